This is an optimization exercise on Yosys and OpenROAD, whose aim is small area and a short achievable clock period, not a production implementation. Where RTL was checked, it was by simulation tests only, not by an equivalence proof against the original. The runs stand in the order in which they began. Some may have run side by side, so a run need not build on the results above it, and the first need not be the original design. Some runs may be left out. An edit can pass the tests and still lose a function that they never use. Function not checked in runs 2 to 5, 7, 8 and 12: the RTL went through the layout flow alone. Power is estimated from default activity; no workload was simulated.

File: config.mk
export PLATFORM = sky130hd
export DESIGN_NAME = pipelined_regfile_4stage
export DESIGN_NICKNAME = pipelined_regfile_4stage
export VERILOG_FILES = /design/flow/design.v
export SDC_FILE = /design/flow/constraint.sdc
export NUM_CORES = 4
export LEC_CHECK = 0
export CAP_MARGIN = 20
export CORE_MARGIN = 2
export CORE_UTILIZATION = 40
export PLACE_DENSITY = 0.6
export SLEW_MARGIN = 20
File: constraint.sdc
create_clock -name core_clock -period 9.0 [get_ports {clk}]
set_input_delay 1.8000 -clock core_clock [delete_from_list [all_inputs] [get_ports {clk}]]
set_output_delay 1.8000 -clock core_clock [all_outputs]
set_load 0.01 [all_outputs]
File: design.v
`timescale 1ns / 10ps
`timescale 1ns / 10ps
module PC1(
       clk,
		 rst,       
		 nextPC,		 
		 currPC);
		 input clk,rst;		 
		 input [16 - 1:0]nextPC;		  
		 output reg [16 - 1:0]currPC;
always @( posedge clk)
begin
if (rst) begin
	 currPC <= 16'h0000;
	end else begin
	 currPC <= nextPC;
	end
end
endmodule	
`timescale 1ns / 10ps
module control(
  input [3:0] inst, 
  output reg wen,
  output reg mem_read,
  output reg mem_write,
  output reg regDst,
  output reg ALUSrc,
  output reg MemToReg,
  output reg branch,
  output reg jump,
  output reg jr,
  output reg jal,
  output reg [3:0] aluop
  );
  always@(*)
 	 begin
		wen = 1;
		mem_read = 0;
		mem_write = 0;
		regDst = 0;
		ALUSrc = 0;
		MemToReg = 1;
		branch = 0;
		aluop = inst[3:0];
		jump=0;
		jr=0;
		jal=0;
		if(aluop==4'b1000)  
		begin
			ALUSrc = 1;
			mem_read = 1;
			MemToReg = 0;
		end
		if(aluop==4'b1001)  
		begin
			wen = 0;
			ALUSrc = 1;
			wen = 0;
			mem_write = 1;
			regDst = 1;
		end
		if(aluop==4'b0100|aluop==4'b0101) 
		begin
			ALUSrc = 1;
		end
		if(aluop==4'b1010) 
		begin
			wen = 0;
			branch = 1;
			regDst = 1;
		end
		if(aluop==4'b1011) 
		begin
			wen = 0;
			jump = 1;
		end
		if(aluop==4'b1100) 
		begin
			wen = 0;
			jr = 1;
		end
		if(aluop==4'b1101) 
		begin
			wen = 1;
			jr = 1;
			jal = 1;
		end
	end
endmodule
`timescale 1ns / 10ps
module regfile (
	clk,
	rst,
	wen,
	raddr1, 
	raddr2, 
	waddr, 
	wdata, 
	rdata1,
	rdata2
	);
	input clk;
	input rst;
	input wen;
	input [4-1:0] raddr1; 
	input [4-1:0] raddr2; 
	input [4-1:0] waddr; 
	input [16-1:0] wdata; 
	output [16-1:0] rdata1;
	output [16-1:0] rdata2;
	reg [16-1:0] regdata [0:16-1];
integer i;
	always@(posedge clk)
		begin
			if(rst)
				begin
					for (i=0; i<16; i=i+1)
						regdata[i] <=0;
					regdata[0] <=6; 
					regdata[1] <=66; 
					regdata[2] <=0; 
					regdata[3] <=3; 
					regdata[7] <=0; 
					regdata[8] <=66; 
				end
			else
				regdata[waddr] <= ((wen == 1)) ? wdata : regdata[waddr];
		end
	assign rdata1 = ((wen) && (waddr == raddr1)) ? wdata : regdata[raddr1];
	assign rdata2 = ((wen) && (waddr == raddr2)) ? wdata : regdata[raddr2];
endmodule 
`timescale 1ns / 10ps
module ID_EXE_stage (
	input  clk,  rst, wen_in1, mem_read_in, mem_write_in, mem_to_reg_in, jal_in,
	input [16-1:0] rdata1_in,
	input [16-1:0] rdata2_in1,
	input [16-1:0] rdata2_in2,
	input [16-1:0] imm_in,
	input [3:0] opcode_in,
	input [4-1:0]waddr_in, 
	input [16-1:0]nPC_in,
	input branch_in,
	output reg wen_out1, mem_read_out, mem_write_out, mem_to_reg_out, jal_out,
	output reg [16-1:0] rdata1_out,
	output reg [16-1:0] rdata2_out1,
	output reg [16-1:0] rdata2_out2,
	output reg [16-1:0] imm_out,
	output reg [3:0] opcode_out,
	output reg[4-1:0]waddr_out,
	output reg [16-1:0]nPC_out,
	output reg branch_out
	);
always @ (posedge clk) begin
	if(rst)
	begin
		wen_out1<=0;
		mem_read_out<=0;
		mem_write_out<=0;
		mem_to_reg_out<=0;
		waddr_out <= 0;
		rdata1_out <= 0;
		rdata2_out1 <= 0;
		rdata2_out2 <= 0;
		imm_out<=0;
		opcode_out<=0;
		nPC_out<=0;
		branch_out<=0;
		jal_out<=0;
	end
   else
	begin
		wen_out1<=wen_in1;
		mem_read_out<=mem_read_in;
		mem_write_out<=mem_write_in;
		mem_to_reg_out<=mem_to_reg_in;
		waddr_out <= waddr_in;
		rdata1_out <= rdata1_in;
		rdata2_out1 <= rdata2_in1;
		rdata2_out2 <= rdata2_in2;
		imm_out<=imm_in;
		opcode_out<=opcode_in;
		nPC_out<=nPC_in;
		branch_out<=branch_in;
		jal_out<=jal_in;
	end
end
endmodule
`timescale 1ns / 10ps
module alu(
   a,    
   b,    
   op,    
   imm,    
   out,    
	zero    
   );
   input [16-1:0] a, b;
   input [3:0] op;
   input [16-1:0] imm;
   output reg [16-1:0] out;
   output reg zero;
always @(a or b or op or imm)
begin
   case(op)
       4'b0000: out = a+b;
       4'b0001: out = a - b;
       4'b0010: out = a & b;
       4'b0011: out = a^b;
       4'b0100: out = a << imm;
       4'b0101: out = a >> imm;
       4'b0110: out = a<=b;
       4'b0111: out = a*b;
       4'b1000: out = a + imm;
		 4'b1001: out = a + imm;
		 4'b1010: out = a - b;
       default: out = 0;
   endcase
	if(out==0)
		zero=1;
	else
		zero=0;
end
endmodule
`timescale 1ns / 1ps
`timescale 1ns / 10ps
module EXE_DM_stage(
    input clk, rst, wen_in2, mem_read_in, mem_write_in, mem_to_reg_in, jal_in,
	 input [4-1:0] waddr_in, 
	 input [16-1:0] aluout_in,
	 input [16-1:0] read_data2_in,
    input [16-1:0] nPC_in,
	 output reg wen_out2, mem_read_out, mem_write_out, mem_to_reg_out, jal_out, 
	 output reg[4-1:0] waddr_out,
	 output reg[16-1:0] aluout_out,
	 output reg[16-1:0] read_data2_out,
	 output reg[16-1:0] nPC_out
    );
always@(posedge clk)
begin
	if(rst)
	begin
		wen_out2<=0;
		mem_read_out<=0;
		mem_write_out<=0;
		mem_to_reg_out<=0;
		waddr_out<=0;
		aluout_out<=0;
		read_data2_out<=0;
		jal_out<=0;
		nPC_out<=0;
	end
	else begin
		wen_out2<=wen_in2;
		mem_read_out<=mem_read_in;
		mem_write_out<=mem_write_in;
		mem_to_reg_out<=mem_to_reg_in;
		waddr_out<=waddr_in;
		aluout_out<=aluout_in;
		read_data2_out<=read_data2_in;
		jal_out<=jal_in;
		nPC_out<=nPC_in;
	end
end
endmodule
`timescale 1ns / 1ps
`timescale 1ns / 10ps
module DM_WB_stage(
    input clk, rst, MemtoReg_in, wen_in, jal_in,
    input [16-1:0] aluout_in,
    input [4-1:0] waddr_in,
	 input [16-1:0] dm_in,
	 input [16-1:0] nPC_in,
	 output reg [16-1:0] dm_out,
    output reg wen_out, jal_out,
    output reg MemtoReg_out,
    output reg [16-1:0]aluout_out,
    output reg [4-1:0] waddr_out,
	 output reg [16-1:0] nPC_out
    );
always @(posedge clk)
begin
	if(rst)
	begin
		wen_out<=0;
		MemtoReg_out<=0;
		aluout_out<=0;			
		waddr_out<=0;
		dm_out<=0;
		jal_out<=0;
		nPC_out<=0;
	end
	else
	begin
		dm_out<=dm_in;
		wen_out<=wen_in;
		MemtoReg_out<=MemtoReg_in;
		aluout_out<=aluout_in;
		waddr_out<=waddr_in;
		jal_out<=jal_in;
		nPC_out<=nPC_in;
	end
end
endmodule
`timescale 1ns / 1ps
`timescale 1ns / 10ps
module pipelined_regfile_4stage(clk, rst, imem_addr, imem_rdata, dmem_addr, dmem_wdata, dmem_we, dmem_rdata, wb_en, wb_addr, wb_data);
input clk;
input rst;
output [16-1:0] imem_addr;
input [16-1:0] imem_rdata;
output [16-1:0] dmem_addr;
output [16-1:0] dmem_wdata;
output dmem_we;
input [16-1:0] dmem_rdata;
output wb_en;
output [4-1:0] wb_addr;
output [16-1:0] wb_data;
wire [16-1:0] dm_out_DM_WB; 
wire [16-1:0] aluout_DM_WB; 
wire [4-1:0] waddr_out_DM_WB; 
wire [16-1:0] PCOUT;
wire [16-1:0] rdata1;
wire [16-1:0] rdata1_ID_EXE;
wire [16-1:0] rdata2;
wire [16-1:0] rdata2_ID_EXE_mux;
wire [16-1:0] rdata2_ID_EXE_pure;
wire [16-1:0] res;
wire [16-1:0] INST;
wire [3:0] aluop;
wire [3:0] aluop_ID_EXE;
wire [4-1:0] waddr_out_ID_EXE;
wire [16-1:0] aluout;
wire [4-1:0] waddr_out_EXE_DM;
wire [16-1:0] aluout_EXE_DM;
wire branch_out_ID_EXE;
wire [16-1:0]PCIN;
wire [16-1:0]nPC_out_ID_EXE;
wire [16-1:0]nPC_out_EXE_DM;
wire [16-1:0]nPC_out_DM_WB;
wire mem_read;
wire mem_read_ID_EXE;
wire mem_read_EXE_DM;
wire PCSrc;  
wire branch_cont;  
wire reg_dst;
wire alu_src;
wire jump;
wire jump_reg;
wire jal;
wire jal_ID_EXE;
wire jal_EXE_DM;
wire jal_DM_WB;
wire mem_write;
wire mem_write_ID_EXE;
wire mem_write_EXE_DM;
wire mem_to_reg;
wire mem_to_reg_ID_EXE;
wire mem_to_reg_EXE_DM;
wire MemtoReg_DM_WB; 
wire zero_out;  
wire [16-1:0] imm;
wire [16-1:0] imm_ID_EXE;
wire wen;
wire wen_out_ID_EXE;
wire wen_out_EXE_DM;
wire wen_out_DM_WB; 
wire [16-1:0] rdata2_EXE_DM;
wire [16-1:0] dm_data_out;
wire [4-1:0] read_addr2;
wire [16-1:0] alu_input2;
wire [16-1:0] write_data_reg;
wire [16-1:0] write_data_mux;
wire [16-1:0] PC_value;
wire [16-1:0] PC_value_mux;
wire [16-1:0] PC_value_jump;
wire [16-1:0] PC_value_jump_reg;
wire [4-1:0] waddr_mux;
assign PCSrc=(branch_out_ID_EXE)&&(zero_out);  
assign PCIN = PCOUT + 16'b1;  
assign PC_value = (PCSrc==1) ? (res):(PCIN); 
assign PC_value_jump = {{PCOUT[15:12]},{INST[11:0]}}; 
assign PC_value_mux=(jump==1) ? PC_value_jump : PC_value; 
assign PC_value_jump_reg = (jump_reg==1) ? rdata1 : PC_value_mux; 
assign write_data_mux = (jal_DM_WB==1) ? nPC_out_DM_WB : write_data_reg; 
assign read_addr2=(reg_dst==1)? INST[11:8]: INST[3:0];  
assign imm={{12{INST[3]}}, {{INST[3:0]}}};
assign alu_input2=(alu_src==1)?imm:rdata2;
assign res=imm_ID_EXE+nPC_out_ID_EXE;  
assign write_data_reg=(MemtoReg_DM_WB==1)? (aluout_DM_WB) : (dm_out_DM_WB);  
assign waddr_mux=(jal_DM_WB==1)? 4'b1111 : waddr_out_DM_WB;
PC1 pc(.clk(clk), .rst(rst), .nextPC(PC_value_jump_reg), .currPC(PCOUT)); 
assign imem_addr = PCOUT;
assign INST = imem_rdata;
assign dmem_addr = aluout_EXE_DM;
assign dmem_wdata = rdata2_EXE_DM;
assign dmem_we = mem_write_EXE_DM;
assign dm_data_out = (mem_read_EXE_DM==1'b1) ? dmem_rdata : 16'b0;
assign wb_en = wen_out_DM_WB;
assign wb_addr = waddr_mux;
assign wb_data = write_data_mux;
control C0 (.inst(INST[15:12]), .wen(wen), .aluop(aluop), .mem_read(mem_read), .mem_write(mem_write), .regDst(reg_dst), .ALUSrc(alu_src), .MemToReg(mem_to_reg), .branch(branch_cont), .jump(jump), .jr(jump_reg), .jal(jal));
regfile  RF0 (.clk(clk), .rst(rst), .wen(wen_out_DM_WB), .raddr1(INST[7:4]), .raddr2(read_addr2), .waddr(waddr_mux), .wdata(write_data_mux), .rdata1(rdata1), .rdata2(rdata2)); 
ID_EXE_stage PIPE1(.clk(clk), .rst(rst), .wen_in1(wen), .nPC_in(PCIN), .mem_read_in(mem_read), .mem_write_in(mem_write), .mem_to_reg_in(mem_to_reg), .jal_in(jal), .rdata1_in(rdata1), .rdata2_in1(alu_input2), .rdata2_in2(rdata2), .imm_in(imm),.opcode_in(aluop), .waddr_in(INST[11:8]), .wen_out1(wen_out_ID_EXE), .mem_read_out(mem_read_ID_EXE), .mem_write_out(mem_write_ID_EXE), .mem_to_reg_out(mem_to_reg_ID_EXE), .jal_out(jal_ID_EXE), .waddr_out(waddr_out_ID_EXE), .imm_out(imm_ID_EXE), .rdata1_out(rdata1_ID_EXE), .rdata2_out1(rdata2_ID_EXE_mux), .rdata2_out2(rdata2_ID_EXE_pure),.nPC_out(nPC_out_ID_EXE), .opcode_out(aluop_ID_EXE),.branch_in(branch_cont),.branch_out(branch_out_ID_EXE));
alu ALU0(.a(rdata1_ID_EXE), .b(rdata2_ID_EXE_mux), .op(aluop_ID_EXE), .imm(imm_ID_EXE), .out(aluout),.zero(zero_out)); 
EXE_DM_stage PIPE2(.clk(clk), .rst(rst), .wen_in2(wen_out_ID_EXE), .mem_read_in(mem_read_ID_EXE), .mem_write_in(mem_write_ID_EXE), .mem_to_reg_in(mem_to_reg_ID_EXE), .jal_in(jal_ID_EXE), .nPC_in(nPC_out_ID_EXE), .waddr_in(waddr_out_ID_EXE), .aluout_in(aluout), .read_data2_in(rdata2_ID_EXE_pure), .wen_out2(wen_out_EXE_DM), .mem_read_out(mem_read_EXE_DM), .mem_write_out(mem_write_EXE_DM), .mem_to_reg_out(mem_to_reg_EXE_DM), .jal_out(jal_EXE_DM), .nPC_out(nPC_out_EXE_DM),.waddr_out(waddr_out_EXE_DM), .aluout_out(aluout_EXE_DM), .read_data2_out(rdata2_EXE_DM));
DM_WB_stage PIPE3(.clk(clk), .rst(rst), .MemtoReg_in(mem_to_reg_EXE_DM), .wen_in(wen_out_EXE_DM), .jal_in(jal_EXE_DM), .nPC_in(nPC_out_EXE_DM), .aluout_in(aluout_EXE_DM), .waddr_in(waddr_out_EXE_DM), .dm_in(dm_data_out), .dm_out(dm_out_DM_WB), .wen_out(wen_out_DM_WB), .jal_out(jal_DM_WB), .nPC_out(nPC_out_DM_WB), .MemtoReg_out(MemtoReg_DM_WB), .aluout_out(aluout_DM_WB), .waddr_out(waddr_out_DM_WB));
endmodule
File: run.sh
#!/bin/bash
# synth_recipe.tcl (not shown) runs the flow's synth.tcl, then flattens the netlist and writes it again
# the make line also repeats each setting of config.mk as NAME=value (left out here)
make -C /OpenROAD-flow-scripts/flow DESIGN_CONFIG=/design/flow/config.mk WORK_HOME=/design/flow/orfs CLKGATE_MAP_FILE= SYNTH_SCRIPT=/design/flow/synth_recipe.tcl finish
==> summary.md, run 1 <==
| Metric | Value |
|---|---|
| Number of buffers added by the clock tree synthesis step | `51` |
| Max-cap violation count | `0` |
| Status | `timing/DRC/antenna clean` |
| Area of the die | `around 73000 um^2` |
| Clock-pin slew of the registers on the worst-case setup and hold paths | `roughly 0.07 ns` |
| I/O pin cnt | `approximately 100` |
| Worst-path cell with the longest stage delay | `dfxtp_1` |
| Fraction of final layout cells sized beyond drive strength 1 | `12.38%` |
| Slowest cell delay on critical path | `0.87 ns` |
| Main area contributors after synthesis | `edfxtp_1 (27%), dfxtp_1 (15%), mux4_2 (12%)` |
| Synth top area share | `26.99%` |
| Post-layout nets | `a little under 3000` |
| Adder-cell share of the synthesized area | `a little over a tenth` |
| Global-route usage over all layers | `26.53%` |
| Number of placement rows | `97` |
| Worst path most repeated cell | `xnor2_1` |
| Total stage count of the critical path | `20` |
| Clock sinks | `466` |
| Vias per Instance | `roughly 6` |
| Arrival time at the worst endpoint | `roughly 8.0 ns` |
| Total leakage power | `0.01222 uW` |
| CP Data Required Time | `9.52 ns` |
| Cell class contributing the biggest share of worst-path delay | `adder cells` |
| Area inside the core boundary | `70270 um^2` |
| Worst Reg2Reg Path Length in Cells | `20` |
| Number of buffers on the longest clock path | `3` |
| Average footprint of a synthesized cell | `10.77 um^2` |
| Post-synthesis register bit count | `around 470` |
| WL per Instance | `about 27 um` |
| Final Wtd Congestion | `between 0.9 and 1` |
| Period utilization | `between 80 and 90%` |
| Number of buffers and inverters on the critical path | `2` |
| Shortest clock period the worst path allows after layout | `~7.5 ns` |
| Critical-path cell list | `inv_1 > nor2_1 > ha_1 > ha_1 > fa_1 > fa_1 > inv_1 > fa_1 > fa_1 > xnor2_1 > xnor2_1 > xnor2_1 > xnor2_1 > xnor3_1 > xnor2_1 > o21ai_0 > a221oi_2 > and4_1 > mux2_2 > o21ai_0` |
| Setup Buffers After CTS | `0` |
| Number of buffers added to fix hold violations after cts | `0` |
| Netlist area before placement | `between 20000 and 30000 um^2` |
| Largest family of logic cells by synthesized area | `simple AND/OR/NAND/NOR gates` |
| Post-route antenna net violation count | `0` |
| Setup-violating endpoint count in the final report | `0` |
| Library cell with the largest summed area after synthesis | `edfxtp_1` |
| Async SR Flop Fraction | `0%` |
| Port Buffers | `~100` |
| H-tree lvl count | `2` |
| Residual overflow from global routing | `0` |
| Non-Filler Cell Area, Final | `between 30000 and 40000 um^2` |
| Placed instance area | `between 30000 and 40000 um^2` |
| Share of synthesized area spent on multiplexers | `~15%` |
| Overall via count from detail_route | `about 22000` |
| Worst-Skew Late Latency | `~0.62 ns` |
| Via count of the first global-routing pass | `around 21000` |
| Count of TritonRoute iterations in the first routing pass | `5` |
| Clock tree from TritonCTS | `done` |
| Cells on Worst Hold Path | `1` |
| Share of the synthesized netlist area taken by xor and xnor gates | `2.754%` |
| Yosys warnings | `7` |
| Worst min-delay path endpoint | `PIPE2.read_data2_out[4]$_SDFF_PP0_` |
| Die width | `~270 um` |
| Commonest register cell after synthesis | `edfxtp_1` |
| Total Negative Setup Slacks | `0 ns` |
| Transition time at the pin with the least slew margin | `~1.2 ns` |
| Area growth from synthesis to layout | `12.99%` |
| Most frequent cells in the layout | `nor2_1 (373), edfxtp_1 (256), nand2_1 (216)` |
| Terminus of the critical flop-to-flop path | `pc.currPC[9]$_SDFF_PP0_` |
| Clock Root Buffer | `clkbuf_16` |
| Basic-gate share of the synthesized area counting and, or, nand and nor cells | `15.41%` |
| Cell count after placement | `3560` |
| Starting density of the core | `between 40 and 50%` |
| Number of antenna violations at the first check in global routing | `8` |
| Class of the most critical setup path | `reg -> reg` |
| Gate count of the mapped netlist | `2644` |
| Startpoint type of the worst setup path | `flop` |
| Total power per unit cell area | `around 180 nW/um^2` |
| Global-route wire length before repair | `between 100000 and 150000 um` |
| Worst min-delay path category | `reg -> reg` |
| Type of element capturing the critical path | `flop` |
| Number of pins with negative max-slew slack in the final report | `0` |
| Post-detailed-placement half-perimeter wirelength | `between 70000 and 80000 um` |
| Worst r2r src | `PIPE1.rdata1_out[0]$_SDFF_PP0_` |
| Sequential share of the synthesized area | `41.75%` |
| Residual DRC count | `0` |
| Pin count of the biggest net entering global routing | `80` |
| CP Max Fanout | `12` |
| Cell variety after synth | `slightly above 90` |
| IR Drop Worst-Case VDD | `0.0001413 V` |
| Worst slew margin relative to its limit | `between 20% and 30%` |
| Fmax | `between 0.1 and 0.15 GHz` |
| Compound-gate portion of the synthesized area | `9.155%` |
| Die height | `between 200 and 300 um` |
| Setup repair after global routing missed its margin | `false` |
| Post-Route Skew | `around 0.031 ns` |
| # resized after CTS | `0` |
| Minimum setup slack among reg-to-reg paths | `around 1.5 ns` |
| Final hold slack | `around 0.43 ns` |
| Start point of the worst min-delay path | `PIPE1.rdata2_out2[4]$_SDFF_PP0_` |
| Count of final hold-check violations | `0` |
| Most common cell after layout, fill and taps aside | `nor2_1` |
| EDFF count, synth | `between 200 and 300` |
| Total wire length | `roughly 98000 um` |
| Number of nets produced by synthesis | `~2900` |
| Count of placed standard cells in the final layout, fillers left out | `around 3700` |
| Iteration-0 DRC Markers | `approximately 2400` |
how the worst max path moves through the flow:
stage / start / end / slack, ns
CTS: PIPE1.rdata1_out[0]$_SDFF_PP0_ / pc.currPC[9]$_SDFF_PP0_ / 1.66
floorplan: PIPE1.rdata1_out[1]$_SDFF_PP0_ / pc.currPC[10]$_SDFF_PP0_ / 2.58
global route: PIPE1.rdata1_out[10]$_SDFF_PP0_ / pc.currPC[9]$_SDFF_PP0_ / 1.25
finish: PIPE1.rdata1_out[0]$_SDFF_PP0_ / pc.currPC[9]$_SDFF_PP0_ / 1.55
detailed placement: PIPE1.rdata1_out[7]$_SDFF_PP0_ / pc.currPC[9]$_SDFF_PP0_ / 1.72
global placement: PIPE1.rdata1_out[0]$_SDFF_PP0_ / pc.currPC[9]$_SDFF_PP0_ / 1.86
per-stage QoR:
stage / utilization (%) / total power (uW) / worst slack [ns]
finish: 45.79 / 5879 / 1.546
global route: 45.78 / 6074 / 1.251
CTS: 45.77 / 5875 / 1.655
detailed placement: 43.29 / 3724 / 1.721
global placement: 43.29 / 3719 / 1.858
floorplan: - / 3270 / 2.576
routing by layer:
metal	global-route usage [%]	up-vias	wire length (um)
li1	-	9392	-
met1	35.89	10870	39760
met2	39.40	1109	42980
met3	7.313	214	10360
met4	12.50	8	5220
met5	0	-	52
synthesized netlist by cell type, drive strengths merged, types with 53 or more instances:
library cell and instances:
fa 83, clkbuf 132, mux2i 72, inv 175, a21oi 72, edfxtp 256
dfxtp 210, ha 112, xnor2 58, mux4 155, buf 53, nor2 373
nor2b 108, nand2 216, and2 83
cells by family after synthesis:
kind of cell | after synthesis
XOR/XNOR | 88
AND/OR/NAND/NOR | 937
multiplexers | 233
flip-flops | 466
adder cells (fa/ha/maj) | 195
AO/OA/AOI/OAI | 364
buffers and inverters | 361
state kept, by name (all words and copies together), names as in the netlist, 4 cells and up:
name and flops:
PIPE1.waddr_out 4, PIPE1.nPC_out 16, PIPE3.dm_out 16, PIPE1.opcode_out 4, PIPE1.rdata1_out 16, PIPE2.aluout_out 16, RF0.regdata 256, PIPE3.waddr_out 4
PIPE2.nPC_out 16, PIPE2.waddr_out 4, PIPE2.read_data2_out 16, PIPE1.rdata2_out1 16, pc.currPC 16, PIPE3.aluout_out 16, PIPE1.rdata2_out2 16, PIPE3.nPC_out 16
PIPE1.imm_out 4
report_power, final:
| group | leakage, uW | internal, uW | total (uW) | switching (uW) |
|---|---|---|---|---|
| Sequential | 0.00435 | 2350 | 2450 | 102 |
| Clock | 0.000862 | 1260 | 2170 | 919 |
| Combinational | 0.00701 | 514 | 1260 | 742 |
layout make-up:
cell class / count / area, um^2
diodes: 5 / 12.51
clock buffers: 75 / 1540
clock inverters: 19 / 201.4
fillers: 6465 / 38090
inverters: 176 / 660.6
multi-input cells: 1817 / 15210
flip-flops and latches: 466 / 11890
well taps: 940 / 1176
repair buffers: 161 / 1485
==> run 2, diff against run 1 <==
==> design.v (replaced) <==
`timescale 1ns / 10ps
module mul16_csa(input [15:0] a, input [15:0] b, output [15:0] s, output [15:0] c);
wire m1;
wire m2;
wire m3;
wire m4;
wire m5;
wire m6;
wire m7;
wire m8;
wire m9;
wire m10;
wire m11;
wire m12;
wire m13;
wire m14;
wire m15;
wire m16;
wire m17;
wire m18;
wire m19;
wire m20;
wire m21;
wire m22;
wire m23;
wire m24;
wire m25;
wire m26;
wire m27;
wire m28;
wire m29;
wire m30;
wire m31;
wire m32;
wire m33;
wire m34;
wire m35;
wire m36;
wire m37;
wire m38;
wire m39;
wire m40;
wire m41;
wire m42;
wire m43;
wire m44;
wire m45;
wire m46;
wire m47;
wire m48;
wire m49;
wire m50;
wire m51;
wire m52;
wire m53;
wire m54;
wire m55;
wire m56;
wire m57;
wire m58;
wire m59;
wire m60;
wire m61;
wire m62;
wire m63;
wire m64;
wire m65;
wire m66;
wire m67;
wire m68;
wire m69;
wire m70;
wire m71;
wire m72;
wire m73;
wire m74;
wire m75;
wire m76;
wire m77;
wire m78;
wire m79;
wire m80;
wire m81;
wire m82;
wire m83;
wire m84;
wire m85;
wire m86;
wire m87;
wire m88;
wire m89;
wire m90;
wire m91;
wire m92;
wire m93;
wire m94;
wire m95;
wire m96;
wire m97;
wire m98;
wire m99;
wire m100;
wire m101;
wire m102;
wire m103;
wire m104;
wire m105;
wire m106;
wire m107;
wire m108;
wire m109;
wire m110;
wire m111;
wire m112;
wire m113;
wire m114;
wire m115;
wire m116;
wire m117;
wire m118;
wire m119;
wire m120;
wire m121;
wire m122;
wire m123;
wire m124;
wire m125;
wire m126;
wire m127;
wire m128;
wire m129;
wire m130;
wire m131;
wire m132;
wire m133;
wire m134;
wire m135;
wire m136;
wire m137;
wire m138;
wire m139;
wire m140;
wire m141;
wire m142;
wire m143;
wire m144;
wire m145;
wire m146;
wire m147;
wire m148;
wire m149;
wire m150;
wire m151;
wire m152;
wire m153;
wire m154;
wire m155;
wire m156;
wire m157;
wire m158;
wire m159;
wire m160;
wire m161;
wire m162;
wire m163;
wire m164;
wire m165;
wire m166;
wire m167;
wire m168;
wire m169;
wire m170;
wire m171;
wire m172;
wire m173;
wire m174;
wire m175;
wire m176;
wire m177;
wire m178;
wire m179;
wire m180;
wire m181;
wire m182;
wire m183;
wire m184;
wire m185;
wire m186;
wire m187;
wire m188;
wire m189;
wire m190;
wire m191;
wire m192;
wire m193;
wire m194;
wire m195;
wire m196;
wire m197;
wire m198;
wire m199;
wire m200;
wire m201;
wire m202;
wire m203;
wire m204;
wire m205;
wire m206;
wire m207;
wire m208;
wire m209;
wire m210;
assign m1 = (a[13] & b[0]) ^ (a[12] & b[1]);
assign m2 = (a[13] & b[0]) & (a[12] & b[1]);
assign m3 = (a[14] & b[0]) ^ (a[13] & b[1]) ^ (a[12] & b[2]);
assign m4 = ((a[14] & b[0]) & (a[13] & b[1])) | ((a[12] & b[2]) & ((a[14] & b[0]) ^ (a[13] & b[1])));
assign m5 = (a[11] & b[3]) ^ (a[10] & b[4]);
assign m6 = (a[11] & b[3]) & (a[10] & b[4]);
assign m7 = (a[15] & b[0]) ^ (a[14] & b[1]) ^ (a[13] & b[2]);
assign m8 = ((a[15] & b[0]) & (a[14] & b[1])) | ((a[13] & b[2]) & ((a[15] & b[0]) ^ (a[14] & b[1])));
assign m9 = (a[12] & b[3]) ^ (a[11] & b[4]) ^ (a[10] & b[5]);
assign m10 = ((a[12] & b[3]) & (a[11] & b[4])) | ((a[10] & b[5]) & ((a[12] & b[3]) ^ (a[11] & b[4])));
assign m11 = (a[9] & b[6]) ^ (a[8] & b[7]);
assign m12 = (a[9] & b[6]) & (a[8] & b[7]);
assign m13 = (a[9] & b[0]) ^ (a[8] & b[1]);
assign m14 = (a[9] & b[0]) & (a[8] & b[1]);
assign m15 = (a[10] & b[0]) ^ (a[9] & b[1]) ^ (a[8] & b[2]);
assign m16 = ((a[10] & b[0]) & (a[9] & b[1])) | ((a[8] & b[2]) & ((a[10] & b[0]) ^ (a[9] & b[1])));
assign m17 = (a[7] & b[3]) ^ (a[6] & b[4]);
assign m18 = (a[7] & b[3]) & (a[6] & b[4]);
assign m19 = (a[11] & b[0]) ^ (a[10] & b[1]) ^ (a[9] & b[2]);
assign m20 = ((a[11] & b[0]) & (a[10] & b[1])) | ((a[9] & b[2]) & ((a[11] & b[0]) ^ (a[10] & b[1])));
assign m21 = (a[8] & b[3]) ^ (a[7] & b[4]) ^ (a[6] & b[5]);
assign m22 = ((a[8] & b[3]) & (a[7] & b[4])) | ((a[6] & b[5]) & ((a[8] & b[3]) ^ (a[7] & b[4])));
assign m23 = (a[5] & b[6]) ^ (a[4] & b[7]);
assign m24 = (a[5] & b[6]) & (a[4] & b[7]);
assign m25 = (a[12] & b[0]) ^ (a[11] & b[1]) ^ (a[10] & b[2]);
assign m26 = ((a[12] & b[0]) & (a[11] & b[1])) | ((a[10] & b[2]) & ((a[12] & b[0]) ^ (a[11] & b[1])));
assign m27 = (a[9] & b[3]) ^ (a[8] & b[4]) ^ (a[7] & b[5]);
assign m28 = ((a[9] & b[3]) & (a[8] & b[4])) | ((a[7] & b[5]) & ((a[9] & b[3]) ^ (a[8] & b[4])));
assign m29 = (a[6] & b[6]) ^ (a[5] & b[7]) ^ (a[4] & b[8]);
assign m30 = ((a[6] & b[6]) & (a[5] & b[7])) | ((a[4] & b[8]) & ((a[6] & b[6]) ^ (a[5] & b[7])));
assign m31 = (a[3] & b[9]) ^ (a[2] & b[10]);
assign m32 = (a[3] & b[9]) & (a[2] & b[10]);
assign m33 = (a[11] & b[2]) ^ (a[10] & b[3]) ^ (a[9] & b[4]);
assign m34 = ((a[11] & b[2]) & (a[10] & b[3])) | ((a[9] & b[4]) & ((a[11] & b[2]) ^ (a[10] & b[3])));
assign m35 = (a[8] & b[5]) ^ (a[7] & b[6]) ^ (a[6] & b[7]);
assign m36 = ((a[8] & b[5]) & (a[7] & b[6])) | ((a[6] & b[7]) & ((a[8] & b[5]) ^ (a[7] & b[6])));
assign m37 = (a[5] & b[8]) ^ (a[4] & b[9]) ^ (a[3] & b[10]);
assign m38 = ((a[5] & b[8]) & (a[4] & b[9])) | ((a[3] & b[10]) & ((a[5] & b[8]) ^ (a[4] & b[9])));
assign m39 = (a[2] & b[11]) ^ (a[1] & b[12]) ^ (a[0] & b[13]);
assign m40 = ((a[2] & b[11]) & (a[1] & b[12])) | ((a[0] & b[13]) & ((a[2] & b[11]) ^ (a[1] & b[12])));
assign m41 = (a[9] & b[5]) ^ (a[8] & b[6]) ^ (a[7] & b[7]);
assign m42 = ((a[9] & b[5]) & (a[8] & b[6])) | ((a[7] & b[7]) & ((a[9] & b[5]) ^ (a[8] & b[6])));
assign m43 = (a[6] & b[8]) ^ (a[5] & b[9]) ^ (a[4] & b[10]);
assign m44 = ((a[6] & b[8]) & (a[5] & b[9])) | ((a[4] & b[10]) & ((a[6] & b[8]) ^ (a[5] & b[9])));
assign m45 = (a[3] & b[11]) ^ (a[2] & b[12]) ^ (a[1] & b[13]);
assign m46 = ((a[3] & b[11]) & (a[2] & b[12])) | ((a[1] & b[13]) & ((a[3] & b[11]) ^ (a[2] & b[12])));
assign m47 = (a[0] & b[14]) ^ m3 ^ m5;
assign m48 = ((a[0] & b[14]) & m3) | (m5 & ((a[0] & b[14]) ^ m3));
assign m49 = (a[7] & b[8]) ^ (a[6] & b[9]) ^ (a[5] & b[10]);
assign m50 = ((a[7] & b[8]) & (a[6] & b[9])) | ((a[5] & b[10]) & ((a[7] & b[8]) ^ (a[6] & b[9])));
assign m51 = (a[4] & b[11]) ^ (a[3] & b[12]) ^ (a[2] & b[13]);
assign m52 = ((a[4] & b[11]) & (a[3] & b[12])) | ((a[2] & b[13]) & ((a[4] & b[11]) ^ (a[3] & b[12])));
assign m53 = (a[1] & b[14]) ^ (a[0] & b[15]) ^ m7;
assign m54 = ((a[1] & b[14]) & (a[0] & b[15])) | (m7 & ((a[1] & b[14]) ^ (a[0] & b[15])));
assign m55 = m9 ^ m11 ^ m4;
assign m56 = (m9 & m11) | (m4 & (m9 ^ m11));
assign m57 = (a[6] & b[0]) ^ (a[5] & b[1]);
assign m58 = (a[6] & b[0]) & (a[5] & b[1]);
assign m59 = (a[7] & b[0]) ^ (a[6] & b[1]) ^ (a[5] & b[2]);
assign m60 = ((a[7] & b[0]) & (a[6] & b[1])) | ((a[5] & b[2]) & ((a[7] & b[0]) ^ (a[6] & b[1])));
assign m61 = (a[4] & b[3]) ^ (a[3] & b[4]);
assign m62 = (a[4] & b[3]) & (a[3] & b[4]);
assign m63 = (a[8] & b[0]) ^ (a[7] & b[1]) ^ (a[6] & b[2]);
assign m64 = ((a[8] & b[0]) & (a[7] & b[1])) | ((a[6] & b[2]) & ((a[8] & b[0]) ^ (a[7] & b[1])));
assign m65 = (a[5] & b[3]) ^ (a[4] & b[4]) ^ (a[3] & b[5]);
assign m66 = ((a[5] & b[3]) & (a[4] & b[4])) | ((a[3] & b[5]) & ((a[5] & b[3]) ^ (a[4] & b[4])));
assign m67 = (a[2] & b[6]) ^ (a[1] & b[7]);
assign m68 = (a[2] & b[6]) & (a[1] & b[7]);
assign m69 = (a[7] & b[2]) ^ (a[6] & b[3]) ^ (a[5] & b[4]);
assign m70 = ((a[7] & b[2]) & (a[6] & b[3])) | ((a[5] & b[4]) & ((a[7] & b[2]) ^ (a[6] & b[3])));
assign m71 = (a[4] & b[5]) ^ (a[3] & b[6]) ^ (a[2] & b[7]);
assign m72 = ((a[4] & b[5]) & (a[3] & b[6])) | ((a[2] & b[7]) & ((a[4] & b[5]) ^ (a[3] & b[6])));
assign m73 = (a[1] & b[8]) ^ (a[0] & b[9]) ^ m13;
assign m74 = ((a[1] & b[8]) & (a[0] & b[9])) | (m13 & ((a[1] & b[8]) ^ (a[0] & b[9])));
assign m75 = (a[5] & b[5]) ^ (a[4] & b[6]) ^ (a[3] & b[7]);
assign m76 = ((a[5] & b[5]) & (a[4] & b[6])) | ((a[3] & b[7]) & ((a[5] & b[5]) ^ (a[4] & b[6])));
assign m77 = (a[2] & b[8]) ^ (a[1] & b[9]) ^ (a[0] & b[10]);
assign m78 = ((a[2] & b[8]) & (a[1] & b[9])) | ((a[0] & b[10]) & ((a[2] & b[8]) ^ (a[1] & b[9])));
assign m79 = m15 ^ m17 ^ m14;
assign m80 = (m15 & m17) | (m14 & (m15 ^ m17));
assign m81 = (a[3] & b[8]) ^ (a[2] & b[9]) ^ (a[1] & b[10]);
assign m82 = ((a[3] & b[8]) & (a[2] & b[9])) | ((a[1] & b[10]) & ((a[3] & b[8]) ^ (a[2] & b[9])));
assign m83 = (a[0] & b[11]) ^ m19 ^ m21;
assign m84 = ((a[0] & b[11]) & m19) | (m21 & ((a[0] & b[11]) ^ m19));
assign m85 = m23 ^ m16 ^ m18;
assign m86 = (m23 & m16) | (m18 & (m23 ^ m16));
assign m87 = (a[1] & b[11]) ^ (a[0] & b[12]) ^ m25;
assign m88 = ((a[1] & b[11]) & (a[0] & b[12])) | (m25 & ((a[1] & b[11]) ^ (a[0] & b[12])));
assign m89 = m27 ^ m29 ^ m31;
assign m90 = (m27 & m29) | (m31 & (m27 ^ m29));
assign m91 = m20 ^ m22 ^ m24;
assign m92 = (m20 & m22) | (m24 & (m20 ^ m22));
assign m93 = m1 ^ m33 ^ m35;
assign m94 = (m1 & m33) | (m35 & (m1 ^ m33));
assign m95 = m37 ^ m39 ^ m26;
assign m96 = (m37 & m39) | (m26 & (m37 ^ m39));
assign m97 = m28 ^ m30 ^ m32;
assign m98 = (m28 & m30) | (m32 & (m28 ^ m30));
assign m99 = m2 ^ m41 ^ m43;
assign m100 = (m2 & m41) | (m43 & (m2 ^ m41));
assign m101 = m45 ^ m47 ^ m34;
assign m102 = (m45 & m47) | (m34 & (m45 ^ m47));
assign m103 = m36 ^ m38 ^ m40;
assign m104 = (m36 & m38) | (m40 & (m36 ^ m38));
assign m105 = m6 ^ m49 ^ m51;
assign m106 = (m6 & m49) | (m51 & (m6 ^ m49));
assign m107 = m53 ^ m55 ^ m42;
assign m108 = (m53 & m55) | (m42 & (m53 ^ m55));
assign m109 = m44 ^ m46 ^ m48;
assign m110 = (m44 & m46) | (m48 & (m44 ^ m46));
assign m111 = (a[4] & b[0]) ^ (a[3] & b[1]);
assign m112 = (a[4] & b[0]) & (a[3] & b[1]);
assign m113 = (a[5] & b[0]) ^ (a[4] & b[1]) ^ (a[3] & b[2]);
assign m114 = ((a[5] & b[0]) & (a[4] & b[1])) | ((a[3] & b[2]) & ((a[5] & b[0]) ^ (a[4] & b[1])));
assign m115 = (a[2] & b[3]) ^ (a[1] & b[4]);
assign m116 = (a[2] & b[3]) & (a[1] & b[4]);
assign m117 = (a[4] & b[2]) ^ (a[3] & b[3]) ^ (a[2] & b[4]);
assign m118 = ((a[4] & b[2]) & (a[3] & b[3])) | ((a[2] & b[4]) & ((a[4] & b[2]) ^ (a[3] & b[3])));
assign m119 = (a[1] & b[5]) ^ (a[0] & b[6]) ^ m57;
assign m120 = ((a[1] & b[5]) & (a[0] & b[6])) | (m57 & ((a[1] & b[5]) ^ (a[0] & b[6])));
assign m121 = (a[2] & b[5]) ^ (a[1] & b[6]) ^ (a[0] & b[7]);
assign m122 = ((a[2] & b[5]) & (a[1] & b[6])) | ((a[0] & b[7]) & ((a[2] & b[5]) ^ (a[1] & b[6])));
assign m123 = m59 ^ m61 ^ m58;
assign m124 = (m59 & m61) | (m58 & (m59 ^ m61));
assign m125 = (a[0] & b[8]) ^ m63 ^ m65;
assign m126 = ((a[0] & b[8]) & m63) | (m65 & ((a[0] & b[8]) ^ m63));
assign m127 = m67 ^ m60 ^ m62;
assign m128 = (m67 & m60) | (m62 & (m67 ^ m60));
assign m129 = m69 ^ m71 ^ m73;
assign m130 = (m69 & m71) | (m73 & (m69 ^ m71));
assign m131 = m64 ^ m66 ^ m68;
assign m132 = (m64 & m66) | (m68 & (m64 ^ m66));
assign m133 = m75 ^ m77 ^ m79;
assign m134 = (m75 & m77) | (m79 & (m75 ^ m77));
assign m135 = m70 ^ m72 ^ m74;
assign m136 = (m70 & m72) | (m74 & (m70 ^ m72));
assign m137 = m81 ^ m83 ^ m85;
assign m138 = (m81 & m83) | (m85 & (m81 ^ m83));
assign m139 = m76 ^ m78 ^ m80;
assign m140 = (m76 & m78) | (m80 & (m76 ^ m78));
assign m141 = m87 ^ m89 ^ m91;
assign m142 = (m87 & m89) | (m91 & (m87 ^ m89));
assign m143 = m82 ^ m84 ^ m86;
assign m144 = (m82 & m84) | (m86 & (m82 ^ m84));
assign m145 = m93 ^ m95 ^ m97;
assign m146 = (m93 & m95) | (m97 & (m93 ^ m95));
assign m147 = m88 ^ m90 ^ m92;
assign m148 = (m88 & m90) | (m92 & (m88 ^ m90));
assign m149 = m99 ^ m101 ^ m103;
assign m150 = (m99 & m101) | (m103 & (m99 ^ m101));
assign m151 = m94 ^ m96 ^ m98;
assign m152 = (m94 & m96) | (m98 & (m94 ^ m96));
assign m153 = m105 ^ m107 ^ m109;
assign m154 = (m105 & m107) | (m109 & (m105 ^ m107));
assign m155 = m100 ^ m102 ^ m104;
assign m156 = (m100 & m102) | (m104 & (m100 ^ m102));
assign m157 = (a[3] & b[0]) ^ (a[2] & b[1]);
assign m158 = (a[3] & b[0]) & (a[2] & b[1]);
assign m159 = (a[2] & b[2]) ^ (a[1] & b[3]) ^ (a[0] & b[4]);
assign m160 = ((a[2] & b[2]) & (a[1] & b[3])) | ((a[0] & b[4]) & ((a[2] & b[2]) ^ (a[1] & b[3])));
assign m161 = (a[0] & b[5]) ^ m113 ^ m115;
assign m162 = ((a[0] & b[5]) & m113) | (m115 & ((a[0] & b[5]) ^ m113));
assign m163 = m117 ^ m119 ^ m114;
assign m164 = (m117 & m119) | (m114 & (m117 ^ m119));
assign m165 = m121 ^ m123 ^ m118;
assign m166 = (m121 & m123) | (m118 & (m121 ^ m123));
assign m167 = m125 ^ m127 ^ m122;
assign m168 = (m125 & m127) | (m122 & (m125 ^ m127));
assign m169 = m129 ^ m131 ^ m126;
assign m170 = (m129 & m131) | (m126 & (m129 ^ m131));
assign m171 = m133 ^ m135 ^ m130;
assign m172 = (m133 & m135) | (m130 & (m133 ^ m135));
assign m173 = m137 ^ m139 ^ m134;
assign m174 = (m137 & m139) | (m134 & (m137 ^ m139));
assign m175 = m141 ^ m143 ^ m138;
assign m176 = (m141 & m143) | (m138 & (m141 ^ m143));
assign m177 = m145 ^ m147 ^ m142;
assign m178 = (m145 & m147) | (m142 & (m145 ^ m147));
assign m179 = m149 ^ m151 ^ m146;
assign m180 = (m149 & m151) | (m146 & (m149 ^ m151));
assign m181 = m153 ^ m155 ^ m150;
assign m182 = (m153 & m155) | (m150 & (m153 ^ m155));
assign m183 = (a[2] & b[0]) ^ (a[1] & b[1]);
assign m184 = (a[2] & b[0]) & (a[1] & b[1]);
assign m185 = (a[1] & b[2]) ^ (a[0] & b[3]) ^ m157;
assign m186 = ((a[1] & b[2]) & (a[0] & b[3])) | (m157 & ((a[1] & b[2]) ^ (a[0] & b[3])));
assign m187 = m111 ^ m159 ^ m158;
assign m188 = (m111 & m159) | (m158 & (m111 ^ m159));
assign m189 = m112 ^ m161 ^ m160;
assign m190 = (m112 & m161) | (m160 & (m112 ^ m161));
assign m191 = m116 ^ m163 ^ m162;
assign m192 = (m116 & m163) | (m162 & (m116 ^ m163));
assign m193 = m120 ^ m165 ^ m164;
assign m194 = (m120 & m165) | (m164 & (m120 ^ m165));
assign m195 = m124 ^ m167 ^ m166;
assign m196 = (m124 & m167) | (m166 & (m124 ^ m167));
assign m197 = m128 ^ m169 ^ m168;
assign m198 = (m128 & m169) | (m168 & (m128 ^ m169));
assign m199 = m132 ^ m171 ^ m170;
assign m200 = (m132 & m171) | (m170 & (m132 ^ m171));
assign m201 = m136 ^ m173 ^ m172;
assign m202 = (m136 & m173) | (m172 & (m136 ^ m173));
assign m203 = m140 ^ m175 ^ m174;
assign m204 = (m140 & m175) | (m174 & (m140 ^ m175));
assign m205 = m144 ^ m177 ^ m176;
assign m206 = (m144 & m177) | (m176 & (m144 ^ m177));
assign m207 = m148 ^ m179 ^ m178;
assign m208 = (m148 & m179) | (m178 & (m148 ^ m179));
assign m209 = m152 ^ m181 ^ m180;
assign m210 = (m152 & m181) | (m180 & (m152 ^ m181));
assign s[0] = (a[0] & b[0]);
assign c[0] = 1'b0;
assign s[1] = (a[1] & b[0]);
assign c[1] = (a[0] & b[1]);
assign s[2] = (a[0] & b[2]);
assign c[2] = m183;
assign s[3] = m185;
assign c[3] = m184;
assign s[4] = m187;
assign c[4] = m186;
assign s[5] = m189;
assign c[5] = m188;
assign s[6] = m191;
assign c[6] = m190;
assign s[7] = m193;
assign c[7] = m192;
assign s[8] = m195;
assign c[8] = m194;
assign s[9] = m197;
assign c[9] = m196;
assign s[10] = m199;
assign c[10] = m198;
assign s[11] = m201;
assign c[11] = m200;
assign s[12] = m203;
assign c[12] = m202;
assign s[13] = m205;
assign c[13] = m204;
assign s[14] = m207;
assign c[14] = m206;
assign s[15] = m209;
assign c[15] = m208;
endmodule
`timescale 1ns / 1ps
module pipelined_regfile_4stage(clk, rst, imem_addr, imem_rdata, dmem_addr, dmem_wdata, dmem_we, dmem_rdata, wb_en, wb_addr, wb_data);
input clk;
input rst;
output [15:0] imem_addr;
input [15:0] imem_rdata;
output [15:0] dmem_addr;
output [15:0] dmem_wdata;
output dmem_we;
input [15:0] dmem_rdata;
output wb_en;
output [3:0] wb_addr;
output [15:0] wb_data;
reg [15:0] pc_q;           
reg        jr_q;           
reg [3:0]  op_q;           
reg [15:0] a_q, b_q, npc_q;
reg [3:0]  imm_q, rd_q;
reg        we_q, ld_q, wen2_q, cin_q;    
reg [3:0]  waddr2_q;
reg [15:0] x_q, y_q;
reg        wen3_q;         
reg [3:0]  waddr3_q;
reg [15:0] wdata3_q;
wire [15:0] inst = imem_rdata;
wire [3:0]  op = inst[15:12];
wire [3:0]  rs = inst[7:4];
wire [3:0]  r2 = (op == 4'h9 || op == 4'hA) ? inst[11:8] : inst[3:0];
wire [15:0] wsel = wen3_q ? (16'd1 << waddr3_q) : 16'd0;
wire [15:0] rs_oh = 16'd1 << rs;
wire [15:0] r2_oh = 16'd1 << r2;
wire [15:0] regq [0:15];
reg [15:0] rd1, rd2;
integer k;
always @(*) begin
	rd1 = (|(rs_oh & wsel)) ? wdata3_q : 16'd0;
	rd2 = (|(r2_oh & wsel)) ? wdata3_q : 16'd0;
	for (k = 0; k < 16; k = k + 1) begin
		rd1 = rd1 | ({16{rs_oh[k] & ~wsel[k]}} & regq[k]);
		rd2 = rd2 | ({16{r2_oh[k] & ~wsel[k]}} & regq[k]);
	end
end
wire [15:0] cur = jr_q ? a_q : pc_q;    
wire [15:0] cur1 = cur + 16'd1;
wire [15:0] simm = {{12{imm_q[3]}}, imm_q};
wire        eq = (a_q == b_q);
wire        taken = (op_q == 4'hA) && eq;
wire [15:0] target = npc_q + simm;
wire [15:0] pc_next = (op == 4'hB) ? {cur[15:12], inst[11:0]} :
                      taken ? target : cur1;
wire [15:0] ms, mc;
mul16_csa MUL0(.a(a_q), .b(b_q), .s(ms), .c(mc));
wire [15:0] shl = imm_q[3] ? 16'd0 : (a_q << imm_q[2:0]);
wire [15:0] shr = imm_q[3] ? 16'd0 : (a_q >> imm_q[2:0]);
wire [15:0] addr = a_q + simm;
reg [15:0] x_d, y_d;
always @(*) begin
	y_d = 16'd0;
	case (op_q)
		4'h0: begin x_d = a_q; y_d = b_q; end
		4'h1: begin x_d = a_q; y_d = ~b_q; end
		4'h2: x_d = a_q & b_q;
		4'h3: x_d = a_q ^ b_q;
		4'h4: x_d = shl;
		4'h5: x_d = shr;
		4'h6: x_d = {15'd0, a_q <= b_q};
		4'h7: begin x_d = ms; y_d = mc; end
		4'h8: x_d = addr;
		4'h9: begin x_d = addr; y_d = b_q; end
		4'hD: x_d = npc_q;
		default: x_d = 16'd0;
	endcase
end
wire wen_e = !(op_q == 4'h9 || op_q == 4'hA || op_q == 4'hB || op_q == 4'hC);
wire [15:0] sum = x_q + y_q + {15'd0, cin_q};
wire [15:0] wdata_d = ld_q ? dmem_rdata : sum;
assign imem_addr = cur;
assign dmem_addr = x_q;
assign dmem_wdata = y_q;
assign dmem_we = we_q;
assign wb_en = wen3_q;
assign wb_addr = waddr3_q;
assign wb_data = wdata3_q;
always @(posedge clk) begin
	if (rst) begin
		pc_q <= 16'd0;
		jr_q <= 1'b0;
		op_q <= 4'hB;
		we_q <= 1'b0;
		ld_q <= 1'b0;
		wen2_q <= 1'b0;
		wen3_q <= 1'b0;
	end else begin
		pc_q <= pc_next;
		jr_q <= (op == 4'hC || op == 4'hD);
		op_q <= op;
		we_q <= (op_q == 4'h9);
		ld_q <= (op_q == 4'h8);
		wen2_q <= wen_e;
		wen3_q <= wen2_q;
	end
	a_q <= rd1;
	b_q <= rd2;
	npc_q <= cur1;
	imm_q <= inst[3:0];
	rd_q <= inst[11:8];
	x_q <= x_d;
	y_q <= y_d;
	cin_q <= (op_q == 4'h1);
	waddr2_q <= (op_q == 4'hD) ? 4'hF : rd_q;
	waddr3_q <= waddr2_q;
	wdata3_q <= wdata_d;
end
wire [15:0] nrst = {16{~rst}};
wire [15:0] wd_0  = wdata3_q & nrst;
wire [15:0] wd_6  = (wdata3_q & nrst) | {13'd0, rst, rst, 1'b0};
wire [15:0] wd_66 = (wdata3_q & nrst) | {9'd0, rst, 4'd0, rst, 1'b0};
wire [15:0] wd_3  = (wdata3_q & nrst) | {14'd0, rst, rst};
genvar g;
generate
	for (g = 0; g < 16; g = g + 1) begin : RF
		reg [15:0] r;
		wire [15:0] d = (g == 0) ? wd_6 : (g == 1 || g == 8) ? wd_66 : (g == 3) ? wd_3 : wd_0;
		always @(posedge clk)
			if (rst | wsel[g])
				r <= d;
		assign regq[g] = r;
	end
endgenerate
endmodule
--- a/config.mk
+++ b/config.mk
@@ -10,3 +10,4 @@
 export CORE_UTILIZATION = 40
 export PLACE_DENSITY = 0.6
+export SETUP_SLACK_MARGIN = 4
 export SLEW_MARGIN = 20
==> run 2 against run 1 <==
Against the previous run:
- count of clock-buffer cells in the layout decreased by 17
- total power increased by 25%
- routed wire length decreased by 5.3%
- first-iteration DRC count increased by 12%
==> summary.md, run 2 <==
| Metric | Value |
|---|---|
| Filler instances | `5383 (-17%)` |
| Post-synth top cells | `edfxtp_1 (256), nand2_1 (200), dfxtp_1 (138)` |
| Arrival time at the worst endpoint | `5.31 ns (-2.66 ns)` |
| # resized after CTS | `0 (unchanged)` |
| Minimum setup slack among reg-to-reg paths | `4.10 ns (+2.55 ns)` |
| Setup repair after global routing missed its margin | `false` |
| Sw Pwr | `2837 uW (+61%)` |
| CP Max Fanout | `10 (-2)` |
| Cells on Worst Hold Path | `0 (-1)` |
| Final core utilization | `46.22% (+0.43 points)` |
| Synth top area share | `32.49% (+5.5 points)` |
| Post-Route Skew | `0.02419 ns (-0.006482 ns)` |
| Number of nets produced by synthesis | `2451 (-15%)` |
| Worst-Skew Late Latency | `0.60 ns (-0.02 ns)` |
| Async SR Flop Fraction | `0% (unchanged)` |
| Fraction of final layout cells sized beyond drive strength 1 | `9.419% (-3.0 points)` |
| Total Power Consumption | `7378 uW (+25%)` |
| Most frequent cells in the layout | `edfxtp_1 (256), nand2_1 (199), dfxtp_1 (138)` |
| Port Buffers | `103 (unchanged)` |
| Start point of the worst min-delay path | `waddr2_q[3]$_SDFF_PN1_` |
| I/O pin cnt | `104 (unchanged)` |
| Die height | `247.2 um (-8.7%)` |
| Residual overflow from global routing | `0 (unchanged)` |
| Global-route usage over all layers | `30.23% (+3.7 points)` |
| Count of final hold-check violations | `0 (unchanged)` |
| Fraction of power consumed by combinational cells | `39.5% (+18 points)` |
| Area growth from synthesis to layout | `14.85%` |
| Post-layout nets | `2527 (-13%)` |
| Class of the most critical setup path | `reg -> reg` |
| P_int | `4540 uW (+10%)` |
| Period utilization | `54.48% (-28 points)` |
| Status | `timing/DRC/antenna clean` |
| Global-route wire length before repair | `134900 um (-6.4%)` |
| Starting density of the core | `40.24% (-0.29 points)` |
| Total wire length | `93120 um (-5.3%)` |
| CP Data Required Time | `9.41 ns (-0.11 ns)` |
| Iteration-0 DRC Markers | `2699 (+12%)` |
| Number of buffers added to fix hold violations after cts | `0 (unchanged)` |
| Clock Root Buffer | `clkbuf_16` |
| Power share of the sequential group | `34.9% (-6.7 points)` |
| Startpoint type of the worst setup path | `flop` |
| Residual DRC count | `0 (unchanged)` |
| Clk network pwr share | `25.5% (-12 points)` |
| Clock-pin slew of the registers on the worst-case setup and hold paths | `0.06 ns (about the same)` |
| Post-route antenna net violation count | `0 (unchanged)` |
| Clock sinks | `394 (-15%)` |
| Number of buffers added by the clock tree synthesis step | `45 (-12%)` |
| WL per Instance | `29.74 um (+11%)` |
| Library cell with the largest summed area after synthesis | `edfxtp_1` |
| Post-synthesis register bit count | `394 (-15%)` |
| Vias per Instance | `6.540 (+11%)` |
| Number of pins with negative max-slew slack in the final report | `0 (unchanged)` |
| Netlist area before placement | `23660 um^2 (-17%)` |
| IR Drop Worst-Case VDD | `0.0001599 V (+13%)` |
| Worst min-delay path endpoint | `waddr3_q[3]$_DFF_P_` |
| Most common cell after layout, fill and taps aside | `edfxtp_1` |
| Via count of the first global-routing pass | `20350 (-4.6%)` |
| EDFF count, synth | `256 (unchanged)` |
| Number of antenna violations at the first check in global routing | `3 (-5)` |
| Number of buffers on the longest clock path | `3 (unchanged)` |
| Average footprint of a synthesized cell | `10.54 um^2 (-2.1%)` |
| Fmax | `0.2039 GHz (+52%)` |
| Total power per unit cell area | `271.5 nW/um^2 (+49%)` |
| Worst r2r src | `a_q[10]$_DFF_P_` |
| Yosys warnings | `1 (-6)` |
| Main area contributors after synthesis | `edfxtp_1 (32%), dfxtp_1 (12%), fa_1 (6.9%)` |
| Register with the highest flop count | `RF.r` |
| Area of the die | `61110 um^2 (-17%)` |
| Cell variety after synth | `92 (unchanged)` |
| Overall via count from detail_route | `20480 (-5.2%)` |
| Total Negative Setup Slacks | `0 ns (unchanged)` |
| Commonest register cell after synthesis | `edfxtp_1` |
| Area inside the core boundary | `58800 um^2 (-16%)` |
| Total leakage power | `0.01019 uW (-17%)` |
| H-tree lvl count | `2 (unchanged)` |
| Switching share of power | `38.46% (+8.5 points)` |
| Largest register FFs | `256 (unchanged)` |
| Worst min-delay path category | `reg -> reg` |
| Count of TritonRoute iterations in the first routing pass | `9 (+4)` |
| Shortest clock period the worst path allows after layout | `4.903 ns (-2.551 ns)` |
| Max-cap violation count | `0 (unchanged)` |
| Pin count of the biggest net entering global routing | `43 (-46%)` |
| Worst slew margin relative to its limit | `16.18% (-5.5 points)` |
| Non-Filler Cell Area, Final | `27170 um^2 (-16%)` |
| Type of element capturing the critical path | `flop` |
| Transition time at the pin with the least slew margin | `1.257 ns (+0.08638 ns)` |
| Most common cell in the synthesized netlist | `edfxtp_1` |
| Worst Reg2Reg Path Length in Cells | `13 (-35%)` |
| Placed instance area | `25650 um^2 (-16%)` |
| Gate count of the mapped netlist | `2244 (-15%)` |
| Sequential share of the synthesized area | `44.17% (+2.4 points)` |
| Setup-violating endpoint count in the final report | `0 (unchanged)` |
| Terminus of the critical flop-to-flop path | `x_q[14]$_DFF_P_` |
| Die width | `247.2 um (-8.7%)` |
| Final Wtd Congestion | `0.9486 (+1.5%)` |
| Post-detailed-placement half-perimeter wirelength | `60850 um (-15%)` |
| Clock tree from TritonCTS | `done` |
| Setup Buffers After CTS | `0 (unchanged)` |
| Number of placement rows | `89 (-8.2%)` |
run 2: cell count changes in the layout (fill, tap and decap cells not counted), moves of 49 or more:
cell      before  now
a22oi_1        9   58
inv_1        175  125
nor2b_1      107   21
a221oi_1       7  115
dfxtp_1      209  138
nor2_1       373  120
mux4_2       154    2
a22o_1         3   86
o21ai_0       43   98
run 2: stage by stage:
stage | setup WS [ns] | hold WS [ns] | cells
after floorplan | 4.868 | 0.3096 | 2244
after global placement | 3.926 | 0.3579 | 3042
after detailed placement | 3.805 | 0.3274 | 3045
after CTS | 4.164 | 0.3529 | 3129
after global routing | 4.020 | 0.3562 | 3130
final | 4.097 | 0.3530 | 3131
run 2: cells by family (layout without fill, tap and decap cells):
group	after synthesis	count (layout)	share of synthesized area (%)
flops	394	394	44.17
buf+inv	268	381	4.855
compound gates	640	640	20.20
fa+ha+maj	173	173	11.75
simple gates	640	640	13.77
other cells	0	1	0
mux	52	52	2.385
xor+xnor	77	77	2.882
run 2: worst max path at each step:
stage | from | end | depth (start not counted)
detailed placement | imem_rdata[12] | b_q[7]$_DFF_P_ | 8
global placement | imem_rdata[12] | b_q[8]$_DFF_P_ | 8
floorplan | b_q[0]$_DFF_P_ | x_q[14]$_DFF_P_ | 12
global route | a_q[10]$_DFF_P_ | x_q[14]$_DFF_P_ | 13
CTS | a_q[10]$_DFF_P_ | x_q[14]$_DFF_P_ | 13
finish | a_q[10]$_DFF_P_ | x_q[14]$_DFF_P_ | 13
run 2: area by class of cell:
| class | instances | area (um^2) | area share [%] |
|---|---|---|---|
| multi-input combinational | 1582 | 12220 | 44.98 |
| sequential | 394 | 10450 | 38.45 |
| timing repair buffer | 169 | 1544 | 5.682 |
| clock buffer | 58 | 1195 | 4.397 |
| tap | 773 | 967.2 | 3.559 |
| inverter | 128 | 481.7 | 1.773 |
| clock inverter | 26 | 311.5 | 1.146 |
| antenna | 1 | 2.502 | 0.009209 |
run 2: critical path: stages (launching register included):
cell     delay, ns
dfxtp_1       0.31
buf_4         0.27
inv_1         0.25
nor2_1        0.26
ha_1          0.28
inv_1         0.08
fa_1          0.41
fa_1          0.49
fa_1          0.55
fa_1          0.45
fa_1          0.60
o21ai_0       0.11
nor3_1        0.38
o21ai_0       0.26
run 2: power groups by stage:
stage               combinational [uW]  clock [uW]  sequential (uW)
floorplan                         1750           0             2490
global placement                  2760           0             2600
detailed placement                2830           0             2600
CTS                               2870        1900             2570
global route                      3140        1980             2600
finish                            2920        1880             2580
run 2: per-layer routing:
| layer | track usage (%) | up-vias | wire length, um |
|---|---|---|---|
| li1 | - | 8601 | - |
| met1 | 36.80 | 9924 | 34450 |
| met2 | 47.64 | 1495 | 41670 |
| met3 | 7.456 | 454 | 10170 |
| met4 | 19.80 | 2 | 6815 |
| met5 | 0 | - | 16 |
==> run 3, diff against run 2 <==
--- a/config.mk
+++ b/config.mk
@@ -10,4 +10,4 @@
 export CORE_UTILIZATION = 40
 export PLACE_DENSITY = 0.6
-export SETUP_SLACK_MARGIN = 4
+export SETUP_SLACK_MARGIN = 5
 export SLEW_MARGIN = 20
==> run 3 against run 2 <==
Against the previous run:
- critical path type unchanged
- count of clock-buffer cells in the layout fell by 6
- critical endpoint is now x_q[13]$_DFF_P_
- clock skew is 0.0061 ns higher
- final area rose by 2.9%
- still clean on timing, DRC and antenna
- maximum frequency rose by 15%
==> summary.md, run 3 <==
| Metric | Value |
|---|---|
| CP Data Required Time | `9.47 ns (+0.06 ns)` |
| Total Negative Setup Slacks | `0 ns (unchanged)` |
| IR Drop Worst-Case VDD | `0.0001800 V (+13%)` |
| Period utilization | `47.19% (-7.3 points)` |
| Global-route usage over all layers | `30.31% (+0.079 points)` |
| Transition time at the pin with the least slew margin | `1.136 ns (-0.1210 ns)` |
| Worst r2r src | `a_q[10]$_DFF_P_` |
| Type of element capturing the critical path | `flop` |
| Post-layout nets | `2563 (+1.4%)` |
| Worst path most repeated cell | `fa_1` |
| Number of buffers added by the clock tree synthesis step | `46 (+2.2%)` |
| Port Buffers | `103 (unchanged)` |
| Worst min-delay path category | `reg -> reg` |
| Total wire length | `93430 um (+0.34%)` |
| Worst-Skew Late Latency | `0.62 ns (+0.02 ns)` |
| Total leakage power | `0.01052 uW (+3.2%)` |
| Via count of the first global-routing pass | `20470 (+0.60%)` |
| Post-Route Skew | `0.03034 ns (+0.006149 ns)` |
| Cells on Worst Hold Path | `0 (unchanged)` |
| Post-detailed-placement half-perimeter wirelength | `61110 um (+0.43%)` |
| Class of the most critical setup path | `reg -> reg` |
| WL per Instance | `29.50 um (-0.80%)` |
| Async SR Flop Fraction | `0% (unchanged)` |
| Most common cell after layout, fill and taps aside | `edfxtp_1` |
| Average footprint of a synthesized cell | `10.54 um^2 (unchanged)` |
| Max-cap violation count | `0 (unchanged)` |
| Number of buffers on the longest clock path | `3 (unchanged)` |
| Starting density of the core | `40.24% (unchanged)` |
| Vias per Instance | `6.513 (-0.40%)` |
| Post-route antenna net violation count | `0 (unchanged)` |
| Clock Root Buffer | `clkbuf_16` |
| Number of nets produced by synthesis | `2451 (unchanged)` |
| Area growth from synthesis to layout | `18.21%` |
| Final Wtd Congestion | `0.9996 (+5.4%)` |
| Critical-path cell list | `buf_8 > clkinvlp_4 > nor2_4 > fa_1 > inv_1 > fa_1 > fa_1 > fa_1 > inv_1 > fa_1 > a22oi_2 > o311ai_1 > a211o_1` |
| Start point of the worst min-delay path | `waddr2_q[1]$_SDFF_PN1_` |
| Iteration-0 DRC Markers | `2817 (+4.4%)` |
| Post-synthesis register bit count | `394 (unchanged)` |
| Fraction of final layout cells sized beyond drive strength 1 | `13.96% (+4.5 points)` |
| Yosys warnings | `1 (unchanged)` |
| EDFF count, synth | `256 (unchanged)` |
| Number of antenna violations at the first check in global routing | `3 (unchanged)` |
| Overall via count from detail_route | `20630 (+0.74%)` |
| Worst slew margin relative to its limit | `24.06% (+7.9 points)` |
| Main area contributors after synthesis | `edfxtp_1 (32%), dfxtp_1 (12%), fa_1 (6.9%)` |
| Residual DRC count | `0 (unchanged)` |
| Final hold slack | `0.3459 ns (-0.007104 ns)` |
| Status | `timing/DRC/antenna clean` |
| Pin count of the biggest net entering global routing | `43 (unchanged)` |
| Startpoint type of the worst setup path | `flop` |
| Cell variety after synth | `92 (unchanged)` |
| Count of TritonRoute iterations in the first routing pass | `9 (unchanged)` |
| Setup-violating endpoint count in the final report | `0 (unchanged)` |
| Die height | `247.2 um (unchanged)` |
| H-tree lvl count | `2 (unchanged)` |
| Setup repair after global routing missed its margin | `true` |
| Shortest clock period the worst path allows after layout | `4.247 ns (-0.6559 ns)` |
| I/O pin cnt | `104 (unchanged)` |
| Worst Reg2Reg Path Length in Cells | `13 (unchanged)` |
| Register with the highest flop count | `RF.r` |
| Residual overflow from global routing | `0 (unchanged)` |
| Worst-path cell with the longest stage delay | `fa_1` |
| Commonest register cell after synthesis | `edfxtp_1` |
| Arrival time at the worst endpoint | `4.72 ns (-0.59 ns)` |
| CP Max Fanout | `7 (-3)` |
| Most common cell in the synthesized netlist | `edfxtp_1` |
| Most frequent cells in the layout | `edfxtp_1 (256), nand2_1 (198), dfxtp_1 (122)` |
| Clock-pin slew of the registers on the worst-case setup and hold paths | `0.06 ns (about the same)` |
| Clock tree from TritonCTS | `done` |
| Slowest cell delay on critical path | `0.51 ns (-0.09 ns)` |
| Number of buffers added to fix hold violations after cts | `0 (unchanged)` |
| Gate count of the mapped netlist | `2244 (unchanged)` |
| Sequential share of the synthesized area | `44.17% (unchanged)` |
| Area of the die | `61110 um^2 (unchanged)` |
| Largest register FFs | `256 (unchanged)` |
| Number of placement rows | `89 (unchanged)` |
| Worst min-delay path endpoint | `waddr3_q[1]$_DFF_P_` |
| Synth top area share | `32.49% (unchanged)` |
| Library cell with the largest summed area after synthesis | `edfxtp_1` |
| Number of pins with negative max-slew slack in the final report | `0 (unchanged)` |
| Minimum setup slack among reg-to-reg paths | `4.75 ns (+0.66 ns)` |
| Total Power Consumption | `7616 uW (+3.2%)` |
| Clock sinks | `394 (unchanged)` |
| Area inside the core boundary | `58800 um^2 (unchanged)` |
| Die width | `247.2 um (unchanged)` |
| Netlist area before placement | `23660 um^2 (unchanged)` |
| Terminus of the critical flop-to-flop path | `x_q[13]$_DFF_P_` |
| Fmax | `0.2354 GHz (+15%)` |
| Total power per unit cell area | `272.3 nW/um^2 (+0.30%)` |
| Post-synth top cells | `edfxtp_1 (256), nand2_1 (200), dfxtp_1 (138)` |
| Global-route wire length before repair | `135800 um (+0.68%)` |
| Count of final hold-check violations | `0 (unchanged)` |
## run 3: per-stage QoR
step                      setup slack (ns)  cell area (um^2)  std cells  util (%)
final                                4.753             27970       3167     47.57
after global routing                 4.690             27970       3166     47.57
after CTS                            4.653             27560       3143     46.87
after detailed placement             3.856             25570       3037     43.48
after global placement               3.940             25570       3037     43.48
after floorplan                      5.005             23690       2244         -
## run 3: timing repair
action / CTS / global route
endpoints found under the setup margin: 39 / 46
cloned: 0 / 1
pin swaps: 17 / 41
buffers inserted: 21 / 20
gates resized for setup: 79 / 58
## run 3: cell families (layout without fill, tap and decap cells)
kind of cell / count (synthesis) / in the layout / synth area share, %
compound gates: 640 / 640 / 20.20
simple gates: 640 / 640 / 13.77
flops: 394 / 394 / 44.17
buf+inv: 268 / 417 / 4.855
fa+ha+maj: 173 / 173 / 11.75
xor+xnor: 77 / 77 / 2.882
mux: 52 / 52 / 2.385
other cells: 0 / 1 / 0
## run 3: how the worst max path moves through the flow
stage	cells past startpoint	startpoint	slack, ns	to
final	13	a_q[10]$_DFF_P_	4.75	x_q[13]$_DFF_P_
after global routing	12	b_q[1]$_DFF_P_	4.69	x_q[14]$_DFF_P_
after CTS	12	b_q[1]$_DFF_P_	4.65	x_q[14]$_DFF_P_
after detailed placement	8	imem_rdata[13]	3.86	b_q[12]$_DFF_P_
after global placement	8	imem_rdata[12]	3.94	b_q[12]$_DFF_P_
after floorplan	13	a_q[5]$_DFF_P_	5.00	x_q[13]$_DFF_P_
## run 3: metal layers
layer  share of wire [%]  wire, um  global-route usage, %  vias to the layer above
met1                  37     34910                  36.90                     9980
met4                 7.2      6734                  18.51                        4
met3                  10      9375                  6.859                      451
met2                  45     42390                  48.85                     1497
met5               0.026        24                      0                        -
li1                    -         -                      -                     8696
## run 3: worst max-delay path: cells and delay by family (launching register included)
kind	cells	cell delay [ns]
adder cells (fa/ha/maj)	5	2.40
AO/OA/AOI/OAI	3	0.66
buffers and inverters	4	0.47
flip-flops	1	0.33
AND/OR/NAND/NOR	1	0.26
## run 3: area by class of cell
class | count | area [um^2]
inverter | 128 | 504.2
timing repair buffer | 204 | 1958
fill | 5319 | 30830
multi-input combinational | 1582 | 12480
antenna | 1 | 2.502
tap | 773 | 967.2
clock inverter | 33 | 377.9
clock buffer | 52 | 1195
sequential | 394 | 10490
## run 3: power breakdown
part	internal, uW	total (uW)	leakage, uW	switching [uW]
registers	2300	2630	0.00377	326
clock network	1140	1960	0.000763	820
logic	1280	3030	0.00598	1750
==> run 4, diff against run 3 <==
--- a/config.mk
+++ b/config.mk
@@ -8,6 +8,8 @@
 export CAP_MARGIN = 20
 export CORE_MARGIN = 2
-export CORE_UTILIZATION = 40
-export PLACE_DENSITY = 0.6
+export CORE_UTILIZATION = 55
+export CTS_BUF_LIST = sky130_fd_sc_hd__clkbuf_4
+export CTS_CLUSTER_SIZE = 20
+export PLACE_DENSITY = 0.7
 export SETUP_SLACK_MARGIN = 5
 export SLEW_MARGIN = 20
==> run 4 against run 3 <==
Against the previous run:
- count of clock-buffer cells in the layout increased by 103
- total power decreased by 2.9%
- clock skew increased by 0.061 ns
- worst hold slack got worse by 0.015 ns
- sequential power about the same
- combinational power increased by 4%
- critical path type unchanged
- critical endpoint is now x_q[15]$_DFF_P_
- largest power group unchanged
- highest routed layer unchanged
==> summary.md, run 4 <==
| Metric | Value |
|---|---|
| Commonest register cell after synthesis | `edfxtp_1` |
| Terminus of the critical flop-to-flop path | `x_q[15]$_DFF_P_` |
| Cell count after placement | `2806 (-7.6%)` |
| Most common cell after layout, fill and taps aside | `edfxtp_1` |
| Placed instance area | `25330 um^2 (-0.94%)` |
| Class of the most critical setup path | `reg -> reg` |
| Status | `timing/DRC/antenna clean` |
| Cells on Worst Hold Path | `0 (unchanged)` |
| Sequential share of the synthesized area | `44.17% (unchanged)` |
| CP Data Required Time | `9.80 ns (+0.33 ns)` |
| Area of the die | `44690 um^2 (-27%)` |
| Port Buffers | `103 (unchanged)` |
| Number of pins with negative max-slew slack in the final report | `0 (unchanged)` |
| Count of placed standard cells in the final layout, fillers left out | `3057 (-3.5%)` |
| Slowest cell delay on critical path | `0.54 ns (+0.03 ns)` |
| Post-Route Skew | `0.09092 ns (+0.06057 ns)` |
| Library cell with the largest summed area after synthesis | `edfxtp_1` |
| Number of buffers added by the clock tree synthesis step | `100 (+120%)` |
| Post-route antenna net violation count | `0 (unchanged)` |
| Global-route wire length before repair | `133400 um (-1.8%)` |
| Residual DRC count | `0 (unchanged)` |
| Number of buffers on the longest clock path | `3 (unchanged)` |
| Average footprint of a synthesized cell | `10.54 um^2 (unchanged)` |
| Worst-Skew Late Latency | `0.96 ns (+0.34 ns)` |
| Startpoint type of the worst setup path | `flop` |
| EDFF count, synth | `256 (unchanged)` |
| Final Wtd Congestion | `0.9853 (-1.4%)` |
| Fraction of final layout cells sized beyond drive strength 1 | `18.44% (+4.5 points)` |
| Total Power Consumption | `7395 uW (-2.9%)` |
| Transition time at the pin with the least slew margin | `1.139 ns (+0.002282 ns)` |
| Global-route usage over all layers | `41.02% (+11 points)` |
| Post-detailed-placement half-perimeter wirelength | `58330 um (-4.6%)` |
| Fmax | `0.2341 GHz (-0.58%)` |
| Largest register FFs | `256 (unchanged)` |
| Worst slew margin relative to its limit | `23.91% (-0.15 points)` |
| Async SR Flop Fraction | `0% (unchanged)` |
| Count of TritonRoute iterations in the first routing pass | `9 (unchanged)` |
| Die width | `211.4 um (-14%)` |
| Max-cap violation count | `0 (unchanged)` |
| Shortest clock period the worst path allows after layout | `4.272 ns (+0.02479 ns)` |
| Type of element capturing the critical path | `flop` |
| Yosys warnings | `1 (unchanged)` |
| Worst min-delay path category | `reg -> reg` |
| Clock sinks | `394 (unchanged)` |
| Post-synthesis register bit count | `394 (unchanged)` |
| Starting density of the core | `56.03% (+16 points)` |
| Residual overflow from global routing | `0 (unchanged)` |
| Critical-path cell list | `buf_8 > and2_4 > fa_1 > inv_1 > fa_1 > fa_1 > fa_1 > fa_2 > xnor2_2 > xnor2_1 > xnor2_1 > xnor2_1 > xnor2_2 > o211ai_1` |
| Total Negative Setup Slacks | `0 ns (unchanged)` |
| Period utilization | `47.47% (+0.28 points)` |
| Worst Reg2Reg Path Length in Cells | `14 (+1)` |
| Total wire length | `92110 um (-1.4%)` |
| Final core utilization | `66.01% (+18 points)` |
| Post-layout nets | `2635 (+2.8%)` |
| Die height | `211.4 um (-14%)` |
| Netlist area before placement | `23660 um^2 (unchanged)` |
| Gate count of the mapped netlist | `2244 (unchanged)` |
| Iteration-0 DRC Markers | `3063 (+8.7%)` |
| Vias per Instance | `6.963 (+6.9%)` |
| Most frequent cells in the layout | `edfxtp_1 (256), nand2_1 (199), clkbuf_4 (155)` |
| Arrival time at the worst endpoint | `5.07 ns (+0.35 ns)` |
| Via count of the first global-routing pass | `21120 (+3.2%)` |
| Total power per unit cell area | `265.3 nW/um^2 (-2.6%)` |
| Worst min-delay path endpoint | `waddr3_q[1]$_DFF_P_` |
| Area growth from synthesis to layout | `17.81%` |
| I/O pin cnt | `104 (unchanged)` |
| Setup-violating endpoint count in the final report | `0 (unchanged)` |
| Synth top area share | `32.49% (unchanged)` |
| Count of final hold-check violations | `0 (unchanged)` |
| Clock tree from TritonCTS | `done` |
| Non-Filler Cell Area, Final | `27870 um^2 (-0.34%)` |
| Cell variety after synth | `92 (unchanged)` |
| Clock Root Buffer | `clkbuf_4` |
| Start point of the worst min-delay path | `waddr2_q[1]$_SDFF_PN1_` |
| Worst r2r src | `a_q[13]$_DFF_P_` |
| Pin count of the biggest net entering global routing | `43 (unchanged)` |
| Number of antenna violations at the first check in global routing | `3 (unchanged)` |
| Area inside the core boundary | `42230 um^2 (-28%)` |
| Filler instances | `3346 (-37%)` |
| Setup repair after global routing missed its margin | `true` |
| IR Drop Worst-Case VDD | `0.0002255 V (+25%)` |
| Clock-pin slew of the registers on the worst-case setup and hold paths | `0.06 ns (about the same)` |
| Post-synth top cells | `edfxtp_1 (256), nand2_1 (200), dfxtp_1 (138)` |
| Total leakage power | `0.01077 uW (+2.4%)` |
| WL per Instance | `30.13 um (+2.1%)` |
| Overall via count from detail_route | `21290 (+3.2%)` |
| Number of placement rows | `75 (-16%)` |
| Worst-path cell with the longest stage delay | `fa_1` |
| Minimum setup slack among reg-to-reg paths | `4.73 ns (-0.02 ns)` |
| CP Max Fanout | `3 (-4)` |
| Most common cell in the synthesized netlist | `edfxtp_1` |
| Number of nets produced by synthesis | `2451 (unchanged)` |
| Main area contributors after synthesis | `edfxtp_1 (32%), dfxtp_1 (12%), fa_1 (6.9%)` |
| H-tree lvl count | `3 (+1)` |
| Register with the highest flop count | `RF.r` |
| Worst path most repeated cell | `fa_1` |
[run 4: worst max-delay path, delay by kind of cell, from the launching register on]
kind / cells / cell delay (ns)
AO/OA/AOI/OAI: 1 / 0.33
buffers and inverters: 2 / 0.16
adder cells (fa/ha/maj): 5 / 2.32
XOR/XNOR: 5 / 0.84
flip-flops: 1 / 0.32
AND/OR/NAND/NOR: 1 / 0.15
[run 4: worst max-delay path by stage]
stage	from	endpoint	slack, ns	cells past startpoint
after floorplan	a_q[5]$_DFF_P_	x_q[13]$_DFF_P_	5.00	13
final	a_q[13]$_DFF_P_	x_q[15]$_DFF_P_	4.73	14
after global routing	a_q[13]$_DFF_P_	x_q[15]$_DFF_P_	4.70	14
after global placement	imem_rdata[12]	b_q[10]$_DFF_P_	3.90	8
after detailed placement	imem_rdata[12]	b_q[8]$_DFF_P_	3.85	8
after CTS	a_q[13]$_DFF_P_	x_q[15]$_DFF_P_	4.76	14
[run 4: kinds of logic (layout without fill, tap and decap cells)]
family                   count (synthesis)  count (layout)  synth area share [%]
multiplexers                            52              52                 2.385
adder cells (fa/ha/maj)                173             173                 11.75
AO/OA/AOI/OAI                          640             640                 20.20
AND/OR/NAND/NOR                        640             640                 13.77
other                                    0               7                     0
flip-flops                             394             394                 44.17
XOR/XNOR                                77              77                 2.882
buffers and inverters                  268             535                 4.855
[run 4: report_power, final]
| group | switching [uW] | internal (uW) | leakage (uW) | total (uW) |
|---|---|---|---|---|
| sequential | 328 | 2300 | 0.00378 | 2630 |
| clock | 774 | 845 | 0.000810 | 1620 |
| combinational | 1780 | 1360 | 0.00619 | 3150 |
| total | 2880 | 4510 | 0.0108 | 7390 |
[run 4: what timing repair did]
item	in CTS	in global routing
gates cloned	4	2
pin swaps	25	28
hold buffers	0	0
setup endpoints to repair	46	22
buffers inserted	38	14
resized for setup	133	52
[run 4: layer usage]
metal	vias to the layer above	global-route usage (%)	share of wire, %
met5	-	0	0.0098
met4	2	28.92	8.2
met3	538	11.51	12
met2	1701	63.23	44
met1	10130	49.84	35
li1	8918	-	-
[run 4: final cells by class]
class                           count  area, um^2  area share (%)
Antenna cell                        7       17.52         0.06285
Clock buffer                      155        1164           4.175
Timing Repair Buffer              222        2278           8.174
Inverter                          128       494.2           1.773
Multi-Input combinational cell   1582       12540           45.00
Sequential cell                   394       10510           37.72
Tap cell                          539       674.4           2.420
Clock inverter                     30       188.9          0.6778
[run 4: metrics by stage]
stage,hold slack (ns),setup WS [ns]
2_1_floorplan,0.3096,5.005
3_3_place_gp,0.3107,3.905
3_5_place_dp,0.3121,3.853
4_1_cts,0.3353,4.760
5_1_grt,0.3511,4.700
6_report,0.3309,4.728
==> run 5, diff against run 4 <==
==> design.v (replaced) <==
`timescale 1ns / 10ps
module mul16_csa(input [15:0] a, input [15:0] b, output [15:0] s, output [15:0] c, output [15:0] t);
wire m1;
wire m2;
wire m3;
wire m4;
wire m5;
wire m6;
wire m7;
wire m8;
wire m9;
wire m10;
wire m11;
wire m12;
wire m13;
wire m14;
wire m15;
wire m16;
wire m17;
wire m18;
wire m19;
wire m20;
wire m21;
wire m22;
wire m23;
wire m24;
wire m25;
wire m26;
wire m27;
wire m28;
wire m29;
wire m30;
wire m31;
wire m32;
wire m33;
wire m34;
wire m35;
wire m36;
wire m37;
wire m38;
wire m39;
wire m40;
wire m41;
wire m42;
wire m43;
wire m44;
wire m45;
wire m46;
wire m47;
wire m48;
wire m49;
wire m50;
wire m51;
wire m52;
wire m53;
wire m54;
wire m55;
wire m56;
wire m57;
wire m58;
wire m59;
wire m60;
wire m61;
wire m62;
wire m63;
wire m64;
wire m65;
wire m66;
wire m67;
wire m68;
wire m69;
wire m70;
wire m71;
wire m72;
wire m73;
wire m74;
wire m75;
wire m76;
wire m77;
wire m78;
wire m79;
wire m80;
wire m81;
wire m82;
wire m83;
wire m84;
wire m85;
wire m86;
wire m87;
wire m88;
wire m89;
wire m90;
wire m91;
wire m92;
wire m93;
wire m94;
wire m95;
wire m96;
wire m97;
wire m98;
wire m99;
wire m100;
wire m101;
wire m102;
wire m103;
wire m104;
wire m105;
wire m106;
wire m107;
wire m108;
wire m109;
wire m110;
wire m111;
wire m112;
wire m113;
wire m114;
wire m115;
wire m116;
wire m117;
wire m118;
wire m119;
wire m120;
wire m121;
wire m122;
wire m123;
wire m124;
wire m125;
wire m126;
wire m127;
wire m128;
wire m129;
wire m130;
wire m131;
wire m132;
wire m133;
wire m134;
wire m135;
wire m136;
wire m137;
wire m138;
wire m139;
wire m140;
wire m141;
wire m142;
wire m143;
wire m144;
wire m145;
wire m146;
wire m147;
wire m148;
wire m149;
wire m150;
wire m151;
wire m152;
wire m153;
wire m154;
wire m155;
wire m156;
wire m157;
wire m158;
wire m159;
wire m160;
wire m161;
wire m162;
wire m163;
wire m164;
wire m165;
wire m166;
wire m167;
wire m168;
wire m169;
wire pp0_0 = a[0] & b[0];
wire pp0_1 = a[1] & b[0];
wire pp1_0 = a[0] & b[1];
wire pp0_2 = a[2] & b[0];
wire pp1_1 = a[1] & b[1];
wire pp2_0 = a[0] & b[2];
wire pp0_3 = a[3] & b[0];
wire pp1_2 = a[2] & b[1];
wire pp2_1 = a[1] & b[2];
wire pp3_0 = a[0] & b[3];
wire pp0_4 = a[4] & b[0];
wire pp1_3 = a[3] & b[1];
wire pp2_2 = a[2] & b[2];
wire pp3_1 = a[1] & b[3];
wire pp4_0 = a[0] & b[4];
wire pp0_5 = a[5] & b[0];
wire pp1_4 = a[4] & b[1];
wire pp2_3 = a[3] & b[2];
wire pp3_2 = a[2] & b[3];
wire pp4_1 = a[1] & b[4];
wire pp5_0 = a[0] & b[5];
wire pp0_6 = a[6] & b[0];
wire pp1_5 = a[5] & b[1];
wire pp2_4 = a[4] & b[2];
wire pp3_3 = a[3] & b[3];
wire pp4_2 = a[2] & b[4];
wire pp5_1 = a[1] & b[5];
wire pp6_0 = a[0] & b[6];
wire pp0_7 = a[7] & b[0];
wire pp1_6 = a[6] & b[1];
wire pp2_5 = a[5] & b[2];
wire pp3_4 = a[4] & b[3];
wire pp4_3 = a[3] & b[4];
wire pp5_2 = a[2] & b[5];
wire pp6_1 = a[1] & b[6];
wire pp7_0 = a[0] & b[7];
wire pp0_8 = a[8] & b[0];
wire pp1_7 = a[7] & b[1];
wire pp2_6 = a[6] & b[2];
wire pp3_5 = a[5] & b[3];
wire pp4_4 = a[4] & b[4];
wire pp5_3 = a[3] & b[5];
wire pp6_2 = a[2] & b[6];
wire pp7_1 = a[1] & b[7];
wire pp8_0 = a[0] & b[8];
wire pp0_9 = a[9] & b[0];
wire pp1_8 = a[8] & b[1];
wire pp2_7 = a[7] & b[2];
wire pp3_6 = a[6] & b[3];
wire pp4_5 = a[5] & b[4];
wire pp5_4 = a[4] & b[5];
wire pp6_3 = a[3] & b[6];
wire pp7_2 = a[2] & b[7];
wire pp8_1 = a[1] & b[8];
wire pp9_0 = a[0] & b[9];
wire pp0_10 = a[10] & b[0];
wire pp1_9 = a[9] & b[1];
wire pp2_8 = a[8] & b[2];
wire pp3_7 = a[7] & b[3];
wire pp4_6 = a[6] & b[4];
wire pp5_5 = a[5] & b[5];
wire pp6_4 = a[4] & b[6];
wire pp7_3 = a[3] & b[7];
wire pp8_2 = a[2] & b[8];
wire pp9_1 = a[1] & b[9];
wire pp10_0 = a[0] & b[10];
wire pp0_11 = a[11] & b[0];
wire pp1_10 = a[10] & b[1];
wire pp2_9 = a[9] & b[2];
wire pp3_8 = a[8] & b[3];
wire pp4_7 = a[7] & b[4];
wire pp5_6 = a[6] & b[5];
wire pp6_5 = a[5] & b[6];
wire pp7_4 = a[4] & b[7];
wire pp8_3 = a[3] & b[8];
wire pp9_2 = a[2] & b[9];
wire pp10_1 = a[1] & b[10];
wire pp11_0 = a[0] & b[11];
wire pp0_12 = a[12] & b[0];
wire pp1_11 = a[11] & b[1];
wire pp2_10 = a[10] & b[2];
wire pp3_9 = a[9] & b[3];
wire pp4_8 = a[8] & b[4];
wire pp5_7 = a[7] & b[5];
wire pp6_6 = a[6] & b[6];
wire pp7_5 = a[5] & b[7];
wire pp8_4 = a[4] & b[8];
wire pp9_3 = a[3] & b[9];
wire pp10_2 = a[2] & b[10];
wire pp11_1 = a[1] & b[11];
wire pp12_0 = a[0] & b[12];
wire pp0_13 = a[13] & b[0];
wire pp1_12 = a[12] & b[1];
wire pp2_11 = a[11] & b[2];
wire pp3_10 = a[10] & b[3];
wire pp4_9 = a[9] & b[4];
wire pp5_8 = a[8] & b[5];
wire pp6_7 = a[7] & b[6];
wire pp7_6 = a[6] & b[7];
wire pp8_5 = a[5] & b[8];
wire pp9_4 = a[4] & b[9];
wire pp10_3 = a[3] & b[10];
wire pp11_2 = a[2] & b[11];
wire pp12_1 = a[1] & b[12];
wire pp13_0 = a[0] & b[13];
wire pp0_14 = a[14] & b[0];
wire pp1_13 = a[13] & b[1];
wire pp2_12 = a[12] & b[2];
wire pp3_11 = a[11] & b[3];
wire pp4_10 = a[10] & b[4];
wire pp5_9 = a[9] & b[5];
wire pp6_8 = a[8] & b[6];
wire pp7_7 = a[7] & b[7];
wire pp8_6 = a[6] & b[8];
wire pp9_5 = a[5] & b[9];
wire pp10_4 = a[4] & b[10];
wire pp11_3 = a[3] & b[11];
wire pp12_2 = a[2] & b[12];
wire pp13_1 = a[1] & b[13];
wire pp14_0 = a[0] & b[14];
wire pp0_15 = a[15] & b[0];
wire pp1_14 = a[14] & b[1];
wire pp2_13 = a[13] & b[2];
wire pp3_12 = a[12] & b[3];
wire pp4_11 = a[11] & b[4];
wire pp5_10 = a[10] & b[5];
wire pp6_9 = a[9] & b[6];
wire pp7_8 = a[8] & b[7];
wire pp8_7 = a[7] & b[8];
wire pp9_6 = a[6] & b[9];
wire pp10_5 = a[5] & b[10];
wire pp11_4 = a[4] & b[11];
wire pp12_3 = a[3] & b[12];
wire pp13_2 = a[2] & b[13];
wire pp14_1 = a[1] & b[14];
wire pp15_0 = a[0] & b[15];
assign m1 = pp0_3 ^ pp1_2;
assign m2 = pp0_3 & pp1_2;
assign m3 = pp0_4 ^ pp1_3 ^ pp2_2;
assign m4 = (pp0_4 & pp1_3) | (pp2_2 & (pp0_4 ^ pp1_3));
assign m5 = pp3_1 ^ pp4_0;
assign m6 = pp3_1 & pp4_0;
assign m7 = pp0_5 ^ pp1_4 ^ pp2_3;
assign m8 = (pp0_5 & pp1_4) | (pp2_3 & (pp0_5 ^ pp1_4));
assign m9 = pp3_2 ^ pp4_1 ^ pp5_0;
assign m10 = (pp3_2 & pp4_1) | (pp5_0 & (pp3_2 ^ pp4_1));
assign m11 = m6 ^ m4;
assign m12 = m6 & m4;
assign m13 = pp0_6 ^ pp1_5 ^ pp2_4;
assign m14 = (pp0_6 & pp1_5) | (pp2_4 & (pp0_6 ^ pp1_5));
assign m15 = pp3_3 ^ pp4_2 ^ pp5_1;
assign m16 = (pp3_3 & pp4_2) | (pp5_1 & (pp3_3 ^ pp4_2));
assign m17 = pp6_0 ^ m10 ^ m8;
assign m18 = (pp6_0 & m10) | (m8 & (pp6_0 ^ m10));
assign m19 = m13 ^ m15;
assign m20 = m13 & m15;
assign m21 = pp0_7 ^ pp1_6 ^ pp2_5;
assign m22 = (pp0_7 & pp1_6) | (pp2_5 & (pp0_7 ^ pp1_6));
assign m23 = pp3_4 ^ pp4_3 ^ pp5_2;
assign m24 = (pp3_4 & pp4_3) | (pp5_2 & (pp3_4 ^ pp4_3));
assign m25 = pp6_1 ^ pp7_0 ^ m14;
assign m26 = (pp6_1 & pp7_0) | (m14 & (pp6_1 ^ pp7_0));
assign m27 = m16 ^ m21 ^ m23;
assign m28 = (m16 & m21) | (m23 & (m16 ^ m21));
assign m29 = m20 ^ m18;
assign m30 = m20 & m18;
assign m31 = pp0_8 ^ pp1_7 ^ pp2_6;
assign m32 = (pp0_8 & pp1_7) | (pp2_6 & (pp0_8 ^ pp1_7));
assign m33 = pp3_5 ^ pp4_4 ^ pp5_3;
assign m34 = (pp3_5 & pp4_4) | (pp5_3 & (pp3_5 ^ pp4_4));
assign m35 = pp6_2 ^ pp7_1 ^ pp8_0;
assign m36 = (pp6_2 & pp7_1) | (pp8_0 & (pp6_2 ^ pp7_1));
assign m37 = m22 ^ m24 ^ m31;
assign m38 = (m22 & m24) | (m31 & (m22 ^ m24));
assign m39 = m33 ^ m35 ^ m26;
assign m40 = (m33 & m35) | (m26 & (m33 ^ m35));
assign m41 = m28 ^ m37;
assign m42 = m28 & m37;
assign m43 = pp0_9 ^ pp1_8 ^ pp2_7;
assign m44 = (pp0_9 & pp1_8) | (pp2_7 & (pp0_9 ^ pp1_8));
assign m45 = pp3_6 ^ pp4_5 ^ pp5_4;
assign m46 = (pp3_6 & pp4_5) | (pp5_4 & (pp3_6 ^ pp4_5));
assign m47 = pp6_3 ^ pp7_2 ^ pp8_1;
assign m48 = (pp6_3 & pp7_2) | (pp8_1 & (pp6_3 ^ pp7_2));
assign m49 = pp9_0 ^ m32 ^ m34;
assign m50 = (pp9_0 & m32) | (m34 & (pp9_0 ^ m32));
assign m51 = m36 ^ m43 ^ m45;
assign m52 = (m36 & m43) | (m45 & (m36 ^ m43));
assign m53 = m47 ^ m38 ^ m49;
assign m54 = (m47 & m38) | (m49 & (m47 ^ m38));
assign m55 = m51 ^ m42;
assign m56 = m51 & m42;
assign m57 = pp0_10 ^ pp10_0 ^ pp1_9;
assign m58 = (pp0_10 & pp10_0) | (pp1_9 & (pp0_10 ^ pp10_0));
assign m59 = pp2_8 ^ pp3_7 ^ pp4_6;
assign m60 = (pp2_8 & pp3_7) | (pp4_6 & (pp2_8 ^ pp3_7));
assign m61 = pp5_5 ^ pp6_4 ^ pp7_3;
assign m62 = (pp5_5 & pp6_4) | (pp7_3 & (pp5_5 ^ pp6_4));
assign m63 = pp8_2 ^ pp9_1 ^ m44;
assign m64 = (pp8_2 & pp9_1) | (m44 & (pp8_2 ^ pp9_1));
assign m65 = m46 ^ m48 ^ m57;
assign m66 = (m46 & m48) | (m57 & (m46 ^ m48));
assign m67 = m59 ^ m61 ^ m50;
assign m68 = (m59 & m61) | (m50 & (m59 ^ m61));
assign m69 = m52 ^ m63 ^ m65;
assign m70 = (m52 & m63) | (m65 & (m52 ^ m63));
assign m71 = m54 ^ m56;
assign m72 = m54 & m56;
assign m73 = pp0_11 ^ pp10_1 ^ pp11_0;
assign m74 = (pp0_11 & pp10_1) | (pp11_0 & (pp0_11 ^ pp10_1));
assign m75 = pp1_10 ^ pp2_9 ^ pp3_8;
assign m76 = (pp1_10 & pp2_9) | (pp3_8 & (pp1_10 ^ pp2_9));
assign m77 = pp4_7 ^ pp5_6 ^ pp6_5;
assign m78 = (pp4_7 & pp5_6) | (pp6_5 & (pp4_7 ^ pp5_6));
assign m79 = pp7_4 ^ pp8_3 ^ pp9_2;
assign m80 = (pp7_4 & pp8_3) | (pp9_2 & (pp7_4 ^ pp8_3));
assign m81 = m58 ^ m60 ^ m62;
assign m82 = (m58 & m60) | (m62 & (m58 ^ m60));
assign m83 = m73 ^ m75 ^ m77;
assign m84 = (m73 & m75) | (m77 & (m73 ^ m75));
assign m85 = m79 ^ m64 ^ m66;
assign m86 = (m79 & m64) | (m66 & (m79 ^ m64));
assign m87 = m81 ^ m83 ^ m68;
assign m88 = (m81 & m83) | (m68 & (m81 ^ m83));
assign m89 = m70 ^ m85;
assign m90 = m70 & m85;
assign m91 = pp0_12 ^ pp10_2 ^ pp11_1;
assign m92 = (pp0_12 & pp10_2) | (pp11_1 & (pp0_12 ^ pp10_2));
assign m93 = pp12_0 ^ pp1_11 ^ pp2_10;
assign m94 = (pp12_0 & pp1_11) | (pp2_10 & (pp12_0 ^ pp1_11));
assign m95 = pp3_9 ^ pp4_8 ^ pp5_7;
assign m96 = (pp3_9 & pp4_8) | (pp5_7 & (pp3_9 ^ pp4_8));
assign m97 = pp6_6 ^ pp7_5 ^ pp8_4;
assign m98 = (pp6_6 & pp7_5) | (pp8_4 & (pp6_6 ^ pp7_5));
assign m99 = pp9_3 ^ m74 ^ m76;
assign m100 = (pp9_3 & m74) | (m76 & (pp9_3 ^ m74));
assign m101 = m78 ^ m80 ^ m91;
assign m102 = (m78 & m80) | (m91 & (m78 ^ m80));
assign m103 = m93 ^ m95 ^ m97;
assign m104 = (m93 & m95) | (m97 & (m93 ^ m95));
assign m105 = m82 ^ m84 ^ m99;
assign m106 = (m82 & m84) | (m99 & (m82 ^ m84));
assign m107 = m101 ^ m103 ^ m86;
assign m108 = (m101 & m103) | (m86 & (m101 ^ m103));
assign m109 = m105 ^ m90;
assign m110 = m105 & m90;
assign m111 = pp0_13 ^ pp10_3 ^ pp11_2;
assign m112 = (pp0_13 & pp10_3) | (pp11_2 & (pp0_13 ^ pp10_3));
assign m113 = pp12_1 ^ pp13_0 ^ pp1_12;
assign m114 = (pp12_1 & pp13_0) | (pp1_12 & (pp12_1 ^ pp13_0));
assign m115 = pp2_11 ^ pp3_10 ^ pp4_9;
assign m116 = (pp2_11 & pp3_10) | (pp4_9 & (pp2_11 ^ pp3_10));
assign m117 = pp5_8 ^ pp6_7 ^ pp7_6;
assign m118 = (pp5_8 & pp6_7) | (pp7_6 & (pp5_8 ^ pp6_7));
assign m119 = pp8_5 ^ pp9_4 ^ m92;
assign m120 = (pp8_5 & pp9_4) | (m92 & (pp8_5 ^ pp9_4));
assign m121 = m94 ^ m96 ^ m98;
assign m122 = (m94 & m96) | (m98 & (m94 ^ m96));
assign m123 = m111 ^ m113 ^ m115;
assign m124 = (m111 & m113) | (m115 & (m111 ^ m113));
assign m125 = m117 ^ m100 ^ m102;
assign m126 = (m117 & m100) | (m102 & (m117 ^ m100));
assign m127 = m104 ^ m119 ^ m121;
assign m128 = (m104 & m119) | (m121 & (m104 ^ m119));
assign m129 = m123 ^ m106 ^ m125;
assign m130 = (m123 & m106) | (m125 & (m123 ^ m106));
assign m131 = m127 ^ m108;
assign m132 = m127 & m108;
assign m133 = pp0_14 ^ pp10_4 ^ pp11_3;
assign m134 = (pp0_14 & pp10_4) | (pp11_3 & (pp0_14 ^ pp10_4));
assign m135 = pp12_2 ^ pp13_1 ^ pp14_0;
assign m136 = (pp12_2 & pp13_1) | (pp14_0 & (pp12_2 ^ pp13_1));
assign m137 = pp1_13 ^ pp2_12 ^ pp3_11;
assign m138 = (pp1_13 & pp2_12) | (pp3_11 & (pp1_13 ^ pp2_12));
assign m139 = pp4_10 ^ pp5_9 ^ pp6_8;
assign m140 = (pp4_10 & pp5_9) | (pp6_8 & (pp4_10 ^ pp5_9));
assign m141 = pp7_7 ^ pp8_6 ^ pp9_5;
assign m142 = (pp7_7 & pp8_6) | (pp9_5 & (pp7_7 ^ pp8_6));
assign m143 = m112 ^ m114 ^ m116;
assign m144 = (m112 & m114) | (m116 & (m112 ^ m114));
assign m145 = m118 ^ m133 ^ m135;
assign m146 = (m118 & m133) | (m135 & (m118 ^ m133));
assign m147 = m137 ^ m139 ^ m141;
assign m148 = (m137 & m139) | (m141 & (m137 ^ m139));
assign m149 = m120 ^ m122 ^ m124;
assign m150 = (m120 & m122) | (m124 & (m120 ^ m122));
assign m151 = m143 ^ m145 ^ m147;
assign m152 = (m143 & m145) | (m147 & (m143 ^ m145));
assign m153 = m126 ^ m128 ^ m149;
assign m154 = (m126 & m128) | (m149 & (m126 ^ m128));
assign m155 = m151 ^ m130;
assign m156 = m151 & m130;
assign m157 = pp0_15 ^ pp10_5 ^ pp11_4;
assign m158 = pp12_3 ^ pp13_2 ^ pp14_1;
assign m159 = pp15_0 ^ pp1_14 ^ pp2_13;
assign m160 = pp3_12 ^ pp4_11 ^ pp5_10;
assign m161 = pp6_9 ^ pp7_8 ^ pp8_7;
assign m162 = pp9_6 ^ m157 ^ m158;
assign m163 = m159 ^ m160 ^ m161;
assign m164 = m134 ^ m136 ^ m138;
assign m165 = m140 ^ m142 ^ m162;
assign m166 = m163 ^ m164 ^ m144;
assign m167 = m146 ^ m148 ^ m165;
assign m168 = m166 ^ m150 ^ m152;
assign m169 = m167 ^ m168 ^ m154;
assign s[0] = pp0_0;
assign c[0] = 1'b0;
assign t[0] = 1'b0;
assign s[1] = pp0_1;
assign c[1] = pp1_0;
assign t[1] = 1'b0;
assign s[2] = pp0_2;
assign c[2] = pp1_1;
assign t[2] = pp2_0;
assign s[3] = pp2_1;
assign c[3] = pp3_0;
assign t[3] = m1;
assign s[4] = m2;
assign c[4] = m3;
assign t[4] = m5;
assign s[5] = m7;
assign c[5] = m9;
assign t[5] = m11;
assign s[6] = m12;
assign c[6] = m17;
assign t[6] = m19;
assign s[7] = m25;
assign c[7] = m27;
assign t[7] = m29;
assign s[8] = m30;
assign c[8] = m39;
assign t[8] = m41;
assign s[9] = m40;
assign c[9] = m53;
assign t[9] = m55;
assign s[10] = m67;
assign c[10] = m69;
assign t[10] = m71;
assign s[11] = m72;
assign c[11] = m87;
assign t[11] = m89;
assign s[12] = m88;
assign c[12] = m107;
assign t[12] = m109;
assign s[13] = m110;
assign c[13] = m129;
assign t[13] = m131;
assign s[14] = m153;
assign c[14] = m132;
assign t[14] = m155;
assign s[15] = m156;
assign c[15] = m169;
assign t[15] = 1'b0;
endmodule
`timescale 1ns / 1ps
module pipelined_regfile_4stage(clk, rst, imem_addr, imem_rdata, dmem_addr, dmem_wdata, dmem_we, dmem_rdata, wb_en, wb_addr, wb_data);
input clk;
input rst;
output [15:0] imem_addr;
input [15:0] imem_rdata;
output [15:0] dmem_addr;
output [15:0] dmem_wdata;
output dmem_we;
input [15:0] dmem_rdata;
output wb_en;
output [3:0] wb_addr;
output [15:0] wb_data;
reg [15:0] pc_q;           
reg        jr_q;           
reg [3:0]  op_q;           
reg [15:0] a_q, b_q, npc_q;
reg [3:0]  imm_q, rd_q;
reg        we_q, ld_q, wen2_q, cin_q, com_q;    
reg [3:0]  waddr2_q;
reg [15:0] x_q, y_q, z_q;
reg        wen3_q;         
reg [3:0]  waddr3_q;
reg [15:0] wdata3_q;
wire [15:0] inst = imem_rdata;
wire [3:0]  op = inst[15:12];
wire [3:0]  rs = inst[7:4];
wire [3:0]  r2 = (op == 4'h9 || op == 4'hA) ? inst[11:8] : inst[3:0];
wire [15:0] wsel = wen3_q ? (16'd1 << waddr3_q) : 16'd0;
wire [15:0] rs_oh = 16'd1 << rs;
wire        sll = (op == 4'h4);
wire [15:0] r2_oh = sll ? 16'd0 : (16'd1 << r2);
wire [15:0] shf = inst[3] ? 16'd0 : (16'd1 << inst[2:0]);
wire [15:0] regq [0:15];
reg [15:0] rd1, rd2;
integer k;
always @(*) begin
	rd1 = (|(rs_oh & wsel)) ? wdata3_q : 16'd0;
	rd2 = (|(r2_oh & wsel)) ? wdata3_q : sll ? shf : 16'd0;
	for (k = 0; k < 16; k = k + 1) begin
		rd1 = rd1 | ({16{rs_oh[k] & ~wsel[k]}} & regq[k]);
		rd2 = rd2 | ({16{r2_oh[k] & ~wsel[k]}} & regq[k]);
	end
end
wire [15:0] cur = jr_q ? a_q : pc_q;    
wire [15:0] cur1 = cur + 16'd1;
wire [15:0] simm = {{12{imm_q[3]}}, imm_q};
wire        eq = (a_q == b_q);
wire        taken = (op_q == 4'hA) && eq;
wire [15:0] asum = ((op_q == 4'hA) ? npc_q : a_q) + simm;
wire [15:0] target = asum;
wire [15:0] pc_next = (op == 4'hB) ? {cur[15:12], inst[11:0]} :
                      taken ? target : cur1;
wire [15:0] ms, mc, mt;
mul16_csa MUL0(.a(a_q), .b(b_q), .s(ms), .c(mc), .t(mt));
wire [15:0] shr = imm_q[3] ? 16'd0 : (a_q >> imm_q[2:0]);
wire [15:0] addr = asum;
reg [15:0] x_d, y_d;
always @(*) begin
	y_d = 16'd0;
	case (op_q)
		4'h0: begin x_d = a_q; y_d = b_q; end
		4'h1: begin x_d = a_q; y_d = ~b_q; end
		4'h2: x_d = a_q & b_q;
		4'h3: x_d = a_q ^ b_q;
		4'h4: begin x_d = ms; y_d = mc; end
		4'h5: x_d = shr;
		4'h6: begin x_d = ~a_q; y_d = b_q; end
		4'h7: begin x_d = ms; y_d = mc; end
		4'h8: x_d = addr;
		4'h9: begin x_d = addr; y_d = b_q; end
		4'hD: x_d = npc_q;
		default: x_d = 16'd0;
	endcase
end
wire wen_e = !(op_q == 4'h9 || op_q == 4'hA || op_q == 4'hB || op_q == 4'hC);
wire [15:0] p3 = x_q ^ y_q ^ z_q;
wire [15:0] g3 = (x_q & y_q) | (z_q & (x_q ^ y_q));
wire [16:0] sum = {1'b0, p3} + {g3, 1'b0} + {16'd0, cin_q};
wire [15:0] wdata_d = ld_q ? dmem_rdata : com_q ? {15'd0, sum[16]} : sum[15:0];
assign imem_addr = cur;
assign dmem_addr = x_q;
assign dmem_wdata = y_q;
assign dmem_we = we_q;
assign wb_en = wen3_q;
assign wb_addr = waddr3_q;
assign wb_data = wdata3_q;
always @(posedge clk) begin
	if (rst) begin
		pc_q <= 16'd0;
		jr_q <= 1'b0;
		op_q <= 4'hB;
		we_q <= 1'b0;
		ld_q <= 1'b0;
		wen2_q <= 1'b0;
		wen3_q <= 1'b0;
	end else begin
		pc_q <= pc_next;
		jr_q <= (op == 4'hC || op == 4'hD);
		op_q <= op;
		we_q <= (op_q == 4'h9);
		ld_q <= (op_q == 4'h8);
		wen2_q <= wen_e;
		wen3_q <= wen2_q;
	end
	a_q <= rd1;
	b_q <= rd2;
	npc_q <= cur1;
	imm_q <= inst[3:0];
	rd_q <= inst[11:8];
	x_q <= x_d;
	y_q <= y_d;
	z_q <= (op_q == 4'h7 || op_q == 4'h4) ? mt : 16'd0;
	cin_q <= (op_q == 4'h1 || op_q == 4'h6);
	com_q <= (op_q == 4'h6);
	waddr2_q <= (op_q == 4'hD) ? 4'hF : rd_q;
	waddr3_q <= waddr2_q;
	wdata3_q <= wdata_d;
end
wire [15:0] nrst = {16{~rst}};
wire [15:0] wd_0  = wdata3_q & nrst;
wire [15:0] wd_6  = (wdata3_q & nrst) | {13'd0, rst, rst, 1'b0};
wire [15:0] wd_66 = (wdata3_q & nrst) | {9'd0, rst, 4'd0, rst, 1'b0};
wire [15:0] wd_3  = (wdata3_q & nrst) | {14'd0, rst, rst};
genvar g;
generate
	for (g = 0; g < 16; g = g + 1) begin : RF
		reg [15:0] r;
		wire [15:0] d = (g == 0) ? wd_6 : (g == 1 || g == 8) ? wd_66 : (g == 3) ? wd_3 : wd_0;
		always @(posedge clk)
			if (rst | wsel[g])
				r <= d;
		assign regq[g] = r;
	end
endgenerate
endmodule
==> flow/run.sh (new file) <==
#!/bin/bash
# The standard layout (standard.sh, standard synthesis included), with one change:
# the buffers that placement puts on every input and output port are buf_4 cells instead of
# the resizer's default pick (a slow clock-delay buffer). The make output goes to
# standard.log; ORFS keeps each step's log under orfs/logs/.
set -euo pipefail
export BUFFER_PORTS_ARGS="-buffer_cell sky130_fd_sc_hd__buf_4"
bash standard.sh > standard.log 2>&1
==> standard.sh (new file) <==
#!/bin/bash
# synth_recipe.tcl (not shown) runs the flow's synth.tcl, then flattens the netlist and writes it again
# the make line also repeats each setting of config.mk as NAME=value (left out here)
make -C /OpenROAD-flow-scripts/flow DESIGN_CONFIG=/design/flow/config.mk WORK_HOME=/design/flow/orfs CLKGATE_MAP_FILE= SYNTH_SCRIPT=/design/flow/synth_recipe.tcl "${@:-finish}"
--- a/config.mk
+++ b/config.mk
@@ -8,8 +8,6 @@
 export CAP_MARGIN = 20
 export CORE_MARGIN = 2
-export CORE_UTILIZATION = 55
-export CTS_BUF_LIST = sky130_fd_sc_hd__clkbuf_4
-export CTS_CLUSTER_SIZE = 20
-export PLACE_DENSITY = 0.7
+export CORE_UTILIZATION = 40
+export PLACE_DENSITY = 0.6
 export SETUP_SLACK_MARGIN = 5
 export SLEW_MARGIN = 20
removed: run.sh
==> run 5 against run 4 <==
Against the previous run:
- first-iteration DRC count down 7.0%
- largest power group is now sequential cells
- highest routed layer is now met4
- critical path type unchanged
- count of clock-buffer cells in the layout down 104
- die area up 33%
- final cell count up 1.8%
==> summary.md, run 5 <==
| Metric | Value |
|---|---|
| Period utilization | `44.98% (-2.5 points)` |
| IR Drop Worst-Case VDD | `0.0001894 V (-16%)` |
| Area inside the core boundary | `56600 um^2 (+34%)` |
| Residual DRC count | `0 (unchanged)` |
| Fraction of final layout cells sized beyond drive strength 1 | `19.94% (+1.5 points)` |
| Post-detailed-placement half-perimeter wirelength | `66290 um (+14%)` |
| Filler instances | `5171 (+55%)` |
| Worst min-delay path category | `reg -> reg` |
| CP Max Fanout | `7 (+4)` |
| Sequential share of the synthesized area | `46.67% (+2.5 points)` |
| Pin count of the biggest net entering global routing | `41 (-4.7%)` |
| Startpoint type of the worst setup path | `flop` |
| Shortest clock period the worst path allows after layout | `4.048 ns (-0.2237 ns)` |
| Starting density of the core | `40.62% (-15 points)` |
| Netlist area before placement | `22990 um^2 (-2.8%)` |
| Final core utilization | `48.82% (-17 points)` |
| Cell count after placement | `2969 (+5.8%)` |
| Clock Root Buffer | `clkbuf_16` |
| Most common cell in the synthesized netlist | `edfxtp_1` |
| Clock-pin slew of the registers on the worst-case setup and hold paths | `0.07 ns (about the same)` |
| Port Buffers | `103 (unchanged)` |
| Count of final hold-check violations | `0 (unchanged)` |
| Number of diodes added for antenna fixing | `0 (-7)` |
| Number of pins with negative max-slew slack in the final report | `0 (unchanged)` |
| Total leakage power | `0.01066 uW (-1.1%)` |
| Max-cap violation count | `0 (unchanged)` |
| Global-route wire length before repair | `140000 um (+5.0%)` |
| Worst slew margin relative to its limit | `24.51% (+0.60 points)` |
| Worst-Skew Late Latency | `0.60 ns (-0.36 ns)` |
| Via count of the first global-routing pass | `20160 (-4.5%)` |
| Transition time at the pin with the least slew margin | `1.126 ns (-0.01243 ns)` |
| Count of TritonRoute iterations in the first routing pass | `9 (unchanged)` |
| Residual overflow from global routing | `0 (unchanged)` |
| Most frequent cells in the layout | `edfxtp_1 (256), buf_4 (205), a22oi_1 (202)` |
| Post-Route Skew | `0.03634 ns (-0.05457 ns)` |
| Average footprint of a synthesized cell | `10.55 um^2 (about the same)` |
| Placed instance area | `25060 um^2 (-1.1%)` |
| Die height | `243.8 um (+15%)` |
| Type of element capturing the critical path | `flop` |
| Die width | `243.8 um (+15%)` |
| Clock tree from TritonCTS | `done` |
| Final Wtd Congestion | `0.9924 (+0.72%)` |
| Vias per Instance | `6.539 (-6.1%)` |
| Number of antenna violations at the first check in global routing | `3 (unchanged)` |
| Number of nets produced by synthesis | `2357 (-3.8%)` |
| Cell variety after synth | `77 (-16%)` |
| I/O pin cnt | `104 (unchanged)` |
| Global-route usage over all layers | `32.51% (-8.5 points)` |
| Status | `timing/DRC/antenna clean` |
| EDFF count, synth | `256 (unchanged)` |
| H-tree lvl count | `2 (-1)` |
| Count of placed standard cells in the final layout, fillers left out | `3113 (+1.8%)` |
| Minimum setup slack among reg-to-reg paths | `4.95 ns (+0.22 ns)` |
| Register with the highest flop count | `RF.r` |
| Setup repair after global routing missed its margin | `true` |
| Post-route antenna net violation count | `0 (unchanged)` |
| Arrival time at the worst endpoint | `4.52 ns (-0.55 ns)` |
| Non-Filler Cell Area, Final | `27640 um^2 (-0.85%)` |
| CP Data Required Time | `9.47 ns (-0.33 ns)` |
| Yosys warnings | `1 (unchanged)` |
| Post-synthesis register bit count | `408 (+3.6%)` |
| Largest register FFs | `256 (unchanged)` |
| Main area contributors after synthesis | `edfxtp_1 (33%), dfxtp_1 (13%), fa_1 (7.1%)` |
| Number of buffers added to fix hold violations after cts | `0 (unchanged)` |
| Post-synth top cells | `edfxtp_1 (256), a22oi_1 (202), nand2_1 (168)` |
| Number of placement rows | `87 (+16%)` |
| Async SR Flop Fraction | `0% (unchanged)` |
| Most common cell after layout, fill and taps aside | `edfxtp_1` |
| WL per Instance | `31.77 um (+5.5%)` |
| Area of the die | `59410 um^2 (+33%)` |
| Class of the most critical setup path | `reg -> reg` |
| Gate count of the mapped netlist | `2179 (-2.9%)` |
| Post-layout nets | `2499 (-5.2%)` |
| Area growth from synthesis to layout | `20.20%` |
| Fmax | `0.2470 GHz (+5.5%)` |
| Commonest register cell after synthesis | `edfxtp_1` |
| Total wire length | `98910 um (+7.4%)` |
| Total power per unit cell area | `236.2 nW/um^2 (-11%)` |
| Number of buffers added by the clock tree synthesis step | `44 (-56%)` |
| Overall via count from detail_route | `20360 (-4.4%)` |
| Iteration-0 DRC Markers | `2850 (-7.0%)` |
| Total Negative Setup Slacks | `0 ns (unchanged)` |
| Clock sinks | `408 (+3.6%)` |
| Library cell with the largest summed area after synthesis | `edfxtp_1` |
| Number of buffers on the longest clock path | `3 (unchanged)` |
| Synth top area share | `33.43% (+0.94 points)` |
| Setup-violating endpoint count in the final report | `0 (unchanged)` |
-- run 5: cell types whose count changed after synthesis, moves of 28 or more --
cell      delta
a22oi_1    +144
a221oi_1    -79
a22o_1      -66
nand4_1     +51
nand2_1     -32
ha_1        -28
-- run 5: power breakdown --
| part | switching (uW) | total, uW | internal (uW) |
|---|---|---|---|
| Combinational | 1110 | 1840 | 736 |
| Sequential | 371 | 2730 | 2360 |
| Clock | 798 | 1950 | 1160 |
| Total | 2280 | 6530 | 4250 |
-- run 5: cells by family (layout without fill, tap and decap cells) --
family	count (synthesis)	count (layout)	share of synthesized area, %
AND/OR/NAND/NOR	675	675	14.82
multiplexers	65	65	3.107
adder cells (fa/ha/maj)	144	144	10.48
XOR/XNOR	69	69	2.721
AO/OA/AOI/OAI	584	584	18.33
buffers and inverters	234	412	3.869
flip-flops	408	408	46.67
-- run 5: worst paths after layout --
path	startpoint	to	cells past startpoint
worst max-delay path	b_q[3]$_DFF_P_	y_q[15]$_DFF_P_	15
worst min-delay path	waddr2_q[0]$_SDFF_PN1_	waddr3_q[0]$_DFF_P_	0
worst max register to register	b_q[3]$_DFF_P_	y_q[15]$_DFF_P_	15
worst min register to register	waddr2_q[0]$_SDFF_PN1_	waddr3_q[0]$_DFF_P_	0
-- run 5: worst max-delay path, cell delays in order (launching register included) --
cell and delay (ns):
dfxtp_2 0.32, buf_8 0.13, and2_1 0.16, fa_1 0.51, inv_2 0.05, fa_2 0.38, fa_1 0.47, fa_2 0.40
xnor2_2 0.16, xnor2_1 0.14, xnor2_1 0.26, xnor2_1 0.17, xnor3_1 0.27, a31oi_1 0.21, o22a_1 0.18, o21ai_2 0.09
-- run 5: repair_timing --
action,4_1_cts,5_1_grt
gates resized for setup,65,68
cloned,0,4
endpoints found under the setup margin,28,30
setup buffers,21,35
pin swaps,10,14
-- run 5: metal layers --
metal | vias to the layer above | track usage (%) | part of all wire (%)
met2 | 1484 | 52.10 | 45
met5 | - | 0 | 0
met3 | 472 | 7.832 | 10
li1 | 8536 | - | -
met4 | 0 | 20.18 | 8.0
met1 | 9863 | 39.49 | 36
-- run 5: metrics by stage --
stage	hold WS, ns	power, uW	setup slack [ns]
after floorplan	0.3096	3555	4.830
after global placement	0.3135	4361	3.851
after detailed placement	0.3164	4371	3.710
after CTS	0.3320	6369	4.905
after global routing	0.3388	6774	4.851
final	0.3323	6526	4.952
-- run 5: layout make-up --
type	count	area [um^2]	share of cell area (%)
Clock buffer	51	1137	4.116
Clock inverter	31	432.9	1.567
Inverter	100	379.1	1.372
Multi-Input combinational cell	1537	11970	43.30
Sequential cell	408	10810	39.10
Tap cell	756	945.9	3.423
Timing Repair Buffer	230	1968	7.122
==> run 6, diff against run 5 <==
--- a/design.v
+++ b/design.v
@@ -542,5 +542,5 @@
 reg [15:0] a_q, b_q, npc_q;
 reg [3:0]  imm_q, rd_q;
-reg        we_q, ld_q, wen2_q, cin_q, com_q;    
+reg        we_q, ld_q, wen2_q, cin_q;    
 reg [3:0]  waddr2_q;
 reg [15:0] x_q, y_q, z_q;
@@ -554,7 +554,5 @@
 wire [15:0] wsel = wen3_q ? (16'd1 << waddr3_q) : 16'd0;
 wire [15:0] rs_oh = 16'd1 << rs;
-wire        sll = (op == 4'h4);
-wire [15:0] r2_oh = sll ? 16'd0 : (16'd1 << r2);
-wire [15:0] shf = inst[3] ? 16'd0 : (16'd1 << inst[2:0]);
+wire [15:0] r2_oh = 16'd1 << r2;
 wire [15:0] regq [0:15];
 reg [15:0] rd1, rd2;
@@ -562,5 +560,5 @@
 always @(*) begin
 	rd1 = (|(rs_oh & wsel)) ? wdata3_q : 16'd0;
-	rd2 = (|(r2_oh & wsel)) ? wdata3_q : sll ? shf : 16'd0;
+	rd2 = (|(r2_oh & wsel)) ? wdata3_q : 16'd0;
 	for (k = 0; k < 16; k = k + 1) begin
 		rd1 = rd1 | ({16{rs_oh[k] & ~wsel[k]}} & regq[k]);
@@ -573,12 +571,12 @@
 wire        eq = (a_q == b_q);
 wire        taken = (op_q == 4'hA) && eq;
-wire [15:0] asum = ((op_q == 4'hA) ? npc_q : a_q) + simm;
-wire [15:0] target = asum;
+wire [15:0] target = npc_q + simm;
 wire [15:0] pc_next = (op == 4'hB) ? {cur[15:12], inst[11:0]} :
                       taken ? target : cur1;
 wire [15:0] ms, mc, mt;
 mul16_csa MUL0(.a(a_q), .b(b_q), .s(ms), .c(mc), .t(mt));
+wire [15:0] shl = imm_q[3] ? 16'd0 : (a_q << imm_q[2:0]);
 wire [15:0] shr = imm_q[3] ? 16'd0 : (a_q >> imm_q[2:0]);
-wire [15:0] addr = asum;
+wire [15:0] addr = a_q + simm;
 reg [15:0] x_d, y_d;
 always @(*) begin
@@ -589,7 +587,7 @@
 		4'h2: x_d = a_q & b_q;
 		4'h3: x_d = a_q ^ b_q;
-		4'h4: begin x_d = ms; y_d = mc; end
+		4'h4: x_d = shl;
 		4'h5: x_d = shr;
-		4'h6: begin x_d = ~a_q; y_d = b_q; end
+		4'h6: x_d = {15'd0, a_q <= b_q};
 		4'h7: begin x_d = ms; y_d = mc; end
 		4'h8: x_d = addr;
@@ -602,6 +600,6 @@
 wire [15:0] p3 = x_q ^ y_q ^ z_q;
 wire [15:0] g3 = (x_q & y_q) | (z_q & (x_q ^ y_q));
-wire [16:0] sum = {1'b0, p3} + {g3, 1'b0} + {16'd0, cin_q};
-wire [15:0] wdata_d = ld_q ? dmem_rdata : com_q ? {15'd0, sum[16]} : sum[15:0];
+wire [15:0] sum = p3 + {g3[14:0], 1'b0} + {15'd0, cin_q};
+wire [15:0] wdata_d = ld_q ? dmem_rdata : sum;
 assign imem_addr = cur;
 assign dmem_addr = x_q;
@@ -636,7 +634,6 @@
 	x_q <= x_d;
 	y_q <= y_d;
-	z_q <= (op_q == 4'h7 || op_q == 4'h4) ? mt : 16'd0;
-	cin_q <= (op_q == 4'h1 || op_q == 4'h6);
-	com_q <= (op_q == 4'h6);
+	z_q <= (op_q == 4'h7) ? mt : 16'd0;
+	cin_q <= (op_q == 4'h1);
 	waddr2_q <= (op_q == 4'hD) ? 4'hF : rd_q;
 	waddr3_q <= waddr2_q;
==> run.sh (new file) <==
#!/bin/bash
# synth_recipe.tcl (not shown) runs the flow's synth.tcl, then flattens the netlist and writes it again
# the make line also repeats each setting of config.mk as NAME=value (left out here)
make -C /OpenROAD-flow-scripts/flow DESIGN_CONFIG=/design/flow/config.mk WORK_HOME=/design/flow/orfs CLKGATE_MAP_FILE= SYNTH_SCRIPT=/design/flow/synth_recipe.tcl finish
removed: flow/run.sh
removed: standard.sh
==> run 6 against run 5 <==
Against the previous run:
- register-to-register slack better by 0.11 ns
- clock skew decreased by 0.012 ns
- die area rose by 2.1%
- count of clock-buffer cells in the layout up 13
- flip-flop and latch count is 1 lower
- still clean
- highest routed layer unchanged
- sequential share of layout area is 0.73 points lower
- worst hold slack lost 0.0059 ns
- final cell count grew 0.80%
- first-iteration DRC count shrank 11%
- area after synthesis is 2.1% higher
==> summary.md, run 6 <==
| Metric | Value |
|---|---|
| Total wire length | `89860 um (-9.1%)` |
| Number of nets produced by synthesis | `2413 (+2.4%)` |
| Post-synth top cells | `a22oi_1 (262), edfxtp_1 (256), nand2_1 (170)` |
| Netlist area before placement | `23480 um^2 (+2.1%)` |
| Total leakage power | `0.01032 uW (-3.2%)` |
| Overall via count from detail_route | `19980 (-1.8%)` |
| Total power per unit cell area | `233.6 nW/um^2 (-1.1%)` |
| Post-route antenna net violation count | `0 (unchanged)` |
| Max-cap violation count | `0 (unchanged)` |
| Total Negative Setup Slacks | `0 ns (unchanged)` |
| Cell variety after synth | `80 (+3.9%)` |
| Die height | `246.3 um (+1.0%)` |
| Number of buffers on the longest clock path | `3 (unchanged)` |
| Count of final hold-check violations | `0 (unchanged)` |
| Pin count of the biggest net entering global routing | `61 (+49%)` |
| Critical-path cell list | `clkdlybuf4s50_1 > and2b_2 > nand2b_4 > mux2_4 > buf_6 > nor2_1 > a222oi_1 > o32ai_2 > nor3_4 > buf_12 > buf_8 > o2111ai_1` |
| Die width | `246.3 um (+1.0%)` |
| Adder-cell share of the synthesized area | `11.95% (+1.5 points)` |
| Worst-path cell with the longest stage delay | `clkdlybuf4s50_1` |
| IR Drop Worst-Case VDD | `0.0001496 V (-21%)` |
| Worst-Skew Late Latency | `0.61 ns (about the same)` |
| Gate count of the mapped netlist | `2204 (+1.1%)` |
| Yosys warnings | `1 (unchanged)` |
| Number of buffers and inverters on the critical path | `4 (+2)` |
| Register with the highest flop count | `RF.r` |
| Number of diodes added for antenna fixing | `0 (unchanged)` |
| Async SR Flop Fraction | `0% (unchanged)` |
| Compound-gate portion of the synthesized area | `17.83% (-0.50 points)` |
| Residual DRC count | `0 (unchanged)` |
| Area growth from synthesis to layout | `19.22%` |
| Setup repair after global routing missed its margin | `true` |
| Most common cell in the synthesized netlist | `a22oi_1` |
| Clock-pin slew of the registers on the worst-case setup and hold paths | `0.07 ns (about the same)` |
| Fmax | `0.2515 GHz (+1.8%)` |
| Final core utilization | `48.33% (-0.50 points)` |
| Number of placement rows | `88 (+1.1%)` |
| Most frequent cells in the layout | `a22oi_1 (262), edfxtp_1 (256), nand2_1 (170)` |
| Clock sinks | `407 (-0.25%)` |
| Number of buffers added to fix hold violations after cts | `0 (unchanged)` |
| Setup-violating endpoint count in the final report | `0 (unchanged)` |
| Sequential share of the synthesized area | `45.62% (-1.0 points)` |
| Worst slew margin relative to its limit | `25.10% (+0.59 points)` |
| Count of TritonRoute iterations in the first routing pass | `6 (-3)` |
| Area inside the core boundary | `57920 um^2 (+2.3%)` |
| Period utilization | `44.17% (-0.81 points)` |
| CP Max Fanout | `6 (-1)` |
| Vias per Instance | `6.368 (-2.6%)` |
| Clock tree from TritonCTS | `done` |
| Share of synthesized area spent on multiplexers | `2.963% (-0.14 points)` |
| Starting density of the core | `40.54% (-0.084 points)` |
| Total Power Consumption | `6537 uW (+0.16%)` |
| Transition time at the pin with the least slew margin | `1.113 ns (-0.01293 ns)` |
| Status | `timing/DRC/antenna clean` |
| Global-route wire length before repair | `131100 um (-6.4%)` |
| WL per Instance | `28.64 um (-9.9%)` |
| Fraction of final layout cells sized beyond drive strength 1 | `13.44% (-6.5 points)` |
| Reg area | `10740 um^2 (-0.63%)` |
| I/O pin cnt | `104 (unchanged)` |
| Main area contributors after synthesis | `edfxtp_1 (33%), dfxtp_1 (13%), a22oi_1 (8.4%)` |
| EDFF count, synth | `256 (unchanged)` |
| Number of antenna violations at the first check in global routing | `3 (unchanged)` |
| Cell class contributing the biggest share of worst-path delay | `buffers and inverters` |
| Crit path launch | `imem_rdata[14]` |
| Largest family of logic cells by synthesized area | `compound AO/OA/AOI/OAI gates` |
| Basic-gate share of the synthesized area counting and, or, nand and nor cells | `14.54% (-0.28 points)` |
| Largest register FFs | `256 (unchanged)` |
| Most common cell after layout, fill and taps aside | `a22oi_1` |
| Final Wtd Congestion | `0.9216 (-7.1%)` |
| CP Data Required Time | `9.45 ns (-0.02 ns)` |
| Area of the die | `60640 um^2 (+2.1%)` |
| Port Buffers | `103 (unchanged)` |
| H-tree lvl count | `2 (unchanged)` |
| Type of element capturing the critical path | `flop` |
| Arrival time at the worst endpoint | `4.43 ns (-0.09 ns)` |
| Start point of the worst min-delay path | `waddr2_q[1]$_SDFF_PN1_` |
| Share of the synthesized netlist area taken by xor and xnor gates | `3.017% (+0.30 points)` |
| Worst min-delay path category | `reg -> reg` |
| Post-synthesis register bit count | `407 (-0.25%)` |
| Startpoint type of the worst setup path | `input pin` |
| Via count of the first global-routing pass | `19930 (-1.1%)` |
| Clock Root Buffer | `clkbuf_16` |
| Filler instances | `5287 (+2.2%)` |
| Post-detailed-placement half-perimeter wirelength | `58160 um (-12%)` |
| Class of the most critical setup path | `in -> reg` |
| Global-route usage over all layers | `29.39% (-3.1 points)` |
| Commonest register cell after synthesis | `edfxtp_1` |
| Library cell with the largest summed area after synthesis | `edfxtp_1` |
| Number of buffers added by the clock tree synthesis step | `46 (+4.5%)` |
| Worst r2r src | `b_q[10]$_DFF_P_` |
| Shortest clock period the worst path allows after layout | `3.976 ns (-0.07280 ns)` |
| Post-Route Skew | `0.02474 ns (-0.01160 ns)` |
| Average footprint of a synthesized cell | `10.65 um^2 (+0.95%)` |
| Iteration-0 DRC Markers | `2538 (-11%)` |
| Post-layout nets | `2544 (+1.8%)` |
| Slowest cell delay on critical path | `0.52 ns (about the same)` |
| Multi-input combinational cell area | `12210 um^2 (+2.1%)` |
| Synth top area share | `32.75% (-0.69 points)` |
| Number of pins with negative max-slew slack in the final report | `0 (unchanged)` |
| Residual overflow from global routing | `0 (unchanged)` |
==> run 6: changes by cell type after synthesis, moves of 17 or more <==
cell | previous run | this run
or2_2 | 11 | 32
clkbuf_1 | 120 | 103
nand3_1 | 58 | 34
a22o_1 | 20 | 3
and3_1 | 29 | 11
ha_1 | 63 | 93
a221oi_1 | 36 | 7
nor2_1 | 125 | 157
a22oi_1 | 202 | 262
==> run 6: stage by stage <==
stage	instances	hold WS [ns]	instance area, um^2	worst slack (ns)
3_3_place_gp	2989	0.3106	25510	3.697
5_1_grt	3138	0.3383	27990	4.952
6_report	3138	0.3264	27990	5.024
4_1_cts	3115	0.3280	27610	4.925
2_1_floorplan	2204	0.3096	23480	5.085
3_5_place_dp	2993	0.3121	25560	3.867
==> run 6: cell families (layout without fill, tap and decap cells) <==
group	after synthesis	after routing
muxes	51	51
AOI/OAI and AO/OA	583	583
DFF	407	407
xor gates and xnor gates	80	80
buffers and inverters	242	410
adders and majority gates	175	175
and+or+nand+nor	666	667
==> run 6: final timing paths <==
check | endpoint | slack (ns) | cells past startpoint
worst max-delay path | b_q[15]$_DFF_P_ | 5.02 | 12
worst min register to register | waddr3_q[1]$_DFF_P_ | 0.33 | 0
worst max register to register | x_q[13]$_DFF_P_ | 5.06 | 10
worst min-delay path | waddr3_q[1]$_DFF_P_ | 0.33 | 0
==> run 6: area by class of cell <==
class	count	share of cell area (%)
multi-input combinational	1556	43.64
sequential	407	38.37
timing repair buffer	206	7.430
clock buffer	64	4.466
tap	765	3.420
inverter	118	1.614
clock inverter	22	1.068
==> run 6: what timing repair did <==
action | CTS | global route
cloned | 1 | 1
endpoints found under the hold margin | 0 | 0
resized for setup | 26 | 34
buffers inserted | 35 | 22
setup endpoints to repair | 58 | 35
pin swaps | 15 | 8
==> run 6: power by group <==
part,leakage (uW),switching [uW],total (uW),internal [uW]
clock,0.000736,811,1940,1130
sequential,0.00388,319,2660,2340
combinational,0.00570,1160,1940,780
total,0.0103,2290,6540,4250
==> run 6: metal layers <==
metal	wire [um]	vias up	GRT usage [%]	part of all wire (%)
met2	40630	1323	46.46	45
met5	0	-	0	0
li1	-	8487	-	-
met3	9010	366	7.015	10
met4	6625	0	17.98	7.4
met1	33600	9806	36.33	37
==> run 7, diff against run 6 <==
==> design.v (replaced) <==
`timescale 1ns / 10ps
module mul16_csa(input [15:0] a, input [15:0] b, output [15:0] s, output [15:0] c, output [15:0] t);
wire m1;
wire m2;
wire m3;
wire m4;
wire m5;
wire m6;
wire m7;
wire m8;
wire m9;
wire m10;
wire m11;
wire m12;
wire m13;
wire m14;
wire m15;
wire m16;
wire m17;
wire m18;
wire m19;
wire m20;
wire m21;
wire m22;
wire m23;
wire m24;
wire m25;
wire m26;
wire m27;
wire m28;
wire m29;
wire m30;
wire m31;
wire m32;
wire m33;
wire m34;
wire m35;
wire m36;
wire m37;
wire m38;
wire m39;
wire m40;
wire m41;
wire m42;
wire m43;
wire m44;
wire m45;
wire m46;
wire m47;
wire m48;
wire m49;
wire m50;
wire m51;
wire m52;
wire m53;
wire m54;
wire m55;
wire m56;
wire m57;
wire m58;
wire m59;
wire m60;
wire m61;
wire m62;
wire m63;
wire m64;
wire m65;
wire m66;
wire m67;
wire m68;
wire m69;
wire m70;
wire m71;
wire m72;
wire m73;
wire m74;
wire m75;
wire m76;
wire m77;
wire m78;
wire one0 = b[0] ^ 1'b0;
wire two0 = (b[1] & ~b[0] & ~1'b0) | (~b[1] & b[0] & 1'b0);
wire neg0 = b[1];
wire pp0_0 = (one0 & a[0]) ^ neg0;
wire pp0_1 = ((one0 & a[1]) | (two0 & a[0])) ^ neg0;
wire pp0_2 = ((one0 & a[2]) | (two0 & a[1])) ^ neg0;
wire pp0_3 = ((one0 & a[3]) | (two0 & a[2])) ^ neg0;
wire pp0_4 = ((one0 & a[4]) | (two0 & a[3])) ^ neg0;
wire pp0_5 = ((one0 & a[5]) | (two0 & a[4])) ^ neg0;
wire pp0_6 = ((one0 & a[6]) | (two0 & a[5])) ^ neg0;
wire pp0_7 = ((one0 & a[7]) | (two0 & a[6])) ^ neg0;
wire pp0_8 = ((one0 & a[8]) | (two0 & a[7])) ^ neg0;
wire pp0_9 = ((one0 & a[9]) | (two0 & a[8])) ^ neg0;
wire pp0_10 = ((one0 & a[10]) | (two0 & a[9])) ^ neg0;
wire pp0_11 = ((one0 & a[11]) | (two0 & a[10])) ^ neg0;
wire pp0_12 = ((one0 & a[12]) | (two0 & a[11])) ^ neg0;
wire pp0_13 = ((one0 & a[13]) | (two0 & a[12])) ^ neg0;
wire pp0_14 = ((one0 & a[14]) | (two0 & a[13])) ^ neg0;
wire pp0_15 = ((one0 & a[15]) | (two0 & a[14])) ^ neg0;
wire one1 = b[2] ^ b[1];
wire two1 = (b[3] & ~b[2] & ~b[1]) | (~b[3] & b[2] & b[1]);
wire neg1 = b[3];
wire pp1_0 = (one1 & a[0]) ^ neg1;
wire pp1_1 = ((one1 & a[1]) | (two1 & a[0])) ^ neg1;
wire pp1_2 = ((one1 & a[2]) | (two1 & a[1])) ^ neg1;
wire pp1_3 = ((one1 & a[3]) | (two1 & a[2])) ^ neg1;
wire pp1_4 = ((one1 & a[4]) | (two1 & a[3])) ^ neg1;
wire pp1_5 = ((one1 & a[5]) | (two1 & a[4])) ^ neg1;
wire pp1_6 = ((one1 & a[6]) | (two1 & a[5])) ^ neg1;
wire pp1_7 = ((one1 & a[7]) | (two1 & a[6])) ^ neg1;
wire pp1_8 = ((one1 & a[8]) | (two1 & a[7])) ^ neg1;
wire pp1_9 = ((one1 & a[9]) | (two1 & a[8])) ^ neg1;
wire pp1_10 = ((one1 & a[10]) | (two1 & a[9])) ^ neg1;
wire pp1_11 = ((one1 & a[11]) | (two1 & a[10])) ^ neg1;
wire pp1_12 = ((one1 & a[12]) | (two1 & a[11])) ^ neg1;
wire pp1_13 = ((one1 & a[13]) | (two1 & a[12])) ^ neg1;
wire one2 = b[4] ^ b[3];
wire two2 = (b[5] & ~b[4] & ~b[3]) | (~b[5] & b[4] & b[3]);
wire neg2 = b[5];
wire pp2_0 = (one2 & a[0]) ^ neg2;
wire pp2_1 = ((one2 & a[1]) | (two2 & a[0])) ^ neg2;
wire pp2_2 = ((one2 & a[2]) | (two2 & a[1])) ^ neg2;
wire pp2_3 = ((one2 & a[3]) | (two2 & a[2])) ^ neg2;
wire pp2_4 = ((one2 & a[4]) | (two2 & a[3])) ^ neg2;
wire pp2_5 = ((one2 & a[5]) | (two2 & a[4])) ^ neg2;
wire pp2_6 = ((one2 & a[6]) | (two2 & a[5])) ^ neg2;
wire pp2_7 = ((one2 & a[7]) | (two2 & a[6])) ^ neg2;
wire pp2_8 = ((one2 & a[8]) | (two2 & a[7])) ^ neg2;
wire pp2_9 = ((one2 & a[9]) | (two2 & a[8])) ^ neg2;
wire pp2_10 = ((one2 & a[10]) | (two2 & a[9])) ^ neg2;
wire pp2_11 = ((one2 & a[11]) | (two2 & a[10])) ^ neg2;
wire one3 = b[6] ^ b[5];
wire two3 = (b[7] & ~b[6] & ~b[5]) | (~b[7] & b[6] & b[5]);
wire neg3 = b[7];
wire pp3_0 = (one3 & a[0]) ^ neg3;
wire pp3_1 = ((one3 & a[1]) | (two3 & a[0])) ^ neg3;
wire pp3_2 = ((one3 & a[2]) | (two3 & a[1])) ^ neg3;
wire pp3_3 = ((one3 & a[3]) | (two3 & a[2])) ^ neg3;
wire pp3_4 = ((one3 & a[4]) | (two3 & a[3])) ^ neg3;
wire pp3_5 = ((one3 & a[5]) | (two3 & a[4])) ^ neg3;
wire pp3_6 = ((one3 & a[6]) | (two3 & a[5])) ^ neg3;
wire pp3_7 = ((one3 & a[7]) | (two3 & a[6])) ^ neg3;
wire pp3_8 = ((one3 & a[8]) | (two3 & a[7])) ^ neg3;
wire pp3_9 = ((one3 & a[9]) | (two3 & a[8])) ^ neg3;
wire one4 = b[8] ^ b[7];
wire two4 = (b[9] & ~b[8] & ~b[7]) | (~b[9] & b[8] & b[7]);
wire neg4 = b[9];
wire pp4_0 = (one4 & a[0]) ^ neg4;
wire pp4_1 = ((one4 & a[1]) | (two4 & a[0])) ^ neg4;
wire pp4_2 = ((one4 & a[2]) | (two4 & a[1])) ^ neg4;
wire pp4_3 = ((one4 & a[3]) | (two4 & a[2])) ^ neg4;
wire pp4_4 = ((one4 & a[4]) | (two4 & a[3])) ^ neg4;
wire pp4_5 = ((one4 & a[5]) | (two4 & a[4])) ^ neg4;
wire pp4_6 = ((one4 & a[6]) | (two4 & a[5])) ^ neg4;
wire pp4_7 = ((one4 & a[7]) | (two4 & a[6])) ^ neg4;
wire one5 = b[10] ^ b[9];
wire two5 = (b[11] & ~b[10] & ~b[9]) | (~b[11] & b[10] & b[9]);
wire neg5 = b[11];
wire pp5_0 = (one5 & a[0]) ^ neg5;
wire pp5_1 = ((one5 & a[1]) | (two5 & a[0])) ^ neg5;
wire pp5_2 = ((one5 & a[2]) | (two5 & a[1])) ^ neg5;
wire pp5_3 = ((one5 & a[3]) | (two5 & a[2])) ^ neg5;
wire pp5_4 = ((one5 & a[4]) | (two5 & a[3])) ^ neg5;
wire pp5_5 = ((one5 & a[5]) | (two5 & a[4])) ^ neg5;
wire one6 = b[12] ^ b[11];
wire two6 = (b[13] & ~b[12] & ~b[11]) | (~b[13] & b[12] & b[11]);
wire neg6 = b[13];
wire pp6_0 = (one6 & a[0]) ^ neg6;
wire pp6_1 = ((one6 & a[1]) | (two6 & a[0])) ^ neg6;
wire pp6_2 = ((one6 & a[2]) | (two6 & a[1])) ^ neg6;
wire pp6_3 = ((one6 & a[3]) | (two6 & a[2])) ^ neg6;
wire one7 = b[14] ^ b[13];
wire two7 = (b[15] & ~b[14] & ~b[13]) | (~b[15] & b[14] & b[13]);
wire neg7 = b[15];
wire pp7_0 = (one7 & a[0]) ^ neg7;
wire pp7_1 = ((one7 & a[1]) | (two7 & a[0])) ^ neg7;
assign m1 = neg2 ^ pp0_4;
assign m2 = neg2 & pp0_4;
assign m3 = pp0_5 ^ pp1_3;
assign m4 = pp0_5 & pp1_3;
assign m5 = neg3 ^ pp0_6 ^ pp1_4;
assign m6 = (neg3 & pp0_6) | (pp1_4 & (neg3 ^ pp0_6));
assign m7 = pp2_2 ^ pp3_0;
assign m8 = pp2_2 & pp3_0;
assign m9 = pp0_7 ^ pp1_5 ^ pp2_3;
assign m10 = (pp0_7 & pp1_5) | (pp2_3 & (pp0_7 ^ pp1_5));
assign m11 = pp3_1 ^ m8;
assign m12 = pp3_1 & m8;
assign m13 = neg4 ^ pp0_8 ^ pp1_6;
assign m14 = (neg4 & pp0_8) | (pp1_6 & (neg4 ^ pp0_8));
assign m15 = pp2_4 ^ pp3_2 ^ pp4_0;
assign m16 = (pp2_4 & pp3_2) | (pp4_0 & (pp2_4 ^ pp3_2));
assign m17 = m12 ^ m10;
assign m18 = m12 & m10;
assign m19 = pp0_9 ^ pp1_7 ^ pp2_5;
assign m20 = (pp0_9 & pp1_7) | (pp2_5 & (pp0_9 ^ pp1_7));
assign m21 = pp3_3 ^ pp4_1 ^ m14;
assign m22 = (pp3_3 & pp4_1) | (m14 & (pp3_3 ^ pp4_1));
assign m23 = m16 ^ m19;
assign m24 = m16 & m19;
assign m25 = neg5 ^ pp0_10 ^ pp1_8;
assign m26 = (neg5 & pp0_10) | (pp1_8 & (neg5 ^ pp0_10));
assign m27 = pp2_6 ^ pp3_4 ^ pp4_2;
assign m28 = (pp2_6 & pp3_4) | (pp4_2 & (pp2_6 ^ pp3_4));
assign m29 = pp5_0 ^ m20 ^ m25;
assign m30 = (pp5_0 & m20) | (m25 & (pp5_0 ^ m20));
assign m31 = m27 ^ m24;
assign m32 = m27 & m24;
assign m33 = pp0_11 ^ pp1_9 ^ pp2_7;
assign m34 = (pp0_11 & pp1_9) | (pp2_7 & (pp0_11 ^ pp1_9));
assign m35 = pp3_5 ^ pp4_3 ^ pp5_1;
assign m36 = (pp3_5 & pp4_3) | (pp5_1 & (pp3_5 ^ pp4_3));
assign m37 = m26 ^ m28 ^ m33;
assign m38 = (m26 & m28) | (m33 & (m26 ^ m28));
assign m39 = m35 ^ m32;
assign m40 = m35 & m32;
assign m41 = neg6 ^ pp0_12 ^ pp1_10;
assign m42 = (neg6 & pp0_12) | (pp1_10 & (neg6 ^ pp0_12));
assign m43 = pp2_8 ^ pp3_6 ^ pp4_4;
assign m44 = (pp2_8 & pp3_6) | (pp4_4 & (pp2_8 ^ pp3_6));
assign m45 = pp5_2 ^ pp6_0 ^ m34;
assign m46 = (pp5_2 & pp6_0) | (m34 & (pp5_2 ^ pp6_0));
assign m47 = m36 ^ m41 ^ m43;
assign m48 = (m36 & m41) | (m43 & (m36 ^ m41));
assign m49 = m38 ^ m45;
assign m50 = m38 & m45;
assign m51 = pp0_13 ^ pp1_11 ^ pp2_9;
assign m52 = (pp0_13 & pp1_11) | (pp2_9 & (pp0_13 ^ pp1_11));
assign m53 = pp3_7 ^ pp4_5 ^ pp5_3;
assign m54 = (pp3_7 & pp4_5) | (pp5_3 & (pp3_7 ^ pp4_5));
assign m55 = pp6_1 ^ m42 ^ m44;
assign m56 = (pp6_1 & m42) | (m44 & (pp6_1 ^ m42));
assign m57 = m51 ^ m53 ^ m46;
assign m58 = (m51 & m53) | (m46 & (m51 ^ m53));
assign m59 = m48 ^ m55;
assign m60 = m48 & m55;
assign m61 = neg7 ^ pp0_14 ^ pp1_12;
assign m62 = (neg7 & pp0_14) | (pp1_12 & (neg7 ^ pp0_14));
assign m63 = pp2_10 ^ pp3_8 ^ pp4_6;
assign m64 = (pp2_10 & pp3_8) | (pp4_6 & (pp2_10 ^ pp3_8));
assign m65 = pp5_4 ^ pp6_2 ^ pp7_0;
assign m66 = (pp5_4 & pp6_2) | (pp7_0 & (pp5_4 ^ pp6_2));
assign m67 = m52 ^ m54 ^ m61;
assign m68 = (m52 & m54) | (m61 & (m52 ^ m54));
assign m69 = m63 ^ m65 ^ m56;
assign m70 = (m63 & m65) | (m56 & (m63 ^ m65));
assign m71 = m67 ^ m60;
assign m72 = m67 & m60;
assign m73 = pp0_15 ^ pp1_13 ^ pp2_11;
assign m74 = pp3_9 ^ pp4_7 ^ pp5_5;
assign m75 = pp6_3 ^ pp7_1 ^ m73;
assign m76 = m74 ^ m62 ^ m64;
assign m77 = m66 ^ m75 ^ m76;
assign m78 = m68 ^ m77 ^ m70;
assign s[0] = neg0;
assign c[0] = pp0_0;
assign t[0] = 1'b0;
assign s[1] = pp0_1;
assign c[1] = 1'b0;
assign t[1] = 1'b0;
assign s[2] = neg1;
assign c[2] = pp0_2;
assign t[2] = pp1_0;
assign s[3] = pp0_3;
assign c[3] = pp1_1;
assign t[3] = 1'b0;
assign s[4] = pp1_2;
assign c[4] = pp2_0;
assign t[4] = m1;
assign s[5] = pp2_1;
assign c[5] = m2;
assign t[5] = m3;
assign s[6] = m4;
assign c[6] = m5;
assign t[6] = m7;
assign s[7] = m6;
assign c[7] = m9;
assign t[7] = m11;
assign s[8] = m13;
assign c[8] = m15;
assign t[8] = m17;
assign s[9] = m18;
assign c[9] = m21;
assign t[9] = m23;
assign s[10] = m22;
assign c[10] = m29;
assign t[10] = m31;
assign s[11] = m30;
assign c[11] = m37;
assign t[11] = m39;
assign s[12] = m47;
assign c[12] = m40;
assign t[12] = m49;
assign s[13] = m50;
assign c[13] = m57;
assign t[13] = m59;
assign s[14] = m58;
assign c[14] = m69;
assign t[14] = m71;
assign s[15] = m72;
assign c[15] = m78;
assign t[15] = 1'b0;
endmodule
`timescale 1ns / 1ps
module pipelined_regfile_4stage(clk, rst, imem_addr, imem_rdata, dmem_addr, dmem_wdata, dmem_we, dmem_rdata, wb_en, wb_addr, wb_data);
input clk;
input rst;
output [15:0] imem_addr;
input [15:0] imem_rdata;
output [15:0] dmem_addr;
output [15:0] dmem_wdata;
output dmem_we;
input [15:0] dmem_rdata;
output wb_en;
output [3:0] wb_addr;
output [15:0] wb_data;
reg [15:0] pc_q;           
reg        jr_q;           
reg [3:0]  op_q;           
reg [15:0] a_q, b_q, npc_q;
reg [3:0]  imm_q, rd_q;
reg        we_q, ld_q, wen2_q, cin_q, com_q;    
reg [3:0]  waddr2_q;
reg [15:0] x_q, y_q, z_q;
reg        wen3_q;         
reg [3:0]  waddr3_q;
reg [15:0] wdata3_q;
wire [15:0] inst = imem_rdata;
wire [3:0]  op = inst[15:12];
wire [3:0]  rs = inst[7:4];
wire [3:0]  r2 = op[3] ? inst[11:8] : inst[3:0];
wire [15:0] wsel = wen3_q ? (16'd1 << waddr3_q) : 16'd0;
wire [15:0] rs_oh = 16'd1 << rs;
wire        sll = (op == 4'h4);
wire [15:0] r2_oh = sll ? 16'd0 : (16'd1 << r2);
wire [15:0] shf = inst[3] ? 16'd0 : (16'd1 << inst[2:0]);
wire [15:0] regq [0:15];
reg [15:0] rd1, rd2;
integer k;
always @(*) begin
	rd1 = (|(rs_oh & wsel)) ? wdata3_q : 16'd0;
	rd2 = (|(r2_oh & wsel)) ? wdata3_q : sll ? shf : 16'd0;
	for (k = 0; k < 16; k = k + 1) begin
		rd1 = rd1 | ({16{rs_oh[k] & ~wsel[k]}} & regq[k]);
		rd2 = rd2 | ({16{r2_oh[k] & ~wsel[k]}} & regq[k]);
	end
end
wire [15:0] cur = jr_q ? a_q : pc_q;    
wire [15:0] cur1 = cur + 16'd1;
wire [15:0] simm = {{12{imm_q[3]}}, imm_q};
wire        eq = (a_q == b_q);
wire        taken = (op_q == 4'hA) && eq;
wire [15:0] target = npc_q + simm;
wire        jump = (op == 4'hB);
wire [15:0] pc_next = (taken && !jump) ? target :
                      jump ? {cur[15:12], inst[11:0]} : cur1;
wire [15:0] ms, mc, mt;
mul16_csa MUL0(.a(a_q), .b(b_q), .s(ms), .c(mc), .t(mt));
wire [15:0] shr = imm_q[3] ? 16'd0 : (a_q >> imm_q[2:0]);
wire [15:0] addr = a_q + simm;
reg [15:0] x_d, y_d;
always @(*) begin
	y_d = 16'd0;
	case (op_q)
		4'h0: begin x_d = a_q; y_d = b_q; end
		4'h1: begin x_d = a_q; y_d = ~b_q; end
		4'h2: x_d = a_q & b_q;
		4'h3: x_d = a_q ^ b_q;
		4'h4: begin x_d = ms; y_d = mc; end
		4'h5: x_d = shr;
		4'h6: begin x_d = ~a_q; y_d = b_q; end
		4'h7: begin x_d = ms; y_d = mc; end
		4'h8: x_d = addr;
		4'h9: begin x_d = addr; y_d = b_q; end
		4'hD: x_d = npc_q;
		default: x_d = 16'd0;
	endcase
end
wire wen_e = !(op_q == 4'h9 || op_q == 4'hA || op_q == 4'hB || op_q == 4'hC);
wire [15:0] p3 = x_q ^ y_q ^ z_q;
wire [15:0] g3 = (x_q & y_q) | (z_q & (x_q ^ y_q));
wire [16:0] sum = {1'b0, p3} + {g3, 1'b0} + {16'd0, cin_q};
wire [15:0] wdata_d = ld_q ? dmem_rdata : com_q ? {15'd0, sum[16]} : sum[15:0];
assign imem_addr = cur;
assign dmem_addr = x_q;
assign dmem_wdata = y_q;
assign dmem_we = we_q;
assign wb_en = wen3_q;
assign wb_addr = waddr3_q;
assign wb_data = wdata3_q;
always @(posedge clk) begin
	if (rst) begin
		pc_q <= 16'd0;
		jr_q <= 1'b0;
		op_q <= 4'hB;
		we_q <= 1'b0;
		ld_q <= 1'b0;
		wen2_q <= 1'b0;
		wen3_q <= 1'b0;
	end else begin
		pc_q <= pc_next;
		jr_q <= (op == 4'hC || op == 4'hD);
		op_q <= op;
		we_q <= (op_q == 4'h9);
		ld_q <= (op_q == 4'h8);
		wen2_q <= wen_e;
		wen3_q <= wen2_q;
	end
	a_q <= rd1;
	b_q <= rd2;
	npc_q <= cur1;
	imm_q <= inst[3:0];
	rd_q <= inst[11:8];
	x_q <= x_d;
	y_q <= y_d;
	z_q <= (op_q == 4'h7 || op_q == 4'h4) ? mt : 16'd0;
	cin_q <= (op_q == 4'h1 || op_q == 4'h6);
	com_q <= (op_q == 4'h6);
	waddr2_q <= (op_q == 4'hD) ? 4'hF : rd_q;
	waddr3_q <= waddr2_q;
	wdata3_q <= wdata_d;
end
wire [15:0] nrst = {16{~rst}};
wire [15:0] wd_0  = wdata3_q & nrst;
wire [15:0] wd_6  = (wdata3_q & nrst) | {13'd0, rst, rst, 1'b0};
wire [15:0] wd_66 = (wdata3_q & nrst) | {9'd0, rst, 4'd0, rst, 1'b0};
wire [15:0] wd_3  = (wdata3_q & nrst) | {14'd0, rst, rst};
genvar g;
generate
	for (g = 0; g < 16; g = g + 1) begin : RF
		reg [15:0] r;
		wire [15:0] d = (g == 0) ? wd_6 : (g == 1 || g == 8) ? wd_66 : (g == 3) ? wd_3 : wd_0;
		always @(posedge clk)
			if (rst | wsel[g])
				r <= d;
		assign regq[g] = r;
	end
endgenerate
endmodule
==> flow/run.sh (new file) <==
#!/bin/bash
# The standard layout (standard.sh, standard synthesis included), with one change:
# the buffers that placement puts on every input and output port are buf_4 cells instead of
# the resizer's default pick (a slow clock-delay buffer). The make output goes to
# standard.log; ORFS keeps each step's log under orfs/logs/.
set -euo pipefail
export BUFFER_PORTS_ARGS="-buffer_cell sky130_fd_sc_hd__buf_4"
bash standard.sh > standard.log 2>&1
==> standard.sh (new file) <==
#!/bin/bash
# synth_recipe.tcl (not shown) runs the flow's synth.tcl, then flattens the netlist and writes it again
# the make line also repeats each setting of config.mk as NAME=value (left out here)
make -C /OpenROAD-flow-scripts/flow DESIGN_CONFIG=/design/flow/config.mk WORK_HOME=/design/flow/orfs CLKGATE_MAP_FILE= SYNTH_SCRIPT=/design/flow/synth_recipe.tcl "${@:-finish}"
removed: run.sh
==> run 7 against run 6 <==
Against the previous run:
- highest routed layer is now met5
- critical path depth rose by 5
- worst hold slack improved by 0.00069 ns
- critical endpoint is now y_q[15]$_DFF_P_
- clock power barely moved
- combinational power rose by 55%
- routed wire length rose by 5.3%
- global-route usage rose by 0.052 points
- register-to-register slack barely moved
- final area fell by 1.4%
- critical path type is now reg -> reg
- core utilization fell by 1.7 points
==> summary.md, run 7 <==
| Metric | Value |
|---|---|
| Worst r2r src | `b_q[1]$_DFF_P_` |
| Type of element capturing the critical path | `flop` |
| Status | `timing/DRC/antenna clean` |
| Most common cell in the synthesized netlist | `edfxtp_1` |
| Total wire length | `94620 um (+5.3%)` |
| Worst Reg2Reg Path Length in Cells | `17 (+7)` |
| Shortest clock period the worst path allows after layout | `3.926 ns (-0.04925 ns)` |
| CP Max Fanout | `16 (+10)` |
| Post-synth top cells | `edfxtp_1 (256), a22oi_1 (254), nor2_1 (192)` |
| Most common cell after layout, fill and taps aside | `edfxtp_1` |
| Clock sinks | `407 (unchanged)` |
| Number of placement rows | `89 (+1.1%)` |
| Gate count of the mapped netlist | `2412 (+9.4%)` |
| Residual overflow from global routing | `0 (unchanged)` |
| Total leakage power | `0.01024 uW (-0.78%)` |
| Final Wtd Congestion | `0.9256 (+0.43%)` |
| Filler instances | `5458 (+3.2%)` |
| Main area contributors after synthesis | `edfxtp_1 (32%), dfxtp_1 (13%), a22oi_1 (7.9%)` |
| Die height | `249.0 um (+1.1%)` |
| IR Drop Worst-Case VDD | `0.0001749 V (+17%)` |
| Sequential share of the synthesized area | `44.60% (-1.0 points)` |
| Iteration-0 DRC Markers | `3094 (+22%)` |
| CP Data Required Time | `9.50 ns (+0.05 ns)` |
| Netlist area before placement | `24020 um^2 (+2.3%)` |
| Setup repair after global routing missed its margin | `true` |
| Total power per unit cell area | `275.9 nW/um^2 (+18%)` |
| Number of antenna violations at the first check in global routing | `1 (-2)` |
| Startpoint type of the worst setup path | `flop` |
| Via count of the first global-routing pass | `20640 (+3.6%)` |
| Commonest register cell after synthesis | `edfxtp_1` |
| Number of diodes added for antenna fixing | `0 (unchanged)` |
| Area growth from synthesis to layout | `14.91%` |
| I/O pin cnt | `104 (unchanged)` |
| WL per Instance | `28.91 um (+0.95%)` |
| Post-layout nets | `2614 (+2.8%)` |
| Worst-Skew Late Latency | `0.61 ns (about the same)` |
| Transition time at the pin with the least slew margin | `1.089 ns (-0.02381 ns)` |
| Final WS setup | `5.074 ns (+0.04925 ns)` |
| Vias per Instance | `6.625 (+4.0%)` |
| Die width | `249.0 um (+1.1%)` |
| Fmax | `0.2547 GHz (+1.3%)` |
| Async SR Flop Fraction | `0% (unchanged)` |
| Slowest cell delay on critical path | `0.44 ns (-0.08 ns)` |
| Start point of the worst min-delay path | `waddr2_q[1]$_SDFF_PN1_` |
| Count of TritonRoute iterations in the first routing pass | `10 (+4)` |
| Class of the most critical setup path | `reg -> reg` |
| Terminus of the critical flop-to-flop path | `y_q[15]$_DFF_P_` |
| Period utilization | `43.63% (-0.55 points)` |
| Fraction of final layout cells sized beyond drive strength 1 | `15.00% (+1.6 points)` |
| Average footprint of a synthesized cell | `9.957 um^2 (-6.5%)` |
| Number of buffers added by the clock tree synthesis step | `46 (unchanged)` |
| Post-route antenna net violation count | `0 (unchanged)` |
| Post-detailed-placement half-perimeter wirelength | `60820 um (+4.6%)` |
| Largest register FFs | `256 (unchanged)` |
| Library cell with the largest summed area after synthesis | `edfxtp_1` |
| Post-Route Skew | `0.01591 ns (-0.008829 ns)` |
| Count of final hold-check violations | `0 (unchanged)` |
| Post-synthesis register bit count | `407 (unchanged)` |
| Clock tree from TritonCTS | `done` |
| Minimum setup slack among reg-to-reg paths | `5.07 ns (about the same)` |
| Worst min-delay path endpoint | `waddr3_q[1]$_DFF_P_` |
| Number of buffers on the longest clock path | `3 (unchanged)` |
| Critical-path cell list | `buf_12 > xor2_1 > and2_4 > a22oi_1 > o21ai_0 > fa_1 > inv_1 > fa_1 > inv_1 > fa_1 > xnor2_1 > xnor2_1 > xnor2_1 > xnor2_1 > xnor2_1 > nand3_1 > a221oi_1` |
| Cell variety after synth | `89 (+11%)` |
| Clock Root Buffer | `clkbuf_16` |
| Total Negative Setup Slacks | `0 ns (unchanged)` |
| Max-cap violation count | `0 (unchanged)` |
| Number of nets produced by synthesis | `2564 (+6.3%)` |
| Register with the highest flop count | `RF.r` |
| Worst min-delay path category | `reg -> reg` |
| Area of the die | `62020 um^2 (+2.3%)` |
| Residual DRC count | `0 (unchanged)` |
| Pre-CTS setup slack | `4.232 ns (+0.3642 ns)` |
| Global-route wire length before repair | `136400 um (+4.0%)` |
| Area inside the core boundary | `59240 um^2 (+2.3%)` |
| Pin count of the biggest net entering global routing | `66 (+8.2%)` |
| Cells on Worst Hold Path | `0 (unchanged)` |
| Global-route usage over all layers | `29.44% (+0.052 points)` |
| Number of buffers added to fix hold violations after cts | `0 (unchanged)` |
| Most frequent cells in the layout | `edfxtp_1 (256), a22oi_1 (254), nor2_1 (189)` |
| H-tree lvl count | `2 (unchanged)` |
| Worst-path cell with the longest stage delay | `fa_1` |
| Setup-violating endpoint count in the final report | `0 (unchanged)` |
| Overall via count from detail_route | `21680 (+8.5%)` |
| Port Buffers | `103 (unchanged)` |
| Worst slew margin relative to its limit | `26.45% (+1.3 points)` |
| Number of pins with negative max-slew slack in the final report | `0 (unchanged)` |
| Starting density of the core | `40.54% (about the same)` |
| Clock-pin slew of the registers on the worst-case setup and hold paths | `0.06 ns (about the same)` |
| Yosys warnings | `1 (unchanged)` |
| Arrival time at the worst endpoint | `4.43 ns (about the same)` |
| Worst path most repeated cell | `xnor2_1` |
| EDFF count, synth | `256 (unchanged)` |
| Synth top area share | `32.01% (-0.74 points)` |
-- run 7: power breakdown --
group          switching (uW)  internal, uW  total [uW]
logic                    1850          1160        3000
clock network             808          1120        1930
registers                 313          2370        2680
total                    2970          4650        7620
-- run 7: kinds of logic (layout without fill, tap and decap cells) --
logic type      Yosys count  in the layout  synth area share, %
mux                      65             65                3.027
xor+xnor                114            114                4.215
simple gates            663            663                13.65
buf+inv                 249            337                4.032
compound gates          782            782                22.50
flops                   407            407                44.60
fa+ha+maj               132            132                7.982
-- run 7: critical path, delay by kind of cell (launching register included) --
kind            cells  cell delay [ns]
xor+xnor            6             1.17
fa+ha+maj           3             1.03
compound gates      3             0.56
flops               1             0.38
simple gates        2             0.36
buf+inv             3             0.30
-- run 7: how the worst max path moves through the flow --
stage / start / endpoint / slack (ns) / depth (start not counted)
finish: b_q[1]$_DFF_P_ / y_q[15]$_DFF_P_ / 5.07 / 17
global route: b_q[9]$_DFF_P_ / y_q[15]$_DFF_P_ / 4.91 / 17
CTS: b_q[1]$_DFF_P_ / y_q[15]$_DFF_P_ / 4.96 / 17
detailed placement: imem_rdata[14] / b_q[3]$_DFF_P_ / 4.23 / 9
global placement: imem_rdata[14] / b_q[1]$_DFF_P_ / 4.26 / 9
floorplan: imem_rdata[15] / b_q[9]$_DFF_P_ / 5.13 / 11
-- run 7: final cells by class --
| class | instances | area (um^2) | area share [%] |
|---|---|---|---|
| multi-input combinational | 1756 | 12590 | 45.64 |
| sequential | 407 | 10730 | 38.88 |
| clock buffer | 63 | 1318 | 4.774 |
| inverter | 65 | 245.2 | 0.8886 |
| tap | 773 | 967.2 | 3.505 |
| timing repair buffer | 186 | 1484 | 5.377 |
| clock inverter | 23 | 259.0 | 0.9385 |
-- run 7: routing by layer --
| layer | track usage (%) | routed length (um) | share of wire (%) | up-vias |
|---|---|---|---|---|
| met1 | 37.22 | 36230 | 38 | 10400 |
| met4 | 18.95 | 7031 | 7.4 | 2 |
| met5 | 0 | 12 | 0.013 | - |
| li1 | - | - | - | 9286 |
| met3 | 5.528 | 9309 | 9.8 | 439 |
| met2 | 46.39 | 42030 | 44 | 1560 |
-- run 7: timing repair --
| action | 4_1_cts | 5_1_grt |
|---|---|---|
| pin swaps | 4 | 3 |
| setup endpoints to repair | 13 | 20 |
| buffers inserted | 8 | 5 |
| gates cloned | 0 | 1 |
| resized for setup | 7 | 17 |
-- run 7: metrics by stage --
| stage | cells | area, um^2 | hold WS, ns | util [%] | total power (uW) |
|---|---|---|---|---|---|
| final | 3273 | 27600 | 0.3271 | 46.58 | 7615 |
| after global routing | 3273 | 27600 | 0.3262 | 46.58 | 7963 |
| after global placement | 3171 | 25770 | 0.3128 | 43.51 | 5554 |
| after floorplan | 2412 | 24020 | 0.3096 | - | 4478 |
| after CTS | 3267 | 27470 | 0.3263 | 46.36 | 7543 |
| after detailed placement | 3173 | 25800 | 0.3143 | 43.56 | 5596 |
==> run 8, diff against run 7 <==
==> flow/run.sh (replaced) <==
#!/bin/bash
set -euo pipefail
export BUFFER_PORTS_ARGS="-buffer_cell sky130_fd_sc_hd__buf_4"
export SETUP_SLACK_MARGIN=5.5
bash standard.sh > standard.log 2>&1
--- a/config.mk
+++ b/config.mk
@@ -10,4 +10,3 @@
 export CORE_UTILIZATION = 40
 export PLACE_DENSITY = 0.6
-export SETUP_SLACK_MARGIN = 5
 export SLEW_MARGIN = 20
==> run 8 against run 7 <==
Against the previous run:
- still clean
- sequential power increased by 1%
- clock skew increased by 0.010 ns
- synthesized cell count unchanged
- combinational power increased by 3%
- non-clock buffer count increased by 25
- flip-flop and latch count unchanged
- via count about the same
- die area unchanged
- first-iteration DRC count decreased by 7.8%
- largest power group unchanged
==> summary.md, run 8 <==
| Metric | Value |
|---|---|
| Residual overflow from global routing | `0 (unchanged)` |
| Count of TritonRoute iterations in the first routing pass | `10 (unchanged)` |
| Arrival time at the worst endpoint | `4.09 ns (-0.34 ns)` |
| Cell class contributing the biggest share of worst-path delay | `adder cells` |
| Fraction of final layout cells sized beyond drive strength 1 | `17.55% (+2.6 points)` |
| Worst path most repeated cell | `xnor2_1` |
| Die height | `249.0 um (unchanged)` |
| Clock Root Buffer | `clkbuf_16` |
| Global-route wire length before repair | `138300 um (+1.4%)` |
| Critical-path cell list | `buf_6 > clkinv_2 > o221a_2 > o22ai_1 > fa_1 > fa_2 > xnor2_1 > xnor2_1 > xnor2_1 > xnor2_1 > xnor2_1 > nand3_1 > a221oi_2` |
| Number of buffers added by the clock tree synthesis step | `45 (-2.2%)` |
| Netlist area before placement | `24020 um^2 (unchanged)` |
| WL per Instance | `29.42 um (+1.8%)` |
| Post-detailed-placement half-perimeter wirelength | `60900 um (+0.13%)` |
| Clock-pin slew of the registers on the worst-case setup and hold paths | `0.07 ns (about the same)` |
| Number of placement rows | `89 (unchanged)` |
| Worst slew margin relative to its limit | `28.61% (+2.2 points)` |
| Worst-Skew Late Latency | `0.60 ns (about the same)` |
| Type of element capturing the critical path | `flop` |
| Async SR Flop Fraction | `0% (unchanged)` |
| Port Buffers | `103 (unchanged)` |
| Yosys warnings | `1 (unchanged)` |
| Area growth from synthesis to layout | `17.79%` |
| Residual DRC count | `0 (unchanged)` |
| Average footprint of a synthesized cell | `9.957 um^2 (unchanged)` |
| Largest register FFs | `256 (unchanged)` |
| Sequential share of the synthesized area | `44.60% (unchanged)` |
| Post-synth top cells | `edfxtp_1 (256), a22oi_1 (254), nor2_1 (192)` |
| Library cell with the largest summed area after synthesis | `edfxtp_1` |
| Status | `timing/DRC/antenna clean` |
| Slowest cell delay on critical path | `0.49 ns (+0.05 ns)` |
| Final Wtd Congestion | `0.9347 (+0.98%)` |
| Commonest register cell after synthesis | `edfxtp_1` |
| Global-route usage over all layers | `29.99% (+0.55 points)` |
| Area inside the core boundary | `59240 um^2 (unchanged)` |
| Transition time at the pin with the least slew margin | `1.067 ns (-0.02256 ns)` |
| Number of buffers and inverters on the critical path | `2 (-1)` |
| Number of antenna violations at the first check in global routing | `3 (+2)` |
| Class of the most critical setup path | `reg -> reg` |
| CP Data Required Time | `9.51 ns (about the same)` |
| Starting density of the core | `40.54% (unchanged)` |
| Setup-violating endpoint count in the final report | `0 (unchanged)` |
| Gate count of the mapped netlist | `2412 (unchanged)` |
| CP Max Fanout | `29 (+13)` |
| Total power per unit cell area | `272.2 nW/um^2 (-1.3%)` |
| Clock tree from TritonCTS | `done` |
| Synth top area share | `32.01% (unchanged)` |
| Multi-input combinational cell area | `12860 um^2 (+2.1%)` |
| EDFF count, synth | `256 (unchanged)` |
| Max-cap violation count | `0 (unchanged)` |
| Final hold slack | `0.3176 ns (-0.009534 ns)` |
| Number of nets produced by synthesis | `2564 (unchanged)` |
| Area of the die | `62020 um^2 (unchanged)` |
| Startpoint type of the worst setup path | `flop` |
| Via count of the first global-routing pass | `20830 (+0.88%)` |
| Most common cell in the synthesized netlist | `edfxtp_1` |
| Period utilization | `39.68% (-3.9 points)` |
| Worst-path cell with the longest stage delay | `fa_1` |
| Die width | `249.0 um (unchanged)` |
| Register with the highest flop count | `RF.r` |
| Fmax | `0.2800 GHz (+9.9%)` |
| Post-layout nets | `2639 (+0.96%)` |
| Reg area | `10750 um^2 (+0.21%)` |
| Post-Route Skew | `0.02630 ns (+0.01039 ns)` |
| Setup repair after global routing missed its margin | `true` |
| Filler instances | `5389 (-1.3%)` |
| Shortest clock period the worst path allows after layout | `3.571 ns (-0.3551 ns)` |
| Iteration-0 DRC Markers | `2854 (-7.8%)` |
| I/O pin cnt | `104 (unchanged)` |
| Worst min-delay path category | `reg -> reg` |
| Number of buffers on the longest clock path | `3 (unchanged)` |
| Total leakage power | `0.01051 uW (+2.6%)` |
| Post-synthesis register bit count | `407 (unchanged)` |
| Number of buffers added to fix hold violations after cts | `0 (unchanged)` |
| Clock sinks | `407 (unchanged)` |
| H-tree lvl count | `2 (unchanged)` |
| Total Negative Setup Slacks | `0 ns (unchanged)` |
| Vias per Instance | `6.576 (-0.73%)` |
| Overall via count from detail_route | `21700 (+0.060%)` |
| IR Drop Worst-Case VDD | `0.0001668 V (-4.6%)` |
| Number of pins with negative max-slew slack in the final report | `0 (unchanged)` |
| Total wire length | `97040 um (+2.6%)` |
| Main area contributors after synthesis | `edfxtp_1 (32%), dfxtp_1 (13%), a22oi_1 (7.9%)` |
| Pin count of the biggest net entering global routing | `66 (unchanged)` |
| Cell variety after synth | `89 (unchanged)` |
| Post-route antenna net violation count | `0 (unchanged)` |
| Most frequent cells in the layout | `edfxtp_1 (256), a22oi_1 (252), nor2_1 (189)` |
| Count of final hold-check violations | `0 (unchanged)` |
| Most common cell after layout, fill and taps aside | `edfxtp_1` |
==> run 8: worst paths after layout <==
| check | start | cells after the start | slack, ns | to |
|---|---|---|---|---|
| worst max-delay path | a_q[1]$_DFF_P_ | 13 | 5.43 | y_q[15]$_DFF_P_ |
| worst min-delay path | waddr2_q[0]$_SDFF_PN1_ | 0 | 0.32 | waddr3_q[0]$_DFF_P_ |
| worst max register to register | a_q[1]$_DFF_P_ | 13 | 5.43 | y_q[15]$_DFF_P_ |
| worst min register to register | waddr2_q[0]$_SDFF_PN1_ | 0 | 0.32 | waddr3_q[0]$_DFF_P_ |
==> run 8: kinds of logic after synthesis <==
group | share of synthesized area (%)
AO/OA/AOI/OAI | 22.50
XOR/XNOR | 4.215
adder cells (fa/ha/maj) | 7.982
buffers and inverters | 4.032
flip-flops | 44.60
multiplexers | 3.027
AND/OR/NAND/NOR | 13.65
==> run 8: worst register-to-register path: cells and delay by family, from the launching register on <==
kind / cells / cell delay, ns
xor gates and xnor gates: 5 / 0.81
and+or+nand+nor: 1 / 0.10
AOI/OAI and AO/OA: 3 / 0.79
buffers and inverters: 2 / 0.59
adders and majority gates: 2 / 0.87
DFF: 1 / 0.32
==> run 8: cell type report <==
cell class              count  share of cell area [%]
clock inverters            21                  0.8669
clock buffers              63                   4.436
diodes                      2                 0.01769
repair buffers            211                   6.922
well taps                 773                   3.419
multi-input cells        1757                   45.46
inverters                  65                  0.8669
flip-flops and latches    407                   38.01
==> run 8: metrics by stage <==
stage / utilization, % / cells / power (uW) / instance area, um^2 / setup WS [ns]
after floorplan: - / 2412 / 4498 / 24270 / 5.487
after global placement: 43.59 / 3171 / 5548 / 25820 / 4.605
after detailed placement: 43.59 / 3171 / 5585 / 25820 / 4.588
after CTS: 47.19 / 3285 / 7545 / 27960 / 5.381
after global routing: 47.74 / 3297 / 8072 / 28280 / 5.285
final: 47.75 / 3299 / 7700 / 28290 / 5.429
==> run 8: layer usage <==
layer	track usage, %	wire length [um]
met5	0	26
met4	17.54	6704
met3	6.374	9049
met2	48.26	44040
met1	37.29	37220
==> run 8: repair_timing <==
action | 4_1_cts | 5_1_grt
gates resized for setup | 63 | 54
cloned | 3 | 5
setup buffers | 27 | 7
pin swaps | 14 | 9
endpoints found under the setup margin | 48 | 31
==> run 8: power by group <==
| part | total (uW) | internal, uW | switching (uW) | leakage (uW) |
|---|---|---|---|---|
| registers | 2720 | 2370 | 352 | 0.00388 |
| clock network | 1890 | 1100 | 789 | 0.000720 |
| logic | 3090 | 1240 | 1850 | 0.00591 |
==> run 9, diff against run 8 <==
--- a/design.v
+++ b/design.v
@@ -1,4 +1,4 @@
 `timescale 1ns / 10ps
-module mul16_csa(input [15:0] a, input [15:0] b, output [15:0] s, output [15:0] c, output [15:0] t);
+module mul16_csa(input [15:0] a, input [15:0] b, output [15:0] s, output [15:0] c, output [15:0] t, output [2:0] e);
 wire m1;
 wire m2;
@@ -77,6 +77,4 @@
 wire m75;
 wire m76;
-wire m77;
-wire m78;
 wire one0 = b[0] ^ 1'b0;
 wire two0 = (b[1] & ~b[0] & ~1'b0) | (~b[1] & b[0] & 1'b0);
@@ -251,6 +249,4 @@
 assign m75 = pp6_3 ^ pp7_1 ^ m73;
 assign m76 = m74 ^ m62 ^ m64;
-assign m77 = m66 ^ m75 ^ m76;
-assign m78 = m68 ^ m77 ^ m70;
 assign s[0] = neg0;
 assign c[0] = pp0_0;
@@ -272,15 +268,15 @@
 assign t[5] = m3;
 assign s[6] = m4;
-assign c[6] = m5;
-assign t[6] = m7;
+assign c[6] = m7;
+assign t[6] = m5;
 assign s[7] = m6;
-assign c[7] = m9;
-assign t[7] = m11;
+assign c[7] = m11;
+assign t[7] = m9;
 assign s[8] = m13;
 assign c[8] = m15;
 assign t[8] = m17;
 assign s[9] = m18;
-assign c[9] = m21;
-assign t[9] = m23;
+assign c[9] = m23;
+assign t[9] = m21;
 assign s[10] = m22;
 assign c[10] = m29;
@@ -293,12 +289,15 @@
 assign t[12] = m49;
 assign s[13] = m50;
-assign c[13] = m57;
-assign t[13] = m59;
+assign c[13] = m59;
+assign t[13] = m57;
 assign s[14] = m58;
 assign c[14] = m69;
 assign t[14] = m71;
-assign s[15] = m72;
-assign c[15] = m78;
-assign t[15] = 1'b0;
+assign e[0] = m68;
+assign e[1] = m70;
+assign e[2] = m72;
+assign s[15] = m66;
+assign c[15] = m75;
+assign t[15] = m76;
 endmodule
 `timescale 1ns / 1ps
@@ -316,5 +315,4 @@
 output [15:0] wb_data;
 reg [15:0] pc_q;           
-reg        jr_q;           
 reg [3:0]  op_q;           
 reg [15:0] a_q, b_q, npc_q;
@@ -323,4 +321,5 @@
 reg [3:0]  waddr2_q;
 reg [15:0] x_q, y_q, z_q;
+reg [2:0]  e_q;            
 reg        wen3_q;         
 reg [3:0]  waddr3_q;
@@ -346,5 +345,5 @@
 	end
 end
-wire [15:0] cur = jr_q ? a_q : pc_q;    
+wire [15:0] cur = pc_q;    
 wire [15:0] cur1 = cur + 16'd1;
 wire [15:0] simm = {{12{imm_q[3]}}, imm_q};
@@ -353,8 +352,11 @@
 wire [15:0] target = npc_q + simm;
 wire        jump = (op == 4'hB);
-wire [15:0] pc_next = (taken && !jump) ? target :
+wire        jr = (op == 4'hC || op == 4'hD);
+wire [15:0] pc_next = jr ? rd1 :
+                      (taken && !jump) ? target :
                       jump ? {cur[15:12], inst[11:0]} : cur1;
 wire [15:0] ms, mc, mt;
-mul16_csa MUL0(.a(a_q), .b(b_q), .s(ms), .c(mc), .t(mt));
+wire [2:0]  me;
+mul16_csa MUL0(.a(a_q), .b(b_q), .s(ms), .c(mc), .t(mt), .e(me));
 wire [15:0] shr = imm_q[3] ? 16'd0 : (a_q >> imm_q[2:0]);
 wire [15:0] addr = a_q + simm;
@@ -381,5 +383,5 @@
 wire [15:0] g3 = (x_q & y_q) | (z_q & (x_q ^ y_q));
 wire [16:0] sum = {1'b0, p3} + {g3, 1'b0} + {16'd0, cin_q};
-wire [15:0] wdata_d = ld_q ? dmem_rdata : com_q ? {15'd0, sum[16]} : sum[15:0];
+wire [15:0] wdata_d = ld_q ? dmem_rdata : com_q ? {15'd0, sum[16]} : {sum[15] ^ (^e_q), sum[14:0]};
 assign imem_addr = cur;
 assign dmem_addr = x_q;
@@ -392,5 +394,4 @@
 	if (rst) begin
 		pc_q <= 16'd0;
-		jr_q <= 1'b0;
 		op_q <= 4'hB;
 		we_q <= 1'b0;
@@ -400,5 +401,4 @@
 	end else begin
 		pc_q <= pc_next;
-		jr_q <= (op == 4'hC || op == 4'hD);
 		op_q <= op;
 		we_q <= (op_q == 4'h9);
@@ -415,4 +415,5 @@
 	y_q <= y_d;
 	z_q <= (op_q == 4'h7 || op_q == 4'h4) ? mt : 16'd0;
+	e_q <= (op_q == 4'h7 || op_q == 4'h4) ? me : 3'd0;
 	cin_q <= (op_q == 4'h1 || op_q == 4'h6);
 	com_q <= (op_q == 4'h6);
--- a/config.mk
+++ b/config.mk
@@ -9,4 +9,6 @@
 export CORE_MARGIN = 2
 export CORE_UTILIZATION = 40
+export CTS_CLUSTER_DIAMETER = 100
+export CTS_CLUSTER_SIZE = 22
 export PLACE_DENSITY = 0.6
 export SLEW_MARGIN = 20
==> run 9 against run 8 <==
Against the previous run:
- largest power group is now sequential cells
- worst hold slack better by 0.017 ns
- combinational power shrank 15%
- flip-flop and latch count is 3 higher
- register-to-register slack improved by 0.10 ns
- sequential share of layout area is 0.58 points higher
- global-route usage is 3.2 points higher
- count of clock-buffer cells in the layout fell by 25
- via count up 5.2%
- non-clock buffer count up 4
- critical path type is now in -> reg
- final cell count is 0.42% higher
==> summary.md, run 9 <==
| Metric | Value |
|---|---|
| Final hold slack | `0.3341 ns (+0.01652 ns)` |
| Post-synthesis register bit count | `410 (+0.74%)` |
| Overall via count from detail_route | `22820 (+5.2%)` |
| Commonest register cell after synthesis | `edfxtp_1` |
| Most frequent cells in the layout | `edfxtp_1 (256), a22oi_1 (233), nand2_1 (230)` |
| Number of buffers added to fix hold violations after cts | `0 (unchanged)` |
| Global-route usage over all layers | `33.22% (+3.2 points)` |
| Period utilization | `38.99% (-0.69 points)` |
| P_int | `3906 uW (-17%)` |
| Die width | `252.1 um (+1.2%)` |
| Die height | `252.1 um (+1.2%)` |
| Via count of the first global-routing pass | `21470 (+3.1%)` |
| Post-route antenna net violation count | `0 (unchanged)` |
| Starting density of the core | `40.63% (+0.096 points)` |
| Fraction of final layout cells sized beyond drive strength 1 | `15.90% (-1.7 points)` |
| Shortest clock period the worst path allows after layout | `3.510 ns (-0.06178 ns)` |
| Final WS setup | `5.490 ns (+0.06178 ns)` |
| Area of the die | `63540 um^2 (+2.5%)` |
| Worst min-delay path category | `reg -> reg` |
| Worst-Skew Late Latency | `0.62 ns (+0.02 ns)` |
| Power share of the sequential group | `40.9% (+5.6 points)` |
| Fmax | `0.2849 GHz (+1.8%)` |
| Count of TritonRoute iterations in the first routing pass | `9 (-1)` |
| Library cell with the largest summed area after synthesis | `edfxtp_1` |
| Max-cap violation count | `0 (unchanged)` |
| Post-detailed-placement half-perimeter wirelength | `71370 um (+17%)` |
| Clock Root Buffer | `clkbuf_16` |
| I/O pin cnt | `104 (unchanged)` |
| Clock sinks | `410 (+0.74%)` |
| Synth top area share | `31.23% (-0.78 points)` |
| Total power per unit cell area | `234.0 nW/um^2 (-14%)` |
| Port Buffers | `103 (unchanged)` |
| Number of buffers added by the clock tree synthesis step | `24 (-47%)` |
| Largest family of logic cells by synthesized area | `compound AO/OA/AOI/OAI gates` |
| Largest register FFs | `256 (unchanged)` |
| Worst slew margin relative to its limit | `23.73% (-4.9 points)` |
| CP Max Fanout | `20 (-31%)` |
| Setup repair after global routing missed its margin | `true` |
| Class of the most critical setup path | `in -> reg` |
| Register with the highest flop count | `RF.r` |
| Sw Pwr | `2640 uW (-12%)` |
| Share of synthesized area spent on multiplexers | `1.931% (-1.1 points)` |
| Minimum setup slack among reg-to-reg paths | `5.53 ns (+0.10 ns)` |
| Fraction of power consumed by combinational cells | `40.4% (+0.2 points)` |
| Vias per Instance | `6.888 (+4.7%)` |
| Post-Route Skew | `0.06810 ns (+0.04180 ns)` |
| Netlist area before placement | `24620 um^2 (+2.5%)` |
| Most common cell after layout, fill and taps aside | `edfxtp_1` |
| Number of buffers on the longest clock path | `3 (unchanged)` |
| Pin count of the biggest net entering global routing | `55 (-17%)` |
| WL per Instance | `33.27 um (+13%)` |
| Number of nets produced by synthesis | `2625 (+2.4%)` |
| Compound-gate portion of the synthesized area | `23.84% (+1.3 points)` |
| Total leakage power | `0.01041 uW (-0.90%)` |
| Residual DRC count | `0 (unchanged)` |
| Main area contributors after synthesis | `edfxtp_1 (31%), dfxtp_1 (13%), a22oi_1 (7.3%)` |
| Startpoint type of the worst setup path | `input pin` |
| Adder-cell share of the synthesized area | `8.264% (+0.28 points)` |
| Total Negative Setup Slacks | `0 ns (unchanged)` |
| Gate count of the mapped netlist | `2473 (+2.5%)` |
| Setup-violating endpoint count in the final report | `0 (unchanged)` |
| Number of antenna violations at the first check in global routing | `6 (+3)` |
| Post-synth top cells | `edfxtp_1 (256), a22oi_1 (241), nand2_1 (233)` |
| Type of element capturing the critical path | `flop` |
| Area inside the core boundary | `60580 um^2 (+2.3%)` |
| Average footprint of a synthesized cell | `9.954 um^2 (about the same)` |
| CP Data Required Time | `9.44 ns (-0.07 ns)` |
| Most common cell in the synthesized netlist | `edfxtp_1` |
| Yosys warnings | `1 (unchanged)` |
| Final Wtd Congestion | `1.025 (+9.7%)` |
| Global-route wire length before repair | `152900 um (+11%)` |
| Residual overflow from global routing | `0 (unchanged)` |
| Filler instances | `5592 (+3.8%)` |
| Number of placement rows | `90 (+1.1%)` |
| Clk network pwr share | `18.8% (-5.7 points)` |
| Area growth from synthesis to layout | `13.62%` |
| Pre-CTS setup slack | `4.409 ns (-0.1794 ns)` |
| H-tree lvl count | `1 (-1)` |
| Basic-gate share of the synthesized area counting and, or, nand and nor cells | `14.15% (+0.50 points)` |
| IR Drop Worst-Case VDD | `0.0001656 V (-0.73%)` |
| Iteration-0 DRC Markers | `4013 (+41%)` |
| Switching share of power | `40.33% (+1.5 points)` |
| Clock-pin slew of the registers on the worst-case setup and hold paths | `0.09 ns (+0.02 ns)` |
| Transition time at the pin with the least slew margin | `1.140 ns (+0.07288 ns)` |
| Async SR Flop Fraction | `0% (unchanged)` |
| Cell variety after synth | `97 (+9.0%)` |
| Total wire length | `110200 um (+14%)` |
| Sequential share of the synthesized area | `43.75% (-0.85 points)` |
| EDFF count, synth | `256 (unchanged)` |
| Status | `timing/DRC/antenna clean` |
| Number of pins with negative max-slew slack in the final report | `0 (unchanged)` |
| Clock tree from TritonCTS | `done` |
| Post-layout nets | `2663 (+0.91%)` |
| Arrival time at the worst endpoint | `3.95 ns (-0.14 ns)` |
| Share of the synthesized netlist area taken by xor and xnor gates | `3.593% (-0.62 points)` |
| Count of final hold-check violations | `0 (unchanged)` |
[run 9: repair_timing]
item / in CTS / in global routing
pin swaps: 3 / 16
resized for setup: 51 / 78
endpoints found under the setup margin: 43 / 34
setup buffers: 8 / 22
gates cloned: 2 / 4
[run 9: logic make-up after synthesis]
family / after synthesis
AO/OA/AOI/OAI: 815
XOR/XNOR: 101
adder cells (fa/ha/maj): 143
buffers and inverters: 275
flip-flops: 410
multiplexers: 42
AND/OR/NAND/NOR: 687
[run 9: final timing paths]
kind	from	endpoint	cells after the start
max	imem_rdata[15]	pc_q[11]$_SDFF_PP0_	8
min	waddr2_q[0]$_SDFF_PN1_	waddr3_q[0]$_DFF_P_	0
max reg2reg	b_q[1]$_DFF_P_	x_q[13]$_DFF_P_	12
min reg2reg	waddr2_q[0]$_SDFF_PN1_	waddr3_q[0]$_DFF_P_	0
[run 9: layout make-up]
type | instances | area [um^2] | area share (%)
Clock buffer | 38 | 684.4 | 2.447
Timing Repair Buffer | 215 | 1944 | 6.952
Clock inverter | 6 | 85.08 | 0.3042
Sequential cell | 410 | 10790 | 38.59
Multi-Input combinational cell | 1788 | 13200 | 47.19
Inverter | 72 | 279.0 | 0.9976
Antenna cell | 2 | 5.005 | 0.01789
Tap cell | 782 | 978.4 | 3.498
[run 9: power by group through the flow]
stage          clock network, uW  logic (uW)  registers, uW
2_1_floorplan                  0        1510           2560
5_1_grt                     1300        2820           2690
4_1_cts                     1230        2480           2660
3_5_place_dp                   0        2410           2690
3_3_place_gp                   0        2360           2700
6_report                    1230        2640           2670
[run 9: layer usage]
layer | vias up | part of all wire [%] | GRT usage, % | wire length [um]
li1 | 9553 | - | - | -
met1 | 11090 | 37 | 42.41 | 40710
met2 | 1732 | 43 | 51.26 | 47560
met3 | 437 | 12 | 7.046 | 13100
met4 | 6 | 8.0 | 21.13 | 8828
met5 | - | 0.033 | 0 | 36
[run 9: per-stage QoR]
step	util, %	cell area (um^2)	cells	total power (uW)
floorplan	-	24990	2473	4071
global placement	43.40	26290	3230	5062
detailed placement	43.43	26310	3231	5102
CTS	45.21	27390	3285	6364
global route	46.16	27970	3312	6809
finish	46.17	27970	3313	6546
[run 9: worst max-delay path, cell delays in order]
cell	delay [ns]
buf_4	0.21
nand4b_1	0.13
buf_4	0.31
nand4_1	0.27
or4_4	0.61
o211a_1	0.19
a211oi_2	0.34
nor3_1	0.07
==> run 10, diff against run 9 <==
==> design.v (replaced) <==
`timescale 1ns / 10ps
module mul16_csa(input [15:0] a, input [15:0] b, output [15:0] s, output [15:0] c, output [15:0] t, output [2:0] e);
wire m1;
wire m2;
wire m3;
wire m4;
wire m5;
wire m6;
wire m7;
wire m8;
wire m9;
wire m10;
wire m11;
wire m12;
wire m13;
wire m14;
wire m15;
wire m16;
wire m17;
wire m18;
wire m19;
wire m20;
wire m21;
wire m22;
wire m23;
wire m24;
wire m25;
wire m26;
wire m27;
wire m28;
wire m29;
wire m30;
wire m31;
wire m32;
wire m33;
wire m34;
wire m35;
wire m36;
wire m37;
wire m38;
wire m39;
wire m40;
wire m41;
wire m42;
wire m43;
wire m44;
wire m45;
wire m46;
wire m47;
wire m48;
wire m49;
wire m50;
wire m51;
wire m52;
wire m53;
wire m54;
wire m55;
wire m56;
wire m57;
wire m58;
wire m59;
wire m60;
wire m61;
wire m62;
wire m63;
wire m64;
wire m65;
wire m66;
wire m67;
wire m68;
wire m69;
wire m70;
wire m71;
wire m72;
wire m73;
wire m74;
wire m75;
wire m76;
wire m77;
wire m78;
wire m79;
wire m80;
wire m81;
wire m82;
wire m83;
wire m84;
wire m85;
wire m86;
wire m87;
wire m88;
wire m89;
wire m90;
wire m91;
wire m92;
wire m93;
wire m94;
wire m95;
wire m96;
wire m97;
wire m98;
wire m99;
wire m100;
wire m101;
wire m102;
wire m103;
wire m104;
wire m105;
wire m106;
wire m107;
wire m108;
wire m109;
wire m110;
wire m111;
wire m112;
wire m113;
wire m114;
wire m115;
wire m116;
wire m117;
wire m118;
wire m119;
wire m120;
wire m121;
wire m122;
wire m123;
wire m124;
wire m125;
wire m126;
wire m127;
wire m128;
wire m129;
wire m130;
wire m131;
wire m132;
wire m133;
wire m134;
wire m135;
wire m136;
wire m137;
wire m138;
wire m139;
wire m140;
wire m141;
wire m142;
wire m143;
wire m144;
wire m145;
wire m146;
wire m147;
wire m148;
wire m149;
wire m150;
wire m151;
wire m152;
wire m153;
wire m154;
wire m155;
wire m156;
wire m157;
wire m158;
wire m159;
wire m160;
wire m161;
wire m162;
wire m163;
wire m164;
wire m165;
wire m166;
wire m167;
wire pp0_0 = a[0] & b[0];
wire pp0_1 = a[1] & b[0];
wire pp1_0 = a[0] & b[1];
wire pp0_2 = a[2] & b[0];
wire pp1_1 = a[1] & b[1];
wire pp2_0 = a[0] & b[2];
wire pp0_3 = a[3] & b[0];
wire pp1_2 = a[2] & b[1];
wire pp2_1 = a[1] & b[2];
wire pp3_0 = a[0] & b[3];
wire pp0_4 = a[4] & b[0];
wire pp1_3 = a[3] & b[1];
wire pp2_2 = a[2] & b[2];
wire pp3_1 = a[1] & b[3];
wire pp4_0 = a[0] & b[4];
wire pp0_5 = a[5] & b[0];
wire pp1_4 = a[4] & b[1];
wire pp2_3 = a[3] & b[2];
wire pp3_2 = a[2] & b[3];
wire pp4_1 = a[1] & b[4];
wire pp5_0 = a[0] & b[5];
wire pp0_6 = a[6] & b[0];
wire pp1_5 = a[5] & b[1];
wire pp2_4 = a[4] & b[2];
wire pp3_3 = a[3] & b[3];
wire pp4_2 = a[2] & b[4];
wire pp5_1 = a[1] & b[5];
wire pp6_0 = a[0] & b[6];
wire pp0_7 = a[7] & b[0];
wire pp1_6 = a[6] & b[1];
wire pp2_5 = a[5] & b[2];
wire pp3_4 = a[4] & b[3];
wire pp4_3 = a[3] & b[4];
wire pp5_2 = a[2] & b[5];
wire pp6_1 = a[1] & b[6];
wire pp7_0 = a[0] & b[7];
wire pp0_8 = a[8] & b[0];
wire pp1_7 = a[7] & b[1];
wire pp2_6 = a[6] & b[2];
wire pp3_5 = a[5] & b[3];
wire pp4_4 = a[4] & b[4];
wire pp5_3 = a[3] & b[5];
wire pp6_2 = a[2] & b[6];
wire pp7_1 = a[1] & b[7];
wire pp8_0 = a[0] & b[8];
wire pp0_9 = a[9] & b[0];
wire pp1_8 = a[8] & b[1];
wire pp2_7 = a[7] & b[2];
wire pp3_6 = a[6] & b[3];
wire pp4_5 = a[5] & b[4];
wire pp5_4 = a[4] & b[5];
wire pp6_3 = a[3] & b[6];
wire pp7_2 = a[2] & b[7];
wire pp8_1 = a[1] & b[8];
wire pp9_0 = a[0] & b[9];
wire pp0_10 = a[10] & b[0];
wire pp1_9 = a[9] & b[1];
wire pp2_8 = a[8] & b[2];
wire pp3_7 = a[7] & b[3];
wire pp4_6 = a[6] & b[4];
wire pp5_5 = a[5] & b[5];
wire pp6_4 = a[4] & b[6];
wire pp7_3 = a[3] & b[7];
wire pp8_2 = a[2] & b[8];
wire pp9_1 = a[1] & b[9];
wire pp10_0 = a[0] & b[10];
wire pp0_11 = a[11] & b[0];
wire pp1_10 = a[10] & b[1];
wire pp2_9 = a[9] & b[2];
wire pp3_8 = a[8] & b[3];
wire pp4_7 = a[7] & b[4];
wire pp5_6 = a[6] & b[5];
wire pp6_5 = a[5] & b[6];
wire pp7_4 = a[4] & b[7];
wire pp8_3 = a[3] & b[8];
wire pp9_2 = a[2] & b[9];
wire pp10_1 = a[1] & b[10];
wire pp11_0 = a[0] & b[11];
wire pp0_12 = a[12] & b[0];
wire pp1_11 = a[11] & b[1];
wire pp2_10 = a[10] & b[2];
wire pp3_9 = a[9] & b[3];
wire pp4_8 = a[8] & b[4];
wire pp5_7 = a[7] & b[5];
wire pp6_6 = a[6] & b[6];
wire pp7_5 = a[5] & b[7];
wire pp8_4 = a[4] & b[8];
wire pp9_3 = a[3] & b[9];
wire pp10_2 = a[2] & b[10];
wire pp11_1 = a[1] & b[11];
wire pp12_0 = a[0] & b[12];
wire pp0_13 = a[13] & b[0];
wire pp1_12 = a[12] & b[1];
wire pp2_11 = a[11] & b[2];
wire pp3_10 = a[10] & b[3];
wire pp4_9 = a[9] & b[4];
wire pp5_8 = a[8] & b[5];
wire pp6_7 = a[7] & b[6];
wire pp7_6 = a[6] & b[7];
wire pp8_5 = a[5] & b[8];
wire pp9_4 = a[4] & b[9];
wire pp10_3 = a[3] & b[10];
wire pp11_2 = a[2] & b[11];
wire pp12_1 = a[1] & b[12];
wire pp13_0 = a[0] & b[13];
wire pp0_14 = a[14] & b[0];
wire pp1_13 = a[13] & b[1];
wire pp2_12 = a[12] & b[2];
wire pp3_11 = a[11] & b[3];
wire pp4_10 = a[10] & b[4];
wire pp5_9 = a[9] & b[5];
wire pp6_8 = a[8] & b[6];
wire pp7_7 = a[7] & b[7];
wire pp8_6 = a[6] & b[8];
wire pp9_5 = a[5] & b[9];
wire pp10_4 = a[4] & b[10];
wire pp11_3 = a[3] & b[11];
wire pp12_2 = a[2] & b[12];
wire pp13_1 = a[1] & b[13];
wire pp14_0 = a[0] & b[14];
wire pp0_15 = a[15] & b[0];
wire pp1_14 = a[14] & b[1];
wire pp2_13 = a[13] & b[2];
wire pp3_12 = a[12] & b[3];
wire pp4_11 = a[11] & b[4];
wire pp5_10 = a[10] & b[5];
wire pp6_9 = a[9] & b[6];
wire pp7_8 = a[8] & b[7];
wire pp8_7 = a[7] & b[8];
wire pp9_6 = a[6] & b[9];
wire pp10_5 = a[5] & b[10];
wire pp11_4 = a[4] & b[11];
wire pp12_3 = a[3] & b[12];
wire pp13_2 = a[2] & b[13];
wire pp14_1 = a[1] & b[14];
wire pp15_0 = a[0] & b[15];
assign m1 = pp0_3 ^ pp1_2;
assign m2 = pp0_3 & pp1_2;
assign m3 = pp0_4 ^ pp1_3 ^ pp2_2;
assign m4 = (pp0_4 & pp1_3) | (pp2_2 & (pp0_4 ^ pp1_3));
assign m5 = pp3_1 ^ pp4_0;
assign m6 = pp3_1 & pp4_0;
assign m7 = pp0_5 ^ pp1_4 ^ pp2_3;
assign m8 = (pp0_5 & pp1_4) | (pp2_3 & (pp0_5 ^ pp1_4));
assign m9 = pp3_2 ^ pp4_1 ^ pp5_0;
assign m10 = (pp3_2 & pp4_1) | (pp5_0 & (pp3_2 ^ pp4_1));
assign m11 = m6 ^ m4;
assign m12 = m6 & m4;
assign m13 = pp0_6 ^ pp1_5 ^ pp2_4;
assign m14 = (pp0_6 & pp1_5) | (pp2_4 & (pp0_6 ^ pp1_5));
assign m15 = pp3_3 ^ pp4_2 ^ pp5_1;
assign m16 = (pp3_3 & pp4_2) | (pp5_1 & (pp3_3 ^ pp4_2));
assign m17 = pp6_0 ^ m10 ^ m8;
assign m18 = (pp6_0 & m10) | (m8 & (pp6_0 ^ m10));
assign m19 = m13 ^ m15;
assign m20 = m13 & m15;
assign m21 = pp0_7 ^ pp1_6 ^ pp2_5;
assign m22 = (pp0_7 & pp1_6) | (pp2_5 & (pp0_7 ^ pp1_6));
assign m23 = pp3_4 ^ pp4_3 ^ pp5_2;
assign m24 = (pp3_4 & pp4_3) | (pp5_2 & (pp3_4 ^ pp4_3));
assign m25 = pp6_1 ^ pp7_0 ^ m14;
assign m26 = (pp6_1 & pp7_0) | (m14 & (pp6_1 ^ pp7_0));
assign m27 = m16 ^ m21 ^ m23;
assign m28 = (m16 & m21) | (m23 & (m16 ^ m21));
assign m29 = m20 ^ m18;
assign m30 = m20 & m18;
assign m31 = pp0_8 ^ pp1_7 ^ pp2_6;
assign m32 = (pp0_8 & pp1_7) | (pp2_6 & (pp0_8 ^ pp1_7));
assign m33 = pp3_5 ^ pp4_4 ^ pp5_3;
assign m34 = (pp3_5 & pp4_4) | (pp5_3 & (pp3_5 ^ pp4_4));
assign m35 = pp6_2 ^ pp7_1 ^ pp8_0;
assign m36 = (pp6_2 & pp7_1) | (pp8_0 & (pp6_2 ^ pp7_1));
assign m37 = m22 ^ m24 ^ m31;
assign m38 = (m22 & m24) | (m31 & (m22 ^ m24));
assign m39 = m33 ^ m35 ^ m26;
assign m40 = (m33 & m35) | (m26 & (m33 ^ m35));
assign m41 = m28 ^ m37;
assign m42 = m28 & m37;
assign m43 = pp0_9 ^ pp1_8 ^ pp2_7;
assign m44 = (pp0_9 & pp1_8) | (pp2_7 & (pp0_9 ^ pp1_8));
assign m45 = pp3_6 ^ pp4_5 ^ pp5_4;
assign m46 = (pp3_6 & pp4_5) | (pp5_4 & (pp3_6 ^ pp4_5));
assign m47 = pp6_3 ^ pp7_2 ^ pp8_1;
assign m48 = (pp6_3 & pp7_2) | (pp8_1 & (pp6_3 ^ pp7_2));
assign m49 = pp9_0 ^ m32 ^ m34;
assign m50 = (pp9_0 & m32) | (m34 & (pp9_0 ^ m32));
assign m51 = m36 ^ m43 ^ m45;
assign m52 = (m36 & m43) | (m45 & (m36 ^ m43));
assign m53 = m47 ^ m38 ^ m49;
assign m54 = (m47 & m38) | (m49 & (m47 ^ m38));
assign m55 = m51 ^ m42;
assign m56 = m51 & m42;
assign m57 = pp0_10 ^ pp10_0 ^ pp1_9;
assign m58 = (pp0_10 & pp10_0) | (pp1_9 & (pp0_10 ^ pp10_0));
assign m59 = pp2_8 ^ pp3_7 ^ pp4_6;
assign m60 = (pp2_8 & pp3_7) | (pp4_6 & (pp2_8 ^ pp3_7));
assign m61 = pp5_5 ^ pp6_4 ^ pp7_3;
assign m62 = (pp5_5 & pp6_4) | (pp7_3 & (pp5_5 ^ pp6_4));
assign m63 = pp8_2 ^ pp9_1 ^ m44;
assign m64 = (pp8_2 & pp9_1) | (m44 & (pp8_2 ^ pp9_1));
assign m65 = m46 ^ m48 ^ m57;
assign m66 = (m46 & m48) | (m57 & (m46 ^ m48));
assign m67 = m59 ^ m61 ^ m50;
assign m68 = (m59 & m61) | (m50 & (m59 ^ m61));
assign m69 = m52 ^ m63 ^ m65;
assign m70 = (m52 & m63) | (m65 & (m52 ^ m63));
assign m71 = m56 ^ m54;
assign m72 = m56 & m54;
assign m73 = pp0_11 ^ pp10_1 ^ pp11_0;
assign m74 = (pp0_11 & pp10_1) | (pp11_0 & (pp0_11 ^ pp10_1));
assign m75 = pp1_10 ^ pp2_9 ^ pp3_8;
assign m76 = (pp1_10 & pp2_9) | (pp3_8 & (pp1_10 ^ pp2_9));
assign m77 = pp4_7 ^ pp5_6 ^ pp6_5;
assign m78 = (pp4_7 & pp5_6) | (pp6_5 & (pp4_7 ^ pp5_6));
assign m79 = pp7_4 ^ pp8_3 ^ pp9_2;
assign m80 = (pp7_4 & pp8_3) | (pp9_2 & (pp7_4 ^ pp8_3));
assign m81 = m58 ^ m60 ^ m62;
assign m82 = (m58 & m60) | (m62 & (m58 ^ m60));
assign m83 = m73 ^ m75 ^ m77;
assign m84 = (m73 & m75) | (m77 & (m73 ^ m75));
assign m85 = m79 ^ m64 ^ m66;
assign m86 = (m79 & m64) | (m66 & (m79 ^ m64));
assign m87 = m81 ^ m83 ^ m68;
assign m88 = (m81 & m83) | (m68 & (m81 ^ m83));
assign m89 = m70 ^ m85;
assign m90 = m70 & m85;
assign m91 = pp0_12 ^ pp10_2 ^ pp11_1;
assign m92 = (pp0_12 & pp10_2) | (pp11_1 & (pp0_12 ^ pp10_2));
assign m93 = pp12_0 ^ pp1_11 ^ pp2_10;
assign m94 = (pp12_0 & pp1_11) | (pp2_10 & (pp12_0 ^ pp1_11));
assign m95 = pp3_9 ^ pp4_8 ^ pp5_7;
assign m96 = (pp3_9 & pp4_8) | (pp5_7 & (pp3_9 ^ pp4_8));
assign m97 = pp6_6 ^ pp7_5 ^ pp8_4;
assign m98 = (pp6_6 & pp7_5) | (pp8_4 & (pp6_6 ^ pp7_5));
assign m99 = pp9_3 ^ m74 ^ m76;
assign m100 = (pp9_3 & m74) | (m76 & (pp9_3 ^ m74));
assign m101 = m78 ^ m80 ^ m91;
assign m102 = (m78 & m80) | (m91 & (m78 ^ m80));
assign m103 = m93 ^ m95 ^ m97;
assign m104 = (m93 & m95) | (m97 & (m93 ^ m95));
assign m105 = m82 ^ m84 ^ m99;
assign m106 = (m82 & m84) | (m99 & (m82 ^ m84));
assign m107 = m101 ^ m103 ^ m86;
assign m108 = (m101 & m103) | (m86 & (m101 ^ m103));
assign m109 = m105 ^ m90;
assign m110 = m105 & m90;
assign m111 = pp0_13 ^ pp10_3 ^ pp11_2;
assign m112 = (pp0_13 & pp10_3) | (pp11_2 & (pp0_13 ^ pp10_3));
assign m113 = pp12_1 ^ pp13_0 ^ pp1_12;
assign m114 = (pp12_1 & pp13_0) | (pp1_12 & (pp12_1 ^ pp13_0));
assign m115 = pp2_11 ^ pp3_10 ^ pp4_9;
assign m116 = (pp2_11 & pp3_10) | (pp4_9 & (pp2_11 ^ pp3_10));
assign m117 = pp5_8 ^ pp6_7 ^ pp7_6;
assign m118 = (pp5_8 & pp6_7) | (pp7_6 & (pp5_8 ^ pp6_7));
assign m119 = pp8_5 ^ pp9_4 ^ m92;
assign m120 = (pp8_5 & pp9_4) | (m92 & (pp8_5 ^ pp9_4));
assign m121 = m94 ^ m96 ^ m98;
assign m122 = (m94 & m96) | (m98 & (m94 ^ m96));
assign m123 = m111 ^ m113 ^ m115;
assign m124 = (m111 & m113) | (m115 & (m111 ^ m113));
assign m125 = m117 ^ m100 ^ m102;
assign m126 = (m117 & m100) | (m102 & (m117 ^ m100));
assign m127 = m104 ^ m119 ^ m121;
assign m128 = (m104 & m119) | (m121 & (m104 ^ m119));
assign m129 = m123 ^ m106 ^ m125;
assign m130 = (m123 & m106) | (m125 & (m123 ^ m106));
assign m131 = m127 ^ m108;
assign m132 = m127 & m108;
assign m133 = pp0_14 ^ pp10_4 ^ pp11_3;
assign m134 = (pp0_14 & pp10_4) | (pp11_3 & (pp0_14 ^ pp10_4));
assign m135 = pp12_2 ^ pp13_1 ^ pp14_0;
assign m136 = (pp12_2 & pp13_1) | (pp14_0 & (pp12_2 ^ pp13_1));
assign m137 = pp1_13 ^ pp2_12 ^ pp3_11;
assign m138 = (pp1_13 & pp2_12) | (pp3_11 & (pp1_13 ^ pp2_12));
assign m139 = pp4_10 ^ pp5_9 ^ pp6_8;
assign m140 = (pp4_10 & pp5_9) | (pp6_8 & (pp4_10 ^ pp5_9));
assign m141 = pp7_7 ^ pp8_6 ^ pp9_5;
assign m142 = (pp7_7 & pp8_6) | (pp9_5 & (pp7_7 ^ pp8_6));
assign m143 = m112 ^ m114 ^ m116;
assign m144 = (m112 & m114) | (m116 & (m112 ^ m114));
assign m145 = m118 ^ m133 ^ m135;
assign m146 = (m118 & m133) | (m135 & (m118 ^ m133));
assign m147 = m137 ^ m139 ^ m141;
assign m148 = (m137 & m139) | (m141 & (m137 ^ m139));
assign m149 = m120 ^ m122 ^ m124;
assign m150 = (m120 & m122) | (m124 & (m120 ^ m122));
assign m151 = m143 ^ m145 ^ m147;
assign m152 = (m143 & m145) | (m147 & (m143 ^ m145));
assign m153 = m126 ^ m128 ^ m149;
assign m154 = (m126 & m128) | (m149 & (m126 ^ m128));
assign m155 = m151 ^ m130;
assign m156 = m151 & m130;
assign m157 = pp0_15 ^ pp10_5 ^ pp11_4;
assign m158 = pp12_3 ^ pp13_2 ^ pp14_1;
assign m159 = pp15_0 ^ pp1_14 ^ pp2_13;
assign m160 = pp3_12 ^ pp4_11 ^ pp5_10;
assign m161 = pp6_9 ^ pp7_8 ^ pp8_7;
assign m162 = pp9_6 ^ m157 ^ m158;
assign m163 = m159 ^ m160 ^ m161;
assign m164 = m134 ^ m136 ^ m138;
assign m165 = m140 ^ m142 ^ m162;
assign m166 = m163 ^ m164 ^ m144;
assign m167 = m146 ^ m148 ^ m165;
assign s[0] = pp0_0;
assign c[0] = 1'b0;
assign t[0] = 1'b0;
assign s[1] = pp0_1;
assign c[1] = pp1_0;
assign t[1] = 1'b0;
assign s[2] = pp0_2;
assign c[2] = pp1_1;
assign t[2] = pp2_0;
assign s[3] = pp2_1;
assign c[3] = pp3_0;
assign t[3] = m1;
assign s[4] = m2;
assign c[4] = m5;
assign t[4] = m3;
assign s[5] = m7;
assign c[5] = m9;
assign t[5] = m11;
assign s[6] = m12;
assign c[6] = m19;
assign t[6] = m17;
assign s[7] = m25;
assign c[7] = m27;
assign t[7] = m29;
assign s[8] = m30;
assign c[8] = m41;
assign t[8] = m39;
assign s[9] = m40;
assign c[9] = m53;
assign t[9] = m55;
assign s[10] = m67;
assign c[10] = m69;
assign t[10] = m71;
assign s[11] = m72;
assign c[11] = m89;
assign t[11] = m87;
assign s[12] = m88;
assign c[12] = m107;
assign t[12] = m109;
assign s[13] = m110;
assign c[13] = m129;
assign t[13] = m131;
assign s[14] = m153;
assign c[14] = m132;
assign t[14] = m155;
assign e[0] = m167;
assign e[1] = m154;
assign e[2] = m156;
assign s[15] = m166;
assign c[15] = m150;
assign t[15] = m152;
endmodule
`timescale 1ns / 1ps
module pipelined_regfile_4stage(clk, rst, imem_addr, imem_rdata, dmem_addr, dmem_wdata, dmem_we, dmem_rdata, wb_en, wb_addr, wb_data);
input clk;
input rst;
output [15:0] imem_addr;
input [15:0] imem_rdata;
output [15:0] dmem_addr;
output [15:0] dmem_wdata;
output dmem_we;
input [15:0] dmem_rdata;
output wb_en;
output [3:0] wb_addr;
output [15:0] wb_data;
reg [15:0] pc_q;           
reg [3:0]  op_q;           
reg [15:0] a_q, b_q, npc_q;
reg [3:0]  imm_q, rd_q;
reg        we_q, ld_q, wen2_q, cin_q, com_q;    
reg [3:0]  waddr2_q;
reg [15:0] x_q, y_q, z_q;
reg [2:0]  e_q;            
reg        wen3_q;         
reg [3:0]  waddr3_q;
reg [15:0] wdata3_q;
wire [15:0] inst = imem_rdata;
wire [3:0]  op = inst[15:12];
wire [3:0]  rs = inst[7:4];
wire [3:0]  r2 = op[3] ? inst[11:8] : inst[3:0];
wire [15:0] wsel = wen3_q ? (16'd1 << waddr3_q) : 16'd0;
wire [15:0] rs_oh = 16'd1 << rs;
wire        sll = (op == 4'h4);
wire [15:0] r2_oh = sll ? 16'd0 : (16'd1 << r2);
wire [15:0] shf = inst[3] ? 16'd0 : (16'd1 << inst[2:0]);
wire [15:0] regq [0:15];
reg [15:0] rd1, rd2;
integer k;
always @(*) begin
	rd1 = (|(rs_oh & wsel)) ? wdata3_q : 16'd0;
	rd2 = (|(r2_oh & wsel)) ? wdata3_q : sll ? shf : 16'd0;
	for (k = 0; k < 16; k = k + 1) begin
		rd1 = rd1 | ({16{rs_oh[k] & ~wsel[k]}} & regq[k]);
		rd2 = rd2 | ({16{r2_oh[k] & ~wsel[k]}} & regq[k]);
	end
end
wire [15:0] cur = pc_q;    
wire [15:0] cur1 = cur + 16'd1;
wire [15:0] simm = {{12{imm_q[3]}}, imm_q};
wire        eq = (a_q == b_q);
wire        taken = (op_q == 4'hA) && eq;
wire [15:0] target = npc_q + simm;
wire        jump = (op == 4'hB);
wire        jr = (op == 4'hC || op == 4'hD);
wire [15:0] pc_next = jr ? rd1 :
                      (taken && !jump) ? target :
                      jump ? {cur[15:12], inst[11:0]} : cur1;
wire [15:0] ms, mc, mt;
wire [2:0]  me;
mul16_csa MUL0(.a(a_q), .b(b_q), .s(ms), .c(mc), .t(mt), .e(me));
wire [15:0] shr = imm_q[3] ? 16'd0 : (a_q >> imm_q[2:0]);
wire [15:0] addr = a_q + simm;
reg [15:0] x_d, y_d;
always @(*) begin
	y_d = 16'd0;
	case (op_q)
		4'h0: begin x_d = a_q; y_d = b_q; end
		4'h1: begin x_d = a_q; y_d = ~b_q; end
		4'h2: x_d = a_q & b_q;
		4'h3: x_d = a_q ^ b_q;
		4'h4: begin x_d = ms; y_d = mc; end
		4'h5: x_d = shr;
		4'h6: begin x_d = ~a_q; y_d = b_q; end
		4'h7: begin x_d = ms; y_d = mc; end
		4'h8: x_d = addr;
		4'h9: begin x_d = addr; y_d = b_q; end
		4'hD: x_d = npc_q;
		default: x_d = 16'd0;
	endcase
end
wire wen_e = !(op_q == 4'h9 || op_q == 4'hA || op_q == 4'hB || op_q == 4'hC);
wire [15:0] p3 = x_q ^ y_q ^ z_q;
wire [15:0] g3 = (x_q & y_q) | (z_q & (x_q ^ y_q));
wire [16:0] sum = {1'b0, p3} + {g3, 1'b0} + {16'd0, cin_q};
wire [15:0] wdata_d = ld_q ? dmem_rdata : com_q ? {15'd0, sum[16]} : {sum[15] ^ (^e_q), sum[14:0]};
assign imem_addr = cur;
assign dmem_addr = x_q;
assign dmem_wdata = y_q;
assign dmem_we = we_q;
assign wb_en = wen3_q;
assign wb_addr = waddr3_q;
assign wb_data = wdata3_q;
always @(posedge clk) begin
	if (rst) begin
		pc_q <= 16'd0;
		op_q <= 4'hB;
		we_q <= 1'b0;
		ld_q <= 1'b0;
		wen2_q <= 1'b0;
		wen3_q <= 1'b0;
	end else begin
		pc_q <= pc_next;
		op_q <= op;
		we_q <= (op_q == 4'h9);
		ld_q <= (op_q == 4'h8);
		wen2_q <= wen_e;
		wen3_q <= wen2_q;
	end
	a_q <= rd1;
	b_q <= rd2;
	npc_q <= cur1;
	imm_q <= inst[3:0];
	rd_q <= inst[11:8];
	x_q <= x_d;
	y_q <= y_d;
	z_q <= (op_q == 4'h7 || op_q == 4'h4) ? mt : 16'd0;
	e_q <= (op_q == 4'h7 || op_q == 4'h4) ? me : 3'd0;
	cin_q <= (op_q == 4'h1 || op_q == 4'h6);
	com_q <= (op_q == 4'h6);
	waddr2_q <= (op_q == 4'hD) ? 4'hF : rd_q;
	waddr3_q <= waddr2_q;
	wdata3_q <= wdata_d;
end
wire [15:0] nrst = {16{~rst}};
wire [15:0] wd_0  = wdata3_q & nrst;
wire [15:0] wd_6  = (wdata3_q & nrst) | {13'd0, rst, rst, 1'b0};
wire [15:0] wd_66 = (wdata3_q & nrst) | {9'd0, rst, 4'd0, rst, 1'b0};
wire [15:0] wd_3  = (wdata3_q & nrst) | {14'd0, rst, rst};
genvar g;
generate
	for (g = 0; g < 16; g = g + 1) begin : RF
		reg [15:0] r;
		wire [15:0] d = (g == 0) ? wd_6 : (g == 1 || g == 8) ? wd_66 : (g == 3) ? wd_3 : wd_0;
		always @(posedge clk)
			if (rst | wsel[g])
				r <= d;
		assign regq[g] = r;
	end
endgenerate
endmodule
==> run 10 against run 9 <==
Against the previous run:
- sequential share of layout area rose by 1.5 points
- via count fell by 9.9%
- total power fell by 6.9%
- critical path type unchanged
- critical endpoint is now b_q[0]$_DFF_P_
- largest power group unchanged
==> summary.md, run 10 <==
| Metric | Value |
|---|---|
| Post-route antenna net violation count | `0 (unchanged)` |
| Setup-violating endpoint count in the final report | `0 (unchanged)` |
| EDFF count, synth | `256 (unchanged)` |
| Post-detailed-placement half-perimeter wirelength | `62290 um (-13%)` |
| Status | `timing/DRC/antenna clean` |
| Clock Root Buffer | `clkbuf_16` |
| Worst-Skew Late Latency | `0.59 ns (-0.03 ns)` |
| Area growth from synthesis to layout | `15.83%` |
| Synth top area share | `32.89% (+1.7 points)` |
| Via count of the first global-routing pass | `19820 (-7.7%)` |
| Netlist area before placement | `23370 um^2 (-5.1%)` |
| Startpoint type of the worst setup path | `input pin` |
| Class of the most critical setup path | `in -> reg` |
| Gate count of the mapped netlist | `2158 (-13%)` |
| Terminus of the critical flop-to-flop path | `wdata3_q[15]$_DFF_P_` |
| Cell variety after synth | `80 (-18%)` |
| Post-Route Skew | `0.01943 ns (-0.04867 ns)` |
| Transition time at the pin with the least slew margin | `1.076 ns (-0.06384 ns)` |
| I/O pin cnt | `104 (unchanged)` |
| Main area contributors after synthesis | `edfxtp_1 (33%), dfxtp_1 (13%), fa_1 (7.1%)` |
| Residual overflow from global routing | `0 (unchanged)` |
| Worst r2r src | `x_q[2]$_DFF_P_` |
| Average footprint of a synthesized cell | `10.83 um^2 (+8.8%)` |
| Crit path launch | `imem_rdata[13]` |
| Number of nets produced by synthesis | `2352 (-10%)` |
| Number of placement rows | `88 (-2.2%)` |
| Post-layout nets | `2457 (-7.7%)` |
| Number of antenna violations at the first check in global routing | `3 (-3)` |
| Fmax | `0.2785 GHz (-2.3%)` |
| Start point of the worst min-delay path | `waddr2_q[0]$_SDFF_PN1_` |
| Overall via count from detail_route | `20560 (-9.9%)` |
| Number of buffers on the longest clock path | `3 (unchanged)` |
| Async SR Flop Fraction | `0% (unchanged)` |
| Register with the highest flop count | `RF.r` |
| Fraction of final layout cells sized beyond drive strength 1 | `17.95% (+2.1 points)` |
| Yosys warnings | `1 (unchanged)` |
| Shortest clock period the worst path allows after layout | `3.591 ns (+0.08100 ns)` |
| Sequential share of the synthesized area | `46.17% (+2.4 points)` |
| Minimum setup slack among reg-to-reg paths | `5.53 ns (about the same)` |
| Arrival time at the worst endpoint | `4.07 ns (+0.12 ns)` |
| WL per Instance | `31.51 um (-5.3%)` |
| Placed instance area | `25260 um^2 (-4.0%)` |
| Largest register FFs | `256 (unchanged)` |
| Global-route usage over all layers | `30.72% (-2.5 points)` |
| IR Drop Worst-Case VDD | `0.0001975 V (+19%)` |
| Most common cell after layout, fill and taps aside | `edfxtp_1` |
| H-tree lvl count | `1 (unchanged)` |
| Die height | `245.7 um (-2.5%)` |
| Worst Reg2Reg Path Length in Cells | `8 (-4)` |
| Setup repair after global routing missed its margin | `true` |
| Pin count of the biggest net entering global routing | `41 (-25%)` |
| Type of element capturing the critical path | `flop` |
| Total wire length | `95960 um (-13%)` |
| Library cell with the largest summed area after synthesis | `edfxtp_1` |
| CP Max Fanout | `14 (-30%)` |
| CP Data Required Time | `9.48 ns (+0.04 ns)` |
| Post-synth top cells | `edfxtp_1 (256), a22oi_1 (220), nand2_1 (164)` |
| Area inside the core boundary | `57700 um^2 (-4.8%)` |
| Non-Filler Cell Area, Final | `27070 um^2 (-3.2%)` |
| Number of pins with negative max-slew slack in the final report | `0 (unchanged)` |
| Number of buffers added to fix hold violations after cts | `0 (unchanged)` |
| Clock tree from TritonCTS | `done` |
| Most frequent cells in the layout | `edfxtp_1 (256), a22oi_1 (218), buf_4 (195)` |
| Count of final hold-check violations | `0 (unchanged)` |
| Clock-pin slew of the registers on the worst-case setup and hold paths | `0.09 ns (about the same)` |
| Endpoint of the most critical setup path | `b_q[0]$_DFF_P_` |
| Total power per unit cell area | `225.2 nW/um^2 (-3.8%)` |
| Total leakage power | `0.01054 uW (+1.2%)` |
| Clock sinks | `411 (+0.24%)` |
| Max-cap violation count | `0 (unchanged)` |
| Number of buffers added by the clock tree synthesis step | `24 (unchanged)` |
| Die width | `245.7 um (-2.5%)` |
| Period utilization | `39.89% (+0.90 points)` |
| Iteration-0 DRC Markers | `2834 (-29%)` |
| Worst slew margin relative to its limit | `28.00% (+4.3 points)` |
| Total Negative Setup Slacks | `0 ns (unchanged)` |
| Commonest register cell after synthesis | `edfxtp_1` |
| Vias per Instance | `6.752 (-2.0%)` |
| Starting density of the core | `40.51% (-0.13 points)` |
| Residual DRC count | `0 (unchanged)` |
| Most common cell in the synthesized netlist | `edfxtp_1` |
| Port Buffers | `103 (unchanged)` |
| Worst min-delay path category | `reg -> reg` |
| Area of the die | `60370 um^2 (-5.0%)` |
| Count of TritonRoute iterations in the first routing pass | `8 (-1)` |
| Global-route wire length before repair | `135700 um (-11%)` |
| Final Wtd Congestion | `0.9848 (-4.0%)` |
| Post-synthesis register bit count | `411 (+0.24%)` |
run 10: cell count changes after synthesis, sizes merged, moves of 19 or more:
cell	delta
nand2	-69
buf	-32
fa	+42
o211ai	-19
and2	+44
a21oi	-48
nor2	-34
a22oi	-21
o21ai	-78
xor2	-36
maj3	-25
clkbuf	-23
run 10: cells by family after synthesis:
family                     Yosys count  synth area share, %
DFF                                411                46.17
and+or+nand+nor                    610                13.74
AOI/OAI and AO/OA                  629                20.25
adders and majority gates          160                11.23
buffers and inverters              236                4.026
xor gates and xnor gates            71                2.661
muxes                               41                1.917
run 10: layout make-up:
cell class / count / area [um^2]
fillers: 5319 / 30630
multi-input cells: 1515 / 12200
flip-flops and latches: 411 / 10860
repair buffers: 223 / 1962
well taps: 765 / 957.2
clock buffers: 36 / 666.9
inverters: 88 / 340.3
clock inverters: 6 / 78.83
diodes: 1 / 2.502
run 10: timing repair:
action,in CTS,in global routing
pin swaps,7,26
resized for setup,88,49
setup buffers,20,47
endpoints found under the hold margin,0,0
gates cloned,1,3
setup endpoints to repair,45,33
run 10: worst min-delay path by stage:
| stage | cells after the start | endpoint | slack (ns) |
|---|---|---|---|
| after floorplan | 0 | waddr3_q[0]$_DFF_P_ | 0.31 |
| after global placement | 0 | waddr3_q[1]$_DFF_P_ | 0.31 |
| after detailed placement | 0 | waddr3_q[3]$_DFF_P_ | 0.31 |
| after CTS | 0 | waddr3_q[0]$_DFF_P_ | 0.33 |
| after global routing | 0 | waddr3_q[0]$_DFF_P_ | 0.35 |
| final | 0 | waddr3_q[0]$_DFF_P_ | 0.34 |
run 10: power by group:
part / internal, uW / leakage, uW / total (uW) / switching (uW)
registers: 2410 / 0.00391 / 2880 / 474
logic: 839 / 0.00626 / 2030 / 1190
clock network: 529 / 0.000357 / 1190 / 656
total: 3770 / 0.0105 / 6100 / 2320
run 10: per-stage QoR:
step	worst slack [ns]	std cells	hold slack (ns)	power [uW]	utilization [%]
after global placement	4.460	2930	0.3106	4710	43.73
after floorplan	5.178	2158	0.3096	3817	-
after global routing	5.469	3044	0.3458	6346	46.91
after detailed placement	4.460	2931	0.3121	4728	43.77
final	5.409	3045	0.3373	6096	46.92
after CTS	5.399	2994	0.3334	5952	45.76
run 10: metal layers:
metal,global-route usage (%),vias up,wire length [um]
met4,15.12,2,6012
met3,7.661,417,11740
met1,40.24,10070,36350
li1,-,8477,-
met5,0.2451,-,13
met2,47.35,1590,41850
run 10: worst max-delay path: stages:
cell and delay (ns):
buf_6 0.10, or3b_4 0.46, a22o_4 0.30, and4b_1 0.24, buf_12 0.17, a222oi_1 0.33, nand3_1 0.14, a211o_1 0.25
a221o_1 0.26
==> run 11, diff against run 10 <==
==> design.v: back to that of run 9 <==
--- a/config.mk
+++ b/config.mk
@@ -8,7 +8,7 @@
 export CAP_MARGIN = 20
 export CORE_MARGIN = 2
-export CORE_UTILIZATION = 40
+export CORE_UTILIZATION = 55
 export CTS_CLUSTER_DIAMETER = 100
 export CTS_CLUSTER_SIZE = 22
-export PLACE_DENSITY = 0.6
+export PLACE_DENSITY = 0.7
 export SLEW_MARGIN = 20
==> run 11 against run 10 <==
Against the previous run:
- still clean
- clock skew is 0.0014 ns higher
- first-iteration DRC count is 13% higher
- clock power is 4% lower
- sequential power is 6.9% lower
- routed wire length is 0.44% lower
- via count is 8.5% higher
- maximum frequency is 1.4% higher
- combinational power is 21% higher
- total power is 3.0% higher
- setup slack better by 0.048 ns
- critical path depth is 1 lower
- final area is 1.0% higher
- critical path type unchanged
- critical endpoint is now b_q[1]$_DFF_P_
- highest routed layer is now met4
==> summary.md, run 11 <==
| Metric | Value |
|---|---|
| Arrival time at the worst endpoint | `4.00 ns (-0.07 ns)` |
| Post-route antenna net violation count | `0 (unchanged)` |
| Number of buffers on the longest clock path | `3 (unchanged)` |
| Post-synth top cells | `edfxtp_1 (256), a22oi_1 (241), nand2_1 (233)` |
| Final hold slack | `0.3396 ns (+0.002334 ns)` |
| Total power per unit cell area | `229.7 nW/um^2 (+2.0%)` |
| Worst min-delay path category | `reg -> reg` |
| Vias per Instance | `7.197 (+6.6%)` |
| Residual overflow from global routing | `0 (unchanged)` |
| WL per Instance | `30.81 um (-2.2%)` |
| Number of pins with negative max-slew slack in the final report | `0 (unchanged)` |
| Most frequent cells in the layout | `edfxtp_1 (256), a22oi_1 (231), nand2_1 (225)` |
| Startpoint type of the worst setup path | `input pin` |
| CP Data Required Time | `9.46 ns (-0.02 ns)` |
| Crit path launch | `imem_rdata[12]` |
| I/O pin cnt | `104 (unchanged)` |
| Global-route wire length before repair | `138700 um (+2.2%)` |
| Pin count of the biggest net entering global routing | `61 (+49%)` |
| Die height | `215.6 um (-12%)` |
| Post-detailed-placement half-perimeter wirelength | `64560 um (+3.6%)` |
| Max-cap violation count | `0 (unchanged)` |
| Async SR Flop Fraction | `0% (unchanged)` |
| Average footprint of a synthesized cell | `9.954 um^2 (-8.1%)` |
| Setup-violating endpoint count in the final report | `0 (unchanged)` |
| Sequential share of the synthesized area | `43.75% (-2.4 points)` |
| Netlist area before placement | `24620 um^2 (+5.3%)` |
| Most common cell in the synthesized netlist | `edfxtp_1` |
| Most common cell after layout, fill and taps aside | `edfxtp_1` |
| Fraction of final layout cells sized beyond drive strength 1 | `15.42% (-2.5 points)` |
| Clock sinks | `410 (-0.24%)` |
| Residual DRC count | `0 (unchanged)` |
| Clock-pin slew of the registers on the worst-case setup and hold paths | `0.10 ns (about the same)` |
| Type of element capturing the critical path | `flop` |
| Largest register FFs | `256 (unchanged)` |
| Global-route usage over all layers | `40.07% (+9.3 points)` |
| Number of nets produced by synthesis | `2625 (+12%)` |
| Yosys warnings | `1 (unchanged)` |
| Register with the highest flop count | `RF.r` |
| Gate count of the mapped netlist | `2473 (+15%)` |
| H-tree lvl count | `1 (unchanged)` |
| Placed instance area | `26040 um^2 (+3.1%)` |
| CP Max Fanout | `16 (+2)` |
| Start point of the worst min-delay path | `waddr2_q[0]$_SDFF_PN1_` |
| Class of the most critical setup path | `in -> reg` |
| Area of the die | `46470 um^2 (-23%)` |
| Overall via count from detail_route | `22320 (+8.5%)` |
| Non-Filler Cell Area, Final | `27340 um^2 (+1.0%)` |
| Port Buffers | `103 (unchanged)` |
| Iteration-0 DRC Markers | `3195 (+13%)` |
| Library cell with the largest summed area after synthesis | `edfxtp_1` |
| Starting density of the core | `55.67% (+15 points)` |
| Area growth from synthesis to layout | `11.06%` |
| Commonest register cell after synthesis | `edfxtp_1` |
| Total leakage power | `0.01023 uW (-2.9%)` |
| Clock Root Buffer | `clkbuf_16` |
| Via count of the first global-routing pass | `21140 (+6.7%)` |
| Synth top area share | `31.23% (-1.7 points)` |
| Post-synthesis register bit count | `410 (-0.24%)` |
| EDFF count, synth | `256 (unchanged)` |
| IR Drop Worst-Case VDD | `0.0002074 V (+5.0%)` |
| Transition time at the pin with the least slew margin | `1.116 ns (+0.04031 ns)` |
| Number of antenna violations at the first check in global routing | `0 (-3)` |
| Die width | `215.6 um (-12%)` |
| Shortest clock period the worst path allows after layout | `3.542 ns (-0.04839 ns)` |
| Number of diodes added for antenna fixing | `0 (-1)` |
| Final Wtd Congestion | `1.014 (+2.9%)` |
| Count of TritonRoute iterations in the first routing pass | `10 (+2)` |
| Post-Route Skew | `0.02087 ns (+0.001445 ns)` |
| Post-layout nets | `2647 (+7.7%)` |
| Clock tree from TritonCTS | `done` |
| Number of buffers added to fix hold violations after cts | `0 (unchanged)` |
| Worst slew margin relative to its limit | `25.31% (-2.7 points)` |
| Fmax | `0.2823 GHz (+1.4%)` |
| Number of placement rows | `77 (-13%)` |
| Worst-Skew Late Latency | `0.60 ns (about the same)` |
| Area inside the core boundary | `44220 um^2 (-23%)` |
| Number of buffers added by the clock tree synthesis step | `23 (-4.2%)` |
| Status | `timing/DRC/antenna clean` |
| Cell variety after synth | `97 (+21%)` |
| Count of final hold-check violations | `0 (unchanged)` |
| Worst r2r src | `b_q[0]$_DFF_P_` |
| Period utilization | `39.36% (-0.54 points)` |
| Setup repair after global routing missed its margin | `true` |
| Total Negative Setup Slacks | `0 ns (unchanged)` |
| Total wire length | `95540 um (-0.44%)` |
| Main area contributors after synthesis | `edfxtp_1 (31%), dfxtp_1 (13%), a22oi_1 (7.3%)` |
==> run 11: cell types whose count changed after synthesis, sizes merged, moves of 19 or more <==
cell / delta
clkbuf: +23
xor2: +36
and2: -44
maj3: +25
fa: -42
buf: +32
a21oi: +48
o21ai: +78
nand2: +69
nor2: +34
a22oi: +21
o211ai: +19
==> run 11: metal layers <==
| metal | track usage, % | wire length, um | part of all wire, % | vias to the layer above |
|---|---|---|---|---|
| met3 | 8.668 | 10870 | 11 | 418 |
| met1 | 49.99 | 34180 | 36 | 10700 |
| li1 | - | - | - | 9507 |
| met5 | 0 | 0 | 0 | - |
| met4 | 24.16 | 7149 | 7.5 | 0 |
| met2 | 64.03 | 43340 | 45 | 1690 |
==> run 11: path summary, 6_finish.rpt <==
| path | endpoint | slack [ns] | cells after the start |
|---|---|---|---|
| min reg2reg | waddr3_q[0]$_DFF_P_ | 0.34 | 0 |
| min | waddr3_q[0]$_DFF_P_ | 0.34 | 0 |
| max reg2reg | x_q[14]$_DFF_P_ | 5.54 | 8 |
| max | b_q[1]$_DFF_P_ | 5.46 | 8 |
==> run 11: through the flow <==
step	worst slack [ns]	power (uW)	std cells	utilization (%)
floorplan	5.425	4071	2473	-
global placement	4.254	4940	3036	58.88
detailed placement	4.185	4992	3036	58.88
CTS	5.508	6160	3090	61.23
global route	5.466	6543	3101	61.83
finish	5.458	6279	3101	61.83
==> run 11: what timing repair did <==
action                     4_1_cts  5_1_grt
gates resized for setup         69       51
pin swaps                        6       16
setup endpoints to repair      247       36
gates cloned                     2        0
buffers inserted                13       11
==> run 11: logic make-up (layout without fill, tap and decap cells) <==
| kind of cell | Yosys count | in the layout | synth area share, % |
|---|---|---|---|
| adder cells (fa/ha/maj) | 143 | 143 | 8.264 |
| multiplexers | 42 | 42 | 1.931 |
| XOR/XNOR | 101 | 101 | 3.593 |
| flip-flops | 410 | 410 | 43.75 |
| AO/OA/AOI/OAI | 815 | 815 | 23.84 |
| AND/OR/NAND/NOR | 687 | 687 | 14.15 |
| buffers and inverters | 275 | 311 | 4.468 |
==> run 11: area by class of cell <==
cell class / count / area, um^2
flip-flops and latches: 410 / 10800
repair buffers: 200 / 1704
inverters: 72 / 286.5
fillers: 3598 / 16880
well taps: 592 / 740.7
multi-input cells: 1788 / 13140
clock buffers: 36 / 624.3
clock inverters: 3 / 51.30
==> run 11: critical path: stages <==
cell	delay, ns
buf_4	0.12
or3b_4	0.45
a21o_4	0.26
and4_4	0.27
a222oi_1	0.38
nand3_1	0.18
a211oi_2	0.38
o211ai_1	0.15
==> run 11: power by group <==
group	internal (uW)	leakage (uW)	switching (uW)
sequential	2360	0.00390	325
combinational	944	0.00600	1510
clock	493	0.000324	643
total	3800	0.0102	2480
==> run 12, diff against run 11 <==
==> design.v (replaced) <==
`timescale 1ns / 10ps
module mul16_csa(input [15:0] a, input [15:0] b, output [15:0] s, output [15:0] c, output [15:0] t, output [2:0] e);
wire m1;
wire m2;
wire m3;
wire m4;
wire m5;
wire m6;
wire m7;
wire m8;
wire m9;
wire m10;
wire m11;
wire m12;
wire m13;
wire m14;
wire m15;
wire m16;
wire m17;
wire m18;
wire m19;
wire m20;
wire m21;
wire m22;
wire m23;
wire m24;
wire m25;
wire m26;
wire m27;
wire m28;
wire m29;
wire m30;
wire m31;
wire m32;
wire m33;
wire m34;
wire m35;
wire m36;
wire m37;
wire m38;
wire m39;
wire m40;
wire m41;
wire m42;
wire m43;
wire m44;
wire m45;
wire m46;
wire m47;
wire m48;
wire m49;
wire m50;
wire m51;
wire m52;
wire m53;
wire m54;
wire m55;
wire m56;
wire m57;
wire m58;
wire m59;
wire m60;
wire m61;
wire m62;
wire m63;
wire m64;
wire m65;
wire m66;
wire m67;
wire m68;
wire m69;
wire m70;
wire m71;
wire m72;
wire m73;
wire m74;
wire m75;
wire m76;
wire m77;
wire m78;
wire m79;
wire m80;
wire m81;
wire m82;
wire m83;
wire m84;
wire m85;
wire m86;
wire m87;
wire m88;
wire m89;
wire m90;
wire m91;
wire m92;
wire m93;
wire m94;
wire m95;
wire m96;
wire m97;
wire m98;
wire m99;
wire m100;
wire m101;
wire m102;
wire m103;
wire m104;
wire m105;
wire m106;
wire m107;
wire m108;
wire m109;
wire m110;
wire m111;
wire m112;
wire m113;
wire m114;
wire m115;
wire m116;
wire m117;
wire m118;
wire m119;
wire m120;
wire m121;
wire m122;
wire m123;
wire m124;
wire m125;
wire m126;
wire m127;
wire m128;
wire m129;
wire m130;
wire m131;
wire m132;
wire m133;
wire m134;
wire m135;
wire m136;
wire m137;
wire m138;
wire m139;
wire m140;
wire m141;
wire m142;
wire m143;
wire m144;
wire m145;
wire m146;
wire m147;
wire m148;
wire m149;
wire m150;
wire m151;
wire m152;
wire m153;
wire m154;
wire m155;
wire m156;
wire m157;
wire m158;
wire m159;
wire m160;
wire m161;
wire m162;
wire m163;
wire m164;
wire m165;
wire m166;
wire m167;
wire pp0_0 = a[0] & b[0];
wire pp0_1 = a[1] & b[0];
wire pp1_0 = a[0] & b[1];
wire pp0_2 = a[2] & b[0];
wire pp1_1 = a[1] & b[1];
wire pp2_0 = a[0] & b[2];
wire pp0_3 = a[3] & b[0];
wire pp1_2 = a[2] & b[1];
wire pp2_1 = a[1] & b[2];
wire pp3_0 = a[0] & b[3];
wire pp0_4 = a[4] & b[0];
wire pp1_3 = a[3] & b[1];
wire pp2_2 = a[2] & b[2];
wire pp3_1 = a[1] & b[3];
wire pp4_0 = a[0] & b[4];
wire pp0_5 = a[5] & b[0];
wire pp1_4 = a[4] & b[1];
wire pp2_3 = a[3] & b[2];
wire pp3_2 = a[2] & b[3];
wire pp4_1 = a[1] & b[4];
wire pp5_0 = a[0] & b[5];
wire pp0_6 = a[6] & b[0];
wire pp1_5 = a[5] & b[1];
wire pp2_4 = a[4] & b[2];
wire pp3_3 = a[3] & b[3];
wire pp4_2 = a[2] & b[4];
wire pp5_1 = a[1] & b[5];
wire pp6_0 = a[0] & b[6];
wire pp0_7 = a[7] & b[0];
wire pp1_6 = a[6] & b[1];
wire pp2_5 = a[5] & b[2];
wire pp3_4 = a[4] & b[3];
wire pp4_3 = a[3] & b[4];
wire pp5_2 = a[2] & b[5];
wire pp6_1 = a[1] & b[6];
wire pp7_0 = a[0] & b[7];
wire pp0_8 = a[8] & b[0];
wire pp1_7 = a[7] & b[1];
wire pp2_6 = a[6] & b[2];
wire pp3_5 = a[5] & b[3];
wire pp4_4 = a[4] & b[4];
wire pp5_3 = a[3] & b[5];
wire pp6_2 = a[2] & b[6];
wire pp7_1 = a[1] & b[7];
wire pp8_0 = a[0] & b[8];
wire pp0_9 = a[9] & b[0];
wire pp1_8 = a[8] & b[1];
wire pp2_7 = a[7] & b[2];
wire pp3_6 = a[6] & b[3];
wire pp4_5 = a[5] & b[4];
wire pp5_4 = a[4] & b[5];
wire pp6_3 = a[3] & b[6];
wire pp7_2 = a[2] & b[7];
wire pp8_1 = a[1] & b[8];
wire pp9_0 = a[0] & b[9];
wire pp0_10 = a[10] & b[0];
wire pp1_9 = a[9] & b[1];
wire pp2_8 = a[8] & b[2];
wire pp3_7 = a[7] & b[3];
wire pp4_6 = a[6] & b[4];
wire pp5_5 = a[5] & b[5];
wire pp6_4 = a[4] & b[6];
wire pp7_3 = a[3] & b[7];
wire pp8_2 = a[2] & b[8];
wire pp9_1 = a[1] & b[9];
wire pp10_0 = a[0] & b[10];
wire pp0_11 = a[11] & b[0];
wire pp1_10 = a[10] & b[1];
wire pp2_9 = a[9] & b[2];
wire pp3_8 = a[8] & b[3];
wire pp4_7 = a[7] & b[4];
wire pp5_6 = a[6] & b[5];
wire pp6_5 = a[5] & b[6];
wire pp7_4 = a[4] & b[7];
wire pp8_3 = a[3] & b[8];
wire pp9_2 = a[2] & b[9];
wire pp10_1 = a[1] & b[10];
wire pp11_0 = a[0] & b[11];
wire pp0_12 = a[12] & b[0];
wire pp1_11 = a[11] & b[1];
wire pp2_10 = a[10] & b[2];
wire pp3_9 = a[9] & b[3];
wire pp4_8 = a[8] & b[4];
wire pp5_7 = a[7] & b[5];
wire pp6_6 = a[6] & b[6];
wire pp7_5 = a[5] & b[7];
wire pp8_4 = a[4] & b[8];
wire pp9_3 = a[3] & b[9];
wire pp10_2 = a[2] & b[10];
wire pp11_1 = a[1] & b[11];
wire pp12_0 = a[0] & b[12];
wire pp0_13 = a[13] & b[0];
wire pp1_12 = a[12] & b[1];
wire pp2_11 = a[11] & b[2];
wire pp3_10 = a[10] & b[3];
wire pp4_9 = a[9] & b[4];
wire pp5_8 = a[8] & b[5];
wire pp6_7 = a[7] & b[6];
wire pp7_6 = a[6] & b[7];
wire pp8_5 = a[5] & b[8];
wire pp9_4 = a[4] & b[9];
wire pp10_3 = a[3] & b[10];
wire pp11_2 = a[2] & b[11];
wire pp12_1 = a[1] & b[12];
wire pp13_0 = a[0] & b[13];
wire pp0_14 = a[14] & b[0];
wire pp1_13 = a[13] & b[1];
wire pp2_12 = a[12] & b[2];
wire pp3_11 = a[11] & b[3];
wire pp4_10 = a[10] & b[4];
wire pp5_9 = a[9] & b[5];
wire pp6_8 = a[8] & b[6];
wire pp7_7 = a[7] & b[7];
wire pp8_6 = a[6] & b[8];
wire pp9_5 = a[5] & b[9];
wire pp10_4 = a[4] & b[10];
wire pp11_3 = a[3] & b[11];
wire pp12_2 = a[2] & b[12];
wire pp13_1 = a[1] & b[13];
wire pp14_0 = a[0] & b[14];
wire pp0_15 = a[15] & b[0];
wire pp1_14 = a[14] & b[1];
wire pp2_13 = a[13] & b[2];
wire pp3_12 = a[12] & b[3];
wire pp4_11 = a[11] & b[4];
wire pp5_10 = a[10] & b[5];
wire pp6_9 = a[9] & b[6];
wire pp7_8 = a[8] & b[7];
wire pp8_7 = a[7] & b[8];
wire pp9_6 = a[6] & b[9];
wire pp10_5 = a[5] & b[10];
wire pp11_4 = a[4] & b[11];
wire pp12_3 = a[3] & b[12];
wire pp13_2 = a[2] & b[13];
wire pp14_1 = a[1] & b[14];
wire pp15_0 = a[0] & b[15];
assign m1 = pp0_3 ^ pp1_2;
assign m2 = pp0_3 & pp1_2;
assign m3 = pp0_4 ^ pp1_3 ^ pp2_2;
assign m4 = (pp0_4 & pp1_3) | (pp2_2 & (pp0_4 ^ pp1_3));
assign m5 = pp3_1 ^ pp4_0;
assign m6 = pp3_1 & pp4_0;
assign m7 = pp0_5 ^ pp1_4 ^ pp2_3;
assign m8 = (pp0_5 & pp1_4) | (pp2_3 & (pp0_5 ^ pp1_4));
assign m9 = pp3_2 ^ pp4_1 ^ pp5_0;
assign m10 = (pp3_2 & pp4_1) | (pp5_0 & (pp3_2 ^ pp4_1));
assign m11 = m6 ^ m4;
assign m12 = m6 & m4;
assign m13 = pp0_6 ^ pp1_5 ^ pp2_4;
assign m14 = (pp0_6 & pp1_5) | (pp2_4 & (pp0_6 ^ pp1_5));
assign m15 = pp3_3 ^ pp4_2 ^ pp5_1;
assign m16 = (pp3_3 & pp4_2) | (pp5_1 & (pp3_3 ^ pp4_2));
assign m17 = pp6_0 ^ m10 ^ m8;
assign m18 = (pp6_0 & m10) | (m8 & (pp6_0 ^ m10));
assign m19 = m13 ^ m15;
assign m20 = m13 & m15;
assign m21 = pp0_7 ^ pp1_6 ^ pp2_5;
assign m22 = (pp0_7 & pp1_6) | (pp2_5 & (pp0_7 ^ pp1_6));
assign m23 = pp3_4 ^ pp4_3 ^ pp5_2;
assign m24 = (pp3_4 & pp4_3) | (pp5_2 & (pp3_4 ^ pp4_3));
assign m25 = pp6_1 ^ pp7_0 ^ m14;
assign m26 = (pp6_1 & pp7_0) | (m14 & (pp6_1 ^ pp7_0));
assign m27 = m16 ^ m21 ^ m23;
assign m28 = (m16 & m21) | (m23 & (m16 ^ m21));
assign m29 = m20 ^ m18;
assign m30 = m20 & m18;
assign m31 = pp0_8 ^ pp1_7 ^ pp2_6;
assign m32 = (pp0_8 & pp1_7) | (pp2_6 & (pp0_8 ^ pp1_7));
assign m33 = pp3_5 ^ pp4_4 ^ pp5_3;
assign m34 = (pp3_5 & pp4_4) | (pp5_3 & (pp3_5 ^ pp4_4));
assign m35 = pp6_2 ^ pp7_1 ^ pp8_0;
assign m36 = (pp6_2 & pp7_1) | (pp8_0 & (pp6_2 ^ pp7_1));
assign m37 = m22 ^ m24 ^ m31;
assign m38 = (m22 & m24) | (m31 & (m22 ^ m24));
assign m39 = m33 ^ m35 ^ m26;
assign m40 = (m33 & m35) | (m26 & (m33 ^ m35));
assign m41 = m28 ^ m37;
assign m42 = m28 & m37;
assign m43 = pp0_9 ^ pp1_8 ^ pp2_7;
assign m44 = (pp0_9 & pp1_8) | (pp2_7 & (pp0_9 ^ pp1_8));
assign m45 = pp3_6 ^ pp4_5 ^ pp5_4;
assign m46 = (pp3_6 & pp4_5) | (pp5_4 & (pp3_6 ^ pp4_5));
assign m47 = pp6_3 ^ pp7_2 ^ pp8_1;
assign m48 = (pp6_3 & pp7_2) | (pp8_1 & (pp6_3 ^ pp7_2));
assign m49 = pp9_0 ^ m32 ^ m34;
assign m50 = (pp9_0 & m32) | (m34 & (pp9_0 ^ m32));
assign m51 = m36 ^ m43 ^ m45;
assign m52 = (m36 & m43) | (m45 & (m36 ^ m43));
assign m53 = m47 ^ m38 ^ m49;
assign m54 = (m47 & m38) | (m49 & (m47 ^ m38));
assign m55 = m51 ^ m42;
assign m56 = m51 & m42;
assign m57 = pp0_10 ^ pp10_0 ^ pp1_9;
assign m58 = (pp0_10 & pp10_0) | (pp1_9 & (pp0_10 ^ pp10_0));
assign m59 = pp2_8 ^ pp3_7 ^ pp4_6;
assign m60 = (pp2_8 & pp3_7) | (pp4_6 & (pp2_8 ^ pp3_7));
assign m61 = pp5_5 ^ pp6_4 ^ pp7_3;
assign m62 = (pp5_5 & pp6_4) | (pp7_3 & (pp5_5 ^ pp6_4));
assign m63 = pp8_2 ^ pp9_1 ^ m44;
assign m64 = (pp8_2 & pp9_1) | (m44 & (pp8_2 ^ pp9_1));
assign m65 = m46 ^ m48 ^ m57;
assign m66 = (m46 & m48) | (m57 & (m46 ^ m48));
assign m67 = m59 ^ m61 ^ m50;
assign m68 = (m59 & m61) | (m50 & (m59 ^ m61));
assign m69 = m52 ^ m63 ^ m65;
assign m70 = (m52 & m63) | (m65 & (m52 ^ m63));
assign m71 = m56 ^ m54;
assign m72 = m56 & m54;
assign m73 = pp0_11 ^ pp10_1 ^ pp11_0;
assign m74 = (pp0_11 & pp10_1) | (pp11_0 & (pp0_11 ^ pp10_1));
assign m75 = pp1_10 ^ pp2_9 ^ pp3_8;
assign m76 = (pp1_10 & pp2_9) | (pp3_8 & (pp1_10 ^ pp2_9));
assign m77 = pp4_7 ^ pp5_6 ^ pp6_5;
assign m78 = (pp4_7 & pp5_6) | (pp6_5 & (pp4_7 ^ pp5_6));
assign m79 = pp7_4 ^ pp8_3 ^ pp9_2;
assign m80 = (pp7_4 & pp8_3) | (pp9_2 & (pp7_4 ^ pp8_3));
assign m81 = m58 ^ m60 ^ m62;
assign m82 = (m58 & m60) | (m62 & (m58 ^ m60));
assign m83 = m73 ^ m75 ^ m77;
assign m84 = (m73 & m75) | (m77 & (m73 ^ m75));
assign m85 = m79 ^ m64 ^ m66;
assign m86 = (m79 & m64) | (m66 & (m79 ^ m64));
assign m87 = m81 ^ m83 ^ m68;
assign m88 = (m81 & m83) | (m68 & (m81 ^ m83));
assign m89 = m70 ^ m85;
assign m90 = m70 & m85;
assign m91 = pp0_12 ^ pp10_2 ^ pp11_1;
assign m92 = (pp0_12 & pp10_2) | (pp11_1 & (pp0_12 ^ pp10_2));
assign m93 = pp12_0 ^ pp1_11 ^ pp2_10;
assign m94 = (pp12_0 & pp1_11) | (pp2_10 & (pp12_0 ^ pp1_11));
assign m95 = pp3_9 ^ pp4_8 ^ pp5_7;
assign m96 = (pp3_9 & pp4_8) | (pp5_7 & (pp3_9 ^ pp4_8));
assign m97 = pp6_6 ^ pp7_5 ^ pp8_4;
assign m98 = (pp6_6 & pp7_5) | (pp8_4 & (pp6_6 ^ pp7_5));
assign m99 = pp9_3 ^ m74 ^ m76;
assign m100 = (pp9_3 & m74) | (m76 & (pp9_3 ^ m74));
assign m101 = m78 ^ m80 ^ m91;
assign m102 = (m78 & m80) | (m91 & (m78 ^ m80));
assign m103 = m93 ^ m95 ^ m97;
assign m104 = (m93 & m95) | (m97 & (m93 ^ m95));
assign m105 = m82 ^ m84 ^ m99;
assign m106 = (m82 & m84) | (m99 & (m82 ^ m84));
assign m107 = m101 ^ m103 ^ m86;
assign m108 = (m101 & m103) | (m86 & (m101 ^ m103));
assign m109 = m105 ^ m90;
assign m110 = m105 & m90;
assign m111 = pp0_13 ^ pp10_3 ^ pp11_2;
assign m112 = (pp0_13 & pp10_3) | (pp11_2 & (pp0_13 ^ pp10_3));
assign m113 = pp12_1 ^ pp13_0 ^ pp1_12;
assign m114 = (pp12_1 & pp13_0) | (pp1_12 & (pp12_1 ^ pp13_0));
assign m115 = pp2_11 ^ pp3_10 ^ pp4_9;
assign m116 = (pp2_11 & pp3_10) | (pp4_9 & (pp2_11 ^ pp3_10));
assign m117 = pp5_8 ^ pp6_7 ^ pp7_6;
assign m118 = (pp5_8 & pp6_7) | (pp7_6 & (pp5_8 ^ pp6_7));
assign m119 = pp8_5 ^ pp9_4 ^ m92;
assign m120 = (pp8_5 & pp9_4) | (m92 & (pp8_5 ^ pp9_4));
assign m121 = m94 ^ m96 ^ m98;
assign m122 = (m94 & m96) | (m98 & (m94 ^ m96));
assign m123 = m111 ^ m113 ^ m115;
assign m124 = (m111 & m113) | (m115 & (m111 ^ m113));
assign m125 = m117 ^ m100 ^ m102;
assign m126 = (m117 & m100) | (m102 & (m117 ^ m100));
assign m127 = m104 ^ m119 ^ m121;
assign m128 = (m104 & m119) | (m121 & (m104 ^ m119));
assign m129 = m123 ^ m106 ^ m125;
assign m130 = (m123 & m106) | (m125 & (m123 ^ m106));
assign m131 = m127 ^ m108;
assign m132 = m127 & m108;
assign m133 = pp0_14 ^ pp10_4 ^ pp11_3;
assign m134 = (pp0_14 & pp10_4) | (pp11_3 & (pp0_14 ^ pp10_4));
assign m135 = pp12_2 ^ pp13_1 ^ pp14_0;
assign m136 = (pp12_2 & pp13_1) | (pp14_0 & (pp12_2 ^ pp13_1));
assign m137 = pp1_13 ^ pp2_12 ^ pp3_11;
assign m138 = (pp1_13 & pp2_12) | (pp3_11 & (pp1_13 ^ pp2_12));
assign m139 = pp4_10 ^ pp5_9 ^ pp6_8;
assign m140 = (pp4_10 & pp5_9) | (pp6_8 & (pp4_10 ^ pp5_9));
assign m141 = pp7_7 ^ pp8_6 ^ pp9_5;
assign m142 = (pp7_7 & pp8_6) | (pp9_5 & (pp7_7 ^ pp8_6));
assign m143 = m112 ^ m114 ^ m116;
assign m144 = (m112 & m114) | (m116 & (m112 ^ m114));
assign m145 = m118 ^ m133 ^ m135;
assign m146 = (m118 & m133) | (m135 & (m118 ^ m133));
assign m147 = m137 ^ m139 ^ m141;
assign m148 = (m137 & m139) | (m141 & (m137 ^ m139));
assign m149 = m120 ^ m122 ^ m124;
assign m150 = (m120 & m122) | (m124 & (m120 ^ m122));
assign m151 = m143 ^ m145 ^ m147;
assign m152 = (m143 & m145) | (m147 & (m143 ^ m145));
assign m153 = m126 ^ m128 ^ m149;
assign m154 = (m126 & m128) | (m149 & (m126 ^ m128));
assign m155 = m151 ^ m130;
assign m156 = m151 & m130;
assign m157 = pp0_15 ^ pp10_5 ^ pp11_4;
assign m158 = pp12_3 ^ pp13_2 ^ pp14_1;
assign m159 = pp15_0 ^ pp1_14 ^ pp2_13;
assign m160 = pp3_12 ^ pp4_11 ^ pp5_10;
assign m161 = pp6_9 ^ pp7_8 ^ pp8_7;
assign m162 = pp9_6 ^ m157 ^ m158;
assign m163 = m159 ^ m160 ^ m161;
assign m164 = m134 ^ m136 ^ m138;
assign m165 = m140 ^ m142 ^ m162;
assign m166 = m163 ^ m164 ^ m144;
assign m167 = m146 ^ m148 ^ m165;
assign s[0] = pp0_0;
assign c[0] = 1'b0;
assign t[0] = 1'b0;
assign s[1] = pp0_1;
assign c[1] = pp1_0;
assign t[1] = 1'b0;
assign s[2] = pp0_2;
assign c[2] = pp1_1;
assign t[2] = pp2_0;
assign s[3] = pp2_1;
assign c[3] = pp3_0;
assign t[3] = m1;
assign s[4] = m2;
assign c[4] = m5;
assign t[4] = m3;
assign s[5] = m7;
assign c[5] = m9;
assign t[5] = m11;
assign s[6] = m12;
assign c[6] = m19;
assign t[6] = m17;
assign s[7] = m25;
assign c[7] = m27;
assign t[7] = m29;
assign s[8] = m30;
assign c[8] = m41;
assign t[8] = m39;
assign s[9] = m40;
assign c[9] = m53;
assign t[9] = m55;
assign s[10] = m67;
assign c[10] = m69;
assign t[10] = m71;
assign s[11] = m72;
assign c[11] = m89;
assign t[11] = m87;
assign s[12] = m88;
assign c[12] = m107;
assign t[12] = m109;
assign s[13] = m110;
assign c[13] = m129;
assign t[13] = m131;
assign s[14] = m153;
assign c[14] = m132;
assign t[14] = m155;
assign e[0] = m167;
assign e[1] = m154;
assign e[2] = m156;
assign s[15] = m166;
assign c[15] = m150;
assign t[15] = m152;
endmodule
`timescale 1ns / 1ps
module pipelined_regfile_4stage(clk, rst, imem_addr, imem_rdata, dmem_addr, dmem_wdata, dmem_we, dmem_rdata, wb_en, wb_addr, wb_data);
input clk;
input rst;
output [15:0] imem_addr;
input [15:0] imem_rdata;
output [15:0] dmem_addr;
output [15:0] dmem_wdata;
output dmem_we;
input [15:0] dmem_rdata;
output wb_en;
output [3:0] wb_addr;
output [15:0] wb_data;
reg [15:0] pc_q;           
reg [3:0]  op_q;           
reg [15:0] a_q, b_q, npc_q;
reg [3:0]  imm_q, rd_q;
reg        we_q, ld_q, wen2_q, cin_q;    
reg [1:0]  rsel_q;         
reg [3:0]  waddr2_q;
reg [15:0] x_q, y_q, z_q;
reg [2:0]  e_q;            
reg        wen3_q;         
reg [3:0]  waddr3_q;
reg [15:0] wdata3_q;
wire [15:0] inst = imem_rdata;
wire [3:0]  op = inst[15:12];
wire [3:0]  rs = inst[7:4];
wire [3:0]  r2 = op[3] ? inst[11:8] : inst[3:0];
wire [15:0] wsel = wen3_q ? (16'd1 << waddr3_q) : 16'd0;
wire [15:0] rs_oh = 16'd1 << rs;
wire [15:0] r2_oh = 16'd1 << r2;
wire [15:0] regq [0:15];
reg [15:0] rd1, rd2;
integer k;
always @(*) begin
	rd1 = (|(rs_oh & wsel)) ? wdata3_q : 16'd0;
	rd2 = (|(r2_oh & wsel)) ? wdata3_q : 16'd0;
	for (k = 0; k < 16; k = k + 1) begin
		rd1 = rd1 | ({16{rs_oh[k] & ~wsel[k]}} & regq[k]);
		rd2 = rd2 | ({16{r2_oh[k] & ~wsel[k]}} & regq[k]);
	end
end
wire [15:0] cur = pc_q;    
wire [15:0] cur1 = cur + 16'd1;
wire [15:0] simm = {{12{imm_q[3]}}, imm_q};
wire        eq = (a_q == b_q);
wire        taken = (op_q == 4'hA) && eq;
wire [15:0] target = npc_q + simm;
wire        jump = (op == 4'hB);
wire        jr = (op == 4'hC || op == 4'hD);
wire [15:0] pc_next = jr ? rd1 :
                      (taken && !jump) ? target :
                      jump ? {cur[15:12], inst[11:0]} : cur1;
wire [15:0] ms, mc, mt;
wire [2:0]  me;
mul16_csa MUL0(.a(a_q), .b(b_q), .s(ms), .c(mc), .t(mt), .e(me));
wire [15:0] shl = imm_q[3] ? 16'd0 : (a_q << imm_q[2:0]);
wire [15:0] shr = imm_q[3] ? 16'd0 : (a_q >> imm_q[2:0]);
wire [15:0] addr = a_q + simm;
reg [15:0] x_d, y_d;
always @(*) begin
	y_d = 16'd0;
	case (op_q)
		4'h0: begin x_d = a_q; y_d = b_q; end
		4'h1: begin x_d = a_q; y_d = ~b_q; end
		4'h2: begin x_d = a_q; y_d = b_q; end
		4'h3: begin x_d = a_q; y_d = b_q; end
		4'h4: x_d = shl;
		4'h5: x_d = shr;
		4'h6: begin x_d = ~a_q; y_d = b_q; end
		4'h7: begin x_d = ms; y_d = mc; end
		4'h8: x_d = addr;
		4'h9: begin x_d = addr; y_d = b_q; end
		4'hD: x_d = npc_q;
		default: x_d = 16'd0;
	endcase
end
wire wen_e = !(op_q == 4'h9 || op_q == 4'hA || op_q == 4'hB || op_q == 4'hC);
wire [15:0] p3 = x_q ^ y_q ^ z_q;
wire [15:0] g3 = (x_q & y_q) | (z_q & (x_q ^ y_q));
wire [16:0] sum = {1'b0, p3} + {g3, 1'b0} + {16'd0, cin_q};
reg [15:0] res;
always @(*)
	case (rsel_q)
		2'd0: res = {sum[15] ^ (^e_q), sum[14:0]};
		2'd1: res = {15'd0, sum[16]};
		2'd2: res = g3;
		default: res = p3;
	endcase
wire [15:0] wdata_d = ld_q ? dmem_rdata : res;
assign imem_addr = cur;
assign dmem_addr = x_q;
assign dmem_wdata = y_q;
assign dmem_we = we_q;
assign wb_en = wen3_q;
assign wb_addr = waddr3_q;
assign wb_data = wdata3_q;
always @(posedge clk) begin
	if (rst) begin
		pc_q <= 16'd0;
		op_q <= 4'hB;
		we_q <= 1'b0;
		ld_q <= 1'b0;
		wen2_q <= 1'b0;
		wen3_q <= 1'b0;
	end else begin
		pc_q <= pc_next;
		op_q <= op;
		we_q <= (op_q == 4'h9);
		ld_q <= (op_q == 4'h8);
		wen2_q <= wen_e;
		wen3_q <= wen2_q;
	end
	a_q <= rd1;
	b_q <= rd2;
	npc_q <= cur1;
	imm_q <= inst[3:0];
	rd_q <= inst[11:8];
	x_q <= x_d;
	y_q <= y_d;
	z_q <= (op_q == 4'h7) ? mt : 16'd0;
	e_q <= (op_q == 4'h7) ? me : 3'd0;
	cin_q <= (op_q == 4'h1 || op_q == 4'h6);
	rsel_q <= (op_q == 4'h6) ? 2'd1 : (op_q == 4'h2) ? 2'd2 : (op_q == 4'h3) ? 2'd3 : 2'd0;
	waddr2_q <= (op_q == 4'hD) ? 4'hF : rd_q;
	waddr3_q <= waddr2_q;
	wdata3_q <= wdata_d;
end
wire [15:0] nrst = {16{~rst}};
wire [15:0] wd_0  = wdata3_q & nrst;
wire [15:0] wd_6  = (wdata3_q & nrst) | {13'd0, rst, rst, 1'b0};
wire [15:0] wd_66 = (wdata3_q & nrst) | {9'd0, rst, 4'd0, rst, 1'b0};
wire [15:0] wd_3  = (wdata3_q & nrst) | {14'd0, rst, rst};
genvar g;
generate
	for (g = 0; g < 16; g = g + 1) begin : RF
		reg [15:0] r;
		wire [15:0] d = (g == 0) ? wd_6 : (g == 1 || g == 8) ? wd_66 : (g == 3) ? wd_3 : wd_0;
		always @(posedge clk)
			if (rst | wsel[g])
				r <= d;
		assign regq[g] = r;
	end
endgenerate
endmodule
==> run 12 against run 11 <==
Against the previous run:
- still clean
- critical path depth rose by 2
- combinational power fell by about 20%
- worst hold slack got worse by 0.0060 ns
==> summary.md, run 12 <==
| Metric | Value |
|---|---|
| Iteration-0 DRC Markers | `3410 (+6.7%)` |
| Library cell with the largest summed area after synthesis | `edfxtp_1` |
| Number of placement rows | `76 (-1.3%)` |
| Starting density of the core | `55.77% (+0.10 points)` |
| Worst slew margin relative to its limit | `23.54% (-1.8 points)` |
| Netlist area before placement | `24080 um^2 (-2.2%)` |
| Filler instances | `3408 (-5.3%)` |
| Clock-pin slew of the registers on the worst-case setup and hold paths | `0.09 ns (about the same)` |
| Endpoint of the most critical setup path | `pc_q[13]$_SDFFE_PP0P_` |
| Most common cell in the synthesized netlist | `a22oi_1` |
| Main area contributors after synthesis | `edfxtp_1 (32%), dfxtp_1 (13%), a22oi_1 (8.9%)` |
| Terminus of the critical flop-to-flop path | `x_q[14]$_DFF_P_` |
| Fmax | `0.2832 GHz (+0.32%)` |
| Type of element capturing the critical path | `flop` |
| Die height | `213.2 um (-1.1%)` |
| Async SR Flop Fraction | `0% (unchanged)` |
| Total Negative Setup Slacks | `0 ns (unchanged)` |
| Port Buffers | `103 (unchanged)` |
| Setup-violating endpoint count in the final report | `0 (unchanged)` |
| Most common cell after layout, fill and taps aside | `a22oi_1` |
| Number of buffers on the longest clock path | `3 (unchanged)` |
| Post-synth top cells | `a22oi_1 (285), edfxtp_1 (256), nand2_1 (182)` |
| Count of final hold-check violations | `0 (unchanged)` |
| Area growth from synthesis to layout | `13.09%` |
| Residual DRC count | `0 (unchanged)` |
| Post-layout nets | `2606 (-1.5%)` |
| Total leakage power | `0.01035 uW (+1.1%)` |
| Max-cap violation count | `0 (unchanged)` |
| Number of nets produced by synthesis | `2509 (-4.4%)` |
| Average footprint of a synthesized cell | `10.37 um^2 (+4.2%)` |
| Status | `timing/DRC/antenna clean` |
| Post-detailed-placement half-perimeter wirelength | `60590 um (-6.1%)` |
| Class of the most critical setup path | `in -> reg` |
| Minimum setup slack among reg-to-reg paths | `5.53 ns (about the same)` |
| Global-route usage over all layers | `39.87% (-0.20 points)` |
| Yosys warnings | `1 (unchanged)` |
| Via count of the first global-routing pass | `20050 (-5.2%)` |
| Pin count of the biggest net entering global routing | `45 (-26%)` |
| Worst Reg2Reg Path Length in Cells | `12 (+4)` |
| Fraction of final layout cells sized beyond drive strength 1 | `16.64% (+1.2 points)` |
| Post-synthesis register bit count | `412 (+0.49%)` |
| Clock sinks | `412 (+0.49%)` |
| Total power per unit cell area | `212.6 nW/um^2 (-7.4%)` |
| EDFF count, synth | `256 (unchanged)` |
| IR Drop Worst-Case VDD | `0.0001928 V (-7.0%)` |
| Area inside the core boundary | `43170 um^2 (-2.4%)` |
| Worst min-delay path category | `reg -> reg` |
| Synth top area share | `31.93% (+0.70 points)` |
| Arrival time at the worst endpoint | `4.03 ns (+0.03 ns)` |
| CP Max Fanout | `16 (unchanged)` |
| Final WS setup | `5.469 ns (+0.01125 ns)` |
| CP Data Required Time | `9.50 ns (+0.04 ns)` |
| Shortest clock period the worst path allows after layout | `3.531 ns (-0.01125 ns)` |
| Area of the die | `45470 um^2 (-2.2%)` |
| Register with the highest flop count | `RF.r` |
| Setup repair after global routing missed its margin | `true` |
| Sequential share of the synthesized area | `44.90% (+1.1 points)` |
| Worst r2r src | `a_q[2]$_DFF_P_` |
| Post-route antenna net violation count | `0 (unchanged)` |
| Most frequent cells in the layout | `a22oi_1 (285), edfxtp_1 (256), buf_4 (198)` |
| Transition time at the pin with the least slew margin | `1.145 ns (+0.02836 ns)` |
| WL per Instance | `30.29 um (-1.7%)` |
| Post-Route Skew | `0.03367 ns (+0.01280 ns)` |
| Startpoint type of the worst setup path | `input pin` |
| Commonest register cell after synthesis | `edfxtp_1` |
| Count of TritonRoute iterations in the first routing pass | `7 (-3)` |
| Die width | `213.2 um (-1.1%)` |
| Cell variety after synth | `84 (-13%)` |
| Global-route wire length before repair | `131700 um (-5.1%)` |
| H-tree lvl count | `1 (unchanged)` |
| Number of buffers added to fix hold violations after cts | `0 (unchanged)` |
| Clock tree from TritonCTS | `done` |
| Pre-CTS setup slack | `4.527 ns (+0.3426 ns)` |
| Vias per Instance | `7.000 (-2.7%)` |
| Crit path launch | `imem_rdata[7]` |
| Gate count of the mapped netlist | `2322 (-6.1%)` |
| Residual overflow from global routing | `0 (unchanged)` |
| Total wire length | `91560 um (-4.2%)` |
| Overall via count from detail_route | `21160 (-5.2%)` |
| I/O pin cnt | `104 (unchanged)` |
| Number of pins with negative max-slew slack in the final report | `0 (unchanged)` |
| Number of buffers added by the clock tree synthesis step | `23 (unchanged)` |
| Largest register FFs | `256 (unchanged)` |
| Period utilization | `39.23% (-0.12 points)` |
| Number of antenna violations at the first check in global routing | `2 (+2)` |
| Worst-Skew Late Latency | `0.60 ns (about the same)` |
| Final Wtd Congestion | `0.9618 (-5.1%)` |
| Clock Root Buffer | `clkbuf_16` |
==> run 12: changes by cell type after synthesis, sizes merged, moves of 25 or more <==
cell    before  now
inv         70  140
nand2      233  183
a22oi      241  285
a21oi      113   70
and2        28   71
fa          41   83
xor2        58   24
clkbuf     137  105
o21ai      149  117
nand4       48   77
xnor2       43   71
a22o        26    0
maj3        25    0
==> run 12: how the worst min path moves through the flow <==
stage | from | end | slack [ns] | depth (start not counted)
2_1_floorplan | waddr2_q[0]$_SDFF_PN1_ | waddr3_q[0]$_DFF_P_ | 0.31 | 0
3_3_place_gp | waddr2_q[0]$_SDFF_PN1_ | waddr3_q[0]$_DFF_P_ | 0.32 | 0
3_5_place_dp | waddr2_q[1]$_SDFF_PN1_ | waddr3_q[1]$_DFF_P_ | 0.31 | 0
4_1_cts | waddr2_q[1]$_SDFF_PN1_ | waddr3_q[1]$_DFF_P_ | 0.33 | 0
5_1_grt | waddr2_q[2]$_SDFF_PN1_ | waddr3_q[2]$_DFF_P_ | 0.34 | 0
6_report | waddr2_q[1]$_SDFF_PN1_ | waddr3_q[1]$_DFF_P_ | 0.33 | 0
==> run 12: metrics by stage <==
step	hold WS, ns	power (uW)	instances	utilization, %	cell area, um^2
after global placement	0.3157	4440	2922	59.31	25600
final	0.3336	5789	3023	63.08	27230
after CTS	0.3333	5609	2978	61.76	26660
after detailed placement	0.3121	4476	2923	59.38	25630
after floorplan	0.3096	3714	2322	-	24150
after global routing	0.3413	6009	3019	63.05	27220
==> run 12: area by class of cell <==
type	count	area (um^2)	share of cell area [%]
Antenna cell	4	10.01	0.03676
Tap cell	585	732.0	2.688
Clock buffer	37	628.1	2.307
Inverter	142	538.0	1.976
Timing Repair Buffer	221	1954	7.177
Clock inverter	3	51.30	0.1884
Sequential cell	412	10900	40.02
Multi-Input combinational cell	1619	12420	45.61
==> run 12: kinds of logic after synthesis <==
logic type               count (synthesis)  share of synthesized area (%)
AND/OR/NAND/NOR                        669                          13.99
AO/OA/AOI/OAI                          647                          19.70
flip-flops                             412                          44.90
buffers and inverters                  291                          4.900
adder cells (fa/ha/maj)                153                          10.54
XOR/XNOR                                95                          3.456
multiplexers                            55                          2.510
==> run 12: power breakdown <==
part	switching, uW	internal, uW	total (uW)
clock	628	494	1120
combinational	1190	765	1960
sequential	330	2380	2710
total	2150	3640	5790
==> run 12: worst max-delay path, cell delays in order <==
cell      delay [ns]
buf_4           0.24
nand2_2         0.23
a211oi_4        0.58
buf_4           0.39
a22oi_1         0.14
nand4_1         0.13
nor2_1          0.05
o21ai_2         0.10
nor2_1          0.10
nor4_2          0.27
==> run 12: per-layer routing <==
metal  share of wire (%)  GRT usage, %
met5                   0        0.3337
met2                  42         58.72
met1                  36         52.29
met3                  15         12.59
met4                 7.0         22.01
==> run 12: timing repair <==
action	CTS	global route
pin swaps	9	20
setup buffers	14	37
gates resized for setup	56	57
endpoints found under the setup margin	38	29
cloned	1	3
==> run 13, diff against run 12 <==
--- a/design.v
+++ b/design.v
@@ -540,6 +540,5 @@
 reg [15:0] a_q, b_q, npc_q;
 reg [3:0]  imm_q, rd_q;
-reg        we_q, ld_q, wen2_q, cin_q;    
-reg [1:0]  rsel_q;         
+reg        we_q, ld_q, wen2_q, cin_q, com_q;    
 reg [3:0]  waddr2_q;
 reg [15:0] x_q, y_q, z_q;
@@ -554,5 +553,7 @@
 wire [15:0] wsel = wen3_q ? (16'd1 << waddr3_q) : 16'd0;
 wire [15:0] rs_oh = 16'd1 << rs;
-wire [15:0] r2_oh = 16'd1 << r2;
+wire        sll = (op == 4'h4);
+wire [15:0] r2_oh = sll ? 16'd0 : (16'd1 << r2);
+wire [15:0] shf = inst[3] ? 16'd0 : (16'd1 << inst[2:0]);
 wire [15:0] regq [0:15];
 reg [15:0] rd1, rd2;
@@ -560,5 +561,5 @@
 always @(*) begin
 	rd1 = (|(rs_oh & wsel)) ? wdata3_q : 16'd0;
-	rd2 = (|(r2_oh & wsel)) ? wdata3_q : 16'd0;
+	rd2 = (|(r2_oh & wsel)) ? wdata3_q : sll ? shf : 16'd0;
 	for (k = 0; k < 16; k = k + 1) begin
 		rd1 = rd1 | ({16{rs_oh[k] & ~wsel[k]}} & regq[k]);
@@ -580,5 +581,4 @@
 wire [2:0]  me;
 mul16_csa MUL0(.a(a_q), .b(b_q), .s(ms), .c(mc), .t(mt), .e(me));
-wire [15:0] shl = imm_q[3] ? 16'd0 : (a_q << imm_q[2:0]);
 wire [15:0] shr = imm_q[3] ? 16'd0 : (a_q >> imm_q[2:0]);
 wire [15:0] addr = a_q + simm;
@@ -589,7 +589,7 @@
 		4'h0: begin x_d = a_q; y_d = b_q; end
 		4'h1: begin x_d = a_q; y_d = ~b_q; end
-		4'h2: begin x_d = a_q; y_d = b_q; end
-		4'h3: begin x_d = a_q; y_d = b_q; end
-		4'h4: x_d = shl;
+		4'h2: x_d = a_q & b_q;
+		4'h3: x_d = a_q ^ b_q;
+		4'h4: begin x_d = ms; y_d = mc; end
 		4'h5: x_d = shr;
 		4'h6: begin x_d = ~a_q; y_d = b_q; end
@@ -605,13 +605,5 @@
 wire [15:0] g3 = (x_q & y_q) | (z_q & (x_q ^ y_q));
 wire [16:0] sum = {1'b0, p3} + {g3, 1'b0} + {16'd0, cin_q};
-reg [15:0] res;
-always @(*)
-	case (rsel_q)
-		2'd0: res = {sum[15] ^ (^e_q), sum[14:0]};
-		2'd1: res = {15'd0, sum[16]};
-		2'd2: res = g3;
-		default: res = p3;
-	endcase
-wire [15:0] wdata_d = ld_q ? dmem_rdata : res;
+wire [15:0] wdata_d = ld_q ? dmem_rdata : com_q ? {15'd0, sum[16]} : {sum[15] ^ (^e_q), sum[14:0]};
 assign imem_addr = cur;
 assign dmem_addr = x_q;
@@ -644,8 +636,8 @@
 	x_q <= x_d;
 	y_q <= y_d;
-	z_q <= (op_q == 4'h7) ? mt : 16'd0;
-	e_q <= (op_q == 4'h7) ? me : 3'd0;
+	z_q <= (op_q == 4'h7 || op_q == 4'h4) ? mt : 16'd0;
+	e_q <= (op_q == 4'h7 || op_q == 4'h4) ? me : 3'd0;
 	cin_q <= (op_q == 4'h1 || op_q == 4'h6);
-	rsel_q <= (op_q == 4'h6) ? 2'd1 : (op_q == 4'h2) ? 2'd2 : (op_q == 4'h3) ? 2'd3 : 2'd0;
+	com_q <= (op_q == 4'h6);
 	waddr2_q <= (op_q == 4'hD) ? 4'hF : rd_q;
 	waddr3_q <= waddr2_q;
--- a/config.mk
+++ b/config.mk
@@ -9,6 +9,6 @@
 export CORE_MARGIN = 2
 export CORE_UTILIZATION = 55
-export CTS_CLUSTER_DIAMETER = 100
-export CTS_CLUSTER_SIZE = 22
+export CTS_CLUSTER_DIAMETER = 90
+export CTS_CLUSTER_SIZE = 26
 export PLACE_DENSITY = 0.7
 export SLEW_MARGIN = 20
==> run 13 against run 12 <==
Against the previous run:
- maximum frequency down 1.2%
- final cell count down 7.1%
- total power up 3.9%
- setup slack worse by 0.041 ns
- combinational power grew 5%
- flip-flop and latch count is 1 lower
- worst hold slack improved by 0.0053 ns
- largest power group unchanged
- highest routed layer unchanged
==> summary.md, run 13 <==
| Metric | Value |
|---|---|
| Status | `timing/DRC/antenna clean` |
| Area growth from synthesis to layout | `13.53%` |
| Type of element capturing the critical path | `flop` |
| Clock tree from TritonCTS | `done` |
| Transition time at the pin with the least slew margin | `1.162 ns (+0.01693 ns)` |
| Post-route antenna net violation count | `0 (unchanged)` |
| Starting density of the core | `55.71% (-0.060 points)` |
| Worst Reg2Reg Path Length in Cells | `10 (-2)` |
| Residual DRC count | `0 (unchanged)` |
| Number of antenna violations at the first check in global routing | `1 (-1)` |
| Total leakage power | `0.01045 uW (+0.97%)` |
| Fmax | `0.2799 GHz (-1.2%)` |
| Max-cap violation count | `0 (unchanged)` |
| Number of buffers on the longest clock path | `3 (unchanged)` |
| Post-synth top cells | `edfxtp_1 (256), a22oi_1 (220), nand2_1 (164)` |
| Fraction of final layout cells sized beyond drive strength 1 | `17.89% (+1.2 points)` |
| Pin count of the biggest net entering global routing | `41 (-8.9%)` |
| Worst min-delay path endpoint | `waddr3_q[3]$_DFF_P_` |
| EDFF count, synth | `256 (unchanged)` |
| Startpoint type of the worst setup path | `input pin` |
| Most frequent cells in the layout | `edfxtp_1 (256), a22oi_1 (218), buf_4 (197)` |
| Main area contributors after synthesis | `edfxtp_1 (33%), dfxtp_1 (13%), fa_1 (7.1%)` |
| Worst min-delay path category | `reg -> reg` |
| Most common cell after layout, fill and taps aside | `edfxtp_1` |
| Largest register FFs | `256 (unchanged)` |
| Number of buffers added to fix hold violations after cts | `0 (unchanged)` |
| Worst-Skew Late Latency | `0.59 ns (about the same)` |
| Number of placement rows | `75 (-1.3%)` |
| Worst slew margin relative to its limit | `22.01% (-1.5 points)` |
| CP Data Required Time | `9.44 ns (-0.06 ns)` |
| Period utilization | `39.69% (+0.46 points)` |
| Number of nets produced by synthesis | `2352 (-6.3%)` |
| Setup-violating endpoint count in the final report | `0 (unchanged)` |
| Post-detailed-placement half-perimeter wirelength | `59380 um (-2.0%)` |
| Die width | `210.1 um (-1.5%)` |
| Reg area | `10850 um^2 (-0.42%)` |
| Count of TritonRoute iterations in the first routing pass | `12 (+5)` |
| Sequential share of the synthesized area | `46.17% (+1.3 points)` |
| Port Buffers | `103 (unchanged)` |
| Cells on Worst Hold Path | `0 (unchanged)` |
| Residual overflow from global routing | `0 (unchanged)` |
| Final Wtd Congestion | `0.9724 (+1.1%)` |
| Register with the highest flop count | `RF.r` |
| Number of pins with negative max-slew slack in the final report | `0 (unchanged)` |
| Clock Root Buffer | `clkbuf_16` |
| IR Drop Worst-Case VDD | `0.0001822 V (-5.5%)` |
| Number of diodes added for antenna fixing | `0 (-4)` |
| Cell variety after synth | `80 (-4.8%)` |
| Arrival time at the worst endpoint | `4.01 ns (-0.02 ns)` |
| Area inside the core boundary | `41950 um^2 (-2.8%)` |
| Synth top area share | `32.89% (+0.97 points)` |
| Number of buffers added by the clock tree synthesis step | `22 (-4.3%)` |
| Placed instance area | `24990 um^2 (-2.5%)` |
| H-tree lvl count | `1 (unchanged)` |
| Commonest register cell after synthesis | `edfxtp_1` |
| Post-Route Skew | `0.03391 ns (+0.0002339 ns)` |
| Start point of the worst min-delay path | `waddr2_q[3]$_SDFF_PN1_` |
| Multi-input combinational cell area | `12150 um^2 (-2.1%)` |
| WL per Instance | `31.70 um (+4.7%)` |
| Clock-pin slew of the registers on the worst-case setup and hold paths | `0.10 ns (about the same)` |
| Yosys warnings | `1 (unchanged)` |
| Global-route usage over all layers | `39.63% (-0.23 points)` |
| I/O pin cnt | `104 (unchanged)` |
| Class of the most critical setup path | `in -> reg` |
| Overall via count from detail_route | `20180 (-4.6%)` |
| Post-layout nets | `2448 (-6.1%)` |
| Via count of the first global-routing pass | `19380 (-3.3%)` |
| Die height | `210.1 um (-1.5%)` |
| Iteration-0 DRC Markers | `3020 (-11%)` |
| Library cell with the largest summed area after synthesis | `edfxtp_1` |
| Clock sinks | `411 (-0.24%)` |
| Shortest clock period the worst path allows after layout | `3.572 ns (+0.04136 ns)` |
| Gate count of the mapped netlist | `2158 (-7.1%)` |
| Total power per unit cell area | `226.7 nW/um^2 (+6.6%)` |
| Most common cell in the synthesized netlist | `edfxtp_1` |
| Total Negative Setup Slacks | `0 ns (unchanged)` |
| Total wire length | `89050 um (-2.7%)` |
| Filler instances | `3341 (-2.0%)` |
| Setup repair after global routing missed its margin | `true` |
| Post-synthesis register bit count | `411 (-0.24%)` |
| Area of the die | `44150 um^2 (-2.9%)` |
| Global-route wire length before repair | `128500 um (-2.4%)` |
| Worst r2r src | `x_q[2]$_DFF_P_` |
| CP Max Fanout | `5 (-11)` |
| Non-Filler Cell Area, Final | `26530 um^2 (-2.6%)` |
| Average footprint of a synthesized cell | `10.83 um^2 (+4.4%)` |
| Terminus of the critical flop-to-flop path | `wdata3_q[14]$_DFF_P_` |
| Netlist area before placement | `23370 um^2 (-2.9%)` |
| Count of final hold-check violations | `0 (unchanged)` |
| Minimum setup slack among reg-to-reg paths | `5.53 ns (about the same)` |
| Async SR Flop Fraction | `0% (unchanged)` |
| Vias per Instance | `7.184 (+2.6%)` |
run 13: cell types whose count changed in the layout (fill, tap and decap cells not counted), moves of 18 or more:
cell / previous run / this run
xnor2_1: 71 / 49
inv_1: 138 / 83
nor2_1: 153 / 105
a211o_1: 3 / 23
nand2_1: 180 / 162
a22oi_1: 285 / 218
o21ai_0: 72 / 50
run 13: area by class of cell:
| cell class | instances | share of cell area, % |
|---|---|---|
| clock buffer | 32 | 2.216 |
| timing repair buffer | 218 | 6.833 |
| multi-input combinational | 1513 | 45.81 |
| sequential | 411 | 40.90 |
| tap | 539 | 2.542 |
| inverter | 88 | 1.292 |
| clock inverter | 8 | 0.4103 |
run 13: worst max path at each step:
| stage | slack [ns] | from | end |
|---|---|---|---|
| 2_1_floorplan | 5.18 | imem_rdata[12] | b_q[3]$_DFF_P_ |
| 3_3_place_gp | 3.85 | imem_rdata[5] | pc_q[13]$_SDFFE_PP0P_ |
| 3_5_place_dp | 4.15 | imem_rdata[6] | pc_q[13]$_SDFFE_PP0P_ |
| 4_1_cts | 5.46 | imem_rdata[13] | b_q[0]$_DFF_P_ |
| 5_1_grt | 5.38 | imem_rdata[13] | b_q[0]$_DFF_P_ |
| 6_report | 5.43 | imem_rdata[13] | b_q[0]$_DFF_P_ |
run 13: power breakdown:
part	internal, uW	switching, uW	total [uW]
clock network	486	657	1140
registers	2400	415	2820
logic	827	1230	2050
run 13: kinds of logic after synthesis:
family / count (synthesis) / synth area share, %
compound gates: 629 / 20.25
simple gates: 610 / 13.74
flops: 411 / 46.17
buf+inv: 236 / 4.026
fa+ha+maj: 160 / 11.23
xor+xnor: 71 / 2.661
mux: 41 / 1.917
run 13: layer usage:
layer | global-route usage [%] | up-vias | routed length, um
met5 | 0 | - | 0
met3 | 8.269 | 448 | 10440
met4 | 21.99 | 0 | 6873
li1 | - | 8452 | -
met1 | 51.45 | 9732 | 32250
met2 | 62.37 | 1547 | 39490
run 13: repair_timing:
| action | in CTS | in global routing |
|---|---|---|
| pin swaps | 11 | 19 |
| endpoints found under the hold margin | 0 | 0 |
| setup endpoints to repair | 56 | 37 |
| gates cloned | 1 | 1 |
| setup buffers | 14 | 39 |
| gates resized for setup | 84 | 52 |
run 13: worst max-delay path, stage by stage:
cell and delay [ns]:
buf_8 0.09, or3b_4 0.42, a22o_4 0.26, and4b_2 0.28
buf_12 0.15, a222oi_1 0.35, nand3_1 0.13, a211o_1 0.25
a221o_1 0.27
run 13: through the flow:
step	hold WS (ns)	instances	power (uW)	util (%)	setup slack, ns
final	0.3389	2809	6015	63.25	5.428
after global routing	0.3428	2809	6246	63.25	5.378
after CTS	0.3401	2769	5875	62.09	5.455
after detailed placement	0.3157	2714	4709	59.58	4.150
after global placement	0.3104	2714	4692	59.58	3.853
after floorplan	0.3096	2158	3817	-	5.178
==> run 14, diff against run 13 <==
--- a/config.mk
+++ b/config.mk
@@ -9,6 +9,6 @@
 export CORE_MARGIN = 2
 export CORE_UTILIZATION = 55
-export CTS_CLUSTER_DIAMETER = 90
-export CTS_CLUSTER_SIZE = 26
+export CTS_CLUSTER_DIAMETER = 100
+export CTS_CLUSTER_SIZE = 22
 export PLACE_DENSITY = 0.7
 export SLEW_MARGIN = 20
==> run 14 against run 13 <==
Against the previous run:
- area after synthesis is the same
- clock skew shrank 0.011 ns
- flip-flop and latch count did not move
- register-to-register slack got worse by 0.03 ns
- critical endpoint unchanged
==> summary.md, run 14 <==
| Metric | Value |
|---|---|
| Via count of the first global-routing pass | `19480 (+0.51%)` |
| Clock-pin slew of the registers on the worst-case setup and hold paths | `0.10 ns (about the same)` |
| Average footprint of a synthesized cell | `10.83 um^2 (unchanged)` |
| Global-route usage over all layers | `39.97% (+0.33 points)` |
| Async SR Flop Fraction | `0% (unchanged)` |
| Status | `timing/DRC/antenna clean` |
| Register with the highest flop count | `RF.r` |
| Power share of the sequential group | `47.1% (+0.2 points)` |
| Area growth from synthesis to layout | `13.55% (about the same)` |
| Die height | `210.1 um (unchanged)` |
| Most common cell in the synthesized netlist | `edfxtp_1` |
| Fraction of power consumed by combinational cells | `33.8% (-0.3 points)` |
| Setup-violating endpoint count in the final report | `0 (unchanged)` |
| Filler instances | `3368 (+0.81%)` |
| Clock tree from TritonCTS | `done` |
| Post-route antenna net violation count | `0 (unchanged)` |
| Post-synthesis register bit count | `411 (unchanged)` |
| Number of buffers and inverters on the critical path | `2 (unchanged)` |
| Count of final hold-check violations | `0 (unchanged)` |
| Transition time at the pin with the least slew margin | `1.111 ns (-0.05073 ns)` |
| Post-synth top cells | `edfxtp_1 (256), a22oi_1 (220), nand2_1 (164)` |
| Total power per unit cell area | `226.2 nW/um^2 (-0.19%)` |
| Total Negative Setup Slacks | `0 ns (unchanged)` |
| Setup repair after global routing missed its margin | `true` |
| Total wire length | `89530 um (+0.54%)` |
| Yosys warnings | `1 (unchanged)` |
| Clock sinks | `411 (unchanged)` |
| Critical-path cell list | `buf_8 > or3b_4 > a22o_4 > and4b_2 > buf_12 > a222oi_1 > nand3_1 > a211o_1 > a221o_1` |
| Overall via count from detail_route | `20200 (+0.084%)` |
| Vias per Instance | `7.197 (+0.19%)` |
| Worst-Skew Late Latency | `0.61 ns (+0.02 ns)` |
| Clock Root Buffer | `clkbuf_16` |
| Most frequent cells in the layout | `edfxtp_1 (256), a22oi_1 (214), buf_4 (188)` |
| Residual overflow from global routing | `0 (unchanged)` |
| Port Buffers | `103 (unchanged)` |
| Fraction of final layout cells sized beyond drive strength 1 | `17.52% (-0.37 points)` |
| P_int | `3713 uW (-0.10%)` |
| Pin count of the biggest net entering global routing | `41 (unchanged)` |
| Type of element capturing the critical path | `flop` |
| Commonest register cell after synthesis | `edfxtp_1` |
| Multi-input combinational cell area | `12190 um^2 (+0.29%)` |
| Reg area | `10850 um^2 (about the same)` |
| Pre-CTS setup slack | `4.150 ns (unchanged)` |
| Starting density of the core | `55.71% (unchanged)` |
| Class of the most critical setup path | `in -> reg` |
| IR Drop Worst-Case VDD | `0.0002111 V (+16%)` |
| Largest register FFs | `256 (unchanged)` |
| WL per Instance | `31.91 um (+0.64%)` |
| Number of placement rows | `75 (unchanged)` |
| Total leakage power | `0.01044 uW (about the same)` |
| Slowest cell delay on critical path | `0.40 ns (-0.02 ns)` |
| Final WS setup | `5.478 ns (+0.04992 ns)` |
| Post-detailed-placement half-perimeter wirelength | `59380 um (unchanged)` |
| EDFF count, synth | `256 (unchanged)` |
| Worst slew margin relative to its limit | `25.42% (+3.4 points)` |
| Number of antenna violations at the first check in global routing | `1 (unchanged)` |
| I/O pin cnt | `104 (unchanged)` |
| Post-Route Skew | `0.02270 ns (-0.01120 ns)` |
| Residual DRC count | `0 (unchanged)` |
| Most common cell after layout, fill and taps aside | `edfxtp_1` |
| Arrival time at the worst endpoint | `4.02 ns (about the same)` |
| Worst-path cell with the longest stage delay | `or3b_4` |
| Area of the die | `44150 um^2 (unchanged)` |
| Sequential share of the synthesized area | `46.17% (unchanged)` |
| Final Wtd Congestion | `0.9724 (unchanged)` |
| Post-layout nets | `2445 (-0.12%)` |
| Switching share of power | `38.15% (-0.048 points)` |
| Sw Pwr | `2290 uW (-0.31%)` |
| Max-cap violation count | `0 (unchanged)` |
| H-tree lvl count | `1 (unchanged)` |
| Number of buffers added by the clock tree synthesis step | `23 (+4.5%)` |
| Area inside the core boundary | `41950 um^2 (unchanged)` |
| Number of buffers on the longest clock path | `3 (unchanged)` |
| CP Max Fanout | `7 (+2)` |
| Synth top area share | `32.89% (unchanged)` |
| Period utilization | `39.14% (-0.55 points)` |
| Main area contributors after synthesis | `edfxtp_1 (33%), dfxtp_1 (13%), fa_1 (7.1%)` |
| Clk network pwr share | `19.0% (about the same)` |
| Gate count of the mapped netlist | `2158 (unchanged)` |
| CP Data Required Time | `9.50 ns (+0.06 ns)` |
| Number of nets produced by synthesis | `2352 (unchanged)` |
| Number of pins with negative max-slew slack in the final report | `0 (unchanged)` |
| Cell variety after synth | `80 (unchanged)` |
| Worst min-delay path category | `reg -> reg` |
| Global-route wire length before repair | `129400 um (+0.76%)` |
| Startpoint type of the worst setup path | `input pin` |
| Die width | `210.1 um (unchanged)` |
| Shortest clock period the worst path allows after layout | `3.522 ns (-0.04992 ns)` |
| Netlist area before placement | `23370 um^2 (unchanged)` |
| Iteration-0 DRC Markers | `3084 (+2.1%)` |
| Count of TritonRoute iterations in the first routing pass | `7 (-5)` |
| Cell class contributing the biggest share of worst-path delay | `compound AO/OA/AOI/OAI gates` |
| Fmax | `0.2839 GHz (+1.4%)` |
| Library cell with the largest summed area after synthesis | `edfxtp_1` |
-- run 14: cell count changes in the layout (fill, tap and decap cells not counted), sizes merged --
cell	delta
inv	-1
diode	+1
clkbuf	+4
clkinvlp	-2
buf	-4
clkinv	-1
-- run 14: cell families (layout without fill, tap and decap cells) --
| family | count (synthesis) | count (layout) | synth area share (%) |
|---|---|---|---|
| AO/OA/AOI/OAI | 629 | 630 | 20.25 |
| XOR/XNOR | 71 | 71 | 2.661 |
| adder cells (fa/ha/maj) | 160 | 160 | 11.23 |
| buffers and inverters | 236 | 342 | 4.026 |
| flip-flops | 411 | 411 | 46.17 |
| multiplexers | 41 | 41 | 1.917 |
| other | 0 | 1 | 0 |
| AND/OR/NAND/NOR | 610 | 611 | 13.74 |
-- run 14: area by class of cell --
cell class              instances  area share [%]
clock inverters                 4          0.2028
well taps                     539           2.541
clock buffers                  36           2.353
multi-input cells            1513           45.94
flip-flops and latches        411           40.89
repair buffers                214           6.780
inverters                      88           1.292
diodes                          1        0.009430
-- run 14: final timing paths --
| kind | startpoint | endpoint | slack, ns | cells after the start |
|---|---|---|---|---|
| worst min register to register | waddr2_q[2]$_SDFF_PN1_ | waddr3_q[2]$_DFF_P_ | 0.34 | 0 |
| worst min-delay path | waddr2_q[2]$_SDFF_PN1_ | waddr3_q[2]$_DFF_P_ | 0.34 | 0 |
| worst max register to register | a_q[11]$_DFF_P_ | x_q[14]$_DFF_P_ | 5.50 | 10 |
| worst max-delay path | imem_rdata[13] | b_q[0]$_DFF_P_ | 5.48 | 9 |
-- run 14: timing repair --
| item | in CTS | in global routing |
|---|---|---|
| pin swaps | 12 | 25 |
| cloned | 1 | 1 |
| setup endpoints to repair | 56 | 39 |
| buffers inserted | 18 | 31 |
| hold buffers | 0 | 0 |
| gates resized for setup | 82 | 58 |
| hold endpoints to repair | 0 | 0 |
-- run 14: metal layers --
layer	global-route usage (%)	part of all wire (%)	wire length, um
met2	62.48	45	39980
met1	51.31	36	32320
met5	0	0.050	45
met3	9.163	12	10430
met4	23.11	7.5	6757
-- run 14: through the flow --
step	util (%)	std cells	hold WS, ns	instance area, um^2	total power [uW]
3_5_place_dp	59.58	2714	0.3157	24990	4709
2_1_floorplan	-	2158	0.3096	23730	3817
6_report	63.26	2806	0.3368	26540	6004
5_1_grt	63.25	2805	0.3399	26530	6239
3_3_place_gp	59.58	2714	0.3104	24990	4692
4_1_cts	62.13	2773	0.3372	26060	5870
-- run 14: power by group through the flow --
| stage | Combinational, uW | Clock, uW | Sequential, uW |
|---|---|---|---|
| after floorplan | 1180 | 0 | 2630 |
| after global placement | 1840 | 0 | 2850 |
| after detailed placement | 1870 | 0 | 2840 |
| after CTS | 1920 | 1140 | 2820 |
| after global routing | 2180 | 1210 | 2840 |
| final | 2030 | 1140 | 2830 |
-- run 14: worst reg2reg max path: stages, from the launching register on --
cell      delay (ns)
dfxtp_2         0.58
nand2_1         0.13
fa_1            0.49
fa_2            0.41
fa_1            0.53
inv_1           0.05
fa_1            0.49
a221oi_2        0.24
o21ai_1         0.12
a221oi_2        0.21
o211ai_1        0.14
==> run 15, diff against run 14 <==
--- a/config.mk
+++ b/config.mk
@@ -9,6 +9,7 @@
 export CORE_MARGIN = 2
 export CORE_UTILIZATION = 55
-export CTS_CLUSTER_DIAMETER = 100
-export CTS_CLUSTER_SIZE = 22
+export CTS_BUF_LIST = sky130_fd_sc_hd__clkbuf_8
+export CTS_CLUSTER_DIAMETER = 80
+export CTS_CLUSTER_SIZE = 16
 export PLACE_DENSITY = 0.7
 export SLEW_MARGIN = 20
==> run 15 against run 14 <==
Against the previous run:
- worst hold slack gained 0.0020 ns
- area after synthesis stayed put
- setup slack gained 0.023 ns
- via count shrank 0.38%
- maximum frequency increased by 0.65%
- count of clock-buffer cells in the layout unchanged
- sequential share of layout area is 0.41 points higher
- sequential power barely moved
- synthesized cell count unchanged
- non-clock buffer count decreased by 16
- flip-flop and latch count stayed put
- critical path type unchanged
==> summary.md, run 15 <==
| Metric | Value |
|---|---|
| Largest register FFs | `256 (unchanged)` |
| Sw Pwr | `2294 uW (+0.17%)` |
| Adder-cell share of the synthesized area | `11.23% (unchanged)` |
| Number of antenna violations at the first check in global routing | `1 (unchanged)` |
| Post-detailed-placement half-perimeter wirelength | `59380 um (unchanged)` |
| Final Wtd Congestion | `0.9724 (unchanged)` |
| Number of buffers added by the clock tree synthesis step | `34 (+48%)` |
| Gate count of the mapped netlist | `2158 (unchanged)` |
| Compound-gate portion of the synthesized area | `20.25% (unchanged)` |
| Max-cap violation count | `0 (unchanged)` |
| Worst min-delay path category | `reg -> reg` |
| Period utilization | `38.88% (-0.25 points)` |
| Setup-violating endpoint count in the final report | `0 (unchanged)` |
| Clk network pwr share | `17.7% (-1.3 points)` |
| Global-route wire length before repair | `128700 um (-0.61%)` |
| Cell variety after synth | `80 (unchanged)` |
| Number of placement rows | `75 (unchanged)` |
| Transition time at the pin with the least slew margin | `1.145 ns (+0.03432 ns)` |
| Largest family of logic cells by synthesized area | `compound AO/OA/AOI/OAI gates` |
| Residual DRC count | `0 (unchanged)` |
| Type of element capturing the critical path | `flop` |
| Fmax | `0.2858 GHz (+0.65%)` |
| Area of the die | `44150 um^2 (unchanged)` |
| Global-route usage over all layers | `39.85% (-0.11 points)` |
| Area growth from synthesis to layout | `12.45%` |
| Average footprint of a synthesized cell | `10.83 um^2 (unchanged)` |
| Pin count of the biggest net entering global routing | `41 (unchanged)` |
| Register with the highest flop count | `RF.r` |
| Status | `timing/DRC/antenna clean` |
| Number of pins with negative max-slew slack in the final report | `0 (unchanged)` |
| Startpoint type of the worst setup path | `input pin` |
| Worst-Skew Late Latency | `0.64 ns (+0.03 ns)` |
| Iteration-0 DRC Markers | `3134 (+1.6%)` |
| Starting density of the core | `55.71% (unchanged)` |
| Fraction of final layout cells sized beyond drive strength 1 | `17.41% (-0.11 points)` |
| Number of buffers added to fix hold violations after cts | `0 (unchanged)` |
| Count of TritonRoute iterations in the first routing pass | `10 (+3)` |
| Commonest register cell after synthesis | `edfxtp_1` |
| Share of synthesized area spent on multiplexers | `1.917% (unchanged)` |
| Basic-gate share of the synthesized area counting and, or, nand and nor cells | `13.74% (unchanged)` |
| Reg area | `10850 um^2 (about the same)` |
| Die width | `210.1 um (unchanged)` |
| Library cell with the largest summed area after synthesis | `edfxtp_1` |
| Worst slew margin relative to its limit | `23.11% (-2.3 points)` |
| Filler instances | `3408 (+1.2%)` |
| Multi-input combinational cell area | `12140 um^2 (-0.41%)` |
| Total wire length | `88860 um (-0.75%)` |
| Share of the synthesized netlist area taken by xor and xnor gates | `2.661% (unchanged)` |
| Most common cell in the synthesized netlist | `edfxtp_1` |
| Post-route antenna net violation count | `0 (unchanged)` |
| WL per Instance | `31.62 um (-0.89%)` |
| Die height | `210.1 um (unchanged)` |
| Clock-pin slew of the registers on the worst-case setup and hold paths | `0.11 ns (about the same)` |
| Count of final hold-check violations | `0 (unchanged)` |
| Clock tree from TritonCTS | `done` |
| I/O pin cnt | `104 (unchanged)` |
| Arrival time at the worst endpoint | `4.04 ns (+0.02 ns)` |
| Most frequent cells in the layout | `edfxtp_1 (256), a22oi_1 (218), buf_4 (180)` |
| CP Max Fanout | `5 (-2)` |
| Worst-path cell with the longest stage delay | `or3b_4` |
| Overall via count from detail_route | `20120 (-0.38%)` |
| P_int | `3615 uW (-2.7%)` |
| Clock Root Buffer | `clkbuf_8` |
| Port Buffers | `103 (unchanged)` |
| Main area contributors after synthesis | `edfxtp_1 (33%), dfxtp_1 (13%), fa_1 (7.1%)` |
| IR Drop Worst-Case VDD | `0.0001769 V (-16%)` |
| Most common cell after layout, fill and taps aside | `edfxtp_1` |
| Post-layout nets | `2439 (-0.25%)` |
| Vias per Instance | `7.160 (-0.52%)` |
| Worst path most repeated cell | `a211o_1` |
| Class of the most critical setup path | `in -> reg` |
| Total leakage power | `0.01039 uW (-0.48%)` |
| Critical-path cell list | `buf_8 > or3b_4 > a22o_4 > and4b_2 > buf_12 > buf_4 > a222oi_1 > nand3_1 > a211o_1 > a211o_1` |
| Post-synthesis register bit count | `411 (unchanged)` |
| Area inside the core boundary | `41950 um^2 (unchanged)` |
| H-tree lvl count | `2 (+1)` |
| Post-Route Skew | `0.04769 ns (+0.02499 ns)` |
| CP Data Required Time | `9.54 ns (+0.04 ns)` |
| Setup repair after global routing missed its margin | `true` |
| Fraction of power consumed by combinational cells | `34.4% (+0.6 points)` |
| Residual overflow from global routing | `0 (unchanged)` |
| EDFF count, synth | `256 (unchanged)` |
| Slowest cell delay on critical path | `0.43 ns (+0.03 ns)` |
| Number of nets produced by synthesis | `2352 (unchanged)` |
| Total power per unit cell area | `224.8 nW/um^2 (-0.62%)` |
| Via count of the first global-routing pass | `19380 (-0.51%)` |
| Total Power Consumption | `5909 uW (-1.6%)` |
| Yosys warnings | `1 (unchanged)` |
| Sequential share of the synthesized area | `46.17% (unchanged)` |
| Synth top area share | `32.89% (unchanged)` |
| Async SR Flop Fraction | `0% (unchanged)` |
| Power share of the sequential group | `47.9% (+0.8 points)` |
| Switching share of power | `38.83% (+0.68 points)` |
| Total Negative Setup Slacks | `0 ns (unchanged)` |
| Minimum setup slack among reg-to-reg paths | `5.51 ns (about the same)` |
| Shortest clock period the worst path allows after layout | `3.499 ns (-0.02291 ns)` |
| Clock sinks | `411 (unchanged)` |
| Number of buffers on the longest clock path | `3 (unchanged)` |
| Post-synth top cells | `edfxtp_1 (256), a22oi_1 (220), nand2_1 (164)` |
| Netlist area before placement | `23370 um^2 (unchanged)` |
-- run 15: changes by cell type in the layout (fill, tap and decap cells not counted), moves of 3 or more --
cell and change:
clkbuf_8 +36, clkbuf_16 -23, inv_1 +17, clkbuf_1 -13, buf_4 -8, buf_6 -7
a22oi_1 +4, a22oi_2 -4, buf_12 -3, inv_6 +3
-- run 15: cell families (layout without fill, tap and decap cells) --
| logic type | count (synthesis) | in the layout |
|---|---|---|
| AOI/OAI and AO/OA | 629 | 630 |
| xor gates and xnor gates | 71 | 71 |
| adders and majority gates | 160 | 160 |
| buffers and inverters | 236 | 346 |
| DFF | 411 | 411 |
| muxes | 41 | 41 |
| other | 0 | 2 |
| and+or+nand+nor | 610 | 610 |
-- run 15: path summary, 6_finish.rpt --
check,cells after the start,end,start
setup / recovery,10,b_q[2]$_DFF_P_,imem_rdata[13]
setup reg to reg,10,x_q[14]$_DFF_P_,a_q[11]$_DFF_P_
hold / removal,0,waddr3_q[3]$_DFF_P_,waddr2_q[3]$_SDFF_PN1_
hold reg to reg,0,waddr3_q[3]$_DFF_P_,waddr2_q[3]$_SDFF_PN1_
-- run 15: timing repair --
| action | in CTS | in global routing |
|---|---|---|
| gates resized for setup | 70 | 61 |
| setup buffers | 7 | 26 |
| setup endpoints to repair | 56 | 41 |
| gates cloned | 0 | 1 |
| pin swaps | 6 | 18 |
-- run 15: per-layer routing --
| metal | GRT usage, % | up-vias | part of all wire (%) |
|---|---|---|---|
| li1 | - | 8420 | - |
| met1 | 51.82 | 9761 | 37 |
| met2 | 62.02 | 1526 | 45 |
| met3 | 7.971 | 413 | 11 |
| met4 | 23.94 | 0 | 7.3 |
| met5 | 0 | - | 0 |
-- run 15: area by class of cell --
class | instances | area share (%)
clock inverter | 24 | 0.5428
antenna | 2 | 0.01904
multi-input combinational | 1512 | 46.19
tap | 539 | 2.566
timing repair buffer | 198 | 6.204
sequential | 411 | 41.29
inverter | 88 | 1.295
clock buffer | 36 | 1.885
-- run 15: power by group through the flow --
stage | combinational (uW) | sequential [uW] | clock (uW)
after global routing | 2180 | 2840 | 1120
after detailed placement | 1870 | 2840 | 0
after global placement | 1840 | 2850 | 0
after CTS | 1910 | 2810 | 1050
after floorplan | 1180 | 2630 | 0
final | 2030 | 2830 | 1050
-- run 15: worst max-delay path: cells and delay by family --
kind            cells  cell delay (ns)
compound gates      4             1.00
simple gates        3             0.84
buf+inv             3             0.40
-- run 15: metrics by stage --
stage / hold slack, ns / setup slack (ns) / utilization (%) / instances / area, um^2
global route: 0.3446 / 5.409 / 62.64 / 2808 / 26270
detailed placement: 0.3157 / 4.150 / 59.58 / 2714 / 24990
finish: 0.3388 / 5.501 / 62.65 / 2810 / 26280
CTS: 0.3409 / 5.469 / 61.65 / 2781 / 25860
floorplan: 0.3096 / 5.178 / - / 2158 / 23730
global placement: 0.3104 / 3.853 / 59.58 / 2714 / 24990
==> run 16, diff against run 15 <==
--- a/config.mk
+++ b/config.mk
@@ -10,6 +10,6 @@
 export CORE_UTILIZATION = 55
 export CTS_BUF_LIST = sky130_fd_sc_hd__clkbuf_8
-export CTS_CLUSTER_DIAMETER = 80
-export CTS_CLUSTER_SIZE = 16
+export CTS_CLUSTER_DIAMETER = 70
+export CTS_CLUSTER_SIZE = 18
 export PLACE_DENSITY = 0.7
 export SLEW_MARGIN = 20
==> run 16 against run 15 <==
Against the previous run:
- still clean
- register-to-register slack gained 0.04 ns
- count of clock-buffer cells in the layout shrank 4
- total power shrank 0.56%
- global-route usage shrank 0.20 points
- area after synthesis is the same
- non-clock buffer count grew 2
- maximum frequency shrank 0.88%
- sequential share of layout area grew 0.12 points
- critical endpoint is now pc_q[5]$_SDFF_PP0_
==> summary.md, run 16 <==
| Metric | Value |
|---|---|
| Status | `timing/DRC/antenna clean` |
| H-tree lvl count | `1 (-1)` |
| Library cell with the largest summed area after synthesis | `edfxtp_1` |
| Period utilization | `39.23% (+0.35 points)` |
| Most common cell in the synthesized netlist | `edfxtp_1` |
| EDFF count, synth | `256 (unchanged)` |
| Post-Route Skew | `0.02848 ns (-0.01921 ns)` |
| Worst path most repeated cell | `buf_4` |
| Clock sinks | `411 (unchanged)` |
| CP Max Fanout | `17 (+12)` |
| Total wire length | `88880 um (about the same)` |
| Register with the highest flop count | `RF.r` |
| Worst min-delay path endpoint | `waddr3_q[3]$_DFF_P_` |
| Via count of the first global-routing pass | `19370 (-0.041%)` |
| Commonest register cell after synthesis | `edfxtp_1` |
| Main area contributors after synthesis | `edfxtp_1 (33%), dfxtp_1 (13%), fa_1 (7.1%)` |
| Critical-path cell list | `buf_4 > inv_8 > and4_1 > o31a_1 > o32a_1 > or2_4 > buf_4 > a211o_1 > o221a_2` |
| Count of placed standard cells in the final layout, fillers left out | `2806 (-0.14%)` |
| Pin count of the biggest net entering global routing | `41 (unchanged)` |
| Yosys warnings | `1 (unchanged)` |
| Terminus of the critical flop-to-flop path | `x_q[14]$_DFF_P_` |
| Setup-violating endpoint count in the final report | `0 (unchanged)` |
| Worst-path cell with the longest stage delay | `or2_4` |
| Cell count after placement | `2714 (unchanged)` |
| Met1 layer usage reported by global route | `51.62% (-0.20 points)` |
| Clock tree from TritonCTS | `done` |
| Worst-Skew Late Latency | `0.70 ns (+0.06 ns)` |
| Clock Root Buffer | `clkbuf_8` |
| Number of buffers on the longest clock path | `3 (unchanged)` |
| Largest register FFs | `256 (unchanged)` |
| Number of pins with negative max-slew slack in the final report | `0 (unchanged)` |
| Global routing usage on met3 | `7.688% (-0.28 points)` |
| Arrival time at the worst endpoint | `4.13 ns (+0.09 ns)` |
| Global-route usage over all layers | `39.65% (-0.20 points)` |
| Shortest clock period the worst path allows after layout | `3.531 ns (+0.03116 ns)` |
| Final WS setup | `5.469 ns (-0.03116 ns)` |
| Fraction of final layout cells sized beyond drive strength 1 | `17.48% (+0.075 points)` |
| Type of element capturing the critical path | `flop` |
| Number of buffers added by the clock tree synthesis step | `31 (-8.8%)` |
| Post-layout nets | `2438 (-0.041%)` |
| Worst slew margin relative to its limit | `22.29% (-0.83 points)` |
| Global-route wire length before repair | `128700 um (about the same)` |
| Area inside the core boundary | `41950 um^2 (unchanged)` |
| Met2 track utilization from global routing | `62.56% (+0.54 points)` |
| Number of buffers and inverters on the critical path | `3 (unchanged)` |
| Overall via count from detail_route | `20180 (+0.31%)` |
| Final Wtd Congestion | `0.9724 (unchanged)` |
| Startpoint type of the worst setup path | `input pin` |
| Start point of the worst min-delay path | `waddr2_q[3]$_SDFF_PN1_` |
| Area growth from synthesis to layout | `12.09%` |
| Cell class contributing the biggest share of worst-path delay | `compound AO/OA/AOI/OAI gates` |
| Die width | `210.1 um (unchanged)` |
| Non-Filler Cell Area, Final | `26200 um^2 (-0.31%)` |
| Cells on Worst Hold Path | `0 (unchanged)` |
| Sequential share of the synthesized area | `46.17% (unchanged)` |
| Iteration-0 DRC Markers | `3252 (+3.8%)` |
| Transition time at the pin with the least slew margin | `1.157 ns (+0.01229 ns)` |
| Worst min-delay path category | `reg -> reg` |
| Worst r2r src | `b_q[2]$_DFF_P_` |
| Worst Reg2Reg Path Length in Cells | `11 (+1)` |
| Pre-CTS setup slack | `4.150 ns (unchanged)` |
| Final hold slack | `0.3388 ns (-0.000003000 ns)` |
| Most common cell after layout, fill and taps aside | `edfxtp_1` |
| Netlist area before placement | `23370 um^2 (unchanged)` |
| Count of TritonRoute iterations in the first routing pass | `10 (unchanged)` |
| Port Buffers | `103 (unchanged)` |
| Count of final hold-check violations | `0 (unchanged)` |
| Async SR Flop Fraction | `0% (unchanged)` |
| Number of nets produced by synthesis | `2352 (unchanged)` |
| Post-route antenna net violation count | `0 (unchanged)` |
| Slowest cell delay on critical path | `0.36 ns (-0.07 ns)` |
| Post-synthesis register bit count | `411 (unchanged)` |
| IR Drop Worst-Case VDD | `0.0001640 V (-7.2%)` |
| Number of antenna violations at the first check in global routing | `2 (+1)` |
| WL per Instance | `31.67 um (+0.17%)` |
| Post-synth top cells | `edfxtp_1 (256), a22oi_1 (220), nand2_1 (164)` |
| I/O pin cnt | `104 (unchanged)` |
| Number of placement rows | `75 (unchanged)` |
| Most frequent cells in the layout | `edfxtp_1 (256), a22oi_1 (217), buf_4 (188)` |
| Max-cap violation count | `0 (unchanged)` |
| Minimum setup slack among reg-to-reg paths | `5.55 ns (+0.04 ns)` |
| Total Negative Setup Slacks | `0 ns (unchanged)` |
| Placed instance area | `24990 um^2 (unchanged)` |
| Clock-pin slew of the registers on the worst-case setup and hold paths | `0.11 ns (about the same)` |
| Average footprint of a synthesized cell | `10.83 um^2 (unchanged)` |
| Die height | `210.1 um (unchanged)` |
| Cell variety after synth | `80 (unchanged)` |
| Post-detailed-placement half-perimeter wirelength | `59380 um (unchanged)` |
| Gate count of the mapped netlist | `2158 (unchanged)` |
| Setup repair after global routing missed its margin | `true` |
| Total power per unit cell area | `224.3 nW/um^2 (-0.25%)` |
| Vias per Instance | `7.192 (+0.45%)` |
| Synth top area share | `32.89% (unchanged)` |
| Most Crowded Layer GR | `met2` |
| Fmax | `0.2832 GHz (-0.88%)` |
| Residual DRC count | `0 (unchanged)` |
| Class of the most critical setup path | `in -> reg` |
| Area of the die | `44150 um^2 (unchanged)` |
| Total leakage power | `0.01034 uW (-0.39%)` |
| CP Data Required Time | `9.60 ns (+0.06 ns)` |
| Residual overflow from global routing | `0 (unchanged)` |
| Starting density of the core | `55.71% (unchanged)` |
==> run 16: how the worst max path moves through the flow <==
stage | from | end | slack (ns) | depth (start not counted)
finish | imem_rdata[7] | pc_q[5]$_SDFF_PP0_ | 5.47 | 9
global route | x_q[2]$_DFF_P_ | wdata3_q[14]$_DFF_P_ | 5.41 | 10
CTS | a_q[0]$_DFF_P_ | y_q[14]$_DFF_P_ | 5.50 | 11
detailed placement | imem_rdata[6] | pc_q[13]$_SDFFE_PP0P_ | 4.15 | 8
global placement | imem_rdata[5] | pc_q[13]$_SDFFE_PP0P_ | 3.85 | 8
floorplan | imem_rdata[12] | b_q[3]$_DFF_P_ | 5.18 | 9
==> run 16: cell type report <==
cell class | instances | area [um^2]
diodes | 2 | 5.005
clock buffers | 32 | 440.4
clock inverters | 22 | 160.2
fillers | 3398 | 15750
inverters | 88 | 340.3
multi-input cells | 1512 | 12120
flip-flops and latches | 411 | 10850
well taps | 539 | 674.4
repair buffers | 200 | 1603
==> run 16: routing by layer <==
layer	share of wire, %	routed length (um)
met1	37	32690
met2	45	40090
met3	11	9714
met4	7.2	6379
met5	0	0
==> run 16: power by group <==
group	internal, uW	switching [uW]
Clock	355	665
Combinational	817	1210
Sequential	2400	420
==> run 16: cell families after synthesis <==
| logic type | count (synthesis) | share of synthesized area [%] |
|---|---|---|
| AO/OA/AOI/OAI | 629 | 20.25 |
| AND/OR/NAND/NOR | 610 | 13.74 |
| flip-flops | 411 | 46.17 |
| buffers and inverters | 236 | 4.026 |
| adder cells (fa/ha/maj) | 160 | 11.23 |
| XOR/XNOR | 71 | 2.661 |
| multiplexers | 41 | 1.917 |
==> run 16: timing repair <==
action                                  in CTS  in global routing
pin swaps                                    6                 15
gates cloned                                 0                  1
endpoints found under the setup margin      55                 34
setup buffers                                6                 29
resized for setup                           63                 50
hold buffers                                 0                  0
==> run 16: worst register-to-register path, stage by stage, from the launching register on <==
cell      delay [ns]
dfxtp_1         0.35
buf_6           0.21
nand2_1         0.11
fa_1            0.48
fa_2            0.41
fa_1            0.48
inv_1           0.05
fa_1            0.49
a221oi_2        0.26
o21ai_1         0.12
a221oi_2        0.21
o211ai_1        0.13
==> run 16: metrics by stage <==
step / util (%) / power [uW]
after detailed placement: 59.58 / 4709
final: 62.45 / 5876
after floorplan: - / 3817
after CTS: 61.47 / 5744
after global routing: 62.44 / 6106
after global placement: 59.58 / 4692

what the ideal ports hide:
How much do the figures lean on ideal ports? The routed layouts below were timed once more, with nothing changed but the port constraints. Step 1, drivers: a clkbuf_16 drives clk and a buf_2 each remaining input, both assumed. Step 2 adds t to the input delays and takes it off the output delays; t is the mean of the earliest and latest rising clock arrival at the registers after step 1. Input paths then give back, and output paths get back, about the clock's delay inside the block. Slacks: no drivers / after step 1 / after step 2; pairs: no drivers / after step 1.
run	t (ns)	setup slack, ns	clock arrival spread, ns	worst data-port slew with drivers (ns)	cell pins on the clock port's net
run 1	0.667	1.546 / 1.546 / 1.546	0.031 / 0.031	0.14	1
run 2	0.649	4.097 / 4.097 / 3.594	0.025 / 0.026	0.04	1
run 3	0.664	4.753 / 4.753 / 4.383	0.033 / 0.034	0.04	1
run 4	0.970	4.728 / 4.728 / 4.130	0.091 / 0.091	0.05	1
run 5	0.643	4.952 / 4.952 / 4.407	0.040 / 0.040	0.05	1
run 6	0.659	5.024 / 5.009 / 4.403	0.025 / 0.026	0.04	1
run 7	0.659	5.074 / 5.074 / 4.588	0.019 / 0.019	0.06	1
run 8	0.639	5.429 / 5.414 / 4.978	0.032 / 0.032	0.06	1
run 9	0.645	5.490 / 5.505 / 4.860	0.068 / 0.069	0.06	1
run 10	0.639	5.409 / 5.402 / 4.763	0.026 / 0.026	0.07	1
run 11	0.647	5.458 / 5.489 / 4.841	0.021 / 0.021	0.04	1
run 12	0.646	5.469 / 5.406 / 4.760	0.034 / 0.034	0.12	1
run 13	0.625	5.428 / 5.446 / 4.820	0.035 / 0.035	0.08	1
run 14	0.659	5.478 / 5.500 / 4.843	0.022 / 0.023	0.06	1
run 15	0.671	5.501 / 5.514 / 4.845	0.049 / 0.049	0.06	1
run 16	0.746	5.469 / 5.446 / 4.751	0.029 / 0.029	0.06	1
After both steps every run listed still meets setup and hold. The setup slack of run 16, which loses most, moves by -0.023 ns with the drivers and by -0.718 ns with both steps.
